This is an optimization exercise on Yosys and OpenROAD, whose aim is small area, a short achievable clock period and few clock cycles, not a production implementation. Where RTL was checked, it was by simulation tests only, not by an equivalence proof against the original. Order is by start time. A run may have started before the one above it ended, and the first run may already hold edits. Some runs may be left out. An edit can pass the tests and still lose a function that they never use. For runs 4, 5, 7, 9 to 15, 18, 20, 22, 25, 28 and 34, only the layout was checked, not whether the RTL still works. No activity file was given, so power comes from the tool's default toggle rates.

==> design/flow/design.v <==
`timescale 1ns / 1ps
module ALU(
    input [31:0] A,
    input [31:0] B,
    input [31:0] ALT,
    input sub,           
    input [1:0] lop,     
    input sltu,          
    input sl,            
    input sra,           
    input [4:0] rsel,
    output [31:0] res,
    output [31:0] sum,
    output eq
    );
    wire [31:0] bx = sub ? ~B : B;
    assign sum = A + bx + {31'h0, sub};
    wire lt = (A[31] ^ B[31]) ? (sltu ? B[31] : A[31]) : sum[31];
    reg [31:0] lres;
    always @(*)
        case (lop)
            2'b00: lres = A & B;
            2'b01: lres = A | B;
            2'b10: lres = A ^ B;
            default: lres = ~(A | B);
        endcase
    function [31:0] rev(input [31:0] x);
        integer k;
        for (k = 0; k < 32; k = k + 1) rev[k] = x[31 - k];
    endfunction
    wire fill = sra & A[31];
    wire big = |B[31:5];
    wire [31:0] s0 = sl ? rev(A) : A;
    wire [31:0] s1 = B[0] ? {fill, s0[31:1]} : s0;
    wire [31:0] s2 = B[1] ? {{2{fill}}, s1[31:2]} : s1;
    wire [31:0] s3 = B[2] ? {{4{fill}}, s2[31:4]} : s2;
    wire [31:0] s4 = B[3] ? {{8{fill}}, s3[31:8]} : s3;
    wire [31:0] s5 = B[4] ? {{16{fill}}, s4[31:16]} : s4;
    wire [31:0] s6 = big ? {32{fill}} : s5;
    wire [31:0] shres = sl ? rev(s6) : s6;
    assign res = ({32{rsel[0]}} & sum)
               | ({32{rsel[1]}} & lres)
               | ({32{rsel[2]}} & {31'h0, lt})
               | ({32{rsel[3]}} & shres)
               | ({32{rsel[4]}} & ALT);
    assign eq = (A == B);
endmodule
`timescale 1ns / 1ps
module Regs(
    input clk,
    input rst,
    input we,
    input [4:0] wa,
    input [31:0] wd,
    input [4:0] ra,
    input [4:0] rb,
    output [31:0] qa,
    output [31:0] qb
    );
    reg [31:1] v;
    wire [31:0] q [0:31];
    assign q[0] = 32'h0;
    genvar i;
    generate
        for (i = 1; i < 32; i = i + 1) begin : r
            reg [31:0] d;
            always @(posedge clk)
                if (we && wa == i) d <= wd;
            assign q[i] = d;
        end
    endgenerate
    always @(posedge clk or posedge rst)
        if (rst) v <= 31'h0;
        else if (we && wa != 5'd0) v[wa] <= 1'b1;
    wire [31:0] vv = {v, 1'b0};
    assign qa = q[ra] & {32{vv[ra]}};
    assign qb = q[rb] & {32{vv[rb]}};
endmodule
`timescale 1ns / 1ps
module MultiCPU(
    input clk,
    input reset,
    input [31:0] Data_in,
    output mem_w,
    output [2:0] RAMCtrl,
    output [31:0] Data_out,
    output [31:0] Addr_out
    );
    reg [31:0] AR;       
    reg [31:0] FA;       
    reg        isdata;   
    reg        mw_r;
    reg [2:0]  rc_r;
    reg [31:0] IR, SK;
    reg [31:0] NPCD;     
    reg        IRV, SKV;
    reg        EV;
    reg [31:0] A, B, ALT;
    reg [4:0]  rdE;
    reg        weE, memE, stE, phE;
    reg [2:0]  modeE;
    reg        subE, sltuE, slE, sraE;
    reg [1:0]  lopE;
    reg [4:0]  rselE;
    reg        brE, predE, jrE, signE;
    reg [1:0]  brkE;     
    assign Addr_out = AR;
    assign mem_w    = mw_r;
    assign RAMCtrl  = rc_r;
    assign Data_out = ALT;
    wire [31:0] res, sum;
    wire eq;
    ALU alu(.A(A), .B(B), .ALT(ALT), .sub(subE), .lop(lopE), .sltu(sltuE), .sl(slE),
            .sra(sraE), .rsel(rselE), .res(res), .sum(sum), .eq(eq));
    wire e_stall = EV & memE & ~phE;                  
    wire cond = brkE[1] ? ~signE : (brkE[0] ? ~eq : eq);
    wire e_redirect = EV & (jrE | (brE & (cond ^ predE)));
    wire [31:0] e_target = jrE ? sum : ALT;
    wire        wen   = EV & weE & (~memE | phE);
    wire [31:0] wdata = memE ? Data_in : res;
    wire [5:0] op = IR[31:26];
    wire [5:0] fn = IR[5:0];
    wire [4:0] rs = IR[25:21];
    wire [4:0] rt = IR[20:16];
    wire [4:0] rd = IR[15:11];
    wire [4:0] sa = IR[10:6];
    wire [15:0] imm = IR[15:0];
    wire [31:0] simm = {{16{imm[15]}}, imm};
    wire isR    = (op == 6'b000000);
    wire r_jr   = isR & (fn == 6'b001000);
    wire r_jalr = isR & (fn == 6'b001001);
    wire r_shi  = isR & (fn[5:2] == 4'b0000);         
    wire r_sh   = isR & (fn[5:3] == 3'b000);          
    wire r_log  = isR & (fn[5:2] == 4'b1001);
    wire r_slt  = isR & (fn[5:1] == 5'b10101);
    wire isImm  = (op[5:3] == 3'b001) & (op != 6'b001111);
    wire i_log  = isImm & op[2];
    wire i_slt  = isImm & (op[2:1] == 2'b01);
    wire isLui  = (op == 6'b001111);
    wire isLd   = (op[5:3] == 3'b100);
    wire isSt   = (op[5:3] == 3'b101);
    wire isMem  = op[5];
    wire isBeq  = (op == 6'b000100);
    wire isBne  = (op == 6'b000101);
    wire isBgez = (op == 6'b000001);
    wire isJ    = (op == 6'b000010);
    wire isJal  = (op == 6'b000011);
    wire isBr   = isBeq | isBne | isBgez;
    wire [4:0]  wa_d = r_jalr | isJal | isBgez ? 5'd31 : isR ? rd : rt;
    wire        we_d = (isR & ~r_jr) | isImm | isLui | isLd | isJal | isBgez;
    wire [31:0] qa, qb;
    Regs regs(.clk(clk), .rst(reset), .we(wen), .wa(rdE), .wd(wdata),
              .ra(rs), .rb(rt), .qa(qa), .qb(qb));
    wire [31:0] rsv = (wen && rdE == rs) ? wdata : qa;
    wire [31:0] rtv = (wen && rdE == rt) ? wdata : qb;
    wire [31:0] btarget = NPCD + {simm[30:0], 1'b0};
    wire [31:0] jtarget = {NPCD[31:27], IR[25:0], 1'b0};
    wire d_jmp  = isJ | isJal;
    wire d_pt   = d_jmp | (isBr & imm[15]);            
    wire [31:0] d_target = d_jmp ? jtarget : btarget;
    wire d_adv      = IRV & ~e_stall;
    wire d_redirect = d_adv & d_pt & ~e_redirect;
    wire [31:0] a_d = (isJal | isBgez) ? NPCD : isLui ? {imm, 16'h0} : rsv;
    wire [31:0] b_d = (isJal | isBgez | isLui) ? 32'h0 :
                      r_shi ? {27'h0, sa} :
                      isR | isBeq | isBne ? rtv : simm;
    wire [31:0] alt_d = isSt ? rtv : (isBr & ~imm[15]) ? btarget : NPCD;
    wire [4:0] rsel_d;
    assign rsel_d[1] = r_log | i_log;
    assign rsel_d[2] = r_slt | i_slt;
    assign rsel_d[3] = r_sh;
    assign rsel_d[4] = r_jalr;
    assign rsel_d[0] = ~(rsel_d[1] | rsel_d[2] | rsel_d[3] | rsel_d[4]);
    wire sub_d  = isR ? (fn[5] & fn[1]) : (op[5:1] == 5'b00101);
    wire [1:0] lop_d = isR ? fn[1:0] : op[1:0];
    wire sltu_d = isR ? fn[0] : op[0];
    wire [2:0] mode_d = op[2] ? {2'b10, op[0]} : op[1] ? {2'b00, ~op[0]} : {2'b11, op[0]};
    wire kill     = e_redirect | d_redirect;
    wire room     = d_adv | ~IRV | ~SKV;
    wire fetch_ok = ~isdata & ~kill & room;
    wire [31:0] FA2 = FA + 32'd2;
    wire [31:0] FA_next = e_redirect ? e_target :
                          d_redirect ? d_target :
                          fetch_ok ? FA2 : FA;
    always @(posedge clk or posedge reset) begin
        if (reset) begin
            AR <= 32'h0;
            FA <= 32'h0;
            isdata <= 1'b0;
            mw_r <= 1'b0;
            rc_r <= 3'b000;
            IRV <= 1'b0;
            SKV <= 1'b0;
            EV <= 1'b0;
            phE <= 1'b0;
        end else begin
            FA <= FA_next;
            AR <= e_stall ? sum : FA_next;
            isdata <= e_stall;
            mw_r <= e_stall & stE;
            rc_r <= e_stall ? modeE : 3'b000;
            if (e_redirect | d_redirect) begin
                IRV <= 1'b0;
                SKV <= 1'b0;
            end else if (d_adv) begin
                if (SKV) begin
                    IRV <= 1'b1;
                    SKV <= fetch_ok;
                end else begin
                    IRV <= fetch_ok;
                end
            end else if (!IRV) begin
                IRV <= fetch_ok;
            end else if (!SKV) begin
                SKV <= fetch_ok;
            end
            EV <= e_stall | (d_adv & ~e_redirect);
            phE <= e_stall;
        end
    end
    always @(posedge clk) begin
        if (d_adv) begin
            if (SKV) begin
                IR <= SK;
                NPCD <= NPCD + 32'd2;
                SK <= Data_in;
            end else begin
                IR <= Data_in;
                NPCD <= FA2;
            end
        end else if (!IRV) begin
            IR <= Data_in;
            NPCD <= FA2;
        end else if (!SKV) begin
            SK <= Data_in;
        end
    end
    always @(posedge clk) begin
        if (!e_stall) begin
            A <= a_d;
            B <= b_d;
            ALT <= alt_d;
            rdE <= wa_d;
            weE <= we_d & (wa_d != 5'd0);
            memE <= isMem;
            stE <= isSt;
            modeE <= mode_d;
            subE <= sub_d;
            sltuE <= sltu_d;
            slE <= ~fn[1];
            sraE <= fn[0];
            lopE <= lop_d;
            rselE <= rsel_d;
            brE <= isBr;
            brkE <= {isBgez, isBne};
            predE <= imm[15];
            jrE <= r_jr | r_jalr;
            signE <= rsv[31];
        end
    end
endmodule
==> design/flow/run.sh <==
#!/bin/bash
# synth_recipe.tcl (not shown) runs the flow's synth.tcl, then flattens the netlist and writes it again
# the make line also repeats each setting of config.mk as NAME=value (left out here)
make -C /OpenROAD-flow-scripts/flow DESIGN_CONFIG=/design/flow/config.mk WORK_HOME=/design/flow/orfs CLKGATE_MAP_FILE= SYNTH_SCRIPT=/design/flow/synth_recipe.tcl finish
==> design/flow/config.mk <==
export PLATFORM = sky130hd
export DESIGN_NAME = MultiCPU
export DESIGN_NICKNAME = MultiCPU
export VERILOG_FILES = /design/flow/design.v
export SDC_FILE = /design/flow/constraint.sdc
export NUM_CORES = 8
export LEC_CHECK = 0
export CAP_MARGIN = 30
export CORE_MARGIN = 2
export CORE_UTILIZATION = 40
export SLEW_MARGIN = 30
==> design/flow/constraint.sdc <==
create_clock -name core_clock -period 13.0 [get_ports {clk}]
set_input_delay 2.6000 -clock core_clock [delete_from_list [all_inputs] [get_ports {clk}]]
set_output_delay 2.6000 -clock core_clock [all_outputs]
set_load 0.01 [all_outputs]
==> flow_summary.ini, run 1 <==
[place]
portBuffers = 101
dp.cells = 7698
gp_congestion = 1.048
dpl_cell_area_um2 = 72440
hpwl_mm = 205.2

[grt]
grt_util_all_layers_pct = 37.78
grt_remaining_overflow = 0
grt_max_degree = 97
grt_pass1_vias = 54843
grt_first_pass_wirelength_mm = 454.2
grt_antenna_before_repair = 15

[drt]
drc = 0
ant_nets = 0
routed_wl_mm = 337.8
vias = 60203
vias_per_cell = 7.556
drtIter0Drc = 13917
wl_per_cell_um = 42.39
dr.pass1.iters = 12

[clocking]
cts_resized = 0
clockRootBuffer = clkbuf_16
insertion_delay_ns = 0.84
cts_hold_buffers = 0
ctsLongestPathBuffers = 3
cts_tree = done
cts_setup_buffers = 0
htreeDepth = 4
cts_sinks = 1314
cts_made_buffers = 140
clk_pin_slew_ns = 0.07

[worst_setup_path]
path_max_fanout = 35
r2r_end = B[2]
r2r-start = B[1]
crit_end = B[2]
critPathRequiredTime_ns = 13.54
slowest_stage = edfxtp_1
cp-end-kind = register
reg2regPathDepth = 11
slowest_delay_ns = 0.89
path_cells = inv_2 -> mux2_2 -> o21ai_0 -> mux2_2 -> o311ai_0 -> o311ai_0 -> a2bb2oi_2 -> buf_4 -> a21oi_1 -> a21o_1 -> a21oi_1
worstSetupPathType = reg -> reg
worstPathArrival_ns = 5.77
reg2reg_slack_ns = 7.78
startpoint = B[1]
start_kind = register

[yosys]
syn_area_um2 = 67660
synth_seq_cells = 1314
synth_area_per_cell_um2 = 12.12
yosys_warnings = 3
async_flop_share_pct = 7.839
syn_inst = 5583
yosysSeqAreaShare_pct = 57.55
yosys.cell_types.count = 89
synth-edff-count = 1211
dominantRegCellSynth = edfxtp_1

[run]
drv_cap = 0

[floorplan]
num_rows = 150
die-height_um = 415.3
die_w_um = 415.3
initial_core_util_pct = 40.37
core_region_area_um2 = 167600
dieArea_um2 = 172500
io_pins = 102

[pwr]
vdd_drop_max_uv = 212.1
finalPower_mw = 24.92
p_leak_nw = 26.15
powerDensity_nw_per_um2 = 322.5

[finish]
drive_gt1_share_pct = 13.07
nFillCells = 14956
finalCoreUtilization_pct = 46.10
finalInstanceArea_um2 = 77270
area_growth_pct = 14.19
final_nets = 5819
fin_cells = 7968

[sta]
drv_slew = 0
min_period_ns = 5.224
rsz0062_at_grt = false
slew_headroom_pct = 19.15
setup_viol = 0
worst_pin_slew_ns = 1.204
period_share_pct = 40.18
timing.fmax_mhz = 191.4
setup_tns_ns = 0
skew_ns = 0.07225
finalHoldViolCount = 0

[outcome]
run_status = complete, no violations

[hold_path]
worst_hold_path_type = reg -> reg
==> critical path: cells and delay by family (launching register included) <==
kind / cells / cell delay, ns
mux: 2 / 0.75
flops: 1 / 0.89
buf+inv: 2 / 0.88
compound gates: 7 / 2.40
==> Yosys cell counts (29+ instances only) <==
| master | instances | area [um^2] |
|---|---|---|
| a211oi_1 | 44 | 330.3 |
| a21o_1 | 29 | 217.7 |
| a21oi_1 | 228 | 1141 |
| a221o_1 | 37 | 370.4 |
| a221oi_1 | 312 | 2733 |
| a222oi_1 | 67 | 670.6 |
| a22o_1 | 291 | 2549 |
| a22oi_1 | 332 | 2492 |
| a31oi_1 | 34 | 212.7 |
| and3_1 | 45 | 281.5 |
| buf_1 | 46 | 172.7 |
| clkbuf_1 | 339 | 1272 |
| dfrtp_1 | 103 | 2577 |
| edfxtp_1 | 1211 | 36360 |
| ha_1 | 143 | 1789 |
| inv_1 | 148 | 555.5 |
| mux2_2 | 93 | 1047 |
| mux2i_1 | 66 | 660.6 |
| mux4_2 | 55 | 1239 |
| nand2_1 | 347 | 1303 |
| nand2b_1 | 33 | 206.5 |
| nand3_1 | 194 | 970.9 |
| nand4_1 | 111 | 694.4 |
| nor2_1 | 316 | 1186 |
| nor3_1 | 113 | 565.5 |
| nor4_1 | 40 | 250.2 |
| o211ai_1 | 29 | 217.7 |
| o21ai_0 | 239 | 1196 |
| o21bai_1 | 36 | 270.3 |
| o22ai_1 | 31 | 193.9 |
| xnor2_1 | 81 | 709.4 |
| xor2_1 | 96 | 840.8 |
==> report_power, final <==
| group | switching, mW | leakage, nW | internal (mW) |
|---|---|---|---|
| logic | 9.20 | 11.6 | 3.71 |
| registers | 1.16 | 12.4 | 6.73 |
| clock network | 1.86 | 2.21 | 2.26 |
==> cell usage in the layout, fill, tap and decap left out, types with 45 or more instances in the layout <==
cell,netlist,routed
nor2_4,0,93
xnor2_1,81,81
nand2_1,347,346
mux2i_1,66,66
a22oi_1,332,332
clkbuf_16,0,142
mux4_2,55,55
ha_1,143,143
a221oi_1,312,311
dfrtp_1,103,103
a21oi_1,228,223
mux2_2,93,93
buf_4,2,206
nand3_1,194,193
and3_1,45,45
a222oi_1,67,67
a22o_1,291,291
nor3_1,113,95
inv_1,148,147
nand4_1,111,111
o21ai_0,239,237
clkdlybuf4s50_1,0,101
nor2_1,316,222
edfxtp_1,1211,1211
xor2_1,96,96
==> per-layer routing <==
| layer | up-vias | global-route usage, % | part of all wire, % |
|---|---|---|---|
| li1 | 22709 | - | - |
| met1 | 29125 | 46.28 | 33 |
| met2 | 6534 | 52.98 | 40 |
| met3 | 1813 | 16.67 | 17 |
| met4 | 22 | 26.57 | 9.3 |
| met5 | - | 0.1945 | 0.062 |
==> cell type report <==
class / count / area (um^2) / share of cell area, %
clock inverter: 76 / 904.6 / 1.171
multi-input combinational: 3715 / 27610 / 35.73
antenna: 10 / 25.02 / 0.03239
tap: 2204 / 2758 / 3.569
timing repair buffer: 316 / 2728 / 3.530
sequential: 1314 / 38940 / 50.40
clock buffer: 180 / 3726 / 4.822
inverter: 153 / 576.8 / 0.7465
==> how the worst min path moves through the flow <==
stage / start / endpoint / cells after the start
finish: modeE[0] / rc_r[0] / 1
global route: modeE[0] / rc_r[0] / 1
CTS: modeE[1] / rc_r[1] / 1
detailed placement: modeE[1] / rc_r[1] / 1
global placement: modeE[1] / rc_r[1] / 1
floorplan: stE / mw_r / 1
==> metrics by stage <==
| stage | setup WS (ns) | hold WS [ns] |
|---|---|---|
| after floorplan | 7.696 | 0.4271 |
| after global placement | 7.371 | 0.4412 |
| after detailed placement | 7.876 | 0.4531 |
| after CTS | 8.024 | 0.4693 |
| after global routing | 7.656 | 0.4995 |
| final | 7.776 | 0.4683 |
==> flip-flops by register name, summed over array words and instances, names as in the netlist, 31 cells and up <==
register  count
B            32
AR           32
ALT          32
regs.r.d    992
regs.v       31
SK           32
A            32
IR           32
NPCD         32
FA           32
==> kinds of logic after synthesis <==
kind of cell	after synthesis	synth area share, %
mux	217	4.471
flops	1314	57.55
simple gates	1313	9.246
fa+ha+maj	145	2.703
buf+inv	554	3.142
xor+xnor	177	2.291
compound gates	1863	20.60
Testbench counts, summed over its fixed seeds: cycles 49,337.
==> run 2: changes to the inputs <==
--- a/design/flow/design.v
+++ b/design/flow/design.v
@@ -8,7 +8,7 @@
     input sltu,          
     input sl,            
     input sra,           
-    input [4:0] rsel,
+    input [5:0] rsel,
     output [31:0] res,
     output [31:0] sum,
     output eq
@@ -42,7 +42,8 @@
                | ({32{rsel[1]}} & lres)
                | ({32{rsel[2]}} & {31'h0, lt})
                | ({32{rsel[3]}} & shres)
-               | ({32{rsel[4]}} & ALT);
+               | ({32{rsel[4]}} & B)
+               | ({32{rsel[5]}} & ALT);
     assign eq = (A == B);
 endmodule
 `timescale 1ns / 1ps
@@ -58,23 +59,54 @@
     output [31:0] qb
     );
     reg [31:1] v;
-    wire [31:0] q [0:31];
-    assign q[0] = 32'h0;
-    genvar i;
+    wire [31:0] sela, selb;
+    wire [1023:0] all;
+    assign all[31:0] = 32'h0;
+    assign sela[0] = 1'b0;
+    assign selb[0] = 1'b0;
+    genvar i, b;
     generate
         for (i = 1; i < 32; i = i + 1) begin : r
             reg [31:0] d;
             always @(posedge clk)
                 if (we && wa == i) d <= wd;
-            assign q[i] = d;
+            assign all[32*i +: 32] = d;
+            assign sela[i] = v[i] & (ra == i);
+            assign selb[i] = v[i] & (rb == i);
+        end
+        for (b = 0; b < 32; b = b + 1) begin : bt
+            wire [31:0] col;
+            for (i = 0; i < 32; i = i + 1) begin : c
+                assign col[i] = all[32*i + b];
+            end
+            RDSEL32 pa(.s(sela), .d(col), .q(qa[b]));
+            RDSEL32 pb(.s(selb), .d(col), .q(qb[b]));
         end
     endgenerate
     always @(posedge clk or posedge rst)
         if (rst) v <= 31'h0;
         else if (we && wa != 5'd0) v[wa] <= 1'b1;
-    wire [31:0] vv = {v, 1'b0};
-    assign qa = q[ra] & {32{vv[ra]}};
-    assign qb = q[rb] & {32{vv[rb]}};
+endmodule
+module RDSEL32(input [31:0] s, input [31:0] d, output q);
+    wire [10:0] n;
+    genvar g;
+    generate
+        for (g = 0; g < 10; g = g + 1) begin : a
+            AOI222 u(.a1(s[3*g+1]), .a2(d[3*g+1]), .b1(s[3*g+2]), .b2(d[3*g+2]),
+                     .c1(s[3*g+3]), .c2(d[3*g+3]), .y(n[g]));
+        end
+    endgenerate
+    NAND2 u10(.a(s[31]), .b(d[31]), .y(n[10]));
+    NAND11OR m(.n(n), .q(q));
+endmodule
+module AOI222(input a1, a2, b1, b2, c1, c2, output y);
+    assign y = ~((a1 & a2) | (b1 & b2) | (c1 & c2));
+endmodule
+module NAND2(input a, b, output y);
+    assign y = ~(a & b);
+endmodule
+module NAND11OR(input [10:0] n, output q);
+    assign q = ~(&n);
 endmodule
 `timescale 1ns / 1ps
 module MultiCPU(
@@ -96,28 +128,34 @@
     reg        IRV, SKV;
     reg        EV;
     reg [31:0] A, B, ALT;
+    reg        bypA, bypB, bypT;
     reg [4:0]  rdE;
     reg        weE, memE, stE, phE;
     reg [2:0]  modeE;
     reg        subE, sltuE, slE, sraE;
     reg [1:0]  lopE;
-    reg [4:0]  rselE;
-    reg        brE, predE, jrE, signE;
+    reg [5:0]  rselE;
+    reg        brE, predE, jrE, off1E;
     reg [1:0]  brkE;     
+    reg [31:0] R;
+    reg [4:0]  rdW;
+    reg        weW;
     assign Addr_out = AR;
     assign mem_w    = mw_r;
     assign RAMCtrl  = rc_r;
     assign Data_out = ALT;
+    wire [31:0] ea = bypA ? R : A;
+    wire [31:0] eb = bypB ? R : B;
     wire [31:0] res, sum;
     wire eq;
-    ALU alu(.A(A), .B(B), .ALT(ALT), .sub(subE), .lop(lopE), .sltu(sltuE), .sl(slE),
+    ALU alu(.A(ea), .B(eb), .ALT(ALT), .sub(subE), .lop(lopE), .sltu(sltuE), .sl(slE),
             .sra(sraE), .rsel(rselE), .res(res), .sum(sum), .eq(eq));
     wire e_stall = EV & memE & ~phE;                  
-    wire cond = brkE[1] ? ~signE : (brkE[0] ? ~eq : eq);
-    wire e_redirect = EV & (jrE | (brE & (cond ^ predE)));
+    wire cond = brkE[1] ? ~ea[31] : (brkE[0] ? ~eq : eq);
+    wire e_skip = EV & brE & ~predE & cond & off1E & IRV & ~pt(IR);
+    wire e_redirect = EV & (jrE | (brE & (cond ^ predE) & ~e_skip));
     wire [31:0] e_target = jrE ? sum : ALT;
-    wire        wen   = EV & weE & (~memE | phE);
-    wire [31:0] wdata = memE ? Data_in : res;
+    wire e_wr = EV & weE & ~e_stall;                  
     wire [5:0] op = IR[31:26];
     wire [5:0] fn = IR[5:0];
     wire [4:0] rs = IR[25:21];
@@ -149,39 +187,46 @@
     wire [4:0]  wa_d = r_jalr | isJal | isBgez ? 5'd31 : isR ? rd : rt;
     wire        we_d = (isR & ~r_jr) | isImm | isLui | isLd | isJal | isBgez;
     wire [31:0] qa, qb;
-    Regs regs(.clk(clk), .rst(reset), .we(wen), .wa(rdE), .wd(wdata),
+    Regs regs(.clk(clk), .rst(reset), .we(weW), .wa(rdW), .wd(R),
               .ra(rs), .rb(rt), .qa(qa), .qb(qb));
-    wire [31:0] rsv = (wen && rdE == rs) ? wdata : qa;
-    wire [31:0] rtv = (wen && rdE == rt) ? wdata : qb;
+    wire [31:0] rsv = (weW && rdW == rs) ? R : qa;
+    wire [31:0] rtv = (weW && rdW == rt) ? R : qb;
     wire [31:0] btarget = NPCD + {simm[30:0], 1'b0};
-    wire [31:0] jtarget = {NPCD[31:27], IR[25:0], 1'b0};
-    wire d_jmp  = isJ | isJal;
-    wire d_pt   = d_jmp | (isBr & imm[15]);            
-    wire [31:0] d_target = d_jmp ? jtarget : btarget;
-    wire d_adv      = IRV & ~e_stall;
-    wire d_redirect = d_adv & d_pt & ~e_redirect;
-    wire [31:0] a_d = (isJal | isBgez) ? NPCD : isLui ? {imm, 16'h0} : rsv;
-    wire [31:0] b_d = (isJal | isBgez | isLui) ? 32'h0 :
+    wire d_pt = pt(IR);
+    wire d_adv = IRV & ~e_stall;
+    wire b_rt = (isR & ~r_shi) | isBeq | isBne;
+    wire [31:0] b_d = (isJal | isBgez) ? NPCD :
+                      isLui ? {imm, 16'h0} :
                       r_shi ? {27'h0, sa} :
-                      isR | isBeq | isBne ? rtv : simm;
+                      b_rt ? rtv : simm;
     wire [31:0] alt_d = isSt ? rtv : (isBr & ~imm[15]) ? btarget : NPCD;
-    wire [4:0] rsel_d;
+    wire [5:0] rsel_d;
     assign rsel_d[1] = r_log | i_log;
     assign rsel_d[2] = r_slt | i_slt;
     assign rsel_d[3] = r_sh;
-    assign rsel_d[4] = r_jalr;
-    assign rsel_d[0] = ~(rsel_d[1] | rsel_d[2] | rsel_d[3] | rsel_d[4]);
+    assign rsel_d[4] = isLui | isJal | isBgez;
+    assign rsel_d[5] = r_jalr;
+    assign rsel_d[0] = ~(rsel_d[1] | rsel_d[2] | rsel_d[3] | rsel_d[4] | rsel_d[5]);
     wire sub_d  = isR ? (fn[5] & fn[1]) : (op[5:1] == 5'b00101);
     wire [1:0] lop_d = isR ? fn[1:0] : op[1:0];
     wire sltu_d = isR ? fn[0] : op[0];
     wire [2:0] mode_d = op[2] ? {2'b10, op[0]} : op[1] ? {2'b00, ~op[0]} : {2'b11, op[0]};
-    wire kill     = e_redirect | d_redirect;
-    wire room     = d_adv | ~IRV | ~SKV;
-    wire fetch_ok = ~isdata & ~kill & room;
+    function pt(input [31:0] w);
+        pt = ((w[31:26] == 6'b000100 || w[31:26] == 6'b000101 || w[31:26] == 6'b000001) && w[15])
+           || w[31:27] == 5'b00001;
+    endfunction
     wire [31:0] FA2 = FA + 32'd2;
+    wire        fpt = pt(Data_in);
+    wire [31:0] ftarget = (Data_in[31:27] == 5'b00001) ? {FA2[31:27], Data_in[25:0], 1'b0} :
+                          FA2 + {{15{Data_in[15]}}, Data_in[15:0], 1'b0};
+    wire full     = ~d_adv & IRV & SKV;
+    wire room     = ~full & ~(d_adv & SKV & pt(SK)) & ~(~d_adv & IRV & ~SKV & d_pt);
+    wire fetch_ok = ~isdata & ~e_redirect & room;
+    wire [31:0] NPCD2 = NPCD + 32'd2;
     wire [31:0] FA_next = e_redirect ? e_target :
-                          d_redirect ? d_target :
-                          fetch_ok ? FA2 : FA;
+                          ~fetch_ok ? FA :
+                          fpt ? ftarget : FA2;
+    wire [31:0] AR_next = e_stall ? sum : FA_next;
     always @(posedge clk or posedge reset) begin
         if (reset) begin
             AR <= 32'h0;
@@ -193,13 +238,14 @@
             SKV <= 1'b0;
             EV <= 1'b0;
             phE <= 1'b0;
+            weW <= 1'b0;
         end else begin
+            AR <= AR_next;
             FA <= FA_next;
-            AR <= e_stall ? sum : FA_next;
             isdata <= e_stall;
             mw_r <= e_stall & stE;
             rc_r <= e_stall ? modeE : 3'b000;
-            if (e_redirect | d_redirect) begin
+            if (e_redirect) begin
                 IRV <= 1'b0;
                 SKV <= 1'b0;
             end else if (d_adv) begin
@@ -214,15 +260,16 @@
             end else if (!SKV) begin
                 SKV <= fetch_ok;
             end
-            EV <= e_stall | (d_adv & ~e_redirect);
+            EV <= e_stall | (d_adv & ~e_redirect & ~e_skip);
             phE <= e_stall;
+            weW <= e_wr;
         end
     end
     always @(posedge clk) begin
         if (d_adv) begin
             if (SKV) begin
                 IR <= SK;
-                NPCD <= NPCD + 32'd2;
+                NPCD <= NPCD2;
                 SK <= Data_in;
             end else begin
                 IR <= Data_in;
@@ -236,10 +283,15 @@
         end
     end
     always @(posedge clk) begin
+        A <= rsv;
+        B <= b_d;
+        bypA <= e_wr & (rdE == rs);
+        bypB <= e_wr & (rdE == rt) & b_rt;
+        R <= memE ? Data_in : res;
+        rdW <= rdE;
         if (!e_stall) begin
-            A <= a_d;
-            B <= b_d;
             ALT <= alt_d;
+            bypT <= e_wr & (rdE == rt);
             rdE <= wa_d;
             weE <= we_d & (wa_d != 5'd0);
             memE <= isMem;
@@ -255,7 +307,9 @@
             brkE <= {isBgez, isBne};
             predE <= imm[15];
             jrE <= r_jr | r_jalr;
-            signE <= rsv[31];
+            off1E <= (imm == 16'h0001);
+        end else if (bypT) begin
+            ALT <= R;            
         end
     end
 endmodule
--- a/design/flow/config.mk
+++ b/design/flow/config.mk
@@ -9,3 +9,5 @@
 export CORE_MARGIN = 2
 export CORE_UTILIZATION = 40
 export SLEW_MARGIN = 30
+export SYNTH_HIERARCHICAL = 1
+export SYNTH_MINIMUM_KEEP_SIZE = 0
==> flow_summary.ini, run 2 <==
[outcome]
run_status = complete, no violations

[worst_setup_path]
r2r_end = AR[23]
start_kind = register
critPathBufInv = 4
cp.depth = 18
path_cells = buf_4 -> mux2_2 -> buf_4 -> clkinv_1 -> ha_1 -> nor4_1 -> nand4_1 -> nor2_1 -> xor2_1 -> nor2_1 -> a21oi_2 -> nand4b_1 -> o221ai_2 -> buf_4 -> nand2b_1 -> nor2_1 -> a22oi_1 -> o21ai_0
slowest_delay_ns = 0.67
cp-end-kind = register
path_max_fanout = 39
startpoint = bypB
r2r-start = bypB
critPathRequiredTime_ns = 13.72
worstSetupPathType = reg -> reg
reg2regPathDepth = 18
cp_top_family = buffers and inverters
crit_end = AR[23]
worstPathArrival_ns = 6.39
reg2reg_slack_ns = 7.34
slowest_stage = clkinv_1

[clocking]
clockRootBuffer = clkbuf_16
clk_pin_slew_ns = 0.06
cts_made_buffers = 145
cts_hold_buffers = 0
htreeDepth = 4
cts_sinks = 1356
ctsLongestPathBuffers = 3
insertion_delay_ns = 0.84
cts_resized = 0
cts_setup_buffers = 0
cts_tree = done

[finish]
nFillCells = 15274
final_nets = 5948
layout_common_cells = edfxtp_1, a222oi_1, nand2_1
largest_reg_flops = 992
drive_gt1_share_pct = 12.59
final_common_cell = edfxtp_1
regMostFlops = regs.r.d
area_growth_pct = 13.48

[drt]
dr.pass1.iters = 12
wl_met1_mm = 108.0
ant_nets = 0
vias_per_cell = 7.070
routed_wl_mm = 292.6
drtIter0Drc = 12357
route.met2.wl_mm = 127.8
top_layer = met5
drc = 0
wl_per_cell_um = 36.14
vias = 57244
routed-wl-met3_mm = 38.59

[sta]
setup_tns_ns = 0
min_period_ns = 5.663
worst_pin_slew_ns = 1.109
drv_slew = 0
whs_ns = 0.4384
slew_headroom_pct = 25.79
rsz0062_at_grt = false
setup_viol = 0
finalHoldViolCount = 0
skew_ns = 0.06725
timing.fmax_mhz = 176.6
period_share_pct = 43.56

[yosys]
synth_area_per_cell_um2 = 12.47
yosys_warnings = 9
syn_area_um2 = 68650
syn_inst = 5503

[pwr]
powerDensity_nw_per_um2 = 262.4
p_leak_nw = 27.51
vdd_drop_max_uv = 166.2

[grt]
grt_first_pass_wirelength_mm = 403.5
grt_max_degree = 68
grt_antenna_before_repair = 31
grt_util_all_layers_pct = 32.32
grt_remaining_overflow = 0
grt_pass1_vias = 53231

[hold_path]
worst_hold_path_type = reg -> reg

[floorplan]
dieArea_um2 = 175000
die-height_um = 418.3
core_region_area_um2 = 171000
die_w_um = 418.3
num_rows = 152
io_pins = 102
initial_core_util_pct = 40.15

[place]
gp_congestion = 1.042
portBuffers = 101
hpwl_mm = 193.9

[run]
drv_cap = 0
==> run 2: worst min path at each step <==
stage / start / to / slack, ns / cells after the start
after global routing: modeE[2] / rc_r[2] / 0.46 / 1
final: modeE[2] / rc_r[2] / 0.44 / 1
after detailed placement: stE / mw_r / 0.43 / 1
after floorplan: rdE[0] / rdW[0] / 0.41 / 0
after CTS: modeE[2] / rc_r[2] / 0.44 / 1
after global placement: modeE[0] / rc_r[0] / 0.43 / 1
==> run 2: routing by layer <==
layer  global-route usage, %  vias up
met5                  0.1667        -
met4                   17.82       16
met3                   8.784      837
met2                   48.71     4611
met1                   42.15    28299
li1                        -    23481
==> run 2: area by class of cell <==
type | instances | area, um^2 | area share, %
flip-flops and latches | 1356 | 39170 | 50.28
multi-input cells | 3787 | 28240 | 36.25
clock buffers | 181 | 3835 | 4.923
well taps | 2233 | 2794 | 3.587
repair buffers | 283 | 2406 | 3.089
clock inverters | 80 | 814.5 | 1.046
inverters | 159 | 598.1 | 0.7677
diodes | 18 | 45.04 | 0.05782
==> run 2: metrics by stage <==
| step | instance area, um^2 | std cells | total power, mW | worst slack [ns] | util, % |
|---|---|---|---|---|---|
| after floorplan | 68650 | 5503 | 12.07 | 7.913 | - |
| after global placement | 73090 | 7816 | 15.99 | 6.923 | 42.75 |
| after detailed placement | 73140 | 7817 | 16.02 | 6.944 | 42.78 |
| after CTS | 77790 | 8078 | 20.07 | 7.537 | 45.50 |
| after global routing | 77860 | 8079 | 21.10 | 6.992 | 45.54 |
| final | 77900 | 8097 | 20.44 | 7.337 | 45.56 |
==> run 2: report_power, final <==
part / total (mW) / internal, mW / leakage [nW] / switching [mW]
Sequential: 6.92 / 6.04 / 12.6 / 0.879
Clock: 4.06 / 2.21 / 2.24 / 1.85
Combinational: 9.46 / 3.02 / 12.6 / 6.44
Total: 20.4 / 11.3 / 27.5 / 9.16
Testbench counts for the RTL of run 2, summed over its fixed seeds: cycles 44,940.
==> run 3: changes to the inputs <==
==> design/flow/flow/run.sh (new file) <==
#!/bin/bash
# Layout flow: the standard flow (standard.sh) with two changes to how the layout is
# made: timing repair aims at a larger setup slack than 0 (so it keeps shortening the
# critical paths), and the port buffers are plain buffers instead of delay buffers.
# The clock, its period and the I/O constraints are the design's, unchanged.
set -euo pipefail
bash standard.sh synth > synth.log 2>&1
bash standard.sh SETUP_SLACK_MARGIN=8.5 "BUFFER_PORTS_ARGS=-buffer_cell sky130_fd_sc_hd__buf_4" finish > layout.log 2>&1
==> design/flow/standard.sh (new file) <==
#!/bin/bash
# synth_recipe.tcl (not shown) runs the flow's synth.tcl, then flattens the netlist and writes it again
# the make line also repeats each setting of config.mk as NAME=value (left out here)
make -C /OpenROAD-flow-scripts/flow DESIGN_CONFIG=/design/flow/config.mk WORK_HOME=/design/flow/orfs CLKGATE_MAP_FILE= SYNTH_SCRIPT=/design/flow/synth_recipe.tcl "${@:-finish}"
removed: design/flow/run.sh
==> flow_summary.ini, run 3 <==
[yosys]
synth_area_per_cell_um2 = 12.47
syn_inst = 5503
yosys_warnings = 9
syn_area_um2 = 68650

[worst_setup_path]
path_max_fanout = 36
cp-end-kind = register
worstSetupPathType = reg -> reg
r2r_end = R[6]
r2r-start = R[23]
worstPathArrival_ns = 5.21
reg2regPathDepth = 10
reg2reg_slack_ns = 8.50
critPathRequiredTime_ns = 13.71
start_kind = register

[grt]
grt_util_all_layers_pct = 32.88
grt_antenna_before_repair = 20
grt_max_degree = 65
grt_pass1_vias = 53000
grt_remaining_overflow = 0
grt_first_pass_wirelength_mm = 409.6

[clocking]
cts_sinks = 1356
ctsLongestPathBuffers = 3
clockRootBuffer = clkbuf_16
insertion_delay_ns = 0.82
htreeDepth = 4
clk_pin_slew_ns = 0.06
cts_tree = done
cts_made_buffers = 147

[drt]
dr.pass1.iters = 13
ant_nets = 0
wl_per_cell_um = 36.77
drtIter0Drc = 12943
drc = 0
routed_wl_mm = 298.2
vias = 57760
vias_per_cell = 7.122

[place]
hpwl_mm = 189.8
dp.cells = 7803
portBuffers = 101
gp_congestion = 1.025

[floorplan]
die_w_um = 418.3
die-height_um = 418.3
initial_core_util_pct = 40.15
num_rows = 152
dieArea_um2 = 175000
io_pins = 102
core_region_area_um2 = 171000

[sta]
min_period_ns = 4.502
whs_ns = 0.4592
skew_ns = 0.06737
drv_slew = 0
setup_tns_ns = 0
slew_headroom_pct = 25.23
rsz0062_at_grt = true
setup_viol = 0
period_share_pct = 34.63
finalHoldViolCount = 0
worst_pin_slew_ns = 1.114
timing.fmax_mhz = 222.1

[pwr]
p_leak_nw = 27.94
powerDensity_nw_per_um2 = 267.3
vdd_drop_max_uv = 184.1

[finish]
drive_gt1_share_pct = 15.56
fin_cells = 8110
nFillCells = 15199
final_common_cell = edfxtp_1
final_nets = 5959
regMostFlops = regs.r.d
largest_reg_flops = 992
finalCoreUtilization_pct = 45.94
area_growth_pct = 14.41
layout_common_cells = edfxtp_1, a222oi_1, nand2_1

[hold_path]
min_to = rc_r[1]
hold_path_depth = 1
worst_hold_path_type = reg -> reg
worstHoldStart = modeE[1]

[run]
drv_cap = 0

[outcome]
run_status = complete, no violations
-- run 3: final cells by class --
| cell class | instances | area, um^2 | share of cell area [%] |
|---|---|---|---|
| multi-input combinational | 3787 | 28650 | 36.48 |
| inverter | 159 | 613.1 | 0.7806 |
| tap | 2233 | 2794 | 3.557 |
| antenna | 14 | 35.03 | 0.04461 |
| sequential | 1356 | 39170 | 49.88 |
| clock buffer | 189 | 3906 | 4.974 |
| timing repair buffer | 292 | 2477 | 3.154 |
| clock inverter | 80 | 889.6 | 1.133 |
-- run 3: timing repair --
action,CTS,global route
pin swaps,9,20
cloned,0,3
buffers inserted,9,12
endpoints found under the setup margin,89,74
endpoints found under the hold margin,0,0
gates resized for setup,33,88
hold buffers,0,0
-- run 3: critical path, cell delays in order, from the launching register on --
cell and delay, ns:
dfxtp_1 0.30, buf_4 0.28, mux2_2 0.45, nor4_1 0.49, nand4_1 0.56, nor4_2 0.49, nor2_1 0.15, a21oi_1 0.41
mux2i_1 0.27, o211ai_1 0.62, mux2_2 0.37
-- run 3: per-layer routing --
metal | vias up | share of wire (%) | GRT usage, %
li1 | 23494 | - | -
met1 | 28331 | 36 | 42.32
met2 | 4980 | 42 | 48.10
met3 | 943 | 15 | 10.85
met4 | 12 | 7.3 | 19.45
met5 | - | 0.061 | 0.5001
-- run 3: worst max-delay path by stage --
stage               cells after the start       start      to  slack, ns
floorplan                              10  Data_in[0]  AR[15]       8.11
finish                                 10       R[23]    R[6]       8.50
global placement                       16        R[3]  AR[30]       7.58
CTS                                    18        R[4]  AR[20]       8.50
global route                           11  Data_in[1]  AR[16]       8.44
detailed placement                     12  Data_in[0]  FA[23]       7.58
-- run 3: through the flow --
step	total power, mW	setup WS (ns)	cell area, um^2
CTS	20.33	8.500	77910
global route	21.55	8.438	78510
detailed placement	16.09	7.577	72910
floorplan	12.12	8.108	68770
global placement	16.03	7.584	72850
finish	21.00	8.498	78540
-- run 3: power breakdown --
group / switching, mW / total [mW] / internal (mW) / leakage (nW)
Sequential: 0.979 / 7.02 / 6.04 / 12.6
Clock: 1.84 / 4.19 / 2.35 / 2.32
Combinational: 6.63 / 9.78 / 3.15 / 13.0
Total: 9.45 / 21.0 / 11.5 / 27.9
==> run 4: changes to the inputs <==
--- a/design/flow/design.v
+++ b/design/flow/design.v
@@ -128,6 +128,7 @@
     reg        IRV, SKV;
     reg        EV;
     reg [31:0] A, B, ALT;
+    reg [31:0] DO;       
     reg        bypA, bypB, bypT;
     reg [4:0]  rdE;
     reg        weE, memE, stE, phE;
@@ -143,7 +144,7 @@
     assign Addr_out = AR;
     assign mem_w    = mw_r;
     assign RAMCtrl  = rc_r;
-    assign Data_out = ALT;
+    assign Data_out = DO;
     wire [31:0] ea = bypA ? R : A;
     wire [31:0] eb = bypB ? R : B;
     wire [31:0] res, sum;
@@ -194,6 +195,8 @@
     wire [31:0] btarget = NPCD + {simm[30:0], 1'b0};
     wire d_pt = pt(IR);
     wire d_adv = IRV & ~e_stall;
+    wire d_jr  = (r_jr | r_jalr) & (rt == 5'd0) & ~(e_wr & (rdE == rs));
+    wire d_jrr = d_adv & d_jr & ~e_redirect;
     wire b_rt = (isR & ~r_shi) | isBeq | isBne;
     wire [31:0] b_d = (isJal | isBgez) ? NPCD :
                       isLui ? {imm, 16'h0} :
@@ -221,9 +224,10 @@
                           FA2 + {{15{Data_in[15]}}, Data_in[15:0], 1'b0};
     wire full     = ~d_adv & IRV & SKV;
     wire room     = ~full & ~(d_adv & SKV & pt(SK)) & ~(~d_adv & IRV & ~SKV & d_pt);
-    wire fetch_ok = ~isdata & ~e_redirect & room;
+    wire fetch_ok = ~isdata & ~e_redirect & ~d_jrr & room;
     wire [31:0] NPCD2 = NPCD + 32'd2;
     wire [31:0] FA_next = e_redirect ? e_target :
+                          d_jrr ? rsv :
                           ~fetch_ok ? FA :
                           fpt ? ftarget : FA2;
     wire [31:0] AR_next = e_stall ? sum : FA_next;
@@ -245,7 +249,7 @@
             isdata <= e_stall;
             mw_r <= e_stall & stE;
             rc_r <= e_stall ? modeE : 3'b000;
-            if (e_redirect) begin
+            if (e_redirect | d_jrr) begin
                 IRV <= 1'b0;
                 SKV <= 1'b0;
             end else if (d_adv) begin
@@ -288,6 +292,7 @@
         bypA <= e_wr & (rdE == rs);
         bypB <= e_wr & (rdE == rt) & b_rt;
         R <= memE ? Data_in : res;
+        DO <= bypT ? R : ALT;
         rdW <= rdE;
         if (!e_stall) begin
             ALT <= alt_d;
@@ -306,10 +311,8 @@
             brE <= isBr;
             brkE <= {isBgez, isBne};
             predE <= imm[15];
-            jrE <= r_jr | r_jalr;
+            jrE <= (r_jr | r_jalr) & ~d_jr;
             off1E <= (imm == 16'h0001);
-        end else if (bypT) begin
-            ALT <= R;            
         end
     end
 endmodule
--- a/design/flow/flow/run.sh
+++ b/design/flow/flow/run.sh
@@ -5,4 +5,4 @@
 # The clock, its period and the I/O constraints are the design's, unchanged.
 set -euo pipefail
 bash standard.sh synth > synth.log 2>&1
-bash standard.sh SETUP_SLACK_MARGIN=8.5 "BUFFER_PORTS_ARGS=-buffer_cell sky130_fd_sc_hd__buf_4" finish > layout.log 2>&1
+bash standard.sh SETUP_SLACK_MARGIN=9.0 "BUFFER_PORTS_ARGS=-buffer_cell sky130_fd_sc_hd__buf_4" finish > layout.log 2>&1
==> flow_summary.ini, run 4 <==
[worst_setup_path]
worstPathArrival_ns = 5.30
start_kind = primary input
slowest_delay_ns = 0.38
path_max_fanout = 4
slowest_stage = fa_2
reg2reg_slack_ns = 8.43
worstSetupPathType = in -> reg
r2r_end = AR[29]
crit_end = AR[29]
startpoint = Data_in[0]
r2r-start = FA[3]
path_cells = buf_12 -> ha_4 -> fa_2 -> a211oi_4 -> o211ai_2 -> a22oi_2 -> or3_4 -> nand3_4 -> a31oi_4 -> nor2_2 -> o2111a_1 -> a211oi_2 -> o221ai_1
reg2regPathDepth = 16
cp-end-kind = register
critPathRequiredTime_ns = 13.67

[run]
drv_cap = 0

[finish]
largest_reg_flops = 992
nFillCells = 15105
fin_cells = 8402
drive_gt1_share_pct = 22.08
layout_common_cells = edfxtp_1, a222oi_1, nand2_1
final_common_cell = edfxtp_1
finalCoreUtilization_pct = 48.38
area_growth_pct = 19.86
final_nets = 6163
regMostFlops = regs.r.d

[clocking]
ctsLongestPathBuffers = 3
clk_pin_slew_ns = 0.06
clockRootBuffer = clkbuf_16
cts_hold_buffers = 0
htreeDepth = 4
cts_sinks = 1388
insertion_delay_ns = 0.85
cts_tree = done
cts_made_buffers = 147

[sta]
slew_headroom_pct = 27.05
finalHoldViolCount = 0
setup_tns_ns = 0
skew_ns = 0.06665
timing.fmax_mhz = 216.1
drv_slew = 0
min_period_ns = 4.627
rsz0062_at_grt = true
worst_pin_slew_ns = 1.094
setup_viol = 0
period_share_pct = 35.59

[drt]
dr.pass1.iters = 14
routed_wl_mm = 332.0
drtIter0Drc = 14622
wl_per_cell_um = 39.51
ant_nets = 0
vias_per_cell = 7.229
drc = 0
vias = 60734

[pwr]
p_sw_mw = 10.27
clkPwrFrac_pct = 18.9
p_leak_nw = 29.59
switching_share_pct = 44.74
powerDensity_nw_per_um2 = 275.6
combPwrFrac_pct = 49.3
seq_power_share_pct = 31.8
vdd_drop_max_uv = 127.5
p_int_mw = 12.68

[place]
hpwl_mm = 206.7
dp.cells = 7909
gp_congestion = 1.042
portBuffers = 101

[floorplan]
dieArea_um2 = 177000
num_rows = 152
die-height_um = 420.8
core_region_area_um2 = 172100
die_w_um = 420.8
initial_core_util_pct = 40.37
io_pins = 102

[outcome]
run_status = complete, no violations

[grt]
grt_antenna_before_repair = 35
grt_max_degree = 82
grt_util_all_layers_pct = 36.14
grt_remaining_overflow = 0
grt_first_pass_wirelength_mm = 445.2
grt_pass1_vias = 56030

[yosys]
syn_area_um2 = 69480
synth_area_per_cell_um2 = 12.54
yosys_warnings = 9
syn_inst = 5542

[hold_path]
worst_hold_path_type = reg -> reg
run 4: changes by cell type in the layout (fill, tap and decap cells not counted), sizes merged, moves of 14 or more:
cell / change
mux2: +35
nor3: +14
buf: +164
a21oi: +30
dfxtp: +32
o21ai: -21
run 4: worst max-delay path: cells and delay by family:
family	cells	cell delay (ns)
AOI/OAI and AO/OA	7	1.72
adders and majority gates	2	0.54
and+or+nand+nor	3	0.33
buffers and inverters	1	0.10
run 4: layer usage:
layer / track usage, % / up-vias / routed length [um]
li1: - / 23933 / -
met4: 23.21 / 34 / 26430
met5: 0.6834 / - / 472
met3: 14.21 / 1206 / 53360
met2: 50.37 / 5560 / 134400
met1: 46.48 / 30001 / 117300
run 4: what timing repair did:
action                     in CTS  in global routing
gates resized for setup       372                179
cloned                         13                  2
setup endpoints to repair     160                137
setup buffers                 126                 57
pin swaps                      96                 81
run 4: worst min path at each step:
| stage | from | to | slack, ns | depth (start not counted) |
|---|---|---|---|---|
| floorplan | rdE[0] | rdW[0] | 0.41 | 0 |
| global placement | rdE[4] | rdW[4] | 0.43 | 0 |
| detailed placement | rdE[2] | rdW[2] | 0.44 | 0 |
| CTS | rdE[0] | rdW[0] | 0.45 | 0 |
| global route | rdE[0] | rdW[0] | 0.47 | 0 |
| finish | rdE[0] | rdW[0] | 0.44 | 0 |
run 4: layout make-up:
type                            count  area, um^2  share of cell area, %
Antenna cell                       20       50.05                0.06010
Clock inverter                     78       993.5                  1.193
Multi-Input combinational cell   3795       30520                  36.65
Sequential cell                  1388       39850                  47.85
Timing Repair Buffer              461        4395                  5.278
Inverter                          154       609.3                 0.7317
Clock buffer                      196        3964                  4.760
Tap cell                         2310        2890                  3.471
run 4: power by group through the flow:
stage | Combinational (mW) | Clock (mW) | Sequential [mW]
after detailed placement | 9.10 | 0 | 7.30
after global placement | 9.07 | 0 | 7.29
after CTS | 10.2 | 4.34 | 7.20
after global routing | 11.6 | 4.52 | 7.30
final | 11.3 | 4.34 | 7.30
after floorplan | 5.38 | 0 | 6.94
run 4: per-stage QoR:
step / instance area [um^2] / hold slack (ns) / setup slack [ns] / power, mW
after floorplan: 69750 / 0.4075 / 7.960 / 12.32
after global placement: 73830 / 0.4324 / 6.621 / 16.37
after detailed placement: 73870 / 0.4404 / 6.636 / 16.41
after CTS: 81860 / 0.4460 / 8.500 / 21.72
after global routing: 83230 / 0.4664 / 8.275 / 23.40
final: 83270 / 0.4434 / 8.373 / 22.95
==> run 5: changes to the inputs <==
==> design/flow/flow/run.sh (replaced) <==
#!/bin/bash
# Layout flow: the standard flow (standard.sh) with three changes to how the layout
# is made: timing repair aims at a larger setup slack than 0 (so it keeps shortening the
# critical paths), the port buffers are plain buffers instead of delay buffers, and clock
# tree synthesis adds no dummy loads. The clock, its period and the I/O constraints are
# the design's, unchanged.
set -euo pipefail
bash standard.sh synth > synth.log 2>&1
bash standard.sh SETUP_SLACK_MARGIN=9.0 "BUFFER_PORTS_ARGS=-buffer_cell sky130_fd_sc_hd__buf_4" \
  "CTS_ARGS=-sink_clustering_enable -repair_clock_nets -dont_use_dummy_load" finish > layout.log 2>&1
==> flow_summary.ini, run 5 <==
[clocking]
cts_sinks = 1388
clk_pin_slew_ns = 0.06
ctsLongestPathBuffers = 3
cts_hold_buffers = 0
clockRootBuffer = clkbuf_16
cts_tree = done
htreeDepth = 4
cts_made_buffers = 147
insertion_delay_ns = 0.84

[sta]
drv_slew = 0
setup_tns_ns = 0
period_share_pct = 36.31
setup_viol = 0
fin_ws_ns = 8.279
finalHoldViolCount = 0
rsz0062_at_grt = true
worst_pin_slew_ns = 1.077
whs_ns = 0.4515
min_period_ns = 4.721
slew_headroom_pct = 27.10
timing.fmax_mhz = 211.8
skew_ns = 0.1075

[place]
hpwl_mm = 206.7
dpl_cell_area_um2 = 73870
gp_congestion = 1.042
dp_slack_ns = 6.636
dp.cells = 7909
portBuffers = 101

[drt]
drc = 0
vias = 60410
routed_wl_mm = 330.0
wl_per_cell_um = 39.96
vias_per_cell = 7.315
ant_nets = 0
dr.pass1.iters = 14
drtIter0Drc = 14327

[worst_setup_path]
path_max_fanout = 4
start_kind = primary input
worstPathArrival_ns = 5.38
cp-end-kind = register
critPathRequiredTime_ns = 13.66
worstSetupPathType = in -> reg

[finish]
largest_reg_flops = 992
finalInstanceArea_um2 = 81660
regMostFlops = regs.r.d
final-seq-area_um2 = 39840
multi_input_area_um2 = 30440
drive_gt1_share_pct = 21.01
final_nets = 6143
finalCoreUtilization_pct = 47.44
fin_cells = 8258
area_growth_pct = 17.53
final_common_cell = edfxtp_1
layout_common_cells = edfxtp_1, a222oi_1, nand2_1
nFillCells = 15213

[grt]
grt_max_degree = 82
grt_pass1_vias = 55625
use_met1_pct = 46.18
grt_antenna_before_repair = 33
grtUsageMet3_pct = 14.28
grt_remaining_overflow = 0
grt_use_met2_pct = 50.20
grt_first_pass_wirelength_mm = 443.5
busiest_layer = met2
grt_util_all_layers_pct = 36.04

[floorplan]
die-height_um = 420.8
die_w_um = 420.8
io_pins = 102
core_region_area_um2 = 172100
num_rows = 152
dieArea_um2 = 177000
initial_core_util_pct = 40.37

[pwr]
switching_share_pct = 44.99
powerDensity_nw_per_um2 = 269.9
vdd_drop_max_uv = 114.2
combPwrFrac_pct = 50.5
clkPwrFrac_pct = 16.5
p_int_mw = 12.12
p_sw_mw = 9.918
finalPower_mw = 22.04
seq_power_share_pct = 33.1
p_leak_nw = 28.85

[yosys]
yosys_warnings = 9
syn_area_um2 = 69480
synth_area_per_cell_um2 = 12.54
syn_inst = 5542

[hold_path]
worst_hold_path_type = reg -> reg

[run]
drv_cap = 0

[outcome]
run_status = complete, no violations
==> run 5: routing by layer <==
layer	up-vias	part of all wire, %
met2	5526	41
met4	36	7.8
met5	-	0.14
li1	23807	-
met1	29902	35
met3	1139	16
==> run 5: repair_timing <==
action,in CTS,in global routing
pin swaps,89,54
resized for setup,336,166
buffers inserted,131,33
cloned,14,1
setup endpoints to repair,142,131
==> run 5: layout make-up <==
cell class / instances / share of cell area (%)
Antenna cell: 23 / 0.07049
Clock buffer: 147 / 4.505
Inverter: 154 / 0.7447
Multi-Input combinational cell: 3794 / 37.28
Sequential cell: 1388 / 48.80
Tap cell: 2310 / 3.540
Timing Repair Buffer: 442 / 5.064
==> run 5: final timing paths <==
check,start,to,slack (ns),cells past startpoint
worst max-delay path,Data_in[0],AR[27],8.28,15
worst min-delay path,rdE[0],rdW[0],0.45,0
worst max register to register,FA[3],AR[29],8.36,16
worst min register to register,rdE[0],rdW[0],0.45,0
max in group asynchronous,reset,FA[1],9.69,3
min in group asynchronous,reset,regs.v[24],2.07,3
==> run 5: power groups by stage <==
stage | Combinational, mW | Clock [mW] | Sequential (mW)
3_5_place_dp | 9.10 | 0 | 7.30
4_1_cts | 10.2 | 3.63 | 7.20
6_report | 11.1 | 3.63 | 7.29
3_3_place_gp | 9.07 | 0 | 7.29
2_1_floorplan | 5.38 | 0 | 6.94
5_1_grt | 11.4 | 3.79 | 7.28
==> run 5: critical path, stage by stage <==
cell,delay (ns)
buf_12,0.10
ha_4,0.16
fa_2,0.38
a211oi_4,0.30
o211ai_2,0.20
a22oi_2,0.30
or3_4,0.20
nand3_4,0.07
a31oi_4,0.29
buf_4,0.17
buf_6,0.09
xnor2_2,0.05
nor3_2,0.17
o21ai_1,0.11
a22o_1,0.18
==> run 6: changes to the inputs <==
--- a/design/flow/design.v
+++ b/design/flow/design.v
@@ -220,8 +220,13 @@
     endfunction
     wire [31:0] FA2 = FA + 32'd2;
     wire        fpt = pt(Data_in);
+    wire [17:0] flo = {1'b0, FA[16:1], 1'b1} + {1'b0, Data_in[15:0], 1'b1};
+    wire [14:0] fhi_p = FA[31:17] + 15'd1;
+    wire [14:0] fhi_m = FA[31:17] - 15'd1;
+    wire [14:0] fhi = flo[17] ? (Data_in[15] ? FA[31:17] : fhi_p) :
+                                (Data_in[15] ? fhi_m : FA[31:17]);
     wire [31:0] ftarget = (Data_in[31:27] == 5'b00001) ? {FA2[31:27], Data_in[25:0], 1'b0} :
-                          FA2 + {{15{Data_in[15]}}, Data_in[15:0], 1'b0};
+                          {fhi, flo[16:1], 1'b0};
     wire full     = ~d_adv & IRV & SKV;
     wire room     = ~full & ~(d_adv & SKV & pt(SK)) & ~(~d_adv & IRV & ~SKV & d_pt);
     wire fetch_ok = ~isdata & ~e_redirect & ~d_jrr & room;
--- a/design/flow/flow/run.sh
+++ b/design/flow/flow/run.sh
@@ -6,5 +6,5 @@
 # the design's, unchanged.
 set -euo pipefail
 bash standard.sh synth > synth.log 2>&1
-bash standard.sh SETUP_SLACK_MARGIN=9.0 "BUFFER_PORTS_ARGS=-buffer_cell sky130_fd_sc_hd__buf_4" \
+bash standard.sh SETUP_SLACK_MARGIN=8.8 "BUFFER_PORTS_ARGS=-buffer_cell sky130_fd_sc_hd__buf_4" \
   "CTS_ARGS=-sink_clustering_enable -repair_clock_nets -dont_use_dummy_load" finish > layout.log 2>&1
--- a/design/flow/config.mk
+++ b/design/flow/config.mk
@@ -7,7 +7,7 @@
 export LEC_CHECK = 0
 export CAP_MARGIN = 30
 export CORE_MARGIN = 2
-export CORE_UTILIZATION = 40
+export CORE_UTILIZATION = 55
 export SLEW_MARGIN = 30
 export SYNTH_HIERARCHICAL = 1
 export SYNTH_MINIMUM_KEEP_SIZE = 0
==> flow_summary.ini, run 6 <==
[outcome]
run_status = complete, no violations

[pwr]
vdd_drop_max_uv = 252.4
p_leak_nw = 28.80
powerDensity_nw_per_um2 = 271.7

[floorplan]
io_pins = 102
die_w_um = 358.6
dieArea_um2 = 128600
core_region_area_um2 = 125200
initial_core_util_pct = 55.22
die-height_um = 358.6
num_rows = 130

[sta]
drv_slew = 0
slew_headroom_pct = 19.76
worst_pin_slew_ns = 1.194
timing.fmax_mhz = 222.5
setup_viol = 0
setup_tns_ns = 0
rsz0062_at_grt = true
period_share_pct = 34.57
finalHoldViolCount = 0
skew_ns = 0.1052
min_period_ns = 4.494

[worst_setup_path]
start_kind = register
worstSetupPathType = reg -> reg
critPathRequiredTime_ns = 13.65
slowest_stage = or3_1
slowest_delay_ns = 0.64
path_max_fanout = 24
cp-end-kind = register
path_cells = and2_1 -> and3_2 -> buf_4 -> a222oi_1 -> nand4_1 -> or3_1 -> mux2_2 -> nor2_1 -> o31ai_2 -> mux2_4
critPathBufInv = 1
worstPathArrival_ns = 5.14
cp_top_family = simple AND/OR/NAND/NOR gates
reg2reg_slack_ns = 8.51

[grt]
grt_first_pass_wirelength_mm = 432.4
grt_remaining_overflow = 0
grt_max_degree = 92
grt_antenna_before_repair = 57
grt_util_all_layers_pct = 48.77
grt_pass1_vias = 54242

[drt]
vias_per_cell = 8.043
drtIter0Drc = 16407
dr.pass1.iters = 17
wl_per_cell_um = 42.85
routed_wl_mm = 324.0
drc = 0
ant_nets = 0
vias = 60823

[finish]
final_common_cell = edfxtp_1
finalCoreUtilization_pct = 64.09
largest_reg_flops = 992
regMostFlops = regs.r.d
fin_cells = 7562
layout_common_cells = edfxtp_1, a222oi_1, nand2_1
final_nets = 6091
area_growth_pct = 16.06
nFillCells = 9554
finalInstanceArea_um2 = 80270
drive_gt1_share_pct = 19.67

[clocking]
htreeDepth = 4
cts_tree = done
cts_made_buffers = 144
clk_pin_slew_ns = 0.06
clockRootBuffer = clkbuf_16
insertion_delay_ns = 0.82
cts_sinks = 1388
ctsLongestPathBuffers = 3

[place]
hpwl_mm = 206.7
portBuffers = 101
gp_congestion = 1.004
dpl_cell_area_um2 = 72830
dp.cells = 7229

[yosys]
syn_inst = 5514
synth_area_per_cell_um2 = 12.54
syn_area_um2 = 69160
yosys_warnings = 9

[run]
drv_cap = 0

[hold_path]
worst_hold_path_type = reg -> reg
-- run 6: final timing paths --
kind | startpoint | to | depth (start not counted)
min in group asynchronous | reset | EV | 2
hold reg to reg | rdE[2] | rdW[2] | 0
setup reg to reg | IR[25] | AR[20] | 10
setup / recovery | IR[25] | AR[20] | 10
hold / removal | rdE[2] | rdW[2] | 0
max in group asynchronous | reset | AR[5] | 3
-- run 6: metal layers --
layer | GRT usage [%] | wire [um] | vias to the layer above
li1 | - | - | 23727
met1 | 65.10 | 111300 | 29584
met2 | 65.15 | 127500 | 6250
met3 | 23.26 | 62190 | 1206
met4 | 26.25 | 22450 | 56
met5 | 0.2963 | 523 | -
-- run 6: worst reg2reg max path, delay by kind of cell (launching register included) --
family	cells	cell delay, ns
flops	1	0.53
simple gates	5	2.20
compound gates	2	0.57
mux	2	0.69
buf+inv	1	0.42
-- run 6: repair_timing --
item                                   in CTS  in global routing
resized for setup                         252                163
setup buffers                              87                 61
gates cloned                               18                  4
setup endpoints to repair                 146                165
endpoints found under the hold margin       0                  0
pin swaps                                  45                 81
hold buffers                                0                  0
-- run 6: layout make-up --
type	count	area (um^2)	area share, %
diodes	19	47.55	0.05923
inverters	152	638.1	0.7950
repair buffers	454	4420	5.507
repair inverters	1	5.005	0.006235
multi-input cells	3754	29650	36.94
well taps	1650	2064	2.572
flip-flops and latches	1388	39840	49.63
clock buffers	144	3603	4.489
-- run 6: stage by stage --
step	total power, mW	hold WS [ns]	setup slack (ns)
2_1_floorplan	12.09	0.4086	7.874
3_3_place_gp	16.12	0.4343	6.740
3_5_place_dp	16.19	0.4333	6.710
4_1_cts	20.50	0.4520	8.608
5_1_grt	22.11	0.4652	8.505
6_report	21.81	0.4492	8.506
-- run 6: power by group --
part / switching, mW / internal (mW) / total (mW) / leakage (nW)
Combinational: 7.26 / 3.82 / 11.1 / 14.2
Sequential: 0.981 / 6.18 / 7.16 / 12.9
Clock: 1.64 / 1.94 / 3.57 / 1.77
Total: 9.88 / 11.9 / 21.8 / 28.8
Testbench counts for the RTL of run 6, summed over its fixed seeds: cycles 44,251.
==> run 7: changes to the inputs <==
--- a/design/flow/design.v
+++ b/design/flow/design.v
@@ -9,9 +9,10 @@
     input sl,            
     input sra,           
     input [5:0] rsel,
+    input [31:0] D,
+    input dsel,
     output [31:0] res,
-    output [31:0] sum,
-    output eq
+    output [31:0] sum
     );
     wire [31:0] bx = sub ? ~B : B;
     assign sum = A + bx + {31'h0, sub};
@@ -43,8 +44,8 @@
                | ({32{rsel[2]}} & {31'h0, lt})
                | ({32{rsel[3]}} & shres)
                | ({32{rsel[4]}} & B)
-               | ({32{rsel[5]}} & ALT);
-    assign eq = (A == B);
+               | ({32{rsel[5]}} & ALT)
+               | ({32{dsel}} & D);
 endmodule
 `timescale 1ns / 1ps
 module Regs(
@@ -61,9 +62,11 @@
     reg [31:1] v;
     wire [31:0] sela, selb;
     wire [1023:0] all;
-    assign all[31:0] = 32'h0;
-    assign sela[0] = 1'b0;
-    assign selb[0] = 1'b0;
+    wire fwa = we & (wa == ra);
+    wire fwb = we & (wa == rb);
+    assign all[31:0] = wd;
+    assign sela[0] = fwa;
+    assign selb[0] = fwb;
     genvar i, b;
     generate
         for (i = 1; i < 32; i = i + 1) begin : r
@@ -71,8 +74,8 @@
             always @(posedge clk)
                 if (we && wa == i) d <= wd;
             assign all[32*i +: 32] = d;
-            assign sela[i] = v[i] & (ra == i);
-            assign selb[i] = v[i] & (rb == i);
+            assign sela[i] = v[i] & (ra == i) & ~fwa;
+            assign selb[i] = v[i] & (rb == i) & ~fwb;
         end
         for (b = 0; b < 32; b = b + 1) begin : bt
             wire [31:0] col;
@@ -96,14 +99,14 @@
                      .c1(s[3*g+3]), .c2(d[3*g+3]), .y(n[g]));
         end
     endgenerate
-    NAND2 u10(.a(s[31]), .b(d[31]), .y(n[10]));
+    AOI22 u10(.a1(s[31]), .a2(d[31]), .b1(s[0]), .b2(d[0]), .y(n[10]));
     NAND11OR m(.n(n), .q(q));
 endmodule
 module AOI222(input a1, a2, b1, b2, c1, c2, output y);
     assign y = ~((a1 & a2) | (b1 & b2) | (c1 & c2));
 endmodule
-module NAND2(input a, b, output y);
-    assign y = ~(a & b);
+module AOI22(input a1, a2, b1, b2, output y);
+    assign y = ~((a1 & a2) | (b1 & b2));
 endmodule
 module NAND11OR(input [10:0] n, output q);
     assign q = ~(&n);
@@ -148,9 +151,12 @@
     wire [31:0] ea = bypA ? R : A;
     wire [31:0] eb = bypB ? R : B;
     wire [31:0] res, sum;
-    wire eq;
     ALU alu(.A(ea), .B(eb), .ALT(ALT), .sub(subE), .lop(lopE), .sltu(sltuE), .sl(slE),
-            .sra(sraE), .rsel(rselE), .res(res), .sum(sum), .eq(eq));
+            .sra(sraE), .rsel(rselE), .D(Data_in), .dsel(memE), .res(res), .sum(sum));
+    wire eqAB = (A == B);
+    wire eqRB = (R == B);
+    wire eqAR = (A == R);
+    wire eq = bypA ? (bypB | eqRB) : (bypB ? eqAR : eqAB);
     wire e_stall = EV & memE & ~phE;                  
     wire cond = brkE[1] ? ~ea[31] : (brkE[0] ? ~eq : eq);
     wire e_skip = EV & brE & ~predE & cond & off1E & IRV & ~pt(IR);
@@ -190,18 +196,18 @@
     wire [31:0] qa, qb;
     Regs regs(.clk(clk), .rst(reset), .we(weW), .wa(rdW), .wd(R),
               .ra(rs), .rb(rt), .qa(qa), .qb(qb));
-    wire [31:0] rsv = (weW && rdW == rs) ? R : qa;
-    wire [31:0] rtv = (weW && rdW == rt) ? R : qb;
+    wire [31:0] rsv = qa;
+    wire [31:0] rtv = qb;
     wire [31:0] btarget = NPCD + {simm[30:0], 1'b0};
     wire d_pt = pt(IR);
     wire d_adv = IRV & ~e_stall;
     wire d_jr  = (r_jr | r_jalr) & (rt == 5'd0) & ~(e_wr & (rdE == rs));
     wire d_jrr = d_adv & d_jr & ~e_redirect;
     wire b_rt = (isR & ~r_shi) | isBeq | isBne;
-    wire [31:0] b_d = (isJal | isBgez) ? NPCD :
-                      isLui ? {imm, 16'h0} :
-                      r_shi ? {27'h0, sa} :
-                      b_rt ? rtv : simm;
+    wire [31:0] b_other = (isJal | isBgez) ? NPCD :
+                          isLui ? {imm, 16'h0} :
+                          r_shi ? {27'h0, sa} : simm;
+    wire [31:0] b_d = b_rt ? rtv : b_other;
     wire [31:0] alt_d = isSt ? rtv : (isBr & ~imm[15]) ? btarget : NPCD;
     wire [5:0] rsel_d;
     assign rsel_d[1] = r_log | i_log;
@@ -209,7 +215,7 @@
     assign rsel_d[3] = r_sh;
     assign rsel_d[4] = isLui | isJal | isBgez;
     assign rsel_d[5] = r_jalr;
-    assign rsel_d[0] = ~(rsel_d[1] | rsel_d[2] | rsel_d[3] | rsel_d[4] | rsel_d[5]);
+    assign rsel_d[0] = ~(rsel_d[1] | rsel_d[2] | rsel_d[3] | rsel_d[4] | rsel_d[5] | isMem);
     wire sub_d  = isR ? (fn[5] & fn[1]) : (op[5:1] == 5'b00101);
     wire [1:0] lop_d = isR ? fn[1:0] : op[1:0];
     wire sltu_d = isR ? fn[0] : op[0];
@@ -231,11 +237,13 @@
     wire room     = ~full & ~(d_adv & SKV & pt(SK)) & ~(~d_adv & IRV & ~SKV & d_pt);
     wire fetch_ok = ~isdata & ~e_redirect & ~d_jrr & room;
     wire [31:0] NPCD2 = NPCD + 32'd2;
-    wire [31:0] FA_next = e_redirect ? e_target :
-                          d_jrr ? rsv :
-                          ~fetch_ok ? FA :
-                          fpt ? ftarget : FA2;
-    wire [31:0] AR_next = e_stall ? sum : FA_next;
+    wire d_jra = d_adv & d_jr;
+    wire fetch_ok0 = ~isdata & ~d_jra & room;
+    wire [31:0] f_rest = d_jra ? rsv :
+                         ~fetch_ok0 ? FA :
+                         fpt ? ftarget : FA2;
+    wire [31:0] FA_next = e_redirect ? e_target : f_rest;
+    wire [31:0] AR_next = e_redirect ? e_target : e_stall ? sum : f_rest;
     always @(posedge clk or posedge reset) begin
         if (reset) begin
             AR <= 32'h0;
@@ -296,7 +304,7 @@
         B <= b_d;
         bypA <= e_wr & (rdE == rs);
         bypB <= e_wr & (rdE == rt) & b_rt;
-        R <= memE ? Data_in : res;
+        R <= res;            
         DO <= bypT ? R : ALT;
         rdW <= rdE;
         if (!e_stall) begin
==> design/flow/config.mk (replaced) <==
export PLATFORM = sky130hd
export DESIGN_NAME = MultiCPU
export DESIGN_NICKNAME = MultiCPU
export VERILOG_FILES = /design/flow/design.v
export SDC_FILE = /design/flow/constraint.sdc
export NUM_CORES = 8
export LEC_CHECK = 0
export CAP_MARGIN = 10
export CORE_MARGIN = 2
export CORE_UTILIZATION = 40
export SLEW_MARGIN = 10
export SYNTH_HIERARCHICAL = 1
export SYNTH_MINIMUM_KEEP_SIZE = 0
==> flow_summary.ini, run 7 <==
[yosys]
synth-compound-area-share_pct = 18.89
synthMuxAreaShare_pct = 5.143
syn_inst = 5445
synth_common_cells = edfxtp_1, a222oi_1, nand2_1
synth_top_area_cell = edfxtp_1
synthTopCellsByArea = edfxtp_1, a222oi_1, dfxtp_1
syn_area_um2 = 69290
dominantRegCellSynth = edfxtp_1
synth_top_family_by_area = compound AO/OA/AOI/OAI gates
yosys_warnings = 9
yosys.cell_types.count = 107
synthDominantCellAreaShare_pct = 49.80
synthAdderAreaFrac_pct = 2.958
yosysSeqAreaShare_pct = 57.46
synth_seq_cells = 1388
yosysMostFrequentCell = edfxtp_1
synth_xor_area_share_pct = 3.034
synth_area_per_cell_um2 = 12.72
synth-edff-count = 1149
async_flop_share_pct = 7.493
synthSimpleGateAreaFrac_pct = 10.32

[drt]
ant_nets = 0
dr.pass1.iters = 13
drtIter0Drc = 12983
drc = 0
vias = 58931
routed_wl_mm = 319.6
vias_per_cell = 7.287
wl_per_cell_um = 39.52

[place]
dp_slack_ns = 6.902
dpl_cell_area_um2 = 73700
hpwl_mm = 204.2
gp_congestion = 1.018
dp.cells = 7817
portBuffers = 101

[worst_setup_path]
critPathRequiredTime_ns = 13.62
r2r_end = ALT[30]
reg2reg_slack_ns = 8.65
r2r-start = IR[18]
reg2regPathDepth = 13
worstPathArrival_ns = 5.45
worstSetupPathType = in -> reg
path_max_fanout = 4
cp-end-kind = register
start_kind = primary input

[sta]
finalHoldViolCount = 0
whs_ns = 0.4464
skew_ns = 0.09999
rsz0062_at_grt = true
drv_slew = 0
setup_tns_ns = 0
fin_ws_ns = 8.173
setup_viol = 0
slew_headroom_pct = 3.153
worst_pin_slew_ns = 1.453
period_share_pct = 37.13
min_period_ns = 4.827
timing.fmax_mhz = 207.1

[hold_path]
worst_hold_path_type = reg -> reg
min_to = rc_r[1]
hold_path_depth = 1
worstHoldStart = modeE[1]

[grt]
grt_antenna_before_repair = 35
grt_pass1_vias = 53979
grt_remaining_overflow = 0
grt_max_degree = 91
grt_first_pass_wirelength_mm = 427.3
grt_util_all_layers_pct = 34.63

[clocking]
cts_made_buffers = 151
insertion_delay_ns = 0.83
cts_tree = done
clk_pin_slew_ns = 0.05
ctsLongestPathBuffers = 3
htreeDepth = 4
clockRootBuffer = clkbuf_16
cts_hold_buffers = 0
cts_sinks = 1388

[floorplan]
core_region_area_um2 = 171900
dieArea_um2 = 176600
io_pins = 102
die-height_um = 420.2
die_w_um = 420.2
initial_core_util_pct = 40.30
num_rows = 152

[pwr]
vdd_drop_max_uv = 168.9
powerDensity_nw_per_um2 = 258.5
p_leak_nw = 28.29
finalPower_mw = 20.60

[finish]
drive_gt1_share_pct = 17.91
finalInstanceArea_um2 = 79720
layout_common_cells = edfxtp_1, a222oi_1, nand2_1
final_nets = 5953
area_growth_pct = 15.05
largest_reg_flops = 992
fin_cells = 8087
regMostFlops = regs.r.d
finalCoreUtilization_pct = 46.37
final_common_cell = edfxtp_1

[outcome]
run_status = complete, no violations

[run]
drv_cap = 0
## run 7: changes by cell type in the layout (fill, tap and decap cells not counted), sizes merged, moves of 16 or more
cell    previous run  this run
nor2             230       272
a211oi            49        25
and3             104        86
xnor2             73       118
nor3              84        46
buf              435       357
a221oi            13        35
a21oi            247       215
xor2             106       122
nand3            165       140
a22oi             13        91
mux2i            108        92
mux2             213       154
nand2            492       436
## run 7: layout make-up
type                       instances  area, um^2
fill                           15421       92210
sequential                      1388       39840
multi-input combinational       3688       29180
clock buffer                     151        3779
timing repair buffer             367        3352
tap                             2310        2890
inverter                         161       620.6
antenna                           22       55.05
## run 7: per-layer routing
metal  vias to the layer above  routed length, um  GRT usage (%)
li1                      23444                  -              -
met1                     29167             110700          43.29
met2                      5097             137200          52.00
met3                      1201              44380          10.26
met4                        22              27170          22.88
met5                         -                136              0
## run 7: Yosys stat by module, one instance, submodules excluded, excerpt
module | copies in the design | flops+latches | cells inside
ALU | 1 | 0 | 1119
AOI22 | 64 | 0 | 1
AOI222 | 640 | 0 | 1
MultiCPU | 1 | 365 | 2062
NAND11OR | 64 | 0 | 4
Regs | 1 | 1023 | 1304
## run 7: critical path, cell delays in order
cell and delay, ns:
buf_12 0.11, inv_12 0.04, ha_4 0.12, inv_2 0.04
fa_2 0.35, a211oi_2 0.28, o21ai_2 0.10, a221oi_2 0.30
o21ai_2 0.14, o221ai_4 0.21, buf_12 0.16, buf_6 0.09
mux2_4 0.29, mux2i_1 0.12, or3_1 0.32, o21ai_2 0.09
a221oi_2 0.08
## run 7: worst max-delay path by stage
stage / start / endpoint / cells after the start
global route: Data_in[0] / AR[21] / 17
detailed placement: Data_in[0] / FA[25] / 16
global placement: Data_in[0] / FA[25] / 16
finish: Data_in[0] / FA[25] / 17
floorplan: Data_in[0] / AR[21] / 15
CTS: Data_in[0] / AR[21] / 17
## run 7: power breakdown
part	total, mW	switching [mW]	internal, mW	leakage (nW)
sequential	7.35	1.16	6.18	12.9
clock	3.69	1.66	2.03	1.86
combinational	9.57	6.44	3.13	13.5
## run 7: logic make-up after synthesis
family	count (synthesis)
compound gates	1576
simple gates	1426
flops	1388
buf+inv	373
mux	280
xor+xnor	240
fa+ha+maj	162
## run 7: timing repair
action                                  4_1_cts  5_1_grt
pin swaps                                    49       90
cloned                                        4        8
gates resized for setup                     127      161
endpoints found under the setup margin      203      118
buffers inserted                             39       45
==> run 8: changes to the inputs <==
==> design/flow/design.v: back to that of run 6 <==
--- a/design/flow/config.mk
+++ b/design/flow/config.mk
@@ -5,9 +5,9 @@
 export SDC_FILE = /design/flow/constraint.sdc
 export NUM_CORES = 8
 export LEC_CHECK = 0
-export CAP_MARGIN = 10
+export CAP_MARGIN = 30
 export CORE_MARGIN = 2
 export CORE_UTILIZATION = 40
-export SLEW_MARGIN = 10
+export SLEW_MARGIN = 30
 export SYNTH_HIERARCHICAL = 1
 export SYNTH_MINIMUM_KEEP_SIZE = 0
==> flow_summary.ini, run 8 <==
[sta]
worst_pin_slew_ns = 1.092
slew_headroom_pct = 26.65
finalHoldViolCount = 0
timing.fmax_mhz = 225.3
setup_viol = 0
fin_ws_ns = 8.561
rsz0062_at_grt = true
min_period_ns = 4.439
drv_slew = 0
setup_tns_ns = 0
period_share_pct = 34.14
skew_ns = 0.08320

[run]
drv_cap = 0

[worst_setup_path]
worstSetupPathType = in -> reg
path_max_fanout = 6
path_cells = buf_12 -> inv_12 -> ha_4 -> inv_2 -> fa_2 -> a21o_1 -> a21oi_2 -> o21a_2 -> o21a_4 -> o31a_4 -> mux2_4 -> o221a_4 -> o32ai_4 -> mux2_4
cp_top_family = compound AO/OA/AOI/OAI gates
critPathBufInv = 3
cp_common_cell = mux2_4
r2r-start = bypA
critPathRequiredTime_ns = 13.71
slowest_stage = mux2_4
reg2regPathDepth = 17
start_kind = primary input
r2r_end = AR[20]
cp-end-kind = register
worstPathArrival_ns = 5.15
reg2reg_slack_ns = 8.58
slowest_delay_ns = 0.34

[floorplan]
core_region_area_um2 = 171700
dieArea_um2 = 176200
num_rows = 152
die-height_um = 419.8
die_w_um = 419.8
initial_core_util_pct = 40.27
io_pins = 102

[place]
dp.cells = 7881
portBuffers = 101
dp_slack_ns = 6.860
gp_congestion = 1.048
hpwl_mm = 205.8

[clocking]
clk_pin_slew_ns = 0.05
ctsLongestPathBuffers = 3
cts_made_buffers = 147
cts_sinks = 1388
htreeDepth = 4
insertion_delay_ns = 0.83
cts_tree = done
cts_hold_buffers = 0
clockRootBuffer = clkbuf_16

[finish]
multi_input_area_um2 = 29550
final_nets = 6083
layout_common_cells = edfxtp_1, a222oi_1, nand2_1
regMostFlops = regs.r.d
fin_cells = 8219
final_common_cell = edfxtp_1
final-seq-area_um2 = 39840
area_growth_pct = 16.97
drive_gt1_share_pct = 19.64
finalCoreUtilization_pct = 47.11
largest_reg_flops = 992
nFillCells = 15236

[hold_path]
worst_hold_path_type = reg -> reg
min_to = rdW[4]
worstHoldStart = rdE[4]
hold_path_depth = 0

[drt]
vias = 60564
routed_wl_mm = 334.0
wl_per_cell_um = 40.64
top_layer = met5
ant_nets = 0
routed-wl-met3_mm = 55.15
dr.pass1.iters = 13
drc = 0
vias_per_cell = 7.369
drtIter0Drc = 15530
wl_met1_mm = 118.7
route.met2.wl_mm = 136.3

[grt]
grt_util_all_layers_pct = 36.52
grt_first_pass_wirelength_mm = 446.6
grt_remaining_overflow = 0
grt_max_degree = 92
grt_antenna_before_repair = 50
grt_pass1_vias = 55277

[pwr]
powerDensity_nw_per_um2 = 268.2
vdd_drop_max_uv = 162.6
p_leak_nw = 28.70
finalPower_mw = 21.70

[yosys]
syn_area_um2 = 69160
syn_inst = 5514
yosys_warnings = 9
synth_area_per_cell_um2 = 12.54

[outcome]
run_status = complete, no violations
[run 8: final cells by class]
cell class              count  area share (%)
clock buffers             147           4.547
inverters                 152          0.7780
well taps                2310           3.573
flip-flops and latches   1388           49.24
multi-input cells        3753           36.53
diodes                     24         0.07424
repair buffers            445           5.255
[run 8: worst max path at each step]
stage	from	to	slack, ns	cells past startpoint
floorplan	Data_in[0]	AR[23]	7.87	14
global route	Data_in[5]	AR[21]	8.51	12
CTS	Data_in[0]	AR[23]	8.63	14
global placement	R[3]	AR[17]	6.80	17
detailed placement	R[3]	AR[17]	6.86	17
finish	Data_in[0]	AR[23]	8.56	14
[run 8: metal layers]
| layer | vias up | track usage [%] |
|---|---|---|
| met5 | - | 1.223 |
| met4 | 40 | 20.86 |
| met3 | 1107 | 13.55 |
| met2 | 5713 | 51.38 |
| met1 | 29961 | 48.02 |
| li1 | 23743 | - |
[run 8: repair_timing]
action	in CTS	in global routing
gates resized for setup	219	162
pin swaps	41	58
gates cloned	16	4
setup endpoints to repair	98	110
buffers inserted	91	56
[run 8: stage by stage]
| step | cell area (um^2) | hold WS, ns |
|---|---|---|
| global route | 80840 | 0.4797 |
| CTS | 79600 | 0.4491 |
| floorplan | 69410 | 0.4086 |
| detailed placement | 73620 | 0.4353 |
| finish | 80900 | 0.4430 |
| global placement | 73560 | 0.4338 |
[run 8: power by group]
| group | switching [mW] | leakage, nW | total (mW) | internal [mW] |
|---|---|---|---|---|
| clock | 1.66 | 1.81 | 3.63 | 1.97 |
| sequential | 1.07 | 12.9 | 7.25 | 6.18 |
| combinational | 7.10 | 14.0 | 10.8 | 3.72 |
| total | 9.82 | 28.7 | 21.7 | 11.9 |
Testbench counts for the RTL of run 8, summed over its fixed seeds: cycles 44,251.
==> run 9: changes to the inputs <==
--- a/design/flow/design.v
+++ b/design/flow/design.v
@@ -9,9 +9,10 @@
     input sl,            
     input sra,           
     input [5:0] rsel,
+    input [31:0] D,
+    input dsel,
     output [31:0] res,
-    output [31:0] sum,
-    output eq
+    output [31:0] sum
     );
     wire [31:0] bx = sub ? ~B : B;
     assign sum = A + bx + {31'h0, sub};
@@ -43,8 +44,8 @@
                | ({32{rsel[2]}} & {31'h0, lt})
                | ({32{rsel[3]}} & shres)
                | ({32{rsel[4]}} & B)
-               | ({32{rsel[5]}} & ALT);
-    assign eq = (A == B);
+               | ({32{rsel[5]}} & ALT)
+               | ({32{dsel}} & D);
 endmodule
 `timescale 1ns / 1ps
 module Regs(
@@ -61,9 +62,11 @@
     reg [31:1] v;
     wire [31:0] sela, selb;
     wire [1023:0] all;
-    assign all[31:0] = 32'h0;
-    assign sela[0] = 1'b0;
-    assign selb[0] = 1'b0;
+    wire fwa = we & (wa == ra);
+    wire fwb = we & (wa == rb);
+    assign all[31:0] = wd;
+    assign sela[0] = fwa;
+    assign selb[0] = fwb;
     genvar i, b;
     generate
         for (i = 1; i < 32; i = i + 1) begin : r
@@ -71,8 +74,9 @@
             always @(posedge clk)
                 if (we && wa == i) d <= wd;
             assign all[32*i +: 32] = d;
-            assign sela[i] = v[i] & (ra == i);
-            assign selb[i] = v[i] & (rb == i);
+            wire keep = v[i] & ~(we && wa == i);
+            assign sela[i] = keep & (ra == i);
+            assign selb[i] = keep & (rb == i);
         end
         for (b = 0; b < 32; b = b + 1) begin : bt
             wire [31:0] col;
@@ -96,14 +100,14 @@
                      .c1(s[3*g+3]), .c2(d[3*g+3]), .y(n[g]));
         end
     endgenerate
-    NAND2 u10(.a(s[31]), .b(d[31]), .y(n[10]));
+    AOI22 u10(.a1(s[31]), .a2(d[31]), .b1(s[0]), .b2(d[0]), .y(n[10]));
     NAND11OR m(.n(n), .q(q));
 endmodule
 module AOI222(input a1, a2, b1, b2, c1, c2, output y);
     assign y = ~((a1 & a2) | (b1 & b2) | (c1 & c2));
 endmodule
-module NAND2(input a, b, output y);
-    assign y = ~(a & b);
+module AOI22(input a1, a2, b1, b2, output y);
+    assign y = ~((a1 & a2) | (b1 & b2));
 endmodule
 module NAND11OR(input [10:0] n, output q);
     assign q = ~(&n);
@@ -148,9 +152,12 @@
     wire [31:0] ea = bypA ? R : A;
     wire [31:0] eb = bypB ? R : B;
     wire [31:0] res, sum;
-    wire eq;
     ALU alu(.A(ea), .B(eb), .ALT(ALT), .sub(subE), .lop(lopE), .sltu(sltuE), .sl(slE),
-            .sra(sraE), .rsel(rselE), .res(res), .sum(sum), .eq(eq));
+            .sra(sraE), .rsel(rselE), .D(Data_in), .dsel(memE), .res(res), .sum(sum));
+    wire eqAB = (A == B);
+    wire eqRB = (R == B);
+    wire eqAR = (A == R);
+    wire eq = bypA ? (bypB | eqRB) : (bypB ? eqAR : eqAB);
     wire e_stall = EV & memE & ~phE;                  
     wire cond = brkE[1] ? ~ea[31] : (brkE[0] ? ~eq : eq);
     wire e_skip = EV & brE & ~predE & cond & off1E & IRV & ~pt(IR);
@@ -190,52 +197,53 @@
     wire [31:0] qa, qb;
     Regs regs(.clk(clk), .rst(reset), .we(weW), .wa(rdW), .wd(R),
               .ra(rs), .rb(rt), .qa(qa), .qb(qb));
-    wire [31:0] rsv = (weW && rdW == rs) ? R : qa;
-    wire [31:0] rtv = (weW && rdW == rt) ? R : qb;
+    wire [31:0] rsv = qa;
+    wire [31:0] rtv = qb;
     wire [31:0] btarget = NPCD + {simm[30:0], 1'b0};
     wire d_pt = pt(IR);
+    wire br_pt = isBr & (imm[15:7] == 9'h1ff);       
     wire d_adv = IRV & ~e_stall;
     wire d_jr  = (r_jr | r_jalr) & (rt == 5'd0) & ~(e_wr & (rdE == rs));
     wire d_jrr = d_adv & d_jr & ~e_redirect;
     wire b_rt = (isR & ~r_shi) | isBeq | isBne;
-    wire [31:0] b_d = (isJal | isBgez) ? NPCD :
-                      isLui ? {imm, 16'h0} :
-                      r_shi ? {27'h0, sa} :
-                      b_rt ? rtv : simm;
-    wire [31:0] alt_d = isSt ? rtv : (isBr & ~imm[15]) ? btarget : NPCD;
+    wire [31:0] b_other = (isJal | isBgez) ? NPCD :
+                          isLui ? {imm, 16'h0} :
+                          r_shi ? {27'h0, sa} : simm;
+    wire [31:0] b_d = b_rt ? rtv : b_other;
+    wire [31:0] alt_d = isSt ? rtv : (isBr & ~br_pt) ? btarget : NPCD;
     wire [5:0] rsel_d;
     assign rsel_d[1] = r_log | i_log;
     assign rsel_d[2] = r_slt | i_slt;
     assign rsel_d[3] = r_sh;
     assign rsel_d[4] = isLui | isJal | isBgez;
     assign rsel_d[5] = r_jalr;
-    assign rsel_d[0] = ~(rsel_d[1] | rsel_d[2] | rsel_d[3] | rsel_d[4] | rsel_d[5]);
+    assign rsel_d[0] = ~(rsel_d[1] | rsel_d[2] | rsel_d[3] | rsel_d[4] | rsel_d[5] | isMem);
     wire sub_d  = isR ? (fn[5] & fn[1]) : (op[5:1] == 5'b00101);
     wire [1:0] lop_d = isR ? fn[1:0] : op[1:0];
     wire sltu_d = isR ? fn[0] : op[0];
     wire [2:0] mode_d = op[2] ? {2'b10, op[0]} : op[1] ? {2'b00, ~op[0]} : {2'b11, op[0]};
     function pt(input [31:0] w);
-        pt = ((w[31:26] == 6'b000100 || w[31:26] == 6'b000101 || w[31:26] == 6'b000001) && w[15])
+        pt = ((w[31:26] == 6'b000100 || w[31:26] == 6'b000101 || w[31:26] == 6'b000001) &&
+              w[15:7] == 9'h1ff)
            || w[31:27] == 5'b00001;
     endfunction
     wire [31:0] FA2 = FA + 32'd2;
     wire        fpt = pt(Data_in);
-    wire [17:0] flo = {1'b0, FA[16:1], 1'b1} + {1'b0, Data_in[15:0], 1'b1};
-    wire [14:0] fhi_p = FA[31:17] + 15'd1;
-    wire [14:0] fhi_m = FA[31:17] - 15'd1;
-    wire [14:0] fhi = flo[17] ? (Data_in[15] ? FA[31:17] : fhi_p) :
-                                (Data_in[15] ? fhi_m : FA[31:17]);
+    wire [9:0]  flo = {1'b0, FA[8:1], 1'b1} + {1'b0, Data_in[7:0], 1'b1};
+    wire [22:0] fhi_m = FA[31:9] - 23'd1;
     wire [31:0] ftarget = (Data_in[31:27] == 5'b00001) ? {FA2[31:27], Data_in[25:0], 1'b0} :
-                          {fhi, flo[16:1], 1'b0};
+                          {flo[9] ? FA[31:9] : fhi_m, flo[8:1], 1'b0};
     wire full     = ~d_adv & IRV & SKV;
     wire room     = ~full & ~(d_adv & SKV & pt(SK)) & ~(~d_adv & IRV & ~SKV & d_pt);
     wire fetch_ok = ~isdata & ~e_redirect & ~d_jrr & room;
     wire [31:0] NPCD2 = NPCD + 32'd2;
-    wire [31:0] FA_next = e_redirect ? e_target :
-                          d_jrr ? rsv :
-                          ~fetch_ok ? FA :
-                          fpt ? ftarget : FA2;
-    wire [31:0] AR_next = e_stall ? sum : FA_next;
+    wire d_jra = d_adv & d_jr;
+    wire fetch_ok0 = ~isdata & ~d_jra & room;
+    wire sel_ft = fpt & fetch_ok0 & ~e_redirect;
+    wire [31:0] f_other = d_jra ? rsv : fetch_ok0 ? FA2 : FA;
+    wire [31:0] FA_next = sel_ft ? ftarget : e_redirect ? e_target : f_other;
+    wire [31:0] AR_next = (sel_ft & ~e_stall) ? ftarget :
+                          e_redirect ? e_target : e_stall ? sum : f_other;
     always @(posedge clk or posedge reset) begin
         if (reset) begin
             AR <= 32'h0;
@@ -296,7 +304,7 @@
         B <= b_d;
         bypA <= e_wr & (rdE == rs);
         bypB <= e_wr & (rdE == rt) & b_rt;
-        R <= memE ? Data_in : res;
+        R <= res;            
         DO <= bypT ? R : ALT;
         rdW <= rdE;
         if (!e_stall) begin
@@ -315,7 +323,7 @@
             rselE <= rsel_d;
             brE <= isBr;
             brkE <= {isBgez, isBne};
-            predE <= imm[15];
+            predE <= br_pt;
             jrE <= (r_jr | r_jalr) & ~d_jr;
             off1E <= (imm == 16'h0001);
         end
--- a/design/flow/config.mk
+++ b/design/flow/config.mk
@@ -5,9 +5,9 @@
 export SDC_FILE = /design/flow/constraint.sdc
 export NUM_CORES = 8
 export LEC_CHECK = 0
-export CAP_MARGIN = 30
+export CAP_MARGIN = 10
 export CORE_MARGIN = 2
 export CORE_UTILIZATION = 40
-export SLEW_MARGIN = 30
+export SLEW_MARGIN = 10
 export SYNTH_HIERARCHICAL = 1
 export SYNTH_MINIMUM_KEEP_SIZE = 0
==> flow_summary.ini, run 9 <==
[outcome]
run_status = complete, no violations

[drt]
dr.pass1.iters = 12
vias_per_cell = 7.251
drc = 0
ant_nets = 0
wl_per_cell_um = 39.66
vias = 60024
drtIter0Drc = 13534
routed_wl_mm = 328.3

[clocking]
clockRootBuffer = clkbuf_16
cts_sinks = 1388
insertion_delay_ns = 0.83
cts_tree = done
clk_pin_slew_ns = 0.06
cts_made_buffers = 149
ctsLongestPathBuffers = 3
htreeDepth = 4

[place]
dpl_cell_area_um2 = 74970
portBuffers = 101
hpwl_mm = 203.1
gp_congestion = 1.044

[yosys]
synth_common_cells = edfxtp_1, a222oi_1, nand2_1
synth_seq_cells = 1388
syn_inst = 5588
syn_area_um2 = 70010
synthDominantCellAreaShare_pct = 49.28
yosys_warnings = 9
yosys.cell_types.count = 107
synth_area_per_cell_um2 = 12.53
yosysMostFrequentCell = edfxtp_1
synth_top_area_cell = edfxtp_1
synthTopCellsByArea = edfxtp_1, a222oi_1, dfxtp_1
synth-edff-count = 1149
dominantRegCellSynth = edfxtp_1
yosysSeqAreaShare_pct = 56.86
async_flop_share_pct = 7.493

[finish]
drive_gt1_share_pct = 20.62
regMostFlops = regs.r.d
finalCoreUtilization_pct = 47.42
final_common_cell = edfxtp_1
largest_reg_flops = 992
finalInstanceArea_um2 = 82430
final_nets = 6115
layout_common_cells = edfxtp_1, a222oi_1, nand2_1
area_growth_pct = 17.73

[sta]
finalHoldViolCount = 0
drv_slew = 0
min_period_ns = 4.456
period_share_pct = 34.28
timing.fmax_mhz = 224.4
rsz0062_at_grt = true
setup_viol = 0
skew_ns = 0.1102
worst_pin_slew_ns = 1.307
whs_ns = 0.4336
setup_tns_ns = 0
slew_headroom_pct = 12.86

[floorplan]
num_rows = 153
io_pins = 102
core_region_area_um2 = 173800
die_w_um = 422.4
initial_core_util_pct = 40.28
die-height_um = 422.4
dieArea_um2 = 178400

[grt]
grt_remaining_overflow = 0
grt_max_degree = 91
grt_first_pass_wirelength_mm = 438.2
grt_pass1_vias = 54887
grt_util_all_layers_pct = 34.90
grt_antenna_before_repair = 27

[worst_setup_path]
worstPathArrival_ns = 5.10
start_kind = primary input
path_cells = buf_12 -> inv_12 -> ha_4 -> inv_2 -> fa_2 -> a21oi_4 -> o2111ai_4 -> a211o_1 -> or2_4 -> buf_6 -> nor3_4 -> xor2_1 -> o211ai_1 -> nand3_1 -> o21ai_1 -> a21oi_1
cp-end-kind = register
critPathRequiredTime_ns = 13.64
critPathBufInv = 4
slowest_delay_ns = 0.36
path_max_fanout = 4
cp_top_family = compound AO/OA/AOI/OAI gates
slowest_stage = fa_2
worstSetupPathType = in -> reg

[run]
drv_cap = 0

[hold_path]
worst_hold_path_type = reg -> reg

[pwr]
p_leak_nw = 29.18
powerDensity_nw_per_um2 = 262.4
vdd_drop_max_uv = 165.7
## run 9: where the power goes
group / internal [mW] / switching, mW / total [mW] / leakage [nW]
clock network: 2.00 / 1.68 / 3.68 / 1.84
logic: 3.47 / 7.07 / 10.5 / 14.5
registers: 6.20 / 1.20 / 7.41 / 12.9
total: 11.7 / 9.96 / 21.6 / 29.2
## run 9: final timing paths
kind / startpoint / end / slack [ns] / depth (start not counted)
max in group asynchronous: reset / rc_r[1] / 9.75 / 3
hold / removal: modeE[0] / rc_r[0] / 0.43 / 1
setup / recovery: Data_in[0] / AR[21] / 8.54 / 16
setup reg to reg: bypB / AR[25] / 8.59 / 16
hold reg to reg: modeE[0] / rc_r[0] / 0.43 / 1
min in group asynchronous: reset / regs.v[24] / 2.00 / 3
## run 9: modules after synthesis, one instance, submodules excluded, excerpt
module    cells inside  times used
Regs              1340           1
MultiCPU          2169           1
ALU               1119           1
NAND11OR             4          64
AOI22                1          64
AOI222               1         640
## run 9: cells by family after synthesis
group,Yosys count,synth area share [%]
AOI/OAI and AO/OA,1567,18.51
buffers and inverters,401,2.391
and+or+nand+nor,1515,10.81
muxes,297,5.299
xor gates and xnor gates,266,3.349
DFF,1388,56.86
adders and majority gates,154,2.784
## run 9: area by class of cell
type / count / area, um^2
Antenna cell: 28 / 70.07
Clock buffer: 149 / 3729
Fill cell: 15662 / 91390
Inverter: 162 / 628.1
Multi-Input combinational cell: 3806 / 30800
Sequential cell: 1388 / 39860
Tap cell: 2325 / 2909
Timing Repair Buffer: 420 / 4438
## run 9: repair_timing
action | in CTS | in global routing
setup endpoints to repair | 186 | 96
setup buffers | 47 | 65
gates cloned | 22 | 11
pin swaps | 74 | 83
endpoints found under the hold margin | 0 | 0
hold buffers | 0 | 0
gates resized for setup | 276 | 203
## run 9: through the flow
stage	setup slack (ns)	instances	power [mW]
2_1_floorplan	7.870	5588	12.36
3_3_place_gp	7.056	7955	16.40
3_5_place_dp	7.065	7955	16.51
4_1_cts	8.561	8173	20.61
5_1_grt	8.502	8253	22.11
6_report	8.544	8278	21.63
## run 9: metal layers
layer | GRT usage, % | routed length, um | vias to the layer above
met5 | 0 | 54 | -
met4 | 24.89 | 29020 | 8
met3 | 10.90 | 46890 | 1069
met2 | 50.53 | 138200 | 5120
met1 | 44.16 | 114100 | 29924
li1 | - | - | 23903
==> run 10: changes to the inputs <==
--- a/design/flow/design.v
+++ b/design/flow/design.v
@@ -1,53 +1,4 @@
 `timescale 1ns / 1ps
-module ALU(
-    input [31:0] A,
-    input [31:0] B,
-    input [31:0] ALT,
-    input sub,           
-    input [1:0] lop,     
-    input sltu,          
-    input sl,            
-    input sra,           
-    input [5:0] rsel,
-    input [31:0] D,
-    input dsel,
-    output [31:0] res,
-    output [31:0] sum
-    );
-    wire [31:0] bx = sub ? ~B : B;
-    assign sum = A + bx + {31'h0, sub};
-    wire lt = (A[31] ^ B[31]) ? (sltu ? B[31] : A[31]) : sum[31];
-    reg [31:0] lres;
-    always @(*)
-        case (lop)
-            2'b00: lres = A & B;
-            2'b01: lres = A | B;
-            2'b10: lres = A ^ B;
-            default: lres = ~(A | B);
-        endcase
-    function [31:0] rev(input [31:0] x);
-        integer k;
-        for (k = 0; k < 32; k = k + 1) rev[k] = x[31 - k];
-    endfunction
-    wire fill = sra & A[31];
-    wire big = |B[31:5];
-    wire [31:0] s0 = sl ? rev(A) : A;
-    wire [31:0] s1 = B[0] ? {fill, s0[31:1]} : s0;
-    wire [31:0] s2 = B[1] ? {{2{fill}}, s1[31:2]} : s1;
-    wire [31:0] s3 = B[2] ? {{4{fill}}, s2[31:4]} : s2;
-    wire [31:0] s4 = B[3] ? {{8{fill}}, s3[31:8]} : s3;
-    wire [31:0] s5 = B[4] ? {{16{fill}}, s4[31:16]} : s4;
-    wire [31:0] s6 = big ? {32{fill}} : s5;
-    wire [31:0] shres = sl ? rev(s6) : s6;
-    assign res = ({32{rsel[0]}} & sum)
-               | ({32{rsel[1]}} & lres)
-               | ({32{rsel[2]}} & {31'h0, lt})
-               | ({32{rsel[3]}} & shres)
-               | ({32{rsel[4]}} & B)
-               | ({32{rsel[5]}} & ALT)
-               | ({32{dsel}} & D);
-endmodule
-`timescale 1ns / 1ps
 module Regs(
     input clk,
     input rst,
@@ -152,8 +103,38 @@
     wire [31:0] ea = bypA ? R : A;
     wire [31:0] eb = bypB ? R : B;
     wire [31:0] res, sum;
-    ALU alu(.A(ea), .B(eb), .ALT(ALT), .sub(subE), .lop(lopE), .sltu(sltuE), .sl(slE),
-            .sra(sraE), .rsel(rselE), .D(Data_in), .dsel(memE), .res(res), .sum(sum));
+    wire [31:0] bx = subE ? ~eb : eb;
+    assign sum = ea + bx + {31'h0, subE};
+    wire lt = (ea[31] ^ eb[31]) ? (sltuE ? eb[31] : ea[31]) : sum[31];
+    reg [31:0] lres;
+    always @(*)
+        case (lopE)
+            2'b00: lres = ea & eb;
+            2'b01: lres = ea | eb;
+            2'b10: lres = ea ^ eb;
+            default: lres = ~(ea | eb);
+        endcase
+    function [31:0] rev(input [31:0] x);
+        integer k;
+        for (k = 0; k < 32; k = k + 1) rev[k] = x[31 - k];
+    endfunction
+    wire fill = sraE & ea[31];
+    wire big = |eb[31:5];
+    wire [31:0] s0 = slE ? rev(ea) : ea;
+    wire [31:0] s1 = eb[0] ? {fill, s0[31:1]} : s0;
+    wire [31:0] s2 = eb[1] ? {{2{fill}}, s1[31:2]} : s1;
+    wire [31:0] s3 = eb[2] ? {{4{fill}}, s2[31:4]} : s2;
+    wire [31:0] s4 = eb[3] ? {{8{fill}}, s3[31:8]} : s3;
+    wire [31:0] s5 = eb[4] ? {{16{fill}}, s4[31:16]} : s4;
+    wire [31:0] s6 = big ? {32{fill}} : s5;
+    wire [31:0] shres = slE ? rev(s6) : s6;
+    assign res = ({32{rselE[0]}} & sum)
+               | ({32{rselE[1]}} & lres)
+               | ({32{rselE[2]}} & {31'h0, lt})
+               | ({32{rselE[3]}} & shres)
+               | ({32{rselE[4]}} & eb)
+               | ({32{rselE[5]}} & ALT)
+               | ({32{memE}} & Data_in);
     wire eqAB = (A == B);
     wire eqRB = (R == B);
     wire eqAR = (A == R);
==> design/flow/flow/run.sh (replaced) <==
#!/bin/bash
# Layout flow: the standard flow (standard.sh) with these changes to how the layout
# is made: timing repair aims at a larger setup slack than 0 (so it keeps shortening the
# critical paths), the port buffers are plain buffers instead of delay buffers, and clock
# tree synthesis adds no dummy loads and clusters more flip-flops per leaf buffer.
# The clock, its period and the I/O constraints are the design's, unchanged.
set -euo pipefail
bash standard.sh synth > synth.log 2>&1
bash standard.sh SETUP_SLACK_MARGIN=8.8 "BUFFER_PORTS_ARGS=-buffer_cell sky130_fd_sc_hd__buf_4" \
  "CTS_ARGS=-sink_clustering_enable -repair_clock_nets -dont_use_dummy_load -sink_clustering_size 24 -sink_clustering_max_diameter 120" \
  finish > layout.log 2>&1
==> flow_summary.ini, run 10 <==
[sta]
rsz0062_at_grt = true
drv_slew = 0
setup_viol = 0
min_period_ns = 4.952
period_share_pct = 38.09
slew_headroom_pct = 17.43
timing.fmax_mhz = 201.9
setup_tns_ns = 0
finalHoldViolCount = 0
skew_ns = 0.1340
worst_pin_slew_ns = 1.226

[worst_setup_path]
startpoint = Data_in[0]
cp_common_cell = buf_12
slowest_delay_ns = 0.44
worstSetupPathType = in -> reg
critPathRequiredTime_ns = 13.63
r2r_end = AR[25]
slowest_stage = a2111o_1
worstPathArrival_ns = 5.58
reg2regPathDepth = 14
cp-end-kind = register
reg2reg_slack_ns = 8.32
crit_end = AR[29]
path_max_fanout = 5
path_cells = buf_12 -> inv_12 -> ha_4 -> inv_2 -> fa_2 -> a21o_1 -> a21oi_2 -> o21bai_1 -> a2111o_1 -> a2111oi_4 -> nand2b_4 -> buf_12 -> o41ai_4 -> xor2_1 -> nor2_1 -> a31oi_1
r2r-start = rdW[3]
start_kind = primary input

[floorplan]
io_pins = 102
die_w_um = 421.8
core_region_area_um2 = 173600
initial_core_util_pct = 40.22
dieArea_um2 = 177900
die-height_um = 421.8
num_rows = 153

[finish]
nFillCells = 15607
layout_common_cells = edfxtp_1, a222oi_1, nand2_1
area_growth_pct = 14.10
final_nets = 6007
largest_reg_flops = 992
drive_gt1_share_pct = 19.03
final_common_cell = edfxtp_1
finalInstanceArea_um2 = 79670
finalCoreUtilization_pct = 45.89
regMostFlops = regs.r.d

[clocking]
cts_tree = done
htreeDepth = 3
cts_hold_buffers = 0
cts_sinks = 1388
cts_made_buffers = 71
insertion_delay_ns = 0.77
ctsLongestPathBuffers = 3
clk_pin_slew_ns = 0.09
clockRootBuffer = clkbuf_16

[yosys]
synthTopCellsByArea = edfxtp_1, a222oi_1, dfxtp_1
synth_area_per_cell_um2 = 12.55
synth-edff-count = 1149
async_flop_share_pct = 7.493
dominantRegCellSynth = edfxtp_1
synth_seq_cells = 1388
yosys.cell_types.count = 104
synth_top_area_cell = edfxtp_1
yosys_warnings = 8
syn_inst = 5562
synth_common_cells = edfxtp_1, a222oi_1, nand2_1
yosysMostFrequentCell = edfxtp_1
yosysSeqAreaShare_pct = 57.01
syn_area_um2 = 69830
synthDominantCellAreaShare_pct = 49.41

[grt]
grt_first_pass_wirelength_mm = 426.3
grt_max_degree = 92
grt_util_all_layers_pct = 33.95
grt_pass1_vias = 52843
grt_antenna_before_repair = 35
grt_remaining_overflow = 0

[place]
gp_congestion = 0.9955
hpwl_mm = 202.0
portBuffers = 101
dpl_cell_area_um2 = 74710

[run]
drv_cap = 0

[pwr]
powerDensity_nw_per_um2 = 245.6
vdd_drop_max_uv = 145.3
p_leak_nw = 27.39

[drt]
drtIter0Drc = 13216
routed_wl_mm = 317.2
vias_per_cell = 7.123
ant_nets = 0
dr.pass1.iters = 13
vias = 58155
wl_per_cell_um = 38.86
drc = 0

[outcome]
run_status = complete, no violations

[hold_path]
worst_hold_path_type = reg -> reg
==> run 10: metrics by stage <==
step	setup WS, ns	hold WS [ns]	std cells	total power [mW]
CTS	8.058	0.4637	8076	18.81
global route	7.923	0.4851	8144	20.08
detailed placement	6.944	0.4434	7926	16.02
global placement	6.940	0.4323	7926	15.96
finish	8.048	0.4604	8164	19.56
floorplan	7.603	0.4086	5562	12.14
==> run 10: worst min path at each step <==
| stage | start | slack, ns | cells past startpoint | endpoint |
|---|---|---|---|---|
| floorplan | rdE[0] | 0.41 | 0 | rdW[0] |
| global placement | modeE[1] | 0.43 | 1 | rc_r[1] |
| detailed placement | modeE[1] | 0.44 | 1 | rc_r[1] |
| CTS | isdata | 0.46 | 1 | IRV |
| global route | modeE[1] | 0.49 | 1 | rc_r[1] |
| finish | modeE[1] | 0.46 | 1 | rc_r[1] |
==> run 10: layout make-up <==
type	count	area, um^2	area share, %
well taps	2325	2909	3.651
inverters	142	554.3	0.6957
multi-input cells	3813	30550	38.35
diodes	22	55.05	0.06910
repair buffers	403	3949	4.956
flip-flops and latches	1388	39880	50.05
clock buffers	71	1777	2.230
==> run 10: where the power goes <==
part | internal, mW | switching (mW) | total, mW
combinational | 3.25 | 6.43 | 9.67
clock | 0.980 | 1.45 | 2.43
sequential | 6.16 | 1.31 | 7.47
==> run 10: logic make-up after synthesis <==
kind of cell	Yosys count	share of synthesized area [%]
compound gates	1556	18.43
xor+xnor	284	3.632
fa+ha+maj	154	2.792
buf+inv	372	2.181
flops	1388	57.01
mux	315	5.393
simple gates	1493	10.56
==> run 10: repair_timing <==
item                       CTS  global route
setup endpoints to repair  224           105
gates cloned                17             9
gates resized for setup    255           150
pin swaps                   79            56
setup buffers               62            57
==> run 10: Yosys stat by module, one instance, submodules excluded, a selection <==
module	times used	cells inside	area, um^2	flops+latches
AOI222	640	1	10.01	0
MultiCPU	1	3281	28480	365
AOI22	64	1	12.51	0
NAND11OR	64	4	23.77	0
Regs	1	1321	32630	1023
==> run 10: worst max-delay path, delay by kind of cell <==
family | cells | cell delay (ns)
fa+ha+maj | 2 | 0.46
xor+xnor | 1 | 0.23
simple gates | 2 | 0.22
compound gates | 7 | 1.68
buf+inv | 4 | 0.37
==> run 10: metal layers <==
layer,wire length (um),track usage (%),vias to the layer above
met1,112700,43.57,28991
met5,165,0,-
li1,-,-,23536
met2,136100,50.47,4731
met4,25410,21.59,14
met3,42880,9.535,883
==> run 11: changes to the inputs <==
--- a/design/flow/design.v
+++ b/design/flow/design.v
@@ -1,4 +1,53 @@
 `timescale 1ns / 1ps
+module ALU(
+    input [31:0] A,
+    input [31:0] B,
+    input [31:0] ALT,
+    input sub,           
+    input [1:0] lop,     
+    input sltu,          
+    input sl,            
+    input sra,           
+    input [5:0] rsel,
+    input [31:0] D,
+    input dsel,
+    output [31:0] res,
+    output [31:0] sum
+    );
+    wire [31:0] bx = sub ? ~B : B;
+    assign sum = A + bx + {31'h0, sub};
+    wire lt = (A[31] ^ B[31]) ? (sltu ? B[31] : A[31]) : sum[31];
+    reg [31:0] lres;
+    always @(*)
+        case (lop)
+            2'b00: lres = A & B;
+            2'b01: lres = A | B;
+            2'b10: lres = A ^ B;
+            default: lres = ~(A | B);
+        endcase
+    function [31:0] rev(input [31:0] x);
+        integer k;
+        for (k = 0; k < 32; k = k + 1) rev[k] = x[31 - k];
+    endfunction
+    wire fill = sra & A[31];
+    wire big = |B[31:5];
+    wire [31:0] s0 = sl ? rev(A) : A;
+    wire [31:0] s1 = B[0] ? {fill, s0[31:1]} : s0;
+    wire [31:0] s2 = B[1] ? {{2{fill}}, s1[31:2]} : s1;
+    wire [31:0] s3 = B[2] ? {{4{fill}}, s2[31:4]} : s2;
+    wire [31:0] s4 = B[3] ? {{8{fill}}, s3[31:8]} : s3;
+    wire [31:0] s5 = B[4] ? {{16{fill}}, s4[31:16]} : s4;
+    wire [31:0] s6 = big ? {32{fill}} : s5;
+    wire [31:0] shres = sl ? rev(s6) : s6;
+    assign res = ({32{rsel[0]}} & sum)
+               | ({32{rsel[1]}} & lres)
+               | ({32{rsel[2]}} & {31'h0, lt})
+               | ({32{rsel[3]}} & shres)
+               | ({32{rsel[4]}} & B)
+               | ({32{rsel[5]}} & ALT)
+               | ({32{dsel}} & D);
+endmodule
+`timescale 1ns / 1ps
 module Regs(
     input clk,
     input rst,
@@ -81,6 +130,7 @@
     reg [31:0] IR, SK;
     reg [31:0] NPCD;     
     reg        IRV, SKV;
+    reg [6:0]  IRD;      
     reg        EV;
     reg [31:0] A, B, ALT;
     reg [31:0] DO;       
@@ -103,45 +153,15 @@
     wire [31:0] ea = bypA ? R : A;
     wire [31:0] eb = bypB ? R : B;
     wire [31:0] res, sum;
-    wire [31:0] bx = subE ? ~eb : eb;
-    assign sum = ea + bx + {31'h0, subE};
-    wire lt = (ea[31] ^ eb[31]) ? (sltuE ? eb[31] : ea[31]) : sum[31];
-    reg [31:0] lres;
-    always @(*)
-        case (lopE)
-            2'b00: lres = ea & eb;
-            2'b01: lres = ea | eb;
-            2'b10: lres = ea ^ eb;
-            default: lres = ~(ea | eb);
-        endcase
-    function [31:0] rev(input [31:0] x);
-        integer k;
-        for (k = 0; k < 32; k = k + 1) rev[k] = x[31 - k];
-    endfunction
-    wire fill = sraE & ea[31];
-    wire big = |eb[31:5];
-    wire [31:0] s0 = slE ? rev(ea) : ea;
-    wire [31:0] s1 = eb[0] ? {fill, s0[31:1]} : s0;
-    wire [31:0] s2 = eb[1] ? {{2{fill}}, s1[31:2]} : s1;
-    wire [31:0] s3 = eb[2] ? {{4{fill}}, s2[31:4]} : s2;
-    wire [31:0] s4 = eb[3] ? {{8{fill}}, s3[31:8]} : s3;
-    wire [31:0] s5 = eb[4] ? {{16{fill}}, s4[31:16]} : s4;
-    wire [31:0] s6 = big ? {32{fill}} : s5;
-    wire [31:0] shres = slE ? rev(s6) : s6;
-    assign res = ({32{rselE[0]}} & sum)
-               | ({32{rselE[1]}} & lres)
-               | ({32{rselE[2]}} & {31'h0, lt})
-               | ({32{rselE[3]}} & shres)
-               | ({32{rselE[4]}} & eb)
-               | ({32{rselE[5]}} & ALT)
-               | ({32{memE}} & Data_in);
+    ALU alu(.A(ea), .B(eb), .ALT(ALT), .sub(subE), .lop(lopE), .sltu(sltuE), .sl(slE),
+            .sra(sraE), .rsel(rselE), .D(Data_in), .dsel(memE), .res(res), .sum(sum));
     wire eqAB = (A == B);
     wire eqRB = (R == B);
     wire eqAR = (A == R);
     wire eq = bypA ? (bypB | eqRB) : (bypB ? eqAR : eqAB);
     wire e_stall = EV & memE & ~phE;                  
     wire cond = brkE[1] ? ~ea[31] : (brkE[0] ? ~eq : eq);
-    wire e_skip = EV & brE & ~predE & cond & off1E & IRV & ~pt(IR);
+    wire e_skip = EV & brE & ~predE & cond & off1E & IRV & ~d_pt;
     wire e_redirect = EV & (jrE | (brE & (cond ^ predE) & ~e_skip));
     wire [31:0] e_target = jrE ? sum : ALT;
     wire e_wr = EV & weE & ~e_stall;                  
@@ -181,17 +201,37 @@
     wire [31:0] rsv = qa;
     wire [31:0] rtv = qb;
     wire [31:0] btarget = NPCD + {simm[30:0], 1'b0};
-    wire d_pt = pt(IR);
     wire br_pt = isBr & (imm[15:7] == 9'h1ff);       
+    function [6:0] pdec(input [31:0] w);
+        reg [5:0] o, f;
+        reg r, shi, br;
+        begin
+            o = w[31:26];
+            f = w[5:0];
+            r = (o == 6'b000000);
+            shi = r & (f[5:2] == 4'b0000);
+            br = (o == 6'b000100) | (o == 6'b000101) | (o == 6'b000001);
+            pdec = {pt(w),
+                    (r & ~shi) | (o == 6'b000100) | (o == 6'b000101),
+                    (o == 6'b000011) | (o == 6'b000001),
+                    (o == 6'b001111),
+                    shi,
+                    (o[5:3] == 3'b101),
+                    br & (w[15:7] != 9'h1ff)};
+        end
+    endfunction
+    wire [6:0] sk_d = pdec(SK);
+    wire [6:0] in_d = pdec(Data_in);
+    wire d_pt = IRD[6];
+    wire b_rt = IRD[5];
     wire d_adv = IRV & ~e_stall;
     wire d_jr  = (r_jr | r_jalr) & (rt == 5'd0) & ~(e_wr & (rdE == rs));
     wire d_jrr = d_adv & d_jr & ~e_redirect;
-    wire b_rt = (isR & ~r_shi) | isBeq | isBne;
-    wire [31:0] b_other = (isJal | isBgez) ? NPCD :
-                          isLui ? {imm, 16'h0} :
-                          r_shi ? {27'h0, sa} : simm;
+    wire [31:0] b_other = IRD[4] ? NPCD :
+                          IRD[3] ? {imm, 16'h0} :
+                          IRD[2] ? {27'h0, sa} : simm;
     wire [31:0] b_d = b_rt ? rtv : b_other;
-    wire [31:0] alt_d = isSt ? rtv : (isBr & ~br_pt) ? btarget : NPCD;
+    wire [31:0] alt_d = IRD[1] ? rtv : IRD[0] ? btarget : NPCD;
     wire [5:0] rsel_d;
     assign rsel_d[1] = r_log | i_log;
     assign rsel_d[2] = r_slt | i_slt;
@@ -215,16 +255,18 @@
     wire [31:0] ftarget = (Data_in[31:27] == 5'b00001) ? {FA2[31:27], Data_in[25:0], 1'b0} :
                           {flo[9] ? FA[31:9] : fhi_m, flo[8:1], 1'b0};
     wire full     = ~d_adv & IRV & SKV;
-    wire room     = ~full & ~(d_adv & SKV & pt(SK)) & ~(~d_adv & IRV & ~SKV & d_pt);
+    wire room     = ~full & ~(d_adv & SKV & sk_d[6]) & ~(~d_adv & IRV & ~SKV & d_pt);
     wire fetch_ok = ~isdata & ~e_redirect & ~d_jrr & room;
     wire [31:0] NPCD2 = NPCD + 32'd2;
     wire d_jra = d_adv & d_jr;
     wire fetch_ok0 = ~isdata & ~d_jra & room;
     wire sel_ft = fpt & fetch_ok0 & ~e_redirect;
     wire [31:0] f_other = d_jra ? rsv : fetch_ok0 ? FA2 : FA;
-    wire [31:0] FA_next = sel_ft ? ftarget : e_redirect ? e_target : f_other;
-    wire [31:0] AR_next = (sel_ft & ~e_stall) ? ftarget :
-                          e_redirect ? e_target : e_stall ? sum : f_other;
+    wire [31:0] fa_other = e_redirect ? e_target : f_other;
+    wire [31:0] ar_other = e_redirect ? e_target : e_stall ? sum : f_other;
+    wire [31:0] FA_next, AR_next;
+    MUX2X32 fa_mux(.s(sel_ft), .a(ftarget), .b(fa_other), .y(FA_next));
+    MUX2X32 ar_mux(.s(sel_ft & ~e_stall), .a(ftarget), .b(ar_other), .y(AR_next));
     always @(posedge clk or posedge reset) begin
         if (reset) begin
             AR <= 32'h0;
@@ -267,14 +309,17 @@
         if (d_adv) begin
             if (SKV) begin
                 IR <= SK;
+                IRD <= sk_d;
                 NPCD <= NPCD2;
                 SK <= Data_in;
             end else begin
                 IR <= Data_in;
+                IRD <= in_d;
                 NPCD <= FA2;
             end
         end else if (!IRV) begin
             IR <= Data_in;
+            IRD <= in_d;
             NPCD <= FA2;
         end else if (!SKV) begin
             SK <= Data_in;
@@ -310,3 +355,6 @@
         end
     end
 endmodule
+module MUX2X32(input s, input [31:0] a, input [31:0] b, output [31:0] y);
+    assign y = s ? a : b;
+endmodule
==> design/flow/flow/run.sh (replaced) <==
#!/bin/bash
# Layout flow: the standard flow (standard.sh) with three changes to how the layout
# is made: timing repair aims at a larger setup slack than 0 (so it keeps shortening the
# critical paths), the port buffers are plain buffers instead of delay buffers, and clock
# tree synthesis adds no dummy loads. The clock, its period and the I/O constraints are
# the design's, unchanged.
set -euo pipefail
bash standard.sh synth > synth.log 2>&1
bash standard.sh SETUP_SLACK_MARGIN=8.8 "BUFFER_PORTS_ARGS=-buffer_cell sky130_fd_sc_hd__buf_4" \
  "CTS_ARGS=-sink_clustering_enable -repair_clock_nets -dont_use_dummy_load" finish > layout.log 2>&1
==> flow_summary.ini, run 11 <==
[sta]
timing.fmax_mhz = 214.4
min_period_ns = 4.665
setup_viol = 0
whs_ns = 0.4536
setup_tns_ns = 0
skew_ns = 0.09554
worst_pin_slew_ns = 1.304
finalHoldViolCount = 0
drv_slew = 0
rsz0062_at_grt = true
slew_headroom_pct = 13.08
period_share_pct = 35.88

[yosys]
yosysMostFrequentCell = edfxtp_1
synthTopCellsByArea = edfxtp_1, a222oi_1, dfxtp_1
yosysSeqAreaShare_pct = 56.08
synth_seq_cells = 1395
yosys.cell_types.count = 107
synth-edff-count = 1156
async_flop_share_pct = 7.455
yosys_warnings = 9
dominantRegCellSynth = edfxtp_1
synth_area_per_cell_um2 = 12.69
syn_area_um2 = 71360
syn_inst = 5621
synthDominantCellAreaShare_pct = 48.65
synth_top_area_cell = edfxtp_1
synth_common_cells = edfxtp_1, a222oi_1, nand2_1

[pwr]
p_leak_nw = 28.92
powerDensity_nw_per_um2 = 262.4
vdd_drop_max_uv = 148.7
finalPower_mw = 21.54

[grt]
grt_util_all_layers_pct = 33.68
grt_pass1_vias = 54480
grt_remaining_overflow = 0
grt_antenna_before_repair = 38
grt_first_pass_wirelength_mm = 429.4
grt_max_degree = 91

[worst_setup_path]
r2r-start = B[1]
path_max_fanout = 8
path_cells = buf_12 -> inv_12 -> ha_4 -> inv_2 -> fa_2 -> a21o_1 -> a21oi_2 -> o21bai_1 -> a21oi_2 -> o21bai_4 -> a211o_4 -> nor4b_4 -> a21oi_1 -> xnor2_1 -> mux2_4
slowest_delay_ns = 0.41
critPathRequiredTime_ns = 13.64
cp-end-kind = register
worstSetupPathType = in -> reg
reg2reg_slack_ns = 8.48
startpoint = Data_in[0]
r2r_end = AR[14]
crit_end = AR[28]
worstPathArrival_ns = 5.30
cp_common_cell = a21oi_2
start_kind = primary input
reg2regPathDepth = 13
slowest_stage = a211o_4

[clocking]
cts_tree = done
ctsLongestPathBuffers = 3
clockRootBuffer = clkbuf_16
cts_sinks = 1395
cts_hold_buffers = 0
htreeDepth = 4
clk_pin_slew_ns = 0.06
cts_made_buffers = 147
insertion_delay_ns = 0.82

[finish]
multi_input_area_um2 = 31120
layout_common_cells = edfxtp_1, a222oi_1, nand2_1
final-seq-area_um2 = 40050
nFillCells = 15817
area_growth_pct = 15.03
final_common_cell = edfxtp_1
finalInstanceArea_um2 = 82080
regMostFlops = regs.r.d
final_nets = 6069
largest_reg_flops = 992
drive_gt1_share_pct = 18.61
finalCoreUtilization_pct = 46.16

[drt]
routed_wl_mm = 323.3
vias_per_cell = 7.216
drc = 0
drtIter0Drc = 13291
dr.pass1.iters = 14
wl_per_cell_um = 39.16
ant_nets = 0
vias = 59579

[place]
dpl_cell_area_um2 = 76050
hpwl_mm = 198.5
portBuffers = 101
gp_congestion = 1.030

[floorplan]
num_rows = 155
core_region_area_um2 = 177800
initial_core_util_pct = 40.13
dieArea_um2 = 181800
die_w_um = 426.4
io_pins = 102
die-height_um = 426.4

[hold_path]
worst_hold_path_type = reg -> reg

[outcome]
run_status = complete, no violations

[run]
drv_cap = 0
==> run 11: cell types whose count changed in the layout (fill, tap and decap cells not counted), moves of 23 or more <==
cell	delta
buf_4	-56
nor2_1	-123
a31o_1	-23
xor2_1	+64
a41o_1	+31
mux2_4	+85
a21oi_1	-39
o21ai_0	+57
nand2_1	+113
clkbuf_16	+86
xnor2_1	-58
o211ai_1	-36
==> run 11: what timing repair did <==
| item | 4_1_cts | 5_1_grt |
|---|---|---|
| endpoints found under the setup margin | 187 | 89 |
| buffers inserted | 23 | 29 |
| gates cloned | 8 | 18 |
| gates resized for setup | 196 | 140 |
| pin swaps | 45 | 46 |
==> run 11: per-stage QoR <==
step	instances	setup WS, ns
2_1_floorplan	5622	7.918
3_3_place_gp	8008	7.351
3_5_place_dp	8008	7.369
4_1_cts	8186	8.393
5_1_grt	8239	8.235
6_report	8256	8.335
==> run 11: report_power, final <==
group | switching [mW] | internal, mW | total, mW
clock network | 1.66 | 1.97 | 3.64
logic | 7.02 | 3.48 | 10.5
registers | 1.14 | 6.26 | 7.40
total | 9.82 | 11.7 | 21.5
==> run 11: kinds of logic (layout without fill, tap and decap cells) <==
logic type / count (synthesis) / after routing / share of synthesized area [%]
compound gates: 1511 / 1511 / 17.76
simple gates: 1477 / 1479 / 10.28
flops: 1395 / 1395 / 56.08
buf+inv: 407 / 658 / 2.604
mux: 393 / 397 / 7.043
xor+xnor: 283 / 283 / 3.495
fa+ha+maj: 154 / 154 / 2.732
other cells: 1 / 24 / 0.005255
==> run 11: how the worst min path moves through the flow <==
stage                     endpoint  cells past startpoint  startpoint  slack (ns)
after floorplan             rdW[1]                      0      rdE[1]        0.41
after global placement      rdW[4]                      0      rdE[4]        0.43
after detailed placement    rdW[4]                      0      rdE[4]        0.44
after CTS                   rdW[4]                      0      rdE[4]        0.46
after global routing        rdW[4]                      0      rdE[4]        0.47
final                       rdW[4]                      0      rdE[4]        0.45
==> run 11: area by class of cell <==
class                           count  share of cell area (%)
Antenna cell                       22                 0.06707
Clock buffer                      147                   4.482
Inverter                          161                  0.7606
Multi-Input combinational cell   3826                   37.92
Sequential cell                  1395                   48.80
Tap cell                         2355                   3.590
Timing Repair Buffer              350                   4.387
==> run 11: worst max-delay path, delay by kind of cell <==
kind | cells | cell delay, ns
AOI/OAI and AO/OA | 7 | 1.26
xor gates and xnor gates | 1 | 0.20
adders and majority gates | 2 | 0.46
buffers and inverters | 3 | 0.21
muxes | 1 | 0.28
and+or+nand+nor | 1 | 0.28
==> run 11: per-module statistics from Yosys (local to each module, per instance), excerpt <==
module    area, um^2  flops+latches
Regs           32660           1023
MultiCPU       21020            372
ALU             7863              0
MUX2X32        544.3              0
NAND11OR       23.77              0
AOI22          12.51              0
AOI222         10.01              0
==> run 11: routing by layer <==
| metal | GRT usage (%) | part of all wire [%] |
|---|---|---|
| met5 | 0 | 0.058 |
| met4 | 22.30 | 8.0 |
| met3 | 10.70 | 14 |
| met2 | 49.74 | 43 |
| met1 | 42.31 | 35 |
==> run 12: changes to the inputs <==
--- a/design/flow/design.v
+++ b/design/flow/design.v
@@ -251,9 +251,12 @@
     wire [31:0] FA2 = FA + 32'd2;
     wire        fpt = pt(Data_in);
     wire [9:0]  flo = {1'b0, FA[8:1], 1'b1} + {1'b0, Data_in[7:0], 1'b1};
-    wire [22:0] fhi_m = FA[31:9] - 23'd1;
-    wire [31:0] ftarget = (Data_in[31:27] == 5'b00001) ? {FA2[31:27], Data_in[25:0], 1'b0} :
-                          {flo[9] ? FA[31:9] : fhi_m, flo[8:1], 1'b0};
+    wire [22:0] fhi_m, fhi;
+    DEC23 fdec(.a(FA[31:9]), .y(fhi_m));
+    MUX2X23 fhi_mux(.s(flo[9]), .a(FA[31:9]), .b(fhi_m), .y(fhi));
+    wire [31:0] ftarget;
+    MUX2X32 ft_mux(.s(Data_in[31:27] == 5'b00001), .a({FA2[31:27], Data_in[25:0], 1'b0}),
+                   .b({fhi, flo[8:1], 1'b0}), .y(ftarget));
     wire full     = ~d_adv & IRV & SKV;
     wire room     = ~full & ~(d_adv & SKV & sk_d[6]) & ~(~d_adv & IRV & ~SKV & d_pt);
     wire fetch_ok = ~isdata & ~e_redirect & ~d_jrr & room;
@@ -358,3 +361,9 @@
 module MUX2X32(input s, input [31:0] a, input [31:0] b, output [31:0] y);
     assign y = s ? a : b;
 endmodule
+module MUX2X23(input s, input [22:0] a, input [22:0] b, output [22:0] y);
+    assign y = s ? a : b;
+endmodule
+module DEC23(input [22:0] a, output [22:0] y);
+    assign y = a - 23'd1;
+endmodule
==> flow_summary.ini, run 12 <==
[finish]
final-seq-area_um2 = 40050
fin_cells = 8239
area_growth_pct = 15.02
drive_gt1_share_pct = 20.29
final_nets = 6050
regMostFlops = regs.r.d
multi_input_area_um2 = 31240
largest_reg_flops = 992
nFillCells = 15941
final_common_cell = edfxtp_1
layout_common_cells = edfxtp_1, a222oi_1, nand2_1

[worst_setup_path]
reg2regPathDepth = 18
slowest_stage = fa_2
cp-end-kind = register
worstSetupPathType = in -> reg
path_max_fanout = 12
slowest_delay_ns = 0.33
critPathRequiredTime_ns = 13.64
startpoint = Data_in[0]
reg2reg_slack_ns = 8.43
r2r-start = bypB
start_kind = primary input
worstPathArrival_ns = 5.24
r2r_end = FA[30]
path_cells = buf_12 -> inv_12 -> ha_4 -> inv_4 -> fa_2 -> a21o_1 -> a21oi_2 -> o21bai_1 -> a21oi_2 -> nor2b_1 -> o21ai_2 -> nand2b_4 -> buf_12 -> mux2_2 -> mux2_4 -> mux2_4
critPathBufInv = 4
crit_end = FA[25]
cp.depth = 16
cp_top_family = multiplexers

[pwr]
powerDensity_nw_per_um2 = 262.1
p_leak_nw = 29.41
vdd_drop_max_uv = 153.0
finalPower_mw = 21.57

[floorplan]
num_rows = 155
die-height_um = 426.9
initial_core_util_pct = 40.18
core_region_area_um2 = 178000
io_pins = 102
dieArea_um2 = 182200
die_w_um = 426.9

[sta]
finalHoldViolCount = 0
setup_viol = 0
skew_ns = 0.1024
whs_ns = 0.4444
rsz0062_at_grt = true
timing.fmax_mhz = 217.6
period_share_pct = 35.34
setup_tns_ns = 0
min_period_ns = 4.595
worst_pin_slew_ns = 1.200
slew_headroom_pct = 19.84
drv_slew = 0

[yosys]
synth_top_area_cell = edfxtp_1
dominantRegCellSynth = edfxtp_1
yosys_warnings = 9
yosys.cell_types.count = 105
syn_area_um2 = 71540
synth_seq_cells = 1395
syn_inst = 5575
yosysSeqAreaShare_pct = 55.94
synth_area_per_cell_um2 = 12.83
async_flop_share_pct = 7.455
yosysMostFrequentCell = edfxtp_1
synth-edff-count = 1156
synthTopCellsByArea = edfxtp_1, a222oi_1, dfxtp_1
synth_common_cells = edfxtp_1, a222oi_1, nand2_1
synthDominantCellAreaShare_pct = 48.52

[drt]
ant_nets = 0
drc = 0
wl_per_cell_um = 38.98
dr.pass1.iters = 17
vias = 59506
drtIter0Drc = 13286
routed_wl_mm = 321.2
vias_per_cell = 7.222

[grt]
grt_antenna_before_repair = 31
grt_remaining_overflow = 0
grt_first_pass_wirelength_mm = 432.8
grt_pass1_vias = 54510
grt_max_degree = 71
grt_util_all_layers_pct = 33.79

[place]
hpwl_mm = 200.2
portBuffers = 101
dp.cells = 7992
gp_congestion = 0.9995

[clocking]
insertion_delay_ns = 0.83
cts_sinks = 1395
cts_made_buffers = 151
cts_hold_buffers = 0
clk_pin_slew_ns = 0.05
htreeDepth = 4
clockRootBuffer = clkbuf_16
ctsLongestPathBuffers = 3
cts_tree = done

[outcome]
run_status = complete, no violations

[hold_path]
worst_hold_path_type = reg -> reg

[run]
drv_cap = 0
run 12: cell count changes in the layout (fill, tap and decap cells not counted), moves of 24 or more:
cell / before / now
mux2i_1: 137 / 83
mux2_2: 126 / 201
a211oi_1: 37 / 13
mux2_4: 87 / 116
buf_4: 247 / 276
nand2_1: 504 / 463
xor2_1: 135 / 164
run 12: cell families (layout without fill, tap and decap cells):
kind of cell | count (synthesis) | count (layout) | synth area share, %
AO/OA/AOI/OAI | 1459 | 1459 | 17.12
XOR/XNOR | 286 | 286 | 3.522
adder cells (fa/ha/maj) | 153 | 153 | 2.707
buffers and inverters | 389 | 671 | 2.520
flip-flops | 1395 | 1395 | 55.94
multiplexers | 439 | 439 | 7.949
other | 1 | 25 | 0.005242
AND/OR/NAND/NOR | 1453 | 1456 | 10.24
run 12: metrics by stage:
stage | instance area (um^2) | util [%] | worst slack (ns)
2_1_floorplan | 71990 | - | 7.969
3_3_place_gp | 76320 | 42.87 | 6.670
5_1_grt | 82240 | 46.19 | 8.373
6_report | 82290 | 46.22 | 8.405
4_1_cts | 81560 | 45.81 | 8.457
3_5_place_dp | 76320 | 42.87 | 6.702
run 12: layer usage:
metal / part of all wire [%] / track usage, % / vias up
met3: 13 / 9.538 / 982
met2: 43 / 50.16 / 5090
met1: 37 / 44.89 / 29704
li1: - / - / 23712
met5: 0.036 / 0 / -
met4: 6.4 / 17.69 / 18
run 12: Yosys stat by module, one instance, submodules excluded, a selection:
| module | flops+latches | cells inside | copies in the design | area (um^2) |
|---|---|---|---|---|
| MUX2X23 | 0 | 25 | 1 | 281.5 |
| NAND11OR | 0 | 4 | 64 | 23.77 |
| AOI22 | 0 | 1 | 64 | 12.51 |
| MUX2X32 | 0 | 36 | 3 | 544.3 |
| MultiCPU | 372 | 1962 | 1 | 19930 |
| DEC23 | 0 | 61 | 1 | 436.7 |
| ALU | 0 | 1119 | 1 | 7863 |
| Regs | 1023 | 1340 | 1 | 32660 |
| AOI222 | 0 | 1 | 640 | 10.01 |
run 12: report_power, final:
group          leakage [nW]  switching (mW)  total, mW  internal, mW
registers              13.1            1.10       7.34          6.24
clock network          1.86            1.68       3.70          2.03
logic                  14.5            6.88       10.5          3.65
total                  29.4            9.65       21.6          11.9
run 12: cell type report:
cell class | count | area share (%)
diodes | 23 | 0.06994
clock buffers | 151 | 4.592
inverters | 167 | 0.7846
multi-input cells | 3795 | 37.97
flip-flops and latches | 1395 | 48.68
well taps | 2355 | 3.581
repair buffers | 353 | 4.329
run 12: repair_timing:
item                                    in CTS  in global routing
endpoints found under the setup margin     193                108
cloned                                      14                  9
gates resized for setup                    213                 85
pin swaps                                   32                 36
buffers inserted                            32                 18
run 12: worst min path at each step:
stage / slack, ns / start / cells past startpoint / end
floorplan: 0.41 / rdE[0] / 0 / rdW[0]
global placement: 0.44 / modeE[2] / 1 / rc_r[2]
detailed placement: 0.44 / modeE[2] / 1 / rc_r[2]
CTS: 0.45 / modeE[2] / 1 / rc_r[2]
global route: 0.48 / modeE[1] / 1 / rc_r[1]
finish: 0.44 / modeE[2] / 1 / rc_r[2]
==> run 13: changes to the inputs <==
--- a/design/flow/flow/run.sh
+++ b/design/flow/flow/run.sh
@@ -7,4 +7,4 @@
 set -euo pipefail
 bash standard.sh synth > synth.log 2>&1
 bash standard.sh SETUP_SLACK_MARGIN=8.8 "BUFFER_PORTS_ARGS=-buffer_cell sky130_fd_sc_hd__buf_4" \
-  "CTS_ARGS=-sink_clustering_enable -repair_clock_nets -dont_use_dummy_load" finish > layout.log 2>&1
+  "CTS_ARGS=-sink_clustering_enable -repair_clock_nets -dont_use_dummy_load -sink_clustering_size 18 -sink_clustering_max_diameter 100" finish > layout.log 2>&1
==> flow_summary.ini, run 13 <==
[grt]
grt_pass1_vias = 54096
grt_first_pass_wirelength_mm = 430.1
grt_max_degree = 71
grt_util_all_layers_pct = 33.51
grt_antenna_before_repair = 29
grt_remaining_overflow = 0

[clocking]
cts_hold_buffers = 0
cts_sinks = 1395
clockRootBuffer = clkbuf_16
insertion_delay_ns = 0.80
htreeDepth = 3
ctsLongestPathBuffers = 3
clk_pin_slew_ns = 0.09
cts_tree = done
cts_made_buffers = 91

[sta]
drv_slew = 0
skew_ns = 0.1129
period_share_pct = 35.61
worst_pin_slew_ns = 1.192
rsz0062_at_grt = true
slew_headroom_pct = 20.37
setup_tns_ns = 0
finalHoldViolCount = 0
timing.fmax_mhz = 216.0
setup_viol = 0
whs_ns = 0.4841
min_period_ns = 4.629

[yosys]
yosys_warnings = 9
synth_xor_area_share_pct = 3.522
synthAdderAreaFrac_pct = 2.707
yosys.cell_types.count = 105
synth_top_family_by_area = compound AO/OA/AOI/OAI gates
synthSimpleGateAreaFrac_pct = 10.24
synthMuxAreaShare_pct = 7.949
syn_inst = 5575
synth-compound-area-share_pct = 17.12
synth_top_area_cell = edfxtp_1
synth_common_cells = edfxtp_1, a222oi_1, nand2_1
synthDominantCellAreaShare_pct = 48.52
async_flop_share_pct = 7.455
synth_seq_cells = 1395
synth_area_per_cell_um2 = 12.83
yosysMostFrequentCell = edfxtp_1
syn_area_um2 = 71540
synth-edff-count = 1156
yosysSeqAreaShare_pct = 55.94
dominantRegCellSynth = edfxtp_1
synthTopCellsByArea = edfxtp_1, a222oi_1, dfxtp_1

[drt]
drc = 0
ant_nets = 1
dr.pass1.iters = 13
vias = 58674
drtIter0Drc = 13447
wl_per_cell_um = 39.00
routed_wl_mm = 318.8
vias_per_cell = 7.179

[pwr]
p_leak_nw = 28.61
clkPwrFrac_pct = 13.4
vdd_drop_max_uv = 131.5
powerDensity_nw_per_um2 = 254.3
switching_share_pct = 46.03
p_int_mw = 11.06
seq_power_share_pct = 35.7
p_sw_mw = 9.433
combPwrFrac_pct = 50.9

[finish]
largest_reg_flops = 992
final_nets = 5986
nFillCells = 16114
regMostFlops = regs.r.d
drive_gt1_share_pct = 19.30
layout_common_cells = edfxtp_1, a222oi_1, nand2_1
area_growth_pct = 12.64
final_common_cell = edfxtp_1

[floorplan]
initial_core_util_pct = 40.18
num_rows = 155
die-height_um = 426.9
dieArea_um2 = 182200
io_pins = 102
die_w_um = 426.9
core_region_area_um2 = 178000

[worst_setup_path]
path_max_fanout = 12
r2r-start = bypB
startpoint = Data_in[0]
start_kind = primary input
worstPathArrival_ns = 5.22
worstSetupPathType = in -> reg
cp-end-kind = register
critPathRequiredTime_ns = 13.59

[place]
portBuffers = 101
gp_congestion = 0.9995
hpwl_mm = 200.2

[outcome]
run_status = complete, but fails checks
so_faults = antenna rules

[run]
drv_cap = 0

[hold_path]
worstHoldStart = regs.v[11]
worst_hold_path_type = reg -> reg
## run 13: what timing repair did
item                       4_1_cts  5_1_grt
gates cloned                    11        7
setup endpoints to repair      193      115
buffers inserted                35       16
pin swaps                       23       30
resized for setup              196       78
## run 13: layout make-up
class                           count  area, um^2  share of cell area (%)
Antenna cell                       21       52.55                 0.06521
Sequential cell                  1395       40050                   49.70
Tap cell                         2355        2947                   3.656
Multi-Input combinational cell   3795       31200                   38.72
Inverter                          167       645.6                  0.8012
Clock buffer                       91        2277                   2.826
Timing Repair Buffer              349        3408                   4.229
## run 13: layer usage
metal | vias to the layer above | wire [um] | GRT usage (%)
met5 | - | 112 | 0
met3 | 941 | 43850 | 9.417
li1 | 23549 | - | -
met2 | 4908 | 136200 | 49.65
met4 | 14 | 22060 | 18.31
met1 | 29262 | 116600 | 44.32
## run 13: worst paths after layout
kind | to | slack (ns) | cells after the start
max | AR[27] | 8.37 | 16
min | regs.v[11] | 0.48 | 1
max reg2reg | FA[30] | 8.43 | 17
min reg2reg | regs.v[11] | 0.48 | 1
max in group asynchronous | AR[25] | 9.86 | 3
min in group asynchronous | weW | 1.90 | 2
## run 13: critical path: stages
cell      delay, ns
buf_12         0.11
inv_12         0.05
ha_4           0.13
inv_4          0.03
fa_2           0.33
a21o_1         0.17
a21oi_2        0.15
o21bai_1       0.10
a21oi_2        0.18
nor2b_1        0.07
o21ai_2        0.16
nand2b_4       0.13
buf_12         0.18
mux2_2         0.28
mux2_4         0.28
mux2_4         0.26
## run 13: metrics by stage
step	util [%]	total power [mW]	worst slack, ns	std cells	area, um^2
floorplan	-	12.84	7.969	5576	71990
global placement	42.87	16.87	6.670	7992	76320
detailed placement	42.87	16.94	6.702	7992	76320
CTS	44.90	19.95	8.403	8129	79940
global route	45.24	21.06	8.303	8155	80540
finish	45.26	20.49	8.371	8173	80590
## run 13: modules after synthesis (local to each module, per instance), excerpt
module,area [um^2],flops+latches,cells inside,times used
MultiCPU,19930,372,1962,1
Regs,32660,1023,1340,1
MUX2X23,281.5,0,25,1
DEC23,436.7,0,61,1
MUX2X32,544.3,0,36,3
ALU,7863,0,1119,1
AOI222,10.01,0,1,640
## run 13: cell families (layout without fill, tap and decap cells)
| kind of cell | Yosys count | after routing |
|---|---|---|
| DFF | 1395 | 1395 |
| muxes | 439 | 439 |
| adders and majority gates | 153 | 153 |
| and+or+nand+nor | 1453 | 1456 |
| buffers and inverters | 389 | 607 |
| xor gates and xnor gates | 286 | 286 |
| other | 1 | 23 |
| AOI/OAI and AO/OA | 1459 | 1459 |
## run 13: power by group through the flow
stage / clock (mW) / sequential [mW] / combinational (mW)
after floorplan: 0 / 7.10 / 5.74
after global placement: 0 / 7.33 / 9.54
after detailed placement: 0 / 7.34 / 9.60
after CTS: 2.76 / 7.25 / 9.94
after global routing: 2.91 / 7.35 / 10.8
final: 2.76 / 7.31 / 10.4
==> run 14: changes to the inputs <==
--- a/design/flow/design.v
+++ b/design/flow/design.v
@@ -250,7 +250,9 @@
     endfunction
     wire [31:0] FA2 = FA + 32'd2;
     wire        fpt = pt(Data_in);
-    wire [9:0]  flo = {1'b0, FA[8:1], 1'b1} + {1'b0, Data_in[7:0], 1'b1};
+    wire [9:0]  flo;
+    ADD8C1 flo_add(.a(FA[8:1]), .b(Data_in[7:0]), .s(flo[8:1]), .co(flo[9]));
+    assign flo[0] = 1'b0;
     wire [22:0] fhi_m, fhi;
     DEC23 fdec(.a(FA[31:9]), .y(fhi_m));
     MUX2X23 fhi_mux(.s(flo[9]), .a(FA[31:9]), .b(fhi_m), .y(fhi));
@@ -367,3 +369,40 @@
 module DEC23(input [22:0] a, output [22:0] y);
     assign y = a - 23'd1;
 endmodule
+module ADD8C1(input [7:0] a, input [7:0] b, output [7:0] s, output co);
+    wire [7:0] g = a & b;
+    wire [7:0] p = a ^ b;
+    wire [7:0] g0 = {g[7:1], g[0] | p[0]};
+    wire [7:0] p0 = p;
+    wire [7:0] g1, p1, g2, p2, g3;
+    genvar i;
+    generate
+        for (i = 0; i < 8; i = i + 1) begin : l1
+            if (i >= 1) begin : x
+                assign g1[i] = g0[i] | (p0[i] & g0[i-1]);
+                assign p1[i] = p0[i] & p0[i-1];
+            end else begin : y
+                assign g1[i] = g0[i];
+                assign p1[i] = p0[i];
+            end
+        end
+        for (i = 0; i < 8; i = i + 1) begin : l2
+            if (i >= 2) begin : x
+                assign g2[i] = g1[i] | (p1[i] & g1[i-2]);
+                assign p2[i] = p1[i] & p1[i-2];
+            end else begin : y
+                assign g2[i] = g1[i];
+                assign p2[i] = p1[i];
+            end
+        end
+        for (i = 0; i < 8; i = i + 1) begin : l3
+            if (i >= 4) begin : x
+                assign g3[i] = g2[i] | (p2[i] & g2[i-4]);
+            end else begin : y
+                assign g3[i] = g2[i];
+            end
+        end
+    endgenerate
+    assign s = p ^ {g3[6:0], 1'b1};
+    assign co = g3[7];
+endmodule
--- a/design/flow/flow/run.sh
+++ b/design/flow/flow/run.sh
@@ -7,4 +7,4 @@
 set -euo pipefail
 bash standard.sh synth > synth.log 2>&1
 bash standard.sh SETUP_SLACK_MARGIN=8.8 "BUFFER_PORTS_ARGS=-buffer_cell sky130_fd_sc_hd__buf_4" \
-  "CTS_ARGS=-sink_clustering_enable -repair_clock_nets -dont_use_dummy_load -sink_clustering_size 18 -sink_clustering_max_diameter 100" finish > layout.log 2>&1
+  "CTS_ARGS=-sink_clustering_enable -repair_clock_nets -dont_use_dummy_load" finish > layout.log 2>&1
==> flow_summary.ini, run 14 <==
[outcome]
run_status = complete, no violations

[worst_setup_path]
cp-end-kind = register
slowest_delay_ns = 0.55
cp_common_cell = nand2b_1
slowest_stage = or3_4
startpoint = rdW[2]
worstPathArrival_ns = 5.10
path_max_fanout = 33
cp_top_family = simple AND/OR/NAND/NOR gates
critPathRequiredTime_ns = 13.65
r2r-start = rdW[2]
critPathBufInv = 2
worstSetupPathType = reg -> reg
start_kind = register
path_cells = nand2b_1 -> nor2_2 -> and2_2 -> buf_12 -> nand2b_1 -> nor3_4 -> buf_6 -> a222oi_1 -> nand4_1 -> or3_4 -> o21ai_2 -> o221ai_1 -> mux2_4

[drt]
wl_per_cell_um = 39.52
drtIter0Drc = 13217
drc = 0
ant_nets = 0
vias = 59533
routed_wl_mm = 328.3
dr.pass1.iters = 12
vias_per_cell = 7.167

[sta]
whs_ns = 0.4451
drv_slew = 0
finalHoldViolCount = 0
slew_headroom_pct = 13.26
skew_ns = 0.09026
fin_ws_ns = 8.545
min_period_ns = 4.455
period_share_pct = 34.27
timing.fmax_mhz = 224.5
setup_tns_ns = 0
worst_pin_slew_ns = 1.289
rsz0062_at_grt = true
setup_viol = 0

[finish]
area_growth_pct = 15.32
final_common_cell = edfxtp_1
finalInstanceArea_um2 = 82690
nFillCells = 15704
largest_reg_flops = 992
regMostFlops = regs.r.d
final_nets = 6133
layout_common_cells = edfxtp_1, a222oi_1, nand2_1
fin_cells = 8306
drive_gt1_share_pct = 20.29

[pwr]
p_leak_nw = 29.40
powerDensity_nw_per_um2 = 263.0
vdd_drop_max_uv = 187.3

[clocking]
clk_pin_slew_ns = 0.06
clockRootBuffer = clkbuf_16
insertion_delay_ns = 0.83
htreeDepth = 4
cts_tree = done
cts_sinks = 1395
cts_made_buffers = 153
ctsLongestPathBuffers = 3

[yosys]
async_flop_share_pct = 7.455
yosysSeqAreaShare_pct = 55.81
synth-edff-count = 1156
yosys.cell_types.count = 113
synthTopCellsByArea = edfxtp_1, a222oi_1, dfxtp_1
yosys_warnings = 9
synth_area_per_cell_um2 = 12.68
synth_seq_cells = 1395
synthDominantCellAreaShare_pct = 48.41
dominantRegCellSynth = edfxtp_1
synth_common_cells = edfxtp_1, a222oi_1, nand2_1
syn_inst = 5654
synth_top_area_cell = edfxtp_1
yosysMostFrequentCell = edfxtp_1
syn_area_um2 = 71710

[place]
dpl_cell_area_um2 = 76450
portBuffers = 101
hpwl_mm = 203.0
gp_congestion = 1.002
dp_slack_ns = 7.158
dp.cells = 8063

[grt]
grt_util_all_layers_pct = 34.65
grt_antenna_before_repair = 15
grt_remaining_overflow = 0
grt_pass1_vias = 55028
grt_first_pass_wirelength_mm = 440.9
grt_max_degree = 91

[floorplan]
io_pins = 102
die-height_um = 427.4
die_w_um = 427.4
num_rows = 155
core_region_area_um2 = 178200
initial_core_util_pct = 40.23
dieArea_um2 = 182700

[hold_path]
worstHoldStart = modeE[0]
worst_hold_path_type = reg -> reg

[run]
drv_cap = 0
[run 14: metal layers]
| metal | vias up | track usage [%] | wire length [um] |
|---|---|---|---|
| li1 | 23950 | - | - |
| met4 | 6 | 26.48 | 30510 |
| met1 | 29412 | 42.93 | 113700 |
| met2 | 5096 | 50.33 | 137600 |
| met3 | 1069 | 10.87 | 46260 |
| met5 | - | 0 | 102 |
[run 14: metrics by stage]
step | power, mW | util (%)
after floorplan | 12.69 | -
after global placement | 16.81 | 42.89
after detailed placement | 16.89 | 42.89
after CTS | 21.02 | 45.98
after global routing | 22.27 | 46.39
final | 21.75 | 46.40
[run 14: logic make-up (layout without fill, tap and decap cells)]
family          Yosys count  count (layout)  share of synthesized area (%)
other cells               1               9                       0.005230
mux                     388             392                          7.210
buf+inv                 399             678                          2.605
simple gates           1541            1546                          10.72
compound gates         1502            1503                          17.57
xor+xnor                275             275                          3.380
fa+ha+maj               153             153                          2.701
flops                  1395            1395                          55.81
[run 14: final timing paths]
path                           end  slack (ns)  cells after the start
min reg2reg                rc_r[0]        0.45                      1
min in group asynchronous      IRV        1.80                      2
max reg2reg                  AR[8]        8.55                     13
max in group asynchronous   AR[16]        9.84                      3
min                        rc_r[0]        0.45                      1
max                          AR[8]        8.55                     13
[run 14: layout make-up]
class                           instances  area (um^2)  share of cell area (%)
Antenna cell                            7        17.52                 0.02118
Clock buffer                          153         3829                   4.630
Inverter                              172        669.4                  0.8095
Multi-Input combinational cell       3871        31590                   38.20
Sequential cell                      1395        40050                   48.43
Tap cell                             2355         2947                   3.563
Timing Repair Buffer                  352         3581                   4.330
Timing Repair inverter                  1        7.507                0.009079
[run 14: Yosys stat by module, one instance, submodules excluded, excerpt]
module | times used | flip-flops and latches
Regs | 1 | 1023
AOI222 | 640 | 0
MUX2X23 | 1 | 0
ALU | 1 | 0
MUX2X32 | 3 | 0
DEC23 | 1 | 0
NAND11OR | 64 | 0
ADD8C1 | 1 | 0
AOI22 | 64 | 0
MultiCPU | 1 | 372
[run 14: report_power, final]
part | switching (mW) | leakage (nW) | internal [mW]
combinational | 7.04 | 14.4 | 3.61
sequential | 1.14 | 13.1 | 6.22
clock | 1.69 | 1.89 | 2.05
[run 14: what timing repair did]
item	4_1_cts	5_1_grt
buffers inserted	43	17
pin swaps	49	25
gates cloned	16	7
setup endpoints to repair	194	96
hold buffers	0	0
resized for setup	243	97
==> run 15: changes to the inputs <==
--- a/design/flow/flow/run.sh
+++ b/design/flow/flow/run.sh
@@ -6,5 +6,5 @@
 # the design's, unchanged.
 set -euo pipefail
 bash standard.sh synth > synth.log 2>&1
-bash standard.sh SETUP_SLACK_MARGIN=8.8 "BUFFER_PORTS_ARGS=-buffer_cell sky130_fd_sc_hd__buf_4" \
+bash standard.sh SETUP_SLACK_MARGIN=8.5 "BUFFER_PORTS_ARGS=-buffer_cell sky130_fd_sc_hd__buf_4" \
   "CTS_ARGS=-sink_clustering_enable -repair_clock_nets -dont_use_dummy_load" finish > layout.log 2>&1
==> flow_summary.ini, run 15 <==
[yosys]
yosysSeqAreaShare_pct = 55.81
syn_inst = 5654
synthTopCellsByArea = edfxtp_1, a222oi_1, dfxtp_1
synth-compound-area-share_pct = 17.57
dominantRegCellSynth = edfxtp_1
async_flop_share_pct = 7.455
synthAdderAreaFrac_pct = 2.701
synth_top_family_by_area = compound AO/OA/AOI/OAI gates
yosys.cell_types.count = 113
yosys_warnings = 9
synth_top_area_cell = edfxtp_1
synth_area_per_cell_um2 = 12.68
synthSimpleGateAreaFrac_pct = 10.72
synth_common_cells = edfxtp_1, a222oi_1, nand2_1
synth_seq_cells = 1395
syn_area_um2 = 71710
synth_xor_area_share_pct = 3.380
yosysMostFrequentCell = edfxtp_1
synthMuxAreaShare_pct = 7.210
synthDominantCellAreaShare_pct = 48.41
synth-edff-count = 1156

[worst_setup_path]
cp-end-kind = register
worstSetupPathType = reg -> reg
reg2regPathDepth = 13
critPathRequiredTime_ns = 13.40
path_max_fanout = 32
start_kind = register
worstPathArrival_ns = 4.97

[sta]
drv_slew = 0
worst_pin_slew_ns = 1.343
timing.fmax_mhz = 219.0
setup_tns_ns = 0
slew_headroom_pct = 10.48
finalHoldViolCount = 0
min_period_ns = 4.566
rsz0062_at_grt = true
skew_ns = 0.09941
setup_viol = 0
period_share_pct = 35.12

[run]
drv_cap = 0

[drt]
ant_nets = 0
routed_wl_mm = 338.0
vias_per_cell = 7.318
drc = 0
drtIter0Drc = 14139
dr.pass1.iters = 13
vias = 60935
wl_per_cell_um = 40.60

[clocking]
clk_pin_slew_ns = 0.06
insertion_delay_ns = 0.83
cts_made_buffers = 154
cts_hold_buffers = 0
htreeDepth = 4
clockRootBuffer = clkbuf_16
cts_sinks = 1395
cts_tree = done
ctsLongestPathBuffers = 3

[floorplan]
io_pins = 102
dieArea_um2 = 182700
core_region_area_um2 = 178200
die-height_um = 427.4
initial_core_util_pct = 40.23
die_w_um = 427.4
num_rows = 155

[grt]
grt_util_all_layers_pct = 35.32
grt_remaining_overflow = 0
grt_antenna_before_repair = 39
grt_first_pass_wirelength_mm = 446.3
grt_pass1_vias = 54902
grt_max_degree = 84

[outcome]
run_status = complete, no violations

[pwr]
powerDensity_nw_per_um2 = 262.9
p_leak_nw = 28.99
vdd_drop_max_uv = 135.4
finalPower_mw = 21.55

[place]
dp.cells = 8063
hpwl_mm = 204.1
portBuffers = 101
gp_congestion = 1.052

[hold_path]
hold_path_depth = 1
worst_hold_path_type = reg -> reg

[finish]
final_common_cell = edfxtp_1
layout_common_cells = edfxtp_1, a222oi_1, nand2_1
largest_reg_flops = 992
fin_cells = 8327
final_nets = 6129
nFillCells = 15877
area_growth_pct = 14.32
drive_gt1_share_pct = 19.48
regMostFlops = regs.r.d
-- run 15: layer usage --
| metal | vias to the layer above | global-route usage [%] | routed length [um] |
|---|---|---|---|
| met5 | - | 0.3704 | 118 |
| met4 | 18 | 26.28 | 31800 |
| met3 | 1352 | 13.79 | 53380 |
| met2 | 5648 | 50.43 | 139000 |
| met1 | 29957 | 42.99 | 113800 |
| li1 | 23960 | - | - |
-- run 15: Yosys stat by module, one instance, submodules excluded, a selection --
| module | area, um^2 | copies in the design |
|---|---|---|
| MultiCPU | 19740 | 1 |
| MUX2X23 | 281.5 | 1 |
| MUX2X32 | 544.3 | 3 |
| ADD8C1 | 359.1 | 1 |
| AOI22 | 12.51 | 64 |
| Regs | 32660 | 1 |
| NAND11OR | 23.77 | 64 |
| DEC23 | 436.7 | 1 |
| ALU | 7863 | 1 |
| AOI222 | 10.01 | 640 |
-- run 15: critical path, cell delays in order (launching register included) --
cell and delay, ns:
dfrtp_2 0.45, nand2_2 0.16, nor3_4 0.22, buf_4 0.17, buf_4 0.20, and2_2 0.18, nand2b_1 0.15, nor3_2 0.06
buf_4 0.33, a222oi_1 0.38, nand4_1 0.83, or3_4 0.70, nand2_1 0.08, o21ai_0 0.25
-- run 15: area by class of cell --
class                   instances  area [um^2]  share of cell area (%)
diodes                         32        80.08                 0.09768
clock buffers                 154         3854                   4.701
inverters                     172        659.4                  0.8044
multi-input cells            3870        31150                   38.00
flip-flops and latches       1395        40050                   48.85
well taps                    2355         2947                   3.594
repair buffers                349         3241                   3.953
-- run 15: what timing repair did --
action                                  in CTS  in global routing
gates resized for setup                    132                100
endpoints found under the setup margin     151                 75
buffers inserted                            30                 28
pin swaps                                   29                 20
cloned                                       6                 14
-- run 15: cell families (layout without fill, tap and decap cells) --
logic type | after synthesis | after routing
xor gates and xnor gates | 275 | 275
and+or+nand+nor | 1541 | 1547
AOI/OAI and AO/OA | 1502 | 1502
buffers and inverters | 399 | 675
adders and majority gates | 153 | 153
muxes | 388 | 391
other | 1 | 34
DFF | 1395 | 1395
-- run 15: worst paths after layout --
check	startpoint	endpoint	slack, ns
min in group asynchronous	reset	AR[20]	1.71
setup / recovery	weW	ALT[12]	8.43
hold / removal	modeE[1]	rc_r[1]	0.42
max in group asynchronous	reset	AR[13]	9.94
setup reg to reg	weW	ALT[12]	8.43
hold reg to reg	modeE[1]	rc_r[1]	0.42
-- run 15: metrics by stage --
step / setup slack (ns) / utilization [%] / area (um^2) / hold WS, ns
final: 8.434 / 46.00 / 81980 / 0.4157
after global routing: 8.411 / 45.97 / 81920 / 0.4447
after CTS: 8.478 / 45.43 / 80970 / 0.4248
after detailed placement: 6.677 / 42.77 / 76230 / 0.4216
after global placement: 6.783 / 42.77 / 76230 / 0.4275
after floorplan: 8.059 / - / 71920 / 0.4075
-- run 15: where the power goes --
group	internal, mW	leakage (nW)	switching [mW]
registers	6.23	13.1	1.05
logic	3.46	14.0	7.06
clock network	2.06	1.90	1.69
==> run 16: changes to the inputs <==
==> design/flow/design.v: back to that of run 6 <==
--- a/design/flow/flow/run.sh
+++ b/design/flow/flow/run.sh
@@ -6,5 +6,5 @@
 # the design's, unchanged.
 set -euo pipefail
 bash standard.sh synth > synth.log 2>&1
-bash standard.sh SETUP_SLACK_MARGIN=8.5 "BUFFER_PORTS_ARGS=-buffer_cell sky130_fd_sc_hd__buf_4" \
-  "CTS_ARGS=-sink_clustering_enable -repair_clock_nets -dont_use_dummy_load" finish > layout.log 2>&1
+bash standard.sh SETUP_SLACK_MARGIN=8.8 "BUFFER_PORTS_ARGS=-buffer_cell sky130_fd_sc_hd__buf_4" \
+  "CTS_ARGS=-sink_clustering_enable -repair_clock_nets -dont_use_dummy_load -buf_list sky130_fd_sc_hd__clkbuf_8 -root_buf sky130_fd_sc_hd__clkbuf_16" finish > layout.log 2>&1
--- a/design/flow/config.mk
+++ b/design/flow/config.mk
@@ -5,9 +5,9 @@
 export SDC_FILE = /design/flow/constraint.sdc
 export NUM_CORES = 8
 export LEC_CHECK = 0
-export CAP_MARGIN = 10
+export CAP_MARGIN = 30
 export CORE_MARGIN = 2
 export CORE_UTILIZATION = 40
-export SLEW_MARGIN = 10
+export SLEW_MARGIN = 30
 export SYNTH_HIERARCHICAL = 1
 export SYNTH_MINIMUM_KEEP_SIZE = 0
==> flow_summary.ini, run 16 <==
[worst_setup_path]
r2r-start = IR[23]
slowest_delay_ns = 0.65
start_kind = register
critPathBufInv = 1
cp-end-kind = register
worstPathArrival_ns = 5.11
critPathRequiredTime_ns = 13.65
path_max_fanout = 32
cp_common_cell = mux2_2
cp_top_family = simple AND/OR/NAND/NOR gates
slowest_stage = or3_4
reg2reg_slack_ns = 8.54
reg2regPathDepth = 11
path_cells = and2_1 -> and3_2 -> buf_4 -> a222oi_1 -> nand4_1 -> or3_4 -> mux2_2 -> a21oi_1 -> a22o_1 -> o21ai_1 -> mux2_2
r2r_end = AR[22]
worstSetupPathType = reg -> reg

[floorplan]
num_rows = 152
io_pins = 102
die-height_um = 419.8
dieArea_um2 = 176200
initial_core_util_pct = 40.27
core_region_area_um2 = 171700
die_w_um = 419.8

[sta]
period_share_pct = 34.30
min_period_ns = 4.459
worst_pin_slew_ns = 1.068
skew_ns = 0.1352
whs_ns = 0.4474
setup_viol = 0
finalHoldViolCount = 0
setup_tns_ns = 0
slew_headroom_pct = 28.83
timing.fmax_mhz = 224.3
rsz0062_at_grt = true
drv_slew = 0

[clocking]
cts_tree = done
htreeDepth = 4
ctsLongestPathBuffers = 3
cts_hold_buffers = 0
clk_pin_slew_ns = 0.05
clockRootBuffer = clkbuf_16
cts_sinks = 1388
insertion_delay_ns = 0.87
cts_made_buffers = 219

[grt]
grt_util_all_layers_pct = 36.56
grt_antenna_before_repair = 45
grt_first_pass_wirelength_mm = 447.4
grt_max_degree = 92
grt_remaining_overflow = 0
grt_pass1_vias = 55688

[yosys]
syn_inst = 5514
synth_area_per_cell_um2 = 12.54
syn_area_um2 = 69160
yosys_warnings = 9

[drt]
drtIter0Drc = 15252
wl_per_cell_um = 40.41
vias_per_cell = 7.316
ant_nets = 0
drc = 0
dr.pass1.iters = 15
routed_wl_mm = 334.2
vias = 60500

[finish]
fin_cells = 8270
final_nets = 6134
drive_gt1_share_pct = 20.17
final_common_cell = edfxtp_1
largest_reg_flops = 992
layout_common_cells = edfxtp_1, a222oi_1, nand2_1
area_growth_pct = 15.49
regMostFlops = regs.r.d

[pwr]
p_leak_nw = 28.29
powerDensity_nw_per_um2 = 264.3
vdd_drop_max_uv = 171.6

[place]
portBuffers = 101
dp.cells = 7881
gp_congestion = 1.048
hpwl_mm = 205.8

[hold_path]
worst_hold_path_type = reg -> reg
min_to = rdW[4]
worstHoldStart = rdE[4]
hold_path_depth = 0

[outcome]
run_status = complete, no violations

[run]
drv_cap = 0
==> run 16: what timing repair did <==
action / 4_1_cts / 5_1_grt
pin swaps: 44 / 54
cloned: 15 / 3
endpoints found under the setup margin: 98 / 109
resized for setup: 217 / 128
buffers inserted: 83 / 45
==> run 16: power by group <==
part	internal, mW	leakage, nW	switching [mW]
clock	1.48	1.58	1.64
combinational	3.67	13.8	7.08
sequential	6.18	12.9	1.06
==> run 16: stage by stage <==
step	setup slack [ns]	area, um^2	util, %	power [mW]
2_1_floorplan	7.874	69410	-	12.09
3_3_place_gp	6.804	73560	42.84	16.26
3_5_place_dp	6.860	73620	42.87	16.29
4_1_cts	8.641	78800	45.89	20.14
5_1_grt	8.504	79820	46.48	21.53
6_report	8.541	79870	46.51	21.11
==> run 16: per-layer routing <==
| metal | track usage, % | wire (um) |
|---|---|---|
| met1 | 47.63 | 119800 |
| met5 | 1.278 | 572 |
| met3 | 14.05 | 54570 |
| met2 | 51.03 | 136100 |
| met4 | 22.08 | 23140 |
==> run 16: layout make-up <==
type	count	area, um^2
Antenna cell	24	60.06
Sequential cell	1388	39840
Inverter	152	629.4
Fill cell	15423	91860
Timing Repair Buffer	424	4010
Tap cell	2310	2890
Clock buffer	219	3025
Multi-Input combinational cell	3753	29420
==> run 16: worst max-delay path by stage <==
| stage | from | endpoint | slack, ns | cells after the start |
|---|---|---|---|---|
| 2_1_floorplan | Data_in[0] | AR[23] | 7.87 | 14 |
| 3_3_place_gp | R[3] | AR[17] | 6.80 | 17 |
| 3_5_place_dp | R[3] | AR[17] | 6.86 | 17 |
| 4_1_cts | Data_in[27] | AR[3] | 8.64 | 11 |
| 5_1_grt | Data_in[5] | AR[21] | 8.50 | 12 |
| 6_report | IR[23] | AR[22] | 8.54 | 11 |
==> run 16: worst register-to-register path: stages, from the launching register on <==
cell and delay (ns):
edfxtp_1 0.51, and2_1 0.31, and3_2 0.26, buf_4 0.33
a222oi_1 0.58, nand4_1 0.64, or3_4 0.66, mux2_2 0.38
a21oi_1 0.17, a22o_1 0.16, o21ai_1 0.08, mux2_2 0.26
Testbench counts for the RTL of run 16, summed over its fixed seeds: cycles 44,251.
==> run 17: changes to the inputs <==
--- a/design/flow/flow/run.sh
+++ b/design/flow/flow/run.sh
@@ -7,4 +7,4 @@
 set -euo pipefail
 bash standard.sh synth > synth.log 2>&1
 bash standard.sh SETUP_SLACK_MARGIN=8.8 "BUFFER_PORTS_ARGS=-buffer_cell sky130_fd_sc_hd__buf_4" \
-  "CTS_ARGS=-sink_clustering_enable -repair_clock_nets -dont_use_dummy_load -buf_list sky130_fd_sc_hd__clkbuf_8 -root_buf sky130_fd_sc_hd__clkbuf_16" finish > layout.log 2>&1
+  "CTS_ARGS=-sink_clustering_enable -repair_clock_nets -dont_use_dummy_load" finish > layout.log 2>&1
--- a/design/flow/config.mk
+++ b/design/flow/config.mk
@@ -5,9 +5,9 @@
 export SDC_FILE = /design/flow/constraint.sdc
 export NUM_CORES = 8
 export LEC_CHECK = 0
-export CAP_MARGIN = 30
+export CAP_MARGIN = 10
 export CORE_MARGIN = 2
 export CORE_UTILIZATION = 40
-export SLEW_MARGIN = 30
+export SLEW_MARGIN = 10
 export SYNTH_HIERARCHICAL = 1
 export SYNTH_MINIMUM_KEEP_SIZE = 0
==> flow_summary.ini, run 17 <==
[yosys]
yosys_warnings = 9
syn_inst = 5514
syn_area_um2 = 69160
synth_area_per_cell_um2 = 12.54

[worst_setup_path]
path_max_fanout = 6
critPathRequiredTime_ns = 13.73
cp_common_cell = mux2_4
slowest_delay_ns = 0.33
r2r-start = R[22]
slowest_stage = ha_4
startpoint = Data_in[8]
start_kind = primary input
worstSetupPathType = in -> reg
worstPathArrival_ns = 5.19
path_cells = buf_4 -> ha_4 -> o211ai_1 -> or2_1 -> o21a_4 -> o31a_4 -> mux2_4 -> o221a_4 -> o32ai_4 -> mux2_4
cp-end-kind = register

[sta]
worst_pin_slew_ns = 1.159
skew_ns = 0.1099
drv_slew = 0
min_period_ns = 4.466
whs_ns = 0.4446
rsz0062_at_grt = true
period_share_pct = 34.35
timing.fmax_mhz = 223.9
finalHoldViolCount = 0
setup_viol = 0
setup_tns_ns = 0
slew_headroom_pct = 22.04

[clocking]
clockRootBuffer = clkbuf_16
cts_hold_buffers = 0
insertion_delay_ns = 0.84
cts_tree = done
cts_sinks = 1388
htreeDepth = 4
cts_made_buffers = 148
ctsLongestPathBuffers = 3
clk_pin_slew_ns = 0.06

[pwr]
p_int_mw = 11.81
finalPower_mw = 21.59
p_sw_mw = 9.781
powerDensity_nw_per_um2 = 268.0
switching_share_pct = 45.31
seq_power_share_pct = 33.5
combPwrFrac_pct = 49.6
p_leak_nw = 28.52
vdd_drop_max_uv = 162.5
clkPwrFrac_pct = 16.9

[finish]
drive_gt1_share_pct = 19.24
layout_common_cells = edfxtp_1, a222oi_1, nand2_1
area_growth_pct = 16.49
largest_reg_flops = 992
regMostFlops = regs.r.d
nFillCells = 15309
final_common_cell = edfxtp_1
final_nets = 6071

[grt]
grt_max_degree = 92
grt_first_pass_wirelength_mm = 441.6
grt_pass1_vias = 54497
grt_antenna_before_repair = 49
grt_remaining_overflow = 0
grt_util_all_layers_pct = 36.09

[outcome]
run_status = complete, no violations

[floorplan]
io_pins = 102
die_w_um = 419.8
dieArea_um2 = 176200
initial_core_util_pct = 40.27
die-height_um = 419.8
core_region_area_um2 = 171700
num_rows = 152

[drt]
vias_per_cell = 7.351
drc = 0
dr.pass1.iters = 12
wl_per_cell_um = 40.49
drtIter0Drc = 14791
vias = 60337
routed_wl_mm = 332.3
ant_nets = 0

[run]
drv_cap = 0

[hold_path]
worstHoldStart = rdE[2]
worst_hold_path_type = reg -> reg

[place]
portBuffers = 101
gp_congestion = 1.048
hpwl_mm = 205.7
==> run 17: cell types whose count changed in the layout (fill, tap and decap cells not counted), sizes merged <==
cell / before / now
buf: 412 / 415
bufbuf: 9 / 3
clkbuf: 222 / 161
diode: 24 / 25
nand3b: 4 / 5
==> run 17: stage by stage <==
| stage | cell area [um^2] | util [%] | std cells | setup slack [ns] |
|---|---|---|---|---|
| after floorplan | 69410 | - | 5514 | 7.874 |
| after global placement | 73560 | 42.84 | 7880 | 6.804 |
| after detailed placement | 73560 | 42.84 | 7880 | 6.814 |
| after CTS | 78460 | 45.68 | 8079 | 8.538 |
| after global routing | 80510 | 46.88 | 8184 | 8.479 |
| final | 80570 | 46.91 | 8208 | 8.534 |
==> run 17: cell type report <==
| class | count | area [um^2] | area share, % |
|---|---|---|---|
| Tap cell | 2310 | 2890 | 3.587 |
| Timing Repair Buffer | 431 | 4020 | 4.990 |
| Clock buffer | 148 | 3704 | 4.597 |
| Inverter | 152 | 628.1 | 0.7796 |
| Antenna cell | 25 | 62.56 | 0.07765 |
| Sequential cell | 1388 | 39840 | 49.44 |
| Multi-Input combinational cell | 3754 | 29430 | 36.52 |
==> run 17: timing repair <==
action	4_1_cts	5_1_grt
pin swaps	27	72
resized for setup	146	227
cloned	6	11
setup buffers	45	93
setup endpoints to repair	99	125
==> run 17: power groups by stage <==
stage	sequential [mW]	combinational (mW)	clock (mW)
4_1_cts	7.20	9.46	3.65
5_1_grt	7.24	11.0	3.80
3_3_place_gp	7.30	8.96	0
2_1_floorplan	6.93	5.16	0
3_5_place_dp	7.30	8.97	0
6_report	7.24	10.7	3.65
==> run 17: routing by layer <==
layer / wire (um) / share of wire [%] / GRT usage [%] / vias up
met5: 566 / 0.17 / 0.6946 / -
met4: 23720 / 7.1 / 21.11 / 36
met3: 53770 / 16 / 13.62 / 1103
met2: 135600 / 41 / 50.65 / 5658
met1: 118700 / 36 / 47.24 / 29857
li1: - / - / - / 23683
==> run 17: worst paths after layout <==
check                                   to  slack, ns  depth (start not counted)
worst max register to register      AR[20]       8.53                         17
worst min-delay path                rdW[2]       0.44                          0
worst max-delay path                AR[23]       8.53                         10
min in group asynchronous       regs.v[21]       2.07                          3
max in group asynchronous           isdata       9.98                          3
worst min register to register      rdW[2]       0.44                          0
==> run 17: critical path, delay by kind of cell <==
family          cells  cell delay [ns]
buf+inv             1             0.19
mux                 2             0.51
compound gates      5             1.25
fa+ha+maj           1             0.33
simple gates        1             0.31
==> run 18: changes to the inputs <==
--- a/design/flow/design.v
+++ b/design/flow/design.v
@@ -9,12 +9,13 @@
     input sl,            
     input sra,           
     input [5:0] rsel,
+    input [31:0] D,
+    input dsel,
     output [31:0] res,
-    output [31:0] sum,
-    output eq
+    output [31:0] sum
     );
     wire [31:0] bx = sub ? ~B : B;
-    assign sum = A + bx + {31'h0, sub};
+    ADD32 add(.a(A), .b(bx), .ci(sub), .s(sum));
     wire lt = (A[31] ^ B[31]) ? (sltu ? B[31] : A[31]) : sum[31];
     reg [31:0] lres;
     always @(*)
@@ -43,8 +44,31 @@
                | ({32{rsel[2]}} & {31'h0, lt})
                | ({32{rsel[3]}} & shres)
                | ({32{rsel[4]}} & B)
-               | ({32{rsel[5]}} & ALT);
-    assign eq = (A == B);
+               | ({32{rsel[5]}} & ALT)
+               | ({32{dsel}} & D);
+endmodule
+module ADD32(input [31:0] a, input [31:0] b, input ci, output [31:0] s);
+    wire [31:0] g = a & b;
+    wire [31:0] p = a ^ b;
+    wire [31:0] gl [0:5];
+    wire [31:0] pl [0:5];
+    assign gl[0] = {g[31:1], g[0] | (p[0] & ci)};
+    assign pl[0] = p;
+    genvar k, i;
+    generate
+        for (k = 0; k < 5; k = k + 1) begin : lv
+            for (i = 0; i < 32; i = i + 1) begin : bt
+                if (i >= (1 << k)) begin : x
+                    assign gl[k+1][i] = gl[k][i] | (pl[k][i] & gl[k][i - (1 << k)]);
+                    assign pl[k+1][i] = pl[k][i] & pl[k][i - (1 << k)];
+                end else begin : y
+                    assign gl[k+1][i] = gl[k][i];
+                    assign pl[k+1][i] = pl[k][i];
+                end
+            end
+        end
+    endgenerate
+    assign s = p ^ {gl[5][30:0], ci};
 endmodule
 `timescale 1ns / 1ps
 module Regs(
@@ -61,9 +85,11 @@
     reg [31:1] v;
     wire [31:0] sela, selb;
     wire [1023:0] all;
-    assign all[31:0] = 32'h0;
-    assign sela[0] = 1'b0;
-    assign selb[0] = 1'b0;
+    wire fwa = we & (wa == ra);
+    wire fwb = we & (wa == rb);
+    assign all[31:0] = wd;
+    assign sela[0] = fwa;
+    assign selb[0] = fwb;
     genvar i, b;
     generate
         for (i = 1; i < 32; i = i + 1) begin : r
@@ -71,8 +97,9 @@
             always @(posedge clk)
                 if (we && wa == i) d <= wd;
             assign all[32*i +: 32] = d;
-            assign sela[i] = v[i] & (ra == i);
-            assign selb[i] = v[i] & (rb == i);
+            wire keep = v[i] & ~(we && wa == i);
+            assign sela[i] = keep & (ra == i);
+            assign selb[i] = keep & (rb == i);
         end
         for (b = 0; b < 32; b = b + 1) begin : bt
             wire [31:0] col;
@@ -96,14 +123,14 @@
                      .c1(s[3*g+3]), .c2(d[3*g+3]), .y(n[g]));
         end
     endgenerate
-    NAND2 u10(.a(s[31]), .b(d[31]), .y(n[10]));
+    AOI22 u10(.a1(s[31]), .a2(d[31]), .b1(s[0]), .b2(d[0]), .y(n[10]));
     NAND11OR m(.n(n), .q(q));
 endmodule
 module AOI222(input a1, a2, b1, b2, c1, c2, output y);
     assign y = ~((a1 & a2) | (b1 & b2) | (c1 & c2));
 endmodule
-module NAND2(input a, b, output y);
-    assign y = ~(a & b);
+module AOI22(input a1, a2, b1, b2, output y);
+    assign y = ~((a1 & a2) | (b1 & b2));
 endmodule
 module NAND11OR(input [10:0] n, output q);
     assign q = ~(&n);
@@ -126,6 +153,7 @@
     reg [31:0] IR, SK;
     reg [31:0] NPCD;     
     reg        IRV, SKV;
+    reg [6:0]  IRD;      
     reg        EV;
     reg [31:0] A, B, ALT;
     reg [31:0] DO;       
@@ -148,14 +176,18 @@
     wire [31:0] ea = bypA ? R : A;
     wire [31:0] eb = bypB ? R : B;
     wire [31:0] res, sum;
-    wire eq;
     ALU alu(.A(ea), .B(eb), .ALT(ALT), .sub(subE), .lop(lopE), .sltu(sltuE), .sl(slE),
-            .sra(sraE), .rsel(rselE), .res(res), .sum(sum), .eq(eq));
+            .sra(sraE), .rsel(rselE), .D(Data_in), .dsel(memE), .res(res), .sum(sum));
+    wire eqAB = (A == B);
+    wire eqRB = (R == B);
+    wire eqAR = (A == R);
+    wire eq = bypA ? (bypB | eqRB) : (bypB ? eqAR : eqAB);
     wire e_stall = EV & memE & ~phE;                  
     wire cond = brkE[1] ? ~ea[31] : (brkE[0] ? ~eq : eq);
-    wire e_skip = EV & brE & ~predE & cond & off1E & IRV & ~pt(IR);
-    wire e_redirect = EV & (jrE | (brE & (cond ^ predE) & ~e_skip));
-    wire [31:0] e_target = jrE ? sum : ALT;
+    wire e_skip = EV & brE & ~predE & cond & off1E & IRV & ~d_pt;
+    wire e_jr = EV & jrE;                             
+    wire e_brr = EV & brE & (cond ^ predE) & ~e_skip;  
+    wire e_redirect = e_jr | e_brr;
     wire e_wr = EV & weE & ~e_stall;                  
     wire [5:0] op = IR[31:26];
     wire [5:0] fn = IR[5:0];
@@ -190,52 +222,81 @@
     wire [31:0] qa, qb;
     Regs regs(.clk(clk), .rst(reset), .we(weW), .wa(rdW), .wd(R),
               .ra(rs), .rb(rt), .qa(qa), .qb(qb));
-    wire [31:0] rsv = (weW && rdW == rs) ? R : qa;
-    wire [31:0] rtv = (weW && rdW == rt) ? R : qb;
+    wire [31:0] rsv = qa;
+    wire [31:0] rtv = qb;
     wire [31:0] btarget = NPCD + {simm[30:0], 1'b0};
-    wire d_pt = pt(IR);
+    wire br_pt = isBr & (imm[15:7] == 9'h1ff);       
+    function [6:0] pdec(input [31:0] w);
+        reg [5:0] o, f;
+        reg r, shi, br;
+        begin
+            o = w[31:26];
+            f = w[5:0];
+            r = (o == 6'b000000);
+            shi = r & (f[5:2] == 4'b0000);
+            br = (o == 6'b000100) | (o == 6'b000101) | (o == 6'b000001);
+            pdec = {pt(w),
+                    (r & ~shi) | (o == 6'b000100) | (o == 6'b000101),
+                    (o == 6'b000011) | (o == 6'b000001),
+                    (o == 6'b001111),
+                    shi,
+                    (o[5:3] == 3'b101),
+                    br & (w[15:7] != 9'h1ff)};
+        end
+    endfunction
+    wire [6:0] sk_d = pdec(SK);
+    wire [6:0] in_d = pdec(Data_in);
+    wire d_pt = IRD[6];
+    wire b_rt = IRD[5];
     wire d_adv = IRV & ~e_stall;
     wire d_jr  = (r_jr | r_jalr) & (rt == 5'd0) & ~(e_wr & (rdE == rs));
     wire d_jrr = d_adv & d_jr & ~e_redirect;
-    wire b_rt = (isR & ~r_shi) | isBeq | isBne;
-    wire [31:0] b_d = (isJal | isBgez) ? NPCD :
-                      isLui ? {imm, 16'h0} :
-                      r_shi ? {27'h0, sa} :
-                      b_rt ? rtv : simm;
-    wire [31:0] alt_d = isSt ? rtv : (isBr & ~imm[15]) ? btarget : NPCD;
+    wire [31:0] b_other = IRD[4] ? NPCD :
+                          IRD[3] ? {imm, 16'h0} :
+                          IRD[2] ? {27'h0, sa} : simm;
+    wire [31:0] b_d = b_rt ? rtv : b_other;
+    wire [31:0] alt_d = IRD[1] ? rtv : IRD[0] ? btarget : NPCD;
     wire [5:0] rsel_d;
     assign rsel_d[1] = r_log | i_log;
     assign rsel_d[2] = r_slt | i_slt;
     assign rsel_d[3] = r_sh;
     assign rsel_d[4] = isLui | isJal | isBgez;
     assign rsel_d[5] = r_jalr;
-    assign rsel_d[0] = ~(rsel_d[1] | rsel_d[2] | rsel_d[3] | rsel_d[4] | rsel_d[5]);
+    assign rsel_d[0] = ~(rsel_d[1] | rsel_d[2] | rsel_d[3] | rsel_d[4] | rsel_d[5] | isMem);
     wire sub_d  = isR ? (fn[5] & fn[1]) : (op[5:1] == 5'b00101);
     wire [1:0] lop_d = isR ? fn[1:0] : op[1:0];
     wire sltu_d = isR ? fn[0] : op[0];
     wire [2:0] mode_d = op[2] ? {2'b10, op[0]} : op[1] ? {2'b00, ~op[0]} : {2'b11, op[0]};
     function pt(input [31:0] w);
-        pt = ((w[31:26] == 6'b000100 || w[31:26] == 6'b000101 || w[31:26] == 6'b000001) && w[15])
+        pt = ((w[31:26] == 6'b000100 || w[31:26] == 6'b000101 || w[31:26] == 6'b000001) &&
+              w[15:7] == 9'h1ff)
            || w[31:27] == 5'b00001;
     endfunction
     wire [31:0] FA2 = FA + 32'd2;
     wire        fpt = pt(Data_in);
-    wire [17:0] flo = {1'b0, FA[16:1], 1'b1} + {1'b0, Data_in[15:0], 1'b1};
-    wire [14:0] fhi_p = FA[31:17] + 15'd1;
-    wire [14:0] fhi_m = FA[31:17] - 15'd1;
-    wire [14:0] fhi = flo[17] ? (Data_in[15] ? FA[31:17] : fhi_p) :
-                                (Data_in[15] ? fhi_m : FA[31:17]);
-    wire [31:0] ftarget = (Data_in[31:27] == 5'b00001) ? {FA2[31:27], Data_in[25:0], 1'b0} :
-                          {fhi, flo[16:1], 1'b0};
+    wire [9:0]  flo;
+    ADD8C1 flo_add(.a(FA[8:1]), .b(Data_in[7:0]), .s(flo[8:1]), .co(flo[9]));
+    assign flo[0] = 1'b0;
+    wire [22:0] fhi_m, fhi;
+    DEC23 fdec(.a(FA[31:9]), .y(fhi_m));
+    MUX2X23 fhi_mux(.s(flo[9]), .a(FA[31:9]), .b(fhi_m), .y(fhi));
+    wire [31:0] ftarget;
+    MUX2X32 ft_mux(.s(Data_in[31:27] == 5'b00001), .a({FA2[31:27], Data_in[25:0], 1'b0}),
+                   .b({fhi, flo[8:1], 1'b0}), .y(ftarget));
     wire full     = ~d_adv & IRV & SKV;
-    wire room     = ~full & ~(d_adv & SKV & pt(SK)) & ~(~d_adv & IRV & ~SKV & d_pt);
+    wire room     = ~full & ~(d_adv & SKV & sk_d[6]) & ~(~d_adv & IRV & ~SKV & d_pt);
     wire fetch_ok = ~isdata & ~e_redirect & ~d_jrr & room;
     wire [31:0] NPCD2 = NPCD + 32'd2;
-    wire [31:0] FA_next = e_redirect ? e_target :
-                          d_jrr ? rsv :
-                          ~fetch_ok ? FA :
-                          fpt ? ftarget : FA2;
-    wire [31:0] AR_next = e_stall ? sum : FA_next;
+    wire d_jra = d_adv & d_jr;
+    wire fetch_ok0 = ~isdata & ~d_jra & room;
+    wire sel_ft = fpt & fetch_ok0 & ~e_redirect;
+    wire [31:0] f_other = d_jra ? rsv : fetch_ok0 ? FA2 : FA;
+    wire [31:0] f_br = e_brr ? ALT : f_other;
+    wire [31:0] f_pred;
+    MUX2X32 fp_mux(.s(sel_ft), .a(ftarget), .b(f_br), .y(f_pred));
+    wire [31:0] FA_next, AR_next;
+    MUX2X32 fa_mux(.s(e_jr), .a(sum), .b(f_pred), .y(FA_next));
+    MUX2X32 ar_mux(.s(e_jr | e_stall), .a(sum), .b(f_pred), .y(AR_next));
     always @(posedge clk or posedge reset) begin
         if (reset) begin
             AR <= 32'h0;
@@ -278,14 +339,17 @@
         if (d_adv) begin
             if (SKV) begin
                 IR <= SK;
+                IRD <= sk_d;
                 NPCD <= NPCD2;
                 SK <= Data_in;
             end else begin
                 IR <= Data_in;
+                IRD <= in_d;
                 NPCD <= FA2;
             end
         end else if (!IRV) begin
             IR <= Data_in;
+            IRD <= in_d;
             NPCD <= FA2;
         end else if (!SKV) begin
             SK <= Data_in;
@@ -296,7 +360,7 @@
         B <= b_d;
         bypA <= e_wr & (rdE == rs);
         bypB <= e_wr & (rdE == rt) & b_rt;
-        R <= memE ? Data_in : res;
+        R <= res;            
         DO <= bypT ? R : ALT;
         rdW <= rdE;
         if (!e_stall) begin
@@ -315,9 +379,68 @@
             rselE <= rsel_d;
             brE <= isBr;
             brkE <= {isBgez, isBne};
-            predE <= imm[15];
+            predE <= br_pt;
             jrE <= (r_jr | r_jalr) & ~d_jr;
             off1E <= (imm == 16'h0001);
         end
     end
 endmodule
+module MUX2X32(input s, input [31:0] a, input [31:0] b, output [31:0] y);
+    genvar i;
+    generate
+        for (i = 0; i < 32; i = i + 1) begin : m
+            MUX2B u(.s(s), .a(a[i]), .b(b[i]), .y(y[i]));
+        end
+    endgenerate
+endmodule
+module MUX2B(input s, input a, input b, output y);
+    assign y = s ? a : b;
+endmodule
+module MUX2X23(input s, input [22:0] a, input [22:0] b, output [22:0] y);
+    genvar i;
+    generate
+        for (i = 0; i < 23; i = i + 1) begin : m
+            MUX2B u(.s(s), .a(a[i]), .b(b[i]), .y(y[i]));
+        end
+    endgenerate
+endmodule
+module DEC23(input [22:0] a, output [22:0] y);
+    assign y = a - 23'd1;
+endmodule
+module ADD8C1(input [7:0] a, input [7:0] b, output [7:0] s, output co);
+    wire [7:0] g = a & b;
+    wire [7:0] p = a ^ b;
+    wire [7:0] g0 = {g[7:1], g[0] | p[0]};
+    wire [7:0] p0 = p;
+    wire [7:0] g1, p1, g2, p2, g3;
+    genvar i;
+    generate
+        for (i = 0; i < 8; i = i + 1) begin : l1
+            if (i >= 1) begin : x
+                assign g1[i] = g0[i] | (p0[i] & g0[i-1]);
+                assign p1[i] = p0[i] & p0[i-1];
+            end else begin : y
+                assign g1[i] = g0[i];
+                assign p1[i] = p0[i];
+            end
+        end
+        for (i = 0; i < 8; i = i + 1) begin : l2
+            if (i >= 2) begin : x
+                assign g2[i] = g1[i] | (p1[i] & g1[i-2]);
+                assign p2[i] = p1[i] & p1[i-2];
+            end else begin : y
+                assign g2[i] = g1[i];
+                assign p2[i] = p1[i];
+            end
+        end
+        for (i = 0; i < 8; i = i + 1) begin : l3
+            if (i >= 4) begin : x
+                assign g3[i] = g2[i] | (p2[i] & g2[i-4]);
+            end else begin : y
+                assign g3[i] = g2[i];
+            end
+        end
+    endgenerate
+    assign s = p ^ {g3[6:0], 1'b1};
+    assign co = g3[7];
+endmodule
--- a/design/flow/flow/run.sh
+++ b/design/flow/flow/run.sh
@@ -7,4 +7,4 @@
 set -euo pipefail
 bash standard.sh synth > synth.log 2>&1
 bash standard.sh SETUP_SLACK_MARGIN=8.8 "BUFFER_PORTS_ARGS=-buffer_cell sky130_fd_sc_hd__buf_4" \
-  "CTS_ARGS=-sink_clustering_enable -repair_clock_nets -dont_use_dummy_load" finish > layout.log 2>&1
+  "CTS_ARGS=-sink_clustering_enable -repair_clock_nets -dont_use_dummy_load -buf_list sky130_fd_sc_hd__clkbuf_8 -root_buf sky130_fd_sc_hd__clkbuf_16" finish > layout.log 2>&1
==> flow_summary.ini, run 18 <==
[outcome]
run_status = complete, no violations

[clocking]
cts_hold_buffers = 0
cts_sinks = 1395
cts_made_buffers = 223
clk_pin_slew_ns = 0.06
ctsLongestPathBuffers = 3
htreeDepth = 4
cts_tree = done
clockRootBuffer = clkbuf_16
insertion_delay_ns = 0.87

[grt]
grt_max_degree = 77
grt_remaining_overflow = 0
grt_util_all_layers_pct = 33.35
grt_pass1_vias = 54097
grt_use_met2_pct = 48.38
grt_antenna_before_repair = 45
use_met1_pct = 42.72
busiest_layer = met2
grt_first_pass_wirelength_mm = 425.9
grtUsageMet3_pct = 12.41

[yosys]
synth_area_per_cell_um2 = 13.24
yosysSeqAreaShare_pct = 56.23
yosys.cell_types.count = 116
synth_top_area_cell = edfxtp_1
synth_seq_cells = 1395
synthDominantCellAreaShare_pct = 48.78
syn_area_um2 = 71170
yosysMostFrequentCell = edfxtp_1
synth-edff-count = 1156
async_flop_share_pct = 7.455
dominantRegCellSynth = edfxtp_1
synth_common_cells = edfxtp_1, a222oi_1, nand2_1
syn_inst = 5375
synthTopCellsByArea = edfxtp_1, a222oi_1, mux2_4
yosys_warnings = 10

[sta]
worst_pin_slew_ns = 1.151
setup_tns_ns = 0
rsz0062_at_grt = true
timing.fmax_mhz = 214.4
finalHoldViolCount = 0
min_period_ns = 4.665
skew_ns = 0.1510
drv_slew = 0
setup_viol = 0
period_share_pct = 35.88
slew_headroom_pct = 23.11

[drt]
vias_per_cell = 7.114
dr.pass1.iters = 13
ant_nets = 0
routed_wl_mm = 314.2
vias = 58298
drc = 0
wl_per_cell_um = 38.34
drtIter0Drc = 12487

[place]
dp.cells = 7805
dpl_cell_area_um2 = 75880
hpwl_mm = 196.1
gp_congestion = 0.9824
portBuffers = 101

[finish]
finalInstanceArea_um2 = 82160
nFillCells = 15815
layout_common_cells = edfxtp_1, a222oi_1, nand2_1
largest_reg_flops = 992
finalCoreUtilization_pct = 46.55
final_nets = 6021
regMostFlops = regs.r.d
fin_cells = 8195
area_growth_pct = 15.44
drive_gt1_share_pct = 24.10
final_common_cell = edfxtp_1

[run]
drv_cap = 0

[pwr]
p_sw_mw = 9.355
clkPwrFrac_pct = 14.9
p_leak_nw = 28.55
p_int_mw = 11.63
switching_share_pct = 44.57
combPwrFrac_pct = 50.7
seq_power_share_pct = 34.4
powerDensity_nw_per_um2 = 255.5
vdd_drop_max_uv = 192.2

[worst_setup_path]
slowest_stage = fa_2
path_max_fanout = 4
path_cells = buf_8 -> inv_4 -> ha_4 -> fa_2 -> nor2b_4 -> o21ai_2 -> a21oi_2 -> a211oi_4 -> a21oi_4 -> buf_12 -> buf_16 -> mux2_4 -> mux2_4 -> mux2_4 -> mux2_4
worstSetupPathType = in -> reg
critPathRequiredTime_ns = 13.67
cp-end-kind = register
start_kind = primary input
cp_common_cell = mux2_4
slowest_delay_ns = 0.37
worstPathArrival_ns = 5.34

[floorplan]
die_w_um = 425.8
die-height_um = 425.8
dieArea_um2 = 181300
io_pins = 102
core_region_area_um2 = 176500
initial_core_util_pct = 40.32
num_rows = 154

[hold_path]
worst_hold_path_type = reg -> reg
-- run 18: critical path: cells and delay by family --
kind                       cells  cell delay (ns)
AOI/OAI and AO/OA              4             0.63
and+or+nand+nor                1             0.13
muxes                          4             1.09
adders and majority gates      2             0.52
buffers and inverters          4             0.38
-- run 18: final timing paths --
| check | start | to | slack, ns | cells after the start |
|---|---|---|---|---|
| min in group asynchronous | reset | EV | 1.89 | 2 |
| hold / removal | stE | mw_r | 0.45 | 1 |
| setup / recovery | Data_in[0] | AR[22] | 8.34 | 15 |
| hold reg to reg | stE | mw_r | 0.45 | 1 |
| setup reg to reg | memE | AR[15] | 8.37 | 12 |
| max in group asynchronous | reset | AR[12] | 9.85 | 3 |
-- run 18: per-layer routing --
| metal | vias to the layer above | part of all wire, % |
|---|---|---|
| met3 | 1004 | 15 |
| met1 | 28893 | 36 |
| met5 | - | 0.057 |
| met4 | 28 | 6.9 |
| met2 | 5017 | 42 |
| li1 | 23356 | - |
-- run 18: what timing repair did --
item | 4_1_cts | 5_1_grt
pin swaps | 64 | 54
setup buffers | 61 | 60
gates cloned | 17 | 5
setup endpoints to repair | 190 | 114
endpoints found under the hold margin | 0 | 0
resized for setup | 293 | 105
-- run 18: power by group through the flow --
stage	Sequential, mW	Combinational, mW	Clock [mW]
after floorplan	7.07	5.67	0
after global placement	7.26	9.23	0
after detailed placement	7.26	9.30	0
after CTS	7.17	9.92	3.14
after global routing	7.24	11.0	3.32
final	7.22	10.6	3.13
-- run 18: through the flow --
| stage | worst slack [ns] | total power, mW | hold WS (ns) |
|---|---|---|---|
| detailed placement | 6.898 | 16.56 | 0.4380 |
| global placement | 6.920 | 16.49 | 0.4295 |
| global route | 8.282 | 21.56 | 0.4558 |
| finish | 8.335 | 20.99 | 0.4475 |
| floorplan | 7.016 | 12.75 | 0.4086 |
| CTS | 8.424 | 20.23 | 0.4440 |
-- run 18: kinds of logic (layout without fill, tap and decap cells) --
logic type | Yosys count | count (layout) | share of synthesized area [%]
XOR/XNOR | 316 | 316 | 3.957
other | 1 | 26 | 0.005269
multiplexers | 464 | 464 | 9.014
AND/OR/NAND/NOR | 1341 | 1346 | 9.738
buffers and inverters | 306 | 755 | 1.922
AO/OA/AOI/OAI | 1398 | 1399 | 16.39
flip-flops | 1395 | 1395 | 56.23
adder cells (fa/ha/maj) | 154 | 154 | 2.750
-- run 18: Yosys stat by module, one instance, submodules excluded, excerpt --
module / cells inside / times used / area (um^2) / flops+latches
Regs: 1321 / 1 / 32630 / 1023
MultiCPU: 1809 / 1 / 18820 / 372
ALU: 800 / 1 / 6310 / 0
ADD32: 230 / 1 / 1640 / 0
DEC23: 61 / 1 / 436.7 / 0
ADD8C1: 43 / 1 / 342.8 / 0
NAND11OR: 4 / 64 / 23.77 / 0
MUX2B: 1 / 151 / 15.01 / 0
AOI22: 1 / 64 / 12.51 / 0
AOI222: 1 / 640 / 10.01 / 0
-- run 18: area by class of cell --
| type | count | area [um^2] | area share, % |
|---|---|---|---|
| antenna | 24 | 60.06 | 0.07310 |
| timing repair buffer | 405 | 4075 | 4.960 |
| multi-input combinational | 3681 | 31480 | 38.31 |
| clock buffer | 223 | 3080 | 3.749 |
| sequential | 1395 | 40040 | 48.74 |
| tap | 2340 | 2928 | 3.564 |
| inverter | 127 | 491.7 | 0.5985 |
==> run 19: changes to the inputs <==
==> design/flow/design.v: back to that of run 6 <==
--- a/design/flow/flow/run.sh
+++ b/design/flow/flow/run.sh
@@ -7,4 +7,4 @@
 set -euo pipefail
 bash standard.sh synth > synth.log 2>&1
 bash standard.sh SETUP_SLACK_MARGIN=8.8 "BUFFER_PORTS_ARGS=-buffer_cell sky130_fd_sc_hd__buf_4" \
-  "CTS_ARGS=-sink_clustering_enable -repair_clock_nets -dont_use_dummy_load -buf_list sky130_fd_sc_hd__clkbuf_8 -root_buf sky130_fd_sc_hd__clkbuf_16" finish > layout.log 2>&1
+  "CTS_ARGS=-sink_clustering_enable -repair_clock_nets -dont_use_dummy_load -buf_list {sky130_fd_sc_hd__clkbuf_4 sky130_fd_sc_hd__clkbuf_8} -root_buf sky130_fd_sc_hd__clkbuf_16" finish > layout.log 2>&1
--- a/design/flow/config.mk
+++ b/design/flow/config.mk
@@ -5,9 +5,9 @@
 export SDC_FILE = /design/flow/constraint.sdc
 export NUM_CORES = 8
 export LEC_CHECK = 0
-export CAP_MARGIN = 10
+export CAP_MARGIN = 30
 export CORE_MARGIN = 2
 export CORE_UTILIZATION = 40
-export SLEW_MARGIN = 10
+export SLEW_MARGIN = 30
 export SYNTH_HIERARCHICAL = 1
 export SYNTH_MINIMUM_KEEP_SIZE = 0
==> flow_summary.ini, run 19 <==
[grt]
grt_antenna_before_repair = 45
grt_pass1_vias = 55688
grt_max_degree = 92
grt_util_all_layers_pct = 36.56
grt_first_pass_wirelength_mm = 447.4
grt_remaining_overflow = 0

[sta]
timing.fmax_mhz = 224.3
skew_ns = 0.1352
worst_pin_slew_ns = 1.068
min_period_ns = 4.459
whs_ns = 0.4474
period_share_pct = 34.30
setup_tns_ns = 0
drv_slew = 0
fin_ws_ns = 8.541
finalHoldViolCount = 0
setup_viol = 0
slew_headroom_pct = 28.83
rsz0062_at_grt = true

[worst_setup_path]
reg2regPathDepth = 11
path_max_fanout = 32
critPathRequiredTime_ns = 13.65
worstSetupPathType = reg -> reg
cp-end-kind = register
worstPathArrival_ns = 5.11
start_kind = register

[floorplan]
core_region_area_um2 = 171700
dieArea_um2 = 176200
num_rows = 152
initial_core_util_pct = 40.27
die-height_um = 419.8
io_pins = 102
die_w_um = 419.8

[clocking]
ctsLongestPathBuffers = 3
cts_hold_buffers = 0
insertion_delay_ns = 0.87
clockRootBuffer = clkbuf_16
cts_made_buffers = 219
cts_sinks = 1388
htreeDepth = 4
cts_tree = done
clk_pin_slew_ns = 0.05

[place]
gp_congestion = 1.048
dp.cells = 7881
hpwl_mm = 205.8
portBuffers = 101
dp_slack_ns = 6.860

[drt]
drc = 0
routed_wl_mm = 334.2
drtIter0Drc = 15252
dr.pass1.iters = 15
wl_per_cell_um = 40.41
vias = 60500
vias_per_cell = 7.316
ant_nets = 0

[pwr]
vdd_drop_max_uv = 171.6
p_leak_nw = 28.29
powerDensity_nw_per_um2 = 264.3

[run]
drv_cap = 0

[finish]
final_common_cell = edfxtp_1
final_nets = 6134
finalCoreUtilization_pct = 46.51
layout_common_cells = edfxtp_1, a222oi_1, nand2_1
regMostFlops = regs.r.d
largest_reg_flops = 992
area_growth_pct = 15.49
drive_gt1_share_pct = 20.17
fin_cells = 8270

[yosys]
syn_inst = 5514
synth_area_per_cell_um2 = 12.54
yosys_warnings = 9
syn_area_um2 = 69160

[hold_path]
worst_hold_path_type = reg -> reg
hold_path_depth = 0

[outcome]
run_status = complete, no violations
run 19: through the flow:
stage	power [mW]	instance area, um^2
global placement	16.26	73560
detailed placement	16.29	73620
finish	21.11	79870
floorplan	12.09	69410
CTS	20.14	78800
global route	21.53	79820
run 19: area by class of cell:
| cell class | instances | area [um^2] |
|---|---|---|
| fill | 15423 | 91860 |
| sequential | 1388 | 39840 |
| multi-input combinational | 3753 | 29420 |
| timing repair buffer | 424 | 4010 |
| clock buffer | 219 | 3025 |
| tap | 2310 | 2890 |
| inverter | 152 | 629.4 |
| antenna | 24 | 60.06 |
run 19: worst max-delay path, stage by stage, from the launching register on:
cell and delay, ns:
edfxtp_1 0.51, and2_1 0.31, and3_2 0.26, buf_4 0.33, a222oi_1 0.49, nand4_1 0.64, or3_4 0.65, mux2_2 0.38
a21oi_1 0.17, a22o_1 0.16, o21ai_1 0.08, mux2_2 0.26
run 19: path summary, 6_finish.rpt:
path                           to  slack (ns)  startpoint
max in group asynchronous     weW       10.30       reset
max reg2reg                AR[22]        8.54      IR[23]
min reg2reg                rdW[4]        0.45      rdE[4]
min                        rdW[4]        0.45      rdE[4]
min in group asynchronous   FA[6]        2.11       reset
max                        AR[22]        8.54      IR[23]
run 19: where the power goes:
group | internal, mW | leakage [nW] | switching [mW]
registers | 6.18 | 12.9 | 1.06
logic | 3.67 | 13.8 | 7.08
clock network | 1.48 | 1.58 | 1.64
run 19: metal layers:
metal	wire length (um)	global-route usage (%)	vias up	part of all wire, %
met5	572	1.278	-	0.17
met4	23140	22.08	39	6.9
met3	54570	14.05	1103	16
met2	136100	51.03	5663	41
met1	119800	47.63	29908	36
li1	-	-	23787	-
run 19: timing repair:
| item | in CTS | in global routing |
|---|---|---|
| setup buffers | 83 | 45 |
| pin swaps | 44 | 54 |
| resized for setup | 217 | 128 |
| hold endpoints to repair | 0 | 0 |
| endpoints found under the setup margin | 98 | 109 |
| gates cloned | 15 | 3 |
Testbench counts for the RTL of run 19, summed over its fixed seeds: cycles 44,251.
==> run 20: changes to the inputs <==
--- a/design/flow/design.v
+++ b/design/flow/design.v
@@ -61,9 +61,11 @@
     reg [31:1] v;
     wire [31:0] sela, selb;
     wire [1023:0] all;
-    assign all[31:0] = 32'h0;
-    assign sela[0] = 1'b0;
-    assign selb[0] = 1'b0;
+    wire fwa = we & (wa == ra);
+    wire fwb = we & (wa == rb);
+    assign all[31:0] = wd;
+    assign sela[0] = fwa;
+    assign selb[0] = fwb;
     genvar i, b;
     generate
         for (i = 1; i < 32; i = i + 1) begin : r
@@ -71,8 +73,9 @@
             always @(posedge clk)
                 if (we && wa == i) d <= wd;
             assign all[32*i +: 32] = d;
-            assign sela[i] = v[i] & (ra == i);
-            assign selb[i] = v[i] & (rb == i);
+            wire keep = v[i] & ~(we && wa == i);
+            assign sela[i] = keep & (ra == i);
+            assign selb[i] = keep & (rb == i);
         end
         for (b = 0; b < 32; b = b + 1) begin : bt
             wire [31:0] col;
@@ -96,14 +99,14 @@
                      .c1(s[3*g+3]), .c2(d[3*g+3]), .y(n[g]));
         end
     endgenerate
-    NAND2 u10(.a(s[31]), .b(d[31]), .y(n[10]));
+    AOI22 u10(.a1(s[31]), .a2(d[31]), .b1(s[0]), .b2(d[0]), .y(n[10]));
     NAND11OR m(.n(n), .q(q));
 endmodule
 module AOI222(input a1, a2, b1, b2, c1, c2, output y);
     assign y = ~((a1 & a2) | (b1 & b2) | (c1 & c2));
 endmodule
-module NAND2(input a, b, output y);
-    assign y = ~(a & b);
+module AOI22(input a1, a2, b1, b2, output y);
+    assign y = ~((a1 & a2) | (b1 & b2));
 endmodule
 module NAND11OR(input [10:0] n, output q);
     assign q = ~(&n);
@@ -128,7 +131,6 @@
     reg        IRV, SKV;
     reg        EV;
     reg [31:0] A, B, ALT;
-    reg [31:0] DO;       
     reg        bypA, bypB, bypT;
     reg [4:0]  rdE;
     reg        weE, memE, stE, phE;
@@ -144,7 +146,7 @@
     assign Addr_out = AR;
     assign mem_w    = mw_r;
     assign RAMCtrl  = rc_r;
-    assign Data_out = DO;
+    assign Data_out = ALT;
     wire [31:0] ea = bypA ? R : A;
     wire [31:0] eb = bypB ? R : B;
     wire [31:0] res, sum;
@@ -190,10 +192,11 @@
     wire [31:0] qa, qb;
     Regs regs(.clk(clk), .rst(reset), .we(weW), .wa(rdW), .wd(R),
               .ra(rs), .rb(rt), .qa(qa), .qb(qb));
-    wire [31:0] rsv = (weW && rdW == rs) ? R : qa;
-    wire [31:0] rtv = (weW && rdW == rt) ? R : qb;
+    wire [31:0] rsv = qa;
+    wire [31:0] rtv = qb;
     wire [31:0] btarget = NPCD + {simm[30:0], 1'b0};
     wire d_pt = pt(IR);
+    wire br_pt = isBr & (imm[15:7] == 9'h1ff);       
     wire d_adv = IRV & ~e_stall;
     wire d_jr  = (r_jr | r_jalr) & (rt == 5'd0) & ~(e_wr & (rdE == rs));
     wire d_jrr = d_adv & d_jr & ~e_redirect;
@@ -202,7 +205,7 @@
                       isLui ? {imm, 16'h0} :
                       r_shi ? {27'h0, sa} :
                       b_rt ? rtv : simm;
-    wire [31:0] alt_d = isSt ? rtv : (isBr & ~imm[15]) ? btarget : NPCD;
+    wire [31:0] alt_d = isSt ? rtv : (isBr & ~br_pt) ? btarget : NPCD;
     wire [5:0] rsel_d;
     assign rsel_d[1] = r_log | i_log;
     assign rsel_d[2] = r_slt | i_slt;
@@ -215,18 +218,18 @@
     wire sltu_d = isR ? fn[0] : op[0];
     wire [2:0] mode_d = op[2] ? {2'b10, op[0]} : op[1] ? {2'b00, ~op[0]} : {2'b11, op[0]};
     function pt(input [31:0] w);
-        pt = ((w[31:26] == 6'b000100 || w[31:26] == 6'b000101 || w[31:26] == 6'b000001) && w[15])
+        pt = ((w[31:26] == 6'b000100 || w[31:26] == 6'b000101 || w[31:26] == 6'b000001) &&
+              w[15:7] == 9'h1ff)
            || w[31:27] == 5'b00001;
     endfunction
     wire [31:0] FA2 = FA + 32'd2;
     wire        fpt = pt(Data_in);
-    wire [17:0] flo = {1'b0, FA[16:1], 1'b1} + {1'b0, Data_in[15:0], 1'b1};
-    wire [14:0] fhi_p = FA[31:17] + 15'd1;
-    wire [14:0] fhi_m = FA[31:17] - 15'd1;
-    wire [14:0] fhi = flo[17] ? (Data_in[15] ? FA[31:17] : fhi_p) :
-                                (Data_in[15] ? fhi_m : FA[31:17]);
+    wire [7:0]  flo;
+    wire        fco;
+    ADD8C1 flo_add(.a(FA[8:1]), .b(Data_in[7:0]), .s(flo), .co(fco));
+    wire [22:0] fhi_m = FA[31:9] - 23'd1;
     wire [31:0] ftarget = (Data_in[31:27] == 5'b00001) ? {FA2[31:27], Data_in[25:0], 1'b0} :
-                          {fhi, flo[16:1], 1'b0};
+                          {fco ? FA[31:9] : fhi_m, flo, 1'b0};
     wire full     = ~d_adv & IRV & SKV;
     wire room     = ~full & ~(d_adv & SKV & pt(SK)) & ~(~d_adv & IRV & ~SKV & d_pt);
     wire fetch_ok = ~isdata & ~e_redirect & ~d_jrr & room;
@@ -297,7 +300,6 @@
         bypA <= e_wr & (rdE == rs);
         bypB <= e_wr & (rdE == rt) & b_rt;
         R <= memE ? Data_in : res;
-        DO <= bypT ? R : ALT;
         rdW <= rdE;
         if (!e_stall) begin
             ALT <= alt_d;
@@ -315,9 +317,48 @@
             rselE <= rsel_d;
             brE <= isBr;
             brkE <= {isBgez, isBne};
-            predE <= imm[15];
+            predE <= br_pt;
             jrE <= (r_jr | r_jalr) & ~d_jr;
             off1E <= (imm == 16'h0001);
+        end else if (bypT) begin
+            ALT <= R;            
         end
     end
 endmodule
+module ADD8C1(input [7:0] a, input [7:0] b, output [7:0] s, output co);
+    wire [7:0] g = a & b;
+    wire [7:0] p = a ^ b;
+    wire [7:0] g0 = {g[7:1], g[0] | p[0]};
+    wire [7:0] p0 = p;
+    wire [7:0] g1, p1, g2, p2, g3;
+    genvar i;
+    generate
+        for (i = 0; i < 8; i = i + 1) begin : l1
+            if (i >= 1) begin : x
+                assign g1[i] = g0[i] | (p0[i] & g0[i-1]);
+                assign p1[i] = p0[i] & p0[i-1];
+            end else begin : y
+                assign g1[i] = g0[i];
+                assign p1[i] = p0[i];
+            end
+        end
+        for (i = 0; i < 8; i = i + 1) begin : l2
+            if (i >= 2) begin : x
+                assign g2[i] = g1[i] | (p1[i] & g1[i-2]);
+                assign p2[i] = p1[i] & p1[i-2];
+            end else begin : y
+                assign g2[i] = g1[i];
+                assign p2[i] = p1[i];
+            end
+        end
+        for (i = 0; i < 8; i = i + 1) begin : l3
+            if (i >= 4) begin : x
+                assign g3[i] = g2[i] | (p2[i] & g2[i-4]);
+            end else begin : y
+                assign g3[i] = g2[i];
+            end
+        end
+    endgenerate
+    assign s = p ^ {g3[6:0], 1'b1};
+    assign co = g3[7];
+endmodule
--- a/design/flow/flow/run.sh
+++ b/design/flow/flow/run.sh
@@ -7,4 +7,4 @@
 set -euo pipefail
 bash standard.sh synth > synth.log 2>&1
 bash standard.sh SETUP_SLACK_MARGIN=8.8 "BUFFER_PORTS_ARGS=-buffer_cell sky130_fd_sc_hd__buf_4" \
-  "CTS_ARGS=-sink_clustering_enable -repair_clock_nets -dont_use_dummy_load -buf_list {sky130_fd_sc_hd__clkbuf_4 sky130_fd_sc_hd__clkbuf_8} -root_buf sky130_fd_sc_hd__clkbuf_16" finish > layout.log 2>&1
+  "CTS_ARGS=-sink_clustering_enable -repair_clock_nets -dont_use_dummy_load -buf_list sky130_fd_sc_hd__clkbuf_8 -root_buf sky130_fd_sc_hd__clkbuf_16" finish > layout.log 2>&1
==> flow_summary.ini, run 20 <==
[yosys]
synth_area_per_cell_um2 = 12.55
syn_inst = 5431
synth_xor_area_share_pct = 2.451
synthTopCellsByArea = edfxtp_1, a222oi_1, dfrtp_1
async_flop_share_pct = 7.670
synthSimpleGateAreaFrac_pct = 10.83
synthAdderAreaFrac_pct = 2.860
yosys.cell_types.count = 117
dominantRegCellSynth = edfxtp_1
synth_top_family_by_area = compound AO/OA/AOI/OAI gates
yosysSeqAreaShare_pct = 57.47
syn_area_um2 = 68160
yosysMostFrequentCell = edfxtp_1
synth_common_cells = edfxtp_1, a222oi_1, nand2_1
synthMuxAreaShare_pct = 4.696
synth_top_area_cell = edfxtp_1
synth-compound-area-share_pct = 19.40
synthDominantCellAreaShare_pct = 50.62
synth-edff-count = 1149
synth_seq_cells = 1356
yosys_warnings = 9

[finish]
final_common_cell = edfxtp_1
area_growth_pct = 16.81
final_nets = 6055
drive_gt1_share_pct = 21.43
largest_reg_flops = 992
layout_common_cells = edfxtp_1, a222oi_1, nand2_1
multi_input_area_um2 = 29500
finalCoreUtilization_pct = 47.03
regMostFlops = regs.r.d
final-seq-area_um2 = 39210
nFillCells = 15172

[sta]
slew_headroom_pct = 24.36
period_share_pct = 38.37
whs_ns = 0.4498
setup_viol = 0
worst_pin_slew_ns = 1.123
timing.fmax_mhz = 200.5
setup_tns_ns = 0
finalHoldViolCount = 0
rsz0062_at_grt = true
skew_ns = 0.1848
drv_slew = 0
min_period_ns = 4.988

[floorplan]
die_w_um = 416.8
dieArea_um2 = 173700
die-height_um = 416.8
io_pins = 102
core_region_area_um2 = 169300
initial_core_util_pct = 40.26
num_rows = 151

[clocking]
cts_hold_buffers = 0
cts_made_buffers = 220
clockRootBuffer = clkbuf_16
cts_sinks = 1356
insertion_delay_ns = 0.87
htreeDepth = 4
cts_tree = done
clk_pin_slew_ns = 0.05
ctsLongestPathBuffers = 3

[place]
portBuffers = 101
gp_congestion = 1.004
hpwl_mm = 205.7

[pwr]
p_leak_nw = 28.08
finalPower_mw = 21.10
powerDensity_nw_per_um2 = 265.0
vdd_drop_max_uv = 191.3

[worst_setup_path]
path_cells = buf_4 -> ha_1 -> or3_1 -> a211oi_2 -> a21oi_2 -> buf_4 -> nand2b_4 -> nor2_4 -> nand4_1 -> or3_4 -> buf_4 -> o31ai_4 -> nand2_1 -> xor2_2 -> a221oi_2
start_kind = primary input
startpoint = Data_in[5]
slowest_stage = or3_4
worstPathArrival_ns = 5.71
critPathRequiredTime_ns = 13.72
path_max_fanout = 5
cp_common_cell = buf_4
cp-end-kind = register
worstSetupPathType = in -> reg
r2r-start = weW
slowest_delay_ns = 0.46

[drt]
vias_per_cell = 7.282
routed_wl_mm = 322.6
ant_nets = 1
vias = 58985
drc = 0
drtIter0Drc = 13802
wl_per_cell_um = 39.83
dr.pass1.iters = 13

[grt]
grt_first_pass_wirelength_mm = 428.8
grt_util_all_layers_pct = 35.04
grt_max_degree = 80
grt_pass1_vias = 54087
grt_antenna_before_repair = 30
grt_remaining_overflow = 0

[hold_path]
worst_hold_path_type = reg -> reg
worstHoldStart = modeE[0]

[outcome]
run_status = complete, but fails checks
so_faults = antenna rules

[run]
drv_cap = 0
[run 20: path summary, 6_finish.rpt]
path	endpoint	slack (ns)	depth (start not counted)
max in group asynchronous	AR[8]	10.13	3
worst max-delay path	FA[27]	8.01	15
worst max register to register	AR[24]	8.63	14
worst min register to register	rc_r[0]	0.45	1
worst min-delay path	rc_r[0]	0.45	1
min in group asynchronous	isdata	1.89	2
[run 20: metal layers]
metal  wire length, um  vias to the layer above  GRT usage [%]  part of all wire (%)
met5                82                        -              0                 0.025
met4             27280                       12          21.71                   8.5
met3             42640                     1034          9.223                    13
met2            138000                     4955          52.55                    43
met1            114600                    29385          45.23                    36
li1                  -                    23599              -                     -
[run 20: timing repair]
action,4_1_cts,5_1_grt
gates resized for setup,270,195
setup buffers,81,50
setup endpoints to repair,217,122
pin swaps,78,87
gates cloned,11,14
[run 20: worst max-delay path: cells and delay by family]
kind / cells / cell delay [ns]
adders and majority gates: 1 / 0.22
and+or+nand+nor: 6 / 1.44
AOI/OAI and AO/OA: 4 / 0.79
buffers and inverters: 3 / 0.45
xor gates and xnor gates: 1 / 0.20
[run 20: stage by stage]
stage / area, um^2 / std cells / worst slack, ns
after floorplan: 68580 / 5431 / 7.330
after global placement: 73030 / 7707 / 6.796
after detailed placement: 73040 / 7707 / 6.802
after CTS: 78090 / 8019 / 8.120
after global routing: 79570 / 8084 / 7.914
final: 79610 / 8100 / 8.012
[run 20: cell families after synthesis]
group                    Yosys count
multiplexers                     252
AO/OA/AOI/OAI                   1620
XOR/XNOR                         189
adder cells (fa/ha/maj)          154
AND/OR/NAND/NOR                 1477
flip-flops                      1356
buffers and inverters            383
[run 20: Yosys stat by module, one instance, submodules excluded, excerpt]
module | area, um^2 | flip-flops and latches | cells inside | times used
ADD8C1 | 342.8 | 0 | 43 | 1
ALU | 7731 | 0 | 1115 | 1
AOI22 | 12.51 | 0 | 1 | 64
AOI222 | 10.01 | 0 | 1 | 640
MultiCPU | 18690 | 333 | 1973 | 1
NAND11OR | 23.77 | 0 | 4 | 64
Regs | 32660 | 1023 | 1340 | 1
[run 20: layout make-up]
cell class | instances | share of cell area [%]
timing repair buffer | 443 | 5.592
sequential | 1356 | 49.25
clock buffer | 220 | 3.817
antenna | 17 | 0.05343
multi-input combinational | 3697 | 37.05
inverter | 149 | 0.7465
tap | 2218 | 3.486
[run 20: power breakdown]
part,internal [mW],total [mW],switching (mW)
clock network,1.48,3.06,1.58
registers,6.06,7.05,0.986
logic,3.52,11.0,7.48
==> run 21: changes to the inputs <==
--- a/design/flow/design.v
+++ b/design/flow/design.v
@@ -61,11 +61,9 @@
     reg [31:1] v;
     wire [31:0] sela, selb;
     wire [1023:0] all;
-    wire fwa = we & (wa == ra);
-    wire fwb = we & (wa == rb);
-    assign all[31:0] = wd;
-    assign sela[0] = fwa;
-    assign selb[0] = fwb;
+    assign all[31:0] = 32'h0;
+    assign sela[0] = 1'b0;
+    assign selb[0] = 1'b0;
     genvar i, b;
     generate
         for (i = 1; i < 32; i = i + 1) begin : r
@@ -73,9 +71,8 @@
             always @(posedge clk)
                 if (we && wa == i) d <= wd;
             assign all[32*i +: 32] = d;
-            wire keep = v[i] & ~(we && wa == i);
-            assign sela[i] = keep & (ra == i);
-            assign selb[i] = keep & (rb == i);
+            assign sela[i] = v[i] & (ra == i);
+            assign selb[i] = v[i] & (rb == i);
         end
         for (b = 0; b < 32; b = b + 1) begin : bt
             wire [31:0] col;
@@ -99,14 +96,14 @@
                      .c1(s[3*g+3]), .c2(d[3*g+3]), .y(n[g]));
         end
     endgenerate
-    AOI22 u10(.a1(s[31]), .a2(d[31]), .b1(s[0]), .b2(d[0]), .y(n[10]));
+    NAND2 u10(.a(s[31]), .b(d[31]), .y(n[10]));
     NAND11OR m(.n(n), .q(q));
 endmodule
 module AOI222(input a1, a2, b1, b2, c1, c2, output y);
     assign y = ~((a1 & a2) | (b1 & b2) | (c1 & c2));
 endmodule
-module AOI22(input a1, a2, b1, b2, output y);
-    assign y = ~((a1 & a2) | (b1 & b2));
+module NAND2(input a, b, output y);
+    assign y = ~(a & b);
 endmodule
 module NAND11OR(input [10:0] n, output q);
     assign q = ~(&n);
@@ -192,11 +189,10 @@
     wire [31:0] qa, qb;
     Regs regs(.clk(clk), .rst(reset), .we(weW), .wa(rdW), .wd(R),
               .ra(rs), .rb(rt), .qa(qa), .qb(qb));
-    wire [31:0] rsv = qa;
-    wire [31:0] rtv = qb;
+    wire [31:0] rsv = (weW && rdW == rs) ? R : qa;
+    wire [31:0] rtv = (weW && rdW == rt) ? R : qb;
     wire [31:0] btarget = NPCD + {simm[30:0], 1'b0};
     wire d_pt = pt(IR);
-    wire br_pt = isBr & (imm[15:7] == 9'h1ff);       
     wire d_adv = IRV & ~e_stall;
     wire d_jr  = (r_jr | r_jalr) & (rt == 5'd0) & ~(e_wr & (rdE == rs));
     wire d_jrr = d_adv & d_jr & ~e_redirect;
@@ -205,7 +201,7 @@
                       isLui ? {imm, 16'h0} :
                       r_shi ? {27'h0, sa} :
                       b_rt ? rtv : simm;
-    wire [31:0] alt_d = isSt ? rtv : (isBr & ~br_pt) ? btarget : NPCD;
+    wire [31:0] alt_d = isSt ? rtv : (isBr & ~imm[15]) ? btarget : NPCD;
     wire [5:0] rsel_d;
     assign rsel_d[1] = r_log | i_log;
     assign rsel_d[2] = r_slt | i_slt;
@@ -218,18 +214,18 @@
     wire sltu_d = isR ? fn[0] : op[0];
     wire [2:0] mode_d = op[2] ? {2'b10, op[0]} : op[1] ? {2'b00, ~op[0]} : {2'b11, op[0]};
     function pt(input [31:0] w);
-        pt = ((w[31:26] == 6'b000100 || w[31:26] == 6'b000101 || w[31:26] == 6'b000001) &&
-              w[15:7] == 9'h1ff)
+        pt = ((w[31:26] == 6'b000100 || w[31:26] == 6'b000101 || w[31:26] == 6'b000001) && w[15])
            || w[31:27] == 5'b00001;
     endfunction
     wire [31:0] FA2 = FA + 32'd2;
     wire        fpt = pt(Data_in);
-    wire [7:0]  flo;
-    wire        fco;
-    ADD8C1 flo_add(.a(FA[8:1]), .b(Data_in[7:0]), .s(flo), .co(fco));
-    wire [22:0] fhi_m = FA[31:9] - 23'd1;
+    wire [17:0] flo = {1'b0, FA[16:1], 1'b1} + {1'b0, Data_in[15:0], 1'b1};
+    wire [14:0] fhi_p = FA[31:17] + 15'd1;
+    wire [14:0] fhi_m = FA[31:17] - 15'd1;
+    wire [14:0] fhi = flo[17] ? (Data_in[15] ? FA[31:17] : fhi_p) :
+                                (Data_in[15] ? fhi_m : FA[31:17]);
     wire [31:0] ftarget = (Data_in[31:27] == 5'b00001) ? {FA2[31:27], Data_in[25:0], 1'b0} :
-                          {fco ? FA[31:9] : fhi_m, flo, 1'b0};
+                          {fhi, flo[16:1], 1'b0};
     wire full     = ~d_adv & IRV & SKV;
     wire room     = ~full & ~(d_adv & SKV & pt(SK)) & ~(~d_adv & IRV & ~SKV & d_pt);
     wire fetch_ok = ~isdata & ~e_redirect & ~d_jrr & room;
@@ -317,7 +313,7 @@
             rselE <= rsel_d;
             brE <= isBr;
             brkE <= {isBgez, isBne};
-            predE <= br_pt;
+            predE <= imm[15];
             jrE <= (r_jr | r_jalr) & ~d_jr;
             off1E <= (imm == 16'h0001);
         end else if (bypT) begin
@@ -325,40 +321,3 @@
         end
     end
 endmodule
-module ADD8C1(input [7:0] a, input [7:0] b, output [7:0] s, output co);
-    wire [7:0] g = a & b;
-    wire [7:0] p = a ^ b;
-    wire [7:0] g0 = {g[7:1], g[0] | p[0]};
-    wire [7:0] p0 = p;
-    wire [7:0] g1, p1, g2, p2, g3;
-    genvar i;
-    generate
-        for (i = 0; i < 8; i = i + 1) begin : l1
-            if (i >= 1) begin : x
-                assign g1[i] = g0[i] | (p0[i] & g0[i-1]);
-                assign p1[i] = p0[i] & p0[i-1];
-            end else begin : y
-                assign g1[i] = g0[i];
-                assign p1[i] = p0[i];
-            end
-        end
-        for (i = 0; i < 8; i = i + 1) begin : l2
-            if (i >= 2) begin : x
-                assign g2[i] = g1[i] | (p1[i] & g1[i-2]);
-                assign p2[i] = p1[i] & p1[i-2];
-            end else begin : y
-                assign g2[i] = g1[i];
-                assign p2[i] = p1[i];
-            end
-        end
-        for (i = 0; i < 8; i = i + 1) begin : l3
-            if (i >= 4) begin : x
-                assign g3[i] = g2[i] | (p2[i] & g2[i-4]);
-            end else begin : y
-                assign g3[i] = g2[i];
-            end
-        end
-    endgenerate
-    assign s = p ^ {g3[6:0], 1'b1};
-    assign co = g3[7];
-endmodule
--- a/design/flow/flow/run.sh
+++ b/design/flow/flow/run.sh
@@ -6,5 +6,5 @@
 # the design's, unchanged.
 set -euo pipefail
 bash standard.sh synth > synth.log 2>&1
-bash standard.sh SETUP_SLACK_MARGIN=8.8 "BUFFER_PORTS_ARGS=-buffer_cell sky130_fd_sc_hd__buf_4" \
+bash standard.sh SETUP_SLACK_MARGIN=8.6 "BUFFER_PORTS_ARGS=-buffer_cell sky130_fd_sc_hd__buf_4" \
   "CTS_ARGS=-sink_clustering_enable -repair_clock_nets -dont_use_dummy_load -buf_list sky130_fd_sc_hd__clkbuf_8 -root_buf sky130_fd_sc_hd__clkbuf_16" finish > layout.log 2>&1
==> flow_summary.ini, run 21 <==
[outcome]
run_status = complete, no violations

[sta]
setup_viol = 0
rsz0062_at_grt = true
setup_tns_ns = 0
timing.fmax_mhz = 222.2
min_period_ns = 4.501
slew_headroom_pct = 24.60
finalHoldViolCount = 0
worst_pin_slew_ns = 1.123
period_share_pct = 34.62
drv_slew = 0
fin_ws_ns = 8.499
skew_ns = 0.1730

[finish]
final_common_cell = edfxtp_1
nFillCells = 15675
layout_common_cells = edfxtp_1, a222oi_1, nand2_1
final_nets = 6050
area_growth_pct = 12.37
drive_gt1_share_pct = 16.78
largest_reg_flops = 992
regMostFlops = regs.r.d

[pwr]
p_int_mw = 10.73
seq_power_share_pct = 34.9
powerDensity_nw_per_um2 = 263.4
p_sw_mw = 9.637
combPwrFrac_pct = 50.1
clkPwrFrac_pct = 14.9
p_leak_nw = 27.14
switching_share_pct = 47.32
vdd_drop_max_uv = 167.4

[drt]
vias = 58886
drc = 0
wl_per_cell_um = 39.58
vias_per_cell = 7.276
routed_wl_mm = 320.3
drtIter0Drc = 13646
ant_nets = 0
dr.pass1.iters = 13

[floorplan]
num_rows = 152
die-height_um = 418.8
initial_core_util_pct = 40.20
dieArea_um2 = 175400
core_region_area_um2 = 171200
io_pins = 102
die_w_um = 418.8

[grt]
grt_util_all_layers_pct = 35.20
grt_use_met2_pct = 49.71
busiest_layer = met2
use_met1_pct = 47.68
grt_first_pass_wirelength_mm = 431.4
grtUsageMet3_pct = 12.40
grt_max_degree = 70
grt_antenna_before_repair = 26
grt_remaining_overflow = 0
grt_pass1_vias = 53482

[clocking]
clockRootBuffer = clkbuf_16
cts_made_buffers = 218
cts_sinks = 1356
cts_tree = done
clk_pin_slew_ns = 0.06
ctsLongestPathBuffers = 3
cts_hold_buffers = 0
htreeDepth = 4
insertion_delay_ns = 0.87

[worst_setup_path]
cp-end-kind = register
path_max_fanout = 3
start_kind = primary input
worstPathArrival_ns = 5.16
critPathRequiredTime_ns = 13.66
worstSetupPathType = in -> reg

[run]
drv_cap = 0

[yosys]
syn_inst = 5535
syn_area_um2 = 68810
synth_area_per_cell_um2 = 12.43
yosys_warnings = 9

[hold_path]
worst_hold_path_type = reg -> reg

[place]
gp_congestion = 1.032
dp_slack_ns = 7.204
hpwl_mm = 207.4
portBuffers = 101
-- run 21: changes by cell type in the layout (fill, tap and decap cells not counted), moves of 41 or more --
cell     delta
nor3_4     -41
buf_4      -48
a22oi_2    -66
mux2i_1    +43
mux2_2     +52
nand2_1    +64
-- run 21: worst paths after layout --
check / startpoint / end / slack, ns / cells after the start
worst max register to register: IR[16] / ALT[23] / 8.52 / 8
worst max-delay path: Data_in[0] / AR[15] / 8.50 / 15
min in group asynchronous: reset / rc_r[0] / 1.78 / 2
worst min-delay path: modeE[0] / rc_r[0] / 0.45 / 1
worst min register to register: modeE[0] / rc_r[0] / 0.45 / 1
max in group asynchronous: reset / FA[15] / 10.27 / 3
-- run 21: power by group through the flow --
| stage | Clock (mW) | Combinational [mW] | Sequential (mW) |
|---|---|---|---|
| 2_1_floorplan | 0 | 5.27 | 6.80 |
| 3_3_place_gp | 0 | 9.18 | 7.16 |
| 3_5_place_dp | 0 | 9.22 | 7.16 |
| 4_1_cts | 3.05 | 9.44 | 7.05 |
| 5_1_grt | 3.23 | 10.5 | 7.10 |
| 6_report | 3.04 | 10.2 | 7.11 |
-- run 21: final cells by class --
| class | instances | area (um^2) | area share, % |
|---|---|---|---|
| inverter | 156 | 618.1 | 0.7994 |
| sequential | 1356 | 39180 | 50.68 |
| timing repair buffer | 319 | 2706 | 3.500 |
| clock buffer | 218 | 3012 | 3.895 |
| multi-input combinational | 3803 | 28980 | 37.49 |
| tap | 2233 | 2794 | 3.614 |
| antenna | 8 | 20.02 | 0.02589 |
-- run 21: critical path: stages --
cell and delay, ns:
buf_12 0.13, inv_12 0.05, ha_4 0.12, inv_2 0.04
fa_2 0.35, a21o_1 0.20, nand4_1 0.17, buf_4 0.18
buf_4 0.11, a311oi_2 0.09, a211oi_2 0.28, mux2i_2 0.13
a21oi_4 0.31, o21bai_1 0.13, mux2_2 0.27
-- run 21: repair_timing --
action                                  4_1_cts  5_1_grt
resized for setup                            63      125
setup buffers                                14       32
cloned                                        1        3
hold endpoints to repair                      0        0
pin swaps                                     6       34
endpoints found under the setup margin       94       66
-- run 21: metrics by stage --
stage | area, um^2 | cells | total power [mW] | util [%] | hold slack (ns)
detailed placement | 72980 | 7817 | 16.38 | 42.64 | 0.4329
global route | 77300 | 8085 | 20.83 | 45.16 | 0.4729
global placement | 72950 | 7817 | 16.34 | 42.62 | 0.4307
finish | 77320 | 8093 | 20.36 | 45.17 | 0.4475
floorplan | 68940 | 5535 | 12.06 | - | 0.4086
CTS | 76400 | 8050 | 19.53 | 44.64 | 0.4516
-- run 21: metal layers --
metal | vias to the layer above | wire length, um
met4 | 32 | 19620
met5 | - | 390
li1 | 23689 | -
met1 | 29228 | 118900
met3 | 846 | 49780
met2 | 5091 | 131700
Testbench counts for the RTL of run 21, summed over its fixed seeds: cycles 44,251.
==> run 22: changes to the inputs <==
--- a/design/flow/design.v
+++ b/design/flow/design.v
@@ -61,9 +61,11 @@
     reg [31:1] v;
     wire [31:0] sela, selb;
     wire [1023:0] all;
-    assign all[31:0] = 32'h0;
-    assign sela[0] = 1'b0;
-    assign selb[0] = 1'b0;
+    wire fwa = we & (wa == ra);
+    wire fwb = we & (wa == rb);
+    assign all[31:0] = wd;
+    assign sela[0] = fwa;
+    assign selb[0] = fwb;
     genvar i, b;
     generate
         for (i = 1; i < 32; i = i + 1) begin : r
@@ -71,8 +73,9 @@
             always @(posedge clk)
                 if (we && wa == i) d <= wd;
             assign all[32*i +: 32] = d;
-            assign sela[i] = v[i] & (ra == i);
-            assign selb[i] = v[i] & (rb == i);
+            wire keep = v[i] & ~(we && wa == i);
+            assign sela[i] = keep & (ra == i);
+            assign selb[i] = keep & (rb == i);
         end
         for (b = 0; b < 32; b = b + 1) begin : bt
             wire [31:0] col;
@@ -96,14 +99,14 @@
                      .c1(s[3*g+3]), .c2(d[3*g+3]), .y(n[g]));
         end
     endgenerate
-    NAND2 u10(.a(s[31]), .b(d[31]), .y(n[10]));
+    AOI22 u10(.a1(s[31]), .a2(d[31]), .b1(s[0]), .b2(d[0]), .y(n[10]));
     NAND11OR m(.n(n), .q(q));
 endmodule
 module AOI222(input a1, a2, b1, b2, c1, c2, output y);
     assign y = ~((a1 & a2) | (b1 & b2) | (c1 & c2));
 endmodule
-module NAND2(input a, b, output y);
-    assign y = ~(a & b);
+module AOI22(input a1, a2, b1, b2, output y);
+    assign y = ~((a1 & a2) | (b1 & b2));
 endmodule
 module NAND11OR(input [10:0] n, output q);
     assign q = ~(&n);
@@ -189,10 +192,11 @@
     wire [31:0] qa, qb;
     Regs regs(.clk(clk), .rst(reset), .we(weW), .wa(rdW), .wd(R),
               .ra(rs), .rb(rt), .qa(qa), .qb(qb));
-    wire [31:0] rsv = (weW && rdW == rs) ? R : qa;
-    wire [31:0] rtv = (weW && rdW == rt) ? R : qb;
+    wire [31:0] rsv = qa;
+    wire [31:0] rtv = qb;
     wire [31:0] btarget = NPCD + {simm[30:0], 1'b0};
     wire d_pt = pt(IR);
+    wire br_pt = isBr & (imm[15:7] == 9'h1ff);       
     wire d_adv = IRV & ~e_stall;
     wire d_jr  = (r_jr | r_jalr) & (rt == 5'd0) & ~(e_wr & (rdE == rs));
     wire d_jrr = d_adv & d_jr & ~e_redirect;
@@ -201,7 +205,7 @@
                       isLui ? {imm, 16'h0} :
                       r_shi ? {27'h0, sa} :
                       b_rt ? rtv : simm;
-    wire [31:0] alt_d = isSt ? rtv : (isBr & ~imm[15]) ? btarget : NPCD;
+    wire [31:0] alt_d = isSt ? rtv : (isBr & ~br_pt) ? btarget : NPCD;
     wire [5:0] rsel_d;
     assign rsel_d[1] = r_log | i_log;
     assign rsel_d[2] = r_slt | i_slt;
@@ -214,18 +218,19 @@
     wire sltu_d = isR ? fn[0] : op[0];
     wire [2:0] mode_d = op[2] ? {2'b10, op[0]} : op[1] ? {2'b00, ~op[0]} : {2'b11, op[0]};
     function pt(input [31:0] w);
-        pt = ((w[31:26] == 6'b000100 || w[31:26] == 6'b000101 || w[31:26] == 6'b000001) && w[15])
+        pt = ((w[31:26] == 6'b000100 || w[31:26] == 6'b000101 || w[31:26] == 6'b000001) &&
+              w[15:7] == 9'h1ff)
            || w[31:27] == 5'b00001;
     endfunction
     wire [31:0] FA2 = FA + 32'd2;
     wire        fpt = pt(Data_in);
-    wire [17:0] flo = {1'b0, FA[16:1], 1'b1} + {1'b0, Data_in[15:0], 1'b1};
-    wire [14:0] fhi_p = FA[31:17] + 15'd1;
-    wire [14:0] fhi_m = FA[31:17] - 15'd1;
-    wire [14:0] fhi = flo[17] ? (Data_in[15] ? FA[31:17] : fhi_p) :
-                                (Data_in[15] ? fhi_m : FA[31:17]);
+    wire [7:0]  flo;
+    wire        fco;
+    ADD8C1 flo_add(.a(FA[8:1]), .b(Data_in[7:0]), .s(flo), .co(fco));
+    wire [22:0] fhi_m;
+    DEC23 fdec(.a(FA[31:9]), .y(fhi_m));    
     wire [31:0] ftarget = (Data_in[31:27] == 5'b00001) ? {FA2[31:27], Data_in[25:0], 1'b0} :
-                          {fhi, flo[16:1], 1'b0};
+                          {fco ? FA[31:9] : fhi_m, flo, 1'b0};
     wire full     = ~d_adv & IRV & SKV;
     wire room     = ~full & ~(d_adv & SKV & pt(SK)) & ~(~d_adv & IRV & ~SKV & d_pt);
     wire fetch_ok = ~isdata & ~e_redirect & ~d_jrr & room;
@@ -313,7 +318,7 @@
             rselE <= rsel_d;
             brE <= isBr;
             brkE <= {isBgez, isBne};
-            predE <= imm[15];
+            predE <= br_pt;
             jrE <= (r_jr | r_jalr) & ~d_jr;
             off1E <= (imm == 16'h0001);
         end else if (bypT) begin
@@ -321,3 +326,43 @@
         end
     end
 endmodule
+module ADD8C1(input [7:0] a, input [7:0] b, output [7:0] s, output co);
+    wire [7:0] g = a & b;
+    wire [7:0] p = a ^ b;
+    wire [7:0] g0 = {g[7:1], g[0] | p[0]};
+    wire [7:0] p0 = p;
+    wire [7:0] g1, p1, g2, p2, g3;
+    genvar i;
+    generate
+        for (i = 0; i < 8; i = i + 1) begin : l1
+            if (i >= 1) begin : x
+                assign g1[i] = g0[i] | (p0[i] & g0[i-1]);
+                assign p1[i] = p0[i] & p0[i-1];
+            end else begin : y
+                assign g1[i] = g0[i];
+                assign p1[i] = p0[i];
+            end
+        end
+        for (i = 0; i < 8; i = i + 1) begin : l2
+            if (i >= 2) begin : x
+                assign g2[i] = g1[i] | (p1[i] & g1[i-2]);
+                assign p2[i] = p1[i] & p1[i-2];
+            end else begin : y
+                assign g2[i] = g1[i];
+                assign p2[i] = p1[i];
+            end
+        end
+        for (i = 0; i < 8; i = i + 1) begin : l3
+            if (i >= 4) begin : x
+                assign g3[i] = g2[i] | (p2[i] & g2[i-4]);
+            end else begin : y
+                assign g3[i] = g2[i];
+            end
+        end
+    endgenerate
+    assign s = p ^ {g3[6:0], 1'b1};
+    assign co = g3[7];
+endmodule
+module DEC23(input [22:0] a, output [22:0] y);
+    assign y = a - 23'd1;
+endmodule
--- a/design/flow/flow/run.sh
+++ b/design/flow/flow/run.sh
@@ -6,5 +6,5 @@
 # the design's, unchanged.
 set -euo pipefail
 bash standard.sh synth > synth.log 2>&1
-bash standard.sh SETUP_SLACK_MARGIN=8.6 "BUFFER_PORTS_ARGS=-buffer_cell sky130_fd_sc_hd__buf_4" \
+bash standard.sh SETUP_SLACK_MARGIN=8.8 "BUFFER_PORTS_ARGS=-buffer_cell sky130_fd_sc_hd__buf_4" \
   "CTS_ARGS=-sink_clustering_enable -repair_clock_nets -dont_use_dummy_load -buf_list sky130_fd_sc_hd__clkbuf_8 -root_buf sky130_fd_sc_hd__clkbuf_16" finish > layout.log 2>&1
==> flow_summary.ini, run 22 <==
[floorplan]
core_region_area_um2 = 169700
die-height_um = 417.8
num_rows = 151
die_w_um = 417.8
io_pins = 102
initial_core_util_pct = 40.37
dieArea_um2 = 174600

[finish]
layout_common_cells = edfxtp_1, a222oi_1, nand2_1
fin_cells = 8187
final_nets = 6133
drive_gt1_share_pct = 24.29
finalCoreUtilization_pct = 48.17
regMostFlops = regs.r.d
largest_reg_flops = 992
area_growth_pct = 19.33
nFillCells = 15013
final_common_cell = edfxtp_1

[worst_setup_path]
critPathRequiredTime_ns = 13.67
cp-end-kind = register
reg2regPathDepth = 14
path_max_fanout = 6
reg2reg_slack_ns = 8.63
r2r-start = rdW[3]
start_kind = primary input
worstPathArrival_ns = 5.31
r2r_end = AR[14]
worstSetupPathType = in -> reg

[grt]
grt_first_pass_wirelength_mm = 439.2
grt_max_degree = 93
grt_pass1_vias = 55007
grt_remaining_overflow = 0
grt_antenna_before_repair = 37
grt_util_all_layers_pct = 35.78

[outcome]
run_status = complete, no violations

[drt]
drtIter0Drc = 13631
routed_wl_mm = 330.1
vias_per_cell = 7.417
drc = 0
dr.pass1.iters = 14
ant_nets = 0
vias = 60720
wl_per_cell_um = 40.32

[yosys]
yosysSeqAreaShare_pct = 57.18
yosys_warnings = 9
async_flop_share_pct = 7.670
synthTopCellsByArea = edfxtp_1, a222oi_1, dfrtp_1
synth-edff-count = 1149
synth_area_per_cell_um2 = 12.63
synth_seq_cells = 1356
syn_inst = 5424
syn_area_um2 = 68490
synthDominantCellAreaShare_pct = 50.37
yosys.cell_types.count = 113
synth_top_area_cell = edfxtp_1
synth_common_cells = edfxtp_1, a222oi_1, nand2_1
yosysMostFrequentCell = edfxtp_1
dominantRegCellSynth = edfxtp_1

[place]
portBuffers = 101
dp.cells = 7688
gp_congestion = 1.022
hpwl_mm = 205.7

[clocking]
htreeDepth = 4
cts_made_buffers = 222
clk_pin_slew_ns = 0.06
insertion_delay_ns = 0.92
cts_sinks = 1356
ctsLongestPathBuffers = 3
cts_tree = done
clockRootBuffer = clkbuf_16
cts_hold_buffers = 0

[sta]
slew_headroom_pct = 29.85
skew_ns = 0.1664
rsz0062_at_grt = true
setup_tns_ns = 0
timing.fmax_mhz = 215.9
worst_pin_slew_ns = 1.045
setup_viol = 0
finalHoldViolCount = 0
period_share_pct = 35.62
drv_slew = 0
min_period_ns = 4.631

[pwr]
vdd_drop_max_uv = 134.8
p_leak_nw = 28.78
powerDensity_nw_per_um2 = 269.0

[run]
drv_cap = 0

[hold_path]
min_to = rdW[1]
worst_hold_path_type = reg -> reg
worstHoldStart = rdE[1]
hold_path_depth = 0
## run 22: per-layer routing
layer | vias to the layer above | GRT usage, % | share of wire [%]
met1 | 29895 | 44.51 | 34
met2 | 5665 | 53.66 | 43
met4 | 24 | 24.03 | 8.9
met5 | - | 0 | 0.048
li1 | 23837 | - | -
met3 | 1299 | 10.84 | 14
## run 22: how the worst max path moves through the flow
stage	startpoint	endpoint	depth (start not counted)
2_1_floorplan	Data_in[0]	FA[18]	15
3_3_place_gp	R[3]	AR[24]	17
3_5_place_dp	R[3]	AR[24]	17
4_1_cts	Data_in[0]	AR[12]	17
5_1_grt	Data_in[0]	AR[12]	17
6_report	Data_in[0]	AR[12]	17
## run 22: per-module statistics from Yosys, one instance, submodules excluded, excerpt
module    copies in the design  cells  area [um^2]
AOI222                     640      1        10.01
NAND11OR                    64      4        23.77
DEC23                        1     61        436.7
ADD8C1                       1     43        359.1
AOI22                       64      1        12.51
ALU                          1   1115         7731
Regs                         1   1340        32660
MultiCPU                     1   1905        18580
## run 22: critical path, stage by stage
cell and delay (ns):
buf_12 0.09, inv_12 0.03, ha_4 0.15, fa_2 0.36
nor2b_4 0.12, o21ai_2 0.07, a21oi_2 0.20, a211oi_2 0.08
a21oi_4 0.24, buf_12 0.17, mux2i_1 0.18, nor2_1 0.07
a221oi_2 0.20, a211oi_2 0.21, a21oi_2 0.20, nand2_1 0.07
a32o_1 0.24
## run 22: kinds of logic (layout without fill, tap and decap cells)
logic type               Yosys count  count (layout)  synth area share, %
AO/OA/AOI/OAI                   1622            1626                19.29
XOR/XNOR                         189             189                2.439
adder cells (fa/ha/maj)          153             153                2.828
buffers and inverters            382             896                2.285
flip-flops                      1356            1356                57.18
multiplexers                     290             291                5.285
other                              0              25                    0
AND/OR/NAND/NOR                 1432            1433                10.69
## run 22: through the flow
| step | worst slack, ns | hold slack (ns) | cell area, um^2 | total power, mW |
|---|---|---|---|---|
| 6_report | 8.369 | 0.4874 | 81730 | 21.99 |
| 4_1_cts | 8.488 | 0.4809 | 79220 | 20.63 |
| 5_1_grt | 8.273 | 0.4876 | 81680 | 22.37 |
| 3_3_place_gp | 6.912 | 0.4682 | 73270 | 16.61 |
| 2_1_floorplan | 7.964 | 0.4075 | 68990 | 12.16 |
| 3_5_place_dp | 7.061 | 0.4419 | 73370 | 16.63 |
## run 22: what timing repair did
| action | 4_1_cts | 5_1_grt |
|---|---|---|
| gates cloned | 21 | 17 |
| gates resized for setup | 362 | 258 |
| pin swaps | 65 | 98 |
| endpoints found under the setup margin | 220 | 111 |
| buffers inserted | 96 | 118 |
## run 22: layout make-up
| type | count | area, um^2 | share of cell area (%) |
|---|---|---|---|
| sequential | 1356 | 39210 | 47.97 |
| antenna | 25 | 62.56 | 0.07654 |
| timing repair buffer | 525 | 5585 | 6.834 |
| tap | 2218 | 2775 | 3.395 |
| multi-input combinational | 3692 | 30420 | 37.22 |
| inverter | 149 | 613.1 | 0.7501 |
| clock buffer | 222 | 3067 | 3.752 |
## run 22: where the power goes
| group | internal (mW) | switching, mW | leakage, nW |
|---|---|---|---|
| logic | 4.01 | 7.89 | 14.6 |
| clock network | 1.50 | 1.59 | 1.60 |
| registers | 6.06 | 0.950 | 12.6 |
| total | 11.6 | 10.4 | 28.8 |
==> run 23: changes to the inputs <==
==> design/flow/design.v: back to that of run 21 <==
==> flow_summary.ini, run 23 <==
[grt]
grt_remaining_overflow = 0
grt_util_all_layers_pct = 35.66
grt_antenna_before_repair = 31
grt_first_pass_wirelength_mm = 437.3
grt_pass1_vias = 54051
grt_max_degree = 84

[worst_setup_path]
start_kind = primary input
worstSetupPathType = in -> reg
crit_end = AR[26]
slowest_stage = o311a_4
cp_common_cell = buf_12
critPathRequiredTime_ns = 13.63
r2r_end = AR[25]
cp-end-kind = register
path_cells = buf_12 -> inv_12 -> ha_4 -> inv_2 -> fa_2 -> a21o_1 -> nand4_1 -> a311oi_2 -> buf_4 -> o21ai_4 -> buf_12 -> nand2_8 -> o311a_4 -> a2111oi_4 -> o31ai_1
slowest_delay_ns = 0.38
r2r-start = IR[21]
startpoint = Data_in[0]
reg2regPathDepth = 11
reg2reg_slack_ns = 8.59
path_max_fanout = 3
worstPathArrival_ns = 5.10

[floorplan]
core_region_area_um2 = 171200
num_rows = 152
initial_core_util_pct = 40.20
die-height_um = 418.8
dieArea_um2 = 175400
die_w_um = 418.8
io_pins = 102

[clocking]
cts_tree = done
htreeDepth = 4
cts_sinks = 1356
cts_made_buffers = 219
ctsLongestPathBuffers = 3
clk_pin_slew_ns = 0.06
clockRootBuffer = clkbuf_16
insertion_delay_ns = 0.87

[sta]
skew_ns = 0.1554
fin_ws_ns = 8.532
worst_pin_slew_ns = 1.008
drv_slew = 0
setup_viol = 0
finalHoldViolCount = 0
rsz0062_at_grt = true
timing.fmax_mhz = 223.8
setup_tns_ns = 0
period_share_pct = 34.37
min_period_ns = 4.468
slew_headroom_pct = 32.31

[drt]
dr.pass1.iters = 14
routed_wl_mm = 324.0
drc = 0
wl_per_cell_um = 39.60
vias = 59690
vias_per_cell = 7.295
ant_nets = 0
drtIter0Drc = 13975

[finish]
nFillCells = 15492
area_growth_pct = 14.64
finalCoreUtilization_pct = 46.08
final_common_cell = edfxtp_1
drive_gt1_share_pct = 19.08
largest_reg_flops = 992
layout_common_cells = edfxtp_1, a222oi_1, nand2_1
final-seq-area_um2 = 39190
final_nets = 6127
multi_input_area_um2 = 29570
regMostFlops = regs.r.d

[yosys]
synth_area_per_cell_um2 = 12.43
syn_area_um2 = 68810
syn_inst = 5535
yosys_warnings = 9

[place]
gp_congestion = 1.056
dp_slack_ns = 6.854
hpwl_mm = 210.2
portBuffers = 101

[run]
drv_cap = 0

[pwr]
clkPwrFrac_pct = 14.5
seq_power_share_pct = 33.2
p_sw_mw = 9.909
switching_share_pct = 47.19
vdd_drop_max_uv = 157.8
powerDensity_nw_per_um2 = 266.2
p_leak_nw = 27.77
combPwrFrac_pct = 52.3
p_int_mw = 11.09

[outcome]
run_status = complete, no violations

[hold_path]
worst_hold_path_type = reg -> reg
[run 23: power groups by stage]
stage               clock [mW]  sequential [mW]  combinational [mW]
CTS                       3.06             6.91                10.1
finish                    3.05             6.97                11.0
floorplan                    0             6.80                5.28
global route              3.23             6.98                11.3
global placement             0             7.17                9.20
detailed placement           0             7.18                9.24
[run 23: layout make-up]
cell class	instances	area share, %
antenna	20	0.06345
clock buffer	219	3.835
inverter	156	0.7931
multi-input combinational	3803	37.48
sequential	1356	49.68
tap	2233	3.542
timing repair buffer	394	4.594
timing repair inverter	1	0.006345
[run 23: through the flow]
stage	power [mW]	hold slack, ns	area (um^2)	cells
6_report	21.00	0.4438	78880	8182
2_1_floorplan	12.08	0.4086	69040	5535
3_5_place_dp	16.42	0.4409	73120	7824
5_1_grt	21.46	0.4634	78840	8167
4_1_cts	20.02	0.4481	77920	8134
3_3_place_gp	16.37	0.4393	73080	7824
[run 23: worst min path at each step]
stage                         from       to  slack, ns  depth (start not counted)
after floorplan             rdE[4]   rdW[4]       0.41                          0
after global placement    modeE[1]  rc_r[1]       0.44                          1
after detailed placement  modeE[2]  rc_r[2]       0.44                          1
after CTS                   rdE[1]   rdW[1]       0.45                          0
after global routing        rdE[0]   rdW[0]       0.46                          0
final                       rdE[1]   rdW[1]       0.44                          0
[run 23: per-layer routing]
layer / vias to the layer above / global-route usage (%) / routed length [um]
li1: 23861 / - / -
met3: 939 / 13.90 / 54350
met5: - / 0.9725 / 222
met1: 29549 / 48.72 / 119300
met2: 5319 / 48.34 / 128600
met4: 22 / 18.71 / 21500
[run 23: critical path: cells and delay by family]
kind | cells | cell delay, ns
adders and majority gates | 2 | 0.46
and+or+nand+nor | 2 | 0.20
buffers and inverters | 5 | 0.55
AOI/OAI and AO/OA | 6 | 1.29
[run 23: timing repair]
item	in CTS	in global routing
hold buffers	0	0
resized for setup	195	129
pin swaps	46	36
endpoints found under the setup margin	151	127
setup buffers	85	23
gates cloned	6	5
Testbench counts for the RTL of run 23, summed over its fixed seeds: cycles 44,251.
==> run 24: changes to the inputs <==
--- a/design/flow/flow/run.sh
+++ b/design/flow/flow/run.sh
@@ -6,5 +6,5 @@
 # the design's, unchanged.
 set -euo pipefail
 bash standard.sh synth > synth.log 2>&1
-bash standard.sh SETUP_SLACK_MARGIN=8.8 "BUFFER_PORTS_ARGS=-buffer_cell sky130_fd_sc_hd__buf_4" \
+bash standard.sh SETUP_SLACK_MARGIN=8.8 "BUFFER_PORTS_ARGS=-buffer_cell sky130_fd_sc_hd__buf_2" \
   "CTS_ARGS=-sink_clustering_enable -repair_clock_nets -dont_use_dummy_load -buf_list sky130_fd_sc_hd__clkbuf_8 -root_buf sky130_fd_sc_hd__clkbuf_16" finish > layout.log 2>&1
==> flow_summary.ini, run 24 <==
[outcome]
run_status = complete, no violations

[pwr]
clkPwrFrac_pct = 14.4
p_sw_mw = 9.993
p_int_mw = 11.07
powerDensity_nw_per_um2 = 266.8
seq_power_share_pct = 33.1
p_leak_nw = 27.97
combPwrFrac_pct = 52.5
switching_share_pct = 47.44
vdd_drop_max_uv = 161.2

[drt]
routed_wl_mm = 332.9
vias_per_cell = 7.346
drtIter0Drc = 14832
ant_nets = 0
wl_per_cell_um = 40.49
dr.pass1.iters = 13
vias = 60395
drc = 0

[floorplan]
io_pins = 102
dieArea_um2 = 175400
core_region_area_um2 = 171200
die-height_um = 418.8
num_rows = 152
initial_core_util_pct = 40.20
die_w_um = 418.8

[yosys]
syn_inst = 5535
syn_area_um2 = 68810
synth_area_per_cell_um2 = 12.43
yosys_warnings = 9

[place]
portBuffers = 101
dpl_cell_area_um2 = 72890
gp_congestion = 1.074
hpwl_mm = 212.4
dp.cells = 7830
dp_slack_ns = 6.922

[finish]
layout_common_cells = edfxtp_1, a222oi_1, nand2_1
multi_input_area_um2 = 29610
regMostFlops = regs.r.d
finalCoreUtilization_pct = 46.13
finalInstanceArea_um2 = 78960
fin_cells = 8221
final_common_cell = edfxtp_1
final-seq-area_um2 = 39190
drive_gt1_share_pct = 19.58
final_nets = 6169
area_growth_pct = 14.75
nFillCells = 15571
largest_reg_flops = 992

[worst_setup_path]
critPathBufInv = 3
start_kind = primary input
path_cells = buf_2 -> ha_1 -> a21o_1 -> nand2_2 -> a311oi_4 -> o21ai_4 -> buf_6 -> buf_16 -> a31oi_1 -> nor2_1 -> a2111oi_4 -> o22ai_1
worstPathArrival_ns = 5.08
path_max_fanout = 7
cp-end-kind = register
worstSetupPathType = in -> reg
cp_top_family = compound AO/OA/AOI/OAI gates
slowest_delay_ns = 0.44
slowest_stage = a311oi_4
critPathRequiredTime_ns = 13.63

[sta]
timing.fmax_mhz = 224.6
drv_slew = 0
period_share_pct = 34.24
min_period_ns = 4.451
rsz0062_at_grt = true
setup_tns_ns = 0
slew_headroom_pct = 22.94
fin_ws_ns = 8.549
finalHoldViolCount = 0
worst_pin_slew_ns = 1.156
setup_viol = 0
skew_ns = 0.1730

[grt]
grt_first_pass_wirelength_mm = 444.7
grt_util_all_layers_pct = 36.50
grt_antenna_before_repair = 43
grt_pass1_vias = 54578
grt_remaining_overflow = 0
grt_max_degree = 85

[clocking]
insertion_delay_ns = 0.88
htreeDepth = 4
ctsLongestPathBuffers = 3
cts_tree = done
clk_pin_slew_ns = 0.06
cts_sinks = 1356
cts_hold_buffers = 0
cts_made_buffers = 219
clockRootBuffer = clkbuf_16

[hold_path]
worst_hold_path_type = reg -> reg

[run]
drv_cap = 0
-- run 24: worst register-to-register path, cell delays in order (launching register included) --
cell and delay (ns):
dfxtp_1 0.33, buf_6 0.35, mux2_2 0.51, inv_1 0.09, ha_1 0.33, nor4_2 0.44
nand4_1 0.18, nor2_2 0.18, xnor2_1 0.10, mux2i_2 0.22, o211ai_1 0.22, buf_4 0.20
o21bai_4 0.16, buf_12 0.23, nor2_1 0.18, a32o_1 0.31, a31oi_1 0.19, o21ai_1 0.10
-- run 24: power by group through the flow --
stage | clock (mW) | combinational, mW | sequential [mW]
after floorplan | 0 | 5.28 | 6.80
after global placement | 0 | 9.19 | 7.18
after detailed placement | 0 | 9.21 | 7.19
after CTS | 3.04 | 10.0 | 6.94
after global routing | 3.21 | 11.3 | 6.98
final | 3.04 | 11.1 | 6.97
-- run 24: worst paths after layout --
| kind | startpoint | endpoint | slack [ns] | cells past startpoint |
|---|---|---|---|---|
| worst min-delay path | modeE[2] | rc_r[2] | 0.45 | 1 |
| worst max register to register | R[25] | AR[24] | 8.58 | 17 |
| min in group asynchronous | reset | weW | 1.83 | 2 |
| worst min register to register | modeE[2] | rc_r[2] | 0.45 | 1 |
| max in group asynchronous | reset | AR[1] | 10.11 | 3 |
| worst max-delay path | Data_in[4] | FA[26] | 8.55 | 12 |
-- run 24: stage by stage --
| stage | total power [mW] | hold WS, ns |
|---|---|---|
| finish | 21.06 | 0.4529 |
| global route | 21.50 | 0.4869 |
| CTS | 20.01 | 0.4578 |
| detailed placement | 16.39 | 0.4325 |
| global placement | 16.37 | 0.4359 |
| floorplan | 12.08 | 0.4086 |
-- run 24: layer usage --
metal,track usage (%),share of wire (%),vias to the layer above
li1,-,-,23962
met1,47.95,36,29904
met2,50.54,40,5412
met3,14.99,17,1085
met4,20.61,7.0,32
met5,0.1389,0.099,-
-- run 24: timing repair --
action,4_1_cts,5_1_grt
gates cloned,6,4
resized for setup,178,137
buffers inserted,100,45
setup endpoints to repair,126,120
pin swaps,50,71
-- run 24: cell type report --
type                       instances  share of cell area [%]
antenna                           17                 0.05388
clock buffer                     219                   3.832
inverter                         156                  0.8034
multi-input combinational       3804                   37.50
sequential                      1356                   49.63
tap                             2233                   3.539
timing repair buffer             435                   4.630
timing repair inverter             1                 0.01109
==> run 25: changes to the inputs <==
--- a/design/flow/design.v
+++ b/design/flow/design.v
@@ -61,9 +61,11 @@
     reg [31:1] v;
     wire [31:0] sela, selb;
     wire [1023:0] all;
-    assign all[31:0] = 32'h0;
-    assign sela[0] = 1'b0;
-    assign selb[0] = 1'b0;
+    wire fwa = we & (wa == ra);
+    wire fwb = we & (wa == rb);
+    assign all[31:0] = wd;
+    assign sela[0] = fwa;
+    assign selb[0] = fwb;
     genvar i, b;
     generate
         for (i = 1; i < 32; i = i + 1) begin : r
@@ -71,8 +73,9 @@
             always @(posedge clk)
                 if (we && wa == i) d <= wd;
             assign all[32*i +: 32] = d;
-            assign sela[i] = v[i] & (ra == i);
-            assign selb[i] = v[i] & (rb == i);
+            wire keep = v[i] & ~(we && wa == i);
+            assign sela[i] = keep & (ra == i);
+            assign selb[i] = keep & (rb == i);
         end
         for (b = 0; b < 32; b = b + 1) begin : bt
             wire [31:0] col;
@@ -96,14 +99,14 @@
                      .c1(s[3*g+3]), .c2(d[3*g+3]), .y(n[g]));
         end
     endgenerate
-    NAND2 u10(.a(s[31]), .b(d[31]), .y(n[10]));
+    AOI22 u10(.a1(s[31]), .a2(d[31]), .b1(s[0]), .b2(d[0]), .y(n[10]));
     NAND11OR m(.n(n), .q(q));
 endmodule
 module AOI222(input a1, a2, b1, b2, c1, c2, output y);
     assign y = ~((a1 & a2) | (b1 & b2) | (c1 & c2));
 endmodule
-module NAND2(input a, b, output y);
-    assign y = ~(a & b);
+module AOI22(input a1, a2, b1, b2, output y);
+    assign y = ~((a1 & a2) | (b1 & b2));
 endmodule
 module NAND11OR(input [10:0] n, output q);
     assign q = ~(&n);
@@ -189,8 +192,8 @@
     wire [31:0] qa, qb;
     Regs regs(.clk(clk), .rst(reset), .we(weW), .wa(rdW), .wd(R),
               .ra(rs), .rb(rt), .qa(qa), .qb(qb));
-    wire [31:0] rsv = (weW && rdW == rs) ? R : qa;
-    wire [31:0] rtv = (weW && rdW == rt) ? R : qb;
+    wire [31:0] rsv = qa;
+    wire [31:0] rtv = qb;
     wire [31:0] btarget = NPCD + {simm[30:0], 1'b0};
     wire d_pt = pt(IR);
     wire d_adv = IRV & ~e_stall;
--- a/design/flow/flow/run.sh
+++ b/design/flow/flow/run.sh
@@ -6,5 +6,5 @@
 # the design's, unchanged.
 set -euo pipefail
 bash standard.sh synth > synth.log 2>&1
-bash standard.sh SETUP_SLACK_MARGIN=8.8 "BUFFER_PORTS_ARGS=-buffer_cell sky130_fd_sc_hd__buf_2" \
+bash standard.sh SETUP_SLACK_MARGIN=8.8 "BUFFER_PORTS_ARGS=-buffer_cell sky130_fd_sc_hd__buf_4" \
   "CTS_ARGS=-sink_clustering_enable -repair_clock_nets -dont_use_dummy_load -buf_list sky130_fd_sc_hd__clkbuf_8 -root_buf sky130_fd_sc_hd__clkbuf_16" finish > layout.log 2>&1
==> flow_summary.ini, run 25 <==
[worst_setup_path]
start_kind = primary input
r2r-start = rdW[3]
critPathRequiredTime_ns = 13.67
reg2reg_slack_ns = 8.50
cp-end-kind = register
path_max_fanout = 3
r2r_end = AR[30]
worstSetupPathType = in -> reg
reg2regPathDepth = 16
worstPathArrival_ns = 5.36

[yosys]
synth_common_cells = edfxtp_1, a222oi_1, nand2_1
synth_area_per_cell_um2 = 12.53
syn_area_um2 = 68600
syn_inst = 5474
async_flop_share_pct = 7.670
synth_seq_cells = 1356
yosys.cell_types.count = 112
yosys_warnings = 9
yosysSeqAreaShare_pct = 57.09
synth-edff-count = 1149
synthDominantCellAreaShare_pct = 50.29
synth_top_area_cell = edfxtp_1
synthTopCellsByArea = edfxtp_1, a222oi_1, dfrtp_1
dominantRegCellSynth = edfxtp_1
yosysMostFrequentCell = edfxtp_1

[finish]
largest_reg_flops = 992
final_nets = 6091
regMostFlops = regs.r.d
layout_common_cells = edfxtp_1, a222oi_1, nand2_1
drive_gt1_share_pct = 21.84
final_common_cell = edfxtp_1
fin_cells = 8120
area_growth_pct = 16.76
finalCoreUtilization_pct = 47.16
nFillCells = 15208

[clocking]
htreeDepth = 4
cts_sinks = 1356
cts_tree = done
insertion_delay_ns = 0.85
cts_hold_buffers = 0
clk_pin_slew_ns = 0.05
cts_made_buffers = 223
clockRootBuffer = clkbuf_16
ctsLongestPathBuffers = 3

[sta]
min_period_ns = 4.694
timing.fmax_mhz = 213.1
worst_pin_slew_ns = 1.255
setup_viol = 0
finalHoldViolCount = 0
rsz0062_at_grt = true
setup_tns_ns = 0
fin_ws_ns = 8.306
slew_headroom_pct = 15.99
skew_ns = 0.1522
whs_ns = 0.4482
period_share_pct = 36.11
drv_slew = 0

[floorplan]
die_w_um = 418.1
dieArea_um2 = 174800
num_rows = 151
initial_core_util_pct = 40.39
core_region_area_um2 = 169800
io_pins = 102
die-height_um = 418.1

[grt]
grt_max_degree = 79
grt_remaining_overflow = 0
grt_pass1_vias = 54581
grt_antenna_before_repair = 29
grt_first_pass_wirelength_mm = 434.9
grt_util_all_layers_pct = 35.52

[drt]
vias = 59494
drc = 0
vias_per_cell = 7.327
wl_per_cell_um = 40.50
ant_nets = 0
drtIter0Drc = 13094
dr.pass1.iters = 13
routed_wl_mm = 328.9

[pwr]
combPwrFrac_pct = 52.6
vdd_drop_max_uv = 174.9
p_int_mw = 11.11
seq_power_share_pct = 32.9
switching_share_pct = 47.93
p_sw_mw = 10.23
p_leak_nw = 27.98
powerDensity_nw_per_um2 = 266.4
clkPwrFrac_pct = 14.5

[hold_path]
hold_path_depth = 1
worst_hold_path_type = reg -> reg
worstHoldStart = modeE[2]
min_to = rc_r[2]

[place]
portBuffers = 101
hpwl_mm = 207.8
gp_congestion = 1.011
dp_slack_ns = 6.653
dp.cells = 7757

[run]
drv_cap = 0

[outcome]
run_status = complete, no violations
[run 25: area by class of cell]
class / instances / area (um^2) / share of cell area (%)
timing repair buffer: 427 / 4189 / 5.229
antenna: 9 / 22.52 / 0.02812
inverter: 145 / 580.6 / 0.7248
sequential: 1356 / 39200 / 48.93
tap: 2218 / 2775 / 3.464
multi-input combinational: 3742 / 30260 / 37.77
clock buffer: 223 / 3080 / 3.846
[run 25: per-module statistics from Yosys, one instance, submodules excluded, excerpt]
module,flops+latches,area [um^2],cells
AOI22,0,12.51,1
NAND11OR,0,23.77,4
AOI222,0,10.01,1
MultiCPU,333,19480,2059
ALU,0,7731,1115
Regs,1023,32660,1340
[run 25: cells by family after synthesis]
logic type / synth area share, %
flip-flops: 57.09
AND/OR/NAND/NOR: 10.90
adder cells (fa/ha/maj): 2.987
XOR/XNOR: 2.333
AO/OA/AOI/OAI: 19.41
multiplexers: 5.010
buffers and inverters: 2.267
[run 25: stage by stage]
step	area (um^2)	power, mW
floorplan	69030	12.16
global placement	73520	16.72
detailed placement	73580	16.76
CTS	78290	20.31
global route	80090	21.82
finish	80100	21.34
[run 25: critical path, stage by stage]
cell,delay [ns]
buf_12,0.11
inv_12,0.04
ha_4,0.12
inv_2,0.03
fa_2,0.37
a211oi_4,0.25
o21ai_2,0.11
a31o_4,0.29
a311oi_4,0.31
buf_6,0.17
nor4_2,0.04
a41o_1,0.24
xor2_1,0.15
a221oi_2,0.24
buf_4,0.18
o22ai_1,0.08
[run 25: power by group through the flow]
stage          Sequential, mW  Combinational [mW]  Clock (mW)
3_3_place_gp             7.13                9.60           0
5_1_grt                  7.03                11.5        3.27
6_report                 7.03                11.2        3.09
3_5_place_dp             7.12                9.64           0
2_1_floorplan            6.80                5.35           0
4_1_cts                  6.98                10.2        3.09
[run 25: worst max path at each step]
| stage | from | end | slack, ns | cells past startpoint |
|---|---|---|---|---|
| 3_3_place_gp | R[3] | AR[26] | 6.68 | 14 |
| 5_1_grt | Data_in[0] | FA[26] | 8.20 | 16 |
| 4_1_cts | Data_in[0] | FA[26] | 8.33 | 16 |
| 6_report | Data_in[0] | FA[26] | 8.31 | 16 |
| 2_1_floorplan | Data_in[0] | FA[26] | 7.84 | 13 |
| 3_5_place_dp | R[3] | AR[26] | 6.65 | 14 |
[run 25: routing by layer]
metal / track usage [%] / wire length [um]
met5: 0 / 72
met4: 23.97 / 29800
met3: 10.04 / 44240
met2: 53.64 / 141200
met1: 44.26 / 113600
[run 25: what timing repair did]
| item | CTS | global route |
|---|---|---|
| resized for setup | 250 | 221 |
| setup endpoints to repair | 217 | 144 |
| pin swaps | 74 | 85 |
| cloned | 4 | 17 |
| setup buffers | 61 | 48 |
==> run 26: changes to the inputs <==
--- a/design/flow/design.v
+++ b/design/flow/design.v
@@ -61,11 +61,9 @@
     reg [31:1] v;
     wire [31:0] sela, selb;
     wire [1023:0] all;
-    wire fwa = we & (wa == ra);
-    wire fwb = we & (wa == rb);
-    assign all[31:0] = wd;
-    assign sela[0] = fwa;
-    assign selb[0] = fwb;
+    assign all[31:0] = 32'h0;
+    assign sela[0] = 1'b0;
+    assign selb[0] = 1'b0;
     genvar i, b;
     generate
         for (i = 1; i < 32; i = i + 1) begin : r
@@ -73,9 +71,8 @@
             always @(posedge clk)
                 if (we && wa == i) d <= wd;
             assign all[32*i +: 32] = d;
-            wire keep = v[i] & ~(we && wa == i);
-            assign sela[i] = keep & (ra == i);
-            assign selb[i] = keep & (rb == i);
+            assign sela[i] = v[i] & (ra == i);
+            assign selb[i] = v[i] & (rb == i);
         end
         for (b = 0; b < 32; b = b + 1) begin : bt
             wire [31:0] col;
@@ -99,14 +96,14 @@
                      .c1(s[3*g+3]), .c2(d[3*g+3]), .y(n[g]));
         end
     endgenerate
-    AOI22 u10(.a1(s[31]), .a2(d[31]), .b1(s[0]), .b2(d[0]), .y(n[10]));
+    NAND2 u10(.a(s[31]), .b(d[31]), .y(n[10]));
     NAND11OR m(.n(n), .q(q));
 endmodule
 module AOI222(input a1, a2, b1, b2, c1, c2, output y);
     assign y = ~((a1 & a2) | (b1 & b2) | (c1 & c2));
 endmodule
-module AOI22(input a1, a2, b1, b2, output y);
-    assign y = ~((a1 & a2) | (b1 & b2));
+module NAND2(input a, b, output y);
+    assign y = ~(a & b);
 endmodule
 module NAND11OR(input [10:0] n, output q);
     assign q = ~(&n);
@@ -192,8 +189,8 @@
     wire [31:0] qa, qb;
     Regs regs(.clk(clk), .rst(reset), .we(weW), .wa(rdW), .wd(R),
               .ra(rs), .rb(rt), .qa(qa), .qb(qb));
-    wire [31:0] rsv = qa;
-    wire [31:0] rtv = qb;
+    wire [31:0] rsv = (weW && rdW == rs) ? R : qa;
+    wire [31:0] rtv = (weW && rdW == rt) ? R : qb;
     wire [31:0] btarget = NPCD + {simm[30:0], 1'b0};
     wire d_pt = pt(IR);
     wire d_adv = IRV & ~e_stall;
--- a/design/flow/config.mk
+++ b/design/flow/config.mk
@@ -8,6 +8,7 @@
 export CAP_MARGIN = 30
 export CORE_MARGIN = 2
 export CORE_UTILIZATION = 40
+export GPL_TIMING_DRIVEN = 0
 export SLEW_MARGIN = 30
 export SYNTH_HIERARCHICAL = 1
 export SYNTH_MINIMUM_KEEP_SIZE = 0
==> flow_summary.ini, run 26 <==
[finish]
regMostFlops = regs.r.d
largest_reg_flops = 992
nFillCells = 15224
area_growth_pct = 20.18
final_nets = 6365
drive_gt1_share_pct = 22.26
final_common_cell = edfxtp_1
layout_common_cells = edfxtp_1, a222oi_1, nand2_1
fin_cells = 8410

[floorplan]
dieArea_um2 = 175400
die-height_um = 418.8
io_pins = 102
core_region_area_um2 = 171200
initial_core_util_pct = 40.20
die_w_um = 418.8
num_rows = 152

[sta]
setup_tns_ns = 0
setup_viol = 0
worst_pin_slew_ns = 1.106
period_share_pct = 35.72
drv_slew = 0
timing.fmax_mhz = 215.4
skew_ns = 0.1371
finalHoldViolCount = 0
rsz0062_at_grt = true
fin_ws_ns = 8.357
slew_headroom_pct = 26.24
whs_ns = 0.4589
min_period_ns = 4.643

[clocking]
cts_made_buffers = 212
clockRootBuffer = clkbuf_16
cts_tree = done
cts_hold_buffers = 0
ctsLongestPathBuffers = 3
clk_pin_slew_ns = 0.06
htreeDepth = 4
cts_sinks = 1356
insertion_delay_ns = 0.83

[drt]
routed_wl_mm = 342.8
drc = 0
dr.pass1.iters = 13
drtIter0Drc = 13617
ant_nets = 0
vias_per_cell = 7.289
vias = 61298
wl_per_cell_um = 40.77

[hold_path]
hold_path_depth = 0
worst_hold_path_type = reg -> reg
worstHoldStart = rdE[3]
min_to = rdW[3]

[worst_setup_path]
worstPathArrival_ns = 5.32
r2r-start = bypB
path_max_fanout = 5
reg2regPathDepth = 17
start_kind = primary input
cp-end-kind = register
worstSetupPathType = in -> reg
critPathRequiredTime_ns = 13.68
reg2reg_slack_ns = 8.47
slowest_stage = a211oi_4
slowest_delay_ns = 0.40
path_cells = buf_12 -> inv_12 -> ha_4 -> inv_2 -> fa_2 -> a21o_1 -> nand4_1 -> buf_6 -> a311oi_4 -> o21ai_4 -> nand2_4 -> buf_6 -> a211oi_4 -> o22ai_4 -> mux2_4
cp_top_family = compound AO/OA/AOI/OAI gates
r2r_end = R[31]
critPathBufInv = 5
cp_common_cell = buf_6

[grt]
grt_max_degree = 42
grt_antenna_before_repair = 38
grt_first_pass_wirelength_mm = 457.6
grt_pass1_vias = 55887
grt_remaining_overflow = 0
grt_util_all_layers_pct = 37.72

[place]
gp_congestion = 1.085
hpwl_mm = 238.7
dp.cells = 8002
dp_slack_ns = 6.485
portBuffers = 101

[pwr]
combPwrFrac_pct = 55.1
seq_power_share_pct = 31.6
finalPower_mw = 22.67
powerDensity_nw_per_um2 = 274.2
vdd_drop_max_uv = 165.9
clkPwrFrac_pct = 13.2
p_int_mw = 11.89
switching_share_pct = 47.55
p_leak_nw = 29.23
p_sw_mw = 10.78

[yosys]
yosys_warnings = 9
syn_inst = 5535
synth_area_per_cell_um2 = 12.43
syn_area_um2 = 68810

[run]
drv_cap = 0

[outcome]
run_status = complete, no violations
-- run 26: changes by cell type in the layout (fill, tap and decap cells not counted), sizes merged, moves of 23 or more --
cell,change
nor3,-43
a22oi,-55
mux2i,+23
a41o,-31
and3,+71
o21ai,-37
nand2b,-33
nand2,+63
mux2,+38
nand3,+25
buf,+90
clkbuf,+114
nor2,-24
-- run 26: power groups by stage --
stage	Sequential, mW	Combinational, mW	Clock (mW)
floorplan	6.80	5.28	0
global placement	7.79	8.99	0
detailed placement	7.33	9.74	0
CTS	7.11	11.3	3.00
global route	7.16	12.8	3.16
finish	7.17	12.5	3.00
-- run 26: stage by stage --
stage | cell area, um^2 | util [%]
6_report | 82690 | 48.31
5_1_grt | 82670 | 48.30
4_1_cts | 81480 | 47.60
3_5_place_dp | 75260 | 43.97
3_3_place_gp | 72590 | 42.41
2_1_floorplan | 69040 | -
-- run 26: how the worst max path moves through the flow --
stage                from  slack [ns]  cells past startpoint               end
6_report       Data_in[0]        8.36                     15            AR[23]
5_1_grt              bypB        8.39                     18            AR[31]
4_1_cts        Data_in[0]        8.51                     15            AR[27]
3_5_place_dp         bypB        6.49                     18            AR[16]
3_3_place_gp       rdW[1]        5.46                      5  regs.r[21].d[14]
2_1_floorplan  Data_in[0]        8.16                     12            FA[26]
-- run 26: per-layer routing --
layer / routed length, um / track usage (%) / part of all wire [%] / vias up
li1: - / - / - / 24361
met2: 139100 / 52.55 / 41 / 5358
met3: 52320 / 12.80 / 15 / 921
met1: 128200 / 51.24 / 37 / 30638
met4: 23060 / 20.71 / 6.7 / 20
met5: 229 / 0.4724 / 0.067 / -
-- run 26: cell type report --
class	count	area, um^2	area share [%]
antenna	10	25.02	0.03026
sequential	1356	39230	47.44
timing repair buffer	419	4877	5.898
inverter	156	630.6	0.7626
buffer	221	1528	1.847
clock buffer	212	2929	3.542
tap	2233	2794	3.379
multi-input combinational	3803	30680	37.10
-- run 26: what timing repair did --
item,4_1_cts,5_1_grt
gates cloned,3,0
buffers inserted,142,41
gates resized for setup,412,176
pin swaps,90,85
endpoints found under the hold margin,0,0
endpoints found under the setup margin,130,134
Testbench counts for the RTL of run 26, summed over its fixed seeds: cycles 44,251.
==> run 27: changes to the inputs <==
--- a/design/flow/config.mk
+++ b/design/flow/config.mk
@@ -7,8 +7,7 @@
 export LEC_CHECK = 0
 export CAP_MARGIN = 30
 export CORE_MARGIN = 2
-export CORE_UTILIZATION = 40
-export GPL_TIMING_DRIVEN = 0
+export CORE_UTILIZATION = 30
 export SLEW_MARGIN = 30
 export SYNTH_HIERARCHICAL = 1
 export SYNTH_MINIMUM_KEEP_SIZE = 0
==> flow_summary.ini, run 27 <==
[worst_setup_path]
start_kind = register
worstSetupPathType = reg -> reg
critPathRequiredTime_ns = 13.64
r2r_end = AR[25]
path_max_fanout = 22
reg2reg_slack_ns = 8.49
reg2regPathDepth = 11
cp-end-kind = register
r2r-start = IR[25]
worstPathArrival_ns = 5.15

[sta]
min_period_ns = 4.506
finalHoldViolCount = 0
setup_viol = 0
setup_tns_ns = 0
slew_headroom_pct = 26.39
period_share_pct = 34.66
timing.fmax_mhz = 221.9
worst_pin_slew_ns = 1.099
skew_ns = 0.1488
rsz0062_at_grt = true
drv_slew = 0

[clocking]
htreeDepth = 4
cts_made_buffers = 204
cts_sinks = 1356
clockRootBuffer = clkbuf_16
ctsLongestPathBuffers = 3
insertion_delay_ns = 0.84
clk_pin_slew_ns = 0.06
cts_tree = done
cts_hold_buffers = 0

[yosys]
synth_area_per_cell_um2 = 12.43
syn_inst = 5535
yosys_warnings = 9
syn_area_um2 = 68810

[floorplan]
initial_core_util_pct = 30.22
dieArea_um2 = 233200
core_region_area_um2 = 227700
die-height_um = 482.9
die_w_um = 482.9
io_pins = 102
num_rows = 175

[hold_path]
min_to = rdW[2]
hold_path_depth = 0
worstHoldStart = rdE[2]
worst_hold_path_type = reg -> reg

[pwr]
p_leak_nw = 27.92
powerDensity_nw_per_um2 = 263.5
vdd_drop_max_uv = 168.2

[grt]
grt_antenna_before_repair = 19
grt_first_pass_wirelength_mm = 447.2
grt_util_all_layers_pct = 27.37
grt_pass1_vias = 55093
grt_max_degree = 66
grt_remaining_overflow = 0

[finish]
finalInstanceArea_um2 = 80160
final-seq-area_um2 = 39190
drive_gt1_share_pct = 20.02
area_growth_pct = 16.50
multi_input_area_um2 = 29820
nFillCells = 22260
largest_reg_flops = 992
layout_common_cells = edfxtp_1, a222oi_1, nand2_1
final_common_cell = edfxtp_1
final_nets = 6156
regMostFlops = regs.r.d

[place]
gp_congestion = 1.015
dpl_cell_area_um2 = 74120
hpwl_mm = 211.2
portBuffers = 101

[drt]
drtIter0Drc = 14354
wl_per_cell_um = 37.31
vias_per_cell = 6.685
ant_nets = 0
vias = 60010
drc = 0
dr.pass1.iters = 14
routed_wl_mm = 335.0

[outcome]
run_status = complete, no violations

[run]
drv_cap = 0
[run 27: critical path, cell delays in order (launching register included)]
cell      delay [ns]
edfxtp_1        0.54
nor2b_1         0.32
and3_4          0.35
buf_4           0.31
a222oi_1        0.41
nand4_1         0.58
or3_4           0.63
mux2_2          0.40
a221oi_1        0.33
a21o_1          0.12
nand4_1         0.11
mux2_4          0.27
[run 27: worst max path at each step]
stage               startpoint      to  slack (ns)  cells past startpoint
floorplan           Data_in[0]  FA[26]        8.16                     12
detailed placement        R[3]  FA[20]        6.69                     15
CTS                 Data_in[0]  AR[25]        8.55                     15
global route        Data_in[0]  AR[27]        8.46                     15
finish                  IR[25]  AR[25]        8.49                     11
global placement          R[3]  FA[20]        6.72                     15
[run 27: report_power, final]
part | leakage [nW] | internal (mW) | total (mW) | switching, mW
combinational | 13.8 | 3.73 | 11.1 | 7.42
clock | 1.47 | 1.38 | 2.95 | 1.57
sequential | 12.6 | 6.05 | 7.02 | 0.979
[run 27: through the flow]
stage,setup slack (ns),utilization [%],total power [mW],cells,hold WS (ns)
floorplan,8.159,-,12.08,5535,0.4086
global placement,6.716,32.54,16.41,8606,0.4311
detailed placement,6.692,32.55,16.44,8608,0.4437
CTS,8.551,34.56,19.98,8907,0.4482
global route,8.462,35.19,21.55,8970,0.4600
finish,8.494,35.20,21.12,8977,0.4399
[run 27: timing repair]
item,4_1_cts,5_1_grt
gates cloned,9,8
buffers inserted,86,52
resized for setup,182,165
pin swaps,46,57
setup endpoints to repair,130,119
[run 27: layout make-up]
| cell class | instances | share of cell area, % |
|---|---|---|
| multi-input combinational | 3806 | 37.20 |
| tap | 3009 | 4.697 |
| sequential | 1356 | 48.89 |
| inverter | 156 | 0.7742 |
| timing repair buffer | 436 | 4.890 |
| antenna | 10 | 0.03122 |
| clock buffer | 204 | 3.517 |
[run 27: layer usage]
| layer | GRT usage [%] | share of wire (%) |
|---|---|---|
| met4 | 18.12 | 8.2 |
| met2 | 40.42 | 42 |
| met5 | 0.4085 | 0.072 |
| met3 | 8.885 | 15 |
| met1 | 34.10 | 35 |
==> run 28: changes to the inputs <==
--- a/design/flow/design.v
+++ b/design/flow/design.v
@@ -14,7 +14,7 @@
     output eq
     );
     wire [31:0] bx = sub ? ~B : B;
-    assign sum = A + bx + {31'h0, sub};
+    ADD32 add(.a(A), .b(bx), .ci(sub), .s(sum));
     wire lt = (A[31] ^ B[31]) ? (sltu ? B[31] : A[31]) : sum[31];
     reg [31:0] lres;
     always @(*)
@@ -46,6 +46,29 @@
                | ({32{rsel[5]}} & ALT);
     assign eq = (A == B);
 endmodule
+module ADD32(input [31:0] a, input [31:0] b, input ci, output [31:0] s);
+    wire [31:0] g = a & b;
+    wire [31:0] p = a ^ b;
+    wire [31:0] gl [0:5];
+    wire [31:0] pl [0:5];
+    assign gl[0] = {g[31:1], g[0] | (p[0] & ci)};
+    assign pl[0] = p;
+    genvar k, i;
+    generate
+        for (k = 0; k < 5; k = k + 1) begin : lv
+            for (i = 0; i < 32; i = i + 1) begin : bt
+                if (i >= (1 << k)) begin : x
+                    assign gl[k+1][i] = gl[k][i] | (pl[k][i] & gl[k][i - (1 << k)]);
+                    assign pl[k+1][i] = pl[k][i] & pl[k][i - (1 << k)];
+                end else begin : y
+                    assign gl[k+1][i] = gl[k][i];
+                    assign pl[k+1][i] = pl[k][i];
+                end
+            end
+        end
+    endgenerate
+    assign s = p ^ {gl[5][30:0], ci};
+endmodule
 `timescale 1ns / 1ps
 module Regs(
     input clk,
--- a/design/flow/config.mk
+++ b/design/flow/config.mk
@@ -7,7 +7,7 @@
 export LEC_CHECK = 0
 export CAP_MARGIN = 30
 export CORE_MARGIN = 2
-export CORE_UTILIZATION = 30
+export CORE_UTILIZATION = 40
 export SLEW_MARGIN = 30
 export SYNTH_HIERARCHICAL = 1
 export SYNTH_MINIMUM_KEEP_SIZE = 0
==> flow_summary.ini, run 28 <==
[place]
portBuffers = 101
gp_congestion = 1.062
hpwl_mm = 216.8
dp_slack_ns = 6.764

[clocking]
clockRootBuffer = clkbuf_16
cts_sinks = 1356
cts_hold_buffers = 0
cts_made_buffers = 219
ctsLongestPathBuffers = 3
insertion_delay_ns = 0.90
htreeDepth = 4
cts_tree = done
clk_pin_slew_ns = 0.06

[sta]
fin_ws_ns = 8.469
slew_headroom_pct = 28.59
rsz0062_at_grt = true
setup_tns_ns = 0
skew_ns = 0.1842
setup_viol = 0
timing.fmax_mhz = 220.7
worst_pin_slew_ns = 1.060
drv_slew = 0
period_share_pct = 34.86
min_period_ns = 4.531
finalHoldViolCount = 0

[grt]
grt_first_pass_wirelength_mm = 452.9
grt_remaining_overflow = 0
grt_antenna_before_repair = 32
grt_util_all_layers_pct = 37.31
grt_max_degree = 68
grt_pass1_vias = 54808

[floorplan]
io_pins = 102
initial_core_util_pct = 40.20
die_w_um = 418.8
dieArea_um2 = 175400
core_region_area_um2 = 171200
die-height_um = 418.8
num_rows = 152

[worst_setup_path]
critPathRequiredTime_ns = 13.64
start_kind = primary input
path_max_fanout = 5
cp-end-kind = register
worstPathArrival_ns = 5.17
worstSetupPathType = in -> reg

[drt]
routed_wl_mm = 339.9
vias = 60428
wl_per_cell_um = 41.65
drc = 0
ant_nets = 0
dr.pass1.iters = 17
drtIter0Drc = 13931
vias_per_cell = 7.405

[run]
drv_cap = 0

[finish]
regMostFlops = regs.r.d
area_growth_pct = 17.04
final_common_cell = edfxtp_1
final_nets = 6114
drive_gt1_share_pct = 22.61
largest_reg_flops = 992
layout_common_cells = edfxtp_1, a222oi_1, nand2_1

[hold_path]
worst_hold_path_type = reg -> reg

[yosys]
syn_inst = 5434
yosys_warnings = 10
syn_area_um2 = 68810
synth_area_per_cell_um2 = 12.66

[pwr]
powerDensity_nw_per_um2 = 265.5
p_leak_nw = 28.37
vdd_drop_max_uv = 157.6

[outcome]
run_status = complete, no violations
-- run 28: where the power goes --
part | switching (mW) | leakage, nW | internal [mW]
clock | 1.59 | 1.58 | 1.48
sequential | 0.999 | 12.6 | 6.04
combinational | 7.34 | 14.2 | 3.94
total | 9.93 | 28.4 | 11.5
-- run 28: critical path, stage by stage --
cell,delay (ns)
buf_12,0.10
inv_12,0.03
ha_4,0.15
inv_2,0.05
fa_2,0.18
a21o_1,0.14
nand4_1,0.23
a311oi_4,0.40
o21ai_2,0.11
buf_6,0.18
buf_4,0.16
a41oi_2,0.13
mux2i_1,0.30
o21bai_1,0.13
mux2_4,0.27
-- run 28: cell type report --
type | instances | area, um^2
flip-flops and latches | 1356 | 39190
diodes | 14 | 35.03
fillers | 15283 | 90630
well taps | 2233 | 2794
multi-input cells | 3748 | 30730
repair inverters | 2 | 12.51
clock buffers | 219 | 3025
repair buffers | 474 | 4289
inverters | 114 | 460.4
-- run 28: final timing paths --
check	startpoint	endpoint	slack [ns]	cells past startpoint
worst min-delay path	stE	mw_r	0.43	1
min in group asynchronous	reset	isdata	1.79	2
max in group asynchronous	reset	AR[26]	10.20	3
worst max-delay path	Data_in[0]	AR[28]	8.47	15
worst min register to register	stE	mw_r	0.43	1
worst max register to register	bypA	R[29]	8.49	15
-- run 28: metal layers --
metal / global-route usage, % / vias to the layer above / share of wire (%)
met1: 49.60 / 30052 / 36
met2: 51.87 / 5566 / 40
met3: 13.92 / 1054 / 16
li1: - / 23726 / -
met4: 21.48 / 30 / 7.2
met5: 0.02779 / - / 0.053
-- run 28: per-stage QoR --
stage          util [%]  hold slack (ns)  instance area [um^2]  instances  total power [mW]
2_1_floorplan         -           0.4086                 69080       5434             12.04
3_3_place_gp      42.84           0.4321                 73320       7728             16.15
3_5_place_dp      42.85           0.4385                 73350       7728             16.16
4_1_cts           46.05           0.4374                 78830       8073             20.07
5_1_grt           47.04           0.4675                 80510       8152             21.82
6_report          47.05           0.4310                 80530       8160             21.38
-- run 28: timing repair --
| action | in CTS | in global routing |
|---|---|---|
| gates cloned | 11 | 8 |
| resized for setup | 253 | 199 |
| setup buffers | 115 | 65 |
| pin swaps | 80 | 112 |
| hold endpoints to repair | 0 | 0 |
| endpoints found under the setup margin | 158 | 131 |
==> run 29: changes to the inputs <==
--- a/design/flow/design.v
+++ b/design/flow/design.v
@@ -14,7 +14,7 @@
     output eq
     );
     wire [31:0] bx = sub ? ~B : B;
-    ADD32 add(.a(A), .b(bx), .ci(sub), .s(sum));
+    assign sum = A + bx + {31'h0, sub};
     wire lt = (A[31] ^ B[31]) ? (sltu ? B[31] : A[31]) : sum[31];
     reg [31:0] lres;
     always @(*)
@@ -46,29 +46,6 @@
                | ({32{rsel[5]}} & ALT);
     assign eq = (A == B);
 endmodule
-module ADD32(input [31:0] a, input [31:0] b, input ci, output [31:0] s);
-    wire [31:0] g = a & b;
-    wire [31:0] p = a ^ b;
-    wire [31:0] gl [0:5];
-    wire [31:0] pl [0:5];
-    assign gl[0] = {g[31:1], g[0] | (p[0] & ci)};
-    assign pl[0] = p;
-    genvar k, i;
-    generate
-        for (k = 0; k < 5; k = k + 1) begin : lv
-            for (i = 0; i < 32; i = i + 1) begin : bt
-                if (i >= (1 << k)) begin : x
-                    assign gl[k+1][i] = gl[k][i] | (pl[k][i] & gl[k][i - (1 << k)]);
-                    assign pl[k+1][i] = pl[k][i] & pl[k][i - (1 << k)];
-                end else begin : y
-                    assign gl[k+1][i] = gl[k][i];
-                    assign pl[k+1][i] = pl[k][i];
-                end
-            end
-        end
-    endgenerate
-    assign s = p ^ {gl[5][30:0], ci};
-endmodule
 `timescale 1ns / 1ps
 module Regs(
     input clk,
--- a/design/flow/flow/run.sh
+++ b/design/flow/flow/run.sh
@@ -7,4 +7,4 @@
 set -euo pipefail
 bash standard.sh synth > synth.log 2>&1
 bash standard.sh SETUP_SLACK_MARGIN=8.8 "BUFFER_PORTS_ARGS=-buffer_cell sky130_fd_sc_hd__buf_4" \
-  "CTS_ARGS=-sink_clustering_enable -repair_clock_nets -dont_use_dummy_load -buf_list sky130_fd_sc_hd__clkbuf_8 -root_buf sky130_fd_sc_hd__clkbuf_16" finish > layout.log 2>&1
+  "CTS_ARGS=-sink_clustering_enable -repair_clock_nets -dont_use_dummy_load -sink_clustering_size 16 -sink_clustering_max_diameter 80 -buf_list sky130_fd_sc_hd__clkbuf_8 -root_buf sky130_fd_sc_hd__clkbuf_16" finish > layout.log 2>&1
==> flow_summary.ini, run 29 <==
[worst_setup_path]
slowest_delay_ns = 0.34
path_max_fanout = 6
cp-end-kind = register
worstPathArrival_ns = 5.08
cp_common_cell = buf_12
slowest_stage = fa_2
worstSetupPathType = in -> reg
start_kind = primary input
critPathRequiredTime_ns = 13.61
path_cells = buf_12 -> inv_12 -> ha_4 -> inv_2 -> fa_2 -> a21o_1 -> nand4_1 -> a311oi_2 -> buf_4 -> o21ai_4 -> buf_12 -> nand2_4 -> buf_12 -> a211oi_2 -> o22ai_1 -> mux2_4

[pwr]
p_sw_mw = 9.630
combPwrFrac_pct = 53.9
p_leak_nw = 26.87
switching_share_pct = 48.34
seq_power_share_pct = 35.2
vdd_drop_max_uv = 168.6
powerDensity_nw_per_um2 = 258.4
clkPwrFrac_pct = 10.8
p_int_mw = 10.29

[place]
portBuffers = 101
hpwl_mm = 210.2
dpl_cell_area_um2 = 73120
dp.cells = 7824
gp_congestion = 1.056

[finish]
regMostFlops = regs.r.d
final_nets = 5994
fin_cells = 8051
multi_input_area_um2 = 29440
nFillCells = 15581
layout_common_cells = edfxtp_1, a222oi_1, nand2_1
largest_reg_flops = 992
area_growth_pct = 12.04
final-seq-area_um2 = 39190
final_common_cell = edfxtp_1
finalInstanceArea_um2 = 77090
drive_gt1_share_pct = 17.01

[drt]
vias_per_cell = 7.322
wl_per_cell_um = 39.90
routed_wl_mm = 321.2
drc = 0
vias = 58947
ant_nets = 0
drtIter0Drc = 13735
dr.pass1.iters = 13

[clocking]
cts_hold_buffers = 0
htreeDepth = 3
cts_made_buffers = 102
insertion_delay_ns = 0.73
cts_tree = done
ctsLongestPathBuffers = 3
cts_sinks = 1356
clockRootBuffer = clkbuf_16
clk_pin_slew_ns = 0.11

[sta]
setup_viol = 0
skew_ns = 0.08463
worst_pin_slew_ns = 1.051
period_share_pct = 34.41
rsz0062_at_grt = true
finalHoldViolCount = 0
drv_slew = 0
min_period_ns = 4.473
timing.fmax_mhz = 223.5
setup_tns_ns = 0
slew_headroom_pct = 29.45

[yosys]
yosys_warnings = 9
syn_area_um2 = 68810
synth_area_per_cell_um2 = 12.43
syn_inst = 5535

[grt]
grt_util_all_layers_pct = 35.22
grt_antenna_before_repair = 30
grt_max_degree = 84
grt_first_pass_wirelength_mm = 432.4
grt_pass1_vias = 52716
grt_remaining_overflow = 0

[floorplan]
num_rows = 152
die-height_um = 418.8
core_region_area_um2 = 171200
initial_core_util_pct = 40.20
die_w_um = 418.8
io_pins = 102
dieArea_um2 = 175400

[run]
drv_cap = 0

[hold_path]
worst_hold_path_type = reg -> reg

[outcome]
run_status = complete, no violations
-- run 29: power groups by stage --
stage,Clock (mW),Combinational (mW),Sequential [mW]
4_1_cts,2.16,9.86,6.96
6_report,2.16,10.7,7.02
5_1_grt,2.30,11.1,7.02
2_1_floorplan,0,5.28,6.80
3_5_place_dp,0,9.24,7.18
3_3_place_gp,0,9.20,7.17
-- run 29: cell type report --
cell class	count	share of cell area, %
multi-input combinational	3803	38.18
tap	2233	3.624
sequential	1356	50.83
clock buffer	102	1.952
timing repair inverter	1	0.006492
timing repair buffer	378	4.522
antenna	22	0.07141
inverter	156	0.8066
-- run 29: through the flow --
step | hold slack [ns] | utilization [%] | total power [mW] | setup WS, ns
6_report | 0.4577 | 45.04 | 19.92 | 8.527
5_1_grt | 0.4863 | 45.01 | 20.38 | 8.457
4_1_cts | 0.4634 | 44.42 | 18.98 | 8.533
3_5_place_dp | 0.4409 | 42.72 | 16.42 | 6.854
3_3_place_gp | 0.4393 | 42.70 | 16.37 | 6.994
2_1_floorplan | 0.4086 | - | 12.08 | 8.159
-- run 29: final timing paths --
check | depth (start not counted) | end | slack [ns] | from
worst max-delay path | 16 | AR[23] | 8.53 | Data_in[0]
worst min-delay path | 1 | rc_r[2] | 0.46 | modeE[2]
worst max register to register | 11 | AR[25] | 8.56 | IR[21]
worst min register to register | 1 | rc_r[2] | 0.46 | modeE[2]
max in group asynchronous | 3 | FA[3] | 10.10 | reset
min in group asynchronous | 2 | weW | 1.87 | reset
-- run 29: metal layers --
metal	GRT usage (%)	wire, um	vias up
met4	17.14	19370	20
li1	-	-	23633
met3	12.96	52730	780
met5	0	145	-
met1	48.47	119900	29536
met2	48.62	129100	4978
-- run 29: timing repair --
item                                    in CTS  in global routing
endpoints found under the setup margin     140                124
resized for setup                          152                145
gates cloned                                 5                  4
setup buffers                               61                 33
pin swaps                                   50                 41
-- run 29: critical path, delay by kind of cell --
kind                       cells  cell delay [ns]
adders and majority gates      2             0.46
AOI/OAI and AO/OA              5             0.85
and+or+nand+nor                2             0.19
buffers and inverters          6             0.69
muxes                          1             0.28
Testbench counts for the RTL of run 29, summed over its fixed seeds: cycles 44,251.
==> run 30: changes to the inputs <==
--- a/design/flow/flow/run.sh
+++ b/design/flow/flow/run.sh
@@ -7,4 +7,4 @@
 set -euo pipefail
 bash standard.sh synth > synth.log 2>&1
 bash standard.sh SETUP_SLACK_MARGIN=8.8 "BUFFER_PORTS_ARGS=-buffer_cell sky130_fd_sc_hd__buf_4" \
-  "CTS_ARGS=-sink_clustering_enable -repair_clock_nets -dont_use_dummy_load -sink_clustering_size 16 -sink_clustering_max_diameter 80 -buf_list sky130_fd_sc_hd__clkbuf_8 -root_buf sky130_fd_sc_hd__clkbuf_16" finish > layout.log 2>&1
+  "CTS_ARGS=-sink_clustering_enable -repair_clock_nets -dont_use_dummy_load -sink_clustering_size 14 -sink_clustering_max_diameter 60 -buf_list sky130_fd_sc_hd__clkbuf_8 -root_buf sky130_fd_sc_hd__clkbuf_16" finish > layout.log 2>&1
==> flow_summary.ini, run 30 <==
[floorplan]
dieArea_um2 = 175400
die_w_um = 418.8
die-height_um = 418.8
num_rows = 152
initial_core_util_pct = 40.20
core_region_area_um2 = 171200
io_pins = 102

[worst_setup_path]
worstPathArrival_ns = 5.11
path_max_fanout = 5
slowest_delay_ns = 0.34
reg2reg_slack_ns = 8.59
start_kind = primary input
worstSetupPathType = in -> reg
slowest_stage = fa_2
path_cells = buf_12 -> inv_12 -> ha_4 -> inv_2 -> fa_2 -> a21o_1 -> nand4_1 -> a311oi_2 -> buf_4 -> o21ai_4 -> buf_12 -> nand2_8 -> buf_12 -> a211oi_2 -> o22ai_1 -> mux2_4
cp-end-kind = register
critPathRequiredTime_ns = 13.65
r2r_end = AR[7]
r2r-start = IR[21]
cp_common_cell = buf_12
cp.depth = 16
critPathBufInv = 6
reg2regPathDepth = 12
cp_top_family = compound AO/OA/AOI/OAI gates

[sta]
slew_headroom_pct = 24.91
period_share_pct = 34.30
min_period_ns = 4.460
worst_pin_slew_ns = 1.118
fin_ws_ns = 8.541
whs_ns = 0.4528
finalHoldViolCount = 0
setup_tns_ns = 0
drv_slew = 0
rsz0062_at_grt = true
timing.fmax_mhz = 224.2
skew_ns = 0.1418
setup_viol = 0

[finish]
nFillCells = 15525
final_common_cell = edfxtp_1
multi_input_area_um2 = 29580
regMostFlops = regs.r.d
layout_common_cells = edfxtp_1, a222oi_1, nand2_1
final_nets = 6048
largest_reg_flops = 992
final-seq-area_um2 = 39190
area_growth_pct = 12.97
drive_gt1_share_pct = 17.90
finalCoreUtilization_pct = 45.41

[hold_path]
min_to = rc_r[1]
worst_hold_path_type = reg -> reg
worstHoldStart = modeE[1]
hold_path_depth = 1

[pwr]
powerDensity_nw_per_um2 = 260.8
p_leak_nw = 27.19
finalPower_mw = 20.27
vdd_drop_max_uv = 155.3

[clocking]
cts_made_buffers = 130
ctsLongestPathBuffers = 3
cts_sinks = 1356
cts_tree = done
insertion_delay_ns = 0.80
clk_pin_slew_ns = 0.09
htreeDepth = 4
clockRootBuffer = clkbuf_16
cts_hold_buffers = 0

[yosys]
syn_inst = 5535
syn_area_um2 = 68810
synth_area_per_cell_um2 = 12.43
yosys_warnings = 9

[grt]
grt_util_all_layers_pct = 35.44
use_met1_pct = 48.89
grt_antenna_before_repair = 30
grt_pass1_vias = 53031
grt_remaining_overflow = 0
busiest_layer = met1
grt_max_degree = 84
grtUsageMet3_pct = 13.27
grt_use_met2_pct = 48.19
grt_first_pass_wirelength_mm = 433.7

[drt]
routed_wl_mm = 323.2
vias = 59248
ant_nets = 0
dr.pass1.iters = 14
vias_per_cell = 7.316
wl_per_cell_um = 39.91
drc = 0
drtIter0Drc = 13762

[place]
hpwl_mm = 210.2
gp_congestion = 1.056
dp_slack_ns = 6.854
portBuffers = 101

[outcome]
run_status = complete, no violations

[run]
drv_cap = 0
run 30: metal layers:
layer  share of wire (%)  vias to the layer above
met2                  40                     5201
met5               0.056                        -
met1                  37                    29521
met3                  17                      799
met4                 6.1                       16
li1                    -                    23711
run 30: worst max-delay path by stage:
stage                     from      to  slack [ns]
finish              Data_in[0]  AR[23]        8.54
global route        Data_in[0]  FA[26]        8.49
CTS                 Data_in[0]  AR[23]        8.60
detailed placement        R[1]  FA[20]        6.85
global placement    Data_in[0]  FA[26]        6.99
floorplan           Data_in[0]  FA[26]        8.16
run 30: cell type report:
class / instances / share of cell area, %
Antenna cell: 15 / 0.04829
Multi-Input combinational cell: 3803 / 38.05
Sequential cell: 1356 / 50.42
Clock buffer: 130 / 2.316
Timing Repair Buffer: 404 / 4.766
Inverter: 156 / 0.8000
Timing Repair inverter: 1 / 0.006439
Tap cell: 2233 / 3.594
run 30: report_power, final:
group	switching, mW	internal (mW)	total, mW
sequential	0.930	6.03	6.96
clock	1.44	0.899	2.34
combinational	7.38	3.59	11.0
run 30: timing repair:
item / CTS / global route
pin swaps: 46 / 40
setup buffers: 78 / 40
resized for setup: 165 / 157
cloned: 4 / 7
setup endpoints to repair: 148 / 123
run 30: metrics by stage:
step | area [um^2] | instances
final | 77730 | 8098
after global routing | 77700 | 8086
after CTS | 76490 | 8036
after detailed placement | 73120 | 7824
after global placement | 73080 | 7824
after floorplan | 69040 | 5535
==> run 31: changes to the inputs <==
--- a/design/flow/flow/run.sh
+++ b/design/flow/flow/run.sh
@@ -6,5 +6,5 @@
 # the design's, unchanged.
 set -euo pipefail
 bash standard.sh synth > synth.log 2>&1
-bash standard.sh SETUP_SLACK_MARGIN=8.8 "BUFFER_PORTS_ARGS=-buffer_cell sky130_fd_sc_hd__buf_4" \
+bash standard.sh SETUP_SLACK_MARGIN=8.6 "BUFFER_PORTS_ARGS=-buffer_cell sky130_fd_sc_hd__buf_4" \
   "CTS_ARGS=-sink_clustering_enable -repair_clock_nets -dont_use_dummy_load -sink_clustering_size 14 -sink_clustering_max_diameter 60 -buf_list sky130_fd_sc_hd__clkbuf_8 -root_buf sky130_fd_sc_hd__clkbuf_16" finish > layout.log 2>&1
==> flow_summary.ini, run 31 <==
[pwr]
p_leak_nw = 26.46
powerDensity_nw_per_um2 = 257.7
vdd_drop_max_uv = 149.4

[finish]
layout_common_cells = edfxtp_1, a222oi_1, nand2_1
largest_reg_flops = 992
area_growth_pct = 10.60
regMostFlops = regs.r.d
nFillCells = 15711
finalCoreUtilization_pct = 44.46
final_nets = 5938
final_common_cell = edfxtp_1
drive_gt1_share_pct = 15.38

[sta]
skew_ns = 0.1118
period_share_pct = 35.12
min_period_ns = 4.565
finalHoldViolCount = 0
drv_slew = 0
worst_pin_slew_ns = 1.089
setup_tns_ns = 0
rsz0062_at_grt = true
setup_viol = 0
slew_headroom_pct = 27.40
timing.fmax_mhz = 219.0

[clocking]
clockRootBuffer = clkbuf_16
cts_made_buffers = 119
insertion_delay_ns = 0.75
cts_sinks = 1356
clk_pin_slew_ns = 0.09
htreeDepth = 3
cts_tree = done
ctsLongestPathBuffers = 3

[worst_setup_path]
critPathRequiredTime_ns = 13.62
cp-end-kind = register
path_max_fanout = 2
start_kind = primary input
worstPathArrival_ns = 5.19
worstSetupPathType = in -> reg

[drt]
vias = 58184
dr.pass1.iters = 10
drc = 0
wl_per_cell_um = 39.97
drtIter0Drc = 13463
vias_per_cell = 7.291
routed_wl_mm = 319.0
ant_nets = 0

[yosys]
yosys_warnings = 9
syn_inst = 5535
syn_area_um2 = 68810
synth_area_per_cell_um2 = 12.43

[floorplan]
die_w_um = 418.8
die-height_um = 418.8
dieArea_um2 = 175400
initial_core_util_pct = 40.20
core_region_area_um2 = 171200
num_rows = 152
io_pins = 102

[grt]
grt_util_all_layers_pct = 34.94
grt_pass1_vias = 52910
grt_antenna_before_repair = 28
grt_max_degree = 70
grt_remaining_overflow = 0
grt_first_pass_wirelength_mm = 428.7

[place]
hpwl_mm = 207.4
gp_congestion = 1.032
portBuffers = 101

[run]
drv_cap = 0

[outcome]
run_status = complete, no violations

[hold_path]
worst_hold_path_type = reg -> reg
## run 31: final cells by class
type,instances,area (um^2),share of cell area [%]
Timing Repair Buffer,307,2664,3.500
Inverter,156,621.8,0.8172
Tap cell,2233,2794,3.671
Multi-Input combinational cell,3802,29080,38.21
Sequential cell,1356,39180,51.49
Clock buffer,119,1739,2.285
Antenna cell,7,17.52,0.02302
## run 31: critical path: stages
cell and delay, ns:
buf_12 0.12, inv_12 0.05, ha_4 0.11, inv_2 0.04, fa_2 0.34, a21o_1 0.18
nand4_1 0.15, buf_4 0.16, buf_6 0.10, a21oi_1 0.07, o21ai_0 0.47, a311oi_4 0.20
o211ai_1 0.41, nand2_1 0.09, o21ai_1 0.10
## run 31: worst paths after layout
kind | start | to | slack [ns] | cells past startpoint
min in group asynchronous | reset | rc_r[2] | 1.83 | 2
max in group asynchronous | reset | AR[4] | 10.14 | 3
worst min register to register | modeE[0] | rc_r[0] | 0.45 | 1
worst max-delay path | Data_in[0] | FA[13] | 8.43 | 15
worst max register to register | bypB | R[6] | 8.52 | 9
worst min-delay path | modeE[0] | rc_r[0] | 0.45 | 1
## run 31: repair_timing
action,in CTS,in global routing
gates cloned,0,4
pin swaps,17,33
setup buffers,22,11
hold buffers,0,0
endpoints found under the setup margin,89,70
resized for setup,74,128
## run 31: power breakdown
group	internal, mW	switching [mW]
logic	3.22	6.97
registers	6.03	1.09
clock network	0.878	1.42
total	10.1	9.48
## run 31: routing by layer
metal	vias up	routed length (um)	GRT usage, %
met1	29039	119000	47.28
met5	-	312	0.4724
met2	4865	131700	49.78
met4	31	19420	17.27
li1	23444	-	-
met3	805	48620	11.83
## run 31: per-stage QoR
stage	area [um^2]	hold WS [ns]	std cells	worst slack (ns)	power [mW]
2_1_floorplan	68940	0.4086	5535	8.152	12.06
3_3_place_gp	72950	0.4307	7817	7.168	16.34
3_5_place_dp	72980	0.4329	7817	7.204	16.38
4_1_cts	75270	0.4526	7958	8.529	18.79
5_1_grt	76080	0.4768	7974	8.452	20.06
6_report	76100	0.4453	7980	8.435	19.61
==> run 32: changes to the inputs <==
--- a/design/flow/flow/run.sh
+++ b/design/flow/flow/run.sh
@@ -6,5 +6,5 @@
 # the design's, unchanged.
 set -euo pipefail
 bash standard.sh synth > synth.log 2>&1
-bash standard.sh SETUP_SLACK_MARGIN=8.6 "BUFFER_PORTS_ARGS=-buffer_cell sky130_fd_sc_hd__buf_4" \
+bash standard.sh SETUP_SLACK_MARGIN=8.95 "BUFFER_PORTS_ARGS=-buffer_cell sky130_fd_sc_hd__buf_4" \
   "CTS_ARGS=-sink_clustering_enable -repair_clock_nets -dont_use_dummy_load -sink_clustering_size 14 -sink_clustering_max_diameter 60 -buf_list sky130_fd_sc_hd__clkbuf_8 -root_buf sky130_fd_sc_hd__clkbuf_16" finish > layout.log 2>&1
==> flow_summary.ini, run 32 <==
[pwr]
vdd_drop_max_uv = 140.1
p_leak_nw = 28.32
p_sw_mw = 10.30
finalPower_mw = 21.38
powerDensity_nw_per_um2 = 266.2
combPwrFrac_pct = 56.7
seq_power_share_pct = 32.5
p_int_mw = 11.08
switching_share_pct = 48.17
clkPwrFrac_pct = 10.8

[drt]
drc = 0
vias_per_cell = 7.302
ant_nets = 0
dr.pass1.iters = 14
wl_per_cell_um = 41.62
drtIter0Drc = 14208
vias = 59995
routed_wl_mm = 342.0

[grt]
grt_max_degree = 67
grt_util_all_layers_pct = 37.41
grt_first_pass_wirelength_mm = 454.2
grt_pass1_vias = 54140
grt_remaining_overflow = 0
grt_antenna_before_repair = 31

[worst_setup_path]
cp_common_cell = nor2_1
slowest_delay_ns = 0.36
reg2regPathDepth = 11
slowest_stage = or3_4
critPathRequiredTime_ns = 13.55
path_max_fanout = 3
path_cells = buf_12 -> inv_12 -> ha_4 -> inv_2 -> fa_2 -> a21o_1 -> nand4_1 -> buf_4 -> a21oi_2 -> or3_4 -> a311oi_4 -> o211ai_1 -> nor2_1 -> nor2_1
start_kind = primary input
worstSetupPathType = in -> reg
worstPathArrival_ns = 5.11
cp-end-kind = register

[clocking]
cts_sinks = 1356
cts_made_buffers = 120
cts_hold_buffers = 0
ctsLongestPathBuffers = 3
clk_pin_slew_ns = 0.10
cts_tree = done
htreeDepth = 3
clockRootBuffer = clkbuf_16
insertion_delay_ns = 0.76

[sta]
min_period_ns = 4.566
setup_viol = 0
rsz0062_at_grt = true
timing.fmax_mhz = 219.0
skew_ns = 0.1360
slew_headroom_pct = 23.61
drv_slew = 0
worst_pin_slew_ns = 1.130
setup_tns_ns = 0
period_share_pct = 35.12
finalHoldViolCount = 0

[place]
gp_congestion = 1.021
portBuffers = 101
hpwl_mm = 218.3
dp.cells = 7819

[floorplan]
core_region_area_um2 = 171200
die-height_um = 418.8
io_pins = 102
initial_core_util_pct = 40.20
die_w_um = 418.8
dieArea_um2 = 175400
num_rows = 152

[run]
drv_cap = 0

[hold_path]
hold_path_depth = 0
worst_hold_path_type = reg -> reg

[yosys]
syn_area_um2 = 68810
synth_area_per_cell_um2 = 12.43
yosys_warnings = 9
syn_inst = 5535

[finish]
largest_reg_flops = 992
final_common_cell = edfxtp_1
fin_cells = 8216
regMostFlops = regs.r.d
layout_common_cells = edfxtp_1, a222oi_1, nand2_1
final_nets = 6167
nFillCells = 15420
area_growth_pct = 16.70
finalCoreUtilization_pct = 46.91
drive_gt1_share_pct = 21.58

[outcome]
run_status = complete, no violations
run 32: metrics by stage:
stage / hold WS, ns / area, um^2 / worst slack, ns
floorplan: 0.4086 / 69150 / 8.159
global placement: 0.4356 / 73110 / 6.669
detailed placement: 0.4331 / 73170 / 6.540
CTS: 0.4610 / 78320 / 8.541
global route: 0.4699 / 80260 / 8.421
finish: 0.4516 / 80300 / 8.434
run 32: final timing paths:
kind,startpoint,slack (ns),endpoint
setup / recovery,Data_in[0],8.43,AR[13]
hold / removal,rdE[0],0.45,rdW[0]
setup reg to reg,IR[25],8.63,AR[7]
hold reg to reg,rdE[0],0.45,rdW[0]
max in group asynchronous,reset,9.97,AR[16]
min in group asynchronous,reset,1.87,weW
run 32: critical path: cells and delay by family:
| family | cells | cell delay, ns |
|---|---|---|
| simple gates | 4 | 0.79 |
| compound gates | 4 | 0.87 |
| buf+inv | 4 | 0.37 |
| fa+ha+maj | 2 | 0.45 |
run 32: layout make-up:
cell class	count	area, um^2	area share (%)
Timing Repair inverter	1	8.758	0.01091
Clock buffer	120	1753	2.183
Inverter	156	648.1	0.8072
Antenna cell	14	35.03	0.04363
Timing Repair Buffer	529	5077	6.323
Multi-Input combinational cell	3807	30780	38.34
Tap cell	2233	2794	3.480
Sequential cell	1356	39200	48.82
run 32: metal layers:
metal  share of wire (%)  global-route usage (%)
met1                  38                   50.66
met2                  40                   51.93
met3                  16                   14.40
met4                 6.2                   18.68
met5               0.096                 0.05557
run 32: what timing repair did:
item | 4_1_cts | 5_1_grt
pin swaps | 91 | 93
gates cloned | 15 | 6
buffers inserted | 164 | 78
resized for setup | 350 | 238
setup endpoints to repair | 145 | 132
run 32: power groups by stage:
stage | sequential (mW) | combinational [mW] | clock [mW]
finish | 6.96 | 12.1 | 2.30
global route | 6.97 | 12.4 | 2.44
CTS | 6.90 | 10.8 | 2.31
detailed placement | 7.19 | 9.43 | 0
global placement | 7.19 | 9.45 | 0
floorplan | 6.80 | 5.30 | 0
==> run 33: changes to the inputs <==
--- a/design/flow/flow/run.sh
+++ b/design/flow/flow/run.sh
@@ -6,5 +6,5 @@
 # the design's, unchanged.
 set -euo pipefail
 bash standard.sh synth > synth.log 2>&1
-bash standard.sh SETUP_SLACK_MARGIN=8.95 "BUFFER_PORTS_ARGS=-buffer_cell sky130_fd_sc_hd__buf_4" \
+bash standard.sh SETUP_SLACK_MARGIN=8.8 "BUFFER_PORTS_ARGS=-buffer_cell sky130_fd_sc_hd__buf_4" \
   "CTS_ARGS=-sink_clustering_enable -repair_clock_nets -dont_use_dummy_load -sink_clustering_size 14 -sink_clustering_max_diameter 60 -buf_list sky130_fd_sc_hd__clkbuf_8 -root_buf sky130_fd_sc_hd__clkbuf_16" finish > layout.log 2>&1
--- a/design/flow/config.mk
+++ b/design/flow/config.mk
@@ -5,9 +5,9 @@
 export SDC_FILE = /design/flow/constraint.sdc
 export NUM_CORES = 8
 export LEC_CHECK = 0
-export CAP_MARGIN = 30
+export CAP_MARGIN = 20
 export CORE_MARGIN = 2
 export CORE_UTILIZATION = 40
-export SLEW_MARGIN = 30
+export SLEW_MARGIN = 20
 export SYNTH_HIERARCHICAL = 1
 export SYNTH_MINIMUM_KEEP_SIZE = 0
==> flow_summary.ini, run 33 <==
[clocking]
ctsLongestPathBuffers = 3
clockRootBuffer = clkbuf_16
cts_made_buffers = 121
insertion_delay_ns = 0.75
cts_sinks = 1356
cts_hold_buffers = 0
htreeDepth = 3
clk_pin_slew_ns = 0.09
cts_tree = done

[drt]
routed_wl_mm = 323.8
ant_nets = 0
vias = 59312
vias_per_cell = 7.327
drtIter0Drc = 14363
drc = 0
dr.pass1.iters = 13
wl_per_cell_um = 40.00

[sta]
rsz0062_at_grt = true
worst_pin_slew_ns = 1.151
setup_viol = 0
timing.fmax_mhz = 218.8
whs_ns = 0.4531
period_share_pct = 35.15
setup_tns_ns = 0
min_period_ns = 4.569
slew_headroom_pct = 23.28
skew_ns = 0.1030
drv_slew = 0
finalHoldViolCount = 0

[run]
drv_cap = 0

[hold_path]
worst_hold_path_type = reg -> reg
worstHoldStart = stE
hold_path_depth = 1
min_to = mw_r

[worst_setup_path]
cp-end-kind = register
reg2reg_slack_ns = 8.53
start_kind = primary input
startpoint = Data_in[0]
critPathRequiredTime_ns = 13.58
worstSetupPathType = in -> reg
reg2regPathDepth = 11
path_max_fanout = 4
r2r_end = AR[25]
worstPathArrival_ns = 5.15
r2r-start = IR[25]

[grt]
grt_util_all_layers_pct = 35.29
grt_remaining_overflow = 0
grt_first_pass_wirelength_mm = 433.6
grt_pass1_vias = 53177
grt_antenna_before_repair = 44
grt_max_degree = 84

[finish]
final_nets = 6040
final-seq-area_um2 = 39190
final_common_cell = edfxtp_1
finalCoreUtilization_pct = 45.59
layout_common_cells = edfxtp_1, a222oi_1, nand2_1
nFillCells = 15568
multi_input_area_um2 = 29820
area_growth_pct = 13.41
drive_gt1_share_pct = 18.26
regMostFlops = regs.r.d
fin_cells = 8095
finalInstanceArea_um2 = 78030
largest_reg_flops = 992

[place]
dp.cells = 7824
dpl_cell_area_um2 = 73080
portBuffers = 101
hpwl_mm = 210.3
gp_congestion = 1.056

[floorplan]
dieArea_um2 = 175400
die_w_um = 418.8
num_rows = 152
core_region_area_um2 = 171200
initial_core_util_pct = 40.20
die-height_um = 418.8
io_pins = 102

[outcome]
run_status = complete, no violations

[yosys]
syn_area_um2 = 68810
yosys_warnings = 9
synth_area_per_cell_um2 = 12.43
syn_inst = 5535

[pwr]
vdd_drop_max_uv = 149.7
p_leak_nw = 27.32
powerDensity_nw_per_um2 = 261.2
-- run 33: changes by cell type in the layout (fill, tap and decap cells not counted), moves of 8 or more --
cell / previous run / this run
mux2_4: 69 / 58
o21ai_0: 196 / 211
buf_8: 17 / 6
and2_2: 13 / 21
and2_4: 8 / 0
buf_4: 411 / 326
and3_1: 68 / 60
ha_1: 123 / 136
buf_12: 38 / 29
and3_2: 28 / 38
buf_6: 46 / 27
ha_4: 23 / 14
mux2_2: 120 / 130
-- run 33: critical path, cell delays in order --
cell,delay (ns)
buf_12,0.12
inv_12,0.05
ha_4,0.13
inv_2,0.04
fa_2,0.34
a21o_1,0.20
nand4_1,0.16
a311oi_2,0.13
buf_4,0.18
o21ai_4,0.21
buf_6,0.16
nand2_8,0.06
buf_6,0.14
a211oi_2,0.21
o22ai_2,0.12
mux2_4,0.28
-- run 33: metal layers --
layer,global-route usage [%],up-vias,part of all wire [%]
met2,47.97,5111,40
met5,0.5001,-,0.13
met3,13.40,875,16
met1,48.31,29592,37
li1,-,23694,-
met4,18.66,40,6.5
-- run 33: worst max path at each step --
stage	to	slack, ns	cells past startpoint
6_report	AR[23]	8.43	16
5_1_grt	AR[27]	8.40	13
4_1_cts	FA[26]	8.57	15
3_5_place_dp	FA[20]	6.88	15
3_3_place_gp	FA[26]	6.99	13
2_1_floorplan	FA[26]	8.16	12
-- run 33: stage by stage --
step	setup WS [ns]	power [mW]
floorplan	8.159	12.08
global placement	6.994	16.37
detailed placement	6.881	16.41
CTS	8.567	19.14
global route	8.399	20.81
finish	8.431	20.39
-- run 33: cell type report --
| type | instances | area share [%] |
|---|---|---|
| clock buffers | 121 | 2.264 |
| repair buffers | 404 | 4.853 |
| repair inverters | 1 | 0.006414 |
| inverters | 156 | 0.7969 |
| multi-input cells | 3804 | 38.21 |
| flip-flops and latches | 1356 | 50.22 |
| diodes | 20 | 0.06414 |
| well taps | 2233 | 3.580 |
-- run 33: where the power goes --
part           internal (mW)  switching (mW)  leakage, nW  total, mW
logic                   3.66            7.39         13.8       11.1
registers               6.03           0.991         12.6       7.02
clock network          0.892            1.42        0.916       2.31
-- run 33: repair_timing --
action | in CTS | in global routing
buffers inserted | 56 | 59
cloned | 4 | 11
resized for setup | 160 | 218
setup endpoints to repair | 139 | 129
pin swaps | 44 | 67
==> run 34: changes to the inputs <==
--- a/design/flow/design.v
+++ b/design/flow/design.v
@@ -1,52 +1,4 @@
 `timescale 1ns / 1ps
-module ALU(
-    input [31:0] A,
-    input [31:0] B,
-    input [31:0] ALT,
-    input sub,           
-    input [1:0] lop,     
-    input sltu,          
-    input sl,            
-    input sra,           
-    input [5:0] rsel,
-    output [31:0] res,
-    output [31:0] sum,
-    output eq
-    );
-    wire [31:0] bx = sub ? ~B : B;
-    assign sum = A + bx + {31'h0, sub};
-    wire lt = (A[31] ^ B[31]) ? (sltu ? B[31] : A[31]) : sum[31];
-    reg [31:0] lres;
-    always @(*)
-        case (lop)
-            2'b00: lres = A & B;
-            2'b01: lres = A | B;
-            2'b10: lres = A ^ B;
-            default: lres = ~(A | B);
-        endcase
-    function [31:0] rev(input [31:0] x);
-        integer k;
-        for (k = 0; k < 32; k = k + 1) rev[k] = x[31 - k];
-    endfunction
-    wire fill = sra & A[31];
-    wire big = |B[31:5];
-    wire [31:0] s0 = sl ? rev(A) : A;
-    wire [31:0] s1 = B[0] ? {fill, s0[31:1]} : s0;
-    wire [31:0] s2 = B[1] ? {{2{fill}}, s1[31:2]} : s1;
-    wire [31:0] s3 = B[2] ? {{4{fill}}, s2[31:4]} : s2;
-    wire [31:0] s4 = B[3] ? {{8{fill}}, s3[31:8]} : s3;
-    wire [31:0] s5 = B[4] ? {{16{fill}}, s4[31:16]} : s4;
-    wire [31:0] s6 = big ? {32{fill}} : s5;
-    wire [31:0] shres = sl ? rev(s6) : s6;
-    assign res = ({32{rsel[0]}} & sum)
-               | ({32{rsel[1]}} & lres)
-               | ({32{rsel[2]}} & {31'h0, lt})
-               | ({32{rsel[3]}} & shres)
-               | ({32{rsel[4]}} & B)
-               | ({32{rsel[5]}} & ALT);
-    assign eq = (A == B);
-endmodule
-`timescale 1ns / 1ps
 module Regs(
     input clk,
     input rst,
@@ -148,8 +100,38 @@
     wire [31:0] eb = bypB ? R : B;
     wire [31:0] res, sum;
     wire eq;
-    ALU alu(.A(ea), .B(eb), .ALT(ALT), .sub(subE), .lop(lopE), .sltu(sltuE), .sl(slE),
-            .sra(sraE), .rsel(rselE), .res(res), .sum(sum), .eq(eq));
+    wire [31:0] bx = subE ? ~eb : eb;
+    assign sum = ea + bx + {31'h0, subE};
+    wire lt = (ea[31] ^ eb[31]) ? (sltuE ? eb[31] : ea[31]) : sum[31];
+    reg [31:0] lres;
+    always @(*)
+        case (lopE)
+            2'b00: lres = ea & eb;
+            2'b01: lres = ea | eb;
+            2'b10: lres = ea ^ eb;
+            default: lres = ~(ea | eb);
+        endcase
+    function [31:0] rev(input [31:0] x);
+        integer k;
+        for (k = 0; k < 32; k = k + 1) rev[k] = x[31 - k];
+    endfunction
+    wire fill = sraE & ea[31];
+    wire big = |eb[31:5];
+    wire [31:0] s0 = slE ? rev(ea) : ea;
+    wire [31:0] s1 = eb[0] ? {fill, s0[31:1]} : s0;
+    wire [31:0] s2 = eb[1] ? {{2{fill}}, s1[31:2]} : s1;
+    wire [31:0] s3 = eb[2] ? {{4{fill}}, s2[31:4]} : s2;
+    wire [31:0] s4 = eb[3] ? {{8{fill}}, s3[31:8]} : s3;
+    wire [31:0] s5 = eb[4] ? {{16{fill}}, s4[31:16]} : s4;
+    wire [31:0] s6 = big ? {32{fill}} : s5;
+    wire [31:0] shres = slE ? rev(s6) : s6;
+    assign res = ({32{rselE[0]}} & sum)
+               | ({32{rselE[1]}} & lres)
+               | ({32{rselE[2]}} & {31'h0, lt})
+               | ({32{rselE[3]}} & shres)
+               | ({32{rselE[4]}} & eb)
+               | ({32{rselE[5]}} & ALT);
+    assign eq = (ea == eb);
     wire e_stall = EV & memE & ~phE;                  
     wire cond = brkE[1] ? ~ea[31] : (brkE[0] ? ~eq : eq);
     wire e_skip = EV & brE & ~predE & cond & off1E & IRV & ~pt(IR);
--- a/design/flow/config.mk
+++ b/design/flow/config.mk
@@ -5,9 +5,9 @@
 export SDC_FILE = /design/flow/constraint.sdc
 export NUM_CORES = 8
 export LEC_CHECK = 0
-export CAP_MARGIN = 20
+export CAP_MARGIN = 30
 export CORE_MARGIN = 2
 export CORE_UTILIZATION = 40
-export SLEW_MARGIN = 20
+export SLEW_MARGIN = 30
 export SYNTH_HIERARCHICAL = 1
 export SYNTH_MINIMUM_KEEP_SIZE = 0
==> flow_summary.ini, run 34 <==
[outcome]
run_status = complete, no violations

[floorplan]
io_pins = 102
initial_core_util_pct = 40.12
dieArea_um2 = 172700
core_region_area_um2 = 168900
die_w_um = 415.6
die-height_um = 415.6
num_rows = 151

[clocking]
ctsLongestPathBuffers = 3
cts_made_buffers = 133
htreeDepth = 4
clk_pin_slew_ns = 0.08
insertion_delay_ns = 0.84
cts_tree = done
cts_hold_buffers = 0
clockRootBuffer = clkbuf_16
cts_sinks = 1356

[worst_setup_path]
path_cells = buf_12 -> inv_12 -> ha_4 -> inv_2 -> fa_2 -> a211oi_4 -> o21ai_2 -> o2111ai_2 -> a22oi_2 -> buf_4 -> nor4b_4 -> a21oi_1 -> nor2_1 -> xor2_1 -> nand2_1 -> a31oi_1 -> o22a_1
reg2reg_slack_ns = 8.52
cp_top_family = compound AO/OA/AOI/OAI gates
path_max_fanout = 3
cp-end-kind = register
reg2regPathDepth = 15
critPathBufInv = 4
worstPathArrival_ns = 5.30
worstSetupPathType = in -> reg
r2r-start = bypB
slowest_delay_ns = 0.36
slowest_stage = fa_2
r2r_end = AR[15]
critPathRequiredTime_ns = 13.74
start_kind = primary input

[finish]
largest_reg_flops = 992
layout_common_cells = edfxtp_1, a222oi_1, nand2_1
area_growth_pct = 12.94
final_common_cell = edfxtp_1
regMostFlops = regs.r.d
final_nets = 5996
drive_gt1_share_pct = 15.95
finalCoreUtilization_pct = 45.31

[sta]
slew_headroom_pct = 24.81
timing.fmax_mhz = 219.5
rsz0062_at_grt = true
worst_pin_slew_ns = 1.116
skew_ns = 0.1644
setup_viol = 0
drv_slew = 0
min_period_ns = 4.557
whs_ns = 0.4544
period_share_pct = 35.05
setup_tns_ns = 0
finalHoldViolCount = 0

[hold_path]
hold_path_depth = 0
worst_hold_path_type = reg -> reg
min_to = rdW[3]
worstHoldStart = rdE[3]

[pwr]
powerDensity_nw_per_um2 = 246.3
p_leak_nw = 26.88
vdd_drop_max_uv = 132.5

[yosys]
synth_area_per_cell_um2 = 12.34
syn_inst = 5493
yosys_warnings = 8
syn_area_um2 = 67760

[drt]
ant_nets = 0
vias_per_cell = 7.237
wl_per_cell_um = 38.29
routed_wl_mm = 308.0
drc = 0
drtIter0Drc = 13366
vias = 58205
dr.pass1.iters = 13

[grt]
grt_remaining_overflow = 0
grt_first_pass_wirelength_mm = 417.0
grt_antenna_before_repair = 45
grt_util_all_layers_pct = 33.99
grt_max_degree = 69
grt_pass1_vias = 52994

[place]
portBuffers = 101
gp_congestion = 1.040
hpwl_mm = 196.9

[run]
drv_cap = 0
run 34: per-stage QoR:
step	instances	instance area, um^2	setup WS, ns	total power, mW
final	8043	76530	8.443	18.85
after global placement	7772	72110	6.848	15.25
after detailed placement	7773	72150	6.916	15.29
after floorplan	5493	68040	8.022	11.59
after CTS	7968	75300	8.372	18.03
after global routing	8022	76480	8.337	19.38
run 34: power by group:
group | internal, mW | switching, mW
Clock | 0.918 | 1.46
Sequential | 6.01 | 1.14
Combinational | 3.12 | 6.20
run 34: final cells by class:
class | instances | area (um^2)
well taps | 2218 | 2775
inverters | 159 | 613.1
multi-input cells | 3769 | 28590
repair buffers | 381 | 3438
diodes | 27 | 67.56
fillers | 15506 | 92370
flip-flops and latches | 1356 | 39210
clock buffers | 133 | 1842
run 34: worst max-delay path by stage:
stage	start	end	slack [ns]	cells after the start
6_report	Data_in[0]	AR[28]	8.44	17
5_1_grt	Data_in[0]	AR[30]	8.34	17
4_1_cts	Data_in[0]	AR[25]	8.37	17
3_5_place_dp	Data_in[0]	AR[23]	6.92	15
3_3_place_gp	Data_in[0]	AR[23]	6.85	15
2_1_floorplan	Data_in[0]	AR[23]	8.02	15
run 34: what timing repair did:
action	CTS	global route
setup endpoints to repair	117	92
pin swaps	41	54
gates resized for setup	147	161
cloned	5	6
setup buffers	57	42
run 34: per-layer routing:
| layer | global-route usage (%) | wire length, um |
|---|---|---|
| met1 | 45.35 | 112700 |
| met2 | 49.28 | 128500 |
| met3 | 10.23 | 45480 |
| met4 | 18.90 | 21150 |
| met5 | 0 | 138 |

afterwards: timing with drivers on the ports:
Ports are ideal in the flow. The routed layouts listed here were re-timed in OpenROAD. Step 1, drivers: a clkbuf_16 drives clk and a buf_2 each remaining input, both assumed. Step 2 adds t to the input delays and takes it off the output delays; t is the mean of the earliest and latest rising clock arrival at the registers after step 1. Input paths then give back, and output paths get back, about the clock's delay inside the block. Three values: no drivers, after step 1, after step 2; two values: the first two.
run | t, ns | slack for setup (ns) | worst data-port slew with drivers (ns) | cell pins on the clock port's net
run 1 | 0.889 | 7.776 / 7.776 / 7.732 | 0.06 | 1
run 2 | 0.898 | 7.337 / 7.337 / 6.831 | 0.06 | 1
run 3 | 0.873 | 8.498 / 8.455 / 7.682 | 0.06 | 1
run 4 | 0.900 | 8.373 / 8.408 / 7.508 | 0.07 | 1
run 5 | 0.873 | 8.279 / 8.314 / 7.441 | 0.07 | 1
run 6 | 0.848 | 8.506 / 8.506 / 7.742 | 0.16 | 1
run 7 | 0.864 | 8.173 / 8.202 / 7.338 | 0.07 | 1
run 8 | 0.878 | 8.561 / 8.581 / 7.703 | 0.10 | 1
run 9 | 0.852 | 8.544 / 8.561 / 7.709 | 0.09 | 1
run 10 | 0.789 | 8.048 / 8.084 / 7.295 | 0.06 | 1
run 11 | 0.858 | 8.335 / 8.376 / 7.518 | 0.06 | 1
run 12 | 0.854 | 8.405 / 8.432 / 7.581 | 0.07 | 1
run 13 | 0.821 | 8.371 / 8.400 / 7.579 | 0.07 | 1
run 14 | 0.860 | 8.545 / 8.545 / 7.715 | 0.07 | 1
run 15 | 0.854 | 8.434 / 8.434 / 7.656 | 0.05 | 1
run 16 | 0.885 | 8.541 / 8.541 / 7.717 | 0.10 | 1
run 17 | 0.875 | 8.534 / 8.534 / 7.700 | 0.10 | 1
run 18 | 0.887 | 8.335 / 8.366 / 7.480 | 0.08 | 1
run 19 | 0.885 | 8.541 / 8.541 / 7.717 | 0.10 | 1
run 20 | 0.854 | 8.012 / 8.046 / 7.192 | 0.06 | 1
run 21 | 0.867 | 8.499 / 8.499 / 7.666 | 0.06 | 1
run 22 | 0.892 | 8.369 / 8.383 / 7.491 | 0.06 | 1
run 23 | 0.875 | 8.532 / 8.568 / 7.693 | 0.06 | 1
run 24 | 0.881 | 8.549 / 8.581 / 7.718 | 0.07 | 1
run 25 | 0.852 | 8.306 / 8.336 / 7.484 | 0.07 | 1
run 26 | 0.848 | 8.357 / 8.393 / 7.546 | 0.06 | 1
run 27 | 0.859 | 8.494 / 8.494 / 7.703 | 0.07 | 1
run 28 | 0.881 | 8.469 / 8.481 / 7.600 | 0.07 | 1
run 29 | 0.769 | 8.527 / 8.557 / 7.787 | 0.06 | 1
run 30 | 0.819 | 8.541 / 8.578 / 7.760 | 0.06 | 1
run 31 | 0.779 | 8.435 / 8.462 / 7.691 | 0.06 | 1
run 32 | 0.776 | 8.434 / 8.473 / 7.696 | 0.09 | 1
run 33 | 0.777 | 8.431 / 8.462 / 7.685 | 0.06 | 1
run 34 | 0.848 | 8.443 / 8.478 / 7.630 | 0.07 | 1
The setup slack of run 22, which loses most, moves by +0.014 ns with the drivers and by -0.878 ns with both steps.
